What follows belongs to an exercise in optimizing a design on an open flow for small area and a short achievable clock period; a production flow would make more cautious choices. Where RTL was checked, it was by simulation tests only, not by an equivalence proof against the original. Runs are listed by start time; runs that overlapped did not see each other's results, and the first one shown may already differ from the original design. Some runs may be left out. An edit can pass the tests and still lose a function that they never use. For runs 3, 13, 20, 27 and 28, only the layout was checked, not whether the RTL still works. Power and IR drop assume default switching activity.

**flow/design.v**
```verilog
module decoder2x4 (decoder_fun, enable_1, enable_2, enable_3, enable_4);
    input [1:0] decoder_fun;
    output enable_1;
    output enable_2;
    output enable_3;
    output enable_4;
    reg enable_1;
    reg enable_2;
    reg enable_3;
    reg enable_4;
    always @(*) 
    begin
        enable_1=0;
        enable_2=0;
        enable_3=0;
        enable_4=0;
        case (decoder_fun)
        2'b00:enable_1=1;
        2'b01:enable_2=1;
        2'b10:enable_3=1;
        2'b11:enable_4=1;
        endcase
    end
endmodule
module arithmatic_unit #(parameter width = 16) (a, b, clk, rst,
    arith_fun, arith_enable, arith_out, carry_out, arith_flag);
    input [width-1:0] a;
    input [width-1:0] b;
    input [1:0] arith_fun;
    input  clk,rst;
    input arith_enable;
    output [2*width-1:0] arith_out;
    output carry_out;
    output arith_flag;
    reg [2*width-1:0] arith_out;
    wire carry_out;
    reg arith_flag;
    assign carry_out = arith_out[16];
    always@(posedge clk or negedge rst)
    begin
        if(!rst) 
        begin
            arith_out<=0;
            arith_flag<=0;
        end
        else if (arith_enable==1)
        begin
            case (arith_fun)
            2'b00:begin arith_out <= a+b;  arith_flag<=1; end
            2'b01:begin arith_out <= a-b;  arith_flag<=1; end
            2'b10:begin arith_out <= a*b;  arith_flag<=1; end
            2'b11:begin arith_out <= (b==0)? 0 : a/b;  arith_flag<=1; end
            endcase
        end
        else begin arith_out<=0; arith_flag<=0; end
    end
endmodule
module logic_unit #(parameter width = 16) (a, b, clk, rst,
    logic_fun, logic_enable, logic_out, logic_flag);
    input [width-1:0] a;
    input [width-1:0] b;
    input [1:0] logic_fun;
    input  clk,rst;
    input logic_enable;
    output [2*width-1:0] logic_out;
    output logic_flag;
    reg [2*width-1:0] logic_out;
    reg logic_flag;
    always@(posedge clk or negedge rst)
    begin
        if(!rst)
        begin
            logic_out<=0;
            logic_flag<=0;
        end
        else if (logic_enable==1)
        begin
            case (logic_fun)
            2'b00:begin  logic_out <= a&b;       logic_flag<=1; end
            2'b01:begin  logic_out <= a|b;       logic_flag<=1; end
            2'b10:begin  logic_out <= ~(a&b);    logic_flag<=1; end
            2'b11:begin  logic_out <= ~(a|b);    logic_flag<=1; end
            endcase
        end
        else begin logic_out<=0; logic_flag<=0;  end
    end
endmodule
module cmp_unit #(parameter width = 16) (a, b, clk, rst,
    cmp_fun, cmp_enable, cmp_out, cmp_flag);
    input [width-1:0] a;
    input [width-1:0] b;
    input [1:0] cmp_fun;
    input  clk,rst;
    input cmp_enable;
    output [2*width-1:0] cmp_out;
    output cmp_flag;
    reg [2*width-1:0] cmp_out;
    reg cmp_flag;
    always@(posedge clk or negedge rst)
    begin
        if(!rst)
        begin  
            cmp_out<=0;
            cmp_flag<=0;
        end
        else if (cmp_enable==1)
            begin
            case (cmp_fun)
            2'b00:begin  cmp_out <= 0;          cmp_flag<=1; end
            2'b01:begin  cmp_out <= a==b? 1:0;  cmp_flag<=1; end
            2'b10:begin  cmp_out <= a>b?  2:0;  cmp_flag<=1; end
            2'b11:begin  cmp_out <= a<b?  3:0;  cmp_flag<=1; end
            endcase
            end
        else begin cmp_out<=0; cmp_flag<=0;  end
    end
endmodule
module shift_unit #(parameter width = 16) (a, b, clk, rst,
 shift_fun, shift_enable, shift_out, shift_flag);
    input [width-1:0] a;
    input [width-1:0] b;
    input [1:0] shift_fun;
    input  clk,rst;
    input shift_enable;
    output [2*width-1:0] shift_out;
    output shift_flag;
    reg [2*width-1:0] shift_out;
    reg shift_flag;
    always@(posedge clk or negedge rst)
    begin
        if(!rst)
        begin
            shift_out<=0;
            shift_flag<=0;
        end
        else if (shift_enable==1)
        begin
            case (shift_fun)
            2'b00:begin  shift_out <= a >> 1;    shift_flag<=1; end
            2'b01:begin  shift_out <= a << 1;    shift_flag<=1; end
            2'b10:begin  shift_out <= b >> 1;    shift_flag<=1; end
            2'b11:begin  shift_out <= b << 1;    shift_flag<=1; end
            endcase
        end
        else begin shift_out<=0; shift_flag<=0;  end
    end
endmodule
module ALU_TOP #(parameter width_top = 16) (A, B, ALU_FUN,
    CLK,RST,
    ARITH_OUT,
    LOGIC_OUT,
    CMP_OUT,
    SHIFT_OUT,
    CARRY_OUT,
    ARITH_FLAG_OUT,
    LOGIC_FLAG_OUT,
    CMP_FLAG_OUT,
    SHIFT_FLAG_OUT
    );
    input [width_top-1:0] A;
    input [width_top-1:0] B;
    input [3:0] ALU_FUN;
    input CLK;
    input RST;
    output [2*width_top-1:0] ARITH_OUT;
    output [2*width_top-1:0] LOGIC_OUT;
    output [2*width_top-1:0] CMP_OUT;
    output [2*width_top-1:0] SHIFT_OUT;
    output CARRY_OUT;
    output ARITH_FLAG_OUT;
    output LOGIC_FLAG_OUT;
    output CMP_FLAG_OUT;
    output SHIFT_FLAG_OUT;
    wire [2*width_top-1:0] ARITH_OUT;
    wire [2*width_top-1:0] LOGIC_OUT;
    wire [2*width_top-1:0] CMP_OUT;
    wire [2*width_top-1:0] SHIFT_OUT;
    wire CARRY_OUT;
    wire ARITH_EN;
    wire LOGIC_EN;
    wire CMP_EN;
    wire SHIFT_EN;
    wire [1:0] DECODER_FUN;
    wire [1:0] UNITS_FUN;
    assign {DECODER_FUN,UNITS_FUN}=ALU_FUN;
    decoder2x4 decoder2x4_TOP (
        .decoder_fun(DECODER_FUN),
        .enable_1(ARITH_EN),
        .enable_2(LOGIC_EN),
        .enable_3(CMP_EN),
        .enable_4(SHIFT_EN)
    );
    arithmatic_unit #(.width(width_top)) arithmatic_unit_TOP (
        .a(A),
        .b(B),
        .arith_fun(UNITS_FUN),
        .clk(CLK),
        .rst(RST),
        .arith_enable(ARITH_EN),
        .arith_out(ARITH_OUT),
        .carry_out(CARRY_OUT),
        .arith_flag(ARITH_FLAG_OUT)
    );
        logic_unit #(.width(width_top)) logic_unit_TOP (
        .a(A),
        .b(B),
        .logic_fun(UNITS_FUN),
        .clk(CLK),
        .rst(RST),
        .logic_enable(LOGIC_EN),
        .logic_out(LOGIC_OUT),
        .logic_flag(LOGIC_FLAG_OUT)
    );
        cmp_unit #(.width(width_top)) cmp_unit_TOP (
        .a(A),
        .b(B),
        .cmp_fun(UNITS_FUN),
        .clk(CLK),
        .rst(RST),
        .cmp_enable(CMP_EN),
        .cmp_out(CMP_OUT),
        .cmp_flag(CMP_FLAG_OUT)
    );
        shift_unit #(.width(width_top)) shift_unit_TOP (
        .a(A),
        .b(B),
        .shift_fun(UNITS_FUN),
        .clk(CLK),
        .rst(RST),
        .shift_enable(SHIFT_EN),
        .shift_out(SHIFT_OUT),
        .shift_flag(SHIFT_FLAG_OUT)
    );
endmodule
```
**flow/run.sh**
```bash
#!/bin/bash
# synth_recipe.tcl (not shown) runs the flow's synth.tcl, then flattens the netlist and writes it again
# the make line also repeats each setting of config.mk as NAME=value (left out here)
make -C /OpenROAD-flow-scripts/flow DESIGN_CONFIG=/design/flow/config.mk WORK_HOME=/design/flow/orfs CLKGATE_MAP_FILE= SYNTH_SCRIPT=/design/flow/synth_recipe.tcl finish
```
**flow/config.mk**
```make
export PLATFORM = sky130hd
export DESIGN_NAME = ALU_TOP
export DESIGN_NICKNAME = ALU_TOP
export VERILOG_FILES = /design/flow/design.v
export SDC_FILE = /design/flow/constraint.sdc
export NUM_CORES = 4
export LEC_CHECK = 0
export CAP_MARGIN = 20
export CORE_MARGIN = 2
export CORE_UTILIZATION = 40
export SLEW_MARGIN = 20
```
**flow/constraint.sdc**
```tcl
create_clock -name core_clock -period 130.0 [get_ports {CLK}]
set_input_delay 26.0000 -clock core_clock [delete_from_list [all_inputs] [get_ports {CLK}]]
set_output_delay 26.0000 -clock core_clock [all_outputs]
set_load 0.01 [all_outputs]
```
==> results.rst, run 1 <==
.. list-table::
   :header-rows: 1

   * - Metric
     - Value
   * - Result of the run
     - complete, no violations
   * - Clock tree from TritonCTS
     - yes
   * - Number of antenna violations at the first check in global routing
     - 3
   * - Tightest Pin Transition
     - 1100 ps
   * - Arrival time of the worst setup path
     - 121880 ps
   * - Adder-cell area share of the yosys netlist
     - 0.303
   * - Setup total negative slack
     - 0 ps
   * - Max Cap Viol
     - 0
   * - Synth Area in Simple Gates
     - 0.219
   * - Setup repair after global routing missed its margin
     - no
   * - Count of routing violations after the opening detailed-route iteration
     - 2710
   * - DRT Pass-1 Iters
     - 6
   * - Synth top area share
     - 0.191
   * - Total number of H-tree levels
     - 3
   * - Utilization of the core after routing
     - 0.436
   * - Total of warnings raised by yosys
     - 5
   * - Input/output buffers
     - 125
   * - Post-Syn Area per Cell
     - 7.55 sq um
   * - Die Wd
     - 303 um
   * - Library cell contributing the largest single delay on the critical path
     - a221o_1
   * - Dominant combinational cell family by area after synthesis
     - adder cells
   * - Starting Density
     - 0.404
   * - WS Path Type
     - in -> reg
   * - Mux cell area share after synthesis
     - 0.0419
   * - Number of remaining DRC errors
     - 0
   * - Clk pin slew, worst setup/hold paths
     - 70 ps
   * - Ranking of synthesized cells by area
     - ha_1, fa_1, nor2_1, dfrtp_1, nand2_1
   * - Proportion of layout cells with a drive suffix above 1
     - 0.0780
   * - Post-layout min period
     - 121650 ps
   * - Via count of the first global-routing pass
     - 33540
   * - Largest stage delay on the critical path
     - 620 ps
   * - Path type of the worst min-delay path
     - in -> async
   * - Vias
     - 34786
   * - Total clock sinks
     - 72
   * - Dominant synthesized flop cell
     - dfrtp_1
   * - TritonCTS Buffers
     - 9
   * - Critical Path Start Type
     - primary input
   * - Crit path capture type
     - flop
   * - Crit path required time
     - 130230 ps
   * - Estimated wirelength of the detail-placed design
     - 91300 um
   * - Number of hold-repair buffers added at the cts stage
     - 0
   * - Core footprint
     - 88400 sq um
   * - Fraction of the mapped netlist area in compound gates
     - 0.253
   * - Final count of negative-setup-slack endpoints
     - 0
   * - Final Max Slew Viols
     - 0
   * - Post-DRT Antenna Nets
     - 0
   * - Site row count
     - 109
   * - Routability congestion estimate from global placement
     - 0.957
   * - Post-Route WL
     - 117000 um
   * - Leftover overflow at the end of global routing
     - 0
   * - Count of pins on the block boundary
     - 171
   * - Register area share after synthesis
     - 0.0505
   * - Per-cell via count in the routed design
     - 5.85
   * - Top library cells by usage in the layout, fill and taps aside
     - ha_1, nor2_1, nand2_1, a21oi_1, inv_1
   * - Achievable clock frequency
     - 8.22 MHz
   * - Fin nets
     - 5555
   * - Cell at the root of the clock tree
     - clkbuf_16
   * - Maximum number of pins on one net before global-route repair
     - 67
   * - Share of the synthesized netlist area taken by xor and xnor gates
     - 0.0664
   * - Most common cell after layout, fill and taps aside
     - ha_1
   * - Y dimension of the die
     - 303 um
   * - Die outline area
     - 91600 sq um
   * - Post-route fraction of the period consumed by the critical path
     - 0.936
   * - Number of flip-flops and latches in the synthesized netlist
     - 72
   * - Unique cell type count in the Yosys netlist
     - 130
   * - Wire per inst
     - 19.7 um
   * - Peak fanout along the critical path
     - 39
   * - Netlist area before placement
     - 35700 sq um
   * - Global-route wire length before repair
     - 186000 um
   * - Post-synth EDFFs
     - 0
   * - Post-synthesis cell type with the largest combined area
     - ha_1
   * - Share of synthesized registers carrying an async set or reset
     - 1.00
   * - Longest Clk Path Bufs
     - 2
   * - Area added between synthesis and finish
     - 7.99%
   * - Synthesized netlist cell count
     - 4725
   * - Overall track demand over capacity in global routing
     - 0.253
   * - Final Hold Vio Count
     - 0
   * - Worst slew margin
     - 0.262
   * - Most prevalent standard cell on the critical path
     - o21a_1
## per-stage QoR
| stage | instances | area [sq um] | hold WS (ps) | worst slack (ps) |
|---|---|---|---|---|
| 2_1_floorplan | 4785 | 35900 | 25700 | 13100 |
| 3_3_place_gp | 5923 | 38100 | 25890 | 6610 |
| 3_5_place_dp | 5923 | 38100 | 25890 | 4570 |
| 4_1_cts | 5938 | 38300 | 25480 | 4590 |
| 5_1_grt | 5945 | 38500 | 25500 | 89.2 |
| 6_report | 5945 | 38500 | 25480 | 8350 |
## synth_stat cells, types with 76 or more instances
master	instances
o21ai_0	158
nor3_1	221
ha_1	546
xor2_1	87
a21o_1	105
o21a_1	205
o31ai_1	76
fa_1	196
a21oi_1	330
nor2_1	510
inv_1	319
xnor2_1	181
nand2_1	444
clkbuf_1	130
## cell families after synthesis
family                     Yosys count
other                                1
and+or+nand+nor                   1653
buffers and inverters              555
AOI/OAI and AO/OA                 1307
DFF                                 72
xor gates and xnor gates           269
adders and majority gates          748
muxes                              120
## final cells by class
type / instances / area, sq um
Clock buffer: 9 / 225
Timing Repair Buffer: 206 / 1850
Multi-Input combinational cell: 4158 / 31900
Antenna cell: 1 / 2.50
Fill cell: 9069 / 49800
Sequential cell: 72 / 1800
Tap cell: 1165 / 1460
Clock inverter: 6 / 37.5
Inverter: 328 / 1230
## critical path, delay by kind of cell
family,cells,cell delay (ps)
fa+ha+maj,31,9540
buf+inv,19,4100
simple gates,101,20260
compound gates,260,58770
mux,9,2950
## sequential cells by signal, indices dropped and copies added, names as in the netlist
name                            count
arithmatic_unit_TOP.arith_flag      1
arithmatic_unit_TOP.arith_out      32
cmp_unit_TOP.cmp_flag               1
cmp_unit_TOP.cmp_out                2
logic_unit_TOP.logic_flag           1
logic_unit_TOP.logic_out           17
shift_unit_TOP.shift_flag           1
shift_unit_TOP.shift_out           17
## final timing paths
kind / startpoint / to / slack, ps / depth (start not counted)
worst min-delay path: RST / arithmatic_unit_TOP.arith_out[21] / 25480 / 1
min in group core_clock: ALU_FUN[2] / cmp_unit_TOP.cmp_flag / 26280 / 2
max in group asynchronous: RST / arithmatic_unit_TOP.arith_flag / 103410 / 2
worst max-delay path: B[13] / arithmatic_unit_TOP.arith_out[0] / 8350 / 420
## per-layer routing
metal	up-vias	global-route usage	part of all wire
met3	204	0.0264	0.058
met1	16568	0.341	0.45
met4	0	0.0842	0.035
li1	16996	-	-
met2	1018	0.422	0.46
met5	-	0	0
## timing repair
item,in CTS,in global routing
endpoints found under the setup margin,0,2
gates resized for setup,0,28
setup buffers,0,6
Power of run 1 is not shown: default switching activity piles up to over one toggle a cycle in this logic, so the estimate is an artifact.
==> inputs of run 2 (changes only) <==
==> flow/design.v (replaced) <==
module div_hi (
  input [15:0] a,
  input [15:0] b,
  output [8:0] q,
  output [8:0] rout
);
  wire n1 = ~b[0];
  wire n2 = a[15] & n1;
  wire n3 = a[15] ^ n1;
  wire n4 = n2 | n3;
  wire n5 = n3 ^ 1'b1;
  wire n6 = ~|b[15:1];
  wire ge7 = n4 & n6;
  assign q[8] = ge7;
  wire n8 = ge7 ? n5 : a[15];
  wire n9 = ~b[0];
  wire n10 = ~b[1];
  wire n11 = a[14] & n9;
  wire n12 = n8 & n10;
  wire n13 = a[14] ^ n9;
  wire n14 = n8 ^ n10;
  wire n15 = n11 | n13;
  wire n16 = n12 | (n14 & n15);
  wire n17 = n14 & n13;
  wire n18 = n13 ^ 1'b1;
  wire n19 = n14 ^ n15;
  wire n20 = ~|b[15:2];
  wire ge21 = n16 & n20;
  assign q[7] = ge21;
  wire n22 = ge21 ? n18 : a[14];
  wire n23 = ge21 ? n19 : n8;
  wire n24 = ~b[0];
  wire n25 = ~b[1];
  wire n26 = ~b[2];
  wire n27 = a[13] & n24;
  wire n28 = n22 & n25;
  wire n29 = n23 & n26;
  wire n30 = a[13] ^ n24;
  wire n31 = n22 ^ n25;
  wire n32 = n23 ^ n26;
  wire n33 = n27 | n30;
  wire n34 = n28 | (n31 & n33);
  wire n35 = n31 & n30;
  wire n36 = n29 | (n32 & n34);
  wire n37 = n32 & n35;
  wire n38 = n30 ^ 1'b1;
  wire n39 = n31 ^ n33;
  wire n40 = n32 ^ n34;
  wire n41 = ~|b[15:3];
  wire ge42 = n36 & n41;
  assign q[6] = ge42;
  wire n43 = ge42 ? n38 : a[13];
  wire n44 = ge42 ? n39 : n22;
  wire n45 = ge42 ? n40 : n23;
  wire n46 = ~b[0];
  wire n47 = ~b[1];
  wire n48 = ~b[2];
  wire n49 = ~b[3];
  wire n50 = a[12] & n46;
  wire n51 = n43 & n47;
  wire n52 = n44 & n48;
  wire n53 = n45 & n49;
  wire n54 = a[12] ^ n46;
  wire n55 = n43 ^ n47;
  wire n56 = n44 ^ n48;
  wire n57 = n45 ^ n49;
  wire n58 = n50 | n54;
  wire n59 = n51 | (n55 & n58);
  wire n60 = n55 & n54;
  wire n61 = n53 | (n57 & n52);
  wire n62 = n57 & n56;
  wire n63 = n52 | (n56 & n59);
  wire n64 = n56 & n60;
  wire n65 = n61 | (n62 & n59);
  wire n66 = n62 & n60;
  wire n67 = n54 ^ 1'b1;
  wire n68 = n55 ^ n58;
  wire n69 = n56 ^ n59;
  wire n70 = n57 ^ n63;
  wire n71 = ~|b[15:4];
  wire ge72 = n65 & n71;
  assign q[5] = ge72;
  wire n73 = ge72 ? n67 : a[12];
  wire n74 = ge72 ? n68 : n43;
  wire n75 = ge72 ? n69 : n44;
  wire n76 = ge72 ? n70 : n45;
  wire n77 = ~b[0];
  wire n78 = ~b[1];
  wire n79 = ~b[2];
  wire n80 = ~b[3];
  wire n81 = ~b[4];
  wire n82 = a[11] & n77;
  wire n83 = n73 & n78;
  wire n84 = n74 & n79;
  wire n85 = n75 & n80;
  wire n86 = n76 & n81;
  wire n87 = a[11] ^ n77;
  wire n88 = n73 ^ n78;
  wire n89 = n74 ^ n79;
  wire n90 = n75 ^ n80;
  wire n91 = n76 ^ n81;
  wire n92 = n82 | n87;
  wire n93 = n83 | (n88 & n92);
  wire n94 = n88 & n87;
  wire n95 = n85 | (n90 & n84);
  wire n96 = n90 & n89;
  wire n97 = n84 | (n89 & n93);
  wire n98 = n89 & n94;
  wire n99 = n95 | (n96 & n93);
  wire n100 = n96 & n94;
  wire n101 = n86 | (n91 & n99);
  wire n102 = n91 & n100;
  wire n103 = n87 ^ 1'b1;
  wire n104 = n88 ^ n92;
  wire n105 = n89 ^ n93;
  wire n106 = n90 ^ n97;
  wire n107 = n91 ^ n99;
  wire n108 = ~|b[15:5];
  wire ge109 = n101 & n108;
  assign q[4] = ge109;
  wire n110 = ge109 ? n103 : a[11];
  wire n111 = ge109 ? n104 : n73;
  wire n112 = ge109 ? n105 : n74;
  wire n113 = ge109 ? n106 : n75;
  wire n114 = ge109 ? n107 : n76;
  wire n115 = ~b[0];
  wire n116 = ~b[1];
  wire n117 = ~b[2];
  wire n118 = ~b[3];
  wire n119 = ~b[4];
  wire n120 = ~b[5];
  wire n121 = a[10] & n115;
  wire n122 = n110 & n116;
  wire n123 = n111 & n117;
  wire n124 = n112 & n118;
  wire n125 = n113 & n119;
  wire n126 = n114 & n120;
  wire n127 = a[10] ^ n115;
  wire n128 = n110 ^ n116;
  wire n129 = n111 ^ n117;
  wire n130 = n112 ^ n118;
  wire n131 = n113 ^ n119;
  wire n132 = n114 ^ n120;
  wire n133 = n121 | n127;
  wire n134 = n122 | (n128 & n133);
  wire n135 = n128 & n127;
  wire n136 = n124 | (n130 & n123);
  wire n137 = n130 & n129;
  wire n138 = n126 | (n132 & n125);
  wire n139 = n132 & n131;
  wire n140 = n123 | (n129 & n134);
  wire n141 = n129 & n135;
  wire n142 = n136 | (n137 & n134);
  wire n143 = n137 & n135;
  wire n144 = n125 | (n131 & n142);
  wire n145 = n131 & n143;
  wire n146 = n138 | (n139 & n142);
  wire n147 = n139 & n143;
  wire n148 = n127 ^ 1'b1;
  wire n149 = n128 ^ n133;
  wire n150 = n129 ^ n134;
  wire n151 = n130 ^ n140;
  wire n152 = n131 ^ n142;
  wire n153 = n132 ^ n144;
  wire n154 = ~|b[15:6];
  wire ge155 = n146 & n154;
  assign q[3] = ge155;
  wire n156 = ge155 ? n148 : a[10];
  wire n157 = ge155 ? n149 : n110;
  wire n158 = ge155 ? n150 : n111;
  wire n159 = ge155 ? n151 : n112;
  wire n160 = ge155 ? n152 : n113;
  wire n161 = ge155 ? n153 : n114;
  wire n162 = ~b[0];
  wire n163 = ~b[1];
  wire n164 = ~b[2];
  wire n165 = ~b[3];
  wire n166 = ~b[4];
  wire n167 = ~b[5];
  wire n168 = ~b[6];
  wire n169 = a[9] & n162;
  wire n170 = n156 & n163;
  wire n171 = n157 & n164;
  wire n172 = n158 & n165;
  wire n173 = n159 & n166;
  wire n174 = n160 & n167;
  wire n175 = n161 & n168;
  wire n176 = a[9] ^ n162;
  wire n177 = n156 ^ n163;
  wire n178 = n157 ^ n164;
  wire n179 = n158 ^ n165;
  wire n180 = n159 ^ n166;
  wire n181 = n160 ^ n167;
  wire n182 = n161 ^ n168;
  wire n183 = n169 | n176;
  wire n184 = n170 | (n177 & n183);
  wire n185 = n177 & n176;
  wire n186 = n172 | (n179 & n171);
  wire n187 = n179 & n178;
  wire n188 = n174 | (n181 & n173);
  wire n189 = n181 & n180;
  wire n190 = n171 | (n178 & n184);
  wire n191 = n178 & n185;
  wire n192 = n186 | (n187 & n184);
  wire n193 = n187 & n185;
  wire n194 = n175 | (n182 & n188);
  wire n195 = n182 & n189;
  wire n196 = n173 | (n180 & n192);
  wire n197 = n180 & n193;
  wire n198 = n188 | (n189 & n192);
  wire n199 = n189 & n193;
  wire n200 = n194 | (n195 & n192);
  wire n201 = n195 & n193;
  wire n202 = n176 ^ 1'b1;
  wire n203 = n177 ^ n183;
  wire n204 = n178 ^ n184;
  wire n205 = n179 ^ n190;
  wire n206 = n180 ^ n192;
  wire n207 = n181 ^ n196;
  wire n208 = n182 ^ n198;
  wire n209 = ~|b[15:7];
  wire ge210 = n200 & n209;
  assign q[2] = ge210;
  wire n211 = ge210 ? n202 : a[9];
  wire n212 = ge210 ? n203 : n156;
  wire n213 = ge210 ? n204 : n157;
  wire n214 = ge210 ? n205 : n158;
  wire n215 = ge210 ? n206 : n159;
  wire n216 = ge210 ? n207 : n160;
  wire n217 = ge210 ? n208 : n161;
  wire n218 = ~b[0];
  wire n219 = ~b[1];
  wire n220 = ~b[2];
  wire n221 = ~b[3];
  wire n222 = ~b[4];
  wire n223 = ~b[5];
  wire n224 = ~b[6];
  wire n225 = ~b[7];
  wire n226 = a[8] & n218;
  wire n227 = n211 & n219;
  wire n228 = n212 & n220;
  wire n229 = n213 & n221;
  wire n230 = n214 & n222;
  wire n231 = n215 & n223;
  wire n232 = n216 & n224;
  wire n233 = n217 & n225;
  wire n234 = a[8] ^ n218;
  wire n235 = n211 ^ n219;
  wire n236 = n212 ^ n220;
  wire n237 = n213 ^ n221;
  wire n238 = n214 ^ n222;
  wire n239 = n215 ^ n223;
  wire n240 = n216 ^ n224;
  wire n241 = n217 ^ n225;
  wire n242 = n226 | n234;
  wire n243 = n227 | (n235 & n242);
  wire n244 = n235 & n234;
  wire n245 = n229 | (n237 & n228);
  wire n246 = n237 & n236;
  wire n247 = n231 | (n239 & n230);
  wire n248 = n239 & n238;
  wire n249 = n233 | (n241 & n232);
  wire n250 = n241 & n240;
  wire n251 = n228 | (n236 & n243);
  wire n252 = n236 & n244;
  wire n253 = n245 | (n246 & n243);
  wire n254 = n246 & n244;
  wire n255 = n232 | (n240 & n247);
  wire n256 = n240 & n248;
  wire n257 = n249 | (n250 & n247);
  wire n258 = n250 & n248;
  wire n259 = n230 | (n238 & n253);
  wire n260 = n238 & n254;
  wire n261 = n247 | (n248 & n253);
  wire n262 = n248 & n254;
  wire n263 = n255 | (n256 & n253);
  wire n264 = n256 & n254;
  wire n265 = n257 | (n258 & n253);
  wire n266 = n258 & n254;
  wire n267 = n234 ^ 1'b1;
  wire n268 = n235 ^ n242;
  wire n269 = n236 ^ n243;
  wire n270 = n237 ^ n251;
  wire n271 = n238 ^ n253;
  wire n272 = n239 ^ n259;
  wire n273 = n240 ^ n261;
  wire n274 = n241 ^ n263;
  wire n275 = ~|b[15:8];
  wire ge276 = n265 & n275;
  assign q[1] = ge276;
  wire n277 = ge276 ? n267 : a[8];
  wire n278 = ge276 ? n268 : n211;
  wire n279 = ge276 ? n269 : n212;
  wire n280 = ge276 ? n270 : n213;
  wire n281 = ge276 ? n271 : n214;
  wire n282 = ge276 ? n272 : n215;
  wire n283 = ge276 ? n273 : n216;
  wire n284 = ge276 ? n274 : n217;
  wire n285 = ~b[0];
  wire n286 = ~b[1];
  wire n287 = ~b[2];
  wire n288 = ~b[3];
  wire n289 = ~b[4];
  wire n290 = ~b[5];
  wire n291 = ~b[6];
  wire n292 = ~b[7];
  wire n293 = ~b[8];
  wire n294 = a[7] & n285;
  wire n295 = n277 & n286;
  wire n296 = n278 & n287;
  wire n297 = n279 & n288;
  wire n298 = n280 & n289;
  wire n299 = n281 & n290;
  wire n300 = n282 & n291;
  wire n301 = n283 & n292;
  wire n302 = n284 & n293;
  wire n303 = a[7] ^ n285;
  wire n304 = n277 ^ n286;
  wire n305 = n278 ^ n287;
  wire n306 = n279 ^ n288;
  wire n307 = n280 ^ n289;
  wire n308 = n281 ^ n290;
  wire n309 = n282 ^ n291;
  wire n310 = n283 ^ n292;
  wire n311 = n284 ^ n293;
  wire n312 = n294 | n303;
  wire n313 = n295 | (n304 & n312);
  wire n314 = n304 & n303;
  wire n315 = n297 | (n306 & n296);
  wire n316 = n306 & n305;
  wire n317 = n299 | (n308 & n298);
  wire n318 = n308 & n307;
  wire n319 = n301 | (n310 & n300);
  wire n320 = n310 & n309;
  wire n321 = n296 | (n305 & n313);
  wire n322 = n305 & n314;
  wire n323 = n315 | (n316 & n313);
  wire n324 = n316 & n314;
  wire n325 = n300 | (n309 & n317);
  wire n326 = n309 & n318;
  wire n327 = n319 | (n320 & n317);
  wire n328 = n320 & n318;
  wire n329 = n298 | (n307 & n323);
  wire n330 = n307 & n324;
  wire n331 = n317 | (n318 & n323);
  wire n332 = n318 & n324;
  wire n333 = n325 | (n326 & n323);
  wire n334 = n326 & n324;
  wire n335 = n327 | (n328 & n323);
  wire n336 = n328 & n324;
  wire n337 = n302 | (n311 & n335);
  wire n338 = n311 & n336;
  wire n339 = n303 ^ 1'b1;
  wire n340 = n304 ^ n312;
  wire n341 = n305 ^ n313;
  wire n342 = n306 ^ n321;
  wire n343 = n307 ^ n323;
  wire n344 = n308 ^ n329;
  wire n345 = n309 ^ n331;
  wire n346 = n310 ^ n333;
  wire n347 = n311 ^ n335;
  wire n348 = ~|b[15:9];
  wire ge349 = n337 & n348;
  assign q[0] = ge349;
  wire n350 = ge349 ? n339 : a[7];
  wire n351 = ge349 ? n340 : n277;
  wire n352 = ge349 ? n341 : n278;
  wire n353 = ge349 ? n342 : n279;
  wire n354 = ge349 ? n343 : n280;
  wire n355 = ge349 ? n344 : n281;
  wire n356 = ge349 ? n345 : n282;
  wire n357 = ge349 ? n346 : n283;
  wire n358 = ge349 ? n347 : n284;
  assign rout[0] = n350;
  assign rout[1] = n351;
  assign rout[2] = n352;
  assign rout[3] = n353;
  assign rout[4] = n354;
  assign rout[5] = n355;
  assign rout[6] = n356;
  assign rout[7] = n357;
  assign rout[8] = n358;
endmodule
module div_lo (
  input [15:0] a,
  input [15:0] b,
  input [8:0] rin,
  output [6:0] q
);
  wire n359 = ~b[0];
  wire n360 = ~b[1];
  wire n361 = ~b[2];
  wire n362 = ~b[3];
  wire n363 = ~b[4];
  wire n364 = ~b[5];
  wire n365 = ~b[6];
  wire n366 = ~b[7];
  wire n367 = ~b[8];
  wire n368 = ~b[9];
  wire n369 = a[6] & n359;
  wire n370 = rin[0] & n360;
  wire n371 = rin[1] & n361;
  wire n372 = rin[2] & n362;
  wire n373 = rin[3] & n363;
  wire n374 = rin[4] & n364;
  wire n375 = rin[5] & n365;
  wire n376 = rin[6] & n366;
  wire n377 = rin[7] & n367;
  wire n378 = rin[8] & n368;
  wire n379 = a[6] ^ n359;
  wire n380 = rin[0] ^ n360;
  wire n381 = rin[1] ^ n361;
  wire n382 = rin[2] ^ n362;
  wire n383 = rin[3] ^ n363;
  wire n384 = rin[4] ^ n364;
  wire n385 = rin[5] ^ n365;
  wire n386 = rin[6] ^ n366;
  wire n387 = rin[7] ^ n367;
  wire n388 = rin[8] ^ n368;
  wire n389 = n369 | n379;
  wire n390 = n370 | (n380 & n389);
  wire n391 = n380 & n379;
  wire n392 = n372 | (n382 & n371);
  wire n393 = n382 & n381;
  wire n394 = n374 | (n384 & n373);
  wire n395 = n384 & n383;
  wire n396 = n376 | (n386 & n375);
  wire n397 = n386 & n385;
  wire n398 = n378 | (n388 & n377);
  wire n399 = n388 & n387;
  wire n400 = n371 | (n381 & n390);
  wire n401 = n381 & n391;
  wire n402 = n392 | (n393 & n390);
  wire n403 = n393 & n391;
  wire n404 = n375 | (n385 & n394);
  wire n405 = n385 & n395;
  wire n406 = n396 | (n397 & n394);
  wire n407 = n397 & n395;
  wire n408 = n373 | (n383 & n402);
  wire n409 = n383 & n403;
  wire n410 = n394 | (n395 & n402);
  wire n411 = n395 & n403;
  wire n412 = n404 | (n405 & n402);
  wire n413 = n405 & n403;
  wire n414 = n406 | (n407 & n402);
  wire n415 = n407 & n403;
  wire n416 = n377 | (n387 & n414);
  wire n417 = n387 & n415;
  wire n418 = n398 | (n399 & n414);
  wire n419 = n399 & n415;
  wire n420 = n379 ^ 1'b1;
  wire n421 = n380 ^ n389;
  wire n422 = n381 ^ n390;
  wire n423 = n382 ^ n400;
  wire n424 = n383 ^ n402;
  wire n425 = n384 ^ n408;
  wire n426 = n385 ^ n410;
  wire n427 = n386 ^ n412;
  wire n428 = n387 ^ n414;
  wire n429 = n388 ^ n416;
  wire n430 = ~|b[15:10];
  wire ge431 = n418 & n430;
  assign q[6] = ge431;
  wire n432 = ge431 ? n420 : a[6];
  wire n433 = ge431 ? n421 : rin[0];
  wire n434 = ge431 ? n422 : rin[1];
  wire n435 = ge431 ? n423 : rin[2];
  wire n436 = ge431 ? n424 : rin[3];
  wire n437 = ge431 ? n425 : rin[4];
  wire n438 = ge431 ? n426 : rin[5];
  wire n439 = ge431 ? n427 : rin[6];
  wire n440 = ge431 ? n428 : rin[7];
  wire n441 = ge431 ? n429 : rin[8];
  wire n442 = ~b[0];
  wire n443 = ~b[1];
  wire n444 = ~b[2];
  wire n445 = ~b[3];
  wire n446 = ~b[4];
  wire n447 = ~b[5];
  wire n448 = ~b[6];
  wire n449 = ~b[7];
  wire n450 = ~b[8];
  wire n451 = ~b[9];
  wire n452 = ~b[10];
  wire n453 = a[5] & n442;
  wire n454 = n432 & n443;
  wire n455 = n433 & n444;
  wire n456 = n434 & n445;
  wire n457 = n435 & n446;
  wire n458 = n436 & n447;
  wire n459 = n437 & n448;
  wire n460 = n438 & n449;
  wire n461 = n439 & n450;
  wire n462 = n440 & n451;
  wire n463 = n441 & n452;
  wire n464 = a[5] ^ n442;
  wire n465 = n432 ^ n443;
  wire n466 = n433 ^ n444;
  wire n467 = n434 ^ n445;
  wire n468 = n435 ^ n446;
  wire n469 = n436 ^ n447;
  wire n470 = n437 ^ n448;
  wire n471 = n438 ^ n449;
  wire n472 = n439 ^ n450;
  wire n473 = n440 ^ n451;
  wire n474 = n441 ^ n452;
  wire n475 = n453 | n464;
  wire n476 = n454 | (n465 & n475);
  wire n477 = n465 & n464;
  wire n478 = n456 | (n467 & n455);
  wire n479 = n467 & n466;
  wire n480 = n458 | (n469 & n457);
  wire n481 = n469 & n468;
  wire n482 = n460 | (n471 & n459);
  wire n483 = n471 & n470;
  wire n484 = n462 | (n473 & n461);
  wire n485 = n473 & n472;
  wire n486 = n455 | (n466 & n476);
  wire n487 = n466 & n477;
  wire n488 = n478 | (n479 & n476);
  wire n489 = n479 & n477;
  wire n490 = n459 | (n470 & n480);
  wire n491 = n470 & n481;
  wire n492 = n482 | (n483 & n480);
  wire n493 = n483 & n481;
  wire n494 = n463 | (n474 & n484);
  wire n495 = n474 & n485;
  wire n496 = n457 | (n468 & n488);
  wire n497 = n468 & n489;
  wire n498 = n480 | (n481 & n488);
  wire n499 = n481 & n489;
  wire n500 = n490 | (n491 & n488);
  wire n501 = n491 & n489;
  wire n502 = n492 | (n493 & n488);
  wire n503 = n493 & n489;
  wire n504 = n461 | (n472 & n502);
  wire n505 = n472 & n503;
  wire n506 = n484 | (n485 & n502);
  wire n507 = n485 & n503;
  wire n508 = n494 | (n495 & n502);
  wire n509 = n495 & n503;
  wire n510 = n464 ^ 1'b1;
  wire n511 = n465 ^ n475;
  wire n512 = n466 ^ n476;
  wire n513 = n467 ^ n486;
  wire n514 = n468 ^ n488;
  wire n515 = n469 ^ n496;
  wire n516 = n470 ^ n498;
  wire n517 = n471 ^ n500;
  wire n518 = n472 ^ n502;
  wire n519 = n473 ^ n504;
  wire n520 = n474 ^ n506;
  wire n521 = ~|b[15:11];
  wire ge522 = n508 & n521;
  assign q[5] = ge522;
  wire n523 = ge522 ? n510 : a[5];
  wire n524 = ge522 ? n511 : n432;
  wire n525 = ge522 ? n512 : n433;
  wire n526 = ge522 ? n513 : n434;
  wire n527 = ge522 ? n514 : n435;
  wire n528 = ge522 ? n515 : n436;
  wire n529 = ge522 ? n516 : n437;
  wire n530 = ge522 ? n517 : n438;
  wire n531 = ge522 ? n518 : n439;
  wire n532 = ge522 ? n519 : n440;
  wire n533 = ge522 ? n520 : n441;
  wire n534 = ~b[0];
  wire n535 = ~b[1];
  wire n536 = ~b[2];
  wire n537 = ~b[3];
  wire n538 = ~b[4];
  wire n539 = ~b[5];
  wire n540 = ~b[6];
  wire n541 = ~b[7];
  wire n542 = ~b[8];
  wire n543 = ~b[9];
  wire n544 = ~b[10];
  wire n545 = ~b[11];
  wire n546 = a[4] & n534;
  wire n547 = n523 & n535;
  wire n548 = n524 & n536;
  wire n549 = n525 & n537;
  wire n550 = n526 & n538;
  wire n551 = n527 & n539;
  wire n552 = n528 & n540;
  wire n553 = n529 & n541;
  wire n554 = n530 & n542;
  wire n555 = n531 & n543;
  wire n556 = n532 & n544;
  wire n557 = n533 & n545;
  wire n558 = a[4] ^ n534;
  wire n559 = n523 ^ n535;
  wire n560 = n524 ^ n536;
  wire n561 = n525 ^ n537;
  wire n562 = n526 ^ n538;
  wire n563 = n527 ^ n539;
  wire n564 = n528 ^ n540;
  wire n565 = n529 ^ n541;
  wire n566 = n530 ^ n542;
  wire n567 = n531 ^ n543;
  wire n568 = n532 ^ n544;
  wire n569 = n533 ^ n545;
  wire n570 = n546 | n558;
  wire n571 = n547 | (n559 & n570);
  wire n572 = n559 & n558;
  wire n573 = n549 | (n561 & n548);
  wire n574 = n561 & n560;
  wire n575 = n551 | (n563 & n550);
  wire n576 = n563 & n562;
  wire n577 = n553 | (n565 & n552);
  wire n578 = n565 & n564;
  wire n579 = n555 | (n567 & n554);
  wire n580 = n567 & n566;
  wire n581 = n557 | (n569 & n556);
  wire n582 = n569 & n568;
  wire n583 = n548 | (n560 & n571);
  wire n584 = n560 & n572;
  wire n585 = n573 | (n574 & n571);
  wire n586 = n574 & n572;
  wire n587 = n552 | (n564 & n575);
  wire n588 = n564 & n576;
  wire n589 = n577 | (n578 & n575);
  wire n590 = n578 & n576;
  wire n591 = n556 | (n568 & n579);
  wire n592 = n568 & n580;
  wire n593 = n581 | (n582 & n579);
  wire n594 = n582 & n580;
  wire n595 = n550 | (n562 & n585);
  wire n596 = n562 & n586;
  wire n597 = n575 | (n576 & n585);
  wire n598 = n576 & n586;
  wire n599 = n587 | (n588 & n585);
  wire n600 = n588 & n586;
  wire n601 = n589 | (n590 & n585);
  wire n602 = n590 & n586;
  wire n603 = n554 | (n566 & n601);
  wire n604 = n566 & n602;
  wire n605 = n579 | (n580 & n601);
  wire n606 = n580 & n602;
  wire n607 = n591 | (n592 & n601);
  wire n608 = n592 & n602;
  wire n609 = n593 | (n594 & n601);
  wire n610 = n594 & n602;
  wire n611 = n558 ^ 1'b1;
  wire n612 = n559 ^ n570;
  wire n613 = n560 ^ n571;
  wire n614 = n561 ^ n583;
  wire n615 = n562 ^ n585;
  wire n616 = n563 ^ n595;
  wire n617 = n564 ^ n597;
  wire n618 = n565 ^ n599;
  wire n619 = n566 ^ n601;
  wire n620 = n567 ^ n603;
  wire n621 = n568 ^ n605;
  wire n622 = n569 ^ n607;
  wire n623 = ~|b[15:12];
  wire ge624 = n609 & n623;
  assign q[4] = ge624;
  wire n625 = ge624 ? n611 : a[4];
  wire n626 = ge624 ? n612 : n523;
  wire n627 = ge624 ? n613 : n524;
  wire n628 = ge624 ? n614 : n525;
  wire n629 = ge624 ? n615 : n526;
  wire n630 = ge624 ? n616 : n527;
  wire n631 = ge624 ? n617 : n528;
  wire n632 = ge624 ? n618 : n529;
  wire n633 = ge624 ? n619 : n530;
  wire n634 = ge624 ? n620 : n531;
  wire n635 = ge624 ? n621 : n532;
  wire n636 = ge624 ? n622 : n533;
  wire n637 = ~b[0];
  wire n638 = ~b[1];
  wire n639 = ~b[2];
  wire n640 = ~b[3];
  wire n641 = ~b[4];
  wire n642 = ~b[5];
  wire n643 = ~b[6];
  wire n644 = ~b[7];
  wire n645 = ~b[8];
  wire n646 = ~b[9];
  wire n647 = ~b[10];
  wire n648 = ~b[11];
  wire n649 = ~b[12];
  wire n650 = a[3] & n637;
  wire n651 = n625 & n638;
  wire n652 = n626 & n639;
  wire n653 = n627 & n640;
  wire n654 = n628 & n641;
  wire n655 = n629 & n642;
  wire n656 = n630 & n643;
  wire n657 = n631 & n644;
  wire n658 = n632 & n645;
  wire n659 = n633 & n646;
  wire n660 = n634 & n647;
  wire n661 = n635 & n648;
  wire n662 = n636 & n649;
  wire n663 = a[3] ^ n637;
  wire n664 = n625 ^ n638;
  wire n665 = n626 ^ n639;
  wire n666 = n627 ^ n640;
  wire n667 = n628 ^ n641;
  wire n668 = n629 ^ n642;
  wire n669 = n630 ^ n643;
  wire n670 = n631 ^ n644;
  wire n671 = n632 ^ n645;
  wire n672 = n633 ^ n646;
  wire n673 = n634 ^ n647;
  wire n674 = n635 ^ n648;
  wire n675 = n636 ^ n649;
  wire n676 = n650 | n663;
  wire n677 = n651 | (n664 & n676);
  wire n678 = n664 & n663;
  wire n679 = n653 | (n666 & n652);
  wire n680 = n666 & n665;
  wire n681 = n655 | (n668 & n654);
  wire n682 = n668 & n667;
  wire n683 = n657 | (n670 & n656);
  wire n684 = n670 & n669;
  wire n685 = n659 | (n672 & n658);
  wire n686 = n672 & n671;
  wire n687 = n661 | (n674 & n660);
  wire n688 = n674 & n673;
  wire n689 = n652 | (n665 & n677);
  wire n690 = n665 & n678;
  wire n691 = n679 | (n680 & n677);
  wire n692 = n680 & n678;
  wire n693 = n656 | (n669 & n681);
  wire n694 = n669 & n682;
  wire n695 = n683 | (n684 & n681);
  wire n696 = n684 & n682;
  wire n697 = n660 | (n673 & n685);
  wire n698 = n673 & n686;
  wire n699 = n687 | (n688 & n685);
  wire n700 = n688 & n686;
  wire n701 = n654 | (n667 & n691);
  wire n702 = n667 & n692;
  wire n703 = n681 | (n682 & n691);
  wire n704 = n682 & n692;
  wire n705 = n693 | (n694 & n691);
  wire n706 = n694 & n692;
  wire n707 = n695 | (n696 & n691);
  wire n708 = n696 & n692;
  wire n709 = n662 | (n675 & n699);
  wire n710 = n675 & n700;
  wire n711 = n658 | (n671 & n707);
  wire n712 = n671 & n708;
  wire n713 = n685 | (n686 & n707);
  wire n714 = n686 & n708;
  wire n715 = n697 | (n698 & n707);
  wire n716 = n698 & n708;
  wire n717 = n699 | (n700 & n707);
  wire n718 = n700 & n708;
  wire n719 = n709 | (n710 & n707);
  wire n720 = n710 & n708;
  wire n721 = n663 ^ 1'b1;
  wire n722 = n664 ^ n676;
  wire n723 = n665 ^ n677;
  wire n724 = n666 ^ n689;
  wire n725 = n667 ^ n691;
  wire n726 = n668 ^ n701;
  wire n727 = n669 ^ n703;
  wire n728 = n670 ^ n705;
  wire n729 = n671 ^ n707;
  wire n730 = n672 ^ n711;
  wire n731 = n673 ^ n713;
  wire n732 = n674 ^ n715;
  wire n733 = n675 ^ n717;
  wire n734 = ~|b[15:13];
  wire ge735 = n719 & n734;
  assign q[3] = ge735;
  wire n736 = ge735 ? n721 : a[3];
  wire n737 = ge735 ? n722 : n625;
  wire n738 = ge735 ? n723 : n626;
  wire n739 = ge735 ? n724 : n627;
  wire n740 = ge735 ? n725 : n628;
  wire n741 = ge735 ? n726 : n629;
  wire n742 = ge735 ? n727 : n630;
  wire n743 = ge735 ? n728 : n631;
  wire n744 = ge735 ? n729 : n632;
  wire n745 = ge735 ? n730 : n633;
  wire n746 = ge735 ? n731 : n634;
  wire n747 = ge735 ? n732 : n635;
  wire n748 = ge735 ? n733 : n636;
  wire n749 = ~b[0];
  wire n750 = ~b[1];
  wire n751 = ~b[2];
  wire n752 = ~b[3];
  wire n753 = ~b[4];
  wire n754 = ~b[5];
  wire n755 = ~b[6];
  wire n756 = ~b[7];
  wire n757 = ~b[8];
  wire n758 = ~b[9];
  wire n759 = ~b[10];
  wire n760 = ~b[11];
  wire n761 = ~b[12];
  wire n762 = ~b[13];
  wire n763 = a[2] & n749;
  wire n764 = n736 & n750;
  wire n765 = n737 & n751;
  wire n766 = n738 & n752;
  wire n767 = n739 & n753;
  wire n768 = n740 & n754;
  wire n769 = n741 & n755;
  wire n770 = n742 & n756;
  wire n771 = n743 & n757;
  wire n772 = n744 & n758;
  wire n773 = n745 & n759;
  wire n774 = n746 & n760;
  wire n775 = n747 & n761;
  wire n776 = n748 & n762;
  wire n777 = a[2] ^ n749;
  wire n778 = n736 ^ n750;
  wire n779 = n737 ^ n751;
  wire n780 = n738 ^ n752;
  wire n781 = n739 ^ n753;
  wire n782 = n740 ^ n754;
  wire n783 = n741 ^ n755;
  wire n784 = n742 ^ n756;
  wire n785 = n743 ^ n757;
  wire n786 = n744 ^ n758;
  wire n787 = n745 ^ n759;
  wire n788 = n746 ^ n760;
  wire n789 = n747 ^ n761;
  wire n790 = n748 ^ n762;
  wire n791 = n763 | n777;
  wire n792 = n764 | (n778 & n791);
  wire n793 = n778 & n777;
  wire n794 = n766 | (n780 & n765);
  wire n795 = n780 & n779;
  wire n796 = n768 | (n782 & n767);
  wire n797 = n782 & n781;
  wire n798 = n770 | (n784 & n769);
  wire n799 = n784 & n783;
  wire n800 = n772 | (n786 & n771);
  wire n801 = n786 & n785;
  wire n802 = n774 | (n788 & n773);
  wire n803 = n788 & n787;
  wire n804 = n776 | (n790 & n775);
  wire n805 = n790 & n789;
  wire n806 = n765 | (n779 & n792);
  wire n807 = n779 & n793;
  wire n808 = n794 | (n795 & n792);
  wire n809 = n795 & n793;
  wire n810 = n769 | (n783 & n796);
  wire n811 = n783 & n797;
  wire n812 = n798 | (n799 & n796);
  wire n813 = n799 & n797;
  wire n814 = n773 | (n787 & n800);
  wire n815 = n787 & n801;
  wire n816 = n802 | (n803 & n800);
  wire n817 = n803 & n801;
  wire n818 = n767 | (n781 & n808);
  wire n819 = n781 & n809;
  wire n820 = n796 | (n797 & n808);
  wire n821 = n797 & n809;
  wire n822 = n810 | (n811 & n808);
  wire n823 = n811 & n809;
  wire n824 = n812 | (n813 & n808);
  wire n825 = n813 & n809;
  wire n826 = n775 | (n789 & n816);
  wire n827 = n789 & n817;
  wire n828 = n804 | (n805 & n816);
  wire n829 = n805 & n817;
  wire n830 = n771 | (n785 & n824);
  wire n831 = n785 & n825;
  wire n832 = n800 | (n801 & n824);
  wire n833 = n801 & n825;
  wire n834 = n814 | (n815 & n824);
  wire n835 = n815 & n825;
  wire n836 = n816 | (n817 & n824);
  wire n837 = n817 & n825;
  wire n838 = n826 | (n827 & n824);
  wire n839 = n827 & n825;
  wire n840 = n828 | (n829 & n824);
  wire n841 = n829 & n825;
  wire n842 = n777 ^ 1'b1;
  wire n843 = n778 ^ n791;
  wire n844 = n779 ^ n792;
  wire n845 = n780 ^ n806;
  wire n846 = n781 ^ n808;
  wire n847 = n782 ^ n818;
  wire n848 = n783 ^ n820;
  wire n849 = n784 ^ n822;
  wire n850 = n785 ^ n824;
  wire n851 = n786 ^ n830;
  wire n852 = n787 ^ n832;
  wire n853 = n788 ^ n834;
  wire n854 = n789 ^ n836;
  wire n855 = n790 ^ n838;
  wire n856 = ~|b[15:14];
  wire ge857 = n840 & n856;
  assign q[2] = ge857;
  wire n858 = ge857 ? n842 : a[2];
  wire n859 = ge857 ? n843 : n736;
  wire n860 = ge857 ? n844 : n737;
  wire n861 = ge857 ? n845 : n738;
  wire n862 = ge857 ? n846 : n739;
  wire n863 = ge857 ? n847 : n740;
  wire n864 = ge857 ? n848 : n741;
  wire n865 = ge857 ? n849 : n742;
  wire n866 = ge857 ? n850 : n743;
  wire n867 = ge857 ? n851 : n744;
  wire n868 = ge857 ? n852 : n745;
  wire n869 = ge857 ? n853 : n746;
  wire n870 = ge857 ? n854 : n747;
  wire n871 = ge857 ? n855 : n748;
  wire n872 = ~b[0];
  wire n873 = ~b[1];
  wire n874 = ~b[2];
  wire n875 = ~b[3];
  wire n876 = ~b[4];
  wire n877 = ~b[5];
  wire n878 = ~b[6];
  wire n879 = ~b[7];
  wire n880 = ~b[8];
  wire n881 = ~b[9];
  wire n882 = ~b[10];
  wire n883 = ~b[11];
  wire n884 = ~b[12];
  wire n885 = ~b[13];
  wire n886 = ~b[14];
  wire n887 = a[1] & n872;
  wire n888 = n858 & n873;
  wire n889 = n859 & n874;
  wire n890 = n860 & n875;
  wire n891 = n861 & n876;
  wire n892 = n862 & n877;
  wire n893 = n863 & n878;
  wire n894 = n864 & n879;
  wire n895 = n865 & n880;
  wire n896 = n866 & n881;
  wire n897 = n867 & n882;
  wire n898 = n868 & n883;
  wire n899 = n869 & n884;
  wire n900 = n870 & n885;
  wire n901 = n871 & n886;
  wire n902 = a[1] ^ n872;
  wire n903 = n858 ^ n873;
  wire n904 = n859 ^ n874;
  wire n905 = n860 ^ n875;
  wire n906 = n861 ^ n876;
  wire n907 = n862 ^ n877;
  wire n908 = n863 ^ n878;
  wire n909 = n864 ^ n879;
  wire n910 = n865 ^ n880;
  wire n911 = n866 ^ n881;
  wire n912 = n867 ^ n882;
  wire n913 = n868 ^ n883;
  wire n914 = n869 ^ n884;
  wire n915 = n870 ^ n885;
  wire n916 = n871 ^ n886;
  wire n917 = n887 | n902;
  wire n918 = n888 | (n903 & n917);
  wire n919 = n903 & n902;
  wire n920 = n890 | (n905 & n889);
  wire n921 = n905 & n904;
  wire n922 = n892 | (n907 & n891);
  wire n923 = n907 & n906;
  wire n924 = n894 | (n909 & n893);
  wire n925 = n909 & n908;
  wire n926 = n896 | (n911 & n895);
  wire n927 = n911 & n910;
  wire n928 = n898 | (n913 & n897);
  wire n929 = n913 & n912;
  wire n930 = n900 | (n915 & n899);
  wire n931 = n915 & n914;
  wire n932 = n889 | (n904 & n918);
  wire n933 = n904 & n919;
  wire n934 = n920 | (n921 & n918);
  wire n935 = n921 & n919;
  wire n936 = n893 | (n908 & n922);
  wire n937 = n908 & n923;
  wire n938 = n924 | (n925 & n922);
  wire n939 = n925 & n923;
  wire n940 = n897 | (n912 & n926);
  wire n941 = n912 & n927;
  wire n942 = n928 | (n929 & n926);
  wire n943 = n929 & n927;
  wire n944 = n901 | (n916 & n930);
  wire n945 = n916 & n931;
  wire n946 = n891 | (n906 & n934);
  wire n947 = n906 & n935;
  wire n948 = n922 | (n923 & n934);
  wire n949 = n923 & n935;
  wire n950 = n936 | (n937 & n934);
  wire n951 = n937 & n935;
  wire n952 = n938 | (n939 & n934);
  wire n953 = n939 & n935;
  wire n954 = n899 | (n914 & n942);
  wire n955 = n914 & n943;
  wire n956 = n930 | (n931 & n942);
  wire n957 = n931 & n943;
  wire n958 = n944 | (n945 & n942);
  wire n959 = n945 & n943;
  wire n960 = n895 | (n910 & n952);
  wire n961 = n910 & n953;
  wire n962 = n926 | (n927 & n952);
  wire n963 = n927 & n953;
  wire n964 = n940 | (n941 & n952);
  wire n965 = n941 & n953;
  wire n966 = n942 | (n943 & n952);
  wire n967 = n943 & n953;
  wire n968 = n954 | (n955 & n952);
  wire n969 = n955 & n953;
  wire n970 = n956 | (n957 & n952);
  wire n971 = n957 & n953;
  wire n972 = n958 | (n959 & n952);
  wire n973 = n959 & n953;
  wire n974 = n902 ^ 1'b1;
  wire n975 = n903 ^ n917;
  wire n976 = n904 ^ n918;
  wire n977 = n905 ^ n932;
  wire n978 = n906 ^ n934;
  wire n979 = n907 ^ n946;
  wire n980 = n908 ^ n948;
  wire n981 = n909 ^ n950;
  wire n982 = n910 ^ n952;
  wire n983 = n911 ^ n960;
  wire n984 = n912 ^ n962;
  wire n985 = n913 ^ n964;
  wire n986 = n914 ^ n966;
  wire n987 = n915 ^ n968;
  wire n988 = n916 ^ n970;
  wire n989 = ~|b[15:15];
  wire ge990 = n972 & n989;
  assign q[1] = ge990;
  wire n991 = ge990 ? n974 : a[1];
  wire n992 = ge990 ? n975 : n858;
  wire n993 = ge990 ? n976 : n859;
  wire n994 = ge990 ? n977 : n860;
  wire n995 = ge990 ? n978 : n861;
  wire n996 = ge990 ? n979 : n862;
  wire n997 = ge990 ? n980 : n863;
  wire n998 = ge990 ? n981 : n864;
  wire n999 = ge990 ? n982 : n865;
  wire n1000 = ge990 ? n983 : n866;
  wire n1001 = ge990 ? n984 : n867;
  wire n1002 = ge990 ? n985 : n868;
  wire n1003 = ge990 ? n986 : n869;
  wire n1004 = ge990 ? n987 : n870;
  wire n1005 = ge990 ? n988 : n871;
  wire n1006 = ~b[0];
  wire n1007 = ~b[1];
  wire n1008 = ~b[2];
  wire n1009 = ~b[3];
  wire n1010 = ~b[4];
  wire n1011 = ~b[5];
  wire n1012 = ~b[6];
  wire n1013 = ~b[7];
  wire n1014 = ~b[8];
  wire n1015 = ~b[9];
  wire n1016 = ~b[10];
  wire n1017 = ~b[11];
  wire n1018 = ~b[12];
  wire n1019 = ~b[13];
  wire n1020 = ~b[14];
  wire n1021 = ~b[15];
  wire n1022 = a[0] & n1006;
  wire n1023 = n991 & n1007;
  wire n1024 = n992 & n1008;
  wire n1025 = n993 & n1009;
  wire n1026 = n994 & n1010;
  wire n1027 = n995 & n1011;
  wire n1028 = n996 & n1012;
  wire n1029 = n997 & n1013;
  wire n1030 = n998 & n1014;
  wire n1031 = n999 & n1015;
  wire n1032 = n1000 & n1016;
  wire n1033 = n1001 & n1017;
  wire n1034 = n1002 & n1018;
  wire n1035 = n1003 & n1019;
  wire n1036 = n1004 & n1020;
  wire n1037 = n1005 & n1021;
  wire n1038 = a[0] ^ n1006;
  wire n1039 = n991 ^ n1007;
  wire n1040 = n992 ^ n1008;
  wire n1041 = n993 ^ n1009;
  wire n1042 = n994 ^ n1010;
  wire n1043 = n995 ^ n1011;
  wire n1044 = n996 ^ n1012;
  wire n1045 = n997 ^ n1013;
  wire n1046 = n998 ^ n1014;
  wire n1047 = n999 ^ n1015;
  wire n1048 = n1000 ^ n1016;
  wire n1049 = n1001 ^ n1017;
  wire n1050 = n1002 ^ n1018;
  wire n1051 = n1003 ^ n1019;
  wire n1052 = n1004 ^ n1020;
  wire n1053 = n1005 ^ n1021;
  wire n1054 = n1022 | n1038;
  wire n1055 = n1023 | (n1039 & n1054);
  wire n1056 = n1039 & n1038;
  wire n1057 = n1025 | (n1041 & n1024);
  wire n1058 = n1041 & n1040;
  wire n1059 = n1027 | (n1043 & n1026);
  wire n1060 = n1043 & n1042;
  wire n1061 = n1029 | (n1045 & n1028);
  wire n1062 = n1045 & n1044;
  wire n1063 = n1031 | (n1047 & n1030);
  wire n1064 = n1047 & n1046;
  wire n1065 = n1033 | (n1049 & n1032);
  wire n1066 = n1049 & n1048;
  wire n1067 = n1035 | (n1051 & n1034);
  wire n1068 = n1051 & n1050;
  wire n1069 = n1037 | (n1053 & n1036);
  wire n1070 = n1053 & n1052;
  wire n1071 = n1024 | (n1040 & n1055);
  wire n1072 = n1040 & n1056;
  wire n1073 = n1057 | (n1058 & n1055);
  wire n1074 = n1058 & n1056;
  wire n1075 = n1028 | (n1044 & n1059);
  wire n1076 = n1044 & n1060;
  wire n1077 = n1061 | (n1062 & n1059);
  wire n1078 = n1062 & n1060;
  wire n1079 = n1032 | (n1048 & n1063);
  wire n1080 = n1048 & n1064;
  wire n1081 = n1065 | (n1066 & n1063);
  wire n1082 = n1066 & n1064;
  wire n1083 = n1036 | (n1052 & n1067);
  wire n1084 = n1052 & n1068;
  wire n1085 = n1069 | (n1070 & n1067);
  wire n1086 = n1070 & n1068;
  wire n1087 = n1026 | (n1042 & n1073);
  wire n1088 = n1042 & n1074;
  wire n1089 = n1059 | (n1060 & n1073);
  wire n1090 = n1060 & n1074;
  wire n1091 = n1075 | (n1076 & n1073);
  wire n1092 = n1076 & n1074;
  wire n1093 = n1077 | (n1078 & n1073);
  wire n1094 = n1078 & n1074;
  wire n1095 = n1034 | (n1050 & n1081);
  wire n1096 = n1050 & n1082;
  wire n1097 = n1067 | (n1068 & n1081);
  wire n1098 = n1068 & n1082;
  wire n1099 = n1083 | (n1084 & n1081);
  wire n1100 = n1084 & n1082;
  wire n1101 = n1085 | (n1086 & n1081);
  wire n1102 = n1086 & n1082;
  wire n1103 = n1030 | (n1046 & n1093);
  wire n1104 = n1046 & n1094;
  wire n1105 = n1063 | (n1064 & n1093);
  wire n1106 = n1064 & n1094;
  wire n1107 = n1079 | (n1080 & n1093);
  wire n1108 = n1080 & n1094;
  wire n1109 = n1081 | (n1082 & n1093);
  wire n1110 = n1082 & n1094;
  wire n1111 = n1095 | (n1096 & n1093);
  wire n1112 = n1096 & n1094;
  wire n1113 = n1097 | (n1098 & n1093);
  wire n1114 = n1098 & n1094;
  wire n1115 = n1099 | (n1100 & n1093);
  wire n1116 = n1100 & n1094;
  wire n1117 = n1101 | (n1102 & n1093);
  wire n1118 = n1102 & n1094;
  wire n1119 = n1038 ^ 1'b1;
  wire n1120 = n1039 ^ n1054;
  wire n1121 = n1040 ^ n1055;
  wire n1122 = n1041 ^ n1071;
  wire n1123 = n1042 ^ n1073;
  wire n1124 = n1043 ^ n1087;
  wire n1125 = n1044 ^ n1089;
  wire n1126 = n1045 ^ n1091;
  wire n1127 = n1046 ^ n1093;
  wire n1128 = n1047 ^ n1103;
  wire n1129 = n1048 ^ n1105;
  wire n1130 = n1049 ^ n1107;
  wire n1131 = n1050 ^ n1109;
  wire n1132 = n1051 ^ n1111;
  wire n1133 = n1052 ^ n1113;
  wire n1134 = n1053 ^ n1115;
  wire ge1135 = n1117;
  assign q[0] = ge1135;
endmodule
module mul16 (
  input [15:0] a,
  input [15:0] b,
  output [31:0] p
);
  wire pp1136 = a[0] & b[0];
  wire pp1137 = a[0] & b[1];
  wire pp1138 = a[0] & b[2];
  wire pp1139 = a[0] & b[3];
  wire pp1140 = a[0] & b[4];
  wire pp1141 = a[0] & b[5];
  wire pp1142 = a[0] & b[6];
  wire pp1143 = a[0] & b[7];
  wire pp1144 = a[0] & b[8];
  wire pp1145 = a[0] & b[9];
  wire pp1146 = a[0] & b[10];
  wire pp1147 = a[0] & b[11];
  wire pp1148 = a[0] & b[12];
  wire pp1149 = a[0] & b[13];
  wire pp1150 = a[0] & b[14];
  wire pp1151 = a[0] & b[15];
  wire pp1152 = a[1] & b[0];
  wire pp1153 = a[1] & b[1];
  wire pp1154 = a[1] & b[2];
  wire pp1155 = a[1] & b[3];
  wire pp1156 = a[1] & b[4];
  wire pp1157 = a[1] & b[5];
  wire pp1158 = a[1] & b[6];
  wire pp1159 = a[1] & b[7];
  wire pp1160 = a[1] & b[8];
  wire pp1161 = a[1] & b[9];
  wire pp1162 = a[1] & b[10];
  wire pp1163 = a[1] & b[11];
  wire pp1164 = a[1] & b[12];
  wire pp1165 = a[1] & b[13];
  wire pp1166 = a[1] & b[14];
  wire pp1167 = a[1] & b[15];
  wire pp1168 = a[2] & b[0];
  wire pp1169 = a[2] & b[1];
  wire pp1170 = a[2] & b[2];
  wire pp1171 = a[2] & b[3];
  wire pp1172 = a[2] & b[4];
  wire pp1173 = a[2] & b[5];
  wire pp1174 = a[2] & b[6];
  wire pp1175 = a[2] & b[7];
  wire pp1176 = a[2] & b[8];
  wire pp1177 = a[2] & b[9];
  wire pp1178 = a[2] & b[10];
  wire pp1179 = a[2] & b[11];
  wire pp1180 = a[2] & b[12];
  wire pp1181 = a[2] & b[13];
  wire pp1182 = a[2] & b[14];
  wire pp1183 = a[2] & b[15];
  wire pp1184 = a[3] & b[0];
  wire pp1185 = a[3] & b[1];
  wire pp1186 = a[3] & b[2];
  wire pp1187 = a[3] & b[3];
  wire pp1188 = a[3] & b[4];
  wire pp1189 = a[3] & b[5];
  wire pp1190 = a[3] & b[6];
  wire pp1191 = a[3] & b[7];
  wire pp1192 = a[3] & b[8];
  wire pp1193 = a[3] & b[9];
  wire pp1194 = a[3] & b[10];
  wire pp1195 = a[3] & b[11];
  wire pp1196 = a[3] & b[12];
  wire pp1197 = a[3] & b[13];
  wire pp1198 = a[3] & b[14];
  wire pp1199 = a[3] & b[15];
  wire pp1200 = a[4] & b[0];
  wire pp1201 = a[4] & b[1];
  wire pp1202 = a[4] & b[2];
  wire pp1203 = a[4] & b[3];
  wire pp1204 = a[4] & b[4];
  wire pp1205 = a[4] & b[5];
  wire pp1206 = a[4] & b[6];
  wire pp1207 = a[4] & b[7];
  wire pp1208 = a[4] & b[8];
  wire pp1209 = a[4] & b[9];
  wire pp1210 = a[4] & b[10];
  wire pp1211 = a[4] & b[11];
  wire pp1212 = a[4] & b[12];
  wire pp1213 = a[4] & b[13];
  wire pp1214 = a[4] & b[14];
  wire pp1215 = a[4] & b[15];
  wire pp1216 = a[5] & b[0];
  wire pp1217 = a[5] & b[1];
  wire pp1218 = a[5] & b[2];
  wire pp1219 = a[5] & b[3];
  wire pp1220 = a[5] & b[4];
  wire pp1221 = a[5] & b[5];
  wire pp1222 = a[5] & b[6];
  wire pp1223 = a[5] & b[7];
  wire pp1224 = a[5] & b[8];
  wire pp1225 = a[5] & b[9];
  wire pp1226 = a[5] & b[10];
  wire pp1227 = a[5] & b[11];
  wire pp1228 = a[5] & b[12];
  wire pp1229 = a[5] & b[13];
  wire pp1230 = a[5] & b[14];
  wire pp1231 = a[5] & b[15];
  wire pp1232 = a[6] & b[0];
  wire pp1233 = a[6] & b[1];
  wire pp1234 = a[6] & b[2];
  wire pp1235 = a[6] & b[3];
  wire pp1236 = a[6] & b[4];
  wire pp1237 = a[6] & b[5];
  wire pp1238 = a[6] & b[6];
  wire pp1239 = a[6] & b[7];
  wire pp1240 = a[6] & b[8];
  wire pp1241 = a[6] & b[9];
  wire pp1242 = a[6] & b[10];
  wire pp1243 = a[6] & b[11];
  wire pp1244 = a[6] & b[12];
  wire pp1245 = a[6] & b[13];
  wire pp1246 = a[6] & b[14];
  wire pp1247 = a[6] & b[15];
  wire pp1248 = a[7] & b[0];
  wire pp1249 = a[7] & b[1];
  wire pp1250 = a[7] & b[2];
  wire pp1251 = a[7] & b[3];
  wire pp1252 = a[7] & b[4];
  wire pp1253 = a[7] & b[5];
  wire pp1254 = a[7] & b[6];
  wire pp1255 = a[7] & b[7];
  wire pp1256 = a[7] & b[8];
  wire pp1257 = a[7] & b[9];
  wire pp1258 = a[7] & b[10];
  wire pp1259 = a[7] & b[11];
  wire pp1260 = a[7] & b[12];
  wire pp1261 = a[7] & b[13];
  wire pp1262 = a[7] & b[14];
  wire pp1263 = a[7] & b[15];
  wire pp1264 = a[8] & b[0];
  wire pp1265 = a[8] & b[1];
  wire pp1266 = a[8] & b[2];
  wire pp1267 = a[8] & b[3];
  wire pp1268 = a[8] & b[4];
  wire pp1269 = a[8] & b[5];
  wire pp1270 = a[8] & b[6];
  wire pp1271 = a[8] & b[7];
  wire pp1272 = a[8] & b[8];
  wire pp1273 = a[8] & b[9];
  wire pp1274 = a[8] & b[10];
  wire pp1275 = a[8] & b[11];
  wire pp1276 = a[8] & b[12];
  wire pp1277 = a[8] & b[13];
  wire pp1278 = a[8] & b[14];
  wire pp1279 = a[8] & b[15];
  wire pp1280 = a[9] & b[0];
  wire pp1281 = a[9] & b[1];
  wire pp1282 = a[9] & b[2];
  wire pp1283 = a[9] & b[3];
  wire pp1284 = a[9] & b[4];
  wire pp1285 = a[9] & b[5];
  wire pp1286 = a[9] & b[6];
  wire pp1287 = a[9] & b[7];
  wire pp1288 = a[9] & b[8];
  wire pp1289 = a[9] & b[9];
  wire pp1290 = a[9] & b[10];
  wire pp1291 = a[9] & b[11];
  wire pp1292 = a[9] & b[12];
  wire pp1293 = a[9] & b[13];
  wire pp1294 = a[9] & b[14];
  wire pp1295 = a[9] & b[15];
  wire pp1296 = a[10] & b[0];
  wire pp1297 = a[10] & b[1];
  wire pp1298 = a[10] & b[2];
  wire pp1299 = a[10] & b[3];
  wire pp1300 = a[10] & b[4];
  wire pp1301 = a[10] & b[5];
  wire pp1302 = a[10] & b[6];
  wire pp1303 = a[10] & b[7];
  wire pp1304 = a[10] & b[8];
  wire pp1305 = a[10] & b[9];
  wire pp1306 = a[10] & b[10];
  wire pp1307 = a[10] & b[11];
  wire pp1308 = a[10] & b[12];
  wire pp1309 = a[10] & b[13];
  wire pp1310 = a[10] & b[14];
  wire pp1311 = a[10] & b[15];
  wire pp1312 = a[11] & b[0];
  wire pp1313 = a[11] & b[1];
  wire pp1314 = a[11] & b[2];
  wire pp1315 = a[11] & b[3];
  wire pp1316 = a[11] & b[4];
  wire pp1317 = a[11] & b[5];
  wire pp1318 = a[11] & b[6];
  wire pp1319 = a[11] & b[7];
  wire pp1320 = a[11] & b[8];
  wire pp1321 = a[11] & b[9];
  wire pp1322 = a[11] & b[10];
  wire pp1323 = a[11] & b[11];
  wire pp1324 = a[11] & b[12];
  wire pp1325 = a[11] & b[13];
  wire pp1326 = a[11] & b[14];
  wire pp1327 = a[11] & b[15];
  wire pp1328 = a[12] & b[0];
  wire pp1329 = a[12] & b[1];
  wire pp1330 = a[12] & b[2];
  wire pp1331 = a[12] & b[3];
  wire pp1332 = a[12] & b[4];
  wire pp1333 = a[12] & b[5];
  wire pp1334 = a[12] & b[6];
  wire pp1335 = a[12] & b[7];
  wire pp1336 = a[12] & b[8];
  wire pp1337 = a[12] & b[9];
  wire pp1338 = a[12] & b[10];
  wire pp1339 = a[12] & b[11];
  wire pp1340 = a[12] & b[12];
  wire pp1341 = a[12] & b[13];
  wire pp1342 = a[12] & b[14];
  wire pp1343 = a[12] & b[15];
  wire pp1344 = a[13] & b[0];
  wire pp1345 = a[13] & b[1];
  wire pp1346 = a[13] & b[2];
  wire pp1347 = a[13] & b[3];
  wire pp1348 = a[13] & b[4];
  wire pp1349 = a[13] & b[5];
  wire pp1350 = a[13] & b[6];
  wire pp1351 = a[13] & b[7];
  wire pp1352 = a[13] & b[8];
  wire pp1353 = a[13] & b[9];
  wire pp1354 = a[13] & b[10];
  wire pp1355 = a[13] & b[11];
  wire pp1356 = a[13] & b[12];
  wire pp1357 = a[13] & b[13];
  wire pp1358 = a[13] & b[14];
  wire pp1359 = a[13] & b[15];
  wire pp1360 = a[14] & b[0];
  wire pp1361 = a[14] & b[1];
  wire pp1362 = a[14] & b[2];
  wire pp1363 = a[14] & b[3];
  wire pp1364 = a[14] & b[4];
  wire pp1365 = a[14] & b[5];
  wire pp1366 = a[14] & b[6];
  wire pp1367 = a[14] & b[7];
  wire pp1368 = a[14] & b[8];
  wire pp1369 = a[14] & b[9];
  wire pp1370 = a[14] & b[10];
  wire pp1371 = a[14] & b[11];
  wire pp1372 = a[14] & b[12];
  wire pp1373 = a[14] & b[13];
  wire pp1374 = a[14] & b[14];
  wire pp1375 = a[14] & b[15];
  wire pp1376 = a[15] & b[0];
  wire pp1377 = a[15] & b[1];
  wire pp1378 = a[15] & b[2];
  wire pp1379 = a[15] & b[3];
  wire pp1380 = a[15] & b[4];
  wire pp1381 = a[15] & b[5];
  wire pp1382 = a[15] & b[6];
  wire pp1383 = a[15] & b[7];
  wire pp1384 = a[15] & b[8];
  wire pp1385 = a[15] & b[9];
  wire pp1386 = a[15] & b[10];
  wire pp1387 = a[15] & b[11];
  wire pp1388 = a[15] & b[12];
  wire pp1389 = a[15] & b[13];
  wire pp1390 = a[15] & b[14];
  wire pp1391 = a[15] & b[15];
  wire n1392 = pp1149 ^ pp1164;
  wire n1393 = pp1149 & pp1164;
  wire n1394 = pp1150 ^ pp1165 ^ pp1180;
  wire n1395 = (pp1150 & pp1165) | (pp1150 & pp1180) | (pp1165 & pp1180);
  wire n1396 = pp1195 ^ pp1210;
  wire n1397 = pp1195 & pp1210;
  wire n1398 = pp1151 ^ pp1166 ^ pp1181;
  wire n1399 = (pp1151 & pp1166) | (pp1151 & pp1181) | (pp1166 & pp1181);
  wire n1400 = pp1196 ^ pp1211 ^ pp1226;
  wire n1401 = (pp1196 & pp1211) | (pp1196 & pp1226) | (pp1211 & pp1226);
  wire n1402 = pp1241 ^ pp1256;
  wire n1403 = pp1241 & pp1256;
  wire n1404 = pp1167 ^ pp1182 ^ pp1197;
  wire n1405 = (pp1167 & pp1182) | (pp1167 & pp1197) | (pp1182 & pp1197);
  wire n1406 = pp1212 ^ pp1227 ^ pp1242;
  wire n1407 = (pp1212 & pp1227) | (pp1212 & pp1242) | (pp1227 & pp1242);
  wire n1408 = pp1257 ^ pp1272;
  wire n1409 = pp1257 & pp1272;
  wire n1410 = pp1183 ^ pp1198 ^ pp1213;
  wire n1411 = (pp1183 & pp1198) | (pp1183 & pp1213) | (pp1198 & pp1213);
  wire n1412 = pp1228 ^ pp1243 ^ pp1258;
  wire n1413 = (pp1228 & pp1243) | (pp1228 & pp1258) | (pp1243 & pp1258);
  wire n1414 = pp1199 ^ pp1214 ^ pp1229;
  wire n1415 = (pp1199 & pp1214) | (pp1199 & pp1229) | (pp1214 & pp1229);
  wire n1416 = pp1145 ^ pp1160;
  wire n1417 = pp1145 & pp1160;
  wire n1418 = pp1146 ^ pp1161 ^ pp1176;
  wire n1419 = (pp1146 & pp1161) | (pp1146 & pp1176) | (pp1161 & pp1176);
  wire n1420 = pp1191 ^ pp1206;
  wire n1421 = pp1191 & pp1206;
  wire n1422 = pp1147 ^ pp1162 ^ pp1177;
  wire n1423 = (pp1147 & pp1162) | (pp1147 & pp1177) | (pp1162 & pp1177);
  wire n1424 = pp1192 ^ pp1207 ^ pp1222;
  wire n1425 = (pp1192 & pp1207) | (pp1192 & pp1222) | (pp1207 & pp1222);
  wire n1426 = pp1237 ^ pp1252;
  wire n1427 = pp1237 & pp1252;
  wire n1428 = pp1148 ^ pp1163 ^ pp1178;
  wire n1429 = (pp1148 & pp1163) | (pp1148 & pp1178) | (pp1163 & pp1178);
  wire n1430 = pp1193 ^ pp1208 ^ pp1223;
  wire n1431 = (pp1193 & pp1208) | (pp1193 & pp1223) | (pp1208 & pp1223);
  wire n1432 = pp1238 ^ pp1253 ^ pp1268;
  wire n1433 = (pp1238 & pp1253) | (pp1238 & pp1268) | (pp1253 & pp1268);
  wire n1434 = pp1283 ^ pp1298;
  wire n1435 = pp1283 & pp1298;
  wire n1436 = n1392 ^ pp1179 ^ pp1194;
  wire n1437 = (n1392 & pp1179) | (n1392 & pp1194) | (pp1179 & pp1194);
  wire n1438 = pp1209 ^ pp1224 ^ pp1239;
  wire n1439 = (pp1209 & pp1224) | (pp1209 & pp1239) | (pp1224 & pp1239);
  wire n1440 = pp1254 ^ pp1269 ^ pp1284;
  wire n1441 = (pp1254 & pp1269) | (pp1254 & pp1284) | (pp1269 & pp1284);
  wire n1442 = pp1299 ^ pp1314 ^ pp1329;
  wire n1443 = (pp1299 & pp1314) | (pp1299 & pp1329) | (pp1314 & pp1329);
  wire n1444 = n1393 ^ n1394 ^ n1396;
  wire n1445 = (n1393 & n1394) | (n1393 & n1396) | (n1394 & n1396);
  wire n1446 = pp1225 ^ pp1240 ^ pp1255;
  wire n1447 = (pp1225 & pp1240) | (pp1225 & pp1255) | (pp1240 & pp1255);
  wire n1448 = pp1270 ^ pp1285 ^ pp1300;
  wire n1449 = (pp1270 & pp1285) | (pp1270 & pp1300) | (pp1285 & pp1300);
  wire n1450 = pp1315 ^ pp1330 ^ pp1345;
  wire n1451 = (pp1315 & pp1330) | (pp1315 & pp1345) | (pp1330 & pp1345);
  wire n1452 = n1395 ^ n1397 ^ n1398;
  wire n1453 = (n1395 & n1397) | (n1395 & n1398) | (n1397 & n1398);
  wire n1454 = n1400 ^ n1402 ^ pp1271;
  wire n1455 = (n1400 & n1402) | (n1400 & pp1271) | (n1402 & pp1271);
  wire n1456 = pp1286 ^ pp1301 ^ pp1316;
  wire n1457 = (pp1286 & pp1301) | (pp1286 & pp1316) | (pp1301 & pp1316);
  wire n1458 = pp1331 ^ pp1346 ^ pp1361;
  wire n1459 = (pp1331 & pp1346) | (pp1331 & pp1361) | (pp1346 & pp1361);
  wire n1460 = n1399 ^ n1401 ^ n1403;
  wire n1461 = (n1399 & n1401) | (n1399 & n1403) | (n1401 & n1403);
  wire n1462 = n1404 ^ n1406 ^ n1408;
  wire n1463 = (n1404 & n1406) | (n1404 & n1408) | (n1406 & n1408);
  wire n1464 = pp1287 ^ pp1302 ^ pp1317;
  wire n1465 = (pp1287 & pp1302) | (pp1287 & pp1317) | (pp1302 & pp1317);
  wire n1466 = pp1332 ^ pp1347 ^ pp1362;
  wire n1467 = (pp1332 & pp1347) | (pp1332 & pp1362) | (pp1347 & pp1362);
  wire n1468 = n1405 ^ n1407 ^ n1409;
  wire n1469 = (n1405 & n1407) | (n1405 & n1409) | (n1407 & n1409);
  wire n1470 = n1410 ^ n1412 ^ pp1273;
  wire n1471 = (n1410 & n1412) | (n1410 & pp1273) | (n1412 & pp1273);
  wire n1472 = pp1288 ^ pp1303 ^ pp1318;
  wire n1473 = (pp1288 & pp1303) | (pp1288 & pp1318) | (pp1303 & pp1318);
  wire n1474 = pp1333 ^ pp1348 ^ pp1363;
  wire n1475 = (pp1333 & pp1348) | (pp1333 & pp1363) | (pp1348 & pp1363);
  wire n1476 = n1411 ^ n1413 ^ n1414;
  wire n1477 = (n1411 & n1413) | (n1411 & n1414) | (n1413 & n1414);
  wire n1478 = pp1244 ^ pp1259 ^ pp1274;
  wire n1479 = (pp1244 & pp1259) | (pp1244 & pp1274) | (pp1259 & pp1274);
  wire n1480 = pp1289 ^ pp1304 ^ pp1319;
  wire n1481 = (pp1289 & pp1304) | (pp1289 & pp1319) | (pp1304 & pp1319);
  wire n1482 = pp1334 ^ pp1349 ^ pp1364;
  wire n1483 = (pp1334 & pp1349) | (pp1334 & pp1364) | (pp1349 & pp1364);
  wire n1484 = n1415 ^ pp1215 ^ pp1230;
  wire n1485 = (n1415 & pp1215) | (n1415 & pp1230) | (pp1215 & pp1230);
  wire n1486 = pp1245 ^ pp1260 ^ pp1275;
  wire n1487 = (pp1245 & pp1260) | (pp1245 & pp1275) | (pp1260 & pp1275);
  wire n1488 = pp1290 ^ pp1305 ^ pp1320;
  wire n1489 = (pp1290 & pp1305) | (pp1290 & pp1320) | (pp1305 & pp1320);
  wire n1490 = pp1335 ^ pp1350 ^ pp1365;
  wire n1491 = (pp1335 & pp1350) | (pp1335 & pp1365) | (pp1350 & pp1365);
  wire n1492 = pp1231 ^ pp1246 ^ pp1261;
  wire n1493 = (pp1231 & pp1246) | (pp1231 & pp1261) | (pp1246 & pp1261);
  wire n1494 = pp1276 ^ pp1291 ^ pp1306;
  wire n1495 = (pp1276 & pp1291) | (pp1276 & pp1306) | (pp1291 & pp1306);
  wire n1496 = pp1321 ^ pp1336 ^ pp1351;
  wire n1497 = (pp1321 & pp1336) | (pp1321 & pp1351) | (pp1336 & pp1351);
  wire n1498 = pp1247 ^ pp1262 ^ pp1277;
  wire n1499 = (pp1247 & pp1262) | (pp1247 & pp1277) | (pp1262 & pp1277);
  wire n1500 = pp1292 ^ pp1307 ^ pp1322;
  wire n1501 = (pp1292 & pp1307) | (pp1292 & pp1322) | (pp1307 & pp1322);
  wire n1502 = pp1263 ^ pp1278 ^ pp1293;
  wire n1503 = (pp1263 & pp1278) | (pp1263 & pp1293) | (pp1278 & pp1293);
  wire n1504 = pp1142 ^ pp1157;
  wire n1505 = pp1142 & pp1157;
  wire n1506 = pp1143 ^ pp1158 ^ pp1173;
  wire n1507 = (pp1143 & pp1158) | (pp1143 & pp1173) | (pp1158 & pp1173);
  wire n1508 = pp1188 ^ pp1203;
  wire n1509 = pp1188 & pp1203;
  wire n1510 = pp1144 ^ pp1159 ^ pp1174;
  wire n1511 = (pp1144 & pp1159) | (pp1144 & pp1174) | (pp1159 & pp1174);
  wire n1512 = pp1189 ^ pp1204 ^ pp1219;
  wire n1513 = (pp1189 & pp1204) | (pp1189 & pp1219) | (pp1204 & pp1219);
  wire n1514 = pp1234 ^ pp1249;
  wire n1515 = pp1234 & pp1249;
  wire n1516 = n1416 ^ pp1175 ^ pp1190;
  wire n1517 = (n1416 & pp1175) | (n1416 & pp1190) | (pp1175 & pp1190);
  wire n1518 = pp1205 ^ pp1220 ^ pp1235;
  wire n1519 = (pp1205 & pp1220) | (pp1205 & pp1235) | (pp1220 & pp1235);
  wire n1520 = pp1250 ^ pp1265 ^ pp1280;
  wire n1521 = (pp1250 & pp1265) | (pp1250 & pp1280) | (pp1265 & pp1280);
  wire n1522 = n1417 ^ n1418 ^ n1420;
  wire n1523 = (n1417 & n1418) | (n1417 & n1420) | (n1418 & n1420);
  wire n1524 = pp1221 ^ pp1236 ^ pp1251;
  wire n1525 = (pp1221 & pp1236) | (pp1221 & pp1251) | (pp1236 & pp1251);
  wire n1526 = pp1266 ^ pp1281 ^ pp1296;
  wire n1527 = (pp1266 & pp1281) | (pp1266 & pp1296) | (pp1281 & pp1296);
  wire n1528 = n1419 ^ n1421 ^ n1422;
  wire n1529 = (n1419 & n1421) | (n1419 & n1422) | (n1421 & n1422);
  wire n1530 = n1424 ^ n1426 ^ pp1267;
  wire n1531 = (n1424 & n1426) | (n1424 & pp1267) | (n1426 & pp1267);
  wire n1532 = pp1282 ^ pp1297 ^ pp1312;
  wire n1533 = (pp1282 & pp1297) | (pp1282 & pp1312) | (pp1297 & pp1312);
  wire n1534 = n1423 ^ n1425 ^ n1427;
  wire n1535 = (n1423 & n1425) | (n1423 & n1427) | (n1425 & n1427);
  wire n1536 = n1428 ^ n1430 ^ n1432;
  wire n1537 = (n1428 & n1430) | (n1428 & n1432) | (n1430 & n1432);
  wire n1538 = n1434 ^ pp1313 ^ pp1328;
  wire n1539 = (n1434 & pp1313) | (n1434 & pp1328) | (pp1313 & pp1328);
  wire n1540 = n1429 ^ n1431 ^ n1433;
  wire n1541 = (n1429 & n1431) | (n1429 & n1433) | (n1431 & n1433);
  wire n1542 = n1435 ^ n1436 ^ n1438;
  wire n1543 = (n1435 & n1436) | (n1435 & n1438) | (n1436 & n1438);
  wire n1544 = n1440 ^ n1442 ^ pp1344;
  wire n1545 = (n1440 & n1442) | (n1440 & pp1344) | (n1442 & pp1344);
  wire n1546 = n1437 ^ n1439 ^ n1441;
  wire n1547 = (n1437 & n1439) | (n1437 & n1441) | (n1439 & n1441);
  wire n1548 = n1443 ^ n1444 ^ n1446;
  wire n1549 = (n1443 & n1444) | (n1443 & n1446) | (n1444 & n1446);
  wire n1550 = n1448 ^ n1450 ^ pp1360;
  wire n1551 = (n1448 & n1450) | (n1448 & pp1360) | (n1450 & pp1360);
  wire n1552 = n1445 ^ n1447 ^ n1449;
  wire n1553 = (n1445 & n1447) | (n1445 & n1449) | (n1447 & n1449);
  wire n1554 = n1451 ^ n1452 ^ n1454;
  wire n1555 = (n1451 & n1452) | (n1451 & n1454) | (n1452 & n1454);
  wire n1556 = n1456 ^ n1458 ^ pp1376;
  wire n1557 = (n1456 & n1458) | (n1456 & pp1376) | (n1458 & pp1376);
  wire n1558 = n1453 ^ n1455 ^ n1457;
  wire n1559 = (n1453 & n1455) | (n1453 & n1457) | (n1455 & n1457);
  wire n1560 = n1459 ^ n1460 ^ n1462;
  wire n1561 = (n1459 & n1460) | (n1459 & n1462) | (n1460 & n1462);
  wire n1562 = n1464 ^ n1466 ^ pp1377;
  wire n1563 = (n1464 & n1466) | (n1464 & pp1377) | (n1466 & pp1377);
  wire n1564 = n1461 ^ n1463 ^ n1465;
  wire n1565 = (n1461 & n1463) | (n1461 & n1465) | (n1463 & n1465);
  wire n1566 = n1467 ^ n1468 ^ n1470;
  wire n1567 = (n1467 & n1468) | (n1467 & n1470) | (n1468 & n1470);
  wire n1568 = n1472 ^ n1474 ^ pp1378;
  wire n1569 = (n1472 & n1474) | (n1472 & pp1378) | (n1474 & pp1378);
  wire n1570 = n1469 ^ n1471 ^ n1473;
  wire n1571 = (n1469 & n1471) | (n1469 & n1473) | (n1471 & n1473);
  wire n1572 = n1475 ^ n1476 ^ n1478;
  wire n1573 = (n1475 & n1476) | (n1475 & n1478) | (n1476 & n1478);
  wire n1574 = n1480 ^ n1482 ^ pp1379;
  wire n1575 = (n1480 & n1482) | (n1480 & pp1379) | (n1482 & pp1379);
  wire n1576 = n1477 ^ n1479 ^ n1481;
  wire n1577 = (n1477 & n1479) | (n1477 & n1481) | (n1479 & n1481);
  wire n1578 = n1483 ^ n1484 ^ n1486;
  wire n1579 = (n1483 & n1484) | (n1483 & n1486) | (n1484 & n1486);
  wire n1580 = n1488 ^ n1490 ^ pp1380;
  wire n1581 = (n1488 & n1490) | (n1488 & pp1380) | (n1490 & pp1380);
  wire n1582 = n1485 ^ n1487 ^ n1489;
  wire n1583 = (n1485 & n1487) | (n1485 & n1489) | (n1487 & n1489);
  wire n1584 = n1491 ^ n1492 ^ n1494;
  wire n1585 = (n1491 & n1492) | (n1491 & n1494) | (n1492 & n1494);
  wire n1586 = n1496 ^ pp1366 ^ pp1381;
  wire n1587 = (n1496 & pp1366) | (n1496 & pp1381) | (pp1366 & pp1381);
  wire n1588 = n1493 ^ n1495 ^ n1497;
  wire n1589 = (n1493 & n1495) | (n1493 & n1497) | (n1495 & n1497);
  wire n1590 = n1498 ^ n1500 ^ pp1337;
  wire n1591 = (n1498 & n1500) | (n1498 & pp1337) | (n1500 & pp1337);
  wire n1592 = pp1352 ^ pp1367 ^ pp1382;
  wire n1593 = (pp1352 & pp1367) | (pp1352 & pp1382) | (pp1367 & pp1382);
  wire n1594 = n1499 ^ n1501 ^ n1502;
  wire n1595 = (n1499 & n1501) | (n1499 & n1502) | (n1501 & n1502);
  wire n1596 = pp1308 ^ pp1323 ^ pp1338;
  wire n1597 = (pp1308 & pp1323) | (pp1308 & pp1338) | (pp1323 & pp1338);
  wire n1598 = pp1353 ^ pp1368 ^ pp1383;
  wire n1599 = (pp1353 & pp1368) | (pp1353 & pp1383) | (pp1368 & pp1383);
  wire n1600 = n1503 ^ pp1279 ^ pp1294;
  wire n1601 = (n1503 & pp1279) | (n1503 & pp1294) | (pp1279 & pp1294);
  wire n1602 = pp1309 ^ pp1324 ^ pp1339;
  wire n1603 = (pp1309 & pp1324) | (pp1309 & pp1339) | (pp1324 & pp1339);
  wire n1604 = pp1354 ^ pp1369 ^ pp1384;
  wire n1605 = (pp1354 & pp1369) | (pp1354 & pp1384) | (pp1369 & pp1384);
  wire n1606 = pp1295 ^ pp1310 ^ pp1325;
  wire n1607 = (pp1295 & pp1310) | (pp1295 & pp1325) | (pp1310 & pp1325);
  wire n1608 = pp1340 ^ pp1355 ^ pp1370;
  wire n1609 = (pp1340 & pp1355) | (pp1340 & pp1370) | (pp1355 & pp1370);
  wire n1610 = pp1311 ^ pp1326 ^ pp1341;
  wire n1611 = (pp1311 & pp1326) | (pp1311 & pp1341) | (pp1326 & pp1341);
  wire n1612 = pp1140 ^ pp1155;
  wire n1613 = pp1140 & pp1155;
  wire n1614 = pp1141 ^ pp1156 ^ pp1171;
  wire n1615 = (pp1141 & pp1156) | (pp1141 & pp1171) | (pp1156 & pp1171);
  wire n1616 = pp1186 ^ pp1201;
  wire n1617 = pp1186 & pp1201;
  wire n1618 = n1504 ^ pp1172 ^ pp1187;
  wire n1619 = (n1504 & pp1172) | (n1504 & pp1187) | (pp1172 & pp1187);
  wire n1620 = pp1202 ^ pp1217 ^ pp1232;
  wire n1621 = (pp1202 & pp1217) | (pp1202 & pp1232) | (pp1217 & pp1232);
  wire n1622 = n1505 ^ n1506 ^ n1508;
  wire n1623 = (n1505 & n1506) | (n1505 & n1508) | (n1506 & n1508);
  wire n1624 = pp1218 ^ pp1233 ^ pp1248;
  wire n1625 = (pp1218 & pp1233) | (pp1218 & pp1248) | (pp1233 & pp1248);
  wire n1626 = n1507 ^ n1509 ^ n1510;
  wire n1627 = (n1507 & n1509) | (n1507 & n1510) | (n1509 & n1510);
  wire n1628 = n1512 ^ n1514 ^ pp1264;
  wire n1629 = (n1512 & n1514) | (n1512 & pp1264) | (n1514 & pp1264);
  wire n1630 = n1511 ^ n1513 ^ n1515;
  wire n1631 = (n1511 & n1513) | (n1511 & n1515) | (n1513 & n1515);
  wire n1632 = n1516 ^ n1518 ^ n1520;
  wire n1633 = (n1516 & n1518) | (n1516 & n1520) | (n1518 & n1520);
  wire n1634 = n1517 ^ n1519 ^ n1521;
  wire n1635 = (n1517 & n1519) | (n1517 & n1521) | (n1519 & n1521);
  wire n1636 = n1522 ^ n1524 ^ n1526;
  wire n1637 = (n1522 & n1524) | (n1522 & n1526) | (n1524 & n1526);
  wire n1638 = n1523 ^ n1525 ^ n1527;
  wire n1639 = (n1523 & n1525) | (n1523 & n1527) | (n1525 & n1527);
  wire n1640 = n1528 ^ n1530 ^ n1532;
  wire n1641 = (n1528 & n1530) | (n1528 & n1532) | (n1530 & n1532);
  wire n1642 = n1529 ^ n1531 ^ n1533;
  wire n1643 = (n1529 & n1531) | (n1529 & n1533) | (n1531 & n1533);
  wire n1644 = n1534 ^ n1536 ^ n1538;
  wire n1645 = (n1534 & n1536) | (n1534 & n1538) | (n1536 & n1538);
  wire n1646 = n1535 ^ n1537 ^ n1539;
  wire n1647 = (n1535 & n1537) | (n1535 & n1539) | (n1537 & n1539);
  wire n1648 = n1540 ^ n1542 ^ n1544;
  wire n1649 = (n1540 & n1542) | (n1540 & n1544) | (n1542 & n1544);
  wire n1650 = n1541 ^ n1543 ^ n1545;
  wire n1651 = (n1541 & n1543) | (n1541 & n1545) | (n1543 & n1545);
  wire n1652 = n1546 ^ n1548 ^ n1550;
  wire n1653 = (n1546 & n1548) | (n1546 & n1550) | (n1548 & n1550);
  wire n1654 = n1547 ^ n1549 ^ n1551;
  wire n1655 = (n1547 & n1549) | (n1547 & n1551) | (n1549 & n1551);
  wire n1656 = n1552 ^ n1554 ^ n1556;
  wire n1657 = (n1552 & n1554) | (n1552 & n1556) | (n1554 & n1556);
  wire n1658 = n1553 ^ n1555 ^ n1557;
  wire n1659 = (n1553 & n1555) | (n1553 & n1557) | (n1555 & n1557);
  wire n1660 = n1558 ^ n1560 ^ n1562;
  wire n1661 = (n1558 & n1560) | (n1558 & n1562) | (n1560 & n1562);
  wire n1662 = n1559 ^ n1561 ^ n1563;
  wire n1663 = (n1559 & n1561) | (n1559 & n1563) | (n1561 & n1563);
  wire n1664 = n1564 ^ n1566 ^ n1568;
  wire n1665 = (n1564 & n1566) | (n1564 & n1568) | (n1566 & n1568);
  wire n1666 = n1565 ^ n1567 ^ n1569;
  wire n1667 = (n1565 & n1567) | (n1565 & n1569) | (n1567 & n1569);
  wire n1668 = n1570 ^ n1572 ^ n1574;
  wire n1669 = (n1570 & n1572) | (n1570 & n1574) | (n1572 & n1574);
  wire n1670 = n1571 ^ n1573 ^ n1575;
  wire n1671 = (n1571 & n1573) | (n1571 & n1575) | (n1573 & n1575);
  wire n1672 = n1576 ^ n1578 ^ n1580;
  wire n1673 = (n1576 & n1578) | (n1576 & n1580) | (n1578 & n1580);
  wire n1674 = n1577 ^ n1579 ^ n1581;
  wire n1675 = (n1577 & n1579) | (n1577 & n1581) | (n1579 & n1581);
  wire n1676 = n1582 ^ n1584 ^ n1586;
  wire n1677 = (n1582 & n1584) | (n1582 & n1586) | (n1584 & n1586);
  wire n1678 = n1583 ^ n1585 ^ n1587;
  wire n1679 = (n1583 & n1585) | (n1583 & n1587) | (n1585 & n1587);
  wire n1680 = n1588 ^ n1590 ^ n1592;
  wire n1681 = (n1588 & n1590) | (n1588 & n1592) | (n1590 & n1592);
  wire n1682 = n1589 ^ n1591 ^ n1593;
  wire n1683 = (n1589 & n1591) | (n1589 & n1593) | (n1591 & n1593);
  wire n1684 = n1594 ^ n1596 ^ n1598;
  wire n1685 = (n1594 & n1596) | (n1594 & n1598) | (n1596 & n1598);
  wire n1686 = n1595 ^ n1597 ^ n1599;
  wire n1687 = (n1595 & n1597) | (n1595 & n1599) | (n1597 & n1599);
  wire n1688 = n1600 ^ n1602 ^ n1604;
  wire n1689 = (n1600 & n1602) | (n1600 & n1604) | (n1602 & n1604);
  wire n1690 = n1601 ^ n1603 ^ n1605;
  wire n1691 = (n1601 & n1603) | (n1601 & n1605) | (n1603 & n1605);
  wire n1692 = n1606 ^ n1608 ^ pp1385;
  wire n1693 = (n1606 & n1608) | (n1606 & pp1385) | (n1608 & pp1385);
  wire n1694 = n1607 ^ n1609 ^ n1610;
  wire n1695 = (n1607 & n1609) | (n1607 & n1610) | (n1609 & n1610);
  wire n1696 = pp1356 ^ pp1371 ^ pp1386;
  wire n1697 = (pp1356 & pp1371) | (pp1356 & pp1386) | (pp1371 & pp1386);
  wire n1698 = n1611 ^ pp1327 ^ pp1342;
  wire n1699 = (n1611 & pp1327) | (n1611 & pp1342) | (pp1327 & pp1342);
  wire n1700 = pp1357 ^ pp1372 ^ pp1387;
  wire n1701 = (pp1357 & pp1372) | (pp1357 & pp1387) | (pp1372 & pp1387);
  wire n1702 = pp1343 ^ pp1358 ^ pp1373;
  wire n1703 = (pp1343 & pp1358) | (pp1343 & pp1373) | (pp1358 & pp1373);
  wire n1704 = pp1139 ^ pp1154;
  wire n1705 = pp1139 & pp1154;
  wire n1706 = n1612 ^ pp1170 ^ pp1185;
  wire n1707 = (n1612 & pp1170) | (n1612 & pp1185) | (pp1170 & pp1185);
  wire n1708 = n1613 ^ n1614 ^ n1616;
  wire n1709 = (n1613 & n1614) | (n1613 & n1616) | (n1614 & n1616);
  wire n1710 = n1615 ^ n1617 ^ n1618;
  wire n1711 = (n1615 & n1617) | (n1615 & n1618) | (n1617 & n1618);
  wire n1712 = n1619 ^ n1621 ^ n1622;
  wire n1713 = (n1619 & n1621) | (n1619 & n1622) | (n1621 & n1622);
  wire n1714 = n1623 ^ n1625 ^ n1626;
  wire n1715 = (n1623 & n1625) | (n1623 & n1626) | (n1625 & n1626);
  wire n1716 = n1627 ^ n1629 ^ n1630;
  wire n1717 = (n1627 & n1629) | (n1627 & n1630) | (n1629 & n1630);
  wire n1718 = n1631 ^ n1633 ^ n1634;
  wire n1719 = (n1631 & n1633) | (n1631 & n1634) | (n1633 & n1634);
  wire n1720 = n1635 ^ n1637 ^ n1638;
  wire n1721 = (n1635 & n1637) | (n1635 & n1638) | (n1637 & n1638);
  wire n1722 = n1639 ^ n1641 ^ n1642;
  wire n1723 = (n1639 & n1641) | (n1639 & n1642) | (n1641 & n1642);
  wire n1724 = n1643 ^ n1645 ^ n1646;
  wire n1725 = (n1643 & n1645) | (n1643 & n1646) | (n1645 & n1646);
  wire n1726 = n1647 ^ n1649 ^ n1650;
  wire n1727 = (n1647 & n1649) | (n1647 & n1650) | (n1649 & n1650);
  wire n1728 = n1651 ^ n1653 ^ n1654;
  wire n1729 = (n1651 & n1653) | (n1651 & n1654) | (n1653 & n1654);
  wire n1730 = n1655 ^ n1657 ^ n1658;
  wire n1731 = (n1655 & n1657) | (n1655 & n1658) | (n1657 & n1658);
  wire n1732 = n1659 ^ n1661 ^ n1662;
  wire n1733 = (n1659 & n1661) | (n1659 & n1662) | (n1661 & n1662);
  wire n1734 = n1663 ^ n1665 ^ n1666;
  wire n1735 = (n1663 & n1665) | (n1663 & n1666) | (n1665 & n1666);
  wire n1736 = n1667 ^ n1669 ^ n1670;
  wire n1737 = (n1667 & n1669) | (n1667 & n1670) | (n1669 & n1670);
  wire n1738 = n1671 ^ n1673 ^ n1674;
  wire n1739 = (n1671 & n1673) | (n1671 & n1674) | (n1673 & n1674);
  wire n1740 = n1675 ^ n1677 ^ n1678;
  wire n1741 = (n1675 & n1677) | (n1675 & n1678) | (n1677 & n1678);
  wire n1742 = n1679 ^ n1681 ^ n1682;
  wire n1743 = (n1679 & n1681) | (n1679 & n1682) | (n1681 & n1682);
  wire n1744 = n1683 ^ n1685 ^ n1686;
  wire n1745 = (n1683 & n1685) | (n1683 & n1686) | (n1685 & n1686);
  wire n1746 = n1687 ^ n1689 ^ n1690;
  wire n1747 = (n1687 & n1689) | (n1687 & n1690) | (n1689 & n1690);
  wire n1748 = n1691 ^ n1693 ^ n1694;
  wire n1749 = (n1691 & n1693) | (n1691 & n1694) | (n1693 & n1694);
  wire n1750 = n1695 ^ n1697 ^ n1698;
  wire n1751 = (n1695 & n1697) | (n1695 & n1698) | (n1697 & n1698);
  wire n1752 = n1699 ^ n1701 ^ n1702;
  wire n1753 = (n1699 & n1701) | (n1699 & n1702) | (n1701 & n1702);
  wire n1754 = n1703 ^ pp1359 ^ pp1374;
  wire n1755 = (n1703 & pp1359) | (n1703 & pp1374) | (pp1359 & pp1374);
  wire n1756 = pp1138 ^ pp1153;
  wire n1757 = pp1138 & pp1153;
  wire n1758 = n1704 ^ pp1169 ^ pp1184;
  wire n1759 = (n1704 & pp1169) | (n1704 & pp1184) | (pp1169 & pp1184);
  wire n1760 = n1705 ^ n1706 ^ pp1200;
  wire n1761 = (n1705 & n1706) | (n1705 & pp1200) | (n1706 & pp1200);
  wire n1762 = n1707 ^ n1708 ^ pp1216;
  wire n1763 = (n1707 & n1708) | (n1707 & pp1216) | (n1708 & pp1216);
  wire n1764 = n1709 ^ n1710 ^ n1620;
  wire n1765 = (n1709 & n1710) | (n1709 & n1620) | (n1710 & n1620);
  wire n1766 = n1711 ^ n1712 ^ n1624;
  wire n1767 = (n1711 & n1712) | (n1711 & n1624) | (n1712 & n1624);
  wire n1768 = n1713 ^ n1714 ^ n1628;
  wire n1769 = (n1713 & n1714) | (n1713 & n1628) | (n1714 & n1628);
  wire n1770 = n1715 ^ n1716 ^ n1632;
  wire n1771 = (n1715 & n1716) | (n1715 & n1632) | (n1716 & n1632);
  wire n1772 = n1717 ^ n1718 ^ n1636;
  wire n1773 = (n1717 & n1718) | (n1717 & n1636) | (n1718 & n1636);
  wire n1774 = n1719 ^ n1720 ^ n1640;
  wire n1775 = (n1719 & n1720) | (n1719 & n1640) | (n1720 & n1640);
  wire n1776 = n1721 ^ n1722 ^ n1644;
  wire n1777 = (n1721 & n1722) | (n1721 & n1644) | (n1722 & n1644);
  wire n1778 = n1723 ^ n1724 ^ n1648;
  wire n1779 = (n1723 & n1724) | (n1723 & n1648) | (n1724 & n1648);
  wire n1780 = n1725 ^ n1726 ^ n1652;
  wire n1781 = (n1725 & n1726) | (n1725 & n1652) | (n1726 & n1652);
  wire n1782 = n1727 ^ n1728 ^ n1656;
  wire n1783 = (n1727 & n1728) | (n1727 & n1656) | (n1728 & n1656);
  wire n1784 = n1729 ^ n1730 ^ n1660;
  wire n1785 = (n1729 & n1730) | (n1729 & n1660) | (n1730 & n1660);
  wire n1786 = n1731 ^ n1732 ^ n1664;
  wire n1787 = (n1731 & n1732) | (n1731 & n1664) | (n1732 & n1664);
  wire n1788 = n1733 ^ n1734 ^ n1668;
  wire n1789 = (n1733 & n1734) | (n1733 & n1668) | (n1734 & n1668);
  wire n1790 = n1735 ^ n1736 ^ n1672;
  wire n1791 = (n1735 & n1736) | (n1735 & n1672) | (n1736 & n1672);
  wire n1792 = n1737 ^ n1738 ^ n1676;
  wire n1793 = (n1737 & n1738) | (n1737 & n1676) | (n1738 & n1676);
  wire n1794 = n1739 ^ n1740 ^ n1680;
  wire n1795 = (n1739 & n1740) | (n1739 & n1680) | (n1740 & n1680);
  wire n1796 = n1741 ^ n1742 ^ n1684;
  wire n1797 = (n1741 & n1742) | (n1741 & n1684) | (n1742 & n1684);
  wire n1798 = n1743 ^ n1744 ^ n1688;
  wire n1799 = (n1743 & n1744) | (n1743 & n1688) | (n1744 & n1688);
  wire n1800 = n1745 ^ n1746 ^ n1692;
  wire n1801 = (n1745 & n1746) | (n1745 & n1692) | (n1746 & n1692);
  wire n1802 = n1747 ^ n1748 ^ n1696;
  wire n1803 = (n1747 & n1748) | (n1747 & n1696) | (n1748 & n1696);
  wire n1804 = n1749 ^ n1750 ^ n1700;
  wire n1805 = (n1749 & n1750) | (n1749 & n1700) | (n1750 & n1700);
  wire n1806 = n1751 ^ n1752 ^ pp1388;
  wire n1807 = (n1751 & n1752) | (n1751 & pp1388) | (n1752 & pp1388);
  wire n1808 = n1753 ^ n1754 ^ pp1389;
  wire n1809 = (n1753 & n1754) | (n1753 & pp1389) | (n1754 & pp1389);
  wire n1810 = n1755 ^ pp1375 ^ pp1390;
  wire n1811 = (n1755 & pp1375) | (n1755 & pp1390) | (pp1375 & pp1390);
  assign p[0] = pp1136;
  wire n1812 = pp1137 ^ pp1152 ^ 1'b0;
  wire n1813 = (pp1137 & pp1152) | (pp1137 & 1'b0) | (pp1152 & 1'b0);
  wire n1814 = n1756 ^ pp1168 ^ n1813;
  wire n1815 = (n1756 & pp1168) | (n1756 & n1813) | (pp1168 & n1813);
  wire n1816 = n1757 ^ n1758 ^ n1815;
  wire n1817 = (n1757 & n1758) | (n1757 & n1815) | (n1758 & n1815);
  wire n1818 = n1759 ^ n1760 ^ n1817;
  wire n1819 = (n1759 & n1760) | (n1759 & n1817) | (n1760 & n1817);
  wire n1820 = n1761 ^ n1762 ^ n1819;
  wire n1821 = (n1761 & n1762) | (n1761 & n1819) | (n1762 & n1819);
  wire n1822 = n1763 ^ n1764 ^ n1821;
  wire n1823 = (n1763 & n1764) | (n1763 & n1821) | (n1764 & n1821);
  wire n1824 = n1765 ^ n1766 ^ n1823;
  wire n1825 = (n1765 & n1766) | (n1765 & n1823) | (n1766 & n1823);
  wire n1826 = n1767 ^ n1768 ^ n1825;
  wire n1827 = (n1767 & n1768) | (n1767 & n1825) | (n1768 & n1825);
  wire n1828 = n1769 ^ n1770 ^ n1827;
  wire n1829 = (n1769 & n1770) | (n1769 & n1827) | (n1770 & n1827);
  wire n1830 = n1771 ^ n1772 ^ n1829;
  wire n1831 = (n1771 & n1772) | (n1771 & n1829) | (n1772 & n1829);
  wire n1832 = n1773 ^ n1774 ^ n1831;
  wire n1833 = (n1773 & n1774) | (n1773 & n1831) | (n1774 & n1831);
  wire n1834 = n1775 ^ n1776 ^ n1833;
  wire n1835 = (n1775 & n1776) | (n1775 & n1833) | (n1776 & n1833);
  wire n1836 = n1777 ^ n1778 ^ n1835;
  wire n1837 = (n1777 & n1778) | (n1777 & n1835) | (n1778 & n1835);
  wire n1838 = n1779 ^ n1780 ^ n1837;
  wire n1839 = (n1779 & n1780) | (n1779 & n1837) | (n1780 & n1837);
  wire n1840 = n1781 ^ n1782 ^ n1839;
  wire n1841 = (n1781 & n1782) | (n1781 & n1839) | (n1782 & n1839);
  wire n1842 = n1783 ^ n1784 ^ n1841;
  wire n1843 = (n1783 & n1784) | (n1783 & n1841) | (n1784 & n1841);
  wire n1844 = n1785 ^ n1786 ^ n1843;
  wire n1845 = (n1785 & n1786) | (n1785 & n1843) | (n1786 & n1843);
  wire n1846 = n1787 ^ n1788 ^ n1845;
  wire n1847 = (n1787 & n1788) | (n1787 & n1845) | (n1788 & n1845);
  wire n1848 = n1789 ^ n1790 ^ n1847;
  wire n1849 = (n1789 & n1790) | (n1789 & n1847) | (n1790 & n1847);
  wire n1850 = n1791 ^ n1792 ^ n1849;
  wire n1851 = (n1791 & n1792) | (n1791 & n1849) | (n1792 & n1849);
  wire n1852 = n1793 ^ n1794 ^ n1851;
  wire n1853 = (n1793 & n1794) | (n1793 & n1851) | (n1794 & n1851);
  wire n1854 = n1795 ^ n1796 ^ n1853;
  wire n1855 = (n1795 & n1796) | (n1795 & n1853) | (n1796 & n1853);
  wire n1856 = n1797 ^ n1798 ^ n1855;
  wire n1857 = (n1797 & n1798) | (n1797 & n1855) | (n1798 & n1855);
  wire n1858 = n1799 ^ n1800 ^ n1857;
  wire n1859 = (n1799 & n1800) | (n1799 & n1857) | (n1800 & n1857);
  wire n1860 = n1801 ^ n1802 ^ n1859;
  wire n1861 = (n1801 & n1802) | (n1801 & n1859) | (n1802 & n1859);
  wire n1862 = n1803 ^ n1804 ^ n1861;
  wire n1863 = (n1803 & n1804) | (n1803 & n1861) | (n1804 & n1861);
  wire n1864 = n1805 ^ n1806 ^ n1863;
  wire n1865 = (n1805 & n1806) | (n1805 & n1863) | (n1806 & n1863);
  wire n1866 = n1807 ^ n1808 ^ n1865;
  wire n1867 = (n1807 & n1808) | (n1807 & n1865) | (n1808 & n1865);
  wire n1868 = n1809 ^ n1810 ^ n1867;
  wire n1869 = (n1809 & n1810) | (n1809 & n1867) | (n1810 & n1867);
  wire n1870 = n1811 ^ pp1391 ^ n1869;
  wire n1871 = (n1811 & pp1391) | (n1811 & n1869) | (pp1391 & n1869);
  wire n1872 = 1'b0 ^ 1'b0 ^ n1871;
  wire n1873 = (1'b0 & 1'b0) | (1'b0 & n1871) | (1'b0 & n1871);
  assign p[1] = n1812;
  assign p[2] = n1814;
  assign p[3] = n1816;
  assign p[4] = n1818;
  assign p[5] = n1820;
  assign p[6] = n1822;
  assign p[7] = n1824;
  assign p[8] = n1826;
  assign p[9] = n1828;
  assign p[10] = n1830;
  assign p[11] = n1832;
  assign p[12] = n1834;
  assign p[13] = n1836;
  assign p[14] = n1838;
  assign p[15] = n1840;
  assign p[16] = n1842;
  assign p[17] = n1844;
  assign p[18] = n1846;
  assign p[19] = n1848;
  assign p[20] = n1850;
  assign p[21] = n1852;
  assign p[22] = n1854;
  assign p[23] = n1856;
  assign p[24] = n1858;
  assign p[25] = n1860;
  assign p[26] = n1862;
  assign p[27] = n1864;
  assign p[28] = n1866;
  assign p[29] = n1868;
  assign p[30] = n1870;
  assign p[31] = n1872;
endmodule
module addsub16 (
  input [15:0] a,
  input [15:0] b,
  input sub,
  output [15:0] s,
  output c
);
  wire n1874 = b[0] ^ sub;
  wire n1875 = b[1] ^ sub;
  wire n1876 = b[2] ^ sub;
  wire n1877 = b[3] ^ sub;
  wire n1878 = b[4] ^ sub;
  wire n1879 = b[5] ^ sub;
  wire n1880 = b[6] ^ sub;
  wire n1881 = b[7] ^ sub;
  wire n1882 = b[8] ^ sub;
  wire n1883 = b[9] ^ sub;
  wire n1884 = b[10] ^ sub;
  wire n1885 = b[11] ^ sub;
  wire n1886 = b[12] ^ sub;
  wire n1887 = b[13] ^ sub;
  wire n1888 = b[14] ^ sub;
  wire n1889 = b[15] ^ sub;
  wire n1890 = a[0] ^ n1874 ^ sub;
  wire n1891 = (a[0] & n1874) | (a[0] & sub) | (n1874 & sub);
  wire n1892 = a[1] ^ n1875 ^ n1891;
  wire n1893 = (a[1] & n1875) | (a[1] & n1891) | (n1875 & n1891);
  wire n1894 = a[2] ^ n1876 ^ n1893;
  wire n1895 = (a[2] & n1876) | (a[2] & n1893) | (n1876 & n1893);
  wire n1896 = a[3] ^ n1877 ^ n1895;
  wire n1897 = (a[3] & n1877) | (a[3] & n1895) | (n1877 & n1895);
  wire n1898 = a[4] ^ n1878 ^ n1897;
  wire n1899 = (a[4] & n1878) | (a[4] & n1897) | (n1878 & n1897);
  wire n1900 = a[5] ^ n1879 ^ n1899;
  wire n1901 = (a[5] & n1879) | (a[5] & n1899) | (n1879 & n1899);
  wire n1902 = a[6] ^ n1880 ^ n1901;
  wire n1903 = (a[6] & n1880) | (a[6] & n1901) | (n1880 & n1901);
  wire n1904 = a[7] ^ n1881 ^ n1903;
  wire n1905 = (a[7] & n1881) | (a[7] & n1903) | (n1881 & n1903);
  wire n1906 = a[8] ^ n1882 ^ n1905;
  wire n1907 = (a[8] & n1882) | (a[8] & n1905) | (n1882 & n1905);
  wire n1908 = a[9] ^ n1883 ^ n1907;
  wire n1909 = (a[9] & n1883) | (a[9] & n1907) | (n1883 & n1907);
  wire n1910 = a[10] ^ n1884 ^ n1909;
  wire n1911 = (a[10] & n1884) | (a[10] & n1909) | (n1884 & n1909);
  wire n1912 = a[11] ^ n1885 ^ n1911;
  wire n1913 = (a[11] & n1885) | (a[11] & n1911) | (n1885 & n1911);
  wire n1914 = a[12] ^ n1886 ^ n1913;
  wire n1915 = (a[12] & n1886) | (a[12] & n1913) | (n1886 & n1913);
  wire n1916 = a[13] ^ n1887 ^ n1915;
  wire n1917 = (a[13] & n1887) | (a[13] & n1915) | (n1887 & n1915);
  wire n1918 = a[14] ^ n1888 ^ n1917;
  wire n1919 = (a[14] & n1888) | (a[14] & n1917) | (n1888 & n1917);
  wire n1920 = a[15] ^ n1889 ^ n1919;
  wire n1921 = (a[15] & n1889) | (a[15] & n1919) | (n1889 & n1919);
  assign s[0] = n1890;
  assign s[1] = n1892;
  assign s[2] = n1894;
  assign s[3] = n1896;
  assign s[4] = n1898;
  assign s[5] = n1900;
  assign s[6] = n1902;
  assign s[7] = n1904;
  assign s[8] = n1906;
  assign s[9] = n1908;
  assign s[10] = n1910;
  assign s[11] = n1912;
  assign s[12] = n1914;
  assign s[13] = n1916;
  assign s[14] = n1918;
  assign s[15] = n1920;
  assign c = n1921;
endmodule
module ALU_TOP #(parameter width_top = 16) (A, B, ALU_FUN,
    CLK,RST,
    ARITH_OUT,
    LOGIC_OUT,
    CMP_OUT,
    SHIFT_OUT,
    CARRY_OUT,
    ARITH_FLAG_OUT,
    LOGIC_FLAG_OUT,
    CMP_FLAG_OUT,
    SHIFT_FLAG_OUT
    );
    input [width_top-1:0] A;
    input [width_top-1:0] B;
    input [3:0] ALU_FUN;
    input CLK;
    input RST;
    output [2*width_top-1:0] ARITH_OUT;
    output [2*width_top-1:0] LOGIC_OUT;
    output [2*width_top-1:0] CMP_OUT;
    output [2*width_top-1:0] SHIFT_OUT;
    output CARRY_OUT;
    output ARITH_FLAG_OUT;
    output LOGIC_FLAG_OUT;
    output CMP_FLAG_OUT;
    output SHIFT_FLAG_OUT;
    reg        arith_flag, logic_flag, cmp_flag, shift_flag;
    reg [1:0]  op_r;
    reg [15:0] a_r, b_r;
    reg [8:0]  dq_r;      
    reg [8:0]  dr_r;      
    wire [8:0] dq_hi, dr_hi;
    div_hi u_div_hi (.a(A), .b(B), .q(dq_hi), .rout(dr_hi));
    always @(posedge CLK or negedge RST)
    begin
        if (!RST) begin
            arith_flag <= 1'b0;
            logic_flag <= 1'b0;
            cmp_flag   <= 1'b0;
            shift_flag <= 1'b0;
        end else begin
            arith_flag <= (ALU_FUN[3:2] == 2'b00);
            logic_flag <= (ALU_FUN[3:2] == 2'b01);
            cmp_flag   <= (ALU_FUN[3:2] == 2'b10);
            shift_flag <= (ALU_FUN[3:2] == 2'b11);
        end
    end
    always @(posedge CLK)
    begin
        op_r <= ALU_FUN[1:0];
        a_r  <= A;
        b_r  <= B;
        dq_r <= dq_hi;
        dr_r <= dr_hi;
    end
    wire        sub = op_r[0] | cmp_flag;
    wire [15:0] s;
    wire        c;
    addsub16 u_addsub (.a(a_r), .b(b_r), .sub(sub), .s(s), .c(c));
    wire [31:0] prod;
    mul16 u_mul (.a(a_r), .b(b_r), .p(prod));
    wire [6:0] dq_lo;
    div_lo u_div_lo (.a(a_r), .b(b_r), .rin(dr_r), .q(dq_lo));
    wire        bnz = |b_r;
    wire [15:0] quot = bnz ? {dq_r, dq_lo} : 16'd0;
    reg [31:0] arith_val;
    always @(*)
    begin
        case (op_r)
        2'b00: arith_val = {15'd0, c, s};
        2'b01: arith_val = {{16{~c}}, s};
        2'b10: arith_val = prod;
        default: arith_val = {16'd0, quot};
        endcase
    end
    assign ARITH_OUT = arith_flag ? arith_val : 32'd0;
    assign CARRY_OUT = ARITH_OUT[16];
    assign ARITH_FLAG_OUT = arith_flag;
    wire [15:0] lg = op_r[0] ? (a_r | b_r) : (a_r & b_r);
    assign LOGIC_OUT = logic_flag ? {{16{op_r[1]}}, lg ^ {16{op_r[1]}}} : 32'd0;
    assign LOGIC_FLAG_OUT = logic_flag;
    wire eq = ~|s;
    wire lt = ~c;
    wire gt = c & ~eq;
    wire cmp0 = (op_r == 2'b01) ? eq : (op_r == 2'b11) ? lt : 1'b0;
    wire cmp1 = (op_r == 2'b10) ? gt : (op_r == 2'b11) ? lt : 1'b0;
    assign CMP_OUT = cmp_flag ? {30'd0, cmp1, cmp0} : 32'd0;
    assign CMP_FLAG_OUT = cmp_flag;
    wire [15:0] sx = op_r[1] ? b_r : a_r;
    wire [16:0] sh = op_r[0] ? {sx, 1'b0} : {2'b00, sx[15:1]};
    assign SHIFT_OUT = shift_flag ? {15'd0, sh} : 32'd0;
    assign SHIFT_FLAG_OUT = shift_flag;
endmodule
==> results.rst, run 2 <==
.. list-table::
   :header-rows: 1

   * - Metric
     - Value
   * - Result of the run
     - complete, no violations
   * - Maximum VDD drop
     - 0.00865 mV
   * - DRT Pass-1 Iters
     - 5
   * - Proportion of layout cells with a drive suffix above 1
     - 0.0586
   * - Unique cell type count in the Yosys netlist
     - 75
   * - Estimated wirelength of the detail-placed design
     - 41900 um
   * - Arrival time of the worst setup path
     - 16760 ps
   * - Final Hold Vio Count
     - 0
   * - Site row count
     - 74
   * - Path type of the worst min-delay path
     - in -> async
   * - Tightest Pin Transition
     - 1020 ps
   * - Post-synth EDFFs
     - 0
   * - Setup total negative slack
     - 0 ps
   * - Worst slew margin
     - 0.312
   * - Synth top area share
     - 0.344
   * - Top library cells by usage in the layout, fill and taps aside
     - inv_1, fa_1, nor2_1, ha_1, clkdlybuf4s50_1
   * - Post-route fraction of the period consumed by the critical path
     - 0.329
   * - TritonCTS Buffers
     - 5
   * - Number of remaining DRC errors
     - 0
   * - Die outline area
     - 42900 sq um
   * - Most repeated cell in the gate-level netlist after synthesis
     - inv_1
   * - Cell at the root of the clock tree
     - clkbuf_16
   * - Input/output buffers
     - 125
   * - Vias
     - 13799
   * - Maximum number of pins on one net before global-route repair
     - 49
   * - Pwr Density
     - 10.8 nW/um^2
   * - Area added between synthesis and finish
     - 11.0%
   * - Most common cell after layout, fill and taps aside
     - inv_1
   * - Number of hold-repair buffers added at the cts stage
     - 0
   * - Core footprint
     - 40700 sq um
   * - Y dimension of the die
     - 207 um
   * - Total number of H-tree levels
     - 2
   * - Dominant synthesized flop cell
     - dfxtp_1
   * - Dominant combinational cell family by area after synthesis
     - adder cells
   * - Number of flip-flops and latches in the synthesized netlist
     - 56
   * - Crit path capture type
     - output port
   * - Global-route wire length before repair
     - 82400 um
   * - Longest Clk Path Bufs
     - 2
   * - Final Max Slew Viols
     - 0
   * - Library cell contributing the largest single delay on the critical path
     - a2111oi_2
   * - Post-Syn Area per Cell
     - 8.62 sq um
   * - WS Path Type
     - reg -> out
   * - Total of warnings raised by yosys
     - 1
   * - Count of routing violations after the opening detailed-route iteration
     - 999
   * - Cell types with the highest counts after synthesis
     - inv_1, fa_1, nor2_1, ha_1, nand2_1
   * - Achievable clock frequency
     - 23.4 MHz
   * - Leftover overflow at the end of global routing
     - 0
   * - Number of antenna violations at the first check in global routing
     - 0
   * - Per-cell via count in the routed design
     - 5.46
   * - Number of diodes added for antenna fixing
     - 0
   * - Adder-cell area share of the yosys netlist
     - 0.453
   * - Post-synthesis cell type with the largest combined area
     - fa_1
   * - Synth Area in Simple Gates
     - 0.142
   * - WHS
     - 25870 ps
   * - Peak fanout along the critical path
     - 16
   * - Synthesized netlist cell count
     - 1915
   * - Count of pins on the block boundary
     - 171
   * - Overall track demand over capacity in global routing
     - 0.247
   * - Mux cell area share after synthesis
     - 0.0588
   * - Share of synthesized registers carrying an async set or reset
     - 0.0714
   * - Leakage
     - 8.40 nW
   * - Largest regs
     - a_r: 16 flops, b_r: 16 flops
   * - Register area share after synthesis
     - 0.0691
   * - Post-DRT Antenna Nets
     - 0
   * - Starting Density
     - 0.405
   * - Largest stage delay on the critical path
     - 760 ps
   * - Ranking of synthesized cells by area
     - fa_1, ha_1, inv_1, dfxtp_1, nor2_1
   * - Crit path required time
     - 104000 ps
   * - Routability congestion estimate from global placement
     - 0.949
   * - Max Cap Viol
     - 0
   * - Via count of the first global-routing pass
     - 14574
   * - Clock tree from TritonCTS
     - yes
   * - Setup repair after global routing missed its margin
     - no
   * - Wire per inst
     - 20.9 um
   * - Final count of negative-setup-slack endpoints
     - 0
   * - Fraction of the mapped netlist area in compound gates
     - 0.114
   * - Fin nets
     - 2459
   * - Clk pin slew, worst setup/hold paths
     - 90 ps
   * - Post-CTS resize count
     - 0
   * - Most prevalent standard cell on the critical path
     - a21oi_1
   * - Overall power
     - 198 uW
   * - Filler cell count
     - 4025
   * - Share of the synthesized netlist area taken by xor and xnor gates
     - 0.0403
   * - Critical Path Start Type
     - flop
   * - Post-layout min period
     - 42760 ps
   * - Post-CTS setup-driven buffer insertion count
     - 0
   * - Die Wd
     - 207 um
   * - Netlist area before placement
     - 16500 sq um
   * - Total clock sinks
     - 56
   * - Post-Route WL
     - 52900 um
[run 2: per-stage QoR]
step / setup WS [ps] / area (sq um) / util / instances
6_report: 87240 / 18300 / 0.450 / 2527
5_1_grt: 85850 / 18300 / 0.450 / 2527
4_1_cts: 87020 / 18300 / 0.449 / 2526
3_5_place_dp: 87410 / 18200 / 0.446 / 2518
3_3_place_gp: 88050 / 18100 / 0.446 / 2518
2_1_floorplan: 89420 / 16700 / - / 1959
[run 2: layout make-up]
type                            count  area (sq um)  share of cell area
Sequential cell                    56          1140              0.0623
Inverter                          336          1260              0.0688
Clock inverter                      3          27.5             0.00150
Clock buffer                        5           125             0.00683
Timing Repair Buffer              167          1570              0.0859
Multi-Input combinational cell   1428         13500               0.738
Tap cell                          532           666              0.0363
[run 2: critical path, delay by kind of cell (launching register included)]
family	cells	cell delay, ps
AO/OA/AOI/OAI	39	9610
adder cells (fa/ha/maj)	8	2280
buffers and inverters	5	1460
flip-flops	1	390
multiplexers	2	680
AND/OR/NAND/NOR	8	1970
[run 2: logic make-up after synthesis]
family          Yosys count
xor+xnor                 76
simple gates            515
fa+ha+maj               428
other cells               1
compound gates          284
flops                    56
mux                      80
buf+inv                 475
[run 2: worst paths after layout]
kind,from,end,cells after the start
min in group core_clock,ALU_FUN[1],op_r[1],1
max,a_r[6],ARITH_OUT[0],62
max in group asynchronous,RST,shift_flag,1
min,RST,logic_flag,1
[run 2: metal layers]
metal,GRT usage,up-vias,part of all wire
met5,0,-,0
met4,0.104,0,0.048
met3,0.0402,132,0.083
met2,0.411,613,0.46
met1,0.320,6876,0.40
li1,-,6178,-
[run 2: power by group]
| group | total [mW] | leakage [nW] | switching, mW | internal [mW] |
|---|---|---|---|---|
| sequential | 0.0197 | 0.487 | 0.00179 | 0.0180 |
| clock | 0.0145 | 0.0719 | 0.00715 | 0.00734 |
| combinational | 0.164 | 7.84 | 0.0915 | 0.0721 |
## Run 3: large edit since run 2, in outline
flow/design.v: 2116 -> 2085 lines; modules unchanged: 0
  ALU_TOP: edited, 93 -> 2085 lines, not shown
  removed: div_hi, div_lo, mul16, addsub16
==> results.rst, run 3 <==
.. list-table::
   :header-rows: 1

   * - Metric
     - Value
   * - Register area share after synthesis
     - 0.0680
   * - Number of flip-flops and latches in the synthesized netlist
     - 56
   * - Number of diodes added for antenna fixing
     - 0
   * - Number of remaining DRC errors
     - 0
   * - Setup repair after global routing missed its margin
     - no
   * - Count of routing violations after the opening detailed-route iteration
     - 1173
   * - DRT Pass-1 Iters
     - 6
   * - Die outline area
     - 43600 sq um
   * - Vias
     - 13997
   * - Clock tree from TritonCTS
     - yes
   * - Total of warnings raised by yosys
     - 1
   * - Library cell contributing the largest single delay on the critical path
     - a41oi_2
   * - Clk pin slew, worst setup/hold paths
     - 70 ps
   * - Starting Density
     - 0.403
   * - Post-route fraction of the period consumed by the critical path
     - 0.335
   * - Dominant synthesized flop cell
     - dfxtp_1
   * - Pwr Density
     - 11.9 nW/um^2
   * - Setup total negative slack
     - 0 ps
   * - Unique cell type count in the Yosys netlist
     - 83
   * - Wire per inst
     - 20.9 um
   * - Post-DRT Antenna Nets
     - 0
   * - Tightest Pin Transition
     - 1030 ps
   * - Max Cap Viol
     - 0
   * - Peak fanout along the critical path
     - 19
   * - Estimated wirelength of the detail-placed design
     - 41900 um
   * - Core footprint
     - 41700 sq um
   * - WS Path Type
     - reg -> out
   * - Overall power
     - 220 uW
   * - Arrival time of the worst setup path
     - 17570 ps
   * - Count of pins on the block boundary
     - 171
   * - Cell at the root of the clock tree
     - clkbuf_16
   * - Filler cell count
     - 4111
   * - Final Hold Vio Count
     - 0
   * - Synth top area share
     - 0.339
   * - Crit path capture type
     - output port
   * - Largest stage delay on the critical path
     - 860 ps
   * - Longest Clk Path Bufs
     - 2
   * - Most prevalent standard cell on the critical path
     - o21a_1
   * - Utilization of the core after routing
     - 0.444
   * - Fin nets
     - 2474
   * - Y dimension of the die
     - 209 um
   * - Most repeated cell in the gate-level netlist after synthesis
     - inv_1
   * - Worst slew margin
     - 0.314
   * - Leftover overflow at the end of global routing
     - 0
   * - Most common cell after layout, fill and taps aside
     - inv_1
   * - Cell types with the highest counts after synthesis
     - inv_1, fa_1, nor2_1, ha_1, nand2_1
   * - Via count of the first global-routing pass
     - 14390
   * - Share of synthesized registers carrying an async set or reset
     - 0.0714
   * - TritonCTS Buffers
     - 5
   * - Crit path required time
     - 104000 ps
   * - Post-Syn Area per Cell
     - 8.64 sq um
   * - Global-route wire length before repair
     - 82500 um
   * - Maximum number of pins on one net before global-route repair
     - 53
   * - Final count of negative-setup-slack endpoints
     - 0
   * - Total number of H-tree levels
     - 2
   * - Result of the run
     - complete, no violations
   * - Total clock sinks
     - 56
   * - Netlist area before placement
     - 16800 sq um
   * - Per-cell via count in the routed design
     - 5.49
   * - Final Max Slew Viols
     - 0
   * - Area added between synthesis and finish
     - 10.2%
   * - Path type of the worst min-delay path
     - in -> async
   * - Overall track demand over capacity in global routing
     - 0.245
   * - Site row count
     - 75
   * - Synthesized netlist cell count
     - 1942
   * - Combined flip-flop and latch cell area
     - 1140 sq um
   * - Ranking of synthesized cells by area
     - fa_1, ha_1, inv_1, dfxtp_1, nor2_1
   * - Proportion of layout cells with a drive suffix above 1
     - 0.0612
   * - Achievable clock frequency
     - 23.0 MHz
   * - Top library cells by usage in the layout, fill and taps aside
     - inv_1, fa_1, nor2_1, ha_1, nand2_1
   * - Post-synthesis cell type with the largest combined area
     - fa_1
   * - Input/output buffers
     - 125
   * - Critical Path Start Type
     - flop
   * - Post-CTS resize count
     - 0
   * - Area used by multi-input combinational logic
     - 13900 sq um
   * - Number of hold-repair buffers added at the cts stage
     - 0
   * - Maximum VDD drop
     - 0.0189 mV
   * - Leakage
     - 8.26 nW
   * - Post-CTS setup-driven buffer insertion count
     - 0
   * - Largest regs
     - a_r: 16 flops, b_r: 16 flops
   * - Number of antenna violations at the first check in global routing
     - 1
   * - Post-synth EDFFs
     - 0
   * - Routability congestion estimate from global placement
     - 0.923
   * - Post-Route WL
     - 53400 um
   * - Die Wd
     - 209 um
   * - Post-layout min period
     - 43570 ps
run 3: cell count changes after synthesis, moves of 5 or more:
cell      previous run  this run
nand3_1             11        17
mux2i_1             37        26
o31a_1               8         3
nand2_1            114       126
a21oi_1             57        72
nor2_1             242       253
a21o_1              26        20
o211ai_2             0         5
o21a_1              22        29
inv_1              326       295
run 3: worst max-delay path: cells and delay by family, from the launching register on:
| family | cells | cell delay (ps) |
|---|---|---|
| buffers and inverters | 3 | 1110 |
| AND/OR/NAND/NOR | 8 | 1830 |
| multiplexers | 3 | 1190 |
| AO/OA/AOI/OAI | 35 | 9820 |
| flip-flops | 1 | 820 |
| adder cells (fa/ha/maj) | 7 | 2480 |
run 3: metrics by stage:
stage,setup WS [ps],instance area [sq um],hold slack (ps),instances
floorplan,89990,17000,25700,1986
global placement,87310,18300,26210,2540
detailed placement,86920,18300,26220,2540
CTS,86570,18500,25900,2548
global route,84650,18500,25900,2549
finish,86430,18500,25900,2549
run 3: path summary, 6_finish.rpt:
check	from	to	slack (ps)	cells after the start
setup / recovery	b_r[1]	ARITH_OUT[0]	86430	56
hold / removal	RST	cmp_flag	25900	1
max in group asynchronous	RST	arith_flag	103940	1
min in group core_clock	A[3]	a_r[3]	26150	1
run 3: final cells by class:
type | count | share of cell area
inverters | 304 | 0.0617
clock buffers | 5 | 0.00676
clock inverters | 3 | 0.00122
flip-flops and latches | 56 | 0.0617
repair buffers | 159 | 0.0818
multi-input cells | 1483 | 0.750
well taps | 539 | 0.0364
run 3: routing by layer:
layer	GRT usage	wire length, um
met4	0.0638	1520
met2	0.404	24700
met3	0.0359	4660
met5	0	7
met1	0.338	22400
run 3: cell families (layout without fill, tap and decap cells):
| family | Yosys count | count (layout) | synth area share |
|---|---|---|---|
| AND/OR/NAND/NOR | 541 | 541 | 0.146 |
| buffers and inverters | 447 | 471 | 0.115 |
| adder cells (fa/ha/maj) | 428 | 428 | 0.446 |
| AO/OA/AOI/OAI | 314 | 314 | 0.125 |
| multiplexers | 78 | 78 | 0.0600 |
| XOR/XNOR | 77 | 77 | 0.0402 |
| flip-flops | 56 | 56 | 0.0680 |
| other | 1 | 45 | 0.000223 |
run 3: where the power goes:
group / switching [mW] / internal (mW) / leakage (nW)
clock: 0.00604 / 0.00721 / 0.0742
sequential: 0.00199 / 0.0180 / 0.487
combinational: 0.106 / 0.0801 / 7.70
## Run 4: large edit since run 3, in outline
flow/design.v: 2085 -> 2097 lines; modules unchanged: 0
  fa_cell: new, 4 lines
  ha_cell: new, 4 lines
  hai_cell: new, 4 lines
  ALU_TOP: edited, 2085 -> 2085 lines, not shown
==> module fa_cell as of run 4 <==
module fa_cell (input a, input b, input c, output s, output co);
    assign s = a ^ b ^ c;
    assign co = (a & b) | (a & c) | (b & c);
endmodule
==> module ha_cell as of run 4 <==
module ha_cell (input a, input b, output s, output co);
    assign s = a ^ b;
    assign co = a & b;
endmodule
==> module hai_cell as of run 4 <==
module hai_cell (input a, input b, output s, output co);
    assign s = ~(a ^ b);
    assign co = a | b;
endmodule
--- a/flow/config.mk
+++ b/flow/config.mk
@@ -11 +11,2 @@
 export SLEW_MARGIN = 20
+export SYNTH_HIERARCHICAL = 1
==> results.rst, run 4 <==
.. list-table::
   :header-rows: 1

   * - Metric
     - Value
   * - Number of remaining DRC errors
     - 0
   * - Wire per inst
     - 21.0 um
   * - Result of the run
     - complete, no violations
   * - Routability congestion estimate from global placement
     - 0.911
   * - Netlist area before placement
     - 16400 sq um
   * - Starting Density
     - 0.403
   * - Overall power
     - 224 uW
   * - Setup repair after global routing missed its margin
     - no
   * - Peak fanout along the critical path
     - 22
   * - Post-layout min period
     - 43020 ps
   * - Unique cell type count in the Yosys netlist
     - 80
   * - Mux cell area share after synthesis
     - 0.0507
   * - Post-placement worst setup slack
     - 87490 ps
   * - Crit path capture type
     - output port
   * - Site row count
     - 74
   * - Die Wd
     - 206 um
   * - Post-Route WL
     - 50000 um
   * - Largest stage delay on the critical path
     - 960 ps
   * - Longest Clk Path Bufs
     - 2
   * - Post-synth EDFFs
     - 0
   * - Pwr Density
     - 12.4 nW/um^2
   * - Count of pins on the block boundary
     - 171
   * - Final Hold Vio Count
     - 0
   * - Leakage
     - 7.48 nW
   * - Proportion of layout cells with a drive suffix above 1
     - 0.0644
   * - Global-route wire length before repair
     - 79400 um
   * - Post-Syn Area per Cell
     - 9.17 sq um
   * - Largest regs
     - a_r: 16 flops, b_r: 16 flops
   * - Achievable clock frequency
     - 23.2 MHz
   * - Clock tree from TritonCTS
     - yes
   * - Number of buffer and inverter instances along the worst setup path
     - 5
   * - TritonCTS Buffers
     - 5
   * - Total number of H-tree levels
     - 2
   * - Input/output buffers
     - 125
   * - Most repeated cell in the gate-level netlist after synthesis
     - nand2_1
   * - Adder-cell area share of the yosys netlist
     - 0.473
   * - Number of diodes added for antenna fixing
     - 0
   * - Most common cell after layout, fill and taps aside
     - nand2_1
   * - Vias
     - 13255
   * - Design Area, Final
     - 18100 sq um
   * - Synthesized netlist cell count
     - 1785
   * - Timing startpoint of the critical path
     - b_r[3]
   * - Y dimension of the die
     - 206 um
   * - Post-route fraction of the period consumed by the critical path
     - 0.331
   * - Synth top area share
     - 0.368
   * - Core footprint
     - 40600 sq um
   * - Area added between synthesis and finish
     - 10.4%
   * - Utilization of the core after routing
     - 0.445
   * - WS Path Type
     - reg -> out
   * - Number of antenna violations at the first check in global routing
     - 0
   * - Maximum VDD drop
     - 0.0131 mV
   * - Estimated wirelength of the detail-placed design
     - 37700 um
   * - Leftover overflow at the end of global routing
     - 0
   * - Arrival time of the worst setup path
     - 17020 ps
   * - Path type of the worst min-delay path
     - in -> async
   * - Library cell contributing the largest single delay on the critical path
     - dfxtp_1
   * - Crit path required time
     - 104000 ps
   * - Dominant synthesized flop cell
     - dfxtp_1
   * - Max Cap Viol
     - 0
   * - Filler cell count
     - 3917
   * - Post-synthesis cell type with the largest combined area
     - fa_1
   * - Post-DRT Antenna Nets
     - 0
   * - Register area share after synthesis
     - 0.0697
   * - Ranking of synthesized cells by area
     - fa_1, ha_1, nand2_1, dfxtp_1, buf_4
   * - Overall track demand over capacity in global routing
     - 0.244
   * - Placed cell area
     - 17900 sq um
   * - Cell types with the highest counts after synthesis
     - nand2_1, fa_1, ha_1, inv_1, nor2_1
   * - Worst Slack Setup Final
     - 86980 ps
   * - Share of the synthesized netlist area taken by xor and xnor gates
     - 0.0401
   * - Post-CTS setup-driven buffer insertion count
     - 0
   * - Setup total negative slack
     - 0 ps
   * - Count of routing violations after the opening detailed-route iteration
     - 893
   * - Top library cells by usage in the layout, fill and taps aside
     - nand2_1, fa_1, ha_1, clkdlybuf4s50_1, inv_1
   * - Per-cell via count in the routed design
     - 5.57
   * - Total clock sinks
     - 56
   * - Fin nets
     - 2312
   * - Die outline area
     - 42600 sq um
   * - Number of hold-repair buffers added at the cts stage
     - 0
   * - Post-CTS resize count
     - 0
   * - Via count of the first global-routing pass
     - 13977
   * - Final Max Slew Viols
     - 0
   * - Dominant combinational cell family by area after synthesis
     - adder cells
   * - Critical Path Start Type
     - flop
   * - Tightest Pin Transition
     - 965 ps
   * - DRT Pass-1 Iters
     - 6
   * - Synth Area in Simple Gates
     - 0.162
   * - Kind of cell with the highest combined delay on the critical path
     - compound AO/OA/AOI/OAI gates
   * - Clk pin slew, worst setup/hold paths
     - 80 ps
   * - Worst slew margin
     - 0.356
   * - Fraction of the mapped netlist area in compound gates
     - 0.125
   * - Maximum number of pins on one net before global-route repair
     - 44
   * - Number of flip-flops and latches in the synthesized netlist
     - 56
   * - Final count of negative-setup-slack endpoints
     - 0
   * - Cell at the root of the clock tree
     - clkbuf_16
   * - Total of warnings raised by yosys
     - 7
   * - Share of synthesized registers carrying an async set or reset
     - 0.0714
==> run 4: changes by cell type after synthesis, sizes merged, moves of 17 or more <==
cell   previous run  this run
nand2           126       316
ha              143       125
o21ai            77        44
xnor2            56        37
inv             297       107
nor2            253        93
xor2             21        38
fa              284       301
a21oi            73        51
==> run 4: cells by family (layout without fill, tap and decap cells) <==
group                      after synthesis  after routing
other                                    2             62
DFF                                     56             56
AOI/OAI and AO/OA                      285            285
xor gates and xnor gates                75             75
adders and majority gates              442            442
and+or+nand+nor                        588            588
muxes                                   63             63
buffers and inverters                  274            278
==> run 4: worst paths after layout <==
check                      slack [ps]           end  depth (start not counted)
max in group asynchronous      103960    arith_flag                          1
max                             86980  ARITH_OUT[0]                         58
min in group core_clock         26120       op_r[1]                          1
min                             25880    shift_flag                          1
==> run 4: per-module statistics from Yosys (local to each module, per instance) <==
module | cells inside | area, sq um
hai_cell | 5 | 27.5
fa_cell | 1 | 20.0
ALU_TOP | 1524 | 11200
==> run 4: metrics by stage <==
step / hold slack [ps] / cells
finish: 25880 / 2381
global route: 25900 / 2381
CTS: 25880 / 2381
detailed placement: 26220 / 2373
global placement: 26210 / 2373
floorplan: 25700 / 1845
==> run 4: layout make-up <==
cell class / count / area (sq um) / area share
clock inverters: 2 / 17.5 / 0.000969
flip-flops and latches: 56 / 1150 / 0.0634
repair buffers: 162 / 1530 / 0.0846
inverters: 108 / 405 / 0.0224
clock buffers: 6 / 139 / 0.00768
multi-input cells: 1515 / 14200 / 0.784
well taps: 532 / 666 / 0.0368
==> run 4: routing by layer <==
layer  track usage  vias up  share of wire
met3        0.0443       95          0.075
met5             0        -              0
met4        0.0798        0          0.032
met2         0.405      503           0.48
li1              -     5935              -
met1         0.323     6722           0.42
==> run 4: report_power, final <==
group          total, mW  internal [mW]  switching, mW
Sequential        0.0192         0.0179        0.00124
Clock             0.0151        0.00786        0.00727
Combinational      0.190         0.0874          0.102
==> inputs of run 5 (changes only) <==
==> flow/flow/run.sh (new file) <==
#!/bin/bash
# Own layout flow: the standard flow (standard.sh), except that the port
# buffers are sky130_fd_sc_hd__buf_1 instead of the flow's default choice.
# The whole make run's output goes to flow_make.log; ORFS keeps each step's
# log under orfs/logs/.
set -euo pipefail
export BUFFER_PORTS_ARGS="-buffer_cell sky130_fd_sc_hd__buf_1"
bash standard.sh > flow_make.log 2>&1
==> flow/standard.sh (new file) <==
#!/bin/bash
# synth_recipe.tcl (not shown) runs the flow's synth.tcl, then flattens the netlist and writes it again
# the make line also repeats each setting of config.mk as NAME=value (left out here)
make -C /OpenROAD-flow-scripts/flow DESIGN_CONFIG=/design/flow/config.mk WORK_HOME=/design/flow/orfs CLKGATE_MAP_FILE= SYNTH_SCRIPT=/design/flow/synth_recipe.tcl "${@:-finish}"
removed: flow/run.sh
==> results.rst, run 5 <==
.. list-table::
   :header-rows: 1

   * - Metric
     - Value
   * - Cell types with the highest counts after synthesis
     - nand2_1, fa_1, ha_1, inv_1, nor2_1
   * - Input/output buffers
     - 125
   * - Per-cell via count in the routed design
     - 5.54
   * - Crit path required time
     - 104000 ps
   * - Number of remaining DRC errors
     - 0
   * - Routability congestion estimate from global placement
     - 0.904
   * - Vias
     - 13180
   * - Top library cells by usage in the layout, fill and taps aside
     - nand2_1, fa_1, ha_1, buf_1, inv_1
   * - Total of warnings raised by yosys
     - 7
   * - Clk pin slew, worst setup/hold paths
     - 70 ps
   * - Final count of negative-setup-slack endpoints
     - 0
   * - Largest stage delay on the critical path
     - 850 ps
   * - Maximum VDD drop
     - 0.0144 mV
   * - WHS
     - 25500 ps
   * - Area added between synthesis and finish
     - 5.54%
   * - Count of pins on the block boundary
     - 171
   * - Die outline area
     - 42600 sq um
   * - Max Cap Viol
     - 0
   * - Final Hold Vio Count
     - 0
   * - Peak fanout along the critical path
     - 22
   * - Ranking of synthesized cells by area
     - fa_1, ha_1, nand2_1, dfxtp_1, buf_4
   * - Longest Clk Path Bufs
     - 2
   * - Final Max Slew Viols
     - 0
   * - WS Path Type
     - reg -> out
   * - Worst slew margin
     - 0.335
   * - Number of flip-flops and latches in the synthesized netlist
     - 56
   * - TritonCTS Buffers
     - 5
   * - Leftover overflow at the end of global routing
     - 0
   * - Synth top area share
     - 0.368
   * - Tightest Pin Transition
     - 998 ps
   * - Wire per inst
     - 20.3 um
   * - Fin nets
     - 2311
   * - Core footprint
     - 40600 sq um
   * - Share of synthesized registers carrying an async set or reset
     - 0.0714
   * - Post-layout min period
     - 42760 ps
   * - Cell at the root of the clock tree
     - clkbuf_16
   * - Area used by multi-input combinational logic
     - 14200 sq um
   * - Post-synthesis cell type with the largest combined area
     - fa_1
   * - Overall track demand over capacity in global routing
     - 0.236
   * - Most prevalent standard cell on the critical path
     - a21oi_1
   * - Setup total negative slack
     - 0 ps
   * - Register area share after synthesis
     - 0.0697
   * - Post-CTS resize count
     - 0
   * - Clock tree from TritonCTS
     - yes
   * - Arrival time of the worst setup path
     - 16760 ps
   * - Y dimension of the die
     - 206 um
   * - Starting Density
     - 0.403
   * - Dominant synthesized flop cell
     - dfxtp_1
   * - Achievable clock frequency
     - 23.4 MHz
   * - Filler cell count
     - 4025
   * - Pwr Density
     - 12.4 nW/um^2
   * - Maximum number of pins on one net before global-route repair
     - 74
   * - Synthesized netlist cell count
     - 1785
   * - Combined flip-flop and latch cell area
     - 1150 sq um
   * - Number of hold-repair buffers added at the cts stage
     - 0
   * - Count of routing violations after the opening detailed-route iteration
     - 946
   * - Die Wd
     - 206 um
   * - Path type of the worst min-delay path
     - in -> async
   * - Netlist area before placement
     - 16400 sq um
   * - Global-route wire length before repair
     - 77200 um
   * - Setup repair after global routing missed its margin
     - no
   * - Total number of H-tree levels
     - 2
   * - Post-CTS setup-driven buffer insertion count
     - 0
   * - Leakage
     - 7.16 nW
   * - Proportion of layout cells with a drive suffix above 1
     - 0.0639
   * - Most repeated cell in the gate-level netlist after synthesis
     - nand2_1
   * - Post-Route WL
     - 48300 um
   * - Crit path capture type
     - output port
   * - Post-Syn Area per Cell
     - 9.17 sq um
   * - Unique cell type count in the Yosys netlist
     - 80
   * - Number of antenna violations at the first check in global routing
     - 0
   * - Result of the run
     - complete, no violations
   * - Site row count
     - 74
   * - Largest regs
     - a_r: 16 flops, b_r: 16 flops
   * - Most common cell after layout, fill and taps aside
     - nand2_1
   * - DRT Pass-1 Iters
     - 7
   * - Estimated wirelength of the detail-placed design
     - 36200 um
   * - Via count of the first global-routing pass
     - 13859
   * - Library cell contributing the largest single delay on the critical path
     - dfxtp_1
   * - Post-route fraction of the period consumed by the critical path
     - 0.329
   * - Total clock sinks
     - 56
   * - Number of diodes added for antenna fixing
     - 0
   * - Critical Path Start Type
     - flop
   * - Post-synth EDFFs
     - 0
   * - Post-DRT Antenna Nets
     - 0
==> run 5: cell counts after synthesis <==
Identical to the previous run, type by type.
==> run 5: routing by layer <==
metal	vias to the layer above	global-route usage	share of wire
li1	5939	-	-
met1	6658	0.318	0.43
met2	519	0.387	0.48
met3	64	0.0404	0.075
met4	0	0.0699	0.023
met5	-	0	0
==> run 5: cell families after synthesis <==
group / share of synthesized area
DFF: 0.0697
adders and majority gates: 0.473
other: 0.000459
buffers and inverters: 0.0787
and+or+nand+nor: 0.162
muxes: 0.0507
xor gates and xnor gates: 0.0401
AOI/OAI and AO/OA: 0.125
==> run 5: area by class of cell <==
| type | count | area share |
|---|---|---|
| Clock buffer | 5 | 0.00724 |
| Clock inverter | 3 | 0.00145 |
| Inverter | 108 | 0.0235 |
| Multi-Input combinational cell | 1515 | 0.820 |
| Sequential cell | 56 | 0.0663 |
| Tap cell | 532 | 0.0385 |
| Timing Repair Buffer | 161 | 0.0428 |
==> run 5: worst max-delay path by stage <==
stage                     startpoint            to  slack [ps]  depth (start not counted)
after floorplan               b_r[1]  ARITH_OUT[0]       90030                         60
after global placement        b_r[5]  ARITH_OUT[0]       88270                         58
after detailed placement      b_r[5]  ARITH_OUT[0]       87830                         57
after CTS                     b_r[5]  ARITH_OUT[0]       87430                         59
after global routing          b_r[5]  ARITH_OUT[0]       86050                         58
final                         b_r[5]  ARITH_OUT[0]       87240                         59
==> run 5: Yosys stat by module, one instance, submodules excluded <==
module | copies in the design | cells
hai_cell | 1 | 5
ALU_TOP | 1 | 1524
fa_cell | 256 | 1
==> run 5: critical path: cells and delay by family, from the launching register on <==
kind	cells	cell delay, ps
DFF	1	850
AOI/OAI and AO/OA	34	8370
and+or+nand+nor	12	2950
buffers and inverters	4	910
muxes	1	440
adders and majority gates	8	2890
==> run 5: where the power goes <==
group	switching [mW]	internal, mW
Clock	0.00745	0.00732
Combinational	0.0993	0.0810
Sequential	0.00111	0.0179
==> run 5: stage by stage <==
| step | util | power (mW) | worst slack [ps] | cells | cell area (sq um) |
|---|---|---|---|---|---|
| floorplan | - | 0.145 | 90030 | 1845 | 16600 |
| detailed placement | 0.421 | 0.196 | 87830 | 2372 | 17100 |
| finish | 0.425 | 0.214 | 87240 | 2380 | 17300 |
| global placement | 0.421 | 0.195 | 88270 | 2372 | 17100 |
| CTS | 0.425 | 0.215 | 87430 | 2380 | 17300 |
| global route | 0.425 | 0.239 | 86050 | 2380 | 17300 |
==> inputs of run 6 (changes only) <==
--- a/flow/flow/run.sh
+++ b/flow/flow/run.sh
@@ -7,2 +7,3 @@
 export BUFFER_PORTS_ARGS="-buffer_cell sky130_fd_sc_hd__buf_1"
+export SETUP_SLACK_MARGIN=89
 bash standard.sh > flow_make.log 2>&1
==> results.rst, run 6 <==
.. list-table::
   :header-rows: 1

   * - Metric
     - Value
   * - Achievable clock frequency
     - 24.8 MHz
   * - Number of diodes added for antenna fixing
     - 0
   * - Netlist area before placement
     - 16400 sq um
   * - Filler cell count
     - 3993
   * - Largest regs
     - a_r: 16 flops, b_r: 16 flops
   * - Synthesized netlist cell count
     - 1785
   * - Most prevalent standard cell on the critical path
     - ha_1
   * - Top library cells by usage in the layout, fill and taps aside
     - nand2_1, fa_1, ha_1, buf_1, inv_1
   * - Post-layout min period
     - 40370 ps
   * - Wire per inst
     - 20.4 um
   * - Cell types with the highest counts after synthesis
     - nand2_1, fa_1, ha_1, inv_1, nor2_1
   * - Overall power
     - 216 uW
   * - Crit path required time
     - 104000 ps
   * - Number of hold-repair buffers added at the cts stage
     - 0
   * - Total of warnings raised by yosys
     - 7
   * - Estimated wirelength of the detail-placed design
     - 36200 um
   * - Path type of the worst min-delay path
     - in -> async
   * - Register area share after synthesis
     - 0.0697
   * - Post-synth EDFFs
     - 0
   * - Tightest Pin Transition
     - 993 ps
   * - Library cell contributing the largest single delay on the critical path
     - fa_1
   * - Fin nets
     - 2332
   * - Crit path capture type
     - output port
   * - Total number of H-tree levels
     - 2
   * - Part of the power in registers
     - 0.088
   * - Worst slew margin
     - 0.338
   * - Most repeated cell in the gate-level netlist after synthesis
     - nand2_1
   * - Die outline area
     - 42600 sq um
   * - Count of routing violations after the opening detailed-route iteration
     - 993
   * - Arrival time of the worst setup path
     - 14370 ps
   * - DRT Pass-1 Iters
     - 5
   * - Post-route fraction of the period consumed by the critical path
     - 0.311
   * - Final count of negative-setup-slack endpoints
     - 0
   * - Per-cell via count in the routed design
     - 5.59
   * - Site row count
     - 74
   * - Pwr Density
     - 12.2 nW/um^2
   * - Post-Route WL
     - 49000 um
   * - Longest Clk Path Bufs
     - 2
   * - Setup repair after global routing missed its margin
     - no
   * - WS Path Type
     - reg -> out
   * - Max Cap Viol
     - 0
   * - Vias
     - 13420
   * - Post-DRT Antenna Nets
     - 0
   * - Final Hold Vio Count
     - 0
   * - Number of remaining DRC errors
     - 0
   * - Cell at the root of the clock tree
     - clkbuf_16
   * - Number of flip-flops and latches in the synthesized netlist
     - 56
   * - Clock share of power
     - 0.068
   * - Clock tree from TritonCTS
     - yes
   * - Peak fanout along the critical path
     - 21
   * - Core footprint
     - 40600 sq um
   * - Final Max Slew Viols
     - 0
   * - Ranking of synthesized cells by area
     - fa_1, ha_1, nand2_1, dfxtp_1, buf_4
   * - Setup total negative slack
     - 0 ps
   * - Result of the run
     - complete, no violations
   * - Via count of the first global-routing pass
     - 13957
   * - Post-synthesis cell type with the largest combined area
     - fa_1
   * - Largest stage delay on the critical path
     - 450 ps
   * - Area added between synthesis and finish
     - 8.15%
   * - Leftover overflow at the end of global routing
     - 0
   * - Proportion of layout cells with a drive suffix above 1
     - 0.0952
   * - TritonCTS Buffers
     - 5
   * - Maximum VDD drop
     - 0.0143 mV
   * - Die Wd
     - 206 um
   * - Maximum number of pins on one net before global-route repair
     - 74
   * - Y dimension of the die
     - 206 um
   * - Synth top area share
     - 0.368
   * - Input/output buffers
     - 125
   * - Clk pin slew, worst setup/hold paths
     - 90 ps
   * - Utilization of the core after routing
     - 0.436
   * - Most common cell after layout, fill and taps aside
     - nand2_1
   * - Post-Syn Area per Cell
     - 9.17 sq um
   * - Unique cell type count in the Yosys netlist
     - 80
   * - Combinational Power Share
     - 0.844
   * - Routability congestion estimate from global placement
     - 0.904
   * - Total clock sinks
     - 56
   * - Leakage
     - 7.29 nW
   * - Share of synthesized registers carrying an async set or reset
     - 0.0714
   * - Starting Density
     - 0.403
   * - Sw Pwr
     - 109 uW
   * - Switching share of power
     - 0.503
   * - Overall track demand over capacity in global routing
     - 0.236
   * - Count of pins on the block boundary
     - 171
   * - Critical Path Start Type
     - flop
   * - Number of antenna violations at the first check in global routing
     - 0
   * - Cell internal power dissipation
     - 107 uW
   * - Dominant synthesized flop cell
     - dfxtp_1
   * - Global-route wire length before repair
     - 77400 um
-- run 6: cell counts after synthesis --
Identical to the previous run, type by type.
-- run 6: cell families (layout without fill, tap and decap cells) --
family,count (synthesis),in the layout,share of synthesized area
xor+xnor,75,75,0.0401
simple gates,588,588,0.162
flops,56,56,0.0697
fa+ha+maj,442,442,0.473
buf+inv,274,298,0.0787
other cells,2,62,0.000459
compound gates,285,285,0.125
mux,63,63,0.0507
-- run 6: layout make-up --
| class | instances | area, sq um | area share |
|---|---|---|---|
| Multi-Input combinational cell | 1515 | 14400 | 0.812 |
| Sequential cell | 56 | 1150 | 0.0649 |
| Timing Repair Buffer | 182 | 940 | 0.0531 |
| Tap cell | 532 | 666 | 0.0376 |
| Inverter | 108 | 417 | 0.0235 |
| Clock buffer | 5 | 125 | 0.00707 |
| Clock inverter | 3 | 25.0 | 0.00141 |
-- run 6: per-module statistics from Yosys, one instance, submodules excluded --
module / cells / cell area, sq um
ALU_TOP: 1524 / 11200
fa_cell: 1 / 20.0
hai_cell: 5 / 27.5
-- run 6: how the worst max path moves through the flow --
| stage | startpoint | to | slack [ps] | cells past startpoint |
|---|---|---|---|---|
| 4_1_cts | b_r[1] | ARITH_OUT[0] | 89060 | 59 |
| 6_report | a_r[6] | ARITH_OUT[0] | 89630 | 61 |
| 3_5_place_dp | b_r[5] | ARITH_OUT[0] | 87830 | 57 |
| 3_3_place_gp | b_r[5] | ARITH_OUT[0] | 88270 | 58 |
| 2_1_floorplan | b_r[1] | ARITH_OUT[0] | 90030 | 60 |
| 5_1_grt | a_r[6] | ARITH_OUT[0] | 88990 | 60 |
-- run 6: per-layer routing --
| metal | wire length, um | up-vias | track usage |
|---|---|---|---|
| li1 | - | 5983 | - |
| met1 | 20500 | 6792 | 0.318 |
| met2 | 23300 | 572 | 0.389 |
| met3 | 3910 | 73 | 0.0399 |
| met4 | 1250 | 0 | 0.0727 |
| met5 | 0 | - | 0 |
-- run 6: power by group through the flow --
stage | sequential (mW) | combinational [mW] | clock [mW]
2_1_floorplan | 0.0192 | 0.126 | 0
3_3_place_gp | 0.0194 | 0.175 | 0
3_5_place_dp | 0.0195 | 0.177 | 0
4_1_cts | 0.0191 | 0.181 | 0.0152
5_1_grt | 0.0192 | 0.206 | 0.0157
6_report | 0.0191 | 0.182 | 0.0147
-- run 6: critical path: cells and delay by family (launching register included) --
| family | cells | cell delay (ps) |
|---|---|---|
| buffers and inverters | 6 | 890 |
| adder cells (fa/ha/maj) | 9 | 2860 |
| AND/OR/NAND/NOR | 12 | 2390 |
| multiplexers | 1 | 290 |
| flip-flops | 1 | 310 |
| AO/OA/AOI/OAI | 33 | 7280 |
-- run 6: stage by stage --
stage | hold slack, ps | instances | setup slack [ps] | instance area (sq um)
after global placement | 25830 | 2372 | 88270 | 17100
after detailed placement | 25840 | 2372 | 87830 | 17100
after CTS | 25500 | 2384 | 89060 | 17400
final | 25500 | 2401 | 89630 | 17700
after global routing | 25520 | 2401 | 88990 | 17700
after floorplan | 25700 | 1845 | 90030 | 16600
-- run 6: timing repair --
action	in CTS	in global routing
pin swaps	1	7
cloned	0	1
gates resized for setup	17	53
buffers inserted	4	16
setup endpoints to repair	10	11
==> inputs of run 7 (changes only) <==
--- a/flow/flow/run.sh
+++ b/flow/flow/run.sh
@@ -7,3 +7,2 @@
 export BUFFER_PORTS_ARGS="-buffer_cell sky130_fd_sc_hd__buf_1"
-export SETUP_SLACK_MARGIN=89
 bash standard.sh > flow_make.log 2>&1
--- a/flow/config.mk
+++ b/flow/config.mk
@@ -9,3 +9,4 @@
 export CORE_MARGIN = 2
-export CORE_UTILIZATION = 40
+export CORE_UTILIZATION = 60
+export PLACE_DENSITY = 0.72
 export SLEW_MARGIN = 20
==> results.rst, run 7 <==
.. list-table::
   :header-rows: 1

   * - Metric
     - Value
   * - Number of remaining DRC errors
     - 0
   * - Tightest Pin Transition
     - 1040 ps
   * - Post-CTS resize count
     - 0
   * - Fin nets
     - 2312
   * - Longest Clk Path Bufs
     - 2
   * - Crit path capture type
     - output port
   * - Top library cells by usage in the layout, fill and taps aside
     - nand2_1, fa_1, ha_1, buf_1, inv_1
   * - Result of the run
     - complete, no violations
   * - Clock tree from TritonCTS
     - yes
   * - Proportion of layout cells with a drive suffix above 1
     - 0.0638
   * - Total number of H-tree levels
     - 2
   * - Final Hold Vio Count
     - 0
   * - Share of the synthesized netlist area taken by xor and xnor gates
     - 0.0401
   * - Netlist area before placement
     - 16400 sq um
   * - Site row count
     - 60
   * - Library cell contributing the largest single delay on the critical path
     - dfxtp_1
   * - Cell at the root of the clock tree
     - clkbuf_16
   * - Combinational Power Share
     - 0.835
   * - Count of pins on the block boundary
     - 171
   * - Routability congestion estimate from global placement
     - 0.947
   * - Adder-cell area share of the yosys netlist
     - 0.473
   * - Setup total negative slack
     - 0 ps
   * - Fraction of the mapped netlist area in compound gates
     - 0.125
   * - Largest stage delay on the critical path
     - 900 ps
   * - Die outline area
     - 28600 sq um
   * - Critical Path Start Type
     - flop
   * - Synth top area share
     - 0.368
   * - Cell internal power dissipation
     - 108 uW
   * - Unique cell type count in the Yosys netlist
     - 80
   * - Vias
     - 13438
   * - Estimated wirelength of the detail-placed design
     - 35400 um
   * - WS Path Type
     - reg -> out
   * - Part of the power in registers
     - 0.088
   * - Per-cell via count in the routed design
     - 6.14
   * - Area added between synthesis and finish
     - 4.24%
   * - Dominant combinational cell family by area after synthesis
     - adder cells
   * - TritonCTS Buffers
     - 5
   * - Final count of negative-setup-slack endpoints
     - 0
   * - Maximum VDD drop
     - 0.0124 mV
   * - Post-DRT Antenna Nets
     - 0
   * - Switching share of power
     - 0.502
   * - Via count of the first global-routing pass
     - 13967
   * - Placed cells
     - 2182
   * - Post-Route WL
     - 46900 um
   * - Y dimension of the die
     - 169 um
   * - Global-route wire length before repair
     - 75100 um
   * - Wire per inst
     - 21.4 um
   * - DRT Pass-1 Iters
     - 5
   * - Post-synth EDFFs
     - 0
   * - Crit path required time
     - 104000 ps
   * - Number of diodes added for antenna fixing
     - 0
   * - Leftover overflow at the end of global routing
     - 0
   * - Post-route fraction of the period consumed by the critical path
     - 0.327
   * - Finished Layout Cells
     - 2190
   * - Die Wd
     - 169 um
   * - Most common cell after layout, fill and taps aside
     - nand2_1
   * - Input/output buffers
     - 125
   * - Starting Density
     - 0.609
   * - Number of antenna violations at the first check in global routing
     - 0
   * - Count of routing violations after the opening detailed-route iteration
     - 1158
   * - Post-CTS setup-driven buffer insertion count
     - 0
   * - Synthesized netlist cell count
     - 1785
   * - Clock share of power
     - 0.077
   * - Pwr Density
     - 12.6 nW/um^2
   * - Number of flip-flops and latches in the synthesized netlist
     - 56
   * - Mux cell area share after synthesis
     - 0.0507
   * - Setup repair after global routing missed its margin
     - no
   * - Sw Pwr
     - 108 uW
   * - Achievable clock frequency
     - 23.5 MHz
   * - Share of synthesized registers carrying an async set or reset
     - 0.0714
   * - Number of hold-repair buffers added at the cts stage
     - 0
   * - Total clock sinks
     - 56
   * - Clk pin slew, worst setup/hold paths
     - 90 ps
   * - Post-layout min period
     - 42500 ps
   * - Most repeated cell in the gate-level netlist after synthesis
     - nand2_1
   * - Path type of the worst min-delay path
     - in -> async
   * - Cell types with the highest counts after synthesis
     - nand2_1, fa_1, ha_1, inv_1, nor2_1
   * - Arrival time of the worst setup path
     - 16500 ps
   * - Worst slew margin
     - 0.304
   * - Peak fanout along the critical path
     - 22
   * - Register area share after synthesis
     - 0.0697
   * - Total of warnings raised by yosys
     - 7
   * - Maximum number of pins on one net before global-route repair
     - 68
   * - Max Cap Viol
     - 0
   * - Final Max Slew Viols
     - 0
   * - Overall track demand over capacity in global routing
     - 0.341
   * - Largest regs
     - a_r: 16 flops, b_r: 16 flops
   * - Ranking of synthesized cells by area
     - fa_1, ha_1, nand2_1, dfxtp_1, buf_4
   * - Leakage
     - 7.18 nW
   * - Post-synthesis cell type with the largest combined area
     - fa_1
   * - Core footprint
     - 26900 sq um
   * - Utilization of the core after routing
     - 0.635
   * - Dominant synthesized flop cell
     - dfxtp_1
   * - Synth Area in Simple Gates
     - 0.162
   * - Post-Syn Area per Cell
     - 9.17 sq um
[run 7: cell families after synthesis]
group	after synthesis
AND/OR/NAND/NOR	588
adder cells (fa/ha/maj)	442
AO/OA/AOI/OAI	285
buffers and inverters	274
XOR/XNOR	75
multiplexers	63
flip-flops	56
other	2
[run 7: per-layer routing]
layer / routed length (um) / share of wire / track usage / vias up
met2: 22000 / 0.47 / 0.549 / 721
met5: 0 / 0 / 0 / -
met4: 1900 / 0.040 / 0.131 / 0
met1: 18300 / 0.39 / 0.448 / 6643
met3: 4730 / 0.10 / 0.0833 / 123
li1: - / - / - / 5951
[run 7: power by group through the flow]
stage | Clock (mW) | Sequential (mW) | Combinational, mW
after global routing | 0.0174 | 0.0191 | 0.203
final | 0.0167 | 0.0190 | 0.180
after floorplan | 0 | 0.0192 | 0.126
after detailed placement | 0 | 0.0193 | 0.175
after CTS | 0.0169 | 0.0189 | 0.179
after global placement | 0 | 0.0193 | 0.173
[run 7: stage by stage]
stage	setup slack [ps]	area (sq um)	power (mW)	hold slack, ps
floorplan	90030	16600	0.145	25700
global placement	88580	16900	0.192	25830
detailed placement	88100	16900	0.195	25830
CTS	87680	17100	0.215	25500
global route	86170	17100	0.239	25500
finish	87500	17100	0.216	25500
[run 7: critical path, delay by kind of cell, from the launching register on]
family | cells | cell delay [ps]
buf+inv | 4 | 1000
flops | 1 | 900
simple gates | 12 | 2500
compound gates | 31 | 8540
mux | 2 | 760
fa+ha+maj | 7 | 2430
[run 7: cell type report]
class,count,area (sq um)
clock buffers,5,125
clock inverters,3,46.3
fillers,2242,9810
inverters,108,405
multi-input cells,1515,14200
flip-flops and latches,56,1150
well taps,341,427
repair buffers,162,747
[run 7: worst paths after layout]
check,start,end,slack [ps],cells past startpoint
max in group asynchronous,RST,arith_flag,104330,1
min,RST,arith_flag,25500,1
max,b_r[3],ARITH_OUT[0],87500,56
min in group core_clock,A[0],a_r[0],25760,1
[run 7: Yosys stat by module (local to each module, per instance)]
module	cells inside	area, sq um	flip-flops and latches	times used
ALU_TOP	1524	11200	56	1
hai_cell	5	27.5	0	1
fa_cell	1	20.0	0	256
==> inputs of run 8 (changes only) <==
--- a/flow/flow/run.sh
+++ b/flow/flow/run.sh
@@ -7,2 +7,3 @@
 export BUFFER_PORTS_ARGS="-buffer_cell sky130_fd_sc_hd__buf_1"
+export SETUP_SLACK_MARGIN=91
 bash standard.sh > flow_make.log 2>&1
--- a/flow/config.mk
+++ b/flow/config.mk
@@ -9,4 +9,3 @@
 export CORE_MARGIN = 2
-export CORE_UTILIZATION = 60
-export PLACE_DENSITY = 0.72
+export CORE_UTILIZATION = 40
 export SLEW_MARGIN = 20
==> results.rst, run 8 <==
.. list-table::
   :header-rows: 1

   * - Metric
     - Value
   * - Sw Pwr
     - 113 uW
   * - Pwr Density
     - 12.1 nW/um^2
   * - Crit path capture type
     - output port
   * - Proportion of layout cells with a drive suffix above 1
     - 0.208
   * - Netlist area before placement
     - 16400 sq um
   * - Post-layout min period
     - 38940 ps
   * - Path type of the worst min-delay path
     - in -> async
   * - Overall track demand over capacity in global routing
     - 0.253
   * - Largest regs
     - a_r: 16 flops, b_r: 16 flops
   * - Setup repair after global routing missed its margin
     - yes
   * - Post-route fraction of the period consumed by the critical path
     - 0.300
   * - Achievable clock frequency
     - 25.7 MHz
   * - Total number of H-tree levels
     - 2
   * - Max Cap Viol
     - 0
   * - Mux cell area share after synthesis
     - 0.0507
   * - Most common cell after layout, fill and taps aside
     - nand2_1
   * - Number of diodes added for antenna fixing
     - 0
   * - WS Path Type
     - reg -> out
   * - Part of the power in registers
     - 0.080
   * - Post-Syn Area per Cell
     - 9.17 sq um
   * - Register area share after synthesis
     - 0.0697
   * - Peak fanout along the critical path
     - 11
   * - Die Wd
     - 206 um
   * - Crit path required time
     - 104000 ps
   * - Cell at the root of the clock tree
     - clkbuf_16
   * - Number of remaining DRC errors
     - 0
   * - Combinational Power Share
     - 0.848
   * - Vias
     - 14198
   * - Post-Route WL
     - 53700 um
   * - TritonCTS Buffers
     - 5
   * - Maximum number of pins on one net before global-route repair
     - 74
   * - Synth Area in Simple Gates
     - 0.162
   * - Core footprint
     - 40600 sq um
   * - Most prevalent standard cell on the critical path
     - ha_1
   * - Clock share of power
     - 0.072
   * - Clk pin slew, worst setup/hold paths
     - 70 ps
   * - Most repeated cell in the gate-level netlist after synthesis
     - nand2_1
   * - Share of synthesized registers carrying an async set or reset
     - 0.0714
   * - Estimated wirelength of the detail-placed design
     - 36400 um
   * - Starting Density
     - 0.403
   * - Longest Clk Path Bufs
     - 2
   * - Fin nets
     - 2439
   * - Largest stage delay on the critical path
     - 460 ps
   * - Synth top area share
     - 0.368
   * - Count of pins on the block boundary
     - 171
   * - Crit path capture
     - ARITH_OUT[0]
   * - Total clock sinks
     - 56
   * - Top library cells by usage in the layout, fill and taps aside
     - nand2_1, fa_1, buf_4, buf_1, ha_1
   * - Switching share of power
     - 0.482
   * - Post-synth EDFFs
     - 0
   * - DRT Pass-1 Iters
     - 5
   * - Die outline area
     - 42600 sq um
   * - Setup total negative slack
     - 0 ps
   * - Wire per inst
     - 21.4 um
   * - Input/output buffers
     - 125
   * - Final Max Slew Viols
     - 0
   * - Cell internal power dissipation
     - 122 uW
   * - Share of the synthesized netlist area taken by xor and xnor gates
     - 0.0401
   * - Post-placement worst setup slack
     - 88210 ps
   * - Dominant synthesized flop cell
     - dfxtp_1
   * - Total of warnings raised by yosys
     - 7
   * - Via count of the first global-routing pass
     - 14981
   * - Global-route wire length before repair
     - 82700 um
   * - Count of routing violations after the opening detailed-route iteration
     - 1039
   * - Final Hold Vio Count
     - 0
   * - Result of the run
     - complete, no violations
   * - Per-cell via count in the routed design
     - 5.66
   * - WHS
     - 25510 ps
   * - Clock tree from TritonCTS
     - yes
   * - Final count of negative-setup-slack endpoints
     - 0
   * - Unique cell type count in the Yosys netlist
     - 80
   * - Worst slew margin
     - 0.326
   * - Post-synthesis cell type with the largest combined area
     - fa_1
   * - Fraction of the mapped netlist area in compound gates
     - 0.125
   * - Synthesized netlist cell count
     - 1785
   * - Y dimension of the die
     - 206 um
   * - Adder-cell area share of the yosys netlist
     - 0.473
   * - Number of antenna violations at the first check in global routing
     - 1
   * - Site row count
     - 74
   * - Maximum VDD drop
     - 0.0150 mV
   * - Utilization of the core after routing
     - 0.479
   * - Dominant combinational cell family by area after synthesis
     - adder cells
   * - Leftover overflow at the end of global routing
     - 0
   * - Ranking of synthesized cells by area
     - fa_1, ha_1, nand2_1, dfxtp_1, buf_4
   * - Library cell contributing the largest single delay on the critical path
     - a2111oi_4
   * - Number of flip-flops and latches in the synthesized netlist
     - 56
   * - Area added between synthesis and finish
     - 19.0%
   * - Arrival time of the worst setup path
     - 12940 ps
   * - Worst Slack Setup Final
     - 91060 ps
   * - Critical Path Start Type
     - flop
   * - Leakage
     - 8.02 nW
   * - Timing startpoint of the critical path
     - b_r[3]
   * - Cell types with the highest counts after synthesis
     - nand2_1, fa_1, ha_1, inv_1, nor2_1
   * - Number of hold-repair buffers added at the cts stage
     - 0
   * - Tightest Pin Transition
     - 1010 ps
   * - Post-DRT Antenna Nets
     - 0
   * - Routability congestion estimate from global placement
     - 0.891
==> run 8: cell counts after synthesis <==
Identical to the previous run, type by type.
==> run 8: layout make-up <==
class	count	area [sq um]
Fill cell	3778	21200
Tap cell	532	666
Timing Repair Buffer	289	1970
Clock buffer	6	150
Sequential cell	56	1180
Clock inverter	1	30.0
Inverter	108	450
Multi-Input combinational cell	1515	15000
==> run 8: timing repair <==
item                                    in CTS  in global routing
buffers inserted                            72                 52
pin swaps                                   39                 71
hold endpoints to repair                     0                  0
cloned                                       4                  3
endpoints found under the setup margin      16                 13
gates resized for setup                    158                 92
==> run 8: cell families (layout without fill, tap and decap cells) <==
logic type,after synthesis,after routing
AO/OA/AOI/OAI,285,285
multiplexers,63,63
flip-flops,56,56
buffers and inverters,274,404
other,2,62
AND/OR/NAND/NOR,588,588
XOR/XNOR,75,75
adder cells (fa/ha/maj),442,442
==> run 8: how the worst min path moves through the flow <==
stage               cells after the start  slack (ps)    endpoint
floorplan                               0       25700  arith_flag
global placement                        1       25830  shift_flag
detailed placement                      1       25830  shift_flag
CTS                                     1       25500  shift_flag
global route                            1       25510  shift_flag
finish                                  1       25510  shift_flag
==> run 8: routing by layer <==
layer	share of wire	global-route usage	wire [um]
met4	0.047	0.111	2500
met3	0.085	0.0476	4550
met2	0.48	0.429	25800
met1	0.39	0.315	20900
met5	0	0	0
==> run 8: per-stage QoR <==
step | total power [mW] | area [sq um] | instances
floorplan | 0.146 | 16700 | 1845
global placement | 0.194 | 17200 | 2369
detailed placement | 0.193 | 17200 | 2369
CTS | 0.231 | 18600 | 2452
global route | 0.262 | 19500 | 2507
finish | 0.236 | 19500 | 2507
==> run 8: worst max-delay path: cells and delay by family (launching register included) <==
kind            cells  cell delay, ps
flops               1             360
simple gates       13            2440
buf+inv             7            1090
fa+ha+maj           7            1930
compound gates     30            6470
mux                 1             310
==> run 8: power by group through the flow <==
stage          combinational (mW)  clock (mW)  sequential, mW
6_report                    0.200      0.0170          0.0188
5_1_grt                     0.226      0.0179          0.0189
4_1_cts                     0.194      0.0176          0.0188
3_5_place_dp                0.174           0          0.0197
3_3_place_gp                0.174           0          0.0197
2_1_floorplan               0.127           0          0.0192
==> run 8: modules after synthesis, one instance, submodules excluded <==
module / copies in the design / cell area [sq um] / cells / flops+latches
fa_cell: 256 / 20.0 / 1 / 0
hai_cell: 1 / 27.5 / 5 / 0
ALU_TOP: 1 / 11200 / 1524 / 56
==> inputs of run 9 (changes only) <==
--- a/flow/flow/run.sh
+++ b/flow/flow/run.sh
@@ -8,2 +8,3 @@
 export SETUP_SLACK_MARGIN=91
+export TNS_END_PERCENT=0
 bash standard.sh > flow_make.log 2>&1
==> results.rst, run 9 <==
.. list-table::
   :header-rows: 1

   * - Metric
     - Value
   * - Result of the run
     - complete, no violations
   * - Switching share of power
     - 0.487
   * - Most common cell after layout, fill and taps aside
     - nand2_1
   * - Clock share of power
     - 0.071
   * - Register area share after synthesis
     - 0.0697
   * - Die outline area
     - 42600 sq um
   * - Kind of cell with the highest combined delay on the critical path
     - compound AO/OA/AOI/OAI gates
   * - Estimated wirelength of the detail-placed design
     - 36700 um
   * - Cell internal power dissipation
     - 124 uW
   * - Core footprint
     - 40600 sq um
   * - Proportion of layout cells with a drive suffix above 1
     - 0.225
   * - Via count of the first global-routing pass
     - 14936
   * - Tightest Pin Transition
     - 966 ps
   * - Final Hold Vio Count
     - 0
   * - Netlist area before placement
     - 16400 sq um
   * - Starting Density
     - 0.403
   * - Post-layout min period
     - 38910 ps
   * - WS Path Type
     - reg -> out
   * - Combinational Power Share
     - 0.851
   * - Pwr Density
     - 12.2 nW/um^2
   * - Peak fanout along the critical path
     - 8
   * - Achievable clock frequency
     - 25.7 MHz
   * - Count of pins on the block boundary
     - 171
   * - Share of synthesized registers carrying an async set or reset
     - 0.0714
   * - Setup repair after global routing missed its margin
     - yes
   * - Y dimension of the die
     - 206 um
   * - Worst slew margin
     - 0.349
   * - Vias
     - 14419
   * - Design Area, Final
     - 19800 sq um
   * - Max Cap Viol
     - 0
   * - Dominant synthesized flop cell
     - dfxtp_1
   * - Global-route wire length before repair
     - 83600 um
   * - Total of warnings raised by yosys
     - 7
   * - Post-Syn Area per Cell
     - 9.17 sq um
   * - Number of diodes added for antenna fixing
     - 0
   * - Part of the power in registers
     - 0.079
   * - Longest Clk Path Bufs
     - 2
   * - Overall track demand over capacity in global routing
     - 0.258
   * - Post-synth EDFFs
     - 0
   * - Setup total negative slack
     - 0 ps
   * - Cell types with the highest counts after synthesis
     - nand2_1, fa_1, ha_1, inv_1, nor2_1
   * - DRT Pass-1 Iters
     - 6
   * - Cell at the root of the clock tree
     - clkbuf_16
   * - Routability congestion estimate from global placement
     - 0.924
   * - Die Wd
     - 206 um
   * - Critical Path Start Type
     - flop
   * - Number of buffer and inverter instances along the worst setup path
     - 7
   * - Site row count
     - 74
   * - CP Depth
     - 61
   * - Largest regs
     - a_r: 16 flops, b_r: 16 flops
   * - Post-route fraction of the period consumed by the critical path
     - 0.299
   * - Timing startpoint of the critical path
     - b_r[1]
   * - Number of remaining DRC errors
     - 0
   * - Input/output buffers
     - 125
   * - Number of flip-flops and latches in the synthesized netlist
     - 56
   * - Sw Pwr
     - 117 uW
   * - Fin nets
     - 2455
   * - Top library cells by usage in the layout, fill and taps aside
     - nand2_1, fa_1, buf_4, buf_1, ha_1
   * - Share of the synthesized netlist area taken by xor and xnor gates
     - 0.0401
   * - Final count of negative-setup-slack endpoints
     - 0
   * - Number of hold-repair buffers added at the cts stage
     - 0
   * - Library cell contributing the largest single delay on the critical path
     - fa_1
   * - Post-DRT Antenna Nets
     - 0
   * - Clock tree from TritonCTS
     - yes
   * - Area added between synthesis and finish
     - 21.2%
   * - Placed cell area
     - 17200 sq um
   * - Maximum number of pins on one net before global-route repair
     - 60
   * - Unique cell type count in the Yosys netlist
     - 80
   * - Post-Route WL
     - 55200 um
   * - Maximum VDD drop
     - 0.0138 mV
   * - WHS
     - 25510 ps
   * - Adder-cell area share of the yosys netlist
     - 0.473
   * - Largest stage delay on the critical path
     - 500 ps
   * - Arrival time of the worst setup path
     - 12910 ps
   * - Wire per inst
     - 21.9 um
   * - Crit path capture type
     - output port
   * - Ranking of synthesized cells by area
     - fa_1, ha_1, nand2_1, dfxtp_1, buf_4
   * - Most repeated cell in the gate-level netlist after synthesis
     - nand2_1
   * - Mux cell area share after synthesis
     - 0.0507
   * - Final Max Slew Viols
     - 0
   * - Most prevalent standard cell on the critical path
     - a21o_1
   * - Number of antenna violations at the first check in global routing
     - 1
   * - Total clock sinks
     - 56
   * - Crit path required time
     - 104000 ps
   * - Synth top area share
     - 0.368
   * - Synthesized netlist cell count
     - 1785
   * - Dominant combinational cell family by area after synthesis
     - adder cells
   * - Fraction of the mapped netlist area in compound gates
     - 0.125
   * - Clk pin slew, worst setup/hold paths
     - 80 ps
   * - Total number of H-tree levels
     - 2
   * - Leakage
     - 8.12 nW
   * - TritonCTS Buffers
     - 5
   * - Per-cell via count in the routed design
     - 5.71
   * - Crit path capture
     - ARITH_OUT[0]
   * - Count of routing violations after the opening detailed-route iteration
     - 1037
   * - Leftover overflow at the end of global routing
     - 0
   * - Path type of the worst min-delay path
     - in -> async
   * - Synth Area in Simple Gates
     - 0.162
   * - Post-synthesis cell type with the largest combined area
     - fa_1
[run 9: changes by cell type in the layout (fill, tap and decap cells not counted), moves of 3 or more]
cell / previous run / this run
nand3_1: 22 / 19
ha_4: 11 / 17
buf_4: 142 / 150
nand3_2: 1 / 4
clkbuf_2: 4 / 1
ha_1: 113 / 107
nor2_4: 3 / 6
clkbuf_16: 9 / 6
buf_6: 5 / 14
inv_2: 8 / 11
nand2_1: 313 / 310
nand2b_1: 14 / 11
[run 9: final cells by class]
class,count,area [sq um]
clock buffer,6,139
clock inverter,2,38.8
fill,3772,20800
inverter,108,447
multi-input combinational,1516,15300
sequential,56,1180
tap,532,666
timing repair buffer,304,2090
[run 9: power by group through the flow]
stage,Combinational (mW),Sequential (mW),Clock (mW)
after floorplan,0.127,0.0192,0
after global placement,0.176,0.0200,0
after detailed placement,0.176,0.0201,0
after CTS,0.197,0.0190,0.0173
after global routing,0.228,0.0191,0.0178
final,0.205,0.0190,0.0170
[run 9: kinds of logic after synthesis]
kind of cell,count (synthesis)
buffers and inverters,274
other,2
and+or+nand+nor,588
DFF,56
adders and majority gates,442
AOI/OAI and AO/OA,285
xor gates and xnor gates,75
muxes,63
[run 9: routing by layer]
layer,vias up,GRT usage,share of wire
met5,-,0,0
met2,756,0.430,0.48
met1,7260,0.331,0.39
met4,0,0.106,0.044
met3,159,0.0478,0.090
li1,6244,-,-
[run 9: per-stage QoR]
stage                      util  setup WS, ps  power, mW  std cells
after floorplan               -         90970      0.146       1845
after global placement    0.422         88650      0.196       2368
after detailed placement  0.422         88050      0.196       2368
after CTS                 0.462         90980      0.233       2469
after global routing      0.488         90690      0.265       2524
final                     0.488         91090      0.241       2524
[run 9: timing repair]
| item | CTS | global route |
|---|---|---|
| setup buffers | 89 | 53 |
| gates cloned | 4 | 2 |
| pin swaps | 45 | 83 |
| gates resized for setup | 166 | 128 |
| endpoints found under the setup margin | 17 | 12 |
[run 9: worst min path at each step]
stage	start	endpoint	slack, ps
global route	RST	shift_flag	25510
CTS	RST	arith_flag	25500
finish	RST	cmp_flag	25510
detailed placement	RST	arith_flag	25840
floorplan	RST	arith_flag	25700
global placement	RST	shift_flag	25840
[run 9: modules after synthesis (local to each module, per instance)]
module / copies in the design / area [sq um] / cells inside
fa_cell: 256 / 20.0 / 1
hai_cell: 1 / 27.5 / 5
ALU_TOP: 1 / 11200 / 1524
==> inputs of run 10 (changes only) <==
--- a/flow/flow/run.sh
+++ b/flow/flow/run.sh
@@ -7,4 +7,3 @@
 export BUFFER_PORTS_ARGS="-buffer_cell sky130_fd_sc_hd__buf_1"
-export SETUP_SLACK_MARGIN=91
-export TNS_END_PERCENT=0
+export SETUP_SLACK_MARGIN=90
 bash standard.sh > flow_make.log 2>&1
--- a/flow/config.mk
+++ b/flow/config.mk
@@ -9,3 +9,4 @@
 export CORE_MARGIN = 2
-export CORE_UTILIZATION = 40
+export CORE_UTILIZATION = 60
+export PLACE_DENSITY = 0.72
 export SLEW_MARGIN = 20
==> results.rst, run 10 <==
.. list-table::
   :header-rows: 1

   * - Metric
     - Value
   * - Setup total negative slack
     - 0 ps
   * - Maximum VDD drop
     - 0.0143 mV
   * - Largest regs
     - a_r: 16 flops, b_r: 16 flops
   * - Most common cell after layout, fill and taps aside
     - nand2_1
   * - Vias
     - 14119
   * - Max Cap Viol
     - 0
   * - Starting Density
     - 0.609
   * - Post-synthesis cell type with the largest combined area
     - fa_1
   * - Achievable clock frequency
     - 25.2 MHz
   * - Core footprint
     - 26900 sq um
   * - Largest stage delay on the critical path
     - 590 ps
   * - DRT Pass-1 Iters
     - 7
   * - Post-route fraction of the period consumed by the critical path
     - 0.305
   * - Synth top area share
     - 0.368
   * - Share of synthesized registers carrying an async set or reset
     - 0.0714
   * - Number of flip-flops and latches in the synthesized netlist
     - 56
   * - Critical Path Start Type
     - flop
   * - Cell at the root of the clock tree
     - clkbuf_16
   * - Global-route wire length before repair
     - 77100 um
   * - Dominant combinational cell family by area after synthesis
     - adder cells
   * - Final count of negative-setup-slack endpoints
     - 0
   * - Synth Area in Simple Gates
     - 0.162
   * - Share of the synthesized netlist area taken by xor and xnor gates
     - 0.0401
   * - Post-layout min period
     - 39710 ps
   * - Top library cells by usage in the layout, fill and taps aside
     - nand2_1, fa_1, buf_1, ha_1, inv_1
   * - Overall track demand over capacity in global routing
     - 0.351
   * - Total of warnings raised by yosys
     - 7
   * - Maximum number of pins on one net before global-route repair
     - 68
   * - Routability congestion estimate from global placement
     - 0.947
   * - Leftover overflow at the end of global routing
     - 0
   * - Register area share after synthesis
     - 0.0697
   * - Wire per inst
     - 22.4 um
   * - Estimated wirelength of the detail-placed design
     - 35400 um
   * - Fin nets
     - 2372
   * - Synthesized netlist cell count
     - 1785
   * - Cell internal power dissipation
     - 115 uW
   * - Setup repair after global routing missed its margin
     - no
   * - Y dimension of the die
     - 169 um
   * - Final Max Slew Viols
     - 0
   * - Number of hold-repair buffers added at the cts stage
     - 0
   * - Ranking of synthesized cells by area
     - fa_1, ha_1, nand2_1, dfxtp_1, buf_4
   * - Tightest Pin Transition
     - 1070 ps
   * - Clock tree from TritonCTS
     - yes
   * - Post-Syn Area per Cell
     - 9.17 sq um
   * - Site row count
     - 60
   * - Dominant synthesized flop cell
     - dfxtp_1
   * - TritonCTS Buffers
     - 5
   * - Combinational Power Share
     - 0.844
   * - Total clock sinks
     - 56
   * - Most prevalent standard cell on the critical path
     - fa_1
   * - Netlist area before placement
     - 16400 sq um
   * - Post-Route WL
     - 50300 um
   * - Adder-cell area share of the yosys netlist
     - 0.473
   * - Count of routing violations after the opening detailed-route iteration
     - 1303
   * - Mux cell area share after synthesis
     - 0.0507
   * - Unique cell type count in the Yosys netlist
     - 80
   * - Clock share of power
     - 0.073
   * - Library cell contributing the largest single delay on the critical path
     - fa_1
   * - Number of remaining DRC errors
     - 0
   * - Most repeated cell in the gate-level netlist after synthesis
     - nand2_1
   * - Arrival time of the worst setup path
     - 13710 ps
   * - Area added between synthesis and finish
     - 12.0%
   * - Fraction of the mapped netlist area in compound gates
     - 0.125
   * - Clk pin slew, worst setup/hold paths
     - 80 ps
   * - Utilization of the core after routing
     - 0.682
   * - Final Hold Vio Count
     - 0
   * - Cell types with the highest counts after synthesis
     - nand2_1, fa_1, ha_1, inv_1, nor2_1
   * - Peak fanout along the critical path
     - 11
   * - Per-cell via count in the routed design
     - 6.28
   * - Crit path capture type
     - output port
   * - Result of the run
     - complete, no violations
   * - Crit path required time
     - 104000 ps
   * - Longest Clk Path Bufs
     - 2
   * - Number of diodes added for antenna fixing
     - 0
   * - Post-synth EDFFs
     - 0
   * - Proportion of layout cells with a drive suffix above 1
     - 0.144
   * - Part of the power in registers
     - 0.083
   * - Pwr Density
     - 12.5 nW/um^2
   * - WS Path Type
     - reg -> out
   * - Total number of H-tree levels
     - 2
   * - Count of pins on the block boundary
     - 171
   * - Number of antenna violations at the first check in global routing
     - 1
   * - Path type of the worst min-delay path
     - in -> async
   * - Sw Pwr
     - 113 uW
   * - Via count of the first global-routing pass
     - 14232
   * - Leakage
     - 7.61 nW
   * - Worst slew margin
     - 0.285
   * - Input/output buffers
     - 125
   * - Post-DRT Antenna Nets
     - 0
   * - Switching share of power
     - 0.496
   * - Die outline area
     - 28600 sq um
   * - Die Wd
     - 169 um
## run 10: area by class of cell
class / count / area (sq um)
timing repair buffer: 221 / 1400
multi-input combinational: 1516 / 14700
fill: 2100 / 8550
tap: 341 / 427
clock buffer: 5 / 125
sequential: 56 / 1160
clock inverter: 3 / 46.3
inverter: 108 / 433
## run 10: worst max path at each step
stage | start | to | slack, ps | depth (start not counted)
after floorplan | b_r[1] | ARITH_OUT[0] | 90030 | 60
after global placement | b_r[5] | ARITH_OUT[0] | 88580 | 57
after detailed placement | b_r[3] | ARITH_OUT[0] | 88100 | 56
after CTS | a_r[6] | ARITH_OUT[0] | 89990 | 62
after global routing | a_r[6] | ARITH_OUT[0] | 89910 | 64
final | a_r[1] | ARITH_OUT[31] | 90290 | 36
## run 10: worst max-delay path, delay by kind of cell (launching register included)
family,cells,cell delay [ps]
compound gates,1,130
simple gates,2,200
fa+ha+maj,31,12370
buf+inv,2,300
flops,1,370
## run 10: stage by stage
stage,power (mW),setup slack (ps),cell area [sq um],cells,hold slack (ps)
final,0.229,90290,18300,2250,25500
after detailed placement,0.195,88100,16900,2182,25830
after global routing,0.251,89910,18300,2250,25500
after global placement,0.192,88580,16900,2182,25830
after floorplan,0.145,90030,16600,1845,25700
after CTS,0.221,89990,17500,2207,25500
## run 10: metal layers
metal / share of wire / vias up / GRT usage
met5: 0 / - / 0
met4: 0.045 / 0 / 0.132
met3: 0.11 / 166 / 0.0842
met2: 0.47 / 881 / 0.570
met1: 0.37 / 7002 / 0.460
li1: - / 6070 / -
## run 10: power by group through the flow
| stage | Sequential, mW | Clock (mW) | Combinational [mW] |
|---|---|---|---|
| CTS | 0.0190 | 0.0169 | 0.185 |
| floorplan | 0.0192 | 0 | 0.126 |
| finish | 0.0191 | 0.0166 | 0.193 |
| detailed placement | 0.0193 | 0 | 0.175 |
| global route | 0.0192 | 0.0175 | 0.214 |
| global placement | 0.0193 | 0 | 0.173 |
## run 10: logic make-up after synthesis
family | after synthesis
buffers and inverters | 274
xor gates and xnor gates | 75
and+or+nand+nor | 588
AOI/OAI and AO/OA | 285
other | 2
muxes | 63
DFF | 56
adders and majority gates | 442
## run 10: what timing repair did
action / 4_1_cts / 5_1_grt
pin swaps: 10 / 36
setup endpoints to repair: 14 / 12
resized for setup: 79 / 94
buffers inserted: 14 / 40
endpoints found under the hold margin: 0 / 0
gates cloned: 3 / 3
## run 10: Yosys stat by module, one instance, submodules excluded
module    area (sq um)  cells inside
fa_cell           20.0             1
ALU_TOP          11200          1524
hai_cell          27.5             5
==> inputs of run 11 (changes only) <==
--- a/flow/flow/run.sh
+++ b/flow/flow/run.sh
@@ -7,3 +7,3 @@
 export BUFFER_PORTS_ARGS="-buffer_cell sky130_fd_sc_hd__buf_1"
-export SETUP_SLACK_MARGIN=90
+export SETUP_SLACK_MARGIN=88
 bash standard.sh > flow_make.log 2>&1
==> results.rst, run 11 <==
.. list-table::
   :header-rows: 1

   * - Metric
     - Value
   * - Die Wd
     - 169 um
   * - Peak fanout along the critical path
     - 26
   * - Number of flip-flops and latches in the synthesized netlist
     - 56
   * - Max Cap Viol
     - 0
   * - Timing startpoint of the critical path
     - b_r[4]
   * - Synth Area in Simple Gates
     - 0.162
   * - Starting Density
     - 0.609
   * - Site row count
     - 60
   * - Final Max Slew Viols
     - 0
   * - Path type of the worst min-delay path
     - in -> async
   * - Setup total negative slack
     - 0 ps
   * - Maximum number of pins on one net before global-route repair
     - 68
   * - Result of the run
     - complete, no violations
   * - Post-route fraction of the period consumed by the critical path
     - 0.316
   * - Final Hold Vio Count
     - 0
   * - Area added between synthesis and finish
     - 5.17%
   * - Achievable clock frequency
     - 24.3 MHz
   * - Pwr Density
     - 12.6 nW/um^2
   * - Maximum VDD drop
     - 0.0126 mV
   * - Worst slew margin
     - 0.291
   * - Leakage
     - 7.24 nW
   * - Utilization of the core after routing
     - 0.641
   * - Leftover overflow at the end of global routing
     - 0
   * - Most common cell after layout, fill and taps aside
     - nand2_1
   * - Number of hold-repair buffers added at the cts stage
     - 0
   * - Synth top area share
     - 0.368
   * - Post-DRT Antenna Nets
     - 0
   * - Netlist area before placement
     - 16400 sq um
   * - Crit path capture type
     - output port
   * - Combined flip-flop and latch cell area
     - 1150 sq um
   * - Critical Path Start Type
     - flop
   * - Crit path required time
     - 104000 ps
   * - Dominant combinational cell family by area after synthesis
     - adder cells
   * - Clk pin slew, worst setup/hold paths
     - 70 ps
   * - Final count of negative-setup-slack endpoints
     - 0
   * - Number of diodes added for antenna fixing
     - 0
   * - Fraction of the mapped netlist area in compound gates
     - 0.125
   * - Y dimension of the die
     - 169 um
   * - Largest regs
     - a_r: 16 flops, b_r: 16 flops
   * - Per-cell via count in the routed design
     - 6.18
   * - Finished Layout Cells
     - 2200
   * - Post-Route WL
     - 47400 um
   * - Share of the synthesized netlist area taken by xor and xnor gates
     - 0.0401
   * - Unique cell type count in the Yosys netlist
     - 80
   * - Overall track demand over capacity in global routing
     - 0.341
   * - Synthesized netlist cell count
     - 1785
   * - Count of pins on the block boundary
     - 171
   * - Cell at the root of the clock tree
     - clkbuf_16
   * - Filler cell count
     - 2226
   * - Estimated wirelength of the detail-placed design
     - 35400 um
   * - DRT Pass-1 Iters
     - 5
   * - Most repeated cell in the gate-level netlist after synthesis
     - nand2_1
   * - Longest Clk Path Bufs
     - 2
   * - Global-route wire length before repair
     - 75200 um
   * - Post-Syn Area per Cell
     - 9.17 sq um
   * - Top library cells by usage in the layout, fill and taps aside
     - nand2_1, fa_1, ha_1, buf_1, inv_1
   * - Tightest Pin Transition
     - 1060 ps
   * - Wire per inst
     - 21.6 um
   * - Number of remaining DRC errors
     - 0
   * - WHS
     - 25500 ps
   * - Total clock sinks
     - 56
   * - Post-synth EDFFs
     - 0
   * - Adder-cell area share of the yosys netlist
     - 0.473
   * - Via count of the first global-routing pass
     - 13980
   * - Cell types with the highest counts after synthesis
     - nand2_1, fa_1, ha_1, inv_1, nor2_1
   * - Share of synthesized registers carrying an async set or reset
     - 0.0714
   * - Fin nets
     - 2322
   * - TritonCTS Buffers
     - 5
   * - Input/output buffers
     - 125
   * - Total number of H-tree levels
     - 2
   * - Routability congestion estimate from global placement
     - 0.947
   * - Largest stage delay on the critical path
     - 490 ps
   * - Proportion of layout cells with a drive suffix above 1
     - 0.0753
   * - Mux cell area share after synthesis
     - 0.0507
   * - Clock tree from TritonCTS
     - yes
   * - Post-synthesis cell type with the largest combined area
     - fa_1
   * - Register area share after synthesis
     - 0.0697
   * - Core footprint
     - 26900 sq um
   * - Ranking of synthesized cells by area
     - fa_1, ha_1, nand2_1, dfxtp_1, buf_4
   * - Arrival time of the worst setup path
     - 15140 ps
   * - Dominant synthesized flop cell
     - dfxtp_1
   * - Number of antenna violations at the first check in global routing
     - 0
   * - Most prevalent standard cell on the critical path
     - o21ai_0
   * - Count of routing violations after the opening detailed-route iteration
     - 1209
   * - Total of warnings raised by yosys
     - 7
   * - Vias
     - 13588
   * - WS Path Type
     - reg -> out
   * - Setup repair after global routing missed its margin
     - yes
   * - Library cell contributing the largest single delay on the critical path
     - a2111oi_4
   * - Post-layout min period
     - 41140 ps
   * - Area used by multi-input combinational logic
     - 14200 sq um
   * - Overall power
     - 217 uW
   * - Die outline area
     - 28600 sq um
   * - Placed cells
     - 2182
run 11: cell families (layout without fill, tap and decap cells):
kind of cell | Yosys count | count (layout)
buffers and inverters | 274 | 288
adders and majority gates | 442 | 442
AOI/OAI and AO/OA | 285 | 285
DFF | 56 | 56
muxes | 63 | 63
xor gates and xnor gates | 75 | 75
other | 2 | 62
and+or+nand+nor | 588 | 588
run 11: repair_timing:
| item | in CTS | in global routing |
|---|---|---|
| setup buffers | 0 | 10 |
| gates cloned | 0 | 0 |
| pin swaps | 0 | 1 |
| resized for setup | 3 | 17 |
| setup endpoints to repair | 1 | 11 |
run 11: worst max path at each step:
| stage | to | slack, ps |
|---|---|---|
| 6_report | ARITH_OUT[0] | 88860 |
| 4_1_cts | ARITH_OUT[0] | 88150 |
| 3_3_place_gp | ARITH_OUT[0] | 88580 |
| 3_5_place_dp | ARITH_OUT[0] | 88100 |
| 2_1_floorplan | ARITH_OUT[0] | 90030 |
| 5_1_grt | ARITH_OUT[0] | 87870 |
run 11: metrics by stage:
stage	instance area, sq um	setup WS (ps)
after floorplan	16600	90030
after global placement	16900	88580
after detailed placement	16900	88100
after CTS	17100	88150
after global routing	17200	87870
final	17200	88860
run 11: final cells by class:
type	count	area share
clock inverter	3	0.00269
clock buffer	5	0.00727
sequential	56	0.0669
inverter	108	0.0238
tap	341	0.0248
timing repair buffer	172	0.0477
multi-input combinational	1515	0.827
run 11: critical path, delay by kind of cell (launching register included):
kind,cells,cell delay [ps]
multiplexers,2,800
adder cells (fa/ha/maj),7,2560
AO/OA/AOI/OAI,31,7590
flip-flops,1,320
AND/OR/NAND/NOR,11,1990
buffers and inverters,6,1480
run 11: routing by layer:
metal / global-route usage / share of wire / up-vias
met4: 0.132 / 0.042 / 0
met3: 0.0835 / 0.10 / 130
li1: - / - / 5977
met2: 0.549 / 0.47 / 761
met5: 0 / 0 / -
met1: 0.448 / 0.39 / 6720
run 11: power by group:
part / total (mW) / internal (mW) / switching (mW)
Clock: 0.0167 / 0.00924 / 0.00743
Combinational: 0.182 / 0.0809 / 0.101
Sequential: 0.0190 / 0.0179 / 0.00101
run 11: per-module statistics from Yosys, one instance, submodules excluded:
module | cells inside | flops+latches
ALU_TOP | 1524 | 56
hai_cell | 5 | 0
fa_cell | 1 | 0
==> inputs of run 12 (changes only) <==
==> flow/flow/run.sh (replaced) <==
#!/bin/bash
# Own layout flow: the standard flow (standard.sh) with two changes made
# through the environment the ORFS scripts read:
#  - the port buffers are sky130_fd_sc_hd__buf_1 instead of the flow's
#    default choice (every input and output port still gets its buffer);
#  - repair_timing aims for 89 ns of setup slack instead of 0, so that it
#    sizes up and buffers the longest paths (the SDC is unchanged).
# The make run's whole output goes to flow_make.log in this folder; ORFS keeps
# each step's full log under orfs/logs/.
set -euo pipefail
export BUFFER_PORTS_ARGS="-buffer_cell sky130_fd_sc_hd__buf_1"
export SETUP_SLACK_MARGIN=89
bash standard.sh > flow_make.log 2>&1
==> results.rst, run 12 <==
.. list-table::
   :header-rows: 1

   * - Metric
     - Value
   * - Switching share of power
     - 0.502
   * - Largest stage delay on the critical path
     - 590 ps
   * - Site row count
     - 60
   * - Utilization of the core after routing
     - 0.649
   * - Path type of the worst min-delay path
     - in -> async
   * - Crit path capture type
     - output port
   * - Number of remaining DRC errors
     - 0
   * - Estimated wirelength of the detail-placed design
     - 35400 um
   * - Overall track demand over capacity in global routing
     - 0.342
   * - Y dimension of the die
     - 169 um
   * - Result of the run
     - complete, no violations
   * - Leftover overflow at the end of global routing
     - 0
   * - Most prevalent standard cell on the critical path
     - fa_1
   * - Total clock sinks
     - 56
   * - Vias
     - 13622
   * - Share of synthesized registers carrying an async set or reset
     - 0.0714
   * - Maximum VDD drop
     - 0.0125 mV
   * - Part of the power in registers
     - 0.087
   * - Number of flip-flops and latches in the synthesized netlist
     - 56
   * - Die outline area
     - 28600 sq um
   * - Setup total negative slack
     - 0 ps
   * - Final count of negative-setup-slack endpoints
     - 0
   * - Tightest Pin Transition
     - 1050 ps
   * - Register area share after synthesis
     - 0.0697
   * - Most common cell after layout, fill and taps aside
     - nand2_1
   * - Die Wd
     - 169 um
   * - Total of warnings raised by yosys
     - 7
   * - Clk pin slew, worst setup/hold paths
     - 70 ps
   * - Post-DRT Antenna Nets
     - 0
   * - WS Path Type
     - reg -> out
   * - Cell types with the highest counts after synthesis
     - nand2_1, fa_1, ha_1, inv_1, nor2_1
   * - Area used by multi-input combinational logic
     - 14400 sq um
   * - Count of pins on the block boundary
     - 171
   * - Synthesized netlist cell count
     - 1785
   * - Clock tree from TritonCTS
     - yes
   * - Starting Density
     - 0.609
   * - Ranking of synthesized cells by area
     - fa_1, ha_1, nand2_1, dfxtp_1, buf_4
   * - Setup repair after global routing missed its margin
     - yes
   * - Number of diodes added for antenna fixing
     - 0
   * - Arrival time of the worst setup path
     - 14520 ps
   * - Proportion of layout cells with a drive suffix above 1
     - 0.0931
   * - Fin nets
     - 2332
   * - Total number of H-tree levels
     - 2
   * - Post-layout min period
     - 40520 ps
   * - TritonCTS Buffers
     - 5
   * - Worst slew margin
     - 0.298
   * - Leakage
     - 7.29 nW
   * - Count of routing violations after the opening detailed-route iteration
     - 1060
   * - Peak fanout along the critical path
     - 26
   * - Global-route wire length before repair
     - 75400 um
   * - DRT Pass-1 Iters
     - 8
   * - Core footprint
     - 26900 sq um
   * - Input/output buffers
     - 125
   * - Unique cell type count in the Yosys netlist
     - 80
   * - Post-Route WL
     - 47600 um
   * - Pwr Density
     - 12.5 nW/um^2
   * - Cell at the root of the clock tree
     - clkbuf_16
   * - Via count of the first global-routing pass
     - 14046
   * - Number of antenna violations at the first check in global routing
     - 0
   * - Per-cell via count in the routed design
     - 6.16
   * - Max Cap Viol
     - 0
   * - Routability congestion estimate from global placement
     - 0.947
   * - Post-synth EDFFs
     - 0
   * - Dominant synthesized flop cell
     - dfxtp_1
   * - Timing startpoint of the critical path
     - b_r[4]
   * - Critical Path Start Type
     - flop
   * - Crit path required time
     - 104000 ps
   * - Maximum number of pins on one net before global-route repair
     - 68
   * - Post-route fraction of the period consumed by the critical path
     - 0.312
   * - Area added between synthesis and finish
     - 6.53%
   * - Filler cell count
     - 2220
   * - Sw Pwr
     - 110 uW
   * - Synth top area share
     - 0.368
   * - Combined flip-flop and latch cell area
     - 1150 sq um
   * - Final Max Slew Viols
     - 0
   * - Wire per inst
     - 21.6 um
   * - Post-synthesis cell type with the largest combined area
     - fa_1
   * - Combinational Power Share
     - 0.837
   * - Post-Syn Area per Cell
     - 9.17 sq um
   * - Most repeated cell in the gate-level netlist after synthesis
     - nand2_1
   * - Achievable clock frequency
     - 24.7 MHz
   * - Clock share of power
     - 0.076
   * - Longest Clk Path Bufs
     - 2
   * - Final Hold Vio Count
     - 0
   * - Largest regs
     - a_r: 16 flops, b_r: 16 flops
   * - Netlist area before placement
     - 16400 sq um
   * - Top library cells by usage in the layout, fill and taps aside
     - nand2_1, fa_1, ha_1, buf_1, inv_1
   * - Library cell contributing the largest single delay on the critical path
     - fa_1
   * - Cell internal power dissipation
     - 109 uW
==> run 12: cells by family after synthesis <==
family / after synthesis / synth area share
buffers and inverters: 274 / 0.0787
XOR/XNOR: 75 / 0.0401
AND/OR/NAND/NOR: 588 / 0.162
AO/OA/AOI/OAI: 285 / 0.125
multiplexers: 63 / 0.0507
other: 2 / 0.000459
adder cells (fa/ha/maj): 442 / 0.473
flip-flops: 56 / 0.0697
==> run 12: layout make-up <==
class	count	area share
Sequential cell	56	0.0662
Timing Repair Buffer	182	0.0525
Clock buffer	5	0.00717
Multi-Input combinational cell	1515	0.823
Clock inverter	3	0.00265
Tap cell	341	0.0245
Inverter	108	0.0237
==> run 12: worst max-delay path, delay by kind of cell, from the launching register on <==
| family | cells | cell delay (ps) |
|---|---|---|
| DFF | 1 | 320 |
| and+or+nand+nor | 2 | 270 |
| adders and majority gates | 31 | 12870 |
| AOI/OAI and AO/OA | 1 | 140 |
| buffers and inverters | 2 | 610 |
==> run 12: stage by stage <==
step	instance area, sq um	setup WS, ps	hold WS, ps	power (mW)	std cells
floorplan	16600	90030	25700	0.145	1845
global placement	16900	88580	25830	0.192	2182
detailed placement	16900	88100	25830	0.195	2182
CTS	17200	89050	25500	0.215	2194
global route	17400	88970	25500	0.241	2210
finish	17400	89480	25500	0.218	2210
==> run 12: path summary, 6_finish.rpt <==
kind | end | slack [ps] | cells after the start
min in group core_clock | a_r[0] | 25760 | 1
hold / removal | arith_flag | 25500 | 1
setup / recovery | ARITH_OUT[31] | 89480 | 36
max in group asynchronous | arith_flag | 104330 | 1
==> run 12: what timing repair did <==
item / in CTS / in global routing
hold buffers: 0 / 0
gates resized for setup: 14 / 51
pin swaps: 1 / 4
setup buffers: 4 / 16
setup endpoints to repair: 7 / 11
==> run 12: power by group through the flow <==
stage / Sequential, mW / Clock [mW] / Combinational (mW)
final: 0.0190 / 0.0167 / 0.183
after floorplan: 0.0192 / 0 / 0.126
after CTS: 0.0189 / 0.0169 / 0.179
after detailed placement: 0.0193 / 0 / 0.175
after global placement: 0.0193 / 0 / 0.173
after global routing: 0.0191 / 0.0175 / 0.205
==> run 12: per-module statistics from Yosys, one instance, submodules excluded <==
module / flops+latches / cells / area, sq um
ALU_TOP: 56 / 1524 / 11200
fa_cell: 0 / 1 / 20.0
hai_cell: 0 / 5 / 27.5
==> run 12: layer usage <==
metal	wire (um)	GRT usage	up-vias
li1	-	-	5985
met1	18400	0.449	6743
met2	22400	0.551	759
met3	4850	0.0837	135
met4	2030	0.131	0
met5	0	0	-
==> inputs of run 13 (changes only) <==
==> flow/design.v (replaced) <==
module fa_cell (input a, input b, input c, output s, output co);
    assign s = a ^ b ^ c;
    assign co = (a & b) | (a & c) | (b & c);
endmodule
module ha_cell (input a, input b, output s, output co);
    assign s = a ^ b;
    assign co = a & b;
endmodule
module hai_cell (input a, input b, output s, output co);
    assign s = ~(a ^ b);
    assign co = a | b;
endmodule
module ALU_TOP #(parameter width_top = 16) (A, B, ALU_FUN,
    CLK,RST,
    ARITH_OUT,
    LOGIC_OUT,
    CMP_OUT,
    SHIFT_OUT,
    CARRY_OUT,
    ARITH_FLAG_OUT,
    LOGIC_FLAG_OUT,
    CMP_FLAG_OUT,
    SHIFT_FLAG_OUT
    );
    input [width_top-1:0] A;
    input [width_top-1:0] B;
    input [3:0] ALU_FUN;
    input CLK;
    input RST;
    output [2*width_top-1:0] ARITH_OUT;
    output [2*width_top-1:0] LOGIC_OUT;
    output [2*width_top-1:0] CMP_OUT;
    output [2*width_top-1:0] SHIFT_OUT;
    output CARRY_OUT;
    output ARITH_FLAG_OUT;
    output LOGIC_FLAG_OUT;
    output CMP_FLAG_OUT;
    output SHIFT_FLAG_OUT;
    reg        arith_flag, logic_flag, cmp_flag, shift_flag;
    reg [1:0]  op_r;
    reg [15:0] a_r, b_r;
    reg [8:0]  dq_r;      
    reg [8:0]  dr_r;      
    reg [15:0] nb_r;      
    wire [15:7] dq_hi_w;
    wire [8:0] dr_hi;
    wire n1 = ~B[0];
    wire n2 = A[15] & n1;
    wire n3 = A[15] ^ n1;
    wire n4 = n2 | n3;
    wire n5 = n3 ^ 1'b1;
    wire n6 = ~|B[15:1];
    wire ge7 = n4 & n6;
    assign dq_hi_w[15] = ge7;
    wire n8 = ge7 ? n5 : A[15];
    wire n9 = ~B[0];
    wire n10 = ~B[1];
    wire n11 = A[14] & n9;
    wire n12 = n8 & n10;
    wire n13 = A[14] ^ n9;
    wire n14 = n8 ^ n10;
    wire n15 = n11 | n13;
    wire n16 = n12 | (n14 & n15);
    wire n17 = n14 & n13;
    wire n18 = n13 ^ 1'b1;
    wire n19 = n14 ^ n15;
    wire n20 = ~|B[15:2];
    wire ge21 = n16 & n20;
    assign dq_hi_w[14] = ge21;
    wire n22 = ge21 ? n18 : A[14];
    wire n23 = ge21 ? n19 : n8;
    wire n24 = ~B[0];
    wire n25 = ~B[1];
    wire n26 = ~B[2];
    wire n27 = A[13] & n24;
    wire n28 = n22 & n25;
    wire n29 = n23 & n26;
    wire n30 = A[13] ^ n24;
    wire n31 = n22 ^ n25;
    wire n32 = n23 ^ n26;
    wire n33 = n27 | n30;
    wire n34 = n28 | (n31 & n33);
    wire n35 = n31 & n30;
    wire n36 = n29 | (n32 & n34);
    wire n37 = n32 & n35;
    wire n38 = n30 ^ 1'b1;
    wire n39 = n31 ^ n33;
    wire n40 = n32 ^ n34;
    wire n41 = ~|B[15:3];
    wire ge42 = n36 & n41;
    assign dq_hi_w[13] = ge42;
    wire n43 = ge42 ? n38 : A[13];
    wire n44 = ge42 ? n39 : n22;
    wire n45 = ge42 ? n40 : n23;
    wire n46 = ~B[0];
    wire n47 = ~B[1];
    wire n48 = ~B[2];
    wire n49 = ~B[3];
    wire n50 = A[12] & n46;
    wire n51 = n43 & n47;
    wire n52 = n44 & n48;
    wire n53 = n45 & n49;
    wire n54 = A[12] ^ n46;
    wire n55 = n43 ^ n47;
    wire n56 = n44 ^ n48;
    wire n57 = n45 ^ n49;
    wire n58 = n50 | n54;
    wire n59 = n51 | (n55 & n58);
    wire n60 = n55 & n54;
    wire n61 = n53 | (n57 & n52);
    wire n62 = n57 & n56;
    wire n63 = n52 | (n56 & n59);
    wire n64 = n56 & n60;
    wire n65 = n61 | (n62 & n59);
    wire n66 = n62 & n60;
    wire n67 = n54 ^ 1'b1;
    wire n68 = n55 ^ n58;
    wire n69 = n56 ^ n59;
    wire n70 = n57 ^ n63;
    wire n71 = ~|B[15:4];
    wire ge72 = n65 & n71;
    assign dq_hi_w[12] = ge72;
    wire n73 = ge72 ? n67 : A[12];
    wire n74 = ge72 ? n68 : n43;
    wire n75 = ge72 ? n69 : n44;
    wire n76 = ge72 ? n70 : n45;
    wire n77 = ~B[0];
    wire n78 = ~B[1];
    wire n79 = ~B[2];
    wire n80 = ~B[3];
    wire n81 = ~B[4];
    wire n82 = A[11] & n77;
    wire n83 = n73 & n78;
    wire n84 = n74 & n79;
    wire n85 = n75 & n80;
    wire n86 = n76 & n81;
    wire n87 = A[11] ^ n77;
    wire n88 = n73 ^ n78;
    wire n89 = n74 ^ n79;
    wire n90 = n75 ^ n80;
    wire n91 = n76 ^ n81;
    wire n92 = n82 | n87;
    wire n93 = n83 | (n88 & n92);
    wire n94 = n88 & n87;
    wire n95 = n85 | (n90 & n84);
    wire n96 = n90 & n89;
    wire n97 = n84 | (n89 & n93);
    wire n98 = n89 & n94;
    wire n99 = n95 | (n96 & n93);
    wire n100 = n96 & n94;
    wire n101 = n86 | (n91 & n99);
    wire n102 = n91 & n100;
    wire n103 = n87 ^ 1'b1;
    wire n104 = n88 ^ n92;
    wire n105 = n89 ^ n93;
    wire n106 = n90 ^ n97;
    wire n107 = n91 ^ n99;
    wire n108 = ~|B[15:5];
    wire ge109 = n101 & n108;
    assign dq_hi_w[11] = ge109;
    wire n110 = ge109 ? n103 : A[11];
    wire n111 = ge109 ? n104 : n73;
    wire n112 = ge109 ? n105 : n74;
    wire n113 = ge109 ? n106 : n75;
    wire n114 = ge109 ? n107 : n76;
    wire n115 = ~B[0];
    wire n116 = ~B[1];
    wire n117 = ~B[2];
    wire n118 = ~B[3];
    wire n119 = ~B[4];
    wire n120 = ~B[5];
    wire n121 = A[10] & n115;
    wire n122 = n110 & n116;
    wire n123 = n111 & n117;
    wire n124 = n112 & n118;
    wire n125 = n113 & n119;
    wire n126 = n114 & n120;
    wire n127 = A[10] ^ n115;
    wire n128 = n110 ^ n116;
    wire n129 = n111 ^ n117;
    wire n130 = n112 ^ n118;
    wire n131 = n113 ^ n119;
    wire n132 = n114 ^ n120;
    wire n133 = n121 | n127;
    wire n134 = n122 | (n128 & n133);
    wire n135 = n128 & n127;
    wire n136 = n124 | (n130 & n123);
    wire n137 = n130 & n129;
    wire n138 = n126 | (n132 & n125);
    wire n139 = n132 & n131;
    wire n140 = n123 | (n129 & n134);
    wire n141 = n129 & n135;
    wire n142 = n136 | (n137 & n134);
    wire n143 = n137 & n135;
    wire n144 = n125 | (n131 & n142);
    wire n145 = n131 & n143;
    wire n146 = n138 | (n139 & n142);
    wire n147 = n139 & n143;
    wire n148 = n127 ^ 1'b1;
    wire n149 = n128 ^ n133;
    wire n150 = n129 ^ n134;
    wire n151 = n130 ^ n140;
    wire n152 = n131 ^ n142;
    wire n153 = n132 ^ n144;
    wire n154 = ~|B[15:6];
    wire ge155 = n146 & n154;
    assign dq_hi_w[10] = ge155;
    wire n156 = ge155 ? n148 : A[10];
    wire n157 = ge155 ? n149 : n110;
    wire n158 = ge155 ? n150 : n111;
    wire n159 = ge155 ? n151 : n112;
    wire n160 = ge155 ? n152 : n113;
    wire n161 = ge155 ? n153 : n114;
    wire n162 = ~B[0];
    wire n163 = ~B[1];
    wire n164 = ~B[2];
    wire n165 = ~B[3];
    wire n166 = ~B[4];
    wire n167 = ~B[5];
    wire n168 = ~B[6];
    wire n169 = A[9] & n162;
    wire n170 = n156 & n163;
    wire n171 = n157 & n164;
    wire n172 = n158 & n165;
    wire n173 = n159 & n166;
    wire n174 = n160 & n167;
    wire n175 = n161 & n168;
    wire n176 = A[9] ^ n162;
    wire n177 = n156 ^ n163;
    wire n178 = n157 ^ n164;
    wire n179 = n158 ^ n165;
    wire n180 = n159 ^ n166;
    wire n181 = n160 ^ n167;
    wire n182 = n161 ^ n168;
    wire n183 = n169 | n176;
    wire n184 = n170 | (n177 & n183);
    wire n185 = n177 & n176;
    wire n186 = n172 | (n179 & n171);
    wire n187 = n179 & n178;
    wire n188 = n174 | (n181 & n173);
    wire n189 = n181 & n180;
    wire n190 = n171 | (n178 & n184);
    wire n191 = n178 & n185;
    wire n192 = n186 | (n187 & n184);
    wire n193 = n187 & n185;
    wire n194 = n175 | (n182 & n188);
    wire n195 = n182 & n189;
    wire n196 = n173 | (n180 & n192);
    wire n197 = n180 & n193;
    wire n198 = n188 | (n189 & n192);
    wire n199 = n189 & n193;
    wire n200 = n194 | (n195 & n192);
    wire n201 = n195 & n193;
    wire n202 = n176 ^ 1'b1;
    wire n203 = n177 ^ n183;
    wire n204 = n178 ^ n184;
    wire n205 = n179 ^ n190;
    wire n206 = n180 ^ n192;
    wire n207 = n181 ^ n196;
    wire n208 = n182 ^ n198;
    wire n209 = ~|B[15:7];
    wire ge210 = n200 & n209;
    assign dq_hi_w[9] = ge210;
    wire n211 = ge210 ? n202 : A[9];
    wire n212 = ge210 ? n203 : n156;
    wire n213 = ge210 ? n204 : n157;
    wire n214 = ge210 ? n205 : n158;
    wire n215 = ge210 ? n206 : n159;
    wire n216 = ge210 ? n207 : n160;
    wire n217 = ge210 ? n208 : n161;
    wire n218 = ~B[0];
    wire n219 = ~B[1];
    wire n220 = ~B[2];
    wire n221 = ~B[3];
    wire n222 = ~B[4];
    wire n223 = ~B[5];
    wire n224 = ~B[6];
    wire n225 = ~B[7];
    wire n226 = A[8] & n218;
    wire n227 = n211 & n219;
    wire n228 = n212 & n220;
    wire n229 = n213 & n221;
    wire n230 = n214 & n222;
    wire n231 = n215 & n223;
    wire n232 = n216 & n224;
    wire n233 = n217 & n225;
    wire n234 = A[8] ^ n218;
    wire n235 = n211 ^ n219;
    wire n236 = n212 ^ n220;
    wire n237 = n213 ^ n221;
    wire n238 = n214 ^ n222;
    wire n239 = n215 ^ n223;
    wire n240 = n216 ^ n224;
    wire n241 = n217 ^ n225;
    wire n242 = n226 | n234;
    wire n243 = n227 | (n235 & n242);
    wire n244 = n235 & n234;
    wire n245 = n229 | (n237 & n228);
    wire n246 = n237 & n236;
    wire n247 = n231 | (n239 & n230);
    wire n248 = n239 & n238;
    wire n249 = n233 | (n241 & n232);
    wire n250 = n241 & n240;
    wire n251 = n228 | (n236 & n243);
    wire n252 = n236 & n244;
    wire n253 = n245 | (n246 & n243);
    wire n254 = n246 & n244;
    wire n255 = n232 | (n240 & n247);
    wire n256 = n240 & n248;
    wire n257 = n249 | (n250 & n247);
    wire n258 = n250 & n248;
    wire n259 = n230 | (n238 & n253);
    wire n260 = n238 & n254;
    wire n261 = n247 | (n248 & n253);
    wire n262 = n248 & n254;
    wire n263 = n255 | (n256 & n253);
    wire n264 = n256 & n254;
    wire n265 = n257 | (n258 & n253);
    wire n266 = n258 & n254;
    wire n267 = n234 ^ 1'b1;
    wire n268 = n235 ^ n242;
    wire n269 = n236 ^ n243;
    wire n270 = n237 ^ n251;
    wire n271 = n238 ^ n253;
    wire n272 = n239 ^ n259;
    wire n273 = n240 ^ n261;
    wire n274 = n241 ^ n263;
    wire n275 = ~|B[15:8];
    wire ge276 = n265 & n275;
    assign dq_hi_w[8] = ge276;
    wire n277 = ge276 ? n267 : A[8];
    wire n278 = ge276 ? n268 : n211;
    wire n279 = ge276 ? n269 : n212;
    wire n280 = ge276 ? n270 : n213;
    wire n281 = ge276 ? n271 : n214;
    wire n282 = ge276 ? n272 : n215;
    wire n283 = ge276 ? n273 : n216;
    wire n284 = ge276 ? n274 : n217;
    wire n285 = ~B[0];
    wire n286 = ~B[1];
    wire n287 = ~B[2];
    wire n288 = ~B[3];
    wire n289 = ~B[4];
    wire n290 = ~B[5];
    wire n291 = ~B[6];
    wire n292 = ~B[7];
    wire n293 = ~B[8];
    wire n294 = A[7] & n285;
    wire n295 = n277 & n286;
    wire n296 = n278 & n287;
    wire n297 = n279 & n288;
    wire n298 = n280 & n289;
    wire n299 = n281 & n290;
    wire n300 = n282 & n291;
    wire n301 = n283 & n292;
    wire n302 = n284 & n293;
    wire n303 = A[7] ^ n285;
    wire n304 = n277 ^ n286;
    wire n305 = n278 ^ n287;
    wire n306 = n279 ^ n288;
    wire n307 = n280 ^ n289;
    wire n308 = n281 ^ n290;
    wire n309 = n282 ^ n291;
    wire n310 = n283 ^ n292;
    wire n311 = n284 ^ n293;
    wire n312 = n294 | n303;
    wire n313 = n295 | (n304 & n312);
    wire n314 = n304 & n303;
    wire n315 = n297 | (n306 & n296);
    wire n316 = n306 & n305;
    wire n317 = n299 | (n308 & n298);
    wire n318 = n308 & n307;
    wire n319 = n301 | (n310 & n300);
    wire n320 = n310 & n309;
    wire n321 = n296 | (n305 & n313);
    wire n322 = n305 & n314;
    wire n323 = n315 | (n316 & n313);
    wire n324 = n316 & n314;
    wire n325 = n300 | (n309 & n317);
    wire n326 = n309 & n318;
    wire n327 = n319 | (n320 & n317);
    wire n328 = n320 & n318;
    wire n329 = n298 | (n307 & n323);
    wire n330 = n307 & n324;
    wire n331 = n317 | (n318 & n323);
    wire n332 = n318 & n324;
    wire n333 = n325 | (n326 & n323);
    wire n334 = n326 & n324;
    wire n335 = n327 | (n328 & n323);
    wire n336 = n328 & n324;
    wire n337 = n302 | (n311 & n335);
    wire n338 = n311 & n336;
    wire n339 = n303 ^ 1'b1;
    wire n340 = n304 ^ n312;
    wire n341 = n305 ^ n313;
    wire n342 = n306 ^ n321;
    wire n343 = n307 ^ n323;
    wire n344 = n308 ^ n329;
    wire n345 = n309 ^ n331;
    wire n346 = n310 ^ n333;
    wire n347 = n311 ^ n335;
    wire n348 = ~|B[15:9];
    wire ge349 = n337 & n348;
    assign dq_hi_w[7] = ge349;
    wire n350 = ge349 ? n339 : A[7];
    wire n351 = ge349 ? n340 : n277;
    wire n352 = ge349 ? n341 : n278;
    wire n353 = ge349 ? n342 : n279;
    wire n354 = ge349 ? n343 : n280;
    wire n355 = ge349 ? n344 : n281;
    wire n356 = ge349 ? n345 : n282;
    wire n357 = ge349 ? n346 : n283;
    wire n358 = ge349 ? n347 : n284;
    assign dr_hi[0] = n350;
    assign dr_hi[1] = n351;
    assign dr_hi[2] = n352;
    assign dr_hi[3] = n353;
    assign dr_hi[4] = n354;
    assign dr_hi[5] = n355;
    assign dr_hi[6] = n356;
    assign dr_hi[7] = n357;
    assign dr_hi[8] = n358;
    always @(posedge CLK or negedge RST)
    begin
        if (!RST) begin
            arith_flag <= 1'b0;
            logic_flag <= 1'b0;
            cmp_flag   <= 1'b0;
            shift_flag <= 1'b0;
        end else begin
            arith_flag <= (ALU_FUN[3:2] == 2'b00);
            logic_flag <= (ALU_FUN[3:2] == 2'b01);
            cmp_flag   <= (ALU_FUN[3:2] == 2'b10);
            shift_flag <= (ALU_FUN[3:2] == 2'b11);
        end
    end
    always @(posedge CLK)
    begin
        op_r <= ALU_FUN[1:0];
        a_r  <= A;
        b_r  <= B;
        dq_r <= dq_hi_w;
        dr_r <= dr_hi;
        nb_r <= ~B;
    end
    wire        sub = op_r[0] | cmp_flag;
    wire [15:0] s;
    wire        c;
    wire n2024 = b_r[0] ^ sub;
    wire n2025 = b_r[1] ^ sub;
    wire n2026 = b_r[2] ^ sub;
    wire n2027 = b_r[3] ^ sub;
    wire n2028 = b_r[4] ^ sub;
    wire n2029 = b_r[5] ^ sub;
    wire n2030 = b_r[6] ^ sub;
    wire n2031 = b_r[7] ^ sub;
    wire n2032 = b_r[8] ^ sub;
    wire n2033 = b_r[9] ^ sub;
    wire n2034 = b_r[10] ^ sub;
    wire n2035 = b_r[11] ^ sub;
    wire n2036 = b_r[12] ^ sub;
    wire n2037 = b_r[13] ^ sub;
    wire n2038 = b_r[14] ^ sub;
    wire n2039 = b_r[15] ^ sub;
    wire s2040, c2041;
    fa_cell u_fa2042 (.a(a_r[0]), .b(n2024), .c(sub), .s(s2040), .co(c2041));
    wire s2043, c2044;
    fa_cell u_fa2045 (.a(a_r[1]), .b(n2025), .c(c2041), .s(s2043), .co(c2044));
    wire s2046, c2047;
    fa_cell u_fa2048 (.a(a_r[2]), .b(n2026), .c(c2044), .s(s2046), .co(c2047));
    wire s2049, c2050;
    fa_cell u_fa2051 (.a(a_r[3]), .b(n2027), .c(c2047), .s(s2049), .co(c2050));
    wire s2052, c2053;
    fa_cell u_fa2054 (.a(a_r[4]), .b(n2028), .c(c2050), .s(s2052), .co(c2053));
    wire s2055, c2056;
    fa_cell u_fa2057 (.a(a_r[5]), .b(n2029), .c(c2053), .s(s2055), .co(c2056));
    wire s2058, c2059;
    fa_cell u_fa2060 (.a(a_r[6]), .b(n2030), .c(c2056), .s(s2058), .co(c2059));
    wire s2061, c2062;
    fa_cell u_fa2063 (.a(a_r[7]), .b(n2031), .c(c2059), .s(s2061), .co(c2062));
    wire s2064, c2065;
    fa_cell u_fa2066 (.a(a_r[8]), .b(n2032), .c(c2062), .s(s2064), .co(c2065));
    wire s2067, c2068;
    fa_cell u_fa2069 (.a(a_r[9]), .b(n2033), .c(c2065), .s(s2067), .co(c2068));
    wire s2070, c2071;
    fa_cell u_fa2072 (.a(a_r[10]), .b(n2034), .c(c2068), .s(s2070), .co(c2071));
    wire s2073, c2074;
    fa_cell u_fa2075 (.a(a_r[11]), .b(n2035), .c(c2071), .s(s2073), .co(c2074));
    wire s2076, c2077;
    fa_cell u_fa2078 (.a(a_r[12]), .b(n2036), .c(c2074), .s(s2076), .co(c2077));
    wire s2079, c2080;
    fa_cell u_fa2081 (.a(a_r[13]), .b(n2037), .c(c2077), .s(s2079), .co(c2080));
    wire s2082, c2083;
    fa_cell u_fa2084 (.a(a_r[14]), .b(n2038), .c(c2080), .s(s2082), .co(c2083));
    wire s2085, c2086;
    fa_cell u_fa2087 (.a(a_r[15]), .b(n2039), .c(c2083), .s(s2085), .co(c2086));
    assign s[0] = s2040;
    assign s[1] = s2043;
    assign s[2] = s2046;
    assign s[3] = s2049;
    assign s[4] = s2052;
    assign s[5] = s2055;
    assign s[6] = s2058;
    assign s[7] = s2061;
    assign s[8] = s2064;
    assign s[9] = s2067;
    assign s[10] = s2070;
    assign s[11] = s2073;
    assign s[12] = s2076;
    assign s[13] = s2079;
    assign s[14] = s2082;
    assign s[15] = s2085;
    assign c = c2086;
    wire [31:0] prod;
    wire pp1045 = ~(a_r[0] & b_r[0]);
    wire pp1046 = ~(a_r[0] & b_r[1]);
    wire pp1047 = ~(a_r[1] & b_r[0]);
    wire pp1048 = ~(a_r[0] & b_r[2]);
    wire pp1049 = ~(a_r[1] & b_r[1]);
    wire pp1050 = ~(a_r[2] & b_r[0]);
    wire pp1051 = ~(a_r[0] & b_r[3]);
    wire pp1052 = ~(a_r[1] & b_r[2]);
    wire pp1053 = ~(a_r[2] & b_r[1]);
    wire pp1054 = ~(a_r[3] & b_r[0]);
    wire pp1055 = ~(a_r[0] & b_r[4]);
    wire pp1056 = ~(a_r[1] & b_r[3]);
    wire pp1057 = ~(a_r[2] & b_r[2]);
    wire pp1058 = ~(a_r[3] & b_r[1]);
    wire pp1059 = ~(a_r[4] & b_r[0]);
    wire pp1060 = ~(a_r[0] & b_r[5]);
    wire pp1061 = ~(a_r[1] & b_r[4]);
    wire pp1062 = ~(a_r[2] & b_r[3]);
    wire pp1063 = ~(a_r[3] & b_r[2]);
    wire pp1064 = ~(a_r[4] & b_r[1]);
    wire pp1065 = ~(a_r[5] & b_r[0]);
    wire pp1066 = ~(a_r[0] & b_r[6]);
    wire pp1067 = ~(a_r[1] & b_r[5]);
    wire pp1068 = ~(a_r[2] & b_r[4]);
    wire pp1069 = ~(a_r[3] & b_r[3]);
    wire pp1070 = ~(a_r[4] & b_r[2]);
    wire pp1071 = ~(a_r[5] & b_r[1]);
    wire pp1072 = ~(a_r[6] & b_r[0]);
    wire pp1073 = ~(a_r[0] & b_r[7]);
    wire pp1074 = ~(a_r[1] & b_r[6]);
    wire pp1075 = ~(a_r[2] & b_r[5]);
    wire pp1076 = ~(a_r[3] & b_r[4]);
    wire pp1077 = ~(a_r[4] & b_r[3]);
    wire pp1078 = ~(a_r[5] & b_r[2]);
    wire pp1079 = ~(a_r[6] & b_r[1]);
    wire pp1080 = ~(a_r[7] & b_r[0]);
    wire pp1081 = ~(a_r[0] & b_r[8]);
    wire pp1082 = ~(a_r[1] & b_r[7]);
    wire pp1083 = ~(a_r[2] & b_r[6]);
    wire pp1084 = ~(a_r[3] & b_r[5]);
    wire pp1085 = ~(a_r[4] & b_r[4]);
    wire pp1086 = ~(a_r[5] & b_r[3]);
    wire pp1087 = ~(a_r[6] & b_r[2]);
    wire pp1088 = ~(a_r[7] & b_r[1]);
    wire pp1089 = ~(a_r[8] & b_r[0]);
    wire pp1090 = ~(a_r[0] & b_r[9]);
    wire pp1091 = ~(a_r[1] & b_r[8]);
    wire pp1092 = ~(a_r[2] & b_r[7]);
    wire pp1093 = ~(a_r[3] & b_r[6]);
    wire pp1094 = ~(a_r[4] & b_r[5]);
    wire pp1095 = ~(a_r[5] & b_r[4]);
    wire pp1096 = ~(a_r[6] & b_r[3]);
    wire pp1097 = ~(a_r[7] & b_r[2]);
    wire pp1098 = ~(a_r[8] & b_r[1]);
    wire pp1099 = ~(a_r[9] & b_r[0]);
    wire pp1100 = ~(a_r[0] & b_r[10]);
    wire pp1101 = ~(a_r[1] & b_r[9]);
    wire pp1102 = ~(a_r[2] & b_r[8]);
    wire pp1103 = ~(a_r[3] & b_r[7]);
    wire pp1104 = ~(a_r[4] & b_r[6]);
    wire pp1105 = ~(a_r[5] & b_r[5]);
    wire pp1106 = ~(a_r[6] & b_r[4]);
    wire pp1107 = ~(a_r[7] & b_r[3]);
    wire pp1108 = ~(a_r[8] & b_r[2]);
    wire pp1109 = ~(a_r[9] & b_r[1]);
    wire pp1110 = ~(a_r[10] & b_r[0]);
    wire pp1111 = ~(a_r[0] & b_r[11]);
    wire pp1112 = ~(a_r[1] & b_r[10]);
    wire pp1113 = ~(a_r[2] & b_r[9]);
    wire pp1114 = ~(a_r[3] & b_r[8]);
    wire pp1115 = ~(a_r[4] & b_r[7]);
    wire pp1116 = ~(a_r[5] & b_r[6]);
    wire pp1117 = ~(a_r[6] & b_r[5]);
    wire pp1118 = ~(a_r[7] & b_r[4]);
    wire pp1119 = ~(a_r[8] & b_r[3]);
    wire pp1120 = ~(a_r[9] & b_r[2]);
    wire pp1121 = ~(a_r[10] & b_r[1]);
    wire pp1122 = ~(a_r[11] & b_r[0]);
    wire pp1123 = ~(a_r[0] & b_r[12]);
    wire pp1124 = ~(a_r[1] & b_r[11]);
    wire pp1125 = ~(a_r[2] & b_r[10]);
    wire pp1126 = ~(a_r[3] & b_r[9]);
    wire pp1127 = ~(a_r[4] & b_r[8]);
    wire pp1128 = ~(a_r[5] & b_r[7]);
    wire pp1129 = ~(a_r[6] & b_r[6]);
    wire pp1130 = ~(a_r[7] & b_r[5]);
    wire pp1131 = ~(a_r[8] & b_r[4]);
    wire pp1132 = ~(a_r[9] & b_r[3]);
    wire pp1133 = ~(a_r[10] & b_r[2]);
    wire pp1134 = ~(a_r[11] & b_r[1]);
    wire pp1135 = ~(a_r[12] & b_r[0]);
    wire pp1136 = ~(a_r[0] & b_r[13]);
    wire pp1137 = ~(a_r[1] & b_r[12]);
    wire pp1138 = ~(a_r[2] & b_r[11]);
    wire pp1139 = ~(a_r[3] & b_r[10]);
    wire pp1140 = ~(a_r[4] & b_r[9]);
    wire pp1141 = ~(a_r[5] & b_r[8]);
    wire pp1142 = ~(a_r[6] & b_r[7]);
    wire pp1143 = ~(a_r[7] & b_r[6]);
    wire pp1144 = ~(a_r[8] & b_r[5]);
    wire pp1145 = ~(a_r[9] & b_r[4]);
    wire pp1146 = ~(a_r[10] & b_r[3]);
    wire pp1147 = ~(a_r[11] & b_r[2]);
    wire pp1148 = ~(a_r[12] & b_r[1]);
    wire pp1149 = ~(a_r[13] & b_r[0]);
    wire pp1150 = ~(a_r[0] & b_r[14]);
    wire pp1151 = ~(a_r[1] & b_r[13]);
    wire pp1152 = ~(a_r[2] & b_r[12]);
    wire pp1153 = ~(a_r[3] & b_r[11]);
    wire pp1154 = ~(a_r[4] & b_r[10]);
    wire pp1155 = ~(a_r[5] & b_r[9]);
    wire pp1156 = ~(a_r[6] & b_r[8]);
    wire pp1157 = ~(a_r[7] & b_r[7]);
    wire pp1158 = ~(a_r[8] & b_r[6]);
    wire pp1159 = ~(a_r[9] & b_r[5]);
    wire pp1160 = ~(a_r[10] & b_r[4]);
    wire pp1161 = ~(a_r[11] & b_r[3]);
    wire pp1162 = ~(a_r[12] & b_r[2]);
    wire pp1163 = ~(a_r[13] & b_r[1]);
    wire pp1164 = ~(a_r[14] & b_r[0]);
    wire pp1165 = ~(a_r[0] & b_r[15]);
    wire pp1166 = ~(a_r[1] & b_r[14]);
    wire pp1167 = ~(a_r[2] & b_r[13]);
    wire pp1168 = ~(a_r[3] & b_r[12]);
    wire pp1169 = ~(a_r[4] & b_r[11]);
    wire pp1170 = ~(a_r[5] & b_r[10]);
    wire pp1171 = ~(a_r[6] & b_r[9]);
    wire pp1172 = ~(a_r[7] & b_r[8]);
    wire pp1173 = ~(a_r[8] & b_r[7]);
    wire pp1174 = ~(a_r[9] & b_r[6]);
    wire pp1175 = ~(a_r[10] & b_r[5]);
    wire pp1176 = ~(a_r[11] & b_r[4]);
    wire pp1177 = ~(a_r[12] & b_r[3]);
    wire pp1178 = ~(a_r[13] & b_r[2]);
    wire pp1179 = ~(a_r[14] & b_r[1]);
    wire pp1180 = ~(a_r[15] & b_r[0]);
    wire pp1181 = ~(a_r[1] & b_r[15]);
    wire pp1182 = ~(a_r[2] & b_r[14]);
    wire pp1183 = ~(a_r[3] & b_r[13]);
    wire pp1184 = ~(a_r[4] & b_r[12]);
    wire pp1185 = ~(a_r[5] & b_r[11]);
    wire pp1186 = ~(a_r[6] & b_r[10]);
    wire pp1187 = ~(a_r[7] & b_r[9]);
    wire pp1188 = ~(a_r[8] & b_r[8]);
    wire pp1189 = ~(a_r[9] & b_r[7]);
    wire pp1190 = ~(a_r[10] & b_r[6]);
    wire pp1191 = ~(a_r[11] & b_r[5]);
    wire pp1192 = ~(a_r[12] & b_r[4]);
    wire pp1193 = ~(a_r[13] & b_r[3]);
    wire pp1194 = ~(a_r[14] & b_r[2]);
    wire pp1195 = ~(a_r[15] & b_r[1]);
    wire pp1196 = ~(a_r[2] & b_r[15]);
    wire pp1197 = ~(a_r[3] & b_r[14]);
    wire pp1198 = ~(a_r[4] & b_r[13]);
    wire pp1199 = ~(a_r[5] & b_r[12]);
    wire pp1200 = ~(a_r[6] & b_r[11]);
    wire pp1201 = ~(a_r[7] & b_r[10]);
    wire pp1202 = ~(a_r[8] & b_r[9]);
    wire pp1203 = ~(a_r[9] & b_r[8]);
    wire pp1204 = ~(a_r[10] & b_r[7]);
    wire pp1205 = ~(a_r[11] & b_r[6]);
    wire pp1206 = ~(a_r[12] & b_r[5]);
    wire pp1207 = ~(a_r[13] & b_r[4]);
    wire pp1208 = ~(a_r[14] & b_r[3]);
    wire pp1209 = ~(a_r[15] & b_r[2]);
    wire pp1210 = ~(a_r[3] & b_r[15]);
    wire pp1211 = ~(a_r[4] & b_r[14]);
    wire pp1212 = ~(a_r[5] & b_r[13]);
    wire pp1213 = ~(a_r[6] & b_r[12]);
    wire pp1214 = ~(a_r[7] & b_r[11]);
    wire pp1215 = ~(a_r[8] & b_r[10]);
    wire pp1216 = ~(a_r[9] & b_r[9]);
    wire pp1217 = ~(a_r[10] & b_r[8]);
    wire pp1218 = ~(a_r[11] & b_r[7]);
    wire pp1219 = ~(a_r[12] & b_r[6]);
    wire pp1220 = ~(a_r[13] & b_r[5]);
    wire pp1221 = ~(a_r[14] & b_r[4]);
    wire pp1222 = ~(a_r[15] & b_r[3]);
    wire pp1223 = ~(a_r[4] & b_r[15]);
    wire pp1224 = ~(a_r[5] & b_r[14]);
    wire pp1225 = ~(a_r[6] & b_r[13]);
    wire pp1226 = ~(a_r[7] & b_r[12]);
    wire pp1227 = ~(a_r[8] & b_r[11]);
    wire pp1228 = ~(a_r[9] & b_r[10]);
    wire pp1229 = ~(a_r[10] & b_r[9]);
    wire pp1230 = ~(a_r[11] & b_r[8]);
    wire pp1231 = ~(a_r[12] & b_r[7]);
    wire pp1232 = ~(a_r[13] & b_r[6]);
    wire pp1233 = ~(a_r[14] & b_r[5]);
    wire pp1234 = ~(a_r[15] & b_r[4]);
    wire pp1235 = ~(a_r[5] & b_r[15]);
    wire pp1236 = ~(a_r[6] & b_r[14]);
    wire pp1237 = ~(a_r[7] & b_r[13]);
    wire pp1238 = ~(a_r[8] & b_r[12]);
    wire pp1239 = ~(a_r[9] & b_r[11]);
    wire pp1240 = ~(a_r[10] & b_r[10]);
    wire pp1241 = ~(a_r[11] & b_r[9]);
    wire pp1242 = ~(a_r[12] & b_r[8]);
    wire pp1243 = ~(a_r[13] & b_r[7]);
    wire pp1244 = ~(a_r[14] & b_r[6]);
    wire pp1245 = ~(a_r[15] & b_r[5]);
    wire pp1246 = ~(a_r[6] & b_r[15]);
    wire pp1247 = ~(a_r[7] & b_r[14]);
    wire pp1248 = ~(a_r[8] & b_r[13]);
    wire pp1249 = ~(a_r[9] & b_r[12]);
    wire pp1250 = ~(a_r[10] & b_r[11]);
    wire pp1251 = ~(a_r[11] & b_r[10]);
    wire pp1252 = ~(a_r[12] & b_r[9]);
    wire pp1253 = ~(a_r[13] & b_r[8]);
    wire pp1254 = ~(a_r[14] & b_r[7]);
    wire pp1255 = ~(a_r[15] & b_r[6]);
    wire pp1256 = ~(a_r[7] & b_r[15]);
    wire pp1257 = ~(a_r[8] & b_r[14]);
    wire pp1258 = ~(a_r[9] & b_r[13]);
    wire pp1259 = ~(a_r[10] & b_r[12]);
    wire pp1260 = ~(a_r[11] & b_r[11]);
    wire pp1261 = ~(a_r[12] & b_r[10]);
    wire pp1262 = ~(a_r[13] & b_r[9]);
    wire pp1263 = ~(a_r[14] & b_r[8]);
    wire pp1264 = ~(a_r[15] & b_r[7]);
    wire pp1265 = ~(a_r[8] & b_r[15]);
    wire pp1266 = ~(a_r[9] & b_r[14]);
    wire pp1267 = ~(a_r[10] & b_r[13]);
    wire pp1268 = ~(a_r[11] & b_r[12]);
    wire pp1269 = ~(a_r[12] & b_r[11]);
    wire pp1270 = ~(a_r[13] & b_r[10]);
    wire pp1271 = ~(a_r[14] & b_r[9]);
    wire pp1272 = ~(a_r[15] & b_r[8]);
    wire pp1273 = ~(a_r[9] & b_r[15]);
    wire pp1274 = ~(a_r[10] & b_r[14]);
    wire pp1275 = ~(a_r[11] & b_r[13]);
    wire pp1276 = ~(a_r[12] & b_r[12]);
    wire pp1277 = ~(a_r[13] & b_r[11]);
    wire pp1278 = ~(a_r[14] & b_r[10]);
    wire pp1279 = ~(a_r[15] & b_r[9]);
    wire pp1280 = ~(a_r[10] & b_r[15]);
    wire pp1281 = ~(a_r[11] & b_r[14]);
    wire pp1282 = ~(a_r[12] & b_r[13]);
    wire pp1283 = ~(a_r[13] & b_r[12]);
    wire pp1284 = ~(a_r[14] & b_r[11]);
    wire pp1285 = ~(a_r[15] & b_r[10]);
    wire pp1286 = ~(a_r[11] & b_r[15]);
    wire pp1287 = ~(a_r[12] & b_r[14]);
    wire pp1288 = ~(a_r[13] & b_r[13]);
    wire pp1289 = ~(a_r[14] & b_r[12]);
    wire pp1290 = ~(a_r[15] & b_r[11]);
    wire pp1291 = ~(a_r[12] & b_r[15]);
    wire pp1292 = ~(a_r[13] & b_r[14]);
    wire pp1293 = ~(a_r[14] & b_r[13]);
    wire pp1294 = ~(a_r[15] & b_r[12]);
    wire pp1295 = ~(a_r[13] & b_r[15]);
    wire pp1296 = ~(a_r[14] & b_r[14]);
    wire pp1297 = ~(a_r[15] & b_r[13]);
    wire pp1298 = ~(a_r[14] & b_r[15]);
    wire pp1299 = ~(a_r[15] & b_r[14]);
    wire pp1300 = ~(a_r[15] & b_r[15]);
    wire s1301, c1302;
    fa_cell u_fa1303 (.a(pp1136), .b(pp1137), .c(1'b1), .s(s1301), .co(c1302));
    wire s1304, c1305;
    fa_cell u_fa1306 (.a(pp1150), .b(pp1151), .c(pp1152), .s(s1304), .co(c1305));
    wire s1307, c1308;
    fa_cell u_fa1309 (.a(pp1153), .b(pp1154), .c(1'b1), .s(s1307), .co(c1308));
    wire s1310, c1311;
    fa_cell u_fa1312 (.a(pp1165), .b(pp1166), .c(pp1167), .s(s1310), .co(c1311));
    wire s1313, c1314;
    fa_cell u_fa1315 (.a(pp1168), .b(pp1169), .c(pp1170), .s(s1313), .co(c1314));
    wire s1316, c1317;
    fa_cell u_fa1318 (.a(pp1171), .b(pp1172), .c(1'b1), .s(s1316), .co(c1317));
    wire s1319, c1320;
    fa_cell u_fa1321 (.a(pp1181), .b(pp1182), .c(pp1183), .s(s1319), .co(c1320));
    wire s1322, c1323;
    fa_cell u_fa1324 (.a(pp1184), .b(pp1185), .c(pp1186), .s(s1322), .co(c1323));
    wire s1325, c1326;
    fa_cell u_fa1327 (.a(pp1187), .b(pp1188), .c(1'b1), .s(s1325), .co(c1326));
    wire s1328, c1329;
    fa_cell u_fa1330 (.a(pp1196), .b(pp1197), .c(pp1198), .s(s1328), .co(c1329));
    wire s1331, c1332;
    fa_cell u_fa1333 (.a(pp1199), .b(pp1200), .c(pp1201), .s(s1331), .co(c1332));
    wire s1334, c1335;
    fa_cell u_fa1336 (.a(pp1210), .b(pp1211), .c(pp1212), .s(s1334), .co(c1335));
    wire s1337, c1338;
    fa_cell u_fa1339 (.a(pp1090), .b(pp1091), .c(1'b1), .s(s1337), .co(c1338));
    wire s1340, c1341;
    fa_cell u_fa1342 (.a(pp1100), .b(pp1101), .c(pp1102), .s(s1340), .co(c1341));
    wire s1343, c1344;
    fa_cell u_fa1345 (.a(pp1103), .b(pp1104), .c(1'b1), .s(s1343), .co(c1344));
    wire s1346, c1347;
    fa_cell u_fa1348 (.a(pp1111), .b(pp1112), .c(pp1113), .s(s1346), .co(c1347));
    wire s1349, c1350;
    fa_cell u_fa1351 (.a(pp1114), .b(pp1115), .c(pp1116), .s(s1349), .co(c1350));
    wire s1352, c1353;
    fa_cell u_fa1354 (.a(pp1117), .b(pp1118), .c(1'b1), .s(s1352), .co(c1353));
    wire s1355, c1356;
    fa_cell u_fa1357 (.a(pp1123), .b(pp1124), .c(pp1125), .s(s1355), .co(c1356));
    wire s1358, c1359;
    fa_cell u_fa1360 (.a(pp1126), .b(pp1127), .c(pp1128), .s(s1358), .co(c1359));
    wire s1361, c1362;
    fa_cell u_fa1363 (.a(pp1129), .b(pp1130), .c(pp1131), .s(s1361), .co(c1362));
    wire s1364, c1365;
    fa_cell u_fa1366 (.a(pp1132), .b(pp1133), .c(1'b1), .s(s1364), .co(c1365));
    wire s1367, c1368;
    fa_cell u_fa1369 (.a(s1301), .b(pp1138), .c(pp1139), .s(s1367), .co(c1368));
    wire s1370, c1371;
    fa_cell u_fa1372 (.a(pp1140), .b(pp1141), .c(pp1142), .s(s1370), .co(c1371));
    wire s1373, c1374;
    fa_cell u_fa1375 (.a(pp1143), .b(pp1144), .c(pp1145), .s(s1373), .co(c1374));
    wire s1376, c1377;
    fa_cell u_fa1378 (.a(pp1146), .b(pp1147), .c(pp1148), .s(s1376), .co(c1377));
    wire s1379, c1380;
    fa_cell u_fa1381 (.a(c1302), .b(s1304), .c(s1307), .s(s1379), .co(c1380));
    wire s1382, c1383;
    fa_cell u_fa1384 (.a(pp1155), .b(pp1156), .c(pp1157), .s(s1382), .co(c1383));
    wire s1385, c1386;
    fa_cell u_fa1387 (.a(pp1158), .b(pp1159), .c(pp1160), .s(s1385), .co(c1386));
    wire s1388, c1389;
    fa_cell u_fa1390 (.a(pp1161), .b(pp1162), .c(pp1163), .s(s1388), .co(c1389));
    wire s1391, c1392;
    fa_cell u_fa1393 (.a(c1305), .b(c1308), .c(s1310), .s(s1391), .co(c1392));
    wire s1394, c1395;
    fa_cell u_fa1396 (.a(s1313), .b(s1316), .c(pp1173), .s(s1394), .co(c1395));
    wire s1397, c1398;
    fa_cell u_fa1399 (.a(pp1174), .b(pp1175), .c(pp1176), .s(s1397), .co(c1398));
    wire s1400, c1401;
    fa_cell u_fa1402 (.a(pp1177), .b(pp1178), .c(pp1179), .s(s1400), .co(c1401));
    wire s1403, c1404;
    fa_cell u_fa1405 (.a(c1311), .b(c1314), .c(c1317), .s(s1403), .co(c1404));
    wire s1406, c1407;
    fa_cell u_fa1408 (.a(s1319), .b(s1322), .c(s1325), .s(s1406), .co(c1407));
    wire s1409, c1410;
    fa_cell u_fa1411 (.a(pp1189), .b(pp1190), .c(pp1191), .s(s1409), .co(c1410));
    wire s1412, c1413;
    fa_cell u_fa1414 (.a(pp1192), .b(pp1193), .c(pp1194), .s(s1412), .co(c1413));
    wire s1415, c1416;
    fa_cell u_fa1417 (.a(c1320), .b(c1323), .c(c1326), .s(s1415), .co(c1416));
    wire s1418, c1419;
    fa_cell u_fa1420 (.a(s1328), .b(s1331), .c(pp1202), .s(s1418), .co(c1419));
    wire s1421, c1422;
    fa_cell u_fa1423 (.a(pp1203), .b(pp1204), .c(pp1205), .s(s1421), .co(c1422));
    wire s1424, c1425;
    fa_cell u_fa1426 (.a(pp1206), .b(pp1207), .c(pp1208), .s(s1424), .co(c1425));
    wire s1427, c1428;
    fa_cell u_fa1429 (.a(c1329), .b(c1332), .c(s1334), .s(s1427), .co(c1428));
    wire s1430, c1431;
    fa_cell u_fa1432 (.a(pp1213), .b(pp1214), .c(pp1215), .s(s1430), .co(c1431));
    wire s1433, c1434;
    fa_cell u_fa1435 (.a(pp1216), .b(pp1217), .c(pp1218), .s(s1433), .co(c1434));
    wire s1436, c1437;
    fa_cell u_fa1438 (.a(pp1219), .b(pp1220), .c(pp1221), .s(s1436), .co(c1437));
    wire s1439, c1440;
    fa_cell u_fa1441 (.a(c1335), .b(pp1223), .c(pp1224), .s(s1439), .co(c1440));
    wire s1442, c1443;
    fa_cell u_fa1444 (.a(pp1225), .b(pp1226), .c(pp1227), .s(s1442), .co(c1443));
    wire s1445, c1446;
    fa_cell u_fa1447 (.a(pp1228), .b(pp1229), .c(pp1230), .s(s1445), .co(c1446));
    wire s1448, c1449;
    fa_cell u_fa1450 (.a(pp1231), .b(pp1232), .c(pp1233), .s(s1448), .co(c1449));
    wire s1451, c1452;
    fa_cell u_fa1453 (.a(pp1235), .b(pp1236), .c(pp1237), .s(s1451), .co(c1452));
    wire s1454, c1455;
    fa_cell u_fa1456 (.a(pp1238), .b(pp1239), .c(pp1240), .s(s1454), .co(c1455));
    wire s1457, c1458;
    fa_cell u_fa1459 (.a(pp1241), .b(pp1242), .c(pp1243), .s(s1457), .co(c1458));
    wire s1460, c1461;
    fa_cell u_fa1462 (.a(pp1246), .b(pp1247), .c(pp1248), .s(s1460), .co(c1461));
    wire s1463, c1464;
    fa_cell u_fa1465 (.a(pp1249), .b(pp1250), .c(pp1251), .s(s1463), .co(c1464));
    wire s1466, c1467;
    fa_cell u_fa1468 (.a(pp1256), .b(pp1257), .c(pp1258), .s(s1466), .co(c1467));
    wire s1469, c1470;
    fa_cell u_fa1471 (.a(pp1066), .b(pp1067), .c(1'b1), .s(s1469), .co(c1470));
    wire s1472, c1473;
    fa_cell u_fa1474 (.a(pp1073), .b(pp1074), .c(pp1075), .s(s1472), .co(c1473));
    wire s1475, c1476;
    fa_cell u_fa1477 (.a(pp1076), .b(pp1077), .c(1'b1), .s(s1475), .co(c1476));
    wire s1478, c1479;
    fa_cell u_fa1480 (.a(pp1081), .b(pp1082), .c(pp1083), .s(s1478), .co(c1479));
    wire s1481, c1482;
    fa_cell u_fa1483 (.a(pp1084), .b(pp1085), .c(pp1086), .s(s1481), .co(c1482));
    wire s1484, c1485;
    fa_cell u_fa1486 (.a(pp1087), .b(pp1088), .c(1'b1), .s(s1484), .co(c1485));
    wire s1487, c1488;
    fa_cell u_fa1489 (.a(s1337), .b(pp1092), .c(pp1093), .s(s1487), .co(c1488));
    wire s1490, c1491;
    fa_cell u_fa1492 (.a(pp1094), .b(pp1095), .c(pp1096), .s(s1490), .co(c1491));
    wire s1493, c1494;
    fa_cell u_fa1495 (.a(pp1097), .b(pp1098), .c(pp1099), .s(s1493), .co(c1494));
    wire s1496, c1497;
    fa_cell u_fa1498 (.a(c1338), .b(s1340), .c(s1343), .s(s1496), .co(c1497));
    wire s1499, c1500;
    fa_cell u_fa1501 (.a(pp1105), .b(pp1106), .c(pp1107), .s(s1499), .co(c1500));
    wire s1502, c1503;
    fa_cell u_fa1504 (.a(pp1108), .b(pp1109), .c(pp1110), .s(s1502), .co(c1503));
    wire s1505, c1506;
    fa_cell u_fa1507 (.a(c1341), .b(c1344), .c(s1346), .s(s1505), .co(c1506));
    wire s1508, c1509;
    fa_cell u_fa1510 (.a(s1349), .b(s1352), .c(pp1119), .s(s1508), .co(c1509));
    wire s1511, c1512;
    fa_cell u_fa1513 (.a(pp1120), .b(pp1121), .c(pp1122), .s(s1511), .co(c1512));
    wire s1514, c1515;
    fa_cell u_fa1516 (.a(c1347), .b(c1350), .c(c1353), .s(s1514), .co(c1515));
    wire s1517, c1518;
    fa_cell u_fa1519 (.a(s1355), .b(s1358), .c(s1361), .s(s1517), .co(c1518));
    wire s1520, c1521;
    fa_cell u_fa1522 (.a(s1364), .b(pp1134), .c(pp1135), .s(s1520), .co(c1521));
    wire s1523, c1524;
    fa_cell u_fa1525 (.a(c1356), .b(c1359), .c(c1362), .s(s1523), .co(c1524));
    wire s1526, c1527;
    fa_cell u_fa1528 (.a(c1365), .b(s1367), .c(s1370), .s(s1526), .co(c1527));
    wire s1529, c1530;
    fa_cell u_fa1531 (.a(s1373), .b(s1376), .c(pp1149), .s(s1529), .co(c1530));
    wire s1532, c1533;
    fa_cell u_fa1534 (.a(c1368), .b(c1371), .c(c1374), .s(s1532), .co(c1533));
    wire s1535, c1536;
    fa_cell u_fa1537 (.a(c1377), .b(s1379), .c(s1382), .s(s1535), .co(c1536));
    wire s1538, c1539;
    fa_cell u_fa1540 (.a(s1385), .b(s1388), .c(pp1164), .s(s1538), .co(c1539));
    wire s1541, c1542;
    fa_cell u_fa1543 (.a(c1380), .b(c1383), .c(c1386), .s(s1541), .co(c1542));
    wire s1544, c1545;
    fa_cell u_fa1546 (.a(c1389), .b(s1391), .c(s1394), .s(s1544), .co(c1545));
    wire s1547, c1548;
    fa_cell u_fa1549 (.a(s1397), .b(s1400), .c(pp1180), .s(s1547), .co(c1548));
    wire s1550, c1551;
    fa_cell u_fa1552 (.a(c1392), .b(c1395), .c(c1398), .s(s1550), .co(c1551));
    wire s1553, c1554;
    fa_cell u_fa1555 (.a(c1401), .b(s1403), .c(s1406), .s(s1553), .co(c1554));
    wire s1556, c1557;
    fa_cell u_fa1558 (.a(s1409), .b(s1412), .c(pp1195), .s(s1556), .co(c1557));
    wire s1559, c1560;
    fa_cell u_fa1561 (.a(c1404), .b(c1407), .c(c1410), .s(s1559), .co(c1560));
    wire s1562, c1563;
    fa_cell u_fa1564 (.a(c1413), .b(s1415), .c(s1418), .s(s1562), .co(c1563));
    wire s1565, c1566;
    fa_cell u_fa1567 (.a(s1421), .b(s1424), .c(pp1209), .s(s1565), .co(c1566));
    wire s1568, c1569;
    fa_cell u_fa1570 (.a(c1416), .b(c1419), .c(c1422), .s(s1568), .co(c1569));
    wire s1571, c1572;
    fa_cell u_fa1573 (.a(c1425), .b(s1427), .c(s1430), .s(s1571), .co(c1572));
    wire s1574, c1575;
    fa_cell u_fa1576 (.a(s1433), .b(s1436), .c(pp1222), .s(s1574), .co(c1575));
    wire s1577, c1578;
    fa_cell u_fa1579 (.a(c1428), .b(c1431), .c(c1434), .s(s1577), .co(c1578));
    wire s1580, c1581;
    fa_cell u_fa1582 (.a(c1437), .b(s1439), .c(s1442), .s(s1580), .co(c1581));
    wire s1583, c1584;
    fa_cell u_fa1585 (.a(s1445), .b(s1448), .c(pp1234), .s(s1583), .co(c1584));
    wire s1586, c1587;
    fa_cell u_fa1588 (.a(c1440), .b(c1443), .c(c1446), .s(s1586), .co(c1587));
    wire s1589, c1590;
    fa_cell u_fa1591 (.a(c1449), .b(s1451), .c(s1454), .s(s1589), .co(c1590));
    wire s1592, c1593;
    fa_cell u_fa1594 (.a(s1457), .b(pp1244), .c(pp1245), .s(s1592), .co(c1593));
    wire s1595, c1596;
    fa_cell u_fa1597 (.a(c1452), .b(c1455), .c(c1458), .s(s1595), .co(c1596));
    wire s1598, c1599;
    fa_cell u_fa1600 (.a(s1460), .b(s1463), .c(pp1252), .s(s1598), .co(c1599));
    wire s1601, c1602;
    fa_cell u_fa1603 (.a(pp1253), .b(pp1254), .c(pp1255), .s(s1601), .co(c1602));
    wire s1604, c1605;
    fa_cell u_fa1606 (.a(c1461), .b(c1464), .c(s1466), .s(s1604), .co(c1605));
    wire s1607, c1608;
    fa_cell u_fa1609 (.a(pp1259), .b(pp1260), .c(pp1261), .s(s1607), .co(c1608));
    wire s1610, c1611;
    fa_cell u_fa1612 (.a(pp1262), .b(pp1263), .c(pp1264), .s(s1610), .co(c1611));
    wire s1613, c1614;
    fa_cell u_fa1615 (.a(c1467), .b(pp1265), .c(pp1266), .s(s1613), .co(c1614));
    wire s1616, c1617;
    fa_cell u_fa1618 (.a(pp1267), .b(pp1268), .c(pp1269), .s(s1616), .co(c1617));
    wire s1619, c1620;
    fa_cell u_fa1621 (.a(pp1270), .b(pp1271), .c(pp1272), .s(s1619), .co(c1620));
    wire s1622, c1623;
    fa_cell u_fa1624 (.a(pp1273), .b(pp1274), .c(pp1275), .s(s1622), .co(c1623));
    wire s1625, c1626;
    fa_cell u_fa1627 (.a(pp1276), .b(pp1277), .c(pp1278), .s(s1625), .co(c1626));
    wire s1628, c1629;
    fa_cell u_fa1630 (.a(pp1280), .b(pp1281), .c(pp1282), .s(s1628), .co(c1629));
    wire s1631, c1632;
    fa_cell u_fa1633 (.a(pp1055), .b(pp1056), .c(1'b1), .s(s1631), .co(c1632));
    wire s1634, c1635;
    fa_cell u_fa1636 (.a(pp1060), .b(pp1061), .c(pp1062), .s(s1634), .co(c1635));
    wire s1637, c1638;
    fa_cell u_fa1639 (.a(pp1063), .b(pp1064), .c(1'b1), .s(s1637), .co(c1638));
    wire s1640, c1641;
    fa_cell u_fa1642 (.a(s1469), .b(pp1068), .c(pp1069), .s(s1640), .co(c1641));
    wire s1643, c1644;
    fa_cell u_fa1645 (.a(pp1070), .b(pp1071), .c(pp1072), .s(s1643), .co(c1644));
    wire s1646, c1647;
    fa_cell u_fa1648 (.a(c1470), .b(s1472), .c(s1475), .s(s1646), .co(c1647));
    wire s1649, c1650;
    fa_cell u_fa1651 (.a(pp1078), .b(pp1079), .c(pp1080), .s(s1649), .co(c1650));
    wire s1652, c1653;
    fa_cell u_fa1654 (.a(c1473), .b(c1476), .c(s1478), .s(s1652), .co(c1653));
    wire s1655, c1656;
    fa_cell u_fa1657 (.a(s1481), .b(s1484), .c(pp1089), .s(s1655), .co(c1656));
    wire s1658, c1659;
    fa_cell u_fa1660 (.a(c1479), .b(c1482), .c(c1485), .s(s1658), .co(c1659));
    wire s1661, c1662;
    fa_cell u_fa1663 (.a(s1487), .b(s1490), .c(s1493), .s(s1661), .co(c1662));
    wire s1664, c1665;
    fa_cell u_fa1666 (.a(c1488), .b(c1491), .c(c1494), .s(s1664), .co(c1665));
    wire s1667, c1668;
    fa_cell u_fa1669 (.a(s1496), .b(s1499), .c(s1502), .s(s1667), .co(c1668));
    wire s1670, c1671;
    fa_cell u_fa1672 (.a(c1497), .b(c1500), .c(c1503), .s(s1670), .co(c1671));
    wire s1673, c1674;
    fa_cell u_fa1675 (.a(s1505), .b(s1508), .c(s1511), .s(s1673), .co(c1674));
    wire s1676, c1677;
    fa_cell u_fa1678 (.a(c1506), .b(c1509), .c(c1512), .s(s1676), .co(c1677));
    wire s1679, c1680;
    fa_cell u_fa1681 (.a(s1514), .b(s1517), .c(s1520), .s(s1679), .co(c1680));
    wire s1682, c1683;
    fa_cell u_fa1684 (.a(c1515), .b(c1518), .c(c1521), .s(s1682), .co(c1683));
    wire s1685, c1686;
    fa_cell u_fa1687 (.a(s1523), .b(s1526), .c(s1529), .s(s1685), .co(c1686));
    wire s1688, c1689;
    fa_cell u_fa1690 (.a(c1524), .b(c1527), .c(c1530), .s(s1688), .co(c1689));
    wire s1691, c1692;
    fa_cell u_fa1693 (.a(s1532), .b(s1535), .c(s1538), .s(s1691), .co(c1692));
    wire s1694, c1695;
    fa_cell u_fa1696 (.a(c1533), .b(c1536), .c(c1539), .s(s1694), .co(c1695));
    wire s1697, c1698;
    fa_cell u_fa1699 (.a(s1541), .b(s1544), .c(s1547), .s(s1697), .co(c1698));
    wire s1700, c1701;
    fa_cell u_fa1702 (.a(c1542), .b(c1545), .c(c1548), .s(s1700), .co(c1701));
    wire s1703, c1704;
    fa_cell u_fa1705 (.a(s1550), .b(s1553), .c(s1556), .s(s1703), .co(c1704));
    wire s1706, c1707;
    fa_cell u_fa1708 (.a(c1551), .b(c1554), .c(c1557), .s(s1706), .co(c1707));
    wire s1709, c1710;
    fa_cell u_fa1711 (.a(s1559), .b(s1562), .c(s1565), .s(s1709), .co(c1710));
    wire s1712, c1713;
    fa_cell u_fa1714 (.a(c1560), .b(c1563), .c(c1566), .s(s1712), .co(c1713));
    wire s1715, c1716;
    fa_cell u_fa1717 (.a(s1568), .b(s1571), .c(s1574), .s(s1715), .co(c1716));
    wire s1718, c1719;
    fa_cell u_fa1720 (.a(c1569), .b(c1572), .c(c1575), .s(s1718), .co(c1719));
    wire s1721, c1722;
    fa_cell u_fa1723 (.a(s1577), .b(s1580), .c(s1583), .s(s1721), .co(c1722));
    wire s1724, c1725;
    fa_cell u_fa1726 (.a(c1578), .b(c1581), .c(c1584), .s(s1724), .co(c1725));
    wire s1727, c1728;
    fa_cell u_fa1729 (.a(s1586), .b(s1589), .c(s1592), .s(s1727), .co(c1728));
    wire s1730, c1731;
    fa_cell u_fa1732 (.a(c1587), .b(c1590), .c(c1593), .s(s1730), .co(c1731));
    wire s1733, c1734;
    fa_cell u_fa1735 (.a(s1595), .b(s1598), .c(s1601), .s(s1733), .co(c1734));
    wire s1736, c1737;
    fa_cell u_fa1738 (.a(c1596), .b(c1599), .c(c1602), .s(s1736), .co(c1737));
    wire s1739, c1740;
    fa_cell u_fa1741 (.a(s1604), .b(s1607), .c(s1610), .s(s1739), .co(c1740));
    wire s1742, c1743;
    fa_cell u_fa1744 (.a(c1605), .b(c1608), .c(c1611), .s(s1742), .co(c1743));
    wire s1745, c1746;
    fa_cell u_fa1747 (.a(s1613), .b(s1616), .c(s1619), .s(s1745), .co(c1746));
    wire s1748, c1749;
    fa_cell u_fa1750 (.a(c1614), .b(c1617), .c(c1620), .s(s1748), .co(c1749));
    wire s1751, c1752;
    fa_cell u_fa1753 (.a(s1622), .b(s1625), .c(pp1279), .s(s1751), .co(c1752));
    wire s1754, c1755;
    fa_cell u_fa1756 (.a(c1623), .b(c1626), .c(s1628), .s(s1754), .co(c1755));
    wire s1757, c1758;
    fa_cell u_fa1759 (.a(pp1283), .b(pp1284), .c(pp1285), .s(s1757), .co(c1758));
    wire s1760, c1761;
    fa_cell u_fa1762 (.a(c1629), .b(pp1286), .c(pp1287), .s(s1760), .co(c1761));
    wire s1763, c1764;
    fa_cell u_fa1765 (.a(pp1288), .b(pp1289), .c(pp1290), .s(s1763), .co(c1764));
    wire s1766, c1767;
    fa_cell u_fa1768 (.a(pp1291), .b(pp1292), .c(pp1293), .s(s1766), .co(c1767));
    wire s1769, c1770;
    fa_cell u_fa1771 (.a(pp1051), .b(pp1052), .c(1'b1), .s(s1769), .co(c1770));
    wire s1772, c1773;
    fa_cell u_fa1774 (.a(s1631), .b(pp1057), .c(pp1058), .s(s1772), .co(c1773));
    wire s1775, c1776;
    fa_cell u_fa1777 (.a(c1632), .b(s1634), .c(s1637), .s(s1775), .co(c1776));
    wire s1778, c1779;
    fa_cell u_fa1780 (.a(c1635), .b(c1638), .c(s1640), .s(s1778), .co(c1779));
    wire s1781, c1782;
    fa_cell u_fa1783 (.a(c1641), .b(c1644), .c(s1646), .s(s1781), .co(c1782));
    wire s1784, c1785;
    fa_cell u_fa1786 (.a(c1647), .b(c1650), .c(s1652), .s(s1784), .co(c1785));
    wire s1787, c1788;
    fa_cell u_fa1789 (.a(c1653), .b(c1656), .c(s1658), .s(s1787), .co(c1788));
    wire s1790, c1791;
    fa_cell u_fa1792 (.a(c1659), .b(c1662), .c(s1664), .s(s1790), .co(c1791));
    wire s1793, c1794;
    fa_cell u_fa1795 (.a(c1665), .b(c1668), .c(s1670), .s(s1793), .co(c1794));
    wire s1796, c1797;
    fa_cell u_fa1798 (.a(c1671), .b(c1674), .c(s1676), .s(s1796), .co(c1797));
    wire s1799, c1800;
    fa_cell u_fa1801 (.a(c1677), .b(c1680), .c(s1682), .s(s1799), .co(c1800));
    wire s1802, c1803;
    fa_cell u_fa1804 (.a(c1683), .b(c1686), .c(s1688), .s(s1802), .co(c1803));
    wire s1805, c1806;
    fa_cell u_fa1807 (.a(c1689), .b(c1692), .c(s1694), .s(s1805), .co(c1806));
    wire s1808, c1809;
    fa_cell u_fa1810 (.a(c1695), .b(c1698), .c(s1700), .s(s1808), .co(c1809));
    wire s1811, c1812;
    fa_cell u_fa1813 (.a(c1701), .b(c1704), .c(s1706), .s(s1811), .co(c1812));
    wire s1814, c1815;
    fa_cell u_fa1816 (.a(c1707), .b(c1710), .c(s1712), .s(s1814), .co(c1815));
    wire s1817, c1818;
    fa_cell u_fa1819 (.a(c1713), .b(c1716), .c(s1718), .s(s1817), .co(c1818));
    wire s1820, c1821;
    fa_cell u_fa1822 (.a(c1719), .b(c1722), .c(s1724), .s(s1820), .co(c1821));
    wire s1823, c1824;
    fa_cell u_fa1825 (.a(c1725), .b(c1728), .c(s1730), .s(s1823), .co(c1824));
    wire s1826, c1827;
    fa_cell u_fa1828 (.a(c1731), .b(c1734), .c(s1736), .s(s1826), .co(c1827));
    wire s1829, c1830;
    fa_cell u_fa1831 (.a(c1737), .b(c1740), .c(s1742), .s(s1829), .co(c1830));
    wire s1832, c1833;
    fa_cell u_fa1834 (.a(c1743), .b(c1746), .c(s1748), .s(s1832), .co(c1833));
    wire s1835, c1836;
    fa_cell u_fa1837 (.a(c1749), .b(c1752), .c(s1754), .s(s1835), .co(c1836));
    wire s1838, c1839;
    fa_cell u_fa1840 (.a(c1755), .b(c1758), .c(s1760), .s(s1838), .co(c1839));
    wire s1841, c1842;
    fa_cell u_fa1843 (.a(c1761), .b(c1764), .c(s1766), .s(s1841), .co(c1842));
    wire s1844, c1845;
    fa_cell u_fa1846 (.a(c1767), .b(pp1295), .c(pp1296), .s(s1844), .co(c1845));
    wire s1847, c1848;
    fa_cell u_fa1849 (.a(pp1048), .b(pp1049), .c(1'b1), .s(s1847), .co(c1848));
    wire s1850, c1851;
    fa_cell u_fa1852 (.a(s1769), .b(pp1053), .c(pp1054), .s(s1850), .co(c1851));
    wire s1853, c1854;
    fa_cell u_fa1855 (.a(c1770), .b(s1772), .c(pp1059), .s(s1853), .co(c1854));
    wire s1856, c1857;
    fa_cell u_fa1858 (.a(c1773), .b(s1775), .c(pp1065), .s(s1856), .co(c1857));
    wire s1859, c1860;
    fa_cell u_fa1861 (.a(c1776), .b(s1778), .c(s1643), .s(s1859), .co(c1860));
    wire s1862, c1863;
    fa_cell u_fa1864 (.a(c1779), .b(s1781), .c(s1649), .s(s1862), .co(c1863));
    wire s1865, c1866;
    fa_cell u_fa1867 (.a(c1782), .b(s1784), .c(s1655), .s(s1865), .co(c1866));
    wire s1868, c1869;
    fa_cell u_fa1870 (.a(c1785), .b(s1787), .c(s1661), .s(s1868), .co(c1869));
    wire s1871, c1872;
    fa_cell u_fa1873 (.a(c1788), .b(s1790), .c(s1667), .s(s1871), .co(c1872));
    wire s1874, c1875;
    fa_cell u_fa1876 (.a(c1791), .b(s1793), .c(s1673), .s(s1874), .co(c1875));
    wire s1877, c1878;
    fa_cell u_fa1879 (.a(c1794), .b(s1796), .c(s1679), .s(s1877), .co(c1878));
    wire s1880, c1881;
    fa_cell u_fa1882 (.a(c1797), .b(s1799), .c(s1685), .s(s1880), .co(c1881));
    wire s1883, c1884;
    fa_cell u_fa1885 (.a(c1800), .b(s1802), .c(s1691), .s(s1883), .co(c1884));
    wire s1886, c1887;
    fa_cell u_fa1888 (.a(c1803), .b(s1805), .c(s1697), .s(s1886), .co(c1887));
    wire s1889, c1890;
    fa_cell u_fa1891 (.a(c1806), .b(s1808), .c(s1703), .s(s1889), .co(c1890));
    wire s1892, c1893;
    fa_cell u_fa1894 (.a(c1809), .b(s1811), .c(s1709), .s(s1892), .co(c1893));
    wire s1895, c1896;
    fa_cell u_fa1897 (.a(c1812), .b(s1814), .c(s1715), .s(s1895), .co(c1896));
    wire s1898, c1899;
    fa_cell u_fa1900 (.a(c1815), .b(s1817), .c(s1721), .s(s1898), .co(c1899));
    wire s1901, c1902;
    fa_cell u_fa1903 (.a(c1818), .b(s1820), .c(s1727), .s(s1901), .co(c1902));
    wire s1904, c1905;
    fa_cell u_fa1906 (.a(c1821), .b(s1823), .c(s1733), .s(s1904), .co(c1905));
    wire s1907, c1908;
    fa_cell u_fa1909 (.a(c1824), .b(s1826), .c(s1739), .s(s1907), .co(c1908));
    wire s1910, c1911;
    fa_cell u_fa1912 (.a(c1827), .b(s1829), .c(s1745), .s(s1910), .co(c1911));
    wire s1913, c1914;
    fa_cell u_fa1915 (.a(c1830), .b(s1832), .c(s1751), .s(s1913), .co(c1914));
    wire s1916, c1917;
    fa_cell u_fa1918 (.a(c1833), .b(s1835), .c(s1757), .s(s1916), .co(c1917));
    wire s1919, c1920;
    fa_cell u_fa1921 (.a(c1836), .b(s1838), .c(s1763), .s(s1919), .co(c1920));
    wire s1922, c1923;
    fa_cell u_fa1924 (.a(c1839), .b(s1841), .c(pp1294), .s(s1922), .co(c1923));
    wire s1925, c1926;
    fa_cell u_fa1927 (.a(c1842), .b(s1844), .c(pp1297), .s(s1925), .co(c1926));
    wire s1928, c1929;
    fa_cell u_fa1930 (.a(c1845), .b(pp1298), .c(pp1299), .s(s1928), .co(c1929));
    assign prod[0] = ~pp1045;
    wire s1931, c1932;
    hai_cell u_hai1933 (.a(pp1046), .b(pp1047), .s(s1931), .co(c1932));
    wire s1934, c1935;
    fa_cell u_fa1936 (.a(s1847), .b(pp1050), .c(c1932), .s(s1934), .co(c1935));
    wire s1937, c1938;
    fa_cell u_fa1939 (.a(c1848), .b(s1850), .c(c1935), .s(s1937), .co(c1938));
    wire s1940, c1941;
    fa_cell u_fa1942 (.a(c1851), .b(s1853), .c(c1938), .s(s1940), .co(c1941));
    wire s1943, c1944;
    fa_cell u_fa1945 (.a(c1854), .b(s1856), .c(c1941), .s(s1943), .co(c1944));
    wire s1946, c1947;
    fa_cell u_fa1948 (.a(c1857), .b(s1859), .c(c1944), .s(s1946), .co(c1947));
    wire s1949, c1950;
    fa_cell u_fa1951 (.a(c1860), .b(s1862), .c(c1947), .s(s1949), .co(c1950));
    wire s1952, c1953;
    fa_cell u_fa1954 (.a(c1863), .b(s1865), .c(c1950), .s(s1952), .co(c1953));
    wire s1955, c1956;
    fa_cell u_fa1957 (.a(c1866), .b(s1868), .c(c1953), .s(s1955), .co(c1956));
    wire s1958, c1959;
    fa_cell u_fa1960 (.a(c1869), .b(s1871), .c(c1956), .s(s1958), .co(c1959));
    wire s1961, c1962;
    fa_cell u_fa1963 (.a(c1872), .b(s1874), .c(c1959), .s(s1961), .co(c1962));
    wire s1964, c1965;
    fa_cell u_fa1966 (.a(c1875), .b(s1877), .c(c1962), .s(s1964), .co(c1965));
    wire s1967, c1968;
    fa_cell u_fa1969 (.a(c1878), .b(s1880), .c(c1965), .s(s1967), .co(c1968));
    wire s1970, c1971;
    fa_cell u_fa1972 (.a(c1881), .b(s1883), .c(c1968), .s(s1970), .co(c1971));
    wire s1973, c1974;
    fa_cell u_fa1975 (.a(c1884), .b(s1886), .c(c1971), .s(s1973), .co(c1974));
    wire s1976, c1977;
    fa_cell u_fa1978 (.a(c1887), .b(s1889), .c(c1974), .s(s1976), .co(c1977));
    wire s1979, c1980;
    fa_cell u_fa1981 (.a(c1890), .b(s1892), .c(c1977), .s(s1979), .co(c1980));
    wire s1982, c1983;
    fa_cell u_fa1984 (.a(c1893), .b(s1895), .c(c1980), .s(s1982), .co(c1983));
    wire s1985, c1986;
    fa_cell u_fa1987 (.a(c1896), .b(s1898), .c(c1983), .s(s1985), .co(c1986));
    wire s1988, c1989;
    fa_cell u_fa1990 (.a(c1899), .b(s1901), .c(c1986), .s(s1988), .co(c1989));
    wire s1991, c1992;
    fa_cell u_fa1993 (.a(c1902), .b(s1904), .c(c1989), .s(s1991), .co(c1992));
    wire s1994, c1995;
    fa_cell u_fa1996 (.a(c1905), .b(s1907), .c(c1992), .s(s1994), .co(c1995));
    wire s1997, c1998;
    fa_cell u_fa1999 (.a(c1908), .b(s1910), .c(c1995), .s(s1997), .co(c1998));
    wire s2000, c2001;
    fa_cell u_fa2002 (.a(c1911), .b(s1913), .c(c1998), .s(s2000), .co(c2001));
    wire s2003, c2004;
    fa_cell u_fa2005 (.a(c1914), .b(s1916), .c(c2001), .s(s2003), .co(c2004));
    wire s2006, c2007;
    fa_cell u_fa2008 (.a(c1917), .b(s1919), .c(c2004), .s(s2006), .co(c2007));
    wire s2009, c2010;
    fa_cell u_fa2011 (.a(c1920), .b(s1922), .c(c2007), .s(s2009), .co(c2010));
    wire s2012, c2013;
    fa_cell u_fa2014 (.a(c1923), .b(s1925), .c(c2010), .s(s2012), .co(c2013));
    wire s2015, c2016;
    fa_cell u_fa2017 (.a(c1926), .b(s1928), .c(c2013), .s(s2015), .co(c2016));
    wire s2018, c2019;
    fa_cell u_fa2020 (.a(c1929), .b(pp1300), .c(c2016), .s(s2018), .co(c2019));
    wire s2021, c2022;
    fa_cell u_fa2023 (.a(1'b1), .b(1'b1), .c(c2019), .s(s2021), .co(c2022));
    assign prod[1] = ~s1931;
    assign prod[2] = ~s1934;
    assign prod[3] = ~s1937;
    assign prod[4] = ~s1940;
    assign prod[5] = ~s1943;
    assign prod[6] = ~s1946;
    assign prod[7] = ~s1949;
    assign prod[8] = ~s1952;
    assign prod[9] = ~s1955;
    assign prod[10] = ~s1958;
    assign prod[11] = ~s1961;
    assign prod[12] = ~s1964;
    assign prod[13] = ~s1967;
    assign prod[14] = ~s1970;
    assign prod[15] = ~s1973;
    assign prod[16] = ~s1976;
    assign prod[17] = ~s1979;
    assign prod[18] = ~s1982;
    assign prod[19] = ~s1985;
    assign prod[20] = ~s1988;
    assign prod[21] = ~s1991;
    assign prod[22] = ~s1994;
    assign prod[23] = ~s1997;
    assign prod[24] = ~s2000;
    assign prod[25] = ~s2003;
    assign prod[26] = ~s2006;
    assign prod[27] = ~s2009;
    assign prod[28] = ~s2012;
    assign prod[29] = ~s2015;
    assign prod[30] = ~s2018;
    assign prod[31] = ~s2021;
    wire [6:0] dq_lo_w;
    wire n359 = a_r[6] & nb_r[0];
    wire n360 = dr_r[0] & nb_r[1];
    wire n361 = dr_r[1] & nb_r[2];
    wire n362 = dr_r[2] & nb_r[3];
    wire n363 = dr_r[3] & nb_r[4];
    wire n364 = dr_r[4] & nb_r[5];
    wire n365 = dr_r[5] & nb_r[6];
    wire n366 = dr_r[6] & nb_r[7];
    wire n367 = dr_r[7] & nb_r[8];
    wire n368 = dr_r[8] & nb_r[9];
    wire n369 = a_r[6] ^ nb_r[0];
    wire n370 = dr_r[0] ^ nb_r[1];
    wire n371 = dr_r[1] ^ nb_r[2];
    wire n372 = dr_r[2] ^ nb_r[3];
    wire n373 = dr_r[3] ^ nb_r[4];
    wire n374 = dr_r[4] ^ nb_r[5];
    wire n375 = dr_r[5] ^ nb_r[6];
    wire n376 = dr_r[6] ^ nb_r[7];
    wire n377 = dr_r[7] ^ nb_r[8];
    wire n378 = dr_r[8] ^ nb_r[9];
    wire n379 = n359 | n369;
    wire n380 = n360 | (n370 & n379);
    wire n381 = n370 & n369;
    wire n382 = n362 | (n372 & n361);
    wire n383 = n372 & n371;
    wire n384 = n364 | (n374 & n363);
    wire n385 = n374 & n373;
    wire n386 = n366 | (n376 & n365);
    wire n387 = n376 & n375;
    wire n388 = n368 | (n378 & n367);
    wire n389 = n378 & n377;
    wire n390 = n361 | (n371 & n380);
    wire n391 = n371 & n381;
    wire n392 = n382 | (n383 & n380);
    wire n393 = n383 & n381;
    wire n394 = n365 | (n375 & n384);
    wire n395 = n375 & n385;
    wire n396 = n386 | (n387 & n384);
    wire n397 = n387 & n385;
    wire n398 = n363 | (n373 & n392);
    wire n399 = n373 & n393;
    wire n400 = n384 | (n385 & n392);
    wire n401 = n385 & n393;
    wire n402 = n394 | (n395 & n392);
    wire n403 = n395 & n393;
    wire n404 = n396 | (n397 & n392);
    wire n405 = n397 & n393;
    wire n406 = n367 | (n377 & n404);
    wire n407 = n377 & n405;
    wire n408 = n388 | (n389 & n404);
    wire n409 = n389 & n405;
    wire n410 = n369 ^ 1'b1;
    wire n411 = n370 ^ n379;
    wire n412 = n371 ^ n380;
    wire n413 = n372 ^ n390;
    wire n414 = n373 ^ n392;
    wire n415 = n374 ^ n398;
    wire n416 = n375 ^ n400;
    wire n417 = n376 ^ n402;
    wire n418 = n377 ^ n404;
    wire n419 = n378 ^ n406;
    wire n420 = &nb_r[15:10];
    wire ge421 = n408 & n420;
    assign dq_lo_w[6] = ge421;
    wire n422 = ge421 ? n410 : a_r[6];
    wire n423 = ge421 ? n411 : dr_r[0];
    wire n424 = ge421 ? n412 : dr_r[1];
    wire n425 = ge421 ? n413 : dr_r[2];
    wire n426 = ge421 ? n414 : dr_r[3];
    wire n427 = ge421 ? n415 : dr_r[4];
    wire n428 = ge421 ? n416 : dr_r[5];
    wire n429 = ge421 ? n417 : dr_r[6];
    wire n430 = ge421 ? n418 : dr_r[7];
    wire n431 = ge421 ? n419 : dr_r[8];
    wire n432 = a_r[5] & nb_r[0];
    wire n433 = n422 & nb_r[1];
    wire n434 = n423 & nb_r[2];
    wire n435 = n424 & nb_r[3];
    wire n436 = n425 & nb_r[4];
    wire n437 = n426 & nb_r[5];
    wire n438 = n427 & nb_r[6];
    wire n439 = n428 & nb_r[7];
    wire n440 = n429 & nb_r[8];
    wire n441 = n430 & nb_r[9];
    wire n442 = n431 & nb_r[10];
    wire n443 = a_r[5] ^ nb_r[0];
    wire n444 = n422 ^ nb_r[1];
    wire n445 = n423 ^ nb_r[2];
    wire n446 = n424 ^ nb_r[3];
    wire n447 = n425 ^ nb_r[4];
    wire n448 = n426 ^ nb_r[5];
    wire n449 = n427 ^ nb_r[6];
    wire n450 = n428 ^ nb_r[7];
    wire n451 = n429 ^ nb_r[8];
    wire n452 = n430 ^ nb_r[9];
    wire n453 = n431 ^ nb_r[10];
    wire n454 = n432 | n443;
    wire n455 = n433 | (n444 & n454);
    wire n456 = n444 & n443;
    wire n457 = n435 | (n446 & n434);
    wire n458 = n446 & n445;
    wire n459 = n437 | (n448 & n436);
    wire n460 = n448 & n447;
    wire n461 = n439 | (n450 & n438);
    wire n462 = n450 & n449;
    wire n463 = n441 | (n452 & n440);
    wire n464 = n452 & n451;
    wire n465 = n434 | (n445 & n455);
    wire n466 = n445 & n456;
    wire n467 = n457 | (n458 & n455);
    wire n468 = n458 & n456;
    wire n469 = n438 | (n449 & n459);
    wire n470 = n449 & n460;
    wire n471 = n461 | (n462 & n459);
    wire n472 = n462 & n460;
    wire n473 = n442 | (n453 & n463);
    wire n474 = n453 & n464;
    wire n475 = n436 | (n447 & n467);
    wire n476 = n447 & n468;
    wire n477 = n459 | (n460 & n467);
    wire n478 = n460 & n468;
    wire n479 = n469 | (n470 & n467);
    wire n480 = n470 & n468;
    wire n481 = n471 | (n472 & n467);
    wire n482 = n472 & n468;
    wire n483 = n440 | (n451 & n481);
    wire n484 = n451 & n482;
    wire n485 = n463 | (n464 & n481);
    wire n486 = n464 & n482;
    wire n487 = n473 | (n474 & n481);
    wire n488 = n474 & n482;
    wire n489 = n443 ^ 1'b1;
    wire n490 = n444 ^ n454;
    wire n491 = n445 ^ n455;
    wire n492 = n446 ^ n465;
    wire n493 = n447 ^ n467;
    wire n494 = n448 ^ n475;
    wire n495 = n449 ^ n477;
    wire n496 = n450 ^ n479;
    wire n497 = n451 ^ n481;
    wire n498 = n452 ^ n483;
    wire n499 = n453 ^ n485;
    wire n500 = &nb_r[15:11];
    wire ge501 = n487 & n500;
    assign dq_lo_w[5] = ge501;
    wire n502 = ge501 ? n489 : a_r[5];
    wire n503 = ge501 ? n490 : n422;
    wire n504 = ge501 ? n491 : n423;
    wire n505 = ge501 ? n492 : n424;
    wire n506 = ge501 ? n493 : n425;
    wire n507 = ge501 ? n494 : n426;
    wire n508 = ge501 ? n495 : n427;
    wire n509 = ge501 ? n496 : n428;
    wire n510 = ge501 ? n497 : n429;
    wire n511 = ge501 ? n498 : n430;
    wire n512 = ge501 ? n499 : n431;
    wire n513 = a_r[4] & nb_r[0];
    wire n514 = n502 & nb_r[1];
    wire n515 = n503 & nb_r[2];
    wire n516 = n504 & nb_r[3];
    wire n517 = n505 & nb_r[4];
    wire n518 = n506 & nb_r[5];
    wire n519 = n507 & nb_r[6];
    wire n520 = n508 & nb_r[7];
    wire n521 = n509 & nb_r[8];
    wire n522 = n510 & nb_r[9];
    wire n523 = n511 & nb_r[10];
    wire n524 = n512 & nb_r[11];
    wire n525 = a_r[4] ^ nb_r[0];
    wire n526 = n502 ^ nb_r[1];
    wire n527 = n503 ^ nb_r[2];
    wire n528 = n504 ^ nb_r[3];
    wire n529 = n505 ^ nb_r[4];
    wire n530 = n506 ^ nb_r[5];
    wire n531 = n507 ^ nb_r[6];
    wire n532 = n508 ^ nb_r[7];
    wire n533 = n509 ^ nb_r[8];
    wire n534 = n510 ^ nb_r[9];
    wire n535 = n511 ^ nb_r[10];
    wire n536 = n512 ^ nb_r[11];
    wire n537 = n513 | n525;
    wire n538 = n514 | (n526 & n537);
    wire n539 = n526 & n525;
    wire n540 = n516 | (n528 & n515);
    wire n541 = n528 & n527;
    wire n542 = n518 | (n530 & n517);
    wire n543 = n530 & n529;
    wire n544 = n520 | (n532 & n519);
    wire n545 = n532 & n531;
    wire n546 = n522 | (n534 & n521);
    wire n547 = n534 & n533;
    wire n548 = n524 | (n536 & n523);
    wire n549 = n536 & n535;
    wire n550 = n515 | (n527 & n538);
    wire n551 = n527 & n539;
    wire n552 = n540 | (n541 & n538);
    wire n553 = n541 & n539;
    wire n554 = n519 | (n531 & n542);
    wire n555 = n531 & n543;
    wire n556 = n544 | (n545 & n542);
    wire n557 = n545 & n543;
    wire n558 = n523 | (n535 & n546);
    wire n559 = n535 & n547;
    wire n560 = n548 | (n549 & n546);
    wire n561 = n549 & n547;
    wire n562 = n517 | (n529 & n552);
    wire n563 = n529 & n553;
    wire n564 = n542 | (n543 & n552);
    wire n565 = n543 & n553;
    wire n566 = n554 | (n555 & n552);
    wire n567 = n555 & n553;
    wire n568 = n556 | (n557 & n552);
    wire n569 = n557 & n553;
    wire n570 = n521 | (n533 & n568);
    wire n571 = n533 & n569;
    wire n572 = n546 | (n547 & n568);
    wire n573 = n547 & n569;
    wire n574 = n558 | (n559 & n568);
    wire n575 = n559 & n569;
    wire n576 = n560 | (n561 & n568);
    wire n577 = n561 & n569;
    wire n578 = n525 ^ 1'b1;
    wire n579 = n526 ^ n537;
    wire n580 = n527 ^ n538;
    wire n581 = n528 ^ n550;
    wire n582 = n529 ^ n552;
    wire n583 = n530 ^ n562;
    wire n584 = n531 ^ n564;
    wire n585 = n532 ^ n566;
    wire n586 = n533 ^ n568;
    wire n587 = n534 ^ n570;
    wire n588 = n535 ^ n572;
    wire n589 = n536 ^ n574;
    wire n590 = &nb_r[15:12];
    wire ge591 = n576 & n590;
    assign dq_lo_w[4] = ge591;
    wire n592 = ge591 ? n578 : a_r[4];
    wire n593 = ge591 ? n579 : n502;
    wire n594 = ge591 ? n580 : n503;
    wire n595 = ge591 ? n581 : n504;
    wire n596 = ge591 ? n582 : n505;
    wire n597 = ge591 ? n583 : n506;
    wire n598 = ge591 ? n584 : n507;
    wire n599 = ge591 ? n585 : n508;
    wire n600 = ge591 ? n586 : n509;
    wire n601 = ge591 ? n587 : n510;
    wire n602 = ge591 ? n588 : n511;
    wire n603 = ge591 ? n589 : n512;
    wire n604 = a_r[3] & nb_r[0];
    wire n605 = n592 & nb_r[1];
    wire n606 = n593 & nb_r[2];
    wire n607 = n594 & nb_r[3];
    wire n608 = n595 & nb_r[4];
    wire n609 = n596 & nb_r[5];
    wire n610 = n597 & nb_r[6];
    wire n611 = n598 & nb_r[7];
    wire n612 = n599 & nb_r[8];
    wire n613 = n600 & nb_r[9];
    wire n614 = n601 & nb_r[10];
    wire n615 = n602 & nb_r[11];
    wire n616 = n603 & nb_r[12];
    wire n617 = a_r[3] ^ nb_r[0];
    wire n618 = n592 ^ nb_r[1];
    wire n619 = n593 ^ nb_r[2];
    wire n620 = n594 ^ nb_r[3];
    wire n621 = n595 ^ nb_r[4];
    wire n622 = n596 ^ nb_r[5];
    wire n623 = n597 ^ nb_r[6];
    wire n624 = n598 ^ nb_r[7];
    wire n625 = n599 ^ nb_r[8];
    wire n626 = n600 ^ nb_r[9];
    wire n627 = n601 ^ nb_r[10];
    wire n628 = n602 ^ nb_r[11];
    wire n629 = n603 ^ nb_r[12];
    wire n630 = n604 | n617;
    wire n631 = n605 | (n618 & n630);
    wire n632 = n618 & n617;
    wire n633 = n607 | (n620 & n606);
    wire n634 = n620 & n619;
    wire n635 = n609 | (n622 & n608);
    wire n636 = n622 & n621;
    wire n637 = n611 | (n624 & n610);
    wire n638 = n624 & n623;
    wire n639 = n613 | (n626 & n612);
    wire n640 = n626 & n625;
    wire n641 = n615 | (n628 & n614);
    wire n642 = n628 & n627;
    wire n643 = n606 | (n619 & n631);
    wire n644 = n619 & n632;
    wire n645 = n633 | (n634 & n631);
    wire n646 = n634 & n632;
    wire n647 = n610 | (n623 & n635);
    wire n648 = n623 & n636;
    wire n649 = n637 | (n638 & n635);
    wire n650 = n638 & n636;
    wire n651 = n614 | (n627 & n639);
    wire n652 = n627 & n640;
    wire n653 = n641 | (n642 & n639);
    wire n654 = n642 & n640;
    wire n655 = n608 | (n621 & n645);
    wire n656 = n621 & n646;
    wire n657 = n635 | (n636 & n645);
    wire n658 = n636 & n646;
    wire n659 = n647 | (n648 & n645);
    wire n660 = n648 & n646;
    wire n661 = n649 | (n650 & n645);
    wire n662 = n650 & n646;
    wire n663 = n616 | (n629 & n653);
    wire n664 = n629 & n654;
    wire n665 = n612 | (n625 & n661);
    wire n666 = n625 & n662;
    wire n667 = n639 | (n640 & n661);
    wire n668 = n640 & n662;
    wire n669 = n651 | (n652 & n661);
    wire n670 = n652 & n662;
    wire n671 = n653 | (n654 & n661);
    wire n672 = n654 & n662;
    wire n673 = n663 | (n664 & n661);
    wire n674 = n664 & n662;
    wire n675 = n617 ^ 1'b1;
    wire n676 = n618 ^ n630;
    wire n677 = n619 ^ n631;
    wire n678 = n620 ^ n643;
    wire n679 = n621 ^ n645;
    wire n680 = n622 ^ n655;
    wire n681 = n623 ^ n657;
    wire n682 = n624 ^ n659;
    wire n683 = n625 ^ n661;
    wire n684 = n626 ^ n665;
    wire n685 = n627 ^ n667;
    wire n686 = n628 ^ n669;
    wire n687 = n629 ^ n671;
    wire n688 = &nb_r[15:13];
    wire ge689 = n673 & n688;
    assign dq_lo_w[3] = ge689;
    wire n690 = ge689 ? n675 : a_r[3];
    wire n691 = ge689 ? n676 : n592;
    wire n692 = ge689 ? n677 : n593;
    wire n693 = ge689 ? n678 : n594;
    wire n694 = ge689 ? n679 : n595;
    wire n695 = ge689 ? n680 : n596;
    wire n696 = ge689 ? n681 : n597;
    wire n697 = ge689 ? n682 : n598;
    wire n698 = ge689 ? n683 : n599;
    wire n699 = ge689 ? n684 : n600;
    wire n700 = ge689 ? n685 : n601;
    wire n701 = ge689 ? n686 : n602;
    wire n702 = ge689 ? n687 : n603;
    wire n703 = a_r[2] & nb_r[0];
    wire n704 = n690 & nb_r[1];
    wire n705 = n691 & nb_r[2];
    wire n706 = n692 & nb_r[3];
    wire n707 = n693 & nb_r[4];
    wire n708 = n694 & nb_r[5];
    wire n709 = n695 & nb_r[6];
    wire n710 = n696 & nb_r[7];
    wire n711 = n697 & nb_r[8];
    wire n712 = n698 & nb_r[9];
    wire n713 = n699 & nb_r[10];
    wire n714 = n700 & nb_r[11];
    wire n715 = n701 & nb_r[12];
    wire n716 = n702 & nb_r[13];
    wire n717 = a_r[2] ^ nb_r[0];
    wire n718 = n690 ^ nb_r[1];
    wire n719 = n691 ^ nb_r[2];
    wire n720 = n692 ^ nb_r[3];
    wire n721 = n693 ^ nb_r[4];
    wire n722 = n694 ^ nb_r[5];
    wire n723 = n695 ^ nb_r[6];
    wire n724 = n696 ^ nb_r[7];
    wire n725 = n697 ^ nb_r[8];
    wire n726 = n698 ^ nb_r[9];
    wire n727 = n699 ^ nb_r[10];
    wire n728 = n700 ^ nb_r[11];
    wire n729 = n701 ^ nb_r[12];
    wire n730 = n702 ^ nb_r[13];
    wire n731 = n703 | n717;
    wire n732 = n704 | (n718 & n731);
    wire n733 = n718 & n717;
    wire n734 = n706 | (n720 & n705);
    wire n735 = n720 & n719;
    wire n736 = n708 | (n722 & n707);
    wire n737 = n722 & n721;
    wire n738 = n710 | (n724 & n709);
    wire n739 = n724 & n723;
    wire n740 = n712 | (n726 & n711);
    wire n741 = n726 & n725;
    wire n742 = n714 | (n728 & n713);
    wire n743 = n728 & n727;
    wire n744 = n716 | (n730 & n715);
    wire n745 = n730 & n729;
    wire n746 = n705 | (n719 & n732);
    wire n747 = n719 & n733;
    wire n748 = n734 | (n735 & n732);
    wire n749 = n735 & n733;
    wire n750 = n709 | (n723 & n736);
    wire n751 = n723 & n737;
    wire n752 = n738 | (n739 & n736);
    wire n753 = n739 & n737;
    wire n754 = n713 | (n727 & n740);
    wire n755 = n727 & n741;
    wire n756 = n742 | (n743 & n740);
    wire n757 = n743 & n741;
    wire n758 = n707 | (n721 & n748);
    wire n759 = n721 & n749;
    wire n760 = n736 | (n737 & n748);
    wire n761 = n737 & n749;
    wire n762 = n750 | (n751 & n748);
    wire n763 = n751 & n749;
    wire n764 = n752 | (n753 & n748);
    wire n765 = n753 & n749;
    wire n766 = n715 | (n729 & n756);
    wire n767 = n729 & n757;
    wire n768 = n744 | (n745 & n756);
    wire n769 = n745 & n757;
    wire n770 = n711 | (n725 & n764);
    wire n771 = n725 & n765;
    wire n772 = n740 | (n741 & n764);
    wire n773 = n741 & n765;
    wire n774 = n754 | (n755 & n764);
    wire n775 = n755 & n765;
    wire n776 = n756 | (n757 & n764);
    wire n777 = n757 & n765;
    wire n778 = n766 | (n767 & n764);
    wire n779 = n767 & n765;
    wire n780 = n768 | (n769 & n764);
    wire n781 = n769 & n765;
    wire n782 = n717 ^ 1'b1;
    wire n783 = n718 ^ n731;
    wire n784 = n719 ^ n732;
    wire n785 = n720 ^ n746;
    wire n786 = n721 ^ n748;
    wire n787 = n722 ^ n758;
    wire n788 = n723 ^ n760;
    wire n789 = n724 ^ n762;
    wire n790 = n725 ^ n764;
    wire n791 = n726 ^ n770;
    wire n792 = n727 ^ n772;
    wire n793 = n728 ^ n774;
    wire n794 = n729 ^ n776;
    wire n795 = n730 ^ n778;
    wire n796 = &nb_r[15:14];
    wire ge797 = n780 & n796;
    assign dq_lo_w[2] = ge797;
    wire n798 = ge797 ? n782 : a_r[2];
    wire n799 = ge797 ? n783 : n690;
    wire n800 = ge797 ? n784 : n691;
    wire n801 = ge797 ? n785 : n692;
    wire n802 = ge797 ? n786 : n693;
    wire n803 = ge797 ? n787 : n694;
    wire n804 = ge797 ? n788 : n695;
    wire n805 = ge797 ? n789 : n696;
    wire n806 = ge797 ? n790 : n697;
    wire n807 = ge797 ? n791 : n698;
    wire n808 = ge797 ? n792 : n699;
    wire n809 = ge797 ? n793 : n700;
    wire n810 = ge797 ? n794 : n701;
    wire n811 = ge797 ? n795 : n702;
    wire n812 = a_r[1] & nb_r[0];
    wire n813 = n798 & nb_r[1];
    wire n814 = n799 & nb_r[2];
    wire n815 = n800 & nb_r[3];
    wire n816 = n801 & nb_r[4];
    wire n817 = n802 & nb_r[5];
    wire n818 = n803 & nb_r[6];
    wire n819 = n804 & nb_r[7];
    wire n820 = n805 & nb_r[8];
    wire n821 = n806 & nb_r[9];
    wire n822 = n807 & nb_r[10];
    wire n823 = n808 & nb_r[11];
    wire n824 = n809 & nb_r[12];
    wire n825 = n810 & nb_r[13];
    wire n826 = n811 & nb_r[14];
    wire n827 = a_r[1] ^ nb_r[0];
    wire n828 = n798 ^ nb_r[1];
    wire n829 = n799 ^ nb_r[2];
    wire n830 = n800 ^ nb_r[3];
    wire n831 = n801 ^ nb_r[4];
    wire n832 = n802 ^ nb_r[5];
    wire n833 = n803 ^ nb_r[6];
    wire n834 = n804 ^ nb_r[7];
    wire n835 = n805 ^ nb_r[8];
    wire n836 = n806 ^ nb_r[9];
    wire n837 = n807 ^ nb_r[10];
    wire n838 = n808 ^ nb_r[11];
    wire n839 = n809 ^ nb_r[12];
    wire n840 = n810 ^ nb_r[13];
    wire n841 = n811 ^ nb_r[14];
    wire n842 = n812 | n827;
    wire n843 = n813 | (n828 & n842);
    wire n844 = n828 & n827;
    wire n845 = n815 | (n830 & n814);
    wire n846 = n830 & n829;
    wire n847 = n817 | (n832 & n816);
    wire n848 = n832 & n831;
    wire n849 = n819 | (n834 & n818);
    wire n850 = n834 & n833;
    wire n851 = n821 | (n836 & n820);
    wire n852 = n836 & n835;
    wire n853 = n823 | (n838 & n822);
    wire n854 = n838 & n837;
    wire n855 = n825 | (n840 & n824);
    wire n856 = n840 & n839;
    wire n857 = n814 | (n829 & n843);
    wire n858 = n829 & n844;
    wire n859 = n845 | (n846 & n843);
    wire n860 = n846 & n844;
    wire n861 = n818 | (n833 & n847);
    wire n862 = n833 & n848;
    wire n863 = n849 | (n850 & n847);
    wire n864 = n850 & n848;
    wire n865 = n822 | (n837 & n851);
    wire n866 = n837 & n852;
    wire n867 = n853 | (n854 & n851);
    wire n868 = n854 & n852;
    wire n869 = n826 | (n841 & n855);
    wire n870 = n841 & n856;
    wire n871 = n816 | (n831 & n859);
    wire n872 = n831 & n860;
    wire n873 = n847 | (n848 & n859);
    wire n874 = n848 & n860;
    wire n875 = n861 | (n862 & n859);
    wire n876 = n862 & n860;
    wire n877 = n863 | (n864 & n859);
    wire n878 = n864 & n860;
    wire n879 = n824 | (n839 & n867);
    wire n880 = n839 & n868;
    wire n881 = n855 | (n856 & n867);
    wire n882 = n856 & n868;
    wire n883 = n869 | (n870 & n867);
    wire n884 = n870 & n868;
    wire n885 = n820 | (n835 & n877);
    wire n886 = n835 & n878;
    wire n887 = n851 | (n852 & n877);
    wire n888 = n852 & n878;
    wire n889 = n865 | (n866 & n877);
    wire n890 = n866 & n878;
    wire n891 = n867 | (n868 & n877);
    wire n892 = n868 & n878;
    wire n893 = n879 | (n880 & n877);
    wire n894 = n880 & n878;
    wire n895 = n881 | (n882 & n877);
    wire n896 = n882 & n878;
    wire n897 = n883 | (n884 & n877);
    wire n898 = n884 & n878;
    wire n899 = n827 ^ 1'b1;
    wire n900 = n828 ^ n842;
    wire n901 = n829 ^ n843;
    wire n902 = n830 ^ n857;
    wire n903 = n831 ^ n859;
    wire n904 = n832 ^ n871;
    wire n905 = n833 ^ n873;
    wire n906 = n834 ^ n875;
    wire n907 = n835 ^ n877;
    wire n908 = n836 ^ n885;
    wire n909 = n837 ^ n887;
    wire n910 = n838 ^ n889;
    wire n911 = n839 ^ n891;
    wire n912 = n840 ^ n893;
    wire n913 = n841 ^ n895;
    wire n914 = &nb_r[15:15];
    wire ge915 = n897 & n914;
    assign dq_lo_w[1] = ge915;
    wire n916 = ge915 ? n899 : a_r[1];
    wire n917 = ge915 ? n900 : n798;
    wire n918 = ge915 ? n901 : n799;
    wire n919 = ge915 ? n902 : n800;
    wire n920 = ge915 ? n903 : n801;
    wire n921 = ge915 ? n904 : n802;
    wire n922 = ge915 ? n905 : n803;
    wire n923 = ge915 ? n906 : n804;
    wire n924 = ge915 ? n907 : n805;
    wire n925 = ge915 ? n908 : n806;
    wire n926 = ge915 ? n909 : n807;
    wire n927 = ge915 ? n910 : n808;
    wire n928 = ge915 ? n911 : n809;
    wire n929 = ge915 ? n912 : n810;
    wire n930 = ge915 ? n913 : n811;
    wire n931 = a_r[0] & nb_r[0];
    wire n932 = n916 & nb_r[1];
    wire n933 = n917 & nb_r[2];
    wire n934 = n918 & nb_r[3];
    wire n935 = n919 & nb_r[4];
    wire n936 = n920 & nb_r[5];
    wire n937 = n921 & nb_r[6];
    wire n938 = n922 & nb_r[7];
    wire n939 = n923 & nb_r[8];
    wire n940 = n924 & nb_r[9];
    wire n941 = n925 & nb_r[10];
    wire n942 = n926 & nb_r[11];
    wire n943 = n927 & nb_r[12];
    wire n944 = n928 & nb_r[13];
    wire n945 = n929 & nb_r[14];
    wire n946 = n930 & nb_r[15];
    wire n947 = a_r[0] ^ nb_r[0];
    wire n948 = n916 ^ nb_r[1];
    wire n949 = n917 ^ nb_r[2];
    wire n950 = n918 ^ nb_r[3];
    wire n951 = n919 ^ nb_r[4];
    wire n952 = n920 ^ nb_r[5];
    wire n953 = n921 ^ nb_r[6];
    wire n954 = n922 ^ nb_r[7];
    wire n955 = n923 ^ nb_r[8];
    wire n956 = n924 ^ nb_r[9];
    wire n957 = n925 ^ nb_r[10];
    wire n958 = n926 ^ nb_r[11];
    wire n959 = n927 ^ nb_r[12];
    wire n960 = n928 ^ nb_r[13];
    wire n961 = n929 ^ nb_r[14];
    wire n962 = n930 ^ nb_r[15];
    wire n963 = n931 | n947;
    wire n964 = n932 | (n948 & n963);
    wire n965 = n948 & n947;
    wire n966 = n934 | (n950 & n933);
    wire n967 = n950 & n949;
    wire n968 = n936 | (n952 & n935);
    wire n969 = n952 & n951;
    wire n970 = n938 | (n954 & n937);
    wire n971 = n954 & n953;
    wire n972 = n940 | (n956 & n939);
    wire n973 = n956 & n955;
    wire n974 = n942 | (n958 & n941);
    wire n975 = n958 & n957;
    wire n976 = n944 | (n960 & n943);
    wire n977 = n960 & n959;
    wire n978 = n946 | (n962 & n945);
    wire n979 = n962 & n961;
    wire n980 = n933 | (n949 & n964);
    wire n981 = n949 & n965;
    wire n982 = n966 | (n967 & n964);
    wire n983 = n967 & n965;
    wire n984 = n937 | (n953 & n968);
    wire n985 = n953 & n969;
    wire n986 = n970 | (n971 & n968);
    wire n987 = n971 & n969;
    wire n988 = n941 | (n957 & n972);
    wire n989 = n957 & n973;
    wire n990 = n974 | (n975 & n972);
    wire n991 = n975 & n973;
    wire n992 = n945 | (n961 & n976);
    wire n993 = n961 & n977;
    wire n994 = n978 | (n979 & n976);
    wire n995 = n979 & n977;
    wire n996 = n935 | (n951 & n982);
    wire n997 = n951 & n983;
    wire n998 = n968 | (n969 & n982);
    wire n999 = n969 & n983;
    wire n1000 = n984 | (n985 & n982);
    wire n1001 = n985 & n983;
    wire n1002 = n986 | (n987 & n982);
    wire n1003 = n987 & n983;
    wire n1004 = n943 | (n959 & n990);
    wire n1005 = n959 & n991;
    wire n1006 = n976 | (n977 & n990);
    wire n1007 = n977 & n991;
    wire n1008 = n992 | (n993 & n990);
    wire n1009 = n993 & n991;
    wire n1010 = n994 | (n995 & n990);
    wire n1011 = n995 & n991;
    wire n1012 = n939 | (n955 & n1002);
    wire n1013 = n955 & n1003;
    wire n1014 = n972 | (n973 & n1002);
    wire n1015 = n973 & n1003;
    wire n1016 = n988 | (n989 & n1002);
    wire n1017 = n989 & n1003;
    wire n1018 = n990 | (n991 & n1002);
    wire n1019 = n991 & n1003;
    wire n1020 = n1004 | (n1005 & n1002);
    wire n1021 = n1005 & n1003;
    wire n1022 = n1006 | (n1007 & n1002);
    wire n1023 = n1007 & n1003;
    wire n1024 = n1008 | (n1009 & n1002);
    wire n1025 = n1009 & n1003;
    wire n1026 = n1010 | (n1011 & n1002);
    wire n1027 = n1011 & n1003;
    wire n1028 = n947 ^ 1'b1;
    wire n1029 = n948 ^ n963;
    wire n1030 = n949 ^ n964;
    wire n1031 = n950 ^ n980;
    wire n1032 = n951 ^ n982;
    wire n1033 = n952 ^ n996;
    wire n1034 = n953 ^ n998;
    wire n1035 = n954 ^ n1000;
    wire n1036 = n955 ^ n1002;
    wire n1037 = n956 ^ n1012;
    wire n1038 = n957 ^ n1014;
    wire n1039 = n958 ^ n1016;
    wire n1040 = n959 ^ n1018;
    wire n1041 = n960 ^ n1020;
    wire n1042 = n961 ^ n1022;
    wire n1043 = n962 ^ n1024;
    wire ge1044 = n1026;
    assign dq_lo_w[0] = ge1044;
    wire        bnz = |b_r;
    wire [15:0] quot = bnz ? {dq_r, dq_lo_w} : 16'd0;
    reg [31:0] arith_val;
    always @(*)
    begin
        case (op_r)
        2'b00: arith_val = {15'd0, c, s};
        2'b01: arith_val = {{16{~c}}, s};
        2'b10: arith_val = prod;
        default: arith_val = {16'd0, quot};
        endcase
    end
    assign ARITH_OUT = arith_flag ? arith_val : 32'd0;
    assign CARRY_OUT = ARITH_OUT[16];
    assign ARITH_FLAG_OUT = arith_flag;
    wire [15:0] lg = op_r[0] ? (a_r | b_r) : (a_r & b_r);
    assign LOGIC_OUT = logic_flag ? {{16{op_r[1]}}, lg ^ {16{op_r[1]}}} : 32'd0;
    assign LOGIC_FLAG_OUT = logic_flag;
    wire eq = ~|s;
    wire lt = ~c;
    wire gt = c & ~eq;
    wire cmp0 = (op_r == 2'b01) ? eq : (op_r == 2'b11) ? lt : 1'b0;
    wire cmp1 = (op_r == 2'b10) ? gt : (op_r == 2'b11) ? lt : 1'b0;
    assign CMP_OUT = cmp_flag ? {30'd0, cmp1, cmp0} : 32'd0;
    assign CMP_FLAG_OUT = cmp_flag;
    wire [15:0] sx = op_r[1] ? b_r : a_r;
    wire [16:0] sh = op_r[0] ? {sx, 1'b0} : {2'b00, sx[15:1]};
    assign SHIFT_OUT = shift_flag ? {15'd0, sh} : 32'd0;
    assign SHIFT_FLAG_OUT = shift_flag;
endmodule
==> results.rst, run 13 <==
.. list-table::
   :header-rows: 1

   * - Metric
     - Value
   * - Dominant synthesized flop cell
     - dfxtp_1
   * - Clock tree from TritonCTS
     - yes
   * - Post-DRT Antenna Nets
     - 0
   * - Met3 Use GR
     - 0.0625
   * - Combinational Power Share
     - 0.782
   * - Crit path capture type
     - output port
   * - Post-layout min period
     - 40520 ps
   * - Arrival time of the worst setup path
     - 14520 ps
   * - Sw Pwr
     - 114 uW
   * - Critical Path Start Type
     - flop
   * - Most repeated cell in the gate-level netlist after synthesis
     - nand2_1
   * - Placed cells
     - 2215
   * - Total number of H-tree levels
     - 3
   * - Vias
     - 14105
   * - Number of antenna violations at the first check in global routing
     - 0
   * - Leftover overflow at the end of global routing
     - 0
   * - Peak fanout along the critical path
     - 20
   * - Tightest Pin Transition
     - 1120 ps
   * - Longest Clk Path Bufs
     - 2
   * - Cell internal power dissipation
     - 120 uW
   * - Global-route wire length before repair
     - 76100 um
   * - Most common cell after layout, fill and taps aside
     - nand2_1
   * - Ranking of synthesized cells by area
     - fa_1, ha_1, dfxtp_1, nand2_1, nor2_1
   * - Worst slew margin
     - 0.252
   * - Unique cell type count in the Yosys netlist
     - 73
   * - Achievable clock frequency
     - 24.7 MHz
   * - Post-synth EDFFs
     - 0
   * - Synthesized netlist cell count
     - 1818
   * - Share of synthesized registers carrying an async set or reset
     - 0.0556
   * - Die Wd
     - 170 um
   * - Per-cell via count in the routed design
     - 6.24
   * - Post-Route WL
     - 48400 um
   * - Clk pin slew, worst setup/hold paths
     - 60 ps
   * - Proportion of layout cells with a drive suffix above 1
     - 0.0954
   * - Post-synthesis cell type with the largest combined area
     - fa_1
   * - TritonCTS Buffers
     - 9
   * - Largest stage delay on the critical path
     - 580 ps
   * - Die outline area
     - 28800 sq um
   * - Final count of negative-setup-slack endpoints
     - 0
   * - Estimated wirelength of the detail-placed design
     - 35800 um
   * - Register area share after synthesis
     - 0.0886
   * - Met2 layer usage reported by global route
     - 0.558
   * - WS Path Type
     - reg -> out
   * - Final Hold Vio Count
     - 0
   * - Input/output buffers
     - 125
   * - Site row count
     - 60
   * - Netlist area before placement
     - 16500 sq um
   * - Final Max Slew Viols
     - 0
   * - Part of the power in registers
     - 0.106
   * - Clock share of power
     - 0.112
   * - Wire per inst
     - 21.4 um
   * - Busiest layer in global routing
     - met2
   * - Cell types with the highest counts after synthesis
     - nand2_1, fa_1, nor2_1, ha_1, inv_1
   * - Number of flip-flops and latches in the synthesized netlist
     - 72
   * - Largest regs
     - a_r: 16 flops, b_r: 16 flops, nb_r: 16 flops
   * - Placed cell area
     - 17000 sq um
   * - Count of pins on the block boundary
     - 171
   * - Max Cap Viol
     - 0
   * - Count of routing violations after the opening detailed-route iteration
     - 1204
   * - Number of diodes added for antenna fixing
     - 0
   * - Leakage
     - 7.26 nW
   * - Starting Density
     - 0.612
   * - Result of the run
     - complete, no violations
   * - Path type of the worst min-delay path
     - in -> async
   * - Routability congestion estimate from global placement
     - 0.922
   * - Y dimension of the die
     - 170 um
   * - Top library cells by usage in the layout, fill and taps aside
     - nand2_1, fa_1, nor2_1, buf_1, ha_1
   * - Overall track demand over capacity in global routing
     - 0.342
   * - Area added between synthesis and finish
     - 8.32%
   * - Design Area, Final
     - 17900 sq um
   * - M1 GR Usage
     - 0.458
   * - Total of warnings raised by yosys
     - 7
   * - Switching share of power
     - 0.487
   * - Via count of the first global-routing pass
     - 14390
   * - Pwr Density
     - 13.1 nW/um^2
   * - Maximum VDD drop
     - 0.0126 mV
   * - DRT Pass-1 Iters
     - 5
   * - Core footprint
     - 27000 sq um
   * - Post-route fraction of the period consumed by the critical path
     - 0.312
   * - Overall power
     - 235 uW
   * - Maximum number of pins on one net before global-route repair
     - 63
   * - Setup total negative slack
     - 0 ps
   * - Setup repair after global routing missed its margin
     - yes
   * - Timing startpoint of the critical path
     - a_r[0]
   * - Synth top area share
     - 0.365
   * - Cell at the root of the clock tree
     - clkbuf_16
   * - Crit path required time
     - 104000 ps
   * - Library cell contributing the largest single delay on the critical path
     - fa_1
   * - Post-Syn Area per Cell
     - 9.07 sq um
   * - Most prevalent standard cell on the critical path
     - fa_1
   * - Number of remaining DRC errors
     - 0
   * - Finished Layout Cells
     - 2260
   * - Total clock sinks
     - 72
   * - Fin nets
     - 2372
==> run 13: changes by cell type after synthesis, moves of 10 or more <==
cell / previous run / this run
dfxtp_1: 52 / 68
a211oi_1: 13 / 30
o211a_1: 17 / 3
nor2_1: 93 / 130
o21a_1: 38 / 15
clkbuf_1: 69 / 79
nor3_1: 25 / 14
o21ai_0: 44 / 60
xnor2_1: 37 / 53
a21oi_1: 49 / 71
==> run 13: kinds of logic (layout without fill, tap and decap cells) <==
kind of cell / after synthesis / count (layout) / synth area share
muxes: 53 / 53 / 0.0431
and+or+nand+nor: 592 / 593 / 0.159
DFF: 72 / 72 / 0.0886
xor gates and xnor gates: 86 / 86 / 0.0457
other: 2 / 62 / 0.000455
buffers and inverters: 269 / 309 / 0.0753
adders and majority gates: 430 / 430 / 0.462
AOI/OAI and AO/OA: 314 / 314 / 0.126
==> run 13: cell type report <==
class,instances,area [sq um]
clock buffer,10,239
clock inverter,6,66.3
fill,2240,9090
inverter,103,393
multi-input combinational,1538,14300
sequential,72,1470
tap,341,427
timing repair buffer,190,962
==> run 13: routing by layer <==
metal / wire length [um] / up-vias
met5: 0 / -
met4: 1900 / 0
met3: 4380 / 148
met2: 22300 / 782
met1: 19800 / 7038
li1: - / 6137
==> run 13: timing repair <==
action | CTS | global route
gates resized for setup | 23 | 44
gates cloned | 1 | 1
setup endpoints to repair | 12 | 12
buffers inserted | 7 | 20
pin swaps | 4 | 10
hold buffers | 0 | 0
==> run 13: metrics by stage <==
stage	util	hold slack, ps	worst slack [ps]
after floorplan	-	25700	90300
after global placement	0.633	25820	87670
after detailed placement	0.633	25840	87130
after CTS	0.650	25470	88970
after global routing	0.663	25490	88920
final	0.663	25470	89480
==> run 13: worst max path at each step <==
stage               slack (ps)             to  cells after the start
floorplan                90300   ARITH_OUT[0]                     60
global placement         87670   ARITH_OUT[0]                     57
detailed placement       87130   ARITH_OUT[0]                     57
CTS                      88970   ARITH_OUT[0]                     60
global route             88920        dr_r[6]                     68
finish                   89480  ARITH_OUT[31]                     37
==> run 13: Yosys stat by module, one instance, submodules excluded <==
module	cells inside	flops+latches	cell area, sq um	copies in the design
hai_cell	5	0	27.5	1
fa_cell	1	0	20.0	256
ALU_TOP	1557	72	11300	1
==> run 13: power by group through the flow <==
stage                     logic (mW)  registers [mW]  clock network [mW]
after floorplan                0.131          0.0247                   0
after global placement         0.172          0.0253                   0
after detailed placement       0.177          0.0254                   0
after CTS                      0.179          0.0249              0.0266
after global routing           0.207          0.0251              0.0275
final                          0.184          0.0249              0.0263
==> run 13: critical path, delay by kind of cell, from the launching register on <==
kind,cells,cell delay [ps]
flip-flops,1,300
adder cells (fa/ha/maj),31,13030
AND/OR/NAND/NOR,4,400
buffers and inverters,2,450
==> inputs of run 14 (changes only) <==
==> flow/design.v: back to that of run 4 <==
--- a/flow/flow/run.sh
+++ b/flow/flow/run.sh
@@ -12,2 +12,3 @@
 export SETUP_SLACK_MARGIN=89
+export RECOVER_POWER=80
 bash standard.sh > flow_make.log 2>&1
==> results.rst, run 14 <==
.. list-table::
   :header-rows: 1

   * - Metric
     - Value
   * - Routability congestion estimate from global placement
     - 0.947
   * - Path type of the worst min-delay path
     - in -> async
   * - Area used by multi-input combinational logic
     - 14300 sq um
   * - Register area share after synthesis
     - 0.0697
   * - Filler cell count
     - 2242
   * - Post-Route WL
     - 47600 um
   * - DRT Pass-1 Iters
     - 5
   * - Area added between synthesis and finish
     - 6.15%
   * - Ranking of synthesized cells by area
     - fa_1, ha_1, nand2_1, dfxtp_1, buf_4
   * - Total of warnings raised by yosys
     - 7
   * - Most common cell after layout, fill and taps aside
     - nand2_1
   * - Post-synth EDFFs
     - 0
   * - Per-cell via count in the routed design
     - 6.16
   * - Final count of negative-setup-slack endpoints
     - 0
   * - Post-layout min period
     - 42740 ps
   * - Top library cells by usage in the layout, fill and taps aside
     - nand2_1, fa_1, ha_1, buf_1, inv_1
   * - Overall track demand over capacity in global routing
     - 0.342
   * - TritonCTS Buffers
     - 5
   * - Fail Reasons
     - max-capacitance violations, max-slew violations
   * - Proportion of layout cells with a drive suffix above 1
     - 0.0861
   * - Longest Clk Path Bufs
     - 2
   * - Max Cap Viol
     - 4
   * - Die outline area
     - 28600 sq um
   * - Site row count
     - 60
   * - Pwr Density
     - 12.5 nW/um^2
   * - Count of routing violations after the opening detailed-route iteration
     - 1046
   * - Die Wd
     - 169 um
   * - Final Hold Vio Count
     - 0
   * - Unique cell type count in the Yosys netlist
     - 80
   * - Global-route wire length before repair
     - 75400 um
   * - Result of the run
     - failed layout checks
   * - Number of antenna violations at the first check in global routing
     - 0
   * - Core footprint
     - 26900 sq um
   * - Dominant synthesized flop cell
     - dfxtp_1
   * - Arrival time of the worst setup path
     - 16740 ps
   * - Maximum VDD drop
     - 0.0125 mV
   * - Design Area, Final
     - 17400 sq um
   * - Synth top area share
     - 0.368
   * - Estimated wirelength of the detail-placed design
     - 35400 um
   * - Leftover overflow at the end of global routing
     - 0
   * - Maximum number of pins on one net before global-route repair
     - 68
   * - Most prevalent standard cell on the critical path
     - a21o_1
   * - Setup total negative slack
     - 0 ps
   * - Final Max Slew Viols
     - 189
   * - Number of flip-flops and latches in the synthesized netlist
     - 56
   * - Y dimension of the die
     - 169 um
   * - Achievable clock frequency
     - 23.4 MHz
   * - Tightest Pin Transition
     - 3690 ps
   * - Peak fanout along the critical path
     - 26
   * - Count of pins on the block boundary
     - 171
   * - Post-DRT Antenna Nets
     - 0
   * - WS Path Type
     - reg -> out
   * - Via count of the first global-routing pass
     - 14046
   * - Cell at the root of the clock tree
     - clkbuf_16
   * - Fin nets
     - 2332
   * - Post-Syn Area per Cell
     - 9.17 sq um
   * - Most repeated cell in the gate-level netlist after synthesis
     - nand2_1
   * - Starting Density
     - 0.609
   * - Number of hold-repair buffers added at the cts stage
     - 0
   * - Total clock sinks
     - 56
   * - Library cell contributing the largest single delay on the critical path
     - clkbuf_1
   * - Share of synthesized registers carrying an async set or reset
     - 0.0714
   * - Crit path capture type
     - output port
   * - Setup repair after global routing missed its margin
     - yes
   * - Largest regs
     - a_r: 16 flops, b_r: 16 flops
   * - Critical Path Start Type
     - flop
   * - Synthesized netlist cell count
     - 1785
   * - Cell types with the highest counts after synthesis
     - nand2_1, fa_1, ha_1, inv_1, nor2_1
   * - Placed cell area
     - 16900 sq um
   * - Crit path required time
     - 104000 ps
   * - Post-synthesis cell type with the largest combined area
     - fa_1
   * - Clock tree from TritonCTS
     - yes
   * - Leakage
     - 7.24 nW
   * - Total number of H-tree levels
     - 2
   * - Clk pin slew, worst setup/hold paths
     - 70 ps
   * - Wire per inst
     - 21.6 um
   * - Worst slew margin
     - -1.46
   * - Combined flip-flop and latch cell area
     - 1150 sq um
   * - Netlist area before placement
     - 16400 sq um
   * - Vias
     - 13610
   * - Number of diodes added for antenna fixing
     - 0
   * - Input/output buffers
     - 125
   * - Post-route fraction of the period consumed by the critical path
     - 0.329
   * - Largest stage delay on the critical path
     - 1410 ps
   * - Number of remaining DRC errors
     - 0
   * - Overall power
     - 218 uW
-- run 14: changes by cell type after synthesis, sizes merged, moves of 17 or more --
cell | before | now
o21ai | 63 | 44
a211oi | 30 | 13
nor2 | 130 | 93
o21a | 15 | 38
a21oi | 71 | 51
-- run 14: cells by family (layout without fill, tap and decap cells) --
kind of cell | after synthesis | in the layout | synth area share
muxes | 63 | 63 | 0.0507
and+or+nand+nor | 588 | 588 | 0.162
buffers and inverters | 274 | 298 | 0.0787
DFF | 56 | 56 | 0.0697
other | 2 | 62 | 0.000459
adders and majority gates | 442 | 442 | 0.473
xor gates and xnor gates | 75 | 75 | 0.0401
AOI/OAI and AO/OA | 285 | 285 | 0.125
-- run 14: cell type report --
cell class	instances	share of cell area
Timing Repair Buffer	182	0.0514
Multi-Input combinational cell	1515	0.824
Clock inverter	3	0.00266
Inverter	108	0.0236
Tap cell	341	0.0246
Clock buffer	5	0.00720
Sequential cell	56	0.0661
-- run 14: worst max-delay path by stage --
stage                   end    from  slack (ps)
2_1_floorplan  ARITH_OUT[0]  b_r[1]       90030
3_5_place_dp   ARITH_OUT[0]  b_r[3]       88100
3_3_place_gp   ARITH_OUT[0]  b_r[5]       88580
5_1_grt        ARITH_OUT[0]  b_r[4]       86340
4_1_cts        ARITH_OUT[0]  b_r[2]       89050
6_report       ARITH_OUT[0]  b_r[4]       87260
-- run 14: worst max-delay path, delay by kind of cell, from the launching register on --
family | cells | cell delay, ps
AND/OR/NAND/NOR | 11 | 1560
buffers and inverters | 6 | 2850
multiplexers | 2 | 770
flip-flops | 1 | 320
adder cells (fa/ha/maj) | 8 | 3140
AO/OA/AOI/OAI | 32 | 7730
-- run 14: layer usage --
layer  wire [um]  track usage  share of wire  up-vias
li1            -            -              -     5992
met1       18200        0.449           0.38     6713
met2       22300        0.551           0.47      765
met3        5060       0.0837           0.11      140
met4        2020        0.131          0.042        0
met5           0            0              0        -
-- run 14: Yosys stat by module (local to each module, per instance) --
| module | copies in the design | flip-flops and latches |
|---|---|---|
| ALU_TOP | 1 | 56 |
| fa_cell | 256 | 0 |
| hai_cell | 1 | 0 |
-- run 14: stage by stage --
stage | hold WS, ps | util | setup WS (ps) | cells
finish | 25500 | 0.647 | 87260 | 2210
detailed placement | 25830 | 0.629 | 88100 | 2182
global route | 25500 | 0.647 | 86340 | 2210
CTS | 25500 | 0.638 | 89050 | 2194
floorplan | 25700 | - | 90030 | 1845
global placement | 25830 | 0.629 | 88580 | 2182
-- run 14: power breakdown --
group	internal (mW)	total (mW)	switching [mW]	leakage, nW
logic	0.0812	0.182	0.101	6.66
registers	0.0179	0.0190	0.00102	0.488
clock network	0.00924	0.0167	0.00744	0.0857
total	0.108	0.218	0.109	7.24
-- run 14: what timing repair did --
action                     in CTS  in global routing
gates resized for setup        14                 51
buffers inserted                4                 16
pin swaps                       1                  4
setup endpoints to repair       7                 11
cloned                          0                  0
==> inputs of run 15 (changes only) <==
--- a/flow/flow/run.sh
+++ b/flow/flow/run.sh
@@ -12,3 +12,2 @@
 export SETUP_SLACK_MARGIN=89
-export RECOVER_POWER=80
 bash standard.sh > flow_make.log 2>&1
--- a/flow/config.mk
+++ b/flow/config.mk
@@ -9,4 +9,4 @@
 export CORE_MARGIN = 2
-export CORE_UTILIZATION = 60
-export PLACE_DENSITY = 0.72
+export CORE_UTILIZATION = 75
+export PLACE_DENSITY = 0.85
 export SLEW_MARGIN = 20
==> results.rst, run 15 <==
.. list-table::
   :header-rows: 1

   * - Metric
     - Value
   * - Sw Pwr
     - 117 uW
   * - Switching share of power
     - 0.515
   * - Part of the power in registers
     - 0.086
   * - Crit path capture type
     - output port
   * - Number of hold-repair buffers added at the cts stage
     - 0
   * - Max Cap Viol
     - 0
   * - Total number of H-tree levels
     - 2
   * - Number of flip-flops and latches in the synthesized netlist
     - 56
   * - Finished Layout Cells
     - 2153
   * - Netlist area before placement
     - 16400 sq um
   * - Routability congestion estimate from global placement
     - 0.998
   * - Final count of negative-setup-slack endpoints
     - 0
   * - Count of pins on the block boundary
     - 171
   * - Filler cell count
     - 1432
   * - Post-Syn Area per Cell
     - 9.17 sq um
   * - Per-cell via count in the routed design
     - 6.62
   * - Count of routing violations after the opening detailed-route iteration
     - 1491
   * - Vias
     - 14261
   * - Final Hold Vio Count
     - 0
   * - Post-synthesis cell type with the largest combined area
     - fa_1
   * - Placed cells
     - 2121
   * - Fin nets
     - 2336
   * - Register area share after synthesis
     - 0.0697
   * - Setup repair after global routing missed its margin
     - no
   * - Clk pin slew, worst setup/hold paths
     - 80 ps
   * - Post-layout min period
     - 40570 ps
   * - Path type of the worst min-delay path
     - in -> async
   * - Number of antenna violations at the first check in global routing
     - 0
   * - Overall power
     - 227 uW
   * - Result of the run
     - complete, no violations
   * - Maximum VDD drop
     - 0.0223 mV
   * - Synth top area share
     - 0.368
   * - Final Max Slew Viols
     - 0
   * - Area used by multi-input combinational logic
     - 14400 sq um
   * - Library cell contributing the largest single delay on the critical path
     - fa_1
   * - Largest stage delay on the critical path
     - 570 ps
   * - Synthesized netlist cell count
     - 1785
   * - Via count of the first global-routing pass
     - 14570
   * - Input/output buffers
     - 125
   * - Crit path required time
     - 104000 ps
   * - Most common cell after layout, fill and taps aside
     - nand2_1
   * - DRT Pass-1 Iters
     - 9
   * - Longest Clk Path Bufs
     - 2
   * - Clock share of power
     - 0.065
   * - Overall track demand over capacity in global routing
     - 0.434
   * - Leakage
     - 7.28 nW
   * - Starting Density
     - 0.757
   * - Cell internal power dissipation
     - 110 uW
   * - Total of warnings raised by yosys
     - 7
   * - Pwr Density
     - 13.0 nW/um^2
   * - Area added between synthesis and finish
     - 6.21%
   * - Cell at the root of the clock tree
     - clkbuf_16
   * - Worst slew margin
     - 0.311
   * - WHS
     - 25520 ps
   * - Site row count
     - 54
   * - Proportion of layout cells with a drive suffix above 1
     - 0.0961
   * - Wire per inst
     - 22.7 um
   * - Dominant synthesized flop cell
     - dfxtp_1
   * - Post-DRT Antenna Nets
     - 0
   * - Arrival time of the worst setup path
     - 14570 ps
   * - WS Path Type
     - reg -> out
   * - Core footprint
     - 21600 sq um
   * - Unique cell type count in the Yosys netlist
     - 80
   * - Share of synthesized registers carrying an async set or reset
     - 0.0714
   * - Cell types with the highest counts after synthesis
     - nand2_1, fa_1, ha_1, inv_1, nor2_1
   * - Peak fanout along the critical path
     - 26
   * - Tightest Pin Transition
     - 1030 ps
   * - Achievable clock frequency
     - 24.6 MHz
   * - Ranking of synthesized cells by area
     - fa_1, ha_1, nand2_1, dfxtp_1, buf_4
   * - Top library cells by usage in the layout, fill and taps aside
     - nand2_1, fa_1, ha_1, buf_1, inv_1
   * - Combined flip-flop and latch cell area
     - 1150 sq um
   * - TritonCTS Buffers
     - 5
   * - Critical Path Start Type
     - flop
   * - Die outline area
     - 23000 sq um
   * - Die Wd
     - 152 um
   * - Largest regs
     - a_r: 16 flops, b_r: 16 flops
   * - Combinational Power Share
     - 0.850
   * - Number of remaining DRC errors
     - 0
   * - Global-route wire length before repair
     - 75500 um
   * - Clock tree from TritonCTS
     - yes
   * - Post-Route WL
     - 48800 um
   * - Number of diodes added for antenna fixing
     - 0
   * - Most repeated cell in the gate-level netlist after synthesis
     - nand2_1
   * - Estimated wirelength of the detail-placed design
     - 36000 um
   * - Post-synth EDFFs
     - 0
   * - Setup total negative slack
     - 0 ps
   * - Maximum number of pins on one net before global-route repair
     - 74
   * - Y dimension of the die
     - 152 um
   * - Most prevalent standard cell on the critical path
     - fa_1
   * - Total clock sinks
     - 56
   * - Post-route fraction of the period consumed by the critical path
     - 0.312
   * - Leftover overflow at the end of global routing
     - 0
-- run 15: cell counts after synthesis --
Identical to the previous run, type by type.
-- run 15: kinds of logic after synthesis --
logic type,share of synthesized area
flops,0.0697
compound gates,0.125
mux,0.0507
fa+ha+maj,0.473
xor+xnor,0.0401
simple gates,0.162
buf+inv,0.0787
other cells,0.000459
-- run 15: how the worst max path moves through the flow --
stage,from,to,cells past startpoint
2_1_floorplan,b_r[1],ARITH_OUT[0],60
3_3_place_gp,b_r[5],ARITH_OUT[0],57
3_5_place_dp,b_r[5],ARITH_OUT[0],59
4_1_cts,b_r[1],ARITH_OUT[0],60
5_1_grt,a_r[6],ARITH_OUT[0],61
6_report,b_r[4],ARITH_OUT[31],36
-- run 15: what timing repair did --
item | 4_1_cts | 5_1_grt
endpoints found under the hold margin | 0 | 0
gates resized for setup | 9 | 56
pin swaps | 1 | 4
endpoints found under the setup margin | 1 | 12
cloned | 0 | 1
buffers inserted | 3 | 20
-- run 15: Yosys stat by module (local to each module, per instance) --
module    area [sq um]  flops+latches  times used
fa_cell           20.0              0         256
ALU_TOP          11200             56           1
hai_cell          27.5              0           1
-- run 15: critical path: cells and delay by family (launching register included) --
| family | cells | cell delay [ps] |
|---|---|---|
| AOI/OAI and AO/OA | 1 | 160 |
| and+or+nand+nor | 2 | 380 |
| DFF | 1 | 350 |
| buffers and inverters | 2 | 450 |
| adders and majority gates | 31 | 12880 |
-- run 15: power by group through the flow --
stage,registers [mW],clock network (mW),logic (mW)
2_1_floorplan,0.0192,0,0.126
3_3_place_gp,0.0197,0,0.175
3_5_place_dp,0.0198,0,0.180
4_1_cts,0.0194,0.0146,0.184
5_1_grt,0.0196,0.0152,0.216
6_report,0.0195,0.0146,0.192
-- run 15: per-layer routing --
metal  global-route usage  wire (um)  vias up
met1                0.546      17300     6910
li1                     -          -     5988
met5                    0          0        -
met2                0.669      22400     1121
met3                0.157       6580      242
met4                0.206       2570        0
-- run 15: through the flow --
step | area, sq um | utilization | setup WS, ps
5_1_grt | 17400 | 0.804 | 88870
2_1_floorplan | 16600 | - | 90030
3_3_place_gp | 16800 | 0.778 | 88900
3_5_place_dp | 16800 | 0.778 | 88220
4_1_cts | 17000 | 0.788 | 89130
6_report | 17400 | 0.804 | 89430
-- run 15: final cells by class --
cell class / instances / area share
inverter: 108 / 0.0244
tap: 280 / 0.0201
multi-input combinational: 1515 / 0.826
sequential: 56 / 0.0661
timing repair buffer: 186 / 0.0545
clock inverter: 3 / 0.00151
clock buffer: 5 / 0.00720
--- run 16: outline of the changes from run 15 ---
flow/design.v: 2097 -> 2119 lines; modules unchanged: 3
  xnor_cell: new, 3 lines
  or_cell: new, 3 lines
  ALU_TOP: edited, 2085 -> 2101 lines, shown in part
==> module xnor_cell as of run 16 <==
module xnor_cell (input a, input b, output y);
    assign y = ~(a ^ b);
endmodule
==> module or_cell as of run 16 <==
module or_cell (input a, input b, output y);
    assign y = a | b;
endmodule
==> module ALU_TOP as of run 16, first 25 of 2101 lines <==
module ALU_TOP #(parameter width_top = 16) (A, B, ALU_FUN,
    CLK,RST,
    ARITH_OUT,
    LOGIC_OUT,
    CMP_OUT,
    SHIFT_OUT,
    CARRY_OUT,
    ARITH_FLAG_OUT,
    LOGIC_FLAG_OUT,
    CMP_FLAG_OUT,
    SHIFT_FLAG_OUT
    );
    input [width_top-1:0] A;
    input [width_top-1:0] B;
    input [3:0] ALU_FUN;
    input CLK;
    input RST;
    output [2*width_top-1:0] ARITH_OUT;
    output [2*width_top-1:0] LOGIC_OUT;
    output [2*width_top-1:0] CMP_OUT;
    output [2*width_top-1:0] SHIFT_OUT;
    output CARRY_OUT;
    output ARITH_FLAG_OUT;
    output LOGIC_FLAG_OUT;
    output CMP_FLAG_OUT;
--- a/flow/config.mk
+++ b/flow/config.mk
@@ -9,4 +9,7 @@
 export CORE_MARGIN = 2
-export CORE_UTILIZATION = 75
-export PLACE_DENSITY = 0.85
+export CORE_UTILIZATION = 60
+export CTS_BUF_LIST = sky130_fd_sc_hd__clkbuf_8
+export CTS_CLUSTER_DIAMETER = 60
+export CTS_CLUSTER_SIZE = 12
+export PLACE_DENSITY = 0.72
 export SLEW_MARGIN = 20
==> results.rst, run 16 <==
.. list-table::
   :header-rows: 1

   * - Metric
     - Value
   * - Maximum number of pins on one net before global-route repair
     - 61
   * - Achievable clock frequency
     - 24.8 MHz
   * - Post-layout min period
     - 40300 ps
   * - Number of flip-flops and latches in the synthesized netlist
     - 56
   * - Crit path capture type
     - output port
   * - Starting Density
     - 0.610
   * - Leftover overflow at the end of global routing
     - 0
   * - Clock share of power
     - 0.052
   * - Part of the power in registers
     - 0.092
   * - Worst slew margin
     - 0.324
   * - Per-cell via count in the routed design
     - 6.17
   * - Area added between synthesis and finish
     - 5.85%
   * - Placed cell area
     - 16900 sq um
   * - Most common cell after layout, fill and taps aside
     - nand2_1
   * - Post-Route WL
     - 47300 um
   * - Total of warnings raised by yosys
     - 7
   * - Wire per inst
     - 21.1 um
   * - Input/output buffers
     - 125
   * - Max Cap Viol
     - 0
   * - Cell internal power dissipation
     - 100 uW
   * - Post-synthesis cell type with the largest combined area
     - fa_1
   * - Critical Path Start Type
     - flop
   * - Ranking of synthesized cells by area
     - fa_1, ha_1, nand2_1, dfxtp_1, xnor2_1
   * - Pwr Density
     - 11.9 nW/um^2
   * - Switching share of power
     - 0.514
   * - Number of hold-repair buffers added at the cts stage
     - 0
   * - Die outline area
     - 28700 sq um
   * - Final Hold Vio Count
     - 0
   * - Post-route fraction of the period consumed by the critical path
     - 0.310
   * - Share of synthesized registers carrying an async set or reset
     - 0.0714
   * - Post-synth EDFFs
     - 0
   * - Cell types with the highest counts after synthesis
     - nand2_1, fa_1, ha_1, inv_1, nor2_1
   * - Core footprint
     - 26900 sq um
   * - Unique cell type count in the Yosys netlist
     - 85
   * - Post-DRT Antenna Nets
     - 0
   * - Design Area, Final
     - 17400 sq um
   * - Peak fanout along the critical path
     - 24
   * - WS Path Type
     - reg -> out
   * - Top library cells by usage in the layout, fill and taps aside
     - nand2_1, fa_1, buf_1, ha_1, inv_1
   * - Crit path required time
     - 104000 ps
   * - Setup repair after global routing missed its margin
     - yes
   * - Number of antenna violations at the first check in global routing
     - 1
   * - Cell at the root of the clock tree
     - clkbuf_8
   * - Leakage
     - 7.22 nW
   * - Largest stage delay on the critical path
     - 820 ps
   * - Final count of negative-setup-slack endpoints
     - 0
   * - DRT Pass-1 Iters
     - 5
   * - Combinational Power Share
     - 0.856
   * - Tightest Pin Transition
     - 1010 ps
   * - Register area share after synthesis
     - 0.0696
   * - Dominant synthesized flop cell
     - dfxtp_1
   * - Number of diodes added for antenna fixing
     - 0
   * - Total number of H-tree levels
     - 2
   * - Result of the run
     - complete, no violations
   * - Sw Pwr
     - 106 uW
   * - Overall track demand over capacity in global routing
     - 0.337
   * - Vias
     - 13843
   * - Count of routing violations after the opening detailed-route iteration
     - 1074
   * - Synthesized netlist cell count
     - 1828
   * - Library cell contributing the largest single delay on the critical path
     - nor4_4
   * - Largest regs
     - a_r: 16 flops, b_r: 16 flops
   * - Most repeated cell in the gate-level netlist after synthesis
     - nand2_1
   * - Y dimension of the die
     - 169 um
   * - Arrival time of the worst setup path
     - 14300 ps
   * - Clock tree from TritonCTS
     - yes
   * - Netlist area before placement
     - 16400 sq um
   * - Proportion of layout cells with a drive suffix above 1
     - 0.0893
   * - Synth top area share
     - 0.349
   * - Routability congestion estimate from global placement
     - 0.943
   * - Number of remaining DRC errors
     - 0
   * - Longest Clk Path Bufs
     - 2
   * - Site row count
     - 60
   * - Setup total negative slack
     - 0 ps
   * - Die Wd
     - 169 um
   * - Path type of the worst min-delay path
     - in -> async
   * - Final Max Slew Viols
     - 0
   * - Via count of the first global-routing pass
     - 14115
   * - Maximum VDD drop
     - 0.0136 mV
   * - Count of pins on the block boundary
     - 171
   * - Post-Syn Area per Cell
     - 8.97 sq um
   * - Global-route wire length before repair
     - 75300 um
   * - Total clock sinks
     - 56
   * - Clk pin slew, worst setup/hold paths
     - 110 ps
   * - Fin nets
     - 2351
   * - Estimated wirelength of the detail-placed design
     - 35800 um
   * - TritonCTS Buffers
     - 5
-- run 16: worst paths after layout --
check / slack, ps / to / cells after the start / start
hold / removal: 25470 / arith_flag / 1 / RST
max in group asynchronous: 104350 / arith_flag / 1 / RST
min in group core_clock: 25740 / a_r[0] / 1 / A[0]
setup / recovery: 89700 / ARITH_OUT[0] / 54 / b_r[14]
-- run 16: cells by family (layout without fill, tap and decap cells) --
family,after synthesis,in the layout,share of synthesized area
buf+inv,282,313,0.0803
flops,56,56,0.0696
fa+ha+maj,419,419,0.449
mux,59,59,0.0488
other cells,2,47,0.000458
simple gates,605,605,0.170
xor+xnor,100,100,0.0534
compound gates,305,305,0.129
-- run 16: critical path, delay by kind of cell, from the launching register on --
family	cells	cell delay, ps
AOI/OAI and AO/OA	23	5310
and+or+nand+nor	17	5170
adders and majority gates	6	1720
buffers and inverters	6	830
muxes	2	570
DFF	1	330
-- run 16: per-module statistics from Yosys (local to each module, per instance) --
module | area (sq um) | copies in the design | flip-flops and latches
xnor_cell | 8.76 | 16 | 0
fa_cell | 20.0 | 241 | 0
or_cell | 6.26 | 16 | 0
ALU_TOP | 11300 | 1 | 56
-- run 16: area by class of cell --
cell class / instances / area (sq um)
multi-input combinational: 1535 / 14300
fill: 2243 / 9520
inverter: 116 / 447
sequential: 56 / 1150
clock buffer: 5 / 68.8
tap: 341 / 427
clock inverter: 3 / 25.0
timing repair buffer: 189 / 957
-- run 16: metrics by stage --
stage	setup slack [ps]	cells	utilization	hold WS [ps]	power (mW)
finish	89700	2245	0.646	25470	0.206
global route	88970	2245	0.646	25480	0.228
CTS	89050	2221	0.633	25470	0.203
detailed placement	88100	2212	0.628	25840	0.190
global placement	88470	2212	0.628	25830	0.185
floorplan	89930	1873	-	25700	0.140
-- run 16: timing repair --
action	CTS	global route
hold endpoints to repair	0	0
pin swaps	0	6
setup endpoints to repair	4	11
resized for setup	12	41
setup buffers	1	24
-- run 16: power groups by stage --
| stage | registers [mW] | clock network [mW] | logic (mW) |
|---|---|---|---|
| floorplan | 0.0193 | 0 | 0.120 |
| global placement | 0.0192 | 0 | 0.166 |
| detailed placement | 0.0192 | 0 | 0.170 |
| CTS | 0.0188 | 0.0110 | 0.174 |
| global route | 0.0190 | 0.0116 | 0.198 |
| finish | 0.0189 | 0.0108 | 0.176 |
-- run 16: per-layer routing --
metal	global-route usage	wire length, um	vias up
met2	0.540	22000	764
met4	0.135	1990	0
li1	-	-	6142
met3	0.0679	4830	125
met1	0.453	18500	6812
met5	0	0	-
==> inputs of run 17 (changes only) <==
--- a/flow/config.mk
+++ b/flow/config.mk
@@ -10,5 +10,3 @@
 export CORE_UTILIZATION = 60
-export CTS_BUF_LIST = sky130_fd_sc_hd__clkbuf_8
-export CTS_CLUSTER_DIAMETER = 60
-export CTS_CLUSTER_SIZE = 12
+export GPL_TIMING_DRIVEN = 1
 export PLACE_DENSITY = 0.72
==> results.rst, run 17 <==
.. list-table::
   :header-rows: 1

   * - Metric
     - Value
   * - Per-cell via count in the routed design
     - 6.17
   * - Max Cap Viol
     - 0
   * - Most repeated cell in the gate-level netlist after synthesis
     - nand2_1
   * - WS Path Type
     - reg -> out
   * - Number of flip-flops and latches in the synthesized netlist
     - 56
   * - Mux cell area share after synthesis
     - 0.0488
   * - Netlist area before placement
     - 16400 sq um
   * - Clock tree from TritonCTS
     - yes
   * - Post-synthesis cell type with the largest combined area
     - fa_1
   * - Cell types with the highest counts after synthesis
     - nand2_1, fa_1, ha_1, inv_1, nor2_1
   * - Result of the run
     - complete, no violations
   * - Leakage
     - 7.26 nW
   * - Dominant combinational cell family by area after synthesis
     - adder cells
   * - WHS
     - 25510 ps
   * - Synth Area in Simple Gates
     - 0.170
   * - Maximum VDD drop
     - 0.0134 mV
   * - Placed cell area
     - 16900 sq um
   * - Worst slew margin
     - 0.330
   * - Count of routing violations after the opening detailed-route iteration
     - 1110
   * - Area added between synthesis and finish
     - 6.33%
   * - Arrival time of the worst setup path
     - 14200 ps
   * - Utilization of the core after routing
     - 0.649
   * - Share of the synthesized netlist area taken by xor and xnor gates
     - 0.0534
   * - Synth top area share
     - 0.349
   * - Estimated wirelength of the detail-placed design
     - 35800 um
   * - Area used by multi-input combinational logic
     - 14300 sq um
   * - Fin nets
     - 2353
   * - Critical Path Start Type
     - flop
   * - Number of remaining DRC errors
     - 0
   * - Pwr Density
     - 12.1 nW/um^2
   * - Largest regs
     - a_r: 16 flops, b_r: 16 flops
   * - Post-placement worst setup slack
     - 88100 ps
   * - Setup total negative slack
     - 0 ps
   * - Core footprint
     - 26900 sq um
   * - Ranking of synthesized cells by area
     - fa_1, ha_1, nand2_1, dfxtp_1, xnor2_1
   * - Finished Layout Cells
     - 2248
   * - Achievable clock frequency
     - 24.9 MHz
   * - Kind of cell with the highest combined delay on the critical path
     - compound AO/OA/AOI/OAI gates
   * - Final Max Slew Viols
     - 0
   * - Most prevalent standard cell on the critical path
     - a21o_1
   * - Final Hold Vio Count
     - 0
   * - Count of pins on the block boundary
     - 171
   * - Post-DRT Antenna Nets
     - 0
   * - Top library cells by usage in the layout, fill and taps aside
     - nand2_1, fa_1, buf_1, ha_1, inv_1
   * - Routability congestion estimate from global placement
     - 0.943
   * - Final count of negative-setup-slack endpoints
     - 0
   * - Fraction of the mapped netlist area in compound gates
     - 0.129
   * - Die outline area
     - 28700 sq um
   * - Tightest Pin Transition
     - 1000 ps
   * - Post-synth EDFFs
     - 0
   * - Post-route fraction of the period consumed by the critical path
     - 0.309
   * - Placed cells
     - 2212
   * - DRT Pass-1 Iters
     - 5
   * - Clk pin slew, worst setup/hold paths
     - 80 ps
   * - Unique cell type count in the Yosys netlist
     - 85
   * - Filler cell count
     - 2233
   * - Global-route wire length before repair
     - 75300 um
   * - Proportion of layout cells with a drive suffix above 1
     - 0.0908
   * - Combined flip-flop and latch cell area
     - 1150 sq um
   * - Die Wd
     - 169 um
   * - Wire per inst
     - 21.1 um
   * - Starting Density
     - 0.610
   * - Site row count
     - 60
   * - Setup repair after global routing missed its margin
     - no
   * - Crit path capture type
     - output port
   * - Vias
     - 13872
   * - Worst Slack Setup Final
     - 89800 ps
   * - Y dimension of the die
     - 169 um
   * - Share of synthesized registers carrying an async set or reset
     - 0.0714
   * - Via count of the first global-routing pass
     - 14103
   * - Longest Clk Path Bufs
     - 2
   * - Total of warnings raised by yosys
     - 7
   * - Total number of H-tree levels
     - 2
   * - CP Depth
     - 54
   * - Post-Syn Area per Cell
     - 8.97 sq um
   * - Number of hold-repair buffers added at the cts stage
     - 0
   * - Register area share after synthesis
     - 0.0696
   * - Cell at the root of the clock tree
     - clkbuf_16
   * - Post-Route WL
     - 47400 um
   * - Maximum number of pins on one net before global-route repair
     - 61
   * - Input/output buffers
     - 125
   * - Leftover overflow at the end of global routing
     - 0
   * - Post-layout min period
     - 40200 ps
   * - Dominant synthesized flop cell
     - dfxtp_1
   * - Number of buffer and inverter instances along the worst setup path
     - 5
   * - TritonCTS Buffers
     - 5
   * - Most common cell after layout, fill and taps aside
     - nand2_1
   * - Library cell contributing the largest single delay on the critical path
     - nor4_4
   * - Overall track demand over capacity in global routing
     - 0.337
   * - Adder-cell area share of the yosys netlist
     - 0.449
   * - Peak fanout along the critical path
     - 24
   * - Synthesized netlist cell count
     - 1828
   * - Path type of the worst min-delay path
     - in -> async
   * - Largest stage delay on the critical path
     - 810 ps
   * - Crit path required time
     - 104000 ps
   * - Number of antenna violations at the first check in global routing
     - 1
   * - Total clock sinks
     - 56
   * - Design Area, Final
     - 17400 sq um
   * - Overall power
     - 211 uW
run 17: cell counts after synthesis:
No cell type changed its count.
run 17: how the worst max path moves through the flow:
stage / endpoint / slack [ps] / from
after floorplan: ARITH_OUT[0] / 89930 / b_r[1]
after global placement: ARITH_OUT[0] / 88470 / b_r[3]
after detailed placement: ARITH_OUT[0] / 88100 / b_r[3]
after CTS: dr_r[5] / 89040 / B[11]
after global routing: ARITH_OUT[0] / 89020 / a_r[6]
final: ARITH_OUT[0] / 89800 / b_r[14]
run 17: cells by family after synthesis:
logic type | after synthesis
muxes | 59
xor gates and xnor gates | 100
buffers and inverters | 282
other | 2
and+or+nand+nor | 605
DFF | 56
adders and majority gates | 419
AOI/OAI and AO/OA | 305
run 17: area by class of cell:
class                   instances  area share
clock inverters                 3     0.00144
diodes                          1    0.000144
repair buffers                191      0.0560
multi-input cells            1535       0.819
well taps                     341      0.0245
flip-flops and latches         56      0.0660
inverters                     116      0.0256
clock buffers                   5     0.00718
run 17: metal layers:
layer | up-vias | GRT usage | wire length, um
met3 | 117 | 0.0704 | 4750
met2 | 796 | 0.540 | 22100
met1 | 6818 | 0.451 | 18700
li1 | 6141 | - | -
met5 | - | 0 | 0
met4 | 0 | 0.133 | 1900
run 17: timing repair:
item                       4_1_cts  5_1_grt
pin swaps                        0        6
setup buffers                    0       27
gates cloned                     0        0
setup endpoints to repair        3       11
resized for setup               11       44
run 17: where the power goes:
group	switching (mW)	internal (mW)	leakage, nW
logic	0.0990	0.0785	6.70
clock network	0.00723	0.00733	0.0723
registers	0.000920	0.0179	0.488
run 17: per-module statistics from Yosys (local to each module, per instance):
| module | area, sq um | flops+latches | cells |
|---|---|---|---|
| or_cell | 6.26 | 0 | 1 |
| fa_cell | 20.0 | 0 | 1 |
| ALU_TOP | 11300 | 56 | 1555 |
| xnor_cell | 8.76 | 0 | 1 |
==> inputs of run 18 (changes only) <==
--- a/flow/flow/run.sh
+++ b/flow/flow/run.sh
@@ -12,2 +12,3 @@
 export SETUP_SLACK_MARGIN=89
+export REMOVE_ABC_BUFFERS=1
 bash standard.sh > flow_make.log 2>&1
--- a/flow/config.mk
+++ b/flow/config.mk
@@ -10,3 +10,2 @@
 export CORE_UTILIZATION = 60
-export GPL_TIMING_DRIVEN = 1
 export PLACE_DENSITY = 0.72
==> results.rst, run 18 <==
.. list-table::
   :header-rows: 1

   * - Metric
     - Value
   * - Post-Route WL
     - 48200 um
   * - Count of pins on the block boundary
     - 171
   * - Synthesized netlist cell count
     - 1828
   * - Routability congestion estimate from global placement
     - 0.940
   * - Clock tree from TritonCTS
     - yes
   * - Max Cap Viol
     - 0
   * - Arrival time of the worst setup path
     - 14240 ps
   * - Post-Syn Area per Cell
     - 8.97 sq um
   * - Setup repair after global routing missed its margin
     - no
   * - Y dimension of the die
     - 169 um
   * - Maximum VDD drop
     - 0.0102 mV
   * - Ranking of synthesized cells by area
     - fa_1, ha_1, nand2_1, dfxtp_1, xnor2_1
   * - Total number of H-tree levels
     - 2
   * - Synth top area share
     - 0.349
   * - Number of hold-repair buffers added at the cts stage
     - 0
   * - Area added between synthesis and finish
     - 6.83%
   * - Netlist area before placement
     - 16400 sq um
   * - Critical Path Start Type
     - flop
   * - Dominant synthesized flop cell
     - dfxtp_1
   * - Number of remaining DRC errors
     - 0
   * - Largest stage delay on the critical path
     - 570 ps
   * - Achievable clock frequency
     - 24.8 MHz
   * - Worst slew margin
     - 0.319
   * - Leftover overflow at the end of global routing
     - 0
   * - Overall track demand over capacity in global routing
     - 0.340
   * - Total clock sinks
     - 56
   * - Utilization of the core after routing
     - 0.652
   * - Vias
     - 13958
   * - Post-synthesis cell type with the largest combined area
     - fa_1
   * - Peak fanout along the critical path
     - 21
   * - Register area share after synthesis
     - 0.0696
   * - Most common cell after layout, fill and taps aside
     - nand2_1
   * - Final Max Slew Viols
     - 0
   * - Clk pin slew, worst setup/hold paths
     - 70 ps
   * - Post-DRT Antenna Nets
     - 0
   * - WHS
     - 25530 ps
   * - Number of flip-flops and latches in the synthesized netlist
     - 56
   * - Final count of negative-setup-slack endpoints
     - 0
   * - Cell types with the highest counts after synthesis
     - nand2_1, fa_1, ha_1, inv_1, nor2_1
   * - Post-route fraction of the period consumed by the critical path
     - 0.310
   * - Wire per inst
     - 21.4 um
   * - Maximum number of pins on one net before global-route repair
     - 53
   * - Final Hold Vio Count
     - 0
   * - Setup total negative slack
     - 0 ps
   * - Site row count
     - 60
   * - Post-synth EDFFs
     - 0
   * - Leakage
     - 7.29 nW
   * - Path type of the worst min-delay path
     - in -> async
   * - Via count of the first global-routing pass
     - 14244
   * - Number of diodes added for antenna fixing
     - 0
   * - WS Path Type
     - reg -> out
   * - Proportion of layout cells with a drive suffix above 1
     - 0.0957
   * - Core footprint
     - 26900 sq um
   * - Crit path capture type
     - output port
   * - Library cell contributing the largest single delay on the critical path
     - or4_1
   * - Largest regs
     - a_r: 16 flops, b_r: 16 flops
   * - Number of antenna violations at the first check in global routing
     - 0
   * - Count of routing violations after the opening detailed-route iteration
     - 1319
   * - Top library cells by usage in the layout, fill and taps aside
     - nand2_1, fa_1, buf_1, ha_1, inv_1
   * - Per-cell via count in the routed design
     - 6.19
   * - Total of warnings raised by yosys
     - 7
   * - Pwr Density
     - 11.1 nW/um^2
   * - Tightest Pin Transition
     - 1020 ps
   * - Share of synthesized registers carrying an async set or reset
     - 0.0714
   * - Post-layout min period
     - 40240 ps
   * - Starting Density
     - 0.610
   * - Die Wd
     - 169 um
   * - Most repeated cell in the gate-level netlist after synthesis
     - nand2_1
   * - Global-route wire length before repair
     - 76100 um
   * - Fin nets
     - 2360
   * - Crit path required time
     - 104000 ps
   * - Cell at the root of the clock tree
     - clkbuf_16
   * - Die outline area
     - 28700 sq um
   * - Input/output buffers
     - 125
   * - DRT Pass-1 Iters
     - 7
   * - Longest Clk Path Bufs
     - 2
   * - Estimated wirelength of the detail-placed design
     - 36100 um
   * - TritonCTS Buffers
     - 5
   * - Unique cell type count in the Yosys netlist
     - 85
   * - Result of the run
     - complete, no violations
run 18: cell counts after synthesis:
No cell type changed its count.
run 18: power by group:
group          internal [mW]  switching (mW)  total (mW)
Combinational         0.0736          0.0887       0.162
Clock                0.00721         0.00657      0.0138
Sequential            0.0180        0.000873      0.0188
run 18: cells by family (layout without fill, tap and decap cells):
kind of cell,Yosys count,count (layout),synth area share
and+or+nand+nor,605,605,0.170
xor gates and xnor gates,100,100,0.0534
buffers and inverters,282,322,0.0803
DFF,56,56,0.0696
other,2,47,0.000458
adders and majority gates,419,419,0.449
muxes,59,59,0.0488
AOI/OAI and AO/OA,305,305,0.129
run 18: cell type report:
class / count / area [sq um]
sequential: 56 / 1150
inverter: 116 / 454
multi-input combinational: 1535 / 14300
tap: 341 / 427
fill: 2308 / 9360
clock buffer: 5 / 125
clock inverter: 3 / 22.5
timing repair buffer: 198 / 1030
run 18: repair_timing:
action	in CTS	in global routing
resized for setup	13	49
pin swaps	0	5
setup buffers	0	32
setup endpoints to repair	7	11
run 18: stage by stage:
stage          cells  total power [mW]  worst slack, ps  area (sq um)
4_1_cts         2222             0.194            88950         17100
2_1_floorplan   1707             0.137            90020         15700
3_3_place_gp    2214             0.176            88250         16900
3_5_place_dp    2214             0.179            88110         16900
5_1_grt         2254             0.219            88920         17500
6_report        2254             0.195            89760         17500
run 18: final timing paths:
check / slack (ps) / startpoint / end
min in group core_clock: 25790 / A[4] / a_r[4]
worst max-delay path: 89760 / a_r[6] / ARITH_OUT[0]
worst min-delay path: 25530 / RST / cmp_flag
max in group asynchronous: 104280 / RST / shift_flag
run 18: modules after synthesis (local to each module, per instance):
module,cells inside,times used
ALU_TOP,1555,1
xnor_cell,1,16
fa_cell,1,241
or_cell,1,16
run 18: metal layers:
metal  track usage  part of all wire
met1         0.470              0.39
met2         0.551              0.47
met3        0.0574              0.11
met4         0.110             0.032
met5             0                 0
run 18: worst max-delay path, delay by kind of cell, from the launching register on:
family          cells  cell delay [ps]
mux                 1              330
compound gates     29             6140
flops               1              300
buf+inv             5              630
simple gates       16             3410
fa+ha+maj           9             3140
==> inputs of run 19 (changes only) <==
--- a/flow/flow/run.sh
+++ b/flow/flow/run.sh
@@ -12,3 +12,2 @@
 export SETUP_SLACK_MARGIN=89
-export REMOVE_ABC_BUFFERS=1
 bash standard.sh > flow_make.log 2>&1
==> results.rst, run 19 <==
.. list-table::
   :header-rows: 1

   * - Metric
     - Value
   * - Result of the run
     - complete, no violations
   * - Post-route fraction of the period consumed by the critical path
     - 0.309
   * - Largest stage delay on the critical path
     - 810 ps
   * - Share of synthesized registers carrying an async set or reset
     - 0.0714
   * - Setup total negative slack
     - 0 ps
   * - Overall power
     - 211 uW
   * - Area used by multi-input combinational logic
     - 14300 sq um
   * - Clock tree from TritonCTS
     - yes
   * - Post-layout min period
     - 40200 ps
   * - Library cell contributing the largest single delay on the critical path
     - nor4_4
   * - Filler cell count
     - 2233
   * - DRT Pass-1 Iters
     - 5
   * - Maximum VDD drop
     - 0.0134 mV
   * - Number of antenna violations at the first check in global routing
     - 1
   * - Post-Syn Area per Cell
     - 8.97 sq um
   * - Synthesized netlist cell count
     - 1828
   * - Post-Route WL
     - 47400 um
   * - Maximum number of pins on one net before global-route repair
     - 61
   * - Synth top area share
     - 0.349
   * - Arrival time of the worst setup path
     - 14200 ps
   * - Netlist area before placement
     - 16400 sq um
   * - Final count of negative-setup-slack endpoints
     - 0
   * - Number of hold-repair buffers added at the cts stage
     - 0
   * - Top library cells by usage in the layout, fill and taps aside
     - nand2_1, fa_1, buf_1, ha_1, inv_1
   * - WS Path Type
     - reg -> out
   * - Count of routing violations after the opening detailed-route iteration
     - 1110
   * - Total number of H-tree levels
     - 2
   * - Number of flip-flops and latches in the synthesized netlist
     - 56
   * - Crit path required time
     - 104000 ps
   * - Max Cap Viol
     - 0
   * - Overall track demand over capacity in global routing
     - 0.337
   * - Most repeated cell in the gate-level netlist after synthesis
     - nand2_1
   * - Post-synthesis cell type with the largest combined area
     - fa_1
   * - Peak fanout along the critical path
     - 24
   * - Post-synth EDFFs
     - 0
   * - Worst slew margin
     - 0.330
   * - Cell types with the highest counts after synthesis
     - nand2_1, fa_1, ha_1, inv_1, nor2_1
   * - Post-DRT Antenna Nets
     - 0
   * - Total of warnings raised by yosys
     - 7
   * - Design Area, Final
     - 17400 sq um
   * - Site row count
     - 60
   * - Wire per inst
     - 21.1 um
   * - Tightest Pin Transition
     - 1000 ps
   * - Final Max Slew Viols
     - 0
   * - Setup repair after global routing missed its margin
     - no
   * - Input/output buffers
     - 125
   * - Global-route wire length before repair
     - 75300 um
   * - Critical Path Start Type
     - flop
   * - Clk pin slew, worst setup/hold paths
     - 80 ps
   * - Final Hold Vio Count
     - 0
   * - Post-placement worst setup slack
     - 88100 ps
   * - Fin nets
     - 2353
   * - Most prevalent standard cell on the critical path
     - a21o_1
   * - Longest Clk Path Bufs
     - 2
   * - Achievable clock frequency
     - 24.9 MHz
   * - Number of remaining DRC errors
     - 0
   * - Path type of the worst min-delay path
     - in -> async
   * - Cell at the root of the clock tree
     - clkbuf_16
   * - Y dimension of the die
     - 169 um
   * - Starting Density
     - 0.610
   * - Die Wd
     - 169 um
   * - Routability congestion estimate from global placement
     - 0.943
   * - Proportion of layout cells with a drive suffix above 1
     - 0.0908
   * - Count of pins on the block boundary
     - 171
   * - Pwr Density
     - 12.1 nW/um^2
   * - Vias
     - 13872
   * - Leakage
     - 7.26 nW
   * - Core footprint
     - 26900 sq um
   * - Die outline area
     - 28700 sq um
   * - Total clock sinks
     - 56
   * - Area added between synthesis and finish
     - 6.33%
   * - Ranking of synthesized cells by area
     - fa_1, ha_1, nand2_1, dfxtp_1, xnor2_1
   * - Most common cell after layout, fill and taps aside
     - nand2_1
   * - Placed cell area
     - 16900 sq um
   * - Estimated wirelength of the detail-placed design
     - 35800 um
   * - Combined flip-flop and latch cell area
     - 1150 sq um
   * - Per-cell via count in the routed design
     - 6.17
   * - Largest regs
     - a_r: 16 flops, b_r: 16 flops
   * - Crit path capture type
     - output port
   * - Leftover overflow at the end of global routing
     - 0
   * - Register area share after synthesis
     - 0.0696
   * - Dominant synthesized flop cell
     - dfxtp_1
   * - Unique cell type count in the Yosys netlist
     - 85
   * - Via count of the first global-routing pass
     - 14103
   * - Worst Slack Setup Final
     - 89800 ps
   * - TritonCTS Buffers
     - 5
-- run 19: final timing paths --
| kind | start | end | slack (ps) | depth (start not counted) |
|---|---|---|---|---|
| worst max-delay path | b_r[14] | ARITH_OUT[0] | 89800 | 54 |
| worst min-delay path | RST | arith_flag | 25510 | 1 |
| max in group asynchronous | RST | arith_flag | 104310 | 1 |
| min in group core_clock | A[0] | a_r[0] | 25770 | 1 |
-- run 19: through the flow --
stage	util	std cells	hold slack, ps
after floorplan	-	1873	25700
after detailed placement	0.628	2212	25840
after global routing	0.649	2247	25520
after CTS	0.635	2220	25510
after global placement	0.628	2212	25830
final	0.649	2248	25510
-- run 19: Yosys stat by module (local to each module, per instance) --
module	times used	cell area, sq um	cells	flip-flops and latches
ALU_TOP	1	11300	1555	56
fa_cell	241	20.0	1	0
or_cell	16	6.26	1	0
xnor_cell	16	8.76	1	0
-- run 19: worst max-delay path: cells and delay by family, from the launching register on --
family	cells	cell delay, ps
and+or+nand+nor	17	4870
AOI/OAI and AO/OA	25	5720
buffers and inverters	5	630
DFF	1	310
muxes	1	290
adders and majority gates	6	2010
-- run 19: power breakdown --
part | internal [mW] | switching [mW]
Sequential | 0.0179 | 0.000920
Clock | 0.00733 | 0.00723
Combinational | 0.0785 | 0.0990
Total | 0.104 | 0.107
-- run 19: area by class of cell --
class                   count  share of cell area
multi-input cells        1535               0.819
clock inverters             3             0.00144
flip-flops and latches     56              0.0660
diodes                      1            0.000144
well taps                 341              0.0245
repair buffers            191              0.0560
clock buffers               5             0.00718
inverters                 116              0.0256
-- run 19: kinds of logic (layout without fill, tap and decap cells) --
kind of cell    Yosys count  in the layout  share of synthesized area
simple gates            605            605                      0.170
fa+ha+maj               419            419                      0.449
xor+xnor                100            100                     0.0534
buf+inv                 282            315                     0.0803
mux                      59             59                     0.0488
other cells               2             48                   0.000458
flops                    56             56                     0.0696
compound gates          305            305                      0.129
-- run 19: per-layer routing --
layer	global-route usage	up-vias	wire, um
met2	0.540	796	22100
met3	0.0704	117	4750
li1	-	6141	-
met4	0.133	0	1900
met5	0	-	0
met1	0.451	6818	18700
-- run 19: repair_timing --
item,4_1_cts,5_1_grt
resized for setup,11,44
gates cloned,0,0
setup buffers,0,27
pin swaps,0,6
setup endpoints to repair,3,11
hold endpoints to repair,0,0
==> inputs of run 20 (changes only) <==
--- a/flow/design.v
+++ b/flow/design.v
@@ -12,2 +12,5 @@
 endmodule
+module xor_cell (input a, input b, output y);
+    assign y = a ^ b;
+endmodule
 module xnor_cell (input a, input b, output y);
@@ -452,67 +455,67 @@
     wire        c;
-    wire n2131 = b_r[0] ^ sub;
-    wire n2132 = b_r[1] ^ sub;
-    wire n2133 = b_r[2] ^ sub;
-    wire n2134 = b_r[3] ^ sub;
-    wire n2135 = b_r[4] ^ sub;
-    wire n2136 = b_r[5] ^ sub;
-    wire n2137 = b_r[6] ^ sub;
-    wire n2138 = b_r[7] ^ sub;
-    wire n2139 = b_r[8] ^ sub;
-    wire n2140 = b_r[9] ^ sub;
-    wire n2141 = b_r[10] ^ sub;
-    wire n2142 = b_r[11] ^ sub;
-    wire n2143 = b_r[12] ^ sub;
-    wire n2144 = b_r[13] ^ sub;
-    wire n2145 = b_r[14] ^ sub;
-    wire n2146 = b_r[15] ^ sub;
-    wire s2147, c2148;
-    fa_cell u_fa2149 (.a(a_r[0]), .b(n2131), .c(sub), .s(s2147), .co(c2148));
-    wire s2150, c2151;
-    fa_cell u_fa2152 (.a(a_r[1]), .b(n2132), .c(c2148), .s(s2150), .co(c2151));
-    wire s2153, c2154;
-    fa_cell u_fa2155 (.a(a_r[2]), .b(n2133), .c(c2151), .s(s2153), .co(c2154));
-    wire s2156, c2157;
-    fa_cell u_fa2158 (.a(a_r[3]), .b(n2134), .c(c2154), .s(s2156), .co(c2157));
-    wire s2159, c2160;
-    fa_cell u_fa2161 (.a(a_r[4]), .b(n2135), .c(c2157), .s(s2159), .co(c2160));
-    wire s2162, c2163;
-    fa_cell u_fa2164 (.a(a_r[5]), .b(n2136), .c(c2160), .s(s2162), .co(c2163));
-    wire s2165, c2166;
-    fa_cell u_fa2167 (.a(a_r[6]), .b(n2137), .c(c2163), .s(s2165), .co(c2166));
-    wire s2168, c2169;
-    fa_cell u_fa2170 (.a(a_r[7]), .b(n2138), .c(c2166), .s(s2168), .co(c2169));
-    wire s2171, c2172;
-    fa_cell u_fa2173 (.a(a_r[8]), .b(n2139), .c(c2169), .s(s2171), .co(c2172));
-    wire s2174, c2175;
-    fa_cell u_fa2176 (.a(a_r[9]), .b(n2140), .c(c2172), .s(s2174), .co(c2175));
-    wire s2177, c2178;
-    fa_cell u_fa2179 (.a(a_r[10]), .b(n2141), .c(c2175), .s(s2177), .co(c2178));
-    wire s2180, c2181;
-    fa_cell u_fa2182 (.a(a_r[11]), .b(n2142), .c(c2178), .s(s2180), .co(c2181));
-    wire s2183, c2184;
-    fa_cell u_fa2185 (.a(a_r[12]), .b(n2143), .c(c2181), .s(s2183), .co(c2184));
-    wire s2186, c2187;
-    fa_cell u_fa2188 (.a(a_r[13]), .b(n2144), .c(c2184), .s(s2186), .co(c2187));
-    wire s2189, c2190;
-    fa_cell u_fa2191 (.a(a_r[14]), .b(n2145), .c(c2187), .s(s2189), .co(c2190));
-    wire s2192, c2193;
-    fa_cell u_fa2194 (.a(a_r[15]), .b(n2146), .c(c2190), .s(s2192), .co(c2193));
-    assign s[0] = s2147;
-    assign s[1] = s2150;
-    assign s[2] = s2153;
-    assign s[3] = s2156;
-    assign s[4] = s2159;
-    assign s[5] = s2162;
-    assign s[6] = s2165;
-    assign s[7] = s2168;
-    assign s[8] = s2171;
-    assign s[9] = s2174;
-    assign s[10] = s2177;
-    assign s[11] = s2180;
-    assign s[12] = s2183;
-    assign s[13] = s2186;
-    assign s[14] = s2189;
-    assign s[15] = s2192;
-    assign c = c2193;
+    wire n2181 = b_r[0] ^ sub;
+    wire n2182 = b_r[1] ^ sub;
+    wire n2183 = b_r[2] ^ sub;
+    wire n2184 = b_r[3] ^ sub;
+    wire n2185 = b_r[4] ^ sub;
+    wire n2186 = b_r[5] ^ sub;
+    wire n2187 = b_r[6] ^ sub;
+    wire n2188 = b_r[7] ^ sub;
+    wire n2189 = b_r[8] ^ sub;
+    wire n2190 = b_r[9] ^ sub;
+    wire n2191 = b_r[10] ^ sub;
+    wire n2192 = b_r[11] ^ sub;
+    wire n2193 = b_r[12] ^ sub;
+    wire n2194 = b_r[13] ^ sub;
+    wire n2195 = b_r[14] ^ sub;
+    wire n2196 = b_r[15] ^ sub;
+    wire s2197, c2198;
+    fa_cell u_fa2199 (.a(a_r[0]), .b(n2181), .c(sub), .s(s2197), .co(c2198));
+    wire s2200, c2201;
+    fa_cell u_fa2202 (.a(a_r[1]), .b(n2182), .c(c2198), .s(s2200), .co(c2201));
+    wire s2203, c2204;
+    fa_cell u_fa2205 (.a(a_r[2]), .b(n2183), .c(c2201), .s(s2203), .co(c2204));
+    wire s2206, c2207;
+    fa_cell u_fa2208 (.a(a_r[3]), .b(n2184), .c(c2204), .s(s2206), .co(c2207));
+    wire s2209, c2210;
+    fa_cell u_fa2211 (.a(a_r[4]), .b(n2185), .c(c2207), .s(s2209), .co(c2210));
+    wire s2212, c2213;
+    fa_cell u_fa2214 (.a(a_r[5]), .b(n2186), .c(c2210), .s(s2212), .co(c2213));
+    wire s2215, c2216;
+    fa_cell u_fa2217 (.a(a_r[6]), .b(n2187), .c(c2213), .s(s2215), .co(c2216));
+    wire s2218, c2219;
+    fa_cell u_fa2220 (.a(a_r[7]), .b(n2188), .c(c2216), .s(s2218), .co(c2219));
+    wire s2221, c2222;
+    fa_cell u_fa2223 (.a(a_r[8]), .b(n2189), .c(c2219), .s(s2221), .co(c2222));
+    wire s2224, c2225;
+    fa_cell u_fa2226 (.a(a_r[9]), .b(n2190), .c(c2222), .s(s2224), .co(c2225));
+    wire s2227, c2228;
+    fa_cell u_fa2229 (.a(a_r[10]), .b(n2191), .c(c2225), .s(s2227), .co(c2228));
+    wire s2230, c2231;
+    fa_cell u_fa2232 (.a(a_r[11]), .b(n2192), .c(c2228), .s(s2230), .co(c2231));
+    wire s2233, c2234;
+    fa_cell u_fa2235 (.a(a_r[12]), .b(n2193), .c(c2231), .s(s2233), .co(c2234));
+    wire s2236, c2237;
+    fa_cell u_fa2238 (.a(a_r[13]), .b(n2194), .c(c2234), .s(s2236), .co(c2237));
+    wire s2239, c2240;
+    fa_cell u_fa2241 (.a(a_r[14]), .b(n2195), .c(c2237), .s(s2239), .co(c2240));
+    wire s2242, c2243;
+    fa_cell u_fa2244 (.a(a_r[15]), .b(n2196), .c(c2240), .s(s2242), .co(c2243));
+    assign s[0] = s2197;
+    assign s[1] = s2200;
+    assign s[2] = s2203;
+    assign s[3] = s2206;
+    assign s[4] = s2209;
+    assign s[5] = s2212;
+    assign s[6] = s2215;
+    assign s[7] = s2218;
+    assign s[8] = s2221;
+    assign s[9] = s2224;
+    assign s[10] = s2227;
+    assign s[11] = s2230;
+    assign s[12] = s2233;
+    assign s[13] = s2236;
+    assign s[14] = s2239;
+    assign s[15] = s2242;
+    assign c = c2243;
     wire [31:0] prod;
@@ -1250,3 +1253,3 @@
     wire s2095, c2096;
-    fa_cell u_fa2097 (.a(c2005), .b(s2007), .c(c2093), .s(s2095), .co(c2096));
+    ha_cell u_ha2097 (.a(c2005), .b(s2007), .s(s2095), .co(c2096));
     wire s2098, c2099;
@@ -1273,2 +1276,40 @@
     fa_cell u_fa2130 (.a(1'b1), .b(1'b1), .c(c2126), .s(s2128), .co(c2129));
+    wire s2131, c2132;
+    xnor_cell u_xn2133 (.a(c2005), .b(s2007), .y(s2131));
+    or_cell u_or2134 (.a(c2005), .b(s2007), .y(c2132));
+    wire s2135, c2136;
+    fa_cell u_fa2137 (.a(c2008), .b(s2010), .c(c2132), .s(s2135), .co(c2136));
+    wire s2138, c2139;
+    fa_cell u_fa2140 (.a(c2011), .b(s2013), .c(c2136), .s(s2138), .co(c2139));
+    wire s2141, c2142;
+    fa_cell u_fa2143 (.a(c2014), .b(s2016), .c(c2139), .s(s2141), .co(c2142));
+    wire s2144, c2145;
+    fa_cell u_fa2146 (.a(c2017), .b(s2019), .c(c2142), .s(s2144), .co(c2145));
+    wire s2147, c2148;
+    fa_cell u_fa2149 (.a(c2020), .b(s2022), .c(c2145), .s(s2147), .co(c2148));
+    wire s2150, c2151;
+    fa_cell u_fa2152 (.a(c2023), .b(s2025), .c(c2148), .s(s2150), .co(c2151));
+    wire s2153, c2154;
+    fa_cell u_fa2155 (.a(c2026), .b(s2028), .c(c2151), .s(s2153), .co(c2154));
+    wire s2156, c2157;
+    fa_cell u_fa2158 (.a(c2029), .b(s2031), .c(c2154), .s(s2156), .co(c2157));
+    wire s2159, c2160;
+    fa_cell u_fa2161 (.a(c2032), .b(s2034), .c(c2157), .s(s2159), .co(c2160));
+    wire s2162, c2163;
+    fa_cell u_fa2164 (.a(c2035), .b(pp1391), .c(c2160), .s(s2162), .co(c2163));
+    wire s2165, c2166;
+    fa_cell u_fa2167 (.a(1'b1), .b(1'b1), .c(c2163), .s(s2165), .co(c2166));
+    wire n2168 = c2093 ? s2131 : s2095;
+    wire n2169 = c2093 ? s2135 : s2098;
+    wire n2170 = c2093 ? s2138 : s2101;
+    wire n2171 = c2093 ? s2141 : s2104;
+    wire n2172 = c2093 ? s2144 : s2107;
+    wire n2173 = c2093 ? s2147 : s2110;
+    wire n2174 = c2093 ? s2150 : s2113;
+    wire n2175 = c2093 ? s2153 : s2116;
+    wire n2176 = c2093 ? s2156 : s2119;
+    wire n2177 = c2093 ? s2159 : s2122;
+    wire n2178 = c2093 ? s2162 : s2125;
+    wire n2179 = c2093 ? s2165 : s2128;
+    wire n2180 = c2093 ? c2166 : c2129;
     assign prod[1] = ~s2037;
@@ -1292,14 +1333,14 @@
     assign prod[19] = ~s2092;
-    assign prod[20] = ~s2095;
-    assign prod[21] = ~s2098;
-    assign prod[22] = ~s2101;
-    assign prod[23] = ~s2104;
-    assign prod[24] = ~s2107;
-    assign prod[25] = ~s2110;
-    assign prod[26] = ~s2113;
-    assign prod[27] = ~s2116;
-    assign prod[28] = ~s2119;
-    assign prod[29] = ~s2122;
-    assign prod[30] = ~s2125;
-    assign prod[31] = ~s2128;
+    assign prod[20] = ~n2168;
+    assign prod[21] = ~n2169;
+    assign prod[22] = ~n2170;
+    assign prod[23] = ~n2171;
+    assign prod[24] = ~n2172;
+    assign prod[25] = ~n2173;
+    assign prod[26] = ~n2174;
+    assign prod[27] = ~n2175;
+    assign prod[28] = ~n2176;
+    assign prod[29] = ~n2177;
+    assign prod[30] = ~n2178;
+    assign prod[31] = ~n2179;
     wire [6:0] dq_lo_w;
==> results.rst, run 20 <==
.. list-table::
   :header-rows: 1

   * - Metric
     - Value
   * - Result of the run
     - complete, no violations
   * - Maximum number of pins on one net before global-route repair
     - 75
   * - Synth top area share
     - 0.357
   * - Most prevalent standard cell on the critical path
     - ha_1
   * - Die outline area
     - 29000 sq um
   * - Clock tree from TritonCTS
     - yes
   * - Netlist area before placement
     - 16600 sq um
   * - Final count of negative-setup-slack endpoints
     - 0
   * - Ranking of synthesized cells by area
     - fa_1, ha_1, nand2_1, dfxtp_1, xnor2_1
   * - Y dimension of the die
     - 170 um
   * - Maximum VDD drop
     - 0.0212 mV
   * - Share of synthesized registers carrying an async set or reset
     - 0.0714
   * - Worst slew margin
     - 0.316
   * - Met1 WL
     - 18500 um
   * - Per-cell via count in the routed design
     - 6.16
   * - Number of hold-repair buffers added at the cts stage
     - 0
   * - Most common cell after layout, fill and taps aside
     - nand2_1
   * - Uppermost layer routed
     - met4
   * - Starting Density
     - 0.613
   * - Peak fanout along the critical path
     - 27
   * - Post-Syn Area per Cell
     - 9.16 sq um
   * - Leftover overflow at the end of global routing
     - 0
   * - Achievable clock frequency
     - 24.8 MHz
   * - Estimated wirelength of the detail-placed design
     - 35400 um
   * - Most repeated cell in the gate-level netlist after synthesis
     - nand2_1
   * - Global-route wire length before repair
     - 76600 um
   * - Path type of the worst min-delay path
     - in -> async
   * - Finished Layout Cells
     - 2275
   * - Number of flip-flops and latches in the synthesized netlist
     - 56
   * - Leakage
     - 7.23 nW
   * - Total number of H-tree levels
     - 2
   * - Area added between synthesis and finish
     - 7.19%
   * - Final Max Slew Viols
     - 0
   * - Number of remaining DRC errors
     - 0
   * - Total of warnings raised by yosys
     - 7
   * - Post-layout min period
     - 40320 ps
   * - Fin nets
     - 2361
   * - Post-synth EDFFs
     - 0
   * - Dominant synthesized flop cell
     - dfxtp_1
   * - Design Area, Final
     - 17800 sq um
   * - Placed cells
     - 2233
   * - Count of routing violations after the opening detailed-route iteration
     - 996
   * - Critical Path Start Type
     - flop
   * - Vias
     - 14019
   * - Post-DRT Antenna Nets
     - 0
   * - TritonCTS Buffers
     - 5
   * - DRT Pass-1 Iters
     - 6
   * - Proportion of layout cells with a drive suffix above 1
     - 0.0925
   * - Pwr Density
     - 13.0 nW/um^2
   * - Top library cells by usage in the layout, fill and taps aside
     - nand2_1, fa_1, ha_1, buf_1, inv_1
   * - Overall track demand over capacity in global routing
     - 0.343
   * - Metal2 WL
     - 23100 um
   * - Count of pins on the block boundary
     - 171
   * - Number of antenna violations at the first check in global routing
     - 0
   * - Core footprint
     - 27100 sq um
   * - Site row count
     - 60
   * - Unique cell type count in the Yosys netlist
     - 85
   * - Post-Route WL
     - 48300 um
   * - Number of diodes added for antenna fixing
     - 0
   * - Cell types with the highest counts after synthesis
     - nand2_1, fa_1, ha_1, inv_1, clkbuf_1
   * - Longest Clk Path Bufs
     - 2
   * - Placed cell area
     - 17200 sq um
   * - Crit path capture type
     - output port
   * - Wire per inst
     - 21.2 um
   * - Overall power
     - 231 uW
   * - Tightest Pin Transition
     - 1030 ps
   * - Via count of the first global-routing pass
     - 14514
   * - Input/output buffers
     - 125
   * - WS Path Type
     - reg -> out
   * - Post-route fraction of the period consumed by the critical path
     - 0.310
   * - Register area share after synthesis
     - 0.0687
   * - Library cell contributing the largest single delay on the critical path
     - fa_1
   * - Setup repair after global routing missed its margin
     - yes
   * - Clk pin slew, worst setup/hold paths
     - 80 ps
   * - Total clock sinks
     - 56
   * - Cell at the root of the clock tree
     - clkbuf_16
   * - Arrival time of the worst setup path
     - 14320 ps
   * - Max Cap Viol
     - 0
   * - Synthesized netlist cell count
     - 1814
   * - Setup total negative slack
     - 0 ps
   * - Largest stage delay on the critical path
     - 520 ps
   * - Post-synthesis cell type with the largest combined area
     - fa_1
   * - Die Wd
     - 170 um
   * - Crit path required time
     - 104000 ps
   * - Routed length on met3
     - 4530 um
   * - Largest regs
     - a_r: 16 flops, b_r: 16 flops
   * - Routability congestion estimate from global placement
     - 0.903
   * - Final Hold Vio Count
     - 0
## run 20: worst max-delay path, delay by kind of cell (launching register included)
family | cells | cell delay [ps]
muxes | 1 | 380
and+or+nand+nor | 11 | 2960
AOI/OAI and AO/OA | 32 | 7320
DFF | 1 | 370
buffers and inverters | 6 | 770
adders and majority gates | 7 | 2170
## run 20: path summary, 6_finish.rpt
| check | startpoint | end |
|---|---|---|
| setup / recovery | b_r[1] | ARITH_OUT[0] |
| hold / removal | RST | arith_flag |
| max in group asynchronous | RST | arith_flag |
| min in group core_clock | ALU_FUN[1] | op_r[1] |
## run 20: power breakdown
| group | leakage (nW) | switching, mW | internal [mW] |
|---|---|---|---|
| combinational | 6.68 | 0.107 | 0.0910 |
| clock | 0.0712 | 0.00698 | 0.00723 |
| sequential | 0.487 | 0.000971 | 0.0179 |
| total | 7.23 | 0.115 | 0.116 |
## run 20: cell type report
class | count | area (sq um)
multi-input combinational | 1536 | 14600
fill | 2236 | 9300
sequential | 56 | 1150
timing repair buffer | 192 | 996
tap | 372 | 465
inverter | 111 | 432
clock buffer | 6 | 129
clock inverter | 2 | 13.8
## run 20: logic make-up (layout without fill, tap and decap cells)
| group | count (synthesis) | count (layout) | share of synthesized area |
|---|---|---|---|
| AND/OR/NAND/NOR | 591 | 592 | 0.167 |
| other | 2 | 49 | 0.000452 |
| XOR/XNOR | 96 | 96 | 0.0506 |
| AO/OA/AOI/OAI | 287 | 288 | 0.122 |
| buffers and inverters | 271 | 311 | 0.0753 |
| flip-flops | 56 | 56 | 0.0687 |
| adder cells (fa/ha/maj) | 437 | 437 | 0.461 |
| multiplexers | 74 | 74 | 0.0558 |
## run 20: per-module statistics from Yosys (local to each module, per instance)
module	cell area, sq um	flip-flops and latches	cells
ha_cell	12.5	0	1
xnor_cell	8.76	0	1
or_cell	6.26	0	1
fa_cell	20.0	0	1
ALU_TOP	11300	56	1528
## run 20: metal layers
layer | GRT usage | vias to the layer above
met3 | 0.0672 | 157
met1 | 0.437 | 6983
met2 | 0.574 | 720
met5 | 0 | -
met4 | 0.144 | 0
li1 | - | 6159
## run 20: timing repair
action                     in CTS  in global routing
setup buffers                  10                 22
gates cloned                    0                  2
gates resized for setup        19                 35
setup endpoints to repair       1                 11
pin swaps                       2                  8
## run 20: stage by stage
stage               hold WS [ps]  utilization  setup WS (ps)
floorplan                  25700            -          90020
global placement           25830        0.633          88130
detailed placement         25830        0.633          87990
CTS                        25490        0.644          89030
global route               25500        0.657          88890
finish                     25490        0.657          89680
==> inputs of run 21 (changes only) <==
==> flow/design.v: back to that of run 16 <==
--- a/flow/config.mk
+++ b/flow/config.mk
@@ -7,2 +7,3 @@
 export LEC_CHECK = 0
+export ABC_AREA = 1
 export CAP_MARGIN = 20
==> results.rst, run 21 <==
.. list-table::
   :header-rows: 1

   * - Metric
     - Value
   * - Fraction of the mapped netlist area in compound gates
     - 0.0864
   * - Synth top area share
     - 0.350
   * - Die Wd
     - 169 um
   * - DRT Pass-1 Iters
     - 5
   * - Tightest Pin Transition
     - 1080 ps
   * - Count of pins on the block boundary
     - 171
   * - Y dimension of the die
     - 169 um
   * - WS Path Type
     - reg -> out
   * - Post-synthesis cell type with the largest combined area
     - fa_1
   * - Post-layout min period
     - 40220 ps
   * - Longest Clk Path Bufs
     - 2
   * - Cell internal power dissipation
     - 97.0 uW
   * - Total clock sinks
     - 56
   * - Cell types with the highest counts after synthesis
     - nand2_1, fa_1, inv_1, nand3_1, ha_1
   * - Most common cell after layout, fill and taps aside
     - nand2_1
   * - Number of flip-flops and latches in the synthesized netlist
     - 56
   * - Cell at the root of the clock tree
     - clkbuf_16
   * - Most prevalent standard cell on the critical path
     - fa_1
   * - Per-cell via count in the routed design
     - 5.66
   * - Clock share of power
     - 0.074
   * - Share of the synthesized netlist area taken by xor and xnor gates
     - 0.0305
   * - Wire per inst
     - 18.8 um
   * - Dominant combinational cell family by area after synthesis
     - adder cells
   * - Maximum VDD drop
     - 0.0137 mV
   * - Sw Pwr
     - 104 uW
   * - Number of diodes added for antenna fixing
     - 0
   * - Placed cell area
     - 16800 sq um
   * - Top library cells by usage in the layout, fill and taps aside
     - nand2_1, fa_1, inv_1, nand3_1, buf_1
   * - TritonCTS Buffers
     - 5
   * - Setup repair after global routing missed its margin
     - no
   * - Overall power
     - 201 uW
   * - Post-Route WL
     - 47300 um
   * - Register area share after synthesis
     - 0.0697
   * - Overall track demand over capacity in global routing
     - 0.342
   * - Design Area, Final
     - 16900 sq um
   * - Clk pin slew, worst setup/hold paths
     - 80 ps
   * - Post-route fraction of the period consumed by the critical path
     - 0.309
   * - Area added between synthesis and finish
     - 3.46%
   * - Starting Density
     - 0.609
   * - Largest stage delay on the critical path
     - 850 ps
   * - Largest regs
     - a_r: 16 flops, b_r: 16 flops
   * - Estimated wirelength of the detail-placed design
     - 36800 um
   * - Leftover overflow at the end of global routing
     - 0
   * - Setup total negative slack
     - 0 ps
   * - Synthesized netlist cell count
     - 2125
   * - Adder-cell area share of the yosys netlist
     - 0.445
   * - Total of warnings raised by yosys
     - 7
   * - Worst slew margin
     - 0.280
   * - Ranking of synthesized cells by area
     - fa_1, nand2_1, ha_1, dfxtp_1, inv_1
   * - Combinational Power Share
     - 0.831
   * - Final count of negative-setup-slack endpoints
     - 0
   * - Share of synthesized registers carrying an async set or reset
     - 0.0714
   * - Maximum number of pins on one net before global-route repair
     - 52
   * - Final Hold Vio Count
     - 0
   * - Leakage
     - 8.07 nW
   * - Global-route wire length before repair
     - 75100 um
   * - Vias
     - 14246
   * - Part of the power in registers
     - 0.096
   * - Die outline area
     - 28600 sq um
   * - Total number of H-tree levels
     - 2
   * - Input/output buffers
     - 125
   * - Pwr Density
     - 11.9 nW/um^2
   * - Most repeated cell in the gate-level netlist after synthesis
     - nand2_1
   * - Netlist area before placement
     - 16400 sq um
   * - Max Cap Viol
     - 0
   * - Switching share of power
     - 0.518
   * - Number of antenna violations at the first check in global routing
     - 0
   * - Site row count
     - 60
   * - Final Max Slew Viols
     - 0
   * - Count of routing violations after the opening detailed-route iteration
     - 1146
   * - WHS
     - 25500 ps
   * - Crit path required time
     - 104000 ps
   * - Fin nets
     - 2623
   * - Path type of the worst min-delay path
     - in -> async
   * - Mux cell area share after synthesis
     - 0.00122
   * - Number of remaining DRC errors
     - 0
   * - Via count of the first global-routing pass
     - 14235
   * - Crit path capture type
     - output port
   * - Result of the run
     - complete, no violations
   * - Achievable clock frequency
     - 24.9 MHz
   * - Core footprint
     - 26900 sq um
   * - Library cell contributing the largest single delay on the critical path
     - dfxtp_1
   * - Proportion of layout cells with a drive suffix above 1
     - 0.0717
   * - Placed cells
     - 2509
   * - Finished Layout Cells
     - 2517
   * - Peak fanout along the critical path
     - 21
   * - Routability congestion estimate from global placement
     - 0.918
   * - Critical Path Start Type
     - flop
   * - Arrival time of the worst setup path
     - 14220 ps
   * - Clock tree from TritonCTS
     - yes
   * - Unique cell type count in the Yosys netlist
     - 57
   * - Synth Area in Simple Gates
     - 0.251
   * - Dominant synthesized flop cell
     - dfxtp_1
   * - Post-Syn Area per Cell
     - 7.70 sq um
   * - Post-DRT Antenna Nets
     - 0
   * - Post-synth EDFFs
     - 0
## run 21: cell types whose count changed after synthesis, moves of 25 or more
| cell | change |
|---|---|
| nor2b_1 | -25 |
| nand3_1 | +107 |
| xnor2_1 | -40 |
| inv_1 | +142 |
| o21ai_0 | +31 |
| nor3_1 | -28 |
| or2_2 | +34 |
| mux2i_1 | -38 |
| a21oi_1 | +27 |
| nand2_1 | +306 |
## run 21: critical path: cells and delay by family, from the launching register on
family	cells	cell delay, ps
AOI/OAI and AO/OA	1	120
DFF	1	850
buffers and inverters	1	170
and+or+nand+nor	4	690
adders and majority gates	30	12050
## run 21: power groups by stage
stage / logic (mW) / registers [mW] / clock network (mW)
2_1_floorplan: 0.111 / 0.0191 / 0
3_3_place_gp: 0.157 / 0.0196 / 0
3_5_place_dp: 0.160 / 0.0197 / 0
4_1_cts: 0.162 / 0.0193 / 0.0150
5_1_grt: 0.186 / 0.0194 / 0.0156
6_report: 0.167 / 0.0193 / 0.0148
## run 21: kinds of logic after synthesis
kind of cell / Yosys count
flops: 56
simple gates: 929
mux: 2
fa+ha+maj: 410
compound gates: 242
xor+xnor: 57
other cells: 2
buf+inv: 427
## run 21: layout make-up
class,count,area [sq um]
Clock buffer,5,125
Clock inverter,3,20.0
Fill cell,2450,9950
Tap cell,341,427
Inverter,268,1010
Sequential cell,56,1140
Multi-Input combinational cell,1687,13500
Timing Repair Buffer,157,709
## run 21: Yosys stat by module, one instance, submodules excluded
module / times used / flip-flops and latches / cells / cell area (sq um)
xnor_cell: 16 / 0 / 5 / 18.8
or_cell: 16 / 0 / 3 / 11.3
ALU_TOP: 1 / 56 / 1756 / 11100
fa_cell: 241 / 0 / 1 / 20.0
## run 21: worst paths after layout
path	startpoint	end	slack [ps]	cells after the start
worst max-delay path	a_r[1]	ARITH_OUT[31]	89780	36
worst min-delay path	RST	arith_flag	25500	1
max in group asynchronous	RST	arith_flag	104310	1
min in group core_clock	A[3]	a_r[3]	25760	1
## run 21: timing repair
item / 4_1_cts / 5_1_grt
hold buffers: 0 / 0
endpoints found under the setup margin: 0 / 1
resized for setup: 0 / 3
buffers inserted: 0 / 0
## run 21: per-layer routing
metal	global-route usage	share of wire	vias up
li1	-	-	6638
met3	0.130	0.12	104
met5	0	0	-
met1	0.444	0.40	6811
met2	0.537	0.45	693
met4	0.102	0.031	0
## run 21: stage by stage
step	util	worst slack (ps)
after global routing	0.630	89200
after CTS	0.630	89720
after global placement	0.624	90250
after floorplan	-	90430
final	0.630	89780
after detailed placement	0.624	89970
==> inputs of run 22 (changes only) <==
--- a/flow/design.v
+++ b/flow/design.v
@@ -12,2 +12,5 @@
 endmodule
+module xor_cell (input a, input b, output y);
+    assign y = a ^ b;
+endmodule
 module xnor_cell (input a, input b, output y);
@@ -452,67 +455,67 @@
     wire        c;
-    wire n2131 = b_r[0] ^ sub;
-    wire n2132 = b_r[1] ^ sub;
-    wire n2133 = b_r[2] ^ sub;
-    wire n2134 = b_r[3] ^ sub;
-    wire n2135 = b_r[4] ^ sub;
-    wire n2136 = b_r[5] ^ sub;
-    wire n2137 = b_r[6] ^ sub;
-    wire n2138 = b_r[7] ^ sub;
-    wire n2139 = b_r[8] ^ sub;
-    wire n2140 = b_r[9] ^ sub;
-    wire n2141 = b_r[10] ^ sub;
-    wire n2142 = b_r[11] ^ sub;
-    wire n2143 = b_r[12] ^ sub;
-    wire n2144 = b_r[13] ^ sub;
-    wire n2145 = b_r[14] ^ sub;
-    wire n2146 = b_r[15] ^ sub;
-    wire s2147, c2148;
-    fa_cell u_fa2149 (.a(a_r[0]), .b(n2131), .c(sub), .s(s2147), .co(c2148));
-    wire s2150, c2151;
-    fa_cell u_fa2152 (.a(a_r[1]), .b(n2132), .c(c2148), .s(s2150), .co(c2151));
-    wire s2153, c2154;
-    fa_cell u_fa2155 (.a(a_r[2]), .b(n2133), .c(c2151), .s(s2153), .co(c2154));
-    wire s2156, c2157;
-    fa_cell u_fa2158 (.a(a_r[3]), .b(n2134), .c(c2154), .s(s2156), .co(c2157));
-    wire s2159, c2160;
-    fa_cell u_fa2161 (.a(a_r[4]), .b(n2135), .c(c2157), .s(s2159), .co(c2160));
-    wire s2162, c2163;
-    fa_cell u_fa2164 (.a(a_r[5]), .b(n2136), .c(c2160), .s(s2162), .co(c2163));
-    wire s2165, c2166;
-    fa_cell u_fa2167 (.a(a_r[6]), .b(n2137), .c(c2163), .s(s2165), .co(c2166));
-    wire s2168, c2169;
-    fa_cell u_fa2170 (.a(a_r[7]), .b(n2138), .c(c2166), .s(s2168), .co(c2169));
-    wire s2171, c2172;
-    fa_cell u_fa2173 (.a(a_r[8]), .b(n2139), .c(c2169), .s(s2171), .co(c2172));
-    wire s2174, c2175;
-    fa_cell u_fa2176 (.a(a_r[9]), .b(n2140), .c(c2172), .s(s2174), .co(c2175));
-    wire s2177, c2178;
-    fa_cell u_fa2179 (.a(a_r[10]), .b(n2141), .c(c2175), .s(s2177), .co(c2178));
-    wire s2180, c2181;
-    fa_cell u_fa2182 (.a(a_r[11]), .b(n2142), .c(c2178), .s(s2180), .co(c2181));
-    wire s2183, c2184;
-    fa_cell u_fa2185 (.a(a_r[12]), .b(n2143), .c(c2181), .s(s2183), .co(c2184));
-    wire s2186, c2187;
-    fa_cell u_fa2188 (.a(a_r[13]), .b(n2144), .c(c2184), .s(s2186), .co(c2187));
-    wire s2189, c2190;
-    fa_cell u_fa2191 (.a(a_r[14]), .b(n2145), .c(c2187), .s(s2189), .co(c2190));
-    wire s2192, c2193;
-    fa_cell u_fa2194 (.a(a_r[15]), .b(n2146), .c(c2190), .s(s2192), .co(c2193));
-    assign s[0] = s2147;
-    assign s[1] = s2150;
-    assign s[2] = s2153;
-    assign s[3] = s2156;
-    assign s[4] = s2159;
-    assign s[5] = s2162;
-    assign s[6] = s2165;
-    assign s[7] = s2168;
-    assign s[8] = s2171;
-    assign s[9] = s2174;
-    assign s[10] = s2177;
-    assign s[11] = s2180;
-    assign s[12] = s2183;
-    assign s[13] = s2186;
-    assign s[14] = s2189;
-    assign s[15] = s2192;
-    assign c = c2193;
+    wire n2157 = b_r[0] ^ sub;
+    wire n2158 = b_r[1] ^ sub;
+    wire n2159 = b_r[2] ^ sub;
+    wire n2160 = b_r[3] ^ sub;
+    wire n2161 = b_r[4] ^ sub;
+    wire n2162 = b_r[5] ^ sub;
+    wire n2163 = b_r[6] ^ sub;
+    wire n2164 = b_r[7] ^ sub;
+    wire n2165 = b_r[8] ^ sub;
+    wire n2166 = b_r[9] ^ sub;
+    wire n2167 = b_r[10] ^ sub;
+    wire n2168 = b_r[11] ^ sub;
+    wire n2169 = b_r[12] ^ sub;
+    wire n2170 = b_r[13] ^ sub;
+    wire n2171 = b_r[14] ^ sub;
+    wire n2172 = b_r[15] ^ sub;
+    wire s2173, c2174;
+    fa_cell u_fa2175 (.a(a_r[0]), .b(n2157), .c(sub), .s(s2173), .co(c2174));
+    wire s2176, c2177;
+    fa_cell u_fa2178 (.a(a_r[1]), .b(n2158), .c(c2174), .s(s2176), .co(c2177));
+    wire s2179, c2180;
+    fa_cell u_fa2181 (.a(a_r[2]), .b(n2159), .c(c2177), .s(s2179), .co(c2180));
+    wire s2182, c2183;
+    fa_cell u_fa2184 (.a(a_r[3]), .b(n2160), .c(c2180), .s(s2182), .co(c2183));
+    wire s2185, c2186;
+    fa_cell u_fa2187 (.a(a_r[4]), .b(n2161), .c(c2183), .s(s2185), .co(c2186));
+    wire s2188, c2189;
+    fa_cell u_fa2190 (.a(a_r[5]), .b(n2162), .c(c2186), .s(s2188), .co(c2189));
+    wire s2191, c2192;
+    fa_cell u_fa2193 (.a(a_r[6]), .b(n2163), .c(c2189), .s(s2191), .co(c2192));
+    wire s2194, c2195;
+    fa_cell u_fa2196 (.a(a_r[7]), .b(n2164), .c(c2192), .s(s2194), .co(c2195));
+    wire s2197, c2198;
+    fa_cell u_fa2199 (.a(a_r[8]), .b(n2165), .c(c2195), .s(s2197), .co(c2198));
+    wire s2200, c2201;
+    fa_cell u_fa2202 (.a(a_r[9]), .b(n2166), .c(c2198), .s(s2200), .co(c2201));
+    wire s2203, c2204;
+    fa_cell u_fa2205 (.a(a_r[10]), .b(n2167), .c(c2201), .s(s2203), .co(c2204));
+    wire s2206, c2207;
+    fa_cell u_fa2208 (.a(a_r[11]), .b(n2168), .c(c2204), .s(s2206), .co(c2207));
+    wire s2209, c2210;
+    fa_cell u_fa2211 (.a(a_r[12]), .b(n2169), .c(c2207), .s(s2209), .co(c2210));
+    wire s2212, c2213;
+    fa_cell u_fa2214 (.a(a_r[13]), .b(n2170), .c(c2210), .s(s2212), .co(c2213));
+    wire s2215, c2216;
+    fa_cell u_fa2217 (.a(a_r[14]), .b(n2171), .c(c2213), .s(s2215), .co(c2216));
+    wire s2218, c2219;
+    fa_cell u_fa2220 (.a(a_r[15]), .b(n2172), .c(c2216), .s(s2218), .co(c2219));
+    assign s[0] = s2173;
+    assign s[1] = s2176;
+    assign s[2] = s2179;
+    assign s[3] = s2182;
+    assign s[4] = s2185;
+    assign s[5] = s2188;
+    assign s[6] = s2191;
+    assign s[7] = s2194;
+    assign s[8] = s2197;
+    assign s[9] = s2200;
+    assign s[10] = s2203;
+    assign s[11] = s2206;
+    assign s[12] = s2209;
+    assign s[13] = s2212;
+    assign s[14] = s2215;
+    assign s[15] = s2218;
+    assign c = c2219;
     wire [31:0] prod;
@@ -1262,3 +1265,3 @@
     wire s2113, c2114;
-    fa_cell u_fa2115 (.a(c2023), .b(s2025), .c(c2111), .s(s2113), .co(c2114));
+    ha_cell u_ha2115 (.a(c2023), .b(s2025), .s(s2113), .co(c2114));
     wire s2116, c2117;
@@ -1273,2 +1276,22 @@
     fa_cell u_fa2130 (.a(1'b1), .b(1'b1), .c(c2126), .s(s2128), .co(c2129));
+    wire s2131, c2132;
+    xnor_cell u_xn2133 (.a(c2023), .b(s2025), .y(s2131));
+    or_cell u_or2134 (.a(c2023), .b(s2025), .y(c2132));
+    wire s2135, c2136;
+    fa_cell u_fa2137 (.a(c2026), .b(s2028), .c(c2132), .s(s2135), .co(c2136));
+    wire s2138, c2139;
+    fa_cell u_fa2140 (.a(c2029), .b(s2031), .c(c2136), .s(s2138), .co(c2139));
+    wire s2141, c2142;
+    fa_cell u_fa2143 (.a(c2032), .b(s2034), .c(c2139), .s(s2141), .co(c2142));
+    wire s2144, c2145;
+    fa_cell u_fa2146 (.a(c2035), .b(pp1391), .c(c2142), .s(s2144), .co(c2145));
+    wire s2147, c2148;
+    fa_cell u_fa2149 (.a(1'b1), .b(1'b1), .c(c2145), .s(s2147), .co(c2148));
+    wire n2150 = c2111 ? s2131 : s2113;
+    wire n2151 = c2111 ? s2135 : s2116;
+    wire n2152 = c2111 ? s2138 : s2119;
+    wire n2153 = c2111 ? s2141 : s2122;
+    wire n2154 = c2111 ? s2144 : s2125;
+    wire n2155 = c2111 ? s2147 : s2128;
+    wire n2156 = c2111 ? c2148 : c2129;
     assign prod[1] = ~s2037;
@@ -1298,8 +1321,8 @@
     assign prod[25] = ~s2110;
-    assign prod[26] = ~s2113;
-    assign prod[27] = ~s2116;
-    assign prod[28] = ~s2119;
-    assign prod[29] = ~s2122;
-    assign prod[30] = ~s2125;
-    assign prod[31] = ~s2128;
+    assign prod[26] = ~n2150;
+    assign prod[27] = ~n2151;
+    assign prod[28] = ~n2152;
+    assign prod[29] = ~n2153;
+    assign prod[30] = ~n2154;
+    assign prod[31] = ~n2155;
     wire [6:0] dq_lo_w;
==> results.rst, run 22 <==
.. list-table::
   :header-rows: 1

   * - Metric
     - Value
   * - Vias
     - 14464
   * - Timing startpoint of the critical path
     - b_r[4]
   * - Total clock sinks
     - 56
   * - Worst slew margin
     - 0.255
   * - Maximum number of pins on one net before global-route repair
     - 52
   * - Die Wd
     - 171 um
   * - Total number of H-tree levels
     - 2
   * - Crit path required time
     - 104000 ps
   * - DRT Pass-1 Iters
     - 5
   * - Largest stage delay on the critical path
     - 430 ps
   * - Cell types with the highest counts after synthesis
     - nand2_1, fa_1, inv_1, ha_1, nand3_1
   * - Kind of cell with the highest combined delay on the critical path
     - simple AND/OR/NAND/NOR gates
   * - WHS
     - 25500 ps
   * - Maximum VDD drop
     - 0.0153 mV
   * - Y dimension of the die
     - 171 um
   * - Input/output buffers
     - 125
   * - Largest regs
     - a_r: 16 flops, b_r: 16 flops
   * - Routability congestion estimate from global placement
     - 0.974
   * - Most common cell after layout, fill and taps aside
     - nand2_1
   * - Netlist area before placement
     - 16600 sq um
   * - Number of hold-repair buffers added at the cts stage
     - 0
   * - Share of the synthesized netlist area taken by xor and xnor gates
     - 0.0300
   * - Post-route fraction of the period consumed by the critical path
     - 0.304
   * - Wire per inst
     - 18.9 um
   * - Mux cell area share after synthesis
     - 0.00120
   * - Ranking of synthesized cells by area
     - fa_1, nand2_1, ha_1, dfxtp_1, inv_1
   * - Longest Clk Path Bufs
     - 2
   * - Post-Route WL
     - 48800 um
   * - Dominant combinational cell family by area after synthesis
     - adder cells
   * - Critical Path Start Type
     - flop
   * - Top library cells by usage in the layout, fill and taps aside
     - nand2_1, fa_1, inv_1, ha_1, buf_1
   * - Achievable clock frequency
     - 25.3 MHz
   * - WS Path Type
     - reg -> out
   * - Clock tree from TritonCTS
     - yes
   * - Core footprint
     - 27100 sq um
   * - Library cell contributing the largest single delay on the critical path
     - fa_1
   * - Share of synthesized registers carrying an async set or reset
     - 0.0714
   * - Peak fanout along the critical path
     - 24
   * - Post-layout min period
     - 39510 ps
   * - Cell at the root of the clock tree
     - clkbuf_16
   * - Leftover overflow at the end of global routing
     - 0
   * - Arrival time of the worst setup path
     - 13510 ps
   * - Dominant synthesized flop cell
     - dfxtp_1
   * - Area added between synthesis and finish
     - 3.99%
   * - Design Area, Final
     - 17300 sq um
   * - Most repeated cell in the gate-level netlist after synthesis
     - nand2_1
   * - Post-placement worst setup slack
     - 89750 ps
   * - Clk pin slew, worst setup/hold paths
     - 80 ps
   * - Estimated wirelength of the detail-placed design
     - 38500 um
   * - Final Max Slew Viols
     - 0
   * - Pwr Density
     - 11.6 nW/um^2
   * - Most prevalent standard cell on the critical path
     - nand2_1
   * - Number of antenna violations at the first check in global routing
     - 0
   * - Count of pins on the block boundary
     - 171
   * - Path type of the worst min-delay path
     - in -> async
   * - Post-DRT Antenna Nets
     - 0
   * - Fraction of the mapped netlist area in compound gates
     - 0.0846
   * - Number of flip-flops and latches in the synthesized netlist
     - 56
   * - Number of remaining DRC errors
     - 0
   * - Met2 layer usage reported by global route
     - 0.562
   * - Final Hold Vio Count
     - 0
   * - Placed cell area
     - 17100 sq um
   * - TritonCTS Buffers
     - 5
   * - Unique cell type count in the Yosys netlist
     - 56
   * - Register area share after synthesis
     - 0.0686
   * - Placed cells
     - 2570
   * - Crit path capture type
     - output port
   * - Leakage
     - 8.27 nW
   * - Met3 Use GR
     - 0.0900
   * - Total of warnings raised by yosys
     - 7
   * - Overall track demand over capacity in global routing
     - 0.349
   * - Setup repair after global routing missed its margin
     - no
   * - Adder-cell area share of the yosys netlist
     - 0.443
   * - Post-synth EDFFs
     - 0
   * - Per-cell via count in the routed design
     - 5.60
   * - Synth Area in Simple Gates
     - 0.256
   * - Starting Density
     - 0.614
   * - Post-Syn Area per Cell
     - 7.72 sq um
   * - Number of diodes added for antenna fixing
     - 0
   * - Setup total negative slack
     - 0 ps
   * - Fin nets
     - 2663
   * - Site row count
     - 60
   * - Finished Layout Cells
     - 2583
   * - Proportion of layout cells with a drive suffix above 1
     - 0.0791
   * - M1 GR Usage
     - 0.466
   * - Count of routing violations after the opening detailed-route iteration
     - 1008
   * - Number of buffer and inverter instances along the worst setup path
     - 10
   * - Worst Slack Setup Final
     - 90490 ps
   * - Max Cap Viol
     - 0
   * - Final count of negative-setup-slack endpoints
     - 0
   * - Synthesized netlist cell count
     - 2155
   * - Synth top area share
     - 0.349
   * - Result of the run
     - complete, no violations
   * - Die outline area
     - 29100 sq um
   * - Via count of the first global-routing pass
     - 14466
   * - Tightest Pin Transition
     - 1120 ps
   * - Global-route wire length before repair
     - 77100 um
   * - Busiest layer in global routing
     - met2
   * - Post-synthesis cell type with the largest combined area
     - fa_1
-- run 22: changes by cell type after synthesis, moves of 3 or more --
cell,previous run,this run
fa_1,286,290
or2_2,41,35
nand3_2,9,24
nor3_1,8,11
nand2_2,19,16
o21ai_0,73,76
buf_1,15,18
nand2_1,618,637
nand3_1,131,121
inv_1,253,263
-- run 22: final timing paths --
check / endpoint / slack (ps) / cells after the start
min: shift_flag / 25500 / 1
min in group core_clock: a_r[2] / 25770 / 1
max in group asynchronous: cmp_flag / 104300 / 1
max: ARITH_OUT[0] / 90490 / 81
-- run 22: where the power goes --
group          switching [mW]  internal, mW  total, mW  leakage, nW
logic                  0.0946        0.0712      0.166         7.71
registers             0.00128        0.0180     0.0192        0.487
clock network         0.00763       0.00736     0.0150       0.0719
-- run 22: area by class of cell --
type                            instances  area [sq um]
Multi-Input combinational cell       1711         13800
Sequential cell                        56          1150
Fill cell                            2459          9790
Clock buffer                            5           125
Inverter                              274          1040
Tap cell                              372           465
Timing Repair Buffer                  162           747
Clock inverter                          3          27.5
-- run 22: metal layers --
metal  routed length, um  share of wire
met1               19600           0.40
met2               22500           0.46
met3                5120           0.10
met4                1430          0.029
met5                  85         0.0017
-- run 22: modules after synthesis, one instance, submodules excluded --
module / area, sq um / cells inside / flops+latches
ALU_TOP: 11200 / 1773 / 56
xnor_cell: 18.8 / 5 / 0
ha_cell: 12.5 / 1 / 0
fa_cell: 20.0 / 1 / 0
or_cell: 11.3 / 3 / 0
-- run 22: logic make-up (layout without fill, tap and decap cells) --
kind of cell    count (synthesis)  count (layout)
compound gates                242             242
flops                          56              56
buf+inv                       435             444
xor+xnor                       57              57
mux                             2               2
other cells                     2              49
simple gates                  946             946
fa+ha+maj                     415             415
-- run 22: metrics by stage --
step                power [mW]  utilization
global route             0.223        0.639
finish                   0.200        0.639
global placement         0.178        0.631
detailed placement       0.180        0.631
floorplan                0.135            -
CTS                      0.198        0.636
-- run 22: timing repair --
item / CTS / global route
buffers inserted: 0 / 5
resized for setup: 0 / 10
endpoints found under the setup margin: 0 / 2
==> inputs of run 23 (changes only) <==
==> flow/design.v: back to that of run 16 <==
--- a/flow/flow/run.sh
+++ b/flow/flow/run.sh
@@ -5,3 +5,3 @@
 #    default choice (every input and output port still gets its buffer);
-#  - repair_timing aims for 89 ns of setup slack instead of 0, so that it
+#  - repair_timing aims for 90 ns of setup slack instead of 0, so that it
 #    sizes up and buffers the longest paths (the SDC is unchanged).
@@ -11,3 +11,3 @@
 export BUFFER_PORTS_ARGS="-buffer_cell sky130_fd_sc_hd__buf_1"
-export SETUP_SLACK_MARGIN=89
+export SETUP_SLACK_MARGIN=90
 bash standard.sh > flow_make.log 2>&1
==> results.rst, run 23 <==
.. list-table::
   :header-rows: 1

   * - Metric
     - Value
   * - Final Max Slew Viols
     - 0
   * - Clock tree from TritonCTS
     - yes
   * - Number of buffer and inverter instances along the worst setup path
     - 2
   * - Routability congestion estimate from global placement
     - 0.918
   * - M1 GR Usage
     - 0.446
   * - Most common cell after layout, fill and taps aside
     - nand2_1
   * - Register area share after synthesis
     - 0.0697
   * - Fin nets
     - 2642
   * - Number of remaining DRC errors
     - 0
   * - Share of synthesized registers carrying an async set or reset
     - 0.0714
   * - Setup repair after global routing missed its margin
     - no
   * - Post-Route WL
     - 47700 um
   * - Post-DRT Antenna Nets
     - 0
   * - Vias
     - 14302
   * - Max Cap Viol
     - 0
   * - Met2 layer usage reported by global route
     - 0.538
   * - Post-synthesis cell type with the largest combined area
     - fa_1
   * - Number of antenna violations at the first check in global routing
     - 0
   * - Library cell contributing the largest single delay on the critical path
     - fa_1
   * - Most repeated cell in the gate-level netlist after synthesis
     - nand2_1
   * - Y dimension of the die
     - 169 um
   * - DRT Pass-1 Iters
     - 5
   * - Largest stage delay on the critical path
     - 560 ps
   * - Worst slew margin
     - 0.341
   * - Number of diodes added for antenna fixing
     - 0
   * - Synth top area share
     - 0.350
   * - Most prevalent standard cell on the critical path
     - fa_1
   * - Maximum VDD drop
     - 0.0144 mV
   * - Core footprint
     - 26900 sq um
   * - Number of hold-repair buffers added at the cts stage
     - 0
   * - Tightest Pin Transition
     - 988 ps
   * - Peak fanout along the critical path
     - 12
   * - Per-cell via count in the routed design
     - 5.64
   * - Crit path required time
     - 104000 ps
   * - Post-placement worst setup slack
     - 89970 ps
   * - Critical Path Start Type
     - flop
   * - Count of pins on the block boundary
     - 171
   * - Placed cell area
     - 16800 sq um
   * - Longest Clk Path Bufs
     - 2
   * - Cell at the root of the clock tree
     - clkbuf_16
   * - Met3 Use GR
     - 0.127
   * - Maximum number of pins on one net before global-route repair
     - 52
   * - Post-route fraction of the period consumed by the critical path
     - 0.304
   * - Post-Syn Area per Cell
     - 7.70 sq um
   * - Proportion of layout cells with a drive suffix above 1
     - 0.0875
   * - Clk pin slew, worst setup/hold paths
     - 80 ps
   * - Overall power
     - 204 uW
   * - Cell internal power dissipation
     - 99.1 uW
   * - Busiest layer in global routing
     - met2
   * - Combinational Power Share
     - 0.832
   * - Final Hold Vio Count
     - 0
   * - Leftover overflow at the end of global routing
     - 0
   * - Unique cell type count in the Yosys netlist
     - 57
   * - Starting Density
     - 0.609
   * - Number of flip-flops and latches in the synthesized netlist
     - 56
   * - Post-layout min period
     - 39570 ps
   * - Cell types with the highest counts after synthesis
     - nand2_1, fa_1, inv_1, nand3_1, ha_1
   * - Total clock sinks
     - 56
   * - Switching share of power
     - 0.513
   * - Estimated wirelength of the detail-placed design
     - 36800 um
   * - Die outline area
     - 28600 sq um
   * - WS Path Type
     - reg -> out
   * - Result of the run
     - complete, no violations
   * - Crit path capture type
     - output port
   * - Via count of the first global-routing pass
     - 14230
   * - Setup total negative slack
     - 0 ps
   * - Area added between synthesis and finish
     - 5.00%
   * - Sw Pwr
     - 105 uW
   * - Arrival time of the worst setup path
     - 13570 ps
   * - Ranking of synthesized cells by area
     - fa_1, nand2_1, ha_1, dfxtp_1, inv_1
   * - Design Area, Final
     - 17200 sq um
   * - Post-synth EDFFs
     - 0
   * - Input/output buffers
     - 125
   * - Synthesized netlist cell count
     - 2125
   * - Total of warnings raised by yosys
     - 7
   * - Clock share of power
     - 0.073
   * - Site row count
     - 60
   * - Leakage
     - 8.16 nW
   * - Pwr Density
     - 11.9 nW/um^2
   * - Count of routing violations after the opening detailed-route iteration
     - 1063
   * - Final count of negative-setup-slack endpoints
     - 0
   * - Global-route wire length before repair
     - 75100 um
   * - Part of the power in registers
     - 0.094
   * - Largest regs
     - a_r: 16 flops, b_r: 16 flops
   * - Overall track demand over capacity in global routing
     - 0.342
   * - Kind of cell with the highest combined delay on the critical path
     - adder cells
   * - TritonCTS Buffers
     - 5
   * - Path type of the worst min-delay path
     - in -> async
   * - Dominant synthesized flop cell
     - dfxtp_1
   * - Top library cells by usage in the layout, fill and taps aside
     - nand2_1, fa_1, inv_1, nand3_1
   * - Achievable clock frequency
     - 25.3 MHz
   * - Utilization of the core after routing
     - 0.639
   * - Die Wd
     - 169 um
   * - Total number of H-tree levels
     - 2
   * - Netlist area before placement
     - 16400 sq um
   * - Wire per inst
     - 18.8 um
   * - Worst Slack Setup Final
     - 90430 ps
## run 23: cell types whose count changed after synthesis, moves of 4 or more
cell / change
or2_2: +6
fa_1: -4
nand3_1: +10
nand3_2: -15
inv_1: -10
nand2_1: -19
## run 23: how the worst max path moves through the flow
stage,from,depth (start not counted),slack (ps),endpoint
3_3_place_gp,a_r[1],36,90250,ARITH_OUT[31]
5_1_grt,a_r[6],86,90000,ARITH_OUT[0]
3_5_place_dp,a_r[1],36,89970,ARITH_OUT[31]
4_1_cts,a_r[1],36,90020,ARITH_OUT[31]
2_1_floorplan,b_r[4],37,90430,ARITH_OUT[31]
6_report,b_r[4],37,90430,ARITH_OUT[31]
## run 23: cells by family (layout without fill, tap and decap cells)
family	count (synthesis)	after routing	synth area share
other	2	47	0.000459
DFF	56	56	0.0697
adders and majority gates	410	410	0.445
muxes	2	2	0.00122
xor gates and xnor gates	57	57	0.0305
AOI/OAI and AO/OA	242	242	0.0864
buffers and inverters	427	452	0.116
and+or+nand+nor	929	929	0.251
## run 23: stage by stage
step,hold WS [ps],std cells
2_1_floorplan,25700,2170
3_3_place_gp,25830,2509
3_5_place_dp,25840,2509
4_1_cts,25500,2517
5_1_grt,25500,2536
6_report,25500,2536
## run 23: power groups by stage
stage / combinational, mW / clock [mW] / sequential [mW]
6_report: 0.170 / 0.0149 / 0.0192
5_1_grt: 0.189 / 0.0156 / 0.0193
4_1_cts: 0.162 / 0.0150 / 0.0193
3_5_place_dp: 0.160 / 0 / 0.0197
3_3_place_gp: 0.157 / 0 / 0.0196
2_1_floorplan: 0.111 / 0 / 0.0191
## run 23: per-layer routing
metal,vias to the layer above,wire (um)
met2,712,21400
met5,-,0
met3,109,5950
li1,6681,-
met1,6800,18800
met4,0,1540
## run 23: what timing repair did
item / in CTS / in global routing
pin swaps: 0 / 1
gates resized for setup: 6 / 29
endpoints found under the hold margin: 0 / 0
setup buffers: 0 / 18
setup endpoints to repair: 1 / 3
gates cloned: 0 / 1
## run 23: final cells by class
class | instances | area [sq um]
multi-input cells | 1687 | 13500
fillers | 2417 | 9700
flip-flops and latches | 56 | 1160
inverters | 268 | 1030
repair buffers | 176 | 900
well taps | 341 | 427
clock buffers | 5 | 125
clock inverters | 3 | 20.0
## run 23: per-module statistics from Yosys, one instance, submodules excluded
module     cells inside  flops+latches
fa_cell               1              0
or_cell               3              0
xnor_cell             5              0
ALU_TOP            1756             56
==> inputs of run 24 (changes only) <==
==> flow/design.v: back to that of run 22 <==
--- a/flow/flow/run.sh
+++ b/flow/flow/run.sh
@@ -5,3 +5,3 @@
 #    default choice (every input and output port still gets its buffer);
-#  - repair_timing aims for 90 ns of setup slack instead of 0, so that it
+#  - repair_timing aims for 92 ns of setup slack instead of 0, so that it
 #    sizes up and buffers the longest paths (the SDC is unchanged).
@@ -11,3 +11,3 @@
 export BUFFER_PORTS_ARGS="-buffer_cell sky130_fd_sc_hd__buf_1"
-export SETUP_SLACK_MARGIN=90
+export SETUP_SLACK_MARGIN=92
 bash standard.sh > flow_make.log 2>&1
==> results.rst, run 24 <==
.. list-table::
   :header-rows: 1

   * - Metric
     - Value
   * - WS Path Type
     - reg -> out
   * - Number of flip-flops and latches in the synthesized netlist
     - 56
   * - Utilization of the core after routing
     - 0.686
   * - Met1 WL
     - 20200 um
   * - Area added between synthesis and finish
     - 11.8%
   * - Final Hold Vio Count
     - 0
   * - Y dimension of the die
     - 171 um
   * - Number of diodes added for antenna fixing
     - 0
   * - Timing startpoint of the critical path
     - b_r[3]
   * - Number of remaining DRC errors
     - 0
   * - Achievable clock frequency
     - 26.5 MHz
   * - Sw Pwr
     - 108 uW
   * - Combinational Power Share
     - 0.838
   * - Register area share after synthesis
     - 0.0686
   * - Cell internal power dissipation
     - 101 uW
   * - Dominant synthesized flop cell
     - dfxtp_1
   * - WHS
     - 25500 ps
   * - Part of the power in registers
     - 0.091
   * - Unique cell type count in the Yosys netlist
     - 56
   * - Routed length on met3
     - 5800 um
   * - Wire per inst
     - 19.6 um
   * - Number of hold-repair buffers added at the cts stage
     - 0
   * - Post-DRT Antenna Nets
     - 0
   * - Final count of negative-setup-slack endpoints
     - 0
   * - Overall track demand over capacity in global routing
     - 0.357
   * - Clock tree from TritonCTS
     - yes
   * - Top library cells by usage in the layout, fill and taps aside
     - nand2_1, fa_1, inv_1, buf_1
   * - Pwr Density
     - 11.3 nW/um^2
   * - Setup repair after global routing missed its margin
     - yes
   * - Global-route wire length before repair
     - 79000 um
   * - Total of warnings raised by yosys
     - 7
   * - Post-Syn Area per Cell
     - 7.72 sq um
   * - Post-synth EDFFs
     - 0
   * - Routability congestion estimate from global placement
     - 0.974
   * - Maximum number of pins on one net before global-route repair
     - 52
   * - Number of antenna violations at the first check in global routing
     - 0
   * - Longest Clk Path Bufs
     - 2
   * - Switching share of power
     - 0.516
   * - Peak fanout along the critical path
     - 18
   * - Path type of the worst min-delay path
     - in -> async
   * - Count of pins on the block boundary
     - 171
   * - Leftover overflow at the end of global routing
     - 0
   * - Estimated wirelength of the detail-placed design
     - 38500 um
   * - Tightest Pin Transition
     - 1140 ps
   * - Die outline area
     - 29100 sq um
   * - Fin nets
     - 2742
   * - Per-cell via count in the routed design
     - 5.66
   * - Crit path capture type
     - output port
   * - Final Max Slew Viols
     - 0
   * - Placed cells
     - 2570
   * - Post-synthesis cell type with the largest combined area
     - fa_1
   * - Critical Path Start Type
     - flop
   * - Die Wd
     - 171 um
   * - Via count of the first global-routing pass
     - 14804
   * - Starting Density
     - 0.614
   * - Largest stage delay on the critical path
     - 570 ps
   * - Clock share of power
     - 0.072
   * - Finished Layout Cells
     - 2662
   * - Most common cell after layout, fill and taps aside
     - nand2_1
   * - Cell at the root of the clock tree
     - clkbuf_16
   * - Proportion of layout cells with a drive suffix above 1
     - 0.151
   * - Worst slew margin
     - 0.240
   * - Largest regs
     - a_r: 16 flops, b_r: 16 flops
   * - Uppermost layer routed
     - met4
   * - Total clock sinks
     - 56
   * - Share of synthesized registers carrying an async set or reset
     - 0.0714
   * - Post-layout min period
     - 37720 ps
   * - TritonCTS Buffers
     - 5
   * - Crit path required time
     - 104000 ps
   * - Count of routing violations after the opening detailed-route iteration
     - 1283
   * - Input/output buffers
     - 125
   * - Max Cap Viol
     - 0
   * - Leakage
     - 8.74 nW
   * - Site row count
     - 60
   * - Maximum VDD drop
     - 0.0155 mV
   * - Arrival time of the worst setup path
     - 11720 ps
   * - Synth top area share
     - 0.349
   * - Library cell contributing the largest single delay on the critical path
     - fa_1
   * - Setup total negative slack
     - 0 ps
   * - Result of the run
     - complete, no violations
   * - Clk pin slew, worst setup/hold paths
     - 80 ps
   * - Synthesized netlist cell count
     - 2155
   * - Most prevalent standard cell on the critical path
     - fa_1
   * - Metal2 WL
     - 24100 um
   * - Vias
     - 15056
   * - Placed cell area
     - 17100 sq um
   * - Design Area, Final
     - 18600 sq um
   * - Netlist area before placement
     - 16600 sq um
   * - Cell types with the highest counts after synthesis
     - nand2_1, fa_1, inv_1, ha_1, nand3_1
   * - Ranking of synthesized cells by area
     - fa_1, nand2_1, ha_1, dfxtp_1, inv_1
   * - Post-route fraction of the period consumed by the critical path
     - 0.290
   * - Total number of H-tree levels
     - 2
   * - Most repeated cell in the gate-level netlist after synthesis
     - nand2_1
   * - Core footprint
     - 27100 sq um
   * - DRT Pass-1 Iters
     - 8
   * - Crit path capture
     - ARITH_OUT[25]
   * - Post-Route WL
     - 52100 um
-- run 24: cell count changes after synthesis, moves of 3 or more --
cell and delta:
nand3_1 -10, fa_1 +4, nand2_1 +19, nand3_2 +15, inv_1 +10, nand2_2 -3
or2_2 -6, nor3_1 +3, buf_1 +3, o21ai_0 +3
-- run 24: final cells by class --
type | count | area, sq um
multi-input cells | 1715 | 14200
fillers | 2270 | 8500
repair inverters | 1 | 7.51
inverters | 274 | 1090
clock inverters | 3 | 27.5
repair buffers | 236 | 1480
well taps | 372 | 465
clock buffers | 5 | 125
flip-flops and latches | 56 | 1170
-- run 24: worst min path at each step --
stage               start          to  slack (ps)  cells past startpoint
global route          RST  logic_flag       25520                      1
CTS                   RST  logic_flag       25520                      1
finish                RST  shift_flag       25500                      1
floorplan             RST  arith_flag       25700                      0
detailed placement    RST  shift_flag       25860                      1
global placement      RST    cmp_flag       25830                      1
-- run 24: power by group through the flow --
| stage | sequential [mW] | combinational [mW] | clock [mW] |
|---|---|---|---|
| after CTS | 0.0191 | 0.165 | 0.0152 |
| after global routing | 0.0191 | 0.196 | 0.0158 |
| after floorplan | 0.0191 | 0.115 | 0 |
| after detailed placement | 0.0196 | 0.160 | 0 |
| final | 0.0190 | 0.176 | 0.0150 |
| after global placement | 0.0195 | 0.159 | 0 |
-- run 24: metrics by stage --
step	power (mW)	setup WS (ps)
after floorplan	0.135	92710
after global placement	0.178	90330
after detailed placement	0.180	89750
after CTS	0.200	91970
after global routing	0.231	91790
final	0.210	92280
-- run 24: per-layer routing --
| metal | global-route usage | vias to the layer above |
|---|---|---|
| li1 | - | 6892 |
| met2 | 0.576 | 804 |
| met4 | 0.114 | 0 |
| met1 | 0.467 | 7221 |
| met3 | 0.101 | 139 |
| met5 | 0 | - |
-- run 24: timing repair --
| item | CTS | global route |
|---|---|---|
| cloned | 4 | 5 |
| pin swaps | 2 | 36 |
| setup buffers | 25 | 50 |
| endpoints found under the setup margin | 16 | 19 |
| gates resized for setup | 50 | 109 |
-- run 24: logic make-up after synthesis --
family                     synth area share
DFF                                  0.0686
other                              0.000451
muxes                               0.00120
and+or+nand+nor                       0.256
adders and majority gates             0.443
xor gates and xnor gates             0.0300
buffers and inverters                 0.116
AOI/OAI and AO/OA                    0.0846
-- run 24: Yosys stat by module, one instance, submodules excluded --
module	cell area, sq um	cells
ALU_TOP	11200	1773
fa_cell	20.0	1
ha_cell	12.5	1
or_cell	11.3	3
xnor_cell	18.8	5
-- run 24: worst max-delay path: cells and delay by family (launching register included) --
family / cells / cell delay (ps)
compound gates: 1 / 140
simple gates: 4 / 590
buf+inv: 2 / 390
flops: 1 / 390
fa+ha+maj: 24 / 9900
==> inputs of run 25 (changes only) <==
--- a/flow/flow/run.sh
+++ b/flow/flow/run.sh
@@ -5,3 +5,3 @@
 #    default choice (every input and output port still gets its buffer);
-#  - repair_timing aims for 92 ns of setup slack instead of 0, so that it
+#  - repair_timing aims for 93 ns of setup slack instead of 0, so that it
 #    sizes up and buffers the longest paths (the SDC is unchanged).
@@ -11,3 +11,3 @@
 export BUFFER_PORTS_ARGS="-buffer_cell sky130_fd_sc_hd__buf_1"
-export SETUP_SLACK_MARGIN=92
+export SETUP_SLACK_MARGIN=93
 bash standard.sh > flow_make.log 2>&1
==> results.rst, run 25 <==
.. list-table::
   :header-rows: 1

   * - Metric
     - Value
   * - Synth top area share
     - 0.349
   * - Number of remaining DRC errors
     - 0
   * - Die outline area
     - 29100 sq um
   * - Leakage
     - 9.20 nW
   * - Arrival time of the worst setup path
     - 11500 ps
   * - Pwr Density
     - 11.0 nW/um^2
   * - Share of synthesized registers carrying an async set or reset
     - 0.0714
   * - Final Hold Vio Count
     - 0
   * - Achievable clock frequency
     - 26.7 MHz
   * - Library cell contributing the largest single delay on the critical path
     - fa_2
   * - Unique cell type count in the Yosys netlist
     - 56
   * - Post-Route WL
     - 57600 um
   * - Design Area, Final
     - 20000 sq um
   * - Peak fanout along the critical path
     - 7
   * - Number of flip-flops and latches in the synthesized netlist
     - 56
   * - Crit path required time
     - 104000 ps
   * - Largest regs
     - a_r: 16 flops, b_r: 16 flops
   * - Starting Density
     - 0.614
   * - Site row count
     - 60
   * - Dominant synthesized flop cell
     - dfxtp_1
   * - Register area share after synthesis
     - 0.0686
   * - Result of the run
     - complete, no violations
   * - Maximum number of pins on one net before global-route repair
     - 52
   * - DRT Pass-1 Iters
     - 5
   * - Core footprint
     - 27100 sq um
   * - Most prevalent standard cell on the critical path
     - nand2_2
   * - Cell at the root of the clock tree
     - clkbuf_16
   * - Ranking of synthesized cells by area
     - fa_1, nand2_1, ha_1, dfxtp_1, inv_1
   * - Setup total negative slack
     - 0 ps
   * - Longest Clk Path Bufs
     - 2
   * - Vias
     - 16036
   * - Post-layout min period
     - 37500 ps
   * - Per-cell via count in the routed design
     - 5.91
   * - Leftover overflow at the end of global routing
     - 0
   * - Die Wd
     - 171 um
   * - Wire per inst
     - 21.2 um
   * - Total clock sinks
     - 56
   * - Proportion of layout cells with a drive suffix above 1
     - 0.245
   * - Post-DRT Antenna Nets
     - 0
   * - Crit path capture type
     - output port
   * - Part of the power in registers
     - 0.085
   * - Total of warnings raised by yosys
     - 7
   * - Clk pin slew, worst setup/hold paths
     - 80 ps
   * - Kind of cell with the highest combined delay on the critical path
     - simple AND/OR/NAND/NOR gates
   * - Most common cell after layout, fill and taps aside
     - nand2_1
   * - Synthesized netlist cell count
     - 2155
   * - Count of pins on the block boundary
     - 171
   * - Count of routing violations after the opening detailed-route iteration
     - 1616
   * - Clock share of power
     - 0.072
   * - Setup repair after global routing missed its margin
     - yes
   * - Number of buffer and inverter instances along the worst setup path
     - 12
   * - Netlist area before placement
     - 16600 sq um
   * - Post-synthesis cell type with the largest combined area
     - fa_1
   * - Post-route fraction of the period consumed by the critical path
     - 0.288
   * - Global-route wire length before repair
     - 85000 um
   * - Estimated wirelength of the detail-placed design
     - 38300 um
   * - Via count of the first global-routing pass
     - 15965
   * - Area added between synthesis and finish
     - 20.4%
   * - Final count of negative-setup-slack endpoints
     - 0
   * - Input/output buffers
     - 125
   * - Switching share of power
     - 0.500
   * - Utilization of the core after routing
     - 0.740
   * - Sw Pwr
     - 111 uW
   * - Most repeated cell in the gate-level netlist after synthesis
     - nand2_1
   * - Tightest Pin Transition
     - 910 ps
   * - WS Path Type
     - reg -> out
   * - Clock tree from TritonCTS
     - yes
   * - Worst slew margin
     - 0.393
   * - Routability congestion estimate from global placement
     - 0.941
   * - Number of diodes added for antenna fixing
     - 0
   * - Number of antenna violations at the first check in global routing
     - 1
   * - Y dimension of the die
     - 171 um
   * - Filler cell count
     - 2006
   * - Largest stage delay on the critical path
     - 430 ps
   * - TritonCTS Buffers
     - 5
   * - Placed cell area
     - 17100 sq um
   * - Post-Syn Area per Cell
     - 7.72 sq um
   * - Critical Path Start Type
     - flop
   * - Total number of H-tree levels
     - 2
   * - Cell types with the highest counts after synthesis
     - nand2_1, fa_1, inv_1, ha_1, nand3_1
   * - Path type of the worst min-delay path
     - in -> async
   * - Post-synth EDFFs
     - 0
   * - Overall track demand over capacity in global routing
     - 0.386
   * - Cell internal power dissipation
     - 110 uW
   * - Maximum VDD drop
     - 0.0139 mV
   * - Max Cap Viol
     - 0
   * - Final Max Slew Viols
     - 0
   * - Fin nets
     - 2795
   * - Top library cells by usage in the layout, fill and taps aside
     - nand2_1, fa_1, inv_1, buf_4, buf_1
   * - Combinational Power Share
     - 0.843
run 25: cell counts after synthesis:
Identical to the previous run, type by type.
run 25: timing repair:
action,CTS,global route
endpoints found under the setup margin,22,19
resized for setup,174,218
setup buffers,70,53
hold buffers,0,0
pin swaps,44,126
gates cloned,8,2
run 25: worst paths after layout:
| kind | start | endpoint | slack (ps) | cells past startpoint |
|---|---|---|---|---|
| min in group core_clock | A[1] | a_r[1] | 25780 | 1 |
| worst min-delay path | RST | cmp_flag | 25500 | 1 |
| max in group asynchronous | RST | arith_flag | 104320 | 1 |
| worst max-delay path | b_r[1] | ARITH_OUT[0] | 92500 | 77 |
run 25: modules after synthesis, one instance, submodules excluded:
module	flip-flops and latches	times used	cell area, sq um	cells inside
ALU_TOP	56	1	11200	1773
ha_cell	0	1	12.5	1
xnor_cell	0	17	18.8	5
fa_cell	0	245	20.0	1
or_cell	0	17	11.3	3
run 25: per-layer routing:
metal	track usage	up-vias	wire, um
met5	0	-	15
met4	0.197	2	3350
met3	0.112	272	6400
met2	0.610	967	26700
met1	0.484	7796	21100
li1	-	6999	-
run 25: metrics by stage:
step | total power, mW | instances | hold slack (ps) | worst slack (ps)
CTS | 0.204 | 2660 | 25510 | 92940
global route | 0.242 | 2715 | 25520 | 91890
finish | 0.221 | 2715 | 25500 | 92500
floorplan | 0.135 | 2202 | 25700 | 93010
global placement | 0.174 | 2574 | 25830 | 90230
detailed placement | 0.175 | 2574 | 25830 | 89580
run 25: layout make-up:
cell class,count,area (sq um),share of cell area
flip-flops and latches,56,1180,0.0587
multi-input cells,1716,15100,0.755
clock inverters,2,38.8,0.00194
well taps,372,465,0.0232
inverters,274,1100,0.0547
repair buffers,289,2000,0.100
clock buffers,6,129,0.00643
run 25: power by group through the flow:
stage               sequential, mW  clock [mW]  combinational [mW]
floorplan                   0.0191           0               0.115
global placement            0.0195           0               0.154
detailed placement          0.0195           0               0.155
CTS                         0.0187      0.0160               0.170
global route                0.0189      0.0167               0.206
finish                      0.0188      0.0159               0.186
run 25: cells by family (layout without fill, tap and decap cells):
group / count (synthesis) / count (layout) / synth area share
AO/OA/AOI/OAI: 242 / 242 / 0.0846
XOR/XNOR: 57 / 57 / 0.0300
adder cells (fa/ha/maj): 415 / 415 / 0.443
buffers and inverters: 435 / 571 / 0.116
flip-flops: 56 / 56 / 0.0686
multiplexers: 2 / 2 / 0.00120
other: 2 / 49 / 0.000451
AND/OR/NAND/NOR: 946 / 951 / 0.256
==> inputs of run 26 (changes only) <==
--- a/flow/flow/run.sh
+++ b/flow/flow/run.sh
@@ -5,3 +5,3 @@
 #    default choice (every input and output port still gets its buffer);
-#  - repair_timing aims for 93 ns of setup slack instead of 0, so that it
+#  - repair_timing aims for 91 ns of setup slack instead of 0, so that it
 #    sizes up and buffers the longest paths (the SDC is unchanged).
@@ -11,3 +11,3 @@
 export BUFFER_PORTS_ARGS="-buffer_cell sky130_fd_sc_hd__buf_1"
-export SETUP_SLACK_MARGIN=93
+export SETUP_SLACK_MARGIN=91
 bash standard.sh > flow_make.log 2>&1
==> results.rst, run 26 <==
.. list-table::
   :header-rows: 1

   * - Metric
     - Value
   * - Result of the run
     - complete, no violations
   * - Longest Clk Path Bufs
     - 2
   * - Post-synthesis cell type with the largest combined area
     - fa_1
   * - TritonCTS Buffers
     - 5
   * - Max Cap Viol
     - 0
   * - Post-Syn Area per Cell
     - 7.72 sq um
   * - Setup repair after global routing missed its margin
     - yes
   * - Total number of H-tree levels
     - 2
   * - Top library cells by usage in the layout, fill and taps aside
     - nand2_1, fa_1, inv_1, ha_1, buf_1
   * - Post-DRT Antenna Nets
     - 0
   * - Post-placement worst setup slack
     - 89750 ps
   * - Most prevalent standard cell on the critical path
     - fa_1
   * - Largest stage delay on the critical path
     - 990 ps
   * - Input/output buffers
     - 125
   * - Register area share after synthesis
     - 0.0686
   * - Post-synth EDFFs
     - 0
   * - Share of synthesized registers carrying an async set or reset
     - 0.0714
   * - Final Hold Vio Count
     - 0
   * - Vias
     - 14579
   * - Pwr Density
     - 11.5 nW/um^2
   * - Maximum number of pins on one net before global-route repair
     - 52
   * - Number of flip-flops and latches in the synthesized netlist
     - 56
   * - Peak fanout along the critical path
     - 21
   * - Synth top area share
     - 0.349
   * - Y dimension of the die
     - 171 um
   * - Number of buffer and inverter instances along the worst setup path
     - 2
   * - Fin nets
     - 2687
   * - Routability congestion estimate from global placement
     - 0.974
   * - Arrival time of the worst setup path
     - 12400 ps
   * - Die outline area
     - 29100 sq um
   * - DRT Pass-1 Iters
     - 5
   * - Maximum VDD drop
     - 0.0151 mV
   * - Per-cell via count in the routed design
     - 5.59
   * - Dominant synthesized flop cell
     - dfxtp_1
   * - Count of routing violations after the opening detailed-route iteration
     - 1070
   * - Crit path required time
     - 104000 ps
   * - Die Wd
     - 171 um
   * - Worst Slack Setup Final
     - 91600 ps
   * - Netlist area before placement
     - 16600 sq um
   * - Crit path capture type
     - output port
   * - Total clock sinks
     - 56
   * - Number of remaining DRC errors
     - 0
   * - Most common cell after layout, fill and taps aside
     - nand2_1
   * - Post-layout min period
     - 38400 ps
   * - Overall track demand over capacity in global routing
     - 0.351
   * - Most repeated cell in the gate-level netlist after synthesis
     - nand2_1
   * - Unique cell type count in the Yosys netlist
     - 56
   * - Global-route wire length before repair
     - 77500 um
   * - Via count of the first global-routing pass
     - 14596
   * - Synthesized netlist cell count
     - 2155
   * - Leakage
     - 8.39 nW
   * - Clk pin slew, worst setup/hold paths
     - 90 ps
   * - Setup total negative slack
     - 0 ps
   * - WS Path Type
     - reg -> out
   * - Achievable clock frequency
     - 26.0 MHz
   * - Library cell contributing the largest single delay on the critical path
     - dfxtp_1
   * - Tightest Pin Transition
     - 1140 ps
   * - Kind of cell with the highest combined delay on the critical path
     - adder cells
   * - Leftover overflow at the end of global routing
     - 0
   * - Cell types with the highest counts after synthesis
     - nand2_1, fa_1, inv_1, ha_1, nand3_1
   * - Number of hold-repair buffers added at the cts stage
     - 0
   * - Total of warnings raised by yosys
     - 7
   * - Final Max Slew Viols
     - 0
   * - Number of antenna violations at the first check in global routing
     - 0
   * - Final count of negative-setup-slack endpoints
     - 0
   * - Path type of the worst min-delay path
     - in -> async
   * - Filler cell count
     - 2410
   * - Site row count
     - 60
   * - Largest regs
     - a_r: 16 flops, b_r: 16 flops
   * - Number of diodes added for antenna fixing
     - 0
   * - Core footprint
     - 27100 sq um
   * - Area added between synthesis and finish
     - 5.93%
   * - Post-route fraction of the period consumed by the critical path
     - 0.295
   * - Ranking of synthesized cells by area
     - fa_1, nand2_1, ha_1, dfxtp_1, inv_1
   * - Cell at the root of the clock tree
     - clkbuf_16
   * - Count of pins on the block boundary
     - 171
   * - Estimated wirelength of the detail-placed design
     - 38500 um
   * - Starting Density
     - 0.614
   * - Post-Route WL
     - 49600 um
   * - Worst slew margin
     - 0.239
   * - Proportion of layout cells with a drive suffix above 1
     - 0.0953
   * - Wire per inst
     - 19.0 um
   * - Clock tree from TritonCTS
     - yes
   * - Critical Path Start Type
     - flop
## run 26: modules after synthesis, one instance, submodules excluded
module	flip-flops and latches	area, sq um
ALU_TOP	56	11200
fa_cell	0	20.0
xnor_cell	0	18.8
ha_cell	0	12.5
or_cell	0	11.3
## run 26: layout make-up
class | instances | area, sq um | area share
flip-flops and latches | 56 | 1160 | 0.0656
well taps | 372 | 465 | 0.0264
inverters | 274 | 1070 | 0.0609
multi-input cells | 1713 | 13800 | 0.784
repair buffers | 184 | 957 | 0.0543
clock buffers | 5 | 125 | 0.00710
clock inverters | 3 | 27.5 | 0.00156
## run 26: final timing paths
kind	startpoint	endpoint	slack, ps	cells past startpoint
max in group asynchronous	RST	cmp_flag	104300	1
min in group core_clock	A[2]	a_r[2]	25760	1
worst min-delay path	RST	shift_flag	25500	1
worst max-delay path	a_r[1]	ARITH_OUT[27]	91600	32
## run 26: timing repair
item                                    4_1_cts  5_1_grt
endpoints found under the setup margin        2        9
gates cloned                                  0        2
resized for setup                            18       33
pin swaps                                     0        2
buffers inserted                              6       21
## run 26: per-stage QoR
| step | hold WS, ps | std cells | utilization | power (mW) | area [sq um] |
|---|---|---|---|---|---|
| final | 25500 | 2607 | 0.651 | 0.202 | 17600 |
| after global routing | 25520 | 2607 | 0.651 | 0.224 | 17600 |
| after CTS | 25520 | 2584 | 0.640 | 0.198 | 17300 |
| after detailed placement | 25860 | 2570 | 0.631 | 0.180 | 17100 |
| after global placement | 25830 | 2570 | 0.631 | 0.178 | 17100 |
| after floorplan | 25700 | 2202 | - | 0.135 | 16800 |
## run 26: layer usage
metal,vias to the layer above,wire (um),track usage
met3,110,5370,0.0925
met4,2,1640,0.110
li1,6771,-,-
met1,6959,19700,0.465
met5,-,85,0.0226
met2,737,22800,0.563
## run 26: report_power, final
part | switching, mW | internal (mW) | total (mW)
sequential | 0.00126 | 0.0179 | 0.0192
clock | 0.00771 | 0.00736 | 0.0151
combinational | 0.0959 | 0.0721 | 0.168
total | 0.105 | 0.0974 | 0.202
## run 26: kinds of logic (layout without fill, tap and decap cells)
group                      count (synthesis)  after routing  synth area share
AOI/OAI and AO/OA                        242            242            0.0846
xor gates and xnor gates                  57             57            0.0300
adders and majority gates                415            415             0.443
buffers and inverters                    435            466             0.116
DFF                                       56             56            0.0686
muxes                                      2              2           0.00120
other                                      2             49          0.000451
and+or+nand+nor                          946            948             0.256
==> inputs of run 27 (changes only) <==
--- a/flow/design.v
+++ b/flow/design.v
@@ -50,6 +50,6 @@
     reg [15:0] a_r, b_r;
-    reg [8:0]  dq_r;      
-    reg [8:0]  dr_r;      
-    wire [15:7] dq_hi_w;
-    wire [8:0] dr_hi;
+    reg [9:0]  dq_r;      
+    reg [9:0]  dr_r;      
+    wire [15:6] dq_hi_w;
+    wire [9:0] dr_hi;
     wire n1 = ~B[0];
@@ -421,11 +421,96 @@
     wire n358 = ge349 ? n347 : n284;
-    assign dr_hi[0] = n350;
-    assign dr_hi[1] = n351;
-    assign dr_hi[2] = n352;
-    assign dr_hi[3] = n353;
-    assign dr_hi[4] = n354;
-    assign dr_hi[5] = n355;
-    assign dr_hi[6] = n356;
-    assign dr_hi[7] = n357;
-    assign dr_hi[8] = n358;
+    wire n359 = ~B[0];
+    wire n360 = ~B[1];
+    wire n361 = ~B[2];
+    wire n362 = ~B[3];
+    wire n363 = ~B[4];
+    wire n364 = ~B[5];
+    wire n365 = ~B[6];
+    wire n366 = ~B[7];
+    wire n367 = ~B[8];
+    wire n368 = ~B[9];
+    wire n369 = A[6] & n359;
+    wire n370 = n350 & n360;
+    wire n371 = n351 & n361;
+    wire n372 = n352 & n362;
+    wire n373 = n353 & n363;
+    wire n374 = n354 & n364;
+    wire n375 = n355 & n365;
+    wire n376 = n356 & n366;
+    wire n377 = n357 & n367;
+    wire n378 = n358 & n368;
+    wire n379 = A[6] ^ n359;
+    wire n380 = n350 ^ n360;
+    wire n381 = n351 ^ n361;
+    wire n382 = n352 ^ n362;
+    wire n383 = n353 ^ n363;
+    wire n384 = n354 ^ n364;
+    wire n385 = n355 ^ n365;
+    wire n386 = n356 ^ n366;
+    wire n387 = n357 ^ n367;
+    wire n388 = n358 ^ n368;
+    wire n389 = n369 | n379;
+    wire n390 = n370 | (n380 & n389);
+    wire n391 = n380 & n379;
+    wire n392 = n372 | (n382 & n371);
+    wire n393 = n382 & n381;
+    wire n394 = n374 | (n384 & n373);
+    wire n395 = n384 & n383;
+    wire n396 = n376 | (n386 & n375);
+    wire n397 = n386 & n385;
+    wire n398 = n378 | (n388 & n377);
+    wire n399 = n388 & n387;
+    wire n400 = n371 | (n381 & n390);
+    wire n401 = n381 & n391;
+    wire n402 = n392 | (n393 & n390);
+    wire n403 = n393 & n391;
+    wire n404 = n375 | (n385 & n394);
+    wire n405 = n385 & n395;
+    wire n406 = n396 | (n397 & n394);
+    wire n407 = n397 & n395;
+    wire n408 = n373 | (n383 & n402);
+    wire n409 = n383 & n403;
+    wire n410 = n394 | (n395 & n402);
+    wire n411 = n395 & n403;
+    wire n412 = n404 | (n405 & n402);
+    wire n413 = n405 & n403;
+    wire n414 = n406 | (n407 & n402);
+    wire n415 = n407 & n403;
+    wire n416 = n377 | (n387 & n414);
+    wire n417 = n387 & n415;
+    wire n418 = n398 | (n399 & n414);
+    wire n419 = n399 & n415;
+    wire n420 = n379 ^ 1'b1;
+    wire n421 = n380 ^ n389;
+    wire n422 = n381 ^ n390;
+    wire n423 = n382 ^ n400;
+    wire n424 = n383 ^ n402;
+    wire n425 = n384 ^ n408;
+    wire n426 = n385 ^ n410;
+    wire n427 = n386 ^ n412;
+    wire n428 = n387 ^ n414;
+    wire n429 = n388 ^ n416;
+    wire n430 = ~|B[15:10];
+    wire ge431 = n418 & n430;
+    assign dq_hi_w[6] = ge431;
+    wire n432 = ge431 ? n420 : A[6];
+    wire n433 = ge431 ? n421 : n350;
+    wire n434 = ge431 ? n422 : n351;
+    wire n435 = ge431 ? n423 : n352;
+    wire n436 = ge431 ? n424 : n353;
+    wire n437 = ge431 ? n425 : n354;
+    wire n438 = ge431 ? n426 : n355;
+    wire n439 = ge431 ? n427 : n356;
+    wire n440 = ge431 ? n428 : n357;
+    wire n441 = ge431 ? n429 : n358;
+    assign dr_hi[0] = n432;
+    assign dr_hi[1] = n433;
+    assign dr_hi[2] = n434;
+    assign dr_hi[3] = n435;
+    assign dr_hi[4] = n436;
+    assign dr_hi[5] = n437;
+    assign dr_hi[6] = n438;
+    assign dr_hi[7] = n439;
+    assign dr_hi[8] = n440;
+    assign dr_hi[9] = n441;
     always @(posedge CLK or negedge RST)
@@ -1327,87 +1412,3 @@
     assign prod[31] = ~n2155;
-    wire [6:0] dq_lo_w;
-    wire n359 = ~b_r[0];
-    wire n360 = ~b_r[1];
-    wire n361 = ~b_r[2];
-    wire n362 = ~b_r[3];
-    wire n363 = ~b_r[4];
-    wire n364 = ~b_r[5];
-    wire n365 = ~b_r[6];
-    wire n366 = ~b_r[7];
-    wire n367 = ~b_r[8];
-    wire n368 = ~b_r[9];
-    wire n369 = a_r[6] & n359;
-    wire n370 = dr_r[0] & n360;
-    wire n371 = dr_r[1] & n361;
-    wire n372 = dr_r[2] & n362;
-    wire n373 = dr_r[3] & n363;
-    wire n374 = dr_r[4] & n364;
-    wire n375 = dr_r[5] & n365;
-    wire n376 = dr_r[6] & n366;
-    wire n377 = dr_r[7] & n367;
-    wire n378 = dr_r[8] & n368;
-    wire n379 = a_r[6] ^ n359;
-    wire n380 = dr_r[0] ^ n360;
-    wire n381 = dr_r[1] ^ n361;
-    wire n382 = dr_r[2] ^ n362;
-    wire n383 = dr_r[3] ^ n363;
-    wire n384 = dr_r[4] ^ n364;
-    wire n385 = dr_r[5] ^ n365;
-    wire n386 = dr_r[6] ^ n366;
-    wire n387 = dr_r[7] ^ n367;
-    wire n388 = dr_r[8] ^ n368;
-    wire n389 = n369 | n379;
-    wire n390 = n370 | (n380 & n389);
-    wire n391 = n380 & n379;
-    wire n392 = n372 | (n382 & n371);
-    wire n393 = n382 & n381;
-    wire n394 = n374 | (n384 & n373);
-    wire n395 = n384 & n383;
-    wire n396 = n376 | (n386 & n375);
-    wire n397 = n386 & n385;
-    wire n398 = n378 | (n388 & n377);
-    wire n399 = n388 & n387;
-    wire n400 = n371 | (n381 & n390);
-    wire n401 = n381 & n391;
-    wire n402 = n392 | (n393 & n390);
-    wire n403 = n393 & n391;
-    wire n404 = n375 | (n385 & n394);
-    wire n405 = n385 & n395;
-    wire n406 = n396 | (n397 & n394);
-    wire n407 = n397 & n395;
-    wire n408 = n373 | (n383 & n402);
-    wire n409 = n383 & n403;
-    wire n410 = n394 | (n395 & n402);
-    wire n411 = n395 & n403;
-    wire n412 = n404 | (n405 & n402);
-    wire n413 = n405 & n403;
-    wire n414 = n406 | (n407 & n402);
-    wire n415 = n407 & n403;
-    wire n416 = n377 | (n387 & n414);
-    wire n417 = n387 & n415;
-    wire n418 = n398 | (n399 & n414);
-    wire n419 = n399 & n415;
-    wire n420 = n379 ^ 1'b1;
-    wire n421 = n380 ^ n389;
-    wire n422 = n381 ^ n390;
-    wire n423 = n382 ^ n400;
-    wire n424 = n383 ^ n402;
-    wire n425 = n384 ^ n408;
-    wire n426 = n385 ^ n410;
-    wire n427 = n386 ^ n412;
-    wire n428 = n387 ^ n414;
-    wire n429 = n388 ^ n416;
-    wire n430 = ~|b_r[15:10];
-    wire ge431 = n418 & n430;
-    assign dq_lo_w[6] = ge431;
-    wire n432 = ge431 ? n420 : a_r[6];
-    wire n433 = ge431 ? n421 : dr_r[0];
-    wire n434 = ge431 ? n422 : dr_r[1];
-    wire n435 = ge431 ? n423 : dr_r[2];
-    wire n436 = ge431 ? n424 : dr_r[3];
-    wire n437 = ge431 ? n425 : dr_r[4];
-    wire n438 = ge431 ? n426 : dr_r[5];
-    wire n439 = ge431 ? n427 : dr_r[6];
-    wire n440 = ge431 ? n428 : dr_r[7];
-    wire n441 = ge431 ? n429 : dr_r[8];
+    wire [5:0] dq_lo_w;
     wire n442 = ~b_r[0];
@@ -1424,23 +1425,23 @@
     wire n453 = a_r[5] & n442;
-    wire n454 = n432 & n443;
-    wire n455 = n433 & n444;
-    wire n456 = n434 & n445;
-    wire n457 = n435 & n446;
-    wire n458 = n436 & n447;
-    wire n459 = n437 & n448;
-    wire n460 = n438 & n449;
-    wire n461 = n439 & n450;
-    wire n462 = n440 & n451;
-    wire n463 = n441 & n452;
+    wire n454 = dr_r[0] & n443;
+    wire n455 = dr_r[1] & n444;
+    wire n456 = dr_r[2] & n445;
+    wire n457 = dr_r[3] & n446;
+    wire n458 = dr_r[4] & n447;
+    wire n459 = dr_r[5] & n448;
+    wire n460 = dr_r[6] & n449;
+    wire n461 = dr_r[7] & n450;
+    wire n462 = dr_r[8] & n451;
+    wire n463 = dr_r[9] & n452;
     wire n464 = a_r[5] ^ n442;
-    wire n465 = n432 ^ n443;
-    wire n466 = n433 ^ n444;
-    wire n467 = n434 ^ n445;
-    wire n468 = n435 ^ n446;
-    wire n469 = n436 ^ n447;
-    wire n470 = n437 ^ n448;
-    wire n471 = n438 ^ n449;
-    wire n472 = n439 ^ n450;
-    wire n473 = n440 ^ n451;
-    wire n474 = n441 ^ n452;
+    wire n465 = dr_r[0] ^ n443;
+    wire n466 = dr_r[1] ^ n444;
+    wire n467 = dr_r[2] ^ n445;
+    wire n468 = dr_r[3] ^ n446;
+    wire n469 = dr_r[4] ^ n447;
+    wire n470 = dr_r[5] ^ n448;
+    wire n471 = dr_r[6] ^ n449;
+    wire n472 = dr_r[7] ^ n450;
+    wire n473 = dr_r[8] ^ n451;
+    wire n474 = dr_r[9] ^ n452;
     wire n475 = n453 | n464;
@@ -1495,12 +1496,12 @@
     wire n523 = ge522 ? n510 : a_r[5];
-    wire n524 = ge522 ? n511 : n432;
-    wire n525 = ge522 ? n512 : n433;
-    wire n526 = ge522 ? n513 : n434;
-    wire n527 = ge522 ? n514 : n435;
-    wire n528 = ge522 ? n515 : n436;
-    wire n529 = ge522 ? n516 : n437;
-    wire n530 = ge522 ? n517 : n438;
-    wire n531 = ge522 ? n518 : n439;
-    wire n532 = ge522 ? n519 : n440;
-    wire n533 = ge522 ? n520 : n441;
+    wire n524 = ge522 ? n511 : dr_r[0];
+    wire n525 = ge522 ? n512 : dr_r[1];
+    wire n526 = ge522 ? n513 : dr_r[2];
+    wire n527 = ge522 ? n514 : dr_r[3];
+    wire n528 = ge522 ? n515 : dr_r[4];
+    wire n529 = ge522 ? n516 : dr_r[5];
+    wire n530 = ge522 ? n517 : dr_r[6];
+    wire n531 = ge522 ? n518 : dr_r[7];
+    wire n532 = ge522 ? n519 : dr_r[8];
+    wire n533 = ge522 ? n520 : dr_r[9];
     wire n534 = ~b_r[0];
==> results.rst, run 27 <==
.. list-table::
   :header-rows: 1

   * - Metric
     - Value
   * - Leftover overflow at the end of global routing
     - 0
   * - Uppermost layer routed
     - met4
   * - Post-placement worst setup slack
     - 88230 ps
   * - Combined flip-flop and latch cell area
     - 1180 sq um
   * - Starting Density
     - 0.606
   * - Count of routing violations after the opening detailed-route iteration
     - 1185
   * - Die outline area
     - 28300 sq um
   * - Leakage
     - 8.34 nW
   * - Longest Clk Path Bufs
     - 2
   * - Utilization of the core after routing
     - 0.679
   * - Tightest Pin Transition
     - 1030 ps
   * - Worst slew margin
     - 0.312
   * - Peak fanout along the critical path
     - 8
   * - Post-route fraction of the period consumed by the critical path
     - 0.297
   * - Count of pins on the block boundary
     - 171
   * - Crit path required time
     - 130230 ps
   * - Per-cell via count in the routed design
     - 5.75
   * - Library cell contributing the largest single delay on the critical path
     - fa_2
   * - Post-Syn Area per Cell
     - 7.74 sq um
   * - Number of remaining DRC errors
     - 0
   * - Met1 WL
     - 19000 um
   * - Y dimension of the die
     - 168 um
   * - Routability congestion estimate from global placement
     - 0.930
   * - Arrival time of the worst setup path
     - 38840 ps
   * - Routed length on met3
     - 5380 um
   * - Largest stage delay on the critical path
     - 450 ps
   * - Core footprint
     - 26700 sq um
   * - Achievable clock frequency
     - 25.9 MHz
   * - Ranking of synthesized cells by area
     - fa_1, nand2_1, ha_1, dfxtp_1, inv_1
   * - Result of the run
     - complete, no violations
   * - Post-Route WL
     - 49600 um
   * - Die Wd
     - 168 um
   * - Total number of H-tree levels
     - 3
   * - Cell at the root of the clock tree
     - clkbuf_16
   * - Overall power
     - 213 uW
   * - Final Max Slew Viols
     - 0
   * - Clock tree from TritonCTS
     - yes
   * - Post-layout min period
     - 38620 ps
   * - Clk pin slew, worst setup/hold paths
     - 60 ps
   * - Fin nets
     - 2667
   * - Unique cell type count in the Yosys netlist
     - 56
   * - Global-route wire length before repair
     - 77400 um
   * - Share of synthesized registers carrying an async set or reset
     - 0.0690
   * - Final Hold Vio Count
     - 0
   * - Pwr Density
     - 11.7 nW/um^2
   * - Placed cells
     - 2483
   * - Most repeated cell in the gate-level netlist after synthesis
     - nand2_1
   * - Register area share after synthesis
     - 0.0729
   * - Most common cell after layout, fill and taps aside
     - nand2_1
   * - Final count of negative-setup-slack endpoints
     - 0
   * - Number of hold-repair buffers added at the cts stage
     - 0
   * - Netlist area before placement
     - 16200 sq um
   * - Vias
     - 14724
   * - Setup repair after global routing missed its margin
     - no
   * - Filler cell count
     - 2255
   * - WS Path Type
     - in -> reg
   * - Overall track demand over capacity in global routing
     - 0.354
   * - Top library cells by usage in the layout, fill and taps aside
     - nand2_1, fa_1, inv_1, buf_1, ha_1
   * - Area used by multi-input combinational logic
     - 14000 sq um
   * - Finished Layout Cells
     - 2560
   * - Metal2 WL
     - 23200 um
   * - Post-DRT Antenna Nets
     - 0
   * - Post-synth EDFFs
     - 0
   * - TritonCTS Buffers
     - 9
   * - Synthesized netlist cell count
     - 2092
   * - Crit path capture type
     - flop
   * - Post-synthesis cell type with the largest combined area
     - fa_1
   * - Proportion of layout cells with a drive suffix above 1
     - 0.141
   * - Estimated wirelength of the detail-placed design
     - 37000 um
   * - Number of diodes added for antenna fixing
     - 0
   * - Total clock sinks
     - 58
   * - Cell types with the highest counts after synthesis
     - nand2_1, fa_1, inv_1, ha_1, nand3_1
   * - Input/output buffers
     - 125
   * - Number of flip-flops and latches in the synthesized netlist
     - 58
   * - Total of warnings raised by yosys
     - 7
   * - Max Cap Viol
     - 0
   * - Wire per inst
     - 19.4 um
   * - Site row count
     - 60
   * - DRT Pass-1 Iters
     - 5
   * - Synth top area share
     - 0.358
   * - Path type of the worst min-delay path
     - in -> async
   * - Worst Slack Setup Final
     - 91380 ps
   * - Dominant synthesized flop cell
     - dfxtp_1
   * - Maximum number of pins on one net before global-route repair
     - 52
   * - Number of antenna violations at the first check in global routing
     - 0
   * - Critical Path Start Type
     - primary input
   * - Setup total negative slack
     - 0 ps
   * - Largest regs
     - a_r: 16 flops, b_r: 16 flops
   * - Via count of the first global-routing pass
     - 14902
   * - Maximum VDD drop
     - 0.0135 mV
   * - Area added between synthesis and finish
     - 12.0%
[run 27: cell count changes after synthesis, moves of 6 or more]
| cell | change |
|---|---|
| inv_1 | -42 |
| nand2_1 | +13 |
| nand3_1 | -16 |
| nand3_2 | -21 |
| nor2_1 | +7 |
| o21ai_0 | +11 |
| o21ai_2 | -7 |
| xnor2_1 | +6 |
[run 27: layout make-up]
cell class / count / area share
well taps: 341 / 0.0235
repair buffers: 219 / 0.0690
clock inverters: 4 / 0.00421
flip-flops and latches: 58 / 0.0651
inverters: 236 / 0.0523
clock buffers: 11 / 0.0134
repair inverters: 2 / 0.000621
multi-input cells: 1689 / 0.772
[run 27: Yosys stat by module (local to each module, per instance)]
| module | area, sq um | flip-flops and latches | times used | cells |
|---|---|---|---|---|
| xnor_cell | 18.8 | 0 | 17 | 5 |
| fa_cell | 20.0 | 0 | 245 | 1 |
| ha_cell | 12.5 | 0 | 1 | 1 |
| or_cell | 11.3 | 0 | 17 | 3 |
| ALU_TOP | 10800 | 58 | 1 | 1710 |
[run 27: worst max-delay path by stage]
stage | from | to | slack, ps | depth (start not counted)
finish | B[7] | dr_r[9] | 91380 | 85
global route | B[0] | dr_r[9] | 90660 | 92
CTS | A[15] | dr_r[9] | 91000 | 90
detailed placement | B[4] | dr_r[5] | 88230 | 93
global placement | B[4] | dr_r[4] | 88720 | 94
floorplan | B[3] | dr_r[9] | 91050 | 86
[run 27: routing by layer]
metal | vias to the layer above | GRT usage
met4 | 0 | 0.142
met3 | 171 | 0.105
met1 | 7060 | 0.447
met2 | 783 | 0.575
li1 | 6710 | -
met5 | - | 0
[run 27: stage by stage]
stage	hold slack [ps]	instance area (sq um)
final	25480	18100
after global routing	25500	18100
after CTS	25480	17300
after detailed placement	25850	16700
after global placement	25830	16700
after floorplan	25700	16400
[run 27: kinds of logic (layout without fill, tap and decap cells)]
family	Yosys count	count (layout)	share of synthesized area
multiplexers	1	1	0.000618
other	2	49	0.000464
flip-flops	58	58	0.0729
buffers and inverters	395	472	0.109
AND/OR/NAND/NOR	906	908	0.238
adder cells (fa/ha/maj)	414	414	0.454
AO/OA/AOI/OAI	256	257	0.0926
XOR/XNOR	60	60	0.0324
[run 27: critical path: cells and delay by family]
kind	cells	cell delay [ps]
fa+ha+maj	14	4420
xor+xnor	1	140
compound gates	14	1870
buf+inv	10	1230
simple gates	46	5150
[run 27: power by group]
part	internal, mW	total, mW	switching (mW)
clock	0.0172	0.0261	0.00891
combinational	0.0724	0.167	0.0950
sequential	0.0186	0.0194	0.000753
[run 27: timing repair]
| action | in CTS | in global routing |
|---|---|---|
| cloned | 1 | 4 |
| buffers inserted | 20 | 37 |
| endpoints found under the setup margin | 12 | 12 |
| gates resized for setup | 40 | 128 |
| pin swaps | 13 | 68 |
==> inputs of run 28 (changes only) <==
--- a/flow/design.v
+++ b/flow/design.v
@@ -12,2 +12,5 @@
 endmodule
+module mux_cell (input s, input a, input b, output y);
+    assign y = s ? a : b;
+endmodule
 module xor_cell (input a, input b, output y);
@@ -50,6 +53,6 @@
     reg [15:0] a_r, b_r;
-    reg [9:0]  dq_r;      
-    reg [9:0]  dr_r;      
-    wire [15:6] dq_hi_w;
-    wire [9:0] dr_hi;
+    wire is_div = (ALU_FUN == 4'b0011);
+    reg [8:0]  dr_r;      
+    wire [15:7] dq_hi_w;
+    wire [8:0] dr_hi;
     wire n1 = ~B[0];
@@ -421,96 +424,11 @@
     wire n358 = ge349 ? n347 : n284;
-    wire n359 = ~B[0];
-    wire n360 = ~B[1];
-    wire n361 = ~B[2];
-    wire n362 = ~B[3];
-    wire n363 = ~B[4];
-    wire n364 = ~B[5];
-    wire n365 = ~B[6];
-    wire n366 = ~B[7];
-    wire n367 = ~B[8];
-    wire n368 = ~B[9];
-    wire n369 = A[6] & n359;
-    wire n370 = n350 & n360;
-    wire n371 = n351 & n361;
-    wire n372 = n352 & n362;
-    wire n373 = n353 & n363;
-    wire n374 = n354 & n364;
-    wire n375 = n355 & n365;
-    wire n376 = n356 & n366;
-    wire n377 = n357 & n367;
-    wire n378 = n358 & n368;
-    wire n379 = A[6] ^ n359;
-    wire n380 = n350 ^ n360;
-    wire n381 = n351 ^ n361;
-    wire n382 = n352 ^ n362;
-    wire n383 = n353 ^ n363;
-    wire n384 = n354 ^ n364;
-    wire n385 = n355 ^ n365;
-    wire n386 = n356 ^ n366;
-    wire n387 = n357 ^ n367;
-    wire n388 = n358 ^ n368;
-    wire n389 = n369 | n379;
-    wire n390 = n370 | (n380 & n389);
-    wire n391 = n380 & n379;
-    wire n392 = n372 | (n382 & n371);
-    wire n393 = n382 & n381;
-    wire n394 = n374 | (n384 & n373);
-    wire n395 = n384 & n383;
-    wire n396 = n376 | (n386 & n375);
-    wire n397 = n386 & n385;
-    wire n398 = n378 | (n388 & n377);
-    wire n399 = n388 & n387;
-    wire n400 = n371 | (n381 & n390);
-    wire n401 = n381 & n391;
-    wire n402 = n392 | (n393 & n390);
-    wire n403 = n393 & n391;
-    wire n404 = n375 | (n385 & n394);
-    wire n405 = n385 & n395;
-    wire n406 = n396 | (n397 & n394);
-    wire n407 = n397 & n395;
-    wire n408 = n373 | (n383 & n402);
-    wire n409 = n383 & n403;
-    wire n410 = n394 | (n395 & n402);
-    wire n411 = n395 & n403;
-    wire n412 = n404 | (n405 & n402);
-    wire n413 = n405 & n403;
-    wire n414 = n406 | (n407 & n402);
-    wire n415 = n407 & n403;
-    wire n416 = n377 | (n387 & n414);
-    wire n417 = n387 & n415;
-    wire n418 = n398 | (n399 & n414);
-    wire n419 = n399 & n415;
-    wire n420 = n379 ^ 1'b1;
-    wire n421 = n380 ^ n389;
-    wire n422 = n381 ^ n390;
-    wire n423 = n382 ^ n400;
-    wire n424 = n383 ^ n402;
-    wire n425 = n384 ^ n408;
-    wire n426 = n385 ^ n410;
-    wire n427 = n386 ^ n412;
-    wire n428 = n387 ^ n414;
-    wire n429 = n388 ^ n416;
-    wire n430 = ~|B[15:10];
-    wire ge431 = n418 & n430;
-    assign dq_hi_w[6] = ge431;
-    wire n432 = ge431 ? n420 : A[6];
-    wire n433 = ge431 ? n421 : n350;
-    wire n434 = ge431 ? n422 : n351;
-    wire n435 = ge431 ? n423 : n352;
-    wire n436 = ge431 ? n424 : n353;
-    wire n437 = ge431 ? n425 : n354;
-    wire n438 = ge431 ? n426 : n355;
-    wire n439 = ge431 ? n427 : n356;
-    wire n440 = ge431 ? n428 : n357;
-    wire n441 = ge431 ? n429 : n358;
-    assign dr_hi[0] = n432;
-    assign dr_hi[1] = n433;
-    assign dr_hi[2] = n434;
-    assign dr_hi[3] = n435;
-    assign dr_hi[4] = n436;
-    assign dr_hi[5] = n437;
-    assign dr_hi[6] = n438;
-    assign dr_hi[7] = n439;
-    assign dr_hi[8] = n440;
-    assign dr_hi[9] = n441;
+    assign dr_hi[0] = n350;
+    assign dr_hi[1] = n351;
+    assign dr_hi[2] = n352;
+    assign dr_hi[3] = n353;
+    assign dr_hi[4] = n354;
+    assign dr_hi[5] = n355;
+    assign dr_hi[6] = n356;
+    assign dr_hi[7] = n357;
+    assign dr_hi[8] = n358;
     always @(posedge CLK or negedge RST)
@@ -532,5 +450,4 @@
         op_r <= ALU_FUN[1:0];
-        a_r  <= A;
+        a_r  <= is_div ? {dq_hi_w, A[6:0]} : A;
         b_r  <= B;
-        dq_r <= dq_hi_w;
         dr_r <= dr_hi;
@@ -1412,3 +1329,87 @@
     assign prod[31] = ~n2155;
-    wire [5:0] dq_lo_w;
+    wire [6:0] dq_lo_w;
+    wire n359 = ~b_r[0];
+    wire n360 = ~b_r[1];
+    wire n361 = ~b_r[2];
+    wire n362 = ~b_r[3];
+    wire n363 = ~b_r[4];
+    wire n364 = ~b_r[5];
+    wire n365 = ~b_r[6];
+    wire n366 = ~b_r[7];
+    wire n367 = ~b_r[8];
+    wire n368 = ~b_r[9];
+    wire n369 = a_r[6] & n359;
+    wire n370 = dr_r[0] & n360;
+    wire n371 = dr_r[1] & n361;
+    wire n372 = dr_r[2] & n362;
+    wire n373 = dr_r[3] & n363;
+    wire n374 = dr_r[4] & n364;
+    wire n375 = dr_r[5] & n365;
+    wire n376 = dr_r[6] & n366;
+    wire n377 = dr_r[7] & n367;
+    wire n378 = dr_r[8] & n368;
+    wire n379 = a_r[6] ^ n359;
+    wire n380 = dr_r[0] ^ n360;
+    wire n381 = dr_r[1] ^ n361;
+    wire n382 = dr_r[2] ^ n362;
+    wire n383 = dr_r[3] ^ n363;
+    wire n384 = dr_r[4] ^ n364;
+    wire n385 = dr_r[5] ^ n365;
+    wire n386 = dr_r[6] ^ n366;
+    wire n387 = dr_r[7] ^ n367;
+    wire n388 = dr_r[8] ^ n368;
+    wire n389 = n369 | n379;
+    wire n390 = n370 | (n380 & n389);
+    wire n391 = n380 & n379;
+    wire n392 = n372 | (n382 & n371);
+    wire n393 = n382 & n381;
+    wire n394 = n374 | (n384 & n373);
+    wire n395 = n384 & n383;
+    wire n396 = n376 | (n386 & n375);
+    wire n397 = n386 & n385;
+    wire n398 = n378 | (n388 & n377);
+    wire n399 = n388 & n387;
+    wire n400 = n371 | (n381 & n390);
+    wire n401 = n381 & n391;
+    wire n402 = n392 | (n393 & n390);
+    wire n403 = n393 & n391;
+    wire n404 = n375 | (n385 & n394);
+    wire n405 = n385 & n395;
+    wire n406 = n396 | (n397 & n394);
+    wire n407 = n397 & n395;
+    wire n408 = n373 | (n383 & n402);
+    wire n409 = n383 & n403;
+    wire n410 = n394 | (n395 & n402);
+    wire n411 = n395 & n403;
+    wire n412 = n404 | (n405 & n402);
+    wire n413 = n405 & n403;
+    wire n414 = n406 | (n407 & n402);
+    wire n415 = n407 & n403;
+    wire n416 = n377 | (n387 & n414);
+    wire n417 = n387 & n415;
+    wire n418 = n398 | (n399 & n414);
+    wire n419 = n399 & n415;
+    wire n420 = n379 ^ 1'b1;
+    wire n421 = n380 ^ n389;
+    wire n422 = n381 ^ n390;
+    wire n423 = n382 ^ n400;
+    wire n424 = n383 ^ n402;
+    wire n425 = n384 ^ n408;
+    wire n426 = n385 ^ n410;
+    wire n427 = n386 ^ n412;
+    wire n428 = n387 ^ n414;
+    wire n429 = n388 ^ n416;
+    wire n430 = ~|b_r[15:10];
+    wire ge431 = n418 & n430;
+    assign dq_lo_w[6] = ge431;
+    wire n432 = ge431 ? n420 : a_r[6];
+    wire n433 = ge431 ? n421 : dr_r[0];
+    wire n434 = ge431 ? n422 : dr_r[1];
+    wire n435 = ge431 ? n423 : dr_r[2];
+    wire n436 = ge431 ? n424 : dr_r[3];
+    wire n437 = ge431 ? n425 : dr_r[4];
+    wire n438 = ge431 ? n426 : dr_r[5];
+    wire n439 = ge431 ? n427 : dr_r[6];
+    wire n440 = ge431 ? n428 : dr_r[7];
+    wire n441 = ge431 ? n429 : dr_r[8];
     wire n442 = ~b_r[0];
@@ -1425,23 +1426,23 @@
     wire n453 = a_r[5] & n442;
-    wire n454 = dr_r[0] & n443;
-    wire n455 = dr_r[1] & n444;
-    wire n456 = dr_r[2] & n445;
-    wire n457 = dr_r[3] & n446;
-    wire n458 = dr_r[4] & n447;
-    wire n459 = dr_r[5] & n448;
-    wire n460 = dr_r[6] & n449;
-    wire n461 = dr_r[7] & n450;
-    wire n462 = dr_r[8] & n451;
-    wire n463 = dr_r[9] & n452;
+    wire n454 = n432 & n443;
+    wire n455 = n433 & n444;
+    wire n456 = n434 & n445;
+    wire n457 = n435 & n446;
+    wire n458 = n436 & n447;
+    wire n459 = n437 & n448;
+    wire n460 = n438 & n449;
+    wire n461 = n439 & n450;
+    wire n462 = n440 & n451;
+    wire n463 = n441 & n452;
     wire n464 = a_r[5] ^ n442;
-    wire n465 = dr_r[0] ^ n443;
-    wire n466 = dr_r[1] ^ n444;
-    wire n467 = dr_r[2] ^ n445;
-    wire n468 = dr_r[3] ^ n446;
-    wire n469 = dr_r[4] ^ n447;
-    wire n470 = dr_r[5] ^ n448;
-    wire n471 = dr_r[6] ^ n449;
-    wire n472 = dr_r[7] ^ n450;
-    wire n473 = dr_r[8] ^ n451;
-    wire n474 = dr_r[9] ^ n452;
+    wire n465 = n432 ^ n443;
+    wire n466 = n433 ^ n444;
+    wire n467 = n434 ^ n445;
+    wire n468 = n435 ^ n446;
+    wire n469 = n436 ^ n447;
+    wire n470 = n437 ^ n448;
+    wire n471 = n438 ^ n449;
+    wire n472 = n439 ^ n450;
+    wire n473 = n440 ^ n451;
+    wire n474 = n441 ^ n452;
     wire n475 = n453 | n464;
@@ -1496,12 +1497,12 @@
     wire n523 = ge522 ? n510 : a_r[5];
-    wire n524 = ge522 ? n511 : dr_r[0];
-    wire n525 = ge522 ? n512 : dr_r[1];
-    wire n526 = ge522 ? n513 : dr_r[2];
-    wire n527 = ge522 ? n514 : dr_r[3];
-    wire n528 = ge522 ? n515 : dr_r[4];
-    wire n529 = ge522 ? n516 : dr_r[5];
-    wire n530 = ge522 ? n517 : dr_r[6];
-    wire n531 = ge522 ? n518 : dr_r[7];
-    wire n532 = ge522 ? n519 : dr_r[8];
-    wire n533 = ge522 ? n520 : dr_r[9];
+    wire n524 = ge522 ? n511 : n432;
+    wire n525 = ge522 ? n512 : n433;
+    wire n526 = ge522 ? n513 : n434;
+    wire n527 = ge522 ? n514 : n435;
+    wire n528 = ge522 ? n515 : n436;
+    wire n529 = ge522 ? n516 : n437;
+    wire n530 = ge522 ? n517 : n438;
+    wire n531 = ge522 ? n518 : n439;
+    wire n532 = ge522 ? n519 : n440;
+    wire n533 = ge522 ? n520 : n441;
     wire n534 = ~b_r[0];
@@ -2114,3 +2115,3 @@
     wire        bnz = |b_r;
-    wire [15:0] quot = bnz ? {dq_r, dq_lo_w} : 16'd0;
+    wire [15:0] quot = bnz ? {a_r[15:7], dq_lo_w} : 16'd0;
     reg [31:0] arith_val;
==> results.rst, run 28 <==
.. list-table::
   :header-rows: 1

   * - Metric
     - Value
   * - Vias
     - 14996
   * - Count of routing violations after the opening detailed-route iteration
     - 1369
   * - Area added between synthesis and finish
     - 6.48%
   * - Arrival time of the worst setup path
     - 12200 ps
   * - Share of synthesized registers carrying an async set or reset
     - 0.0851
   * - Maximum number of pins on one net before global-route repair
     - 52
   * - Maximum VDD drop
     - 0.0132 mV
   * - Cell at the root of the clock tree
     - clkbuf_16
   * - Post-Syn Area per Cell
     - 7.73 sq um
   * - Unique cell type count in the Yosys netlist
     - 60
   * - Post-route fraction of the period consumed by the critical path
     - 0.294
   * - Cell types with the highest counts after synthesis
     - nand2_1, fa_1, inv_1, ha_1, nand3_1
   * - Critical Path Start Type
     - flop
   * - Clock tree from TritonCTS
     - yes
   * - Clk pin slew, worst setup/hold paths
     - 90 ps
   * - Achievable clock frequency
     - 26.2 MHz
   * - Number of flip-flops and latches in the synthesized netlist
     - 47
   * - Ranking of synthesized cells by area
     - fa_1, nand2_1, ha_1, inv_1, dfxtp_1
   * - Count of pins on the block boundary
     - 171
   * - Result of the run
     - complete, no violations
   * - Final count of negative-setup-slack endpoints
     - 0
   * - Final Max Slew Viols
     - 0
   * - Estimated wirelength of the detail-placed design
     - 37400 um
   * - Die outline area
     - 29100 sq um
   * - Setup repair after global routing missed its margin
     - yes
   * - Per-cell via count in the routed design
     - 5.74
   * - Total number of H-tree levels
     - 2
   * - M1 GR Usage
     - 0.469
   * - Global-route wire length before repair
     - 78100 um
   * - Setup total negative slack
     - 0 ps
   * - Area used by multi-input combinational logic
     - 14000 sq um
   * - Die Wd
     - 170 um
   * - Core footprint
     - 27100 sq um
   * - Total of warnings raised by yosys
     - 7
   * - Number of remaining DRC errors
     - 0
   * - Fin nets
     - 2693
   * - Netlist area before placement
     - 16600 sq um
   * - Peak fanout along the critical path
     - 15
   * - Synth top area share
     - 0.349
   * - Routability congestion estimate from global placement
     - 0.927
   * - TritonCTS Buffers
     - 5
   * - Dominant synthesized flop cell
     - dfxtp_1
   * - Register area share after synthesis
     - 0.0578
   * - Pwr Density
     - 10.8 nW/um^2
   * - Met2 layer usage reported by global route
     - 0.581
   * - Crit path required time
     - 104000 ps
   * - Tightest Pin Transition
     - 918 ps
   * - Filler cell count
     - 2392
   * - Finished Layout Cells
     - 2613
   * - Overall track demand over capacity in global routing
     - 0.352
   * - Largest regs
     - a_r: 16 flops, b_r: 16 flops, dr_r: 9 flops
   * - Most prevalent standard cell on the critical path
     - nand2_1
   * - Input/output buffers
     - 125
   * - Post-Route WL
     - 50100 um
   * - Starting Density
     - 0.614
   * - Worst slew margin
     - 0.382
   * - Number of antenna violations at the first check in global routing
     - 0
   * - Largest stage delay on the critical path
     - 440 ps
   * - Post-layout min period
     - 38200 ps
   * - Final Hold Vio Count
     - 0
   * - Wire per inst
     - 19.2 um
   * - Busiest layer in global routing
     - met2
   * - Library cell contributing the largest single delay on the critical path
     - fa_1
   * - Leftover overflow at the end of global routing
     - 0
   * - DRT Pass-1 Iters
     - 8
   * - Combined flip-flop and latch cell area
     - 968 sq um
   * - Post-synthesis cell type with the largest combined area
     - fa_1
   * - Site row count
     - 60
   * - Post-DRT Antenna Nets
     - 0
   * - Most common cell after layout, fill and taps aside
     - nand2_1
   * - Y dimension of the die
     - 170 um
   * - Synthesized netlist cell count
     - 2151
   * - Most repeated cell in the gate-level netlist after synthesis
     - nand2_1
   * - Leakage
     - 8.30 nW
   * - Total clock sinks
     - 47
   * - Longest Clk Path Bufs
     - 2
   * - Top library cells by usage in the layout, fill and taps aside
     - nand2_1, fa_1, inv_1, ha_1, buf_1
   * - Via count of the first global-routing pass
     - 14841
   * - Crit path capture type
     - output port
   * - Path type of the worst min-delay path
     - in -> async
   * - Placed cells
     - 2570
   * - Post-synth EDFFs
     - 0
   * - Max Cap Viol
     - 0
   * - Number of diodes added for antenna fixing
     - 0
   * - Met3 Use GR
     - 0.0672
   * - WS Path Type
     - reg -> out
   * - Proportion of layout cells with a drive suffix above 1
     - 0.109
-- run 28: worst max-delay path: cells and delay by family, from the launching register on --
family	cells	cell delay (ps)
AND/OR/NAND/NOR	41	4070
adder cells (fa/ha/maj)	9	2990
AO/OA/AOI/OAI	15	2500
buffers and inverters	14	1900
flip-flops	1	390
-- run 28: repair_timing --
item | CTS | global route
setup buffers | 5 | 26
pin swaps | 0 | 4
hold buffers | 0 | 0
setup endpoints to repair | 2 | 12
cloned | 0 | 4
gates resized for setup | 11 | 39
-- run 28: final cells by class --
class	count	share of cell area
Multi-Input combinational cell	1729	0.793
Sequential cell	47	0.0547
Inverter	262	0.0581
Timing Repair Buffer	195	0.0596
Clock inverter	3	0.00163
Clock buffer	5	0.00707
Tap cell	372	0.0263
-- run 28: where the power goes --
group          internal [mW]  switching (mW)
sequential            0.0152        0.000776
combinational         0.0700          0.0907
clock                0.00744         0.00705
-- run 28: worst max-delay path by stage --
stage / from / endpoint / slack [ps] / depth (start not counted)
floorplan: b_r[4] / ARITH_OUT[25] / 92710 / 31
global placement: b_r[3] / ARITH_OUT[0] / 90810 / 83
detailed placement: b_r[3] / ARITH_OUT[0] / 90190 / 83
CTS: a_r[6] / ARITH_OUT[0] / 91030 / 82
global route: b_r[0] / ARITH_OUT[0] / 90770 / 84
finish: a_r[6] / ARITH_OUT[0] / 91800 / 79
-- run 28: metrics by stage --
step           power (mW)  utilization  area (sq um)  setup slack, ps  hold WS [ps]
2_1_floorplan       0.134            -         16800            92710         25700
3_3_place_gp        0.167        0.631         17100            90810         25840
3_5_place_dp        0.171        0.631         17100            90190         25840
4_1_cts             0.188        0.640         17300            91030         25510
5_1_grt             0.212        0.653         17700            90770         25520
6_report            0.191        0.653         17700            91800         25510
-- run 28: logic make-up (layout without fill, tap and decap cells) --
kind of cell	count (synthesis)	count (layout)	synth area share
buffers and inverters	425	465	0.115
and+or+nand+nor	944	947	0.259
adders and majority gates	415	415	0.443
other	2	49	0.000452
muxes	2	2	0.00120
xor gates and xnor gates	58	58	0.0305
AOI/OAI and AO/OA	258	258	0.0930
DFF	47	47	0.0578
-- run 28: per-module statistics from Yosys, one instance, submodules excluded --
module	cells	area [sq um]	flops+latches	times used
fa_cell	1	20.0	0	245
or_cell	3	11.3	0	17
ALU_TOP	1769	11200	47	1
xnor_cell	5	18.8	0	17
ha_cell	1	12.5	0	1
-- run 28: metal layers --
metal | part of all wire | vias up
li1 | - | 6834
met1 | 0.40 | 7186
met2 | 0.47 | 842
met3 | 0.10 | 134
met4 | 0.030 | 0
met5 | 0 | -
==> inputs of run 29 (changes only) <==
--- a/flow/design.v
+++ b/flow/design.v
@@ -12,5 +12,2 @@
 endmodule
-module mux_cell (input s, input a, input b, output y);
-    assign y = s ? a : b;
-endmodule
 module xor_cell (input a, input b, output y);
@@ -53,3 +50,3 @@
     reg [15:0] a_r, b_r;
-    wire is_div = (ALU_FUN == 4'b0011);
+    reg [8:0]  dq_r;      
     reg [8:0]  dr_r;      
@@ -450,4 +447,5 @@
         op_r <= ALU_FUN[1:0];
-        a_r  <= is_div ? {dq_hi_w, A[6:0]} : A;
+        a_r  <= A;
         b_r  <= B;
+        dq_r <= dq_hi_w;
         dr_r <= dr_hi;
@@ -2115,3 +2113,3 @@
     wire        bnz = |b_r;
-    wire [15:0] quot = bnz ? {a_r[15:7], dq_lo_w} : 16'd0;
+    wire [15:0] quot = bnz ? {dq_r, dq_lo_w} : 16'd0;
     reg [31:0] arith_val;
--- a/flow/config.mk
+++ b/flow/config.mk
@@ -10,4 +10,5 @@
 export CORE_MARGIN = 2
-export CORE_UTILIZATION = 60
-export PLACE_DENSITY = 0.72
+export CORE_UTILIZATION = 70
+export GPL_ROUTABILITY_DRIVEN = 0
+export PLACE_DENSITY = 0.8
 export SLEW_MARGIN = 20
==> results.rst, run 29 <==
.. list-table::
   :header-rows: 1

   * - Metric
     - Value
   * - Result of the run
     - complete, no violations
   * - Die outline area
     - 25000 sq um
   * - Register area share after synthesis
     - 0.0686
   * - Maximum VDD drop
     - 0.0144 mV
   * - Routed length on met3
     - 6490 um
   * - Post-synth EDFFs
     - 0
   * - Setup repair after global routing missed its margin
     - no
   * - Pwr Density
     - 11.6 nW/um^2
   * - Fin nets
     - 2682
   * - Total clock sinks
     - 56
   * - Via count of the first global-routing pass
     - 14982
   * - Placed cells
     - 2514
   * - Tightest Pin Transition
     - 1010 ps
   * - Estimated wirelength of the detail-placed design
     - 37600 um
   * - Synth Area in Simple Gates
     - 0.256
   * - Cell internal power dissipation
     - 97.5 uW
   * - Fraction of the mapped netlist area in compound gates
     - 0.0846
   * - Post-route fraction of the period consumed by the critical path
     - 0.297
   * - Unique cell type count in the Yosys netlist
     - 56
   * - Share of synthesized registers carrying an async set or reset
     - 0.0714
   * - Core footprint
     - 23400 sq um
   * - Maximum number of pins on one net before global-route repair
     - 52
   * - Cell at the root of the clock tree
     - clkbuf_16
   * - Post-synthesis cell type with the largest combined area
     - fa_1
   * - Largest regs
     - a_r: 16 flops, b_r: 16 flops
   * - Largest stage delay on the critical path
     - 990 ps
   * - Input/output buffers
     - 125
   * - WHS
     - 25480 ps
   * - Crit path required time
     - 104000 ps
   * - Longest Clk Path Bufs
     - 2
   * - Cell types with the highest counts after synthesis
     - nand2_1, fa_1, inv_1, ha_1, nand3_1
   * - Global-route wire length before repair
     - 78400 um
   * - Clk pin slew, worst setup/hold paths
     - 100 ps
   * - Library cell contributing the largest single delay on the critical path
     - dfxtp_1
   * - Number of hold-repair buffers added at the cts stage
     - 0
   * - Netlist area before placement
     - 16600 sq um
   * - Arrival time of the worst setup path
     - 12550 ps
   * - Starting Density
     - 0.711
   * - Final Hold Vio Count
     - 0
   * - Most prevalent standard cell on the critical path
     - fa_1
   * - Worst Slack Setup Final
     - 91450 ps
   * - Total number of H-tree levels
     - 2
   * - Max Cap Viol
     - 0
   * - Most common cell after layout, fill and taps aside
     - nand2_1
   * - Critical Path Start Type
     - flop
   * - Die Wd
     - 158 um
   * - Switching share of power
     - 0.521
   * - Number of remaining DRC errors
     - 0
   * - Area added between synthesis and finish
     - 5.45%
   * - Setup total negative slack
     - 0 ps
   * - Overall track demand over capacity in global routing
     - 0.416
   * - Most repeated cell in the gate-level netlist after synthesis
     - nand2_1
   * - Worst slew margin
     - 0.324
   * - Sw Pwr
     - 106 uW
   * - Utilization of the core after routing
     - 0.750
   * - Mux cell area share after synthesis
     - 0.00120
   * - Per-cell via count in the routed design
     - 6.01
   * - Uppermost layer routed
     - met4
   * - Proportion of layout cells with a drive suffix above 1
     - 0.0951
   * - Top library cells by usage in the layout, fill and taps aside
     - nand2_1, fa_1, inv_1, ha_1, buf_1
   * - Number of flip-flops and latches in the synthesized netlist
     - 56
   * - Post-DRT Antenna Nets
     - 0
   * - Path type of the worst min-delay path
     - in -> async
   * - Number of diodes added for antenna fixing
     - 0
   * - TritonCTS Buffers
     - 5
   * - Count of routing violations after the opening detailed-route iteration
     - 1599
   * - Peak fanout along the critical path
     - 21
   * - Post-Route WL
     - 50200 um
   * - Metal2 WL
     - 22600 um
   * - Clock tree from TritonCTS
     - yes
   * - Wire per inst
     - 19.7 um
   * - WS Path Type
     - reg -> out
   * - Achievable clock frequency
     - 25.9 MHz
   * - Adder-cell area share of the yosys netlist
     - 0.443
   * - Overall power
     - 203 uW
   * - Finished Layout Cells
     - 2549
   * - Share of the synthesized netlist area taken by xor and xnor gates
     - 0.0300
   * - Final Max Slew Viols
     - 0
   * - Synthesized netlist cell count
     - 2155
   * - Post-Syn Area per Cell
     - 7.72 sq um
   * - Placed cell area
     - 17000 sq um
   * - Y dimension of the die
     - 158 um
   * - Post-layout min period
     - 38550 ps
   * - Crit path capture type
     - output port
   * - Site row count
     - 56
   * - Synth top area share
     - 0.349
   * - Met1 WL
     - 18400 um
   * - Total of warnings raised by yosys
     - 7
   * - Post-placement worst setup slack
     - 89800 ps
   * - Part of the power in registers
     - 0.096
   * - Leftover overflow at the end of global routing
     - 0
   * - Count of pins on the block boundary
     - 171
   * - Leakage
     - 8.37 nW
   * - Final count of negative-setup-slack endpoints
     - 0
   * - Dominant synthesized flop cell
     - dfxtp_1
   * - Dominant combinational cell family by area after synthesis
     - adder cells
   * - Vias
     - 15317
   * - DRT Pass-1 Iters
     - 8
   * - Ranking of synthesized cells by area
     - fa_1, nand2_1, ha_1, dfxtp_1, inv_1
   * - Design Area, Final
     - 17500 sq um
   * - Number of antenna violations at the first check in global routing
     - 0
   * - Combinational Power Share
     - 0.828
   * - Clock share of power
     - 0.076
[run 29: metal layers]
metal | GRT usage | vias up
met5 | 0 | -
met3 | 0.125 | 236
met1 | 0.539 | 7275
met2 | 0.646 | 1041
li1 | - | 6765
met4 | 0.189 | 0
[run 29: worst paths after layout]
check / start / end / cells past startpoint
max: a_r[1] / ARITH_OUT[31] / 32
min in group core_clock: A[3] / a_r[3] / 1
max in group asynchronous: RST / shift_flag / 1
min: RST / arith_flag / 1
[run 29: cells by family (layout without fill, tap and decap cells)]
| kind of cell | count (synthesis) | in the layout |
|---|---|---|
| xor gates and xnor gates | 57 | 57 |
| AOI/OAI and AO/OA | 242 | 242 |
| muxes | 2 | 2 |
| adders and majority gates | 415 | 415 |
| buffers and inverters | 435 | 461 |
| and+or+nand+nor | 946 | 948 |
| DFF | 56 | 56 |
| other | 2 | 49 |
[run 29: layout make-up]
cell class | instances | area, sq um
clock buffer | 5 | 125
clock inverter | 3 | 25.0
fill | 1848 | 5850
inverter | 274 | 1080
multi-input combinational | 1713 | 13800
sequential | 56 | 1160
tap | 319 | 399
timing repair buffer | 178 | 925
timing repair inverter | 1 | 5.00
[run 29: power by group through the flow]
stage | clock, mW | sequential, mW | combinational, mW
floorplan | 0 | 0.0191 | 0.115
global placement | 0 | 0.0197 | 0.156
detailed placement | 0 | 0.0198 | 0.158
finish | 0.0155 | 0.0195 | 0.168
global route | 0.0162 | 0.0196 | 0.188
CTS | 0.0156 | 0.0194 | 0.162
[run 29: per-module statistics from Yosys, one instance, submodules excluded]
module	flip-flops and latches	area, sq um	cells
fa_cell	0	20.0	1
xnor_cell	0	18.8	5
ha_cell	0	12.5	1
or_cell	0	11.3	3
ALU_TOP	56	11200	1773
[run 29: repair_timing]
action,4_1_cts,5_1_grt
pin swaps,0,1
gates cloned,0,4
gates resized for setup,20,35
setup endpoints to repair,2,12
setup buffers,9,14
[run 29: worst max-delay path: cells and delay by family, from the launching register on]
family	cells	cell delay, ps
DFF	1	990
adders and majority gates	24	10130
buffers and inverters	2	390
and+or+nand+nor	5	590
AOI/OAI and AO/OA	1	90
==> inputs of run 30 (changes only) <==
--- a/flow/flow/run.sh
+++ b/flow/flow/run.sh
@@ -12,2 +12,3 @@
 export SETUP_SLACK_MARGIN=91
+export SKIP_GATE_CLONING=1
 bash standard.sh > flow_make.log 2>&1
--- a/flow/config.mk
+++ b/flow/config.mk
@@ -10,5 +10,4 @@
 export CORE_MARGIN = 2
-export CORE_UTILIZATION = 70
-export GPL_ROUTABILITY_DRIVEN = 0
-export PLACE_DENSITY = 0.8
+export CORE_UTILIZATION = 60
+export PLACE_DENSITY = 0.72
 export SLEW_MARGIN = 20
==> results.rst, run 30 <==
.. list-table::
   :header-rows: 1

   * - Metric
     - Value
   * - Result of the run
     - complete, no violations
   * - Site row count
     - 60
   * - Die Wd
     - 171 um
   * - Total of warnings raised by yosys
     - 7
   * - Input/output buffers
     - 125
   * - Max Cap Viol
     - 0
   * - Number of diodes added for antenna fixing
     - 0
   * - Adder-cell area share of the yosys netlist
     - 0.443
   * - Met1 WL
     - 19800 um
   * - Leftover overflow at the end of global routing
     - 0
   * - Via count of the first global-routing pass
     - 14596
   * - Most common cell after layout, fill and taps aside
     - nand2_1
   * - Number of hold-repair buffers added at the cts stage
     - 0
   * - Unique cell type count in the Yosys netlist
     - 56
   * - Number of antenna violations at the first check in global routing
     - 0
   * - Total clock sinks
     - 56
   * - Critical Path Start Type
     - flop
   * - Post-synthesis cell type with the largest combined area
     - fa_1
   * - Post-layout min period
     - 38380 ps
   * - DRT Pass-1 Iters
     - 5
   * - Total number of H-tree levels
     - 2
   * - Leakage
     - 8.39 nW
   * - Proportion of layout cells with a drive suffix above 1
     - 0.0932
   * - Routability congestion estimate from global placement
     - 0.974
   * - Synth top area share
     - 0.349
   * - Post-synth EDFFs
     - 0
   * - Estimated wirelength of the detail-placed design
     - 38500 um
   * - Post-route fraction of the period consumed by the critical path
     - 0.295
   * - Cell at the root of the clock tree
     - clkbuf_16
   * - Y dimension of the die
     - 171 um
   * - Synthesized netlist cell count
     - 2155
   * - Pwr Density
     - 11.4 nW/um^2
   * - Uppermost layer routed
     - met5
   * - Number of flip-flops and latches in the synthesized netlist
     - 56
   * - Setup repair after global routing missed its margin
     - yes
   * - Crit path required time
     - 104000 ps
   * - Library cell contributing the largest single delay on the critical path
     - dfxtp_1
   * - Vias
     - 14566
   * - Global-route wire length before repair
     - 77500 um
   * - Final Max Slew Viols
     - 0
   * - Achievable clock frequency
     - 26.1 MHz
   * - Area added between synthesis and finish
     - 5.80%
   * - Setup total negative slack
     - 0 ps
   * - Starting Density
     - 0.614
   * - Per-cell via count in the routed design
     - 5.59
   * - Final Hold Vio Count
     - 0
   * - Wire per inst
     - 19.0 um
   * - Post-DRT Antenna Nets
     - 0
   * - Dominant combinational cell family by area after synthesis
     - adder cells
   * - Largest regs
     - a_r: 16 flops, b_r: 16 flops
   * - Synth Area in Simple Gates
     - 0.256
   * - TritonCTS Buffers
     - 5
   * - Clock tree from TritonCTS
     - yes
   * - Die outline area
     - 29100 sq um
   * - Top library cells by usage in the layout, fill and taps aside
     - nand2_1, fa_1, inv_1, ha_1, buf_1
   * - Metal2 WL
     - 22800 um
   * - Cell types with the highest counts after synthesis
     - nand2_1, fa_1, inv_1, ha_1, nand3_1
   * - Post-Route WL
     - 49400 um
   * - Finished Layout Cells
     - 2604
   * - Share of synthesized registers carrying an async set or reset
     - 0.0714
   * - Final count of negative-setup-slack endpoints
     - 0
   * - Register area share after synthesis
     - 0.0686
   * - Overall track demand over capacity in global routing
     - 0.351
   * - Peak fanout along the critical path
     - 21
   * - Filler cell count
     - 2417
   * - Share of the synthesized netlist area taken by xor and xnor gates
     - 0.0300
   * - Number of remaining DRC errors
     - 0
   * - Dominant synthesized flop cell
     - dfxtp_1
   * - Placed cells
     - 2570
   * - WS Path Type
     - reg -> out
   * - Largest stage delay on the critical path
     - 970 ps
   * - Fraction of the mapped netlist area in compound gates
     - 0.0846
   * - Tightest Pin Transition
     - 1140 ps
   * - Clk pin slew, worst setup/hold paths
     - 90 ps
   * - Most prevalent standard cell on the critical path
     - fa_1
   * - Ranking of synthesized cells by area
     - fa_1, nand2_1, ha_1, dfxtp_1, inv_1
   * - Post-Syn Area per Cell
     - 7.72 sq um
   * - Count of routing violations after the opening detailed-route iteration
     - 1128
   * - Core footprint
     - 27100 sq um
   * - Netlist area before placement
     - 16600 sq um
   * - Maximum number of pins on one net before global-route repair
     - 52
   * - Worst slew margin
     - 0.236
   * - Longest Clk Path Bufs
     - 2
   * - Path type of the worst min-delay path
     - in -> async
   * - Arrival time of the worst setup path
     - 12380 ps
   * - WHS
     - 25510 ps
   * - Most repeated cell in the gate-level netlist after synthesis
     - nand2_1
   * - Routed length on met3
     - 5190 um
   * - Fin nets
     - 2684
   * - Crit path capture type
     - output port
   * - Mux cell area share after synthesis
     - 0.00120
   * - Overall power
     - 201 uW
   * - Maximum VDD drop
     - 0.0152 mV
   * - Count of pins on the block boundary
     - 171
run 30: changes by cell type in the layout (fill, tap and decap cells not counted), moves of 2 or more:
cell        before  now
clkinvlp_4      13   10
nand2_2         19   16
nand2_1        630  632
buf_4           47   53
inv_1          250  253
run 30: where the power goes:
group          leakage (nW)  switching (mW)  internal [mW]  total [mW]
clock                0.0719         0.00765        0.00736      0.0150
sequential            0.488         0.00125         0.0179      0.0192
combinational          7.83          0.0953         0.0719       0.167
total                  8.39           0.104         0.0972       0.201
run 30: cells by family after synthesis:
logic type               count (synthesis)
AND/OR/NAND/NOR                        946
buffers and inverters                  435
adder cells (fa/ha/maj)                415
AO/OA/AOI/OAI                          242
XOR/XNOR                                57
flip-flops                              56
other                                    2
multiplexers                             2
run 30: worst max-delay path, delay by kind of cell (launching register included):
family,cells,cell delay [ps]
DFF,1,970
AOI/OAI and AO/OA,1,80
and+or+nand+nor,5,560
buffers and inverters,2,370
adders and majority gates,24,10050
run 30: stage by stage:
step,instance area [sq um],setup slack (ps),util
after detailed placement,17100,89750,0.631
final,17600,91620,0.650
after global routing,17600,90760,0.650
after global placement,17100,90330,0.631
after CTS,17300,91000,0.640
after floorplan,16800,92710,-
run 30: per-module statistics from Yosys (local to each module, per instance):
module	copies in the design	area [sq um]	flip-flops and latches
ALU_TOP	1	11200	56
xnor_cell	17	18.8	0
or_cell	17	11.3	0
ha_cell	1	12.5	0
fa_cell	245	20.0	0
run 30: repair_timing:
action                                  CTS  global route
gates resized for setup                  18            30
endpoints found under the setup margin    2             9
pin swaps                                 0             3
setup buffers                             6            20
run 30: cell type report:
| cell class | instances | area, sq um | share of cell area |
|---|---|---|---|
| tap | 372 | 465 | 0.0264 |
| inverter | 274 | 1070 | 0.0608 |
| multi-input combinational | 1711 | 13800 | 0.785 |
| timing repair buffer | 183 | 946 | 0.0537 |
| sequential | 56 | 1160 | 0.0657 |
| clock buffer | 5 | 125 | 0.00711 |
| clock inverter | 3 | 27.5 | 0.00156 |
run 30: how the worst max path moves through the flow:
stage | from | end | cells after the start
after floorplan | b_r[4] | ARITH_OUT[25] | 31
after global placement | b_r[3] | ARITH_OUT[0] | 83
after detailed placement | b_r[3] | ARITH_OUT[0] | 83
after CTS | b_r[1] | ARITH_OUT[0] | 79
after global routing | b_r[9] | ARITH_OUT[0] | 79
final | a_r[1] | ARITH_OUT[28] | 32
run 30: routing by layer:
| layer | global-route usage | vias up |
|---|---|---|
| met1 | 0.465 | 6970 |
| met4 | 0.110 | 2 |
| met3 | 0.0925 | 113 |
| met5 | 0.0226 | - |
| met2 | 0.563 | 723 |
| li1 | - | 6758 |

## static timing again, ports no longer ideal
No port has a modelled driver above. Below, the same layouts with a new extraction and two added sets of constraints. Step 1: set_driving_cell puts a clkbuf_16 on CLK and a buf_2 on each other input, an assumption about the parent block. Step 2 moves the port delays by t, midway between the first and last clock arrival at a register: inputs arrive t later, outputs are due t later. That takes back most of the time a late clock gives input paths. Slacks: ideal / step 1 / step 2; pairs: ideal / step 1.
run | t, ns | slack for setup (ns) | hold slack, ns
run 1 | 0.425 | 8.353 / 8.374 / 7.949 | 25.481 / 25.458 / 25.883
run 2 | 0.344 | 87.244 / 87.206 / 87.549 | 25.873 / 25.869 / 26.212
run 3 | 0.328 | 86.434 / 86.394 / 86.722 | 25.897 / 25.883 / 26.211
run 4 | 0.360 | 86.983 / 86.936 / 87.296 | 25.879 / 25.861 / 26.221
run 5 | 0.359 | 87.244 / 87.200 / 87.559 | 25.502 / 25.484 / 25.843
run 6 | 0.359 | 89.632 / 89.588 / 89.874 | 25.502 / 25.483 / 25.842
run 7 | 0.357 | 87.503 / 87.459 / 87.816 | 25.497 / 25.481 / 25.838
run 8 | 0.352 | 91.063 / 91.016 / 91.317 | 25.509 / 25.504 / 25.856
run 9 | 0.360 | 91.086 / 91.039 / 91.270 | 25.506 / 25.499 / 25.860
run 10 | 0.356 | 90.286 / 90.241 / 90.535 | 25.500 / 25.484 / 25.840
run 11 | 0.358 | 88.858 / 88.813 / 88.907 | 25.497 / 25.481 / 25.839
run 12 | 0.358 | 89.482 / 89.437 / 89.720 | 25.499 / 25.482 / 25.840
run 13 | 0.391 | 89.481 / 89.435 / 89.464 | 25.474 / 25.454 / 25.845
run 14 | 0.358 | 87.259 / 87.214 / 87.572 | 25.497 / 25.479 / 25.837
run 15 | 0.343 | 89.428 / 89.389 / 89.732 | 25.519 / 25.502 / 25.844
run 16 | 0.364 | 89.697 / 89.660 / 89.718 | 25.472 / 25.466 / 25.830
run 17 | 0.343 | 89.799 / 89.758 / 89.803 | 25.510 / 25.499 / 25.842
run 18 | 0.335 | 89.756 / 89.714 / 89.675 | 25.527 / 25.520 / 25.854
run 19 | 0.343 | 89.799 / 89.758 / 89.803 | 25.510 / 25.499 / 25.842
run 20 | 0.350 | 89.682 / 89.641 / 89.465 | 25.486 / 25.467 / 25.817
run 21 | 0.365 | 89.777 / 89.725 / 90.090 | 25.500 / 25.486 / 25.851
run 22 | 0.361 | 90.493 / 90.444 / 90.805 | 25.502 / 25.522 / 25.883
run 23 | 0.366 | 90.434 / 90.383 / 90.750 | 25.495 / 25.482 / 25.849
run 24 | 0.361 | 92.285 / 92.235 / 92.368 | 25.504 / 25.522 / 25.883
run 25 | 0.351 | 92.501 / 92.452 / 92.803 | 25.504 / 25.479 / 25.830
run 26 | 0.362 | 91.599 / 91.548 / 91.643 | 25.502 / 25.521 / 25.883
run 27 | 0.383 | 91.384 / 91.396 / 91.013 | 25.482 / 25.457 / 25.840
run 28 | 0.369 | 91.800 / 91.747 / 91.716 | 25.513 / 25.496 / 25.865
run 29 | 0.367 | 91.450 / 91.406 / 91.773 | 25.484 / 25.487 / 25.854
run 30 | 0.363 | 91.623 / 91.572 / 91.639 | 25.509 / 25.531 / 25.894
For run 1, which loses most, drivers alone change the setup slack by +0.021 ns; drivers and shift together by -0.404 ns.
